Context: an optimization exercise on an open-source flow, tuned for small area and few clock cycles per item. The choices shown serve that exercise and are no tape-out recipe. RTL that was checked went through simulation tests only; none was proved equivalent to the original. Runs are listed by start time; runs that overlapped did not see each other's results, and the first one shown may already differ from the original design. The series may have gaps, and a smaller design here may also do less where the tests do not look. The RTL of run 3 was laid out without a check of its function. Power figures rest on the tool's default switching activity, not on a simulated workload.

==> design.v <==
module dff_s (din, clk, q, se, si, so);
parameter SIZE = 1;
input	[SIZE-1:0]	din ;	 
input			clk ;	 
output	[SIZE-1:0]	q ;	 
input			se ;	 
input	[SIZE-1:0]	si ;	 
output	[SIZE-1:0]	so ;	 
reg 	[SIZE-1:0]	q ;
always @ (posedge clk)
	q[SIZE-1:0]  <= (se) ? si[SIZE-1:0]  : din[SIZE-1:0] ;
assign so[SIZE-1:0] = q[SIZE-1:0] ;
endmodule  
module dffrl_async (din, clk, rst_l, q, se, si, so);
parameter SIZE = 1;
input   [SIZE-1:0]      din ;    
input                   clk ;    
input                   rst_l ;    
output  [SIZE-1:0]      q ;      
input                   se ;     
input   [SIZE-1:0]      si ;     
output  [SIZE-1:0]      so ;     
reg     [SIZE-1:0]      q ;
always @ (posedge clk or negedge rst_l)
  if ((!rst_l)) q[SIZE-1:0] <= {SIZE{1'b0}};
  else q[SIZE-1:0] <= ((se) ? si[SIZE-1:0]  : din[SIZE-1:0] );
assign so[SIZE-1:0] = q[SIZE-1:0] ;
endmodule  
module mux2ds (dout, in0, in1, sel0, sel1) ;
parameter SIZE = 1;
output 	[SIZE-1:0] 	dout;
input	[SIZE-1:0]	in0;
input	[SIZE-1:0]	in1;
input			sel0;
input			sel1;
reg	[SIZE-1:0]	dout ;
wire [1:0] sel = {sel1, sel0};  
always @ (sel0 or sel1 or in0 or in1)
	case ({sel1,sel0})  
		2'b01 :	dout = in0 ;
		2'b10 : dout = in1 ;
		2'b11 : dout = {SIZE{1'bx}} ;
		2'b00 : dout = {SIZE{1'bx}} ;
		default : dout = {SIZE{1'bx}};
	endcase
endmodule  
module mux3ds (dout, in0, in1, in2, sel0, sel1, sel2) ;
parameter SIZE = 1;
output 	[SIZE-1:0] 	dout;
input	[SIZE-1:0]	in0;
input	[SIZE-1:0]	in1;
input	[SIZE-1:0]	in2;
input			sel0;
input			sel1;
input			sel2;
reg	[SIZE-1:0]	dout ;
wire [2:0] sel = {sel2,sel1,sel0};  
always @ (sel0 or sel1 or sel2 or in0 or in1 or in2)
	case ({sel2,sel1,sel0}) 
		3'b001 : dout = in0 ;
		3'b010 : dout = in1 ;
		3'b100 : dout = in2 ;
		3'b000 : dout = {SIZE{1'bx}} ;
		3'b011 : dout = {SIZE{1'bx}} ;
		3'b101 : dout = {SIZE{1'bx}} ;
		3'b110 : dout = {SIZE{1'bx}} ;
		3'b111 : dout = {SIZE{1'bx}} ;
		default : dout = {SIZE{1'bx}};
	endcase
endmodule  
module mux4ds (dout, in0, in1, in2, in3, sel0, sel1, sel2, sel3) ;
parameter SIZE = 1;
output 	[SIZE-1:0] 	dout;
input	[SIZE-1:0]	in0;
input	[SIZE-1:0]	in1;
input	[SIZE-1:0]	in2;
input	[SIZE-1:0]	in3;
input			sel0;
input			sel1;
input			sel2;
input			sel3;
reg	[SIZE-1:0]	dout ;
wire [3:0] sel = {sel3,sel2,sel1,sel0};  
always @ (sel0 or sel1 or sel2 or sel3 or in0 or in1 or in2 or in3)
	case ({sel3,sel2,sel1,sel0}) 
		4'b0001 : dout = in0 ;
		4'b0010 : dout = in1 ;
		4'b0100 : dout = in2 ;
		4'b1000 : dout = in3 ;
		4'b0000 : dout = {SIZE{1'bx}} ;
		4'b0011 : dout = {SIZE{1'bx}} ;
		4'b0101 : dout = {SIZE{1'bx}} ;
		4'b0110 : dout = {SIZE{1'bx}} ;
		4'b0111 : dout = {SIZE{1'bx}} ;
		4'b1001 : dout = {SIZE{1'bx}} ;
		4'b1010 : dout = {SIZE{1'bx}} ;
		4'b1011 : dout = {SIZE{1'bx}} ;
		4'b1100 : dout = {SIZE{1'bx}} ;
		4'b1101 : dout = {SIZE{1'bx}} ;
		4'b1110 : dout = {SIZE{1'bx}} ;
		4'b1111 : dout = {SIZE{1'bx}} ;
		default : dout = {SIZE{1'bx}};
	endcase
endmodule  
module dff_s_cg (din, clk, cen, q, se, si, so);
parameter SIZE = 1;
input	[SIZE-1:0]	din ;
input			clk ;
input			cen ;
output	[SIZE-1:0]	q ;
input			se ;
input	[SIZE-1:0]	si ;
output	[SIZE-1:0]	so ;
reg 	[SIZE-1:0]	q ;
always @ (posedge clk)
  if (cen) q[SIZE-1:0]  <= (se) ? si[SIZE-1:0]  : din[SIZE-1:0] ;
assign so[SIZE-1:0] = q[SIZE-1:0] ;
endmodule  
module ccx_arb( 
   ccx_dest_data_rdy_x, ccx_dest_atom_x, arb_src7_grant_a, 
   arb_src6_grant_a, arb_src5_grant_a, arb_src4_grant_a, 
   arb_src3_grant_a, arb_src2_grant_a, arb_src1_grant_a, 
   arb_src0_grant_a, arb_dp_shift_x, arb_dp_qsel1_a, arb_dp_qsel0_a, 
   arb_dp_q0_hold_a, arb_dp_grant_a, scan_out, 
   stall2_q, stall1_q, src7_arb_req_q, src7_arb_atom_q, 
   src6_arb_req_q, src6_arb_atom_q, src5_arb_req_q, src5_arb_atom_q, 
   src4_arb_req_q, src4_arb_atom_q, src3_arb_req_q, src3_arb_atom_q, 
   src2_arb_req_q, src2_arb_atom_q, src1_arb_req_q, src1_arb_atom_q, 
   src0_arb_req_q, src0_arb_atom_q, reset_l, rclk, adbginit_l, 
   scan_in, se
   );
   output [7:0]		arb_dp_grant_a;		 
   output [7:0]		arb_dp_q0_hold_a;	 
   output [7:0]		arb_dp_qsel0_a;		 
   output [7:0]		arb_dp_qsel1_a;		 
   output [7:0]		arb_dp_shift_x;		 
   output		arb_src0_grant_a;	 
   output		arb_src1_grant_a;	 
   output		arb_src2_grant_a;	 
   output		arb_src3_grant_a;	 
   output		arb_src4_grant_a;	 
   output		arb_src5_grant_a;	 
   output		arb_src6_grant_a;	 
   output		arb_src7_grant_a;	 
   output		ccx_dest_atom_x;	 
   output		ccx_dest_data_rdy_x;	 
   output 		scan_out;
   input		adbginit_l;		 
   input		rclk;			 
   input		reset_l;		 
   input		src0_arb_atom_q;	 
   input		src0_arb_req_q;		 
   input		src1_arb_atom_q;	 
   input		src1_arb_req_q;		 
   input		src2_arb_atom_q;	 
   input		src2_arb_req_q;		 
   input		src3_arb_atom_q;	 
   input		src3_arb_req_q;		 
   input		src4_arb_atom_q;	 
   input		src4_arb_req_q;		 
   input		src5_arb_atom_q;	 
   input		src5_arb_req_q;		 
   input		src6_arb_atom_q;	 
   input		src6_arb_req_q;		 
   input		src7_arb_atom_q;	 
   input		src7_arb_req_q;		 
   input		stall1_q;		 
   input		stall2_q;		 
   input 		scan_in, se;
   wire [7:0]		arbctl_atom;		 
   wire			ccx_dest_atom_a;	 
   wire			ccx_dest_data_rdy_a;	 
   wire			current_req_sel;	 
   wire			direction;		 
   wire			fifo_bypass;		 
   wire			fifo_bypass_l;		 
   wire			fifo_req_sel;		 
   wire			fifo_sel11_8;		 
   wire			fifo_sel15_12;		 
   wire			fifo_sel3_0;		 
   wire			fifo_sel7_4;		 
   wire			fifo_valid;		 
   wire [7:0]		grant_a;		 
   wire			input_req_sel;		 
   wire			input_req_sel_d1;	 
   wire			inreg_req_vld_d1;	 
   wire [7:0]		qfull;			 
   wire [15:0]		rdptr;			 
   wire			req_pkt_empty;		 
   wire			reset_d1;		 
   wire			stall_a;		 
   wire [15:0]		wrptr_l;		 
       ccx_arbctl arbctl( 
			 .reset_d1	(reset_d1),
			 .direction	(direction),
			 .wrptr_l	(wrptr_l[15:0]),
			 .rdptr		(rdptr[15:0]),
			 .fifo_sel15_12	(fifo_sel15_12),
			 .fifo_sel11_8	(fifo_sel11_8),
			 .fifo_sel7_4	(fifo_sel7_4),
			 .fifo_sel3_0	(fifo_sel3_0),
			 .fifo_bypass	(fifo_bypass),
			 .fifo_bypass_l	(fifo_bypass_l),
			 .fifo_valid	(fifo_valid),
			 .qfull		(qfull[7:0]),
			 .input_req_sel	(input_req_sel),
			 .input_req_sel_d1(input_req_sel_d1),
			 .fifo_req_sel	(fifo_req_sel),
			 .current_req_sel(current_req_sel),
			 .stall_a	(stall_a),
			 .ccx_dest_data_rdy_x(ccx_dest_data_rdy_x),
			 .ccx_dest_atom_x(ccx_dest_atom_x),
			 .arb_dp_q0_hold_a(arb_dp_q0_hold_a[7:0]),
			 .arb_dp_qsel0_a(arb_dp_qsel0_a[7:0]),
			 .arb_dp_qsel1_a(arb_dp_qsel1_a[7:0]),
			 .arb_dp_shift_x(arb_dp_shift_x[7:0]),
			 .arbctl_atom	(arbctl_atom[7:0]),
			 .scan_out	(scan_out),
			 .src7_arb_atom_q(src7_arb_atom_q),
			 .src6_arb_atom_q(src6_arb_atom_q),
			 .src5_arb_atom_q(src5_arb_atom_q),
			 .src4_arb_atom_q(src4_arb_atom_q),
			 .src3_arb_atom_q(src3_arb_atom_q),
			 .src2_arb_atom_q(src2_arb_atom_q),
			 .src1_arb_atom_q(src1_arb_atom_q),
			 .src0_arb_atom_q(src0_arb_atom_q),
			 .src7_arb_req_q(src7_arb_req_q),
			 .src6_arb_req_q(src6_arb_req_q),
			 .src5_arb_req_q(src5_arb_req_q),
			 .src4_arb_req_q(src4_arb_req_q),
			 .src3_arb_req_q(src3_arb_req_q),
			 .src2_arb_req_q(src2_arb_req_q),
			 .src1_arb_req_q(src1_arb_req_q),
			 .src0_arb_req_q(src0_arb_req_q),
			 .stall1_q	(stall1_q),
			 .stall2_q	(stall2_q),
			 .ccx_dest_data_rdy_a(ccx_dest_data_rdy_a),
			 .ccx_dest_atom_a(ccx_dest_atom_a),
			 .grant_a	(grant_a[7:0]),
			 .req_pkt_empty	(req_pkt_empty),
			 .inreg_req_vld_d1(inreg_req_vld_d1),
			 .reset_l	(reset_l),
			 .rclk		(rclk),
			 .adbginit_l	(adbginit_l),
			 .se		(se));
       ccx_arbdp arbdp( 
		       .arb_dp_grant_a	(arb_dp_grant_a[7:0]),
		       .arb_src7_grant_a(arb_src7_grant_a),
		       .arb_src6_grant_a(arb_src6_grant_a),
		       .arb_src5_grant_a(arb_src5_grant_a),
		       .arb_src4_grant_a(arb_src4_grant_a),
		       .arb_src3_grant_a(arb_src3_grant_a),
		       .arb_src2_grant_a(arb_src2_grant_a),
		       .arb_src1_grant_a(arb_src1_grant_a),
		       .arb_src0_grant_a(arb_src0_grant_a),
		       .ccx_dest_data_rdy_a(ccx_dest_data_rdy_a),
		       .ccx_dest_atom_a	(ccx_dest_atom_a),
		       .req_pkt_empty	(req_pkt_empty),
		       .grant_a		(grant_a[7:0]),
		       .inreg_req_vld_d1(inreg_req_vld_d1),
		       .src7_arb_atom_q	(src7_arb_atom_q),
		       .src6_arb_atom_q	(src6_arb_atom_q),
		       .src5_arb_atom_q	(src5_arb_atom_q),
		       .src4_arb_atom_q	(src4_arb_atom_q),
		       .src3_arb_atom_q	(src3_arb_atom_q),
		       .src2_arb_atom_q	(src2_arb_atom_q),
		       .src1_arb_atom_q	(src1_arb_atom_q),
		       .src0_arb_atom_q	(src0_arb_atom_q),
		       .src7_arb_req_q	(src7_arb_req_q),
		       .src6_arb_req_q	(src6_arb_req_q),
		       .src5_arb_req_q	(src5_arb_req_q),
		       .src4_arb_req_q	(src4_arb_req_q),
		       .src3_arb_req_q	(src3_arb_req_q),
		       .src2_arb_req_q	(src2_arb_req_q),
		       .src1_arb_req_q	(src1_arb_req_q),
		       .src0_arb_req_q	(src0_arb_req_q),
		       .reset_d1	(reset_d1),
		       .qfull		(qfull[7:0]),
		       .direction	(direction),
		       .stall_a		(stall_a),
		       .fifo_req_sel	(fifo_req_sel),
		       .current_req_sel	(current_req_sel),
		       .input_req_sel	(input_req_sel),
		       .input_req_sel_d1(input_req_sel_d1),
		       .fifo_bypass	(fifo_bypass),
		       .fifo_bypass_l	(fifo_bypass_l),
		       .wrptr_l		(wrptr_l[15:0]),
		       .rdptr		(rdptr[15:0]),
		       .fifo_sel15_12	(fifo_sel15_12),
		       .fifo_sel11_8	(fifo_sel11_8),
		       .fifo_sel7_4	(fifo_sel7_4),
		       .fifo_sel3_0	(fifo_sel3_0),
		       .fifo_valid	(fifo_valid),
		       .arbctl_atom	(arbctl_atom[7:0]),
		       .rclk		(rclk),
		       .se		(se));
endmodule
module ccx_arb_atomq( 
   q0_dataout, scan_out, 
   ctl_qsel1_a_l, ctl_qsel0_a, ctl_shift_a, atom_a, rclk, reset_d1
   );	
   output         q0_dataout;   
   output 	  scan_out;
   input  	           ctl_qsel1_a_l;   
   input  	           ctl_qsel0_a;   
   input 		   ctl_shift_a; 
   input   atom_a;   
   input 		   rclk;
   input		   reset_d1;
   wire    q0_datain_pa;
   wire    q1_datain_pa;
   wire    q1_dataout;
   wire    q1_data_out;
   wire    q0_data_out;
assign	q1_datain_pa  =  ~ctl_qsel1_a_l ? atom_a : q1_dataout;
   dff_s   #(1) dff_pcx_atomin_q1(
	    .din           (q1_datain_pa),
	    .q             (q1_data_out),
	    .clk           (rclk),
	    .se            (1'b0),
	    .si            (),
	    .so            ());
assign	q1_dataout  =  ~reset_d1 ? q1_data_out : 1'b0;
assign q0_datain_pa = 
             ctl_qsel0_a ? atom_a :
	     ctl_shift_a ? q1_dataout : 
             q0_dataout;
   dff_s   #(1) dff_pcx_atomin_q0(
	    .din           (q0_datain_pa),
	    .q             (q0_data_out),
	    .clk           (rclk),
	    .se            (1'b0),
	    .si            (),
	    .so            ());
assign q0_dataout = ~reset_d1 ? q0_data_out : 1'b0;
endmodule
module ccx_arb_srcq( 
   qfull, qsel0, qsel1, shift_x, ctl_qsel0_a, ctl_qsel1_a_l, 
   ctl_shift_a, q0_hold_a, atom_a, 
   req_q, atom_q, grant_a, rclk, reset_d1
   );
   output        qfull;
   output 	 qsel0;
   output 	 qsel1;
   output 	 shift_x;
   output 	 ctl_qsel0_a,ctl_qsel1_a_l;
   output 	 ctl_shift_a;
   output 	 q0_hold_a;
   output        atom_a;
   input 	 req_q;
   input 	 atom_q;
   input 	 grant_a;
   input 	 rclk;
   input 	 reset_d1;
   wire [1:0] 	 qcount_decr, qcount_decr_d1, qcount_decr_r_d1;
   wire [1:0] 	 qcount_incr;
   wire  	 qsel0,qsel1_l;
   wire 	 shift_a, shift_x, q0_hold_a_l;
   wire 	 shift_hi, shift_hi_d1;
   wire 	 qfull;
   wire 	 incr_a;
   wire 	 decr;
   wire 	 atom_rqqual_x, atom_rqqual_a ;
   wire 	 req_atomqual_a;
   wire 	 req_a, atom_a, qfull_a;
   dff_s #(1) dff_ccx_com_atom(
            .din           (atom_q),
	    .q             (atom_a),
	    .clk           (rclk),
	    .se            (1'b0),
	    .si            (1'b0),
	    .so            ());
   dff_s #(1) dff_ccx_com_req(
            .din           (req_q),
	    .q             (req_a),
	    .clk           (rclk),
	    .se            (1'b0),
	    .si            (1'b0),
	    .so            ());
   dff_s #(1) dff_ccx_com_qf(
            .din           (qfull),
	    .q             (qfull_a),
	    .clk           (rclk),
	    .se            (1'b0),
	    .si            (1'b0),
	    .so            ());
 assign atom_rqqual_a = atom_a & req_a | atom_rqqual_x & qfull_a & ~reset_d1;
   dff_s #(1) dff_ccx_com_atomq(
            .din           (atom_rqqual_a),
	    .q             (atom_rqqual_x),
	    .clk           (rclk),
	    .se            (1'b0),
	    .si            (1'b0),
	    .so            ());
   assign req_atomqual_a = (atom_rqqual_x | req_a) & (~qfull_a & ~reset_d1);
   assign incr_a = req_atomqual_a ;
   assign qfull = qcount_incr[1];
   assign shift_hi = ~(qcount_decr[1] | qcount_decr[0]);
   dff_s #(1) dff_ccx_com_shift_hi(
            .din           (shift_hi),
	    .q             (shift_hi_d1),
	    .clk           (rclk),
	    .se            (1'b0),
	    .si            (1'b0),
	    .so            ());
   assign decr = grant_a & ~reset_d1;
      mux2ds #(1) mx2ds_ccx_com_decr0(
	    .dout            (qcount_decr[0]),
	    .in0             (qcount_incr[0]),		    	    
            .in1             (qcount_incr[1]),
	    .sel0            (~decr),
	    .sel1            (decr));
      mux2ds #(1) mx2ds_ccx_com_decr1(
	    .dout            (qcount_decr[1]),
	    .in0             (qcount_incr[1]),		    	    
            .in1             (1'b0),
	    .sel0            (~decr),
	    .sel1            (decr));
   dff_s #(1) dff_ccx_com_decr0(
            .din           (qcount_decr[0]),
	    .q             (qcount_decr_d1[0]),
	    .clk           (rclk),
	    .se            (1'b0),
	    .si            (1'b0),
	    .so            ());
   assign qcount_decr_r_d1[0] = qcount_decr_d1[0] & ~reset_d1;
   dff_s #(1) dff_ccx_com_decr1(
            .din           (qcount_decr[1]),
	    .q             (qcount_decr_d1[1]),
	    .clk           (rclk),
	    .se            (1'b0),
	    .si            (1'b0),
	    .so            ());
   assign qcount_decr_r_d1[1] = qcount_decr_d1[1] & ~reset_d1;
      mux2ds #(1) mx2ds_ccx_com_incr0(
	    .dout            (qcount_incr[0]),
	    .in0             (qcount_decr_r_d1[0]),		    	    
            .in1             (shift_hi_d1),
	    .sel0            (~incr_a),
	    .sel1            (incr_a));
      mux2ds #(1) mx2ds_ccx_com_incr1(
	    .dout            (qcount_incr[1]),
	    .in0             (qcount_decr_r_d1[1]),		    	    
            .in1             (qcount_decr_r_d1[0]),
	    .sel0            (~incr_a),
	    .sel1            (incr_a));
   assign qsel1 = (qcount_incr[1] & incr_a);
   assign qsel0 = qcount_incr[0] & incr_a;
   assign shift_a = qcount_incr[1] & grant_a;
      dff_s #(1) dff_ccx_com_shiftx(
            .din           (shift_a),
	    .q             (shift_x),
	    .clk           (rclk),
	    .se            (1'b0),
	    .si            (1'b0),
	    .so            ());
   assign q0_hold_a = ~(~qsel0  & ~shift_x);
   assign ctl_qsel1_a_l = ~(qcount_decr_r_d1[0] & incr_a & ~grant_a);
   assign ctl_qsel0_a = (qcount_incr[0] & incr_a) |
                        (qcount_decr_r_d1[0] & incr_a & grant_a);
   assign ctl_shift_a = qcount_decr_r_d1[1] & grant_a;
endmodule 
module ccx_arbc( 
   scan_out, ccx_dest_data_rdy_x, arb_src5_grant_a, arb_src4_grant_a, 
   arb_src3_grant_a, arb_src2_grant_a, arb_src1_grant_a, 
   arb_src0_grant_a, arb_dp_grant_a, arb_dp_q0_hold_a, 
   arb_dp_qsel0_a, arb_dp_qsel1_a, arb_dp_shift_x, 
   src5_arb_req_q, src5_arb_atom_q, src4_arb_req_q, src4_arb_atom_q, 
   src3_arb_req_q, src3_arb_atom_q, src2_arb_req_q, src2_arb_atom_q, 
   src1_arb_req_q, src1_arb_atom_q, src0_arb_req_q, src0_arb_atom_q, 
   se, scan_in, reset_l, rclk, adbginit_l
   );
output			arb_src0_grant_a;	 
output			arb_src1_grant_a;	 
output			arb_src2_grant_a;	 
output			arb_src3_grant_a;	 
output			arb_src4_grant_a;	 
output			arb_src5_grant_a;	 
output			ccx_dest_data_rdy_x;	 
output			scan_out;		 
   output [5:0]		arb_dp_grant_a;		
   output [5:0]		arb_dp_q0_hold_a;	
   output [5:0]		arb_dp_qsel0_a;		
   output [5:0]		arb_dp_qsel1_a;		
   output [5:0]		arb_dp_shift_x;		
   input		adbginit_l;		 
   input		rclk;			 
   input		reset_l;		 
   input		scan_in;		 
   input		se;			 
   input		src0_arb_atom_q;	 
   input		src0_arb_req_q;		 
   input		src1_arb_atom_q;	 
   input		src1_arb_req_q;		 
   input		src2_arb_atom_q;	 
   input		src2_arb_req_q;		 
   input		src3_arb_atom_q;	 
   input		src3_arb_req_q;		 
   input		src4_arb_atom_q;	 
   input		src4_arb_req_q;		 
   input		src5_arb_atom_q;	 
   input		src5_arb_req_q;		 
   wire  src6_arb_atom_q ;	
   wire  src6_arb_req_q ;	
   wire  src7_arb_atom_q ;	
   wire  src7_arb_req_q ;	
   wire  stall1_q ;		
   wire  stall2_q ;		
   wire [1:0] 		sinka;
   wire [1:0] 		sinkb;
   wire [1:0] 		sinkc;
   wire [1:0] 		sinkd;
   wire [1:0] 		sinke;
   assign  src6_arb_atom_q = 1'b0;	
   assign  src6_arb_req_q = 1'b0;	
   assign  src7_arb_atom_q = 1'b0;	
   assign  src7_arb_req_q = 1'b0;	
   assign  stall1_q = 1'b0;
   assign  stall2_q = 1'b0;
   ccx_arb ccx_arb( 
		   .arb_dp_grant_a	({sinka[0], sinka[1],arb_dp_grant_a[5:0]}),  
		   .arb_dp_q0_hold_a	({sinkb[0], sinkb[1],arb_dp_q0_hold_a[5:0]}),  
		   .arb_dp_qsel0_a	({sinkc[0], sinkc[1],arb_dp_qsel0_a[5:0]}),  
		   .arb_dp_qsel1_a	({sinkd[0], sinkd[1],arb_dp_qsel1_a[5:0]}),  
		   .arb_dp_shift_x	({sinke[0], sinke[1],arb_dp_shift_x[5:0]}),  
		   .arb_src0_grant_a	(arb_src0_grant_a),
		   .arb_src1_grant_a	(arb_src1_grant_a),
		   .arb_src2_grant_a	(arb_src2_grant_a),
		   .arb_src3_grant_a	(arb_src3_grant_a),
		   .arb_src4_grant_a	(arb_src4_grant_a),
		   .arb_src5_grant_a	(arb_src5_grant_a),
		   .arb_src6_grant_a	(),			  
		   .arb_src7_grant_a	(),			  
		   .ccx_dest_atom_x	(),			  
		   .ccx_dest_data_rdy_x	(ccx_dest_data_rdy_x),
		   .scan_out		(scan_out),
		   .adbginit_l		(adbginit_l),
		   .rclk		(rclk),
		   .reset_l		(reset_l),
		   .src0_arb_atom_q	(src0_arb_atom_q),
		   .src0_arb_req_q	(src0_arb_req_q),
		   .src1_arb_atom_q	(src1_arb_atom_q),
		   .src1_arb_req_q	(src1_arb_req_q),
		   .src2_arb_atom_q	(src2_arb_atom_q),
		   .src2_arb_req_q	(src2_arb_req_q),
		   .src3_arb_atom_q	(src3_arb_atom_q),
		   .src3_arb_req_q	(src3_arb_req_q),
		   .src4_arb_atom_q	(src4_arb_atom_q),
		   .src4_arb_req_q	(src4_arb_req_q),
		   .src5_arb_atom_q	(src5_arb_atom_q),
		   .src5_arb_req_q	(src5_arb_req_q),
		   .src6_arb_atom_q	(src6_arb_atom_q),
		   .src6_arb_req_q	(src6_arb_req_q),
		   .src7_arb_atom_q	(src7_arb_atom_q),
		   .src7_arb_req_q	(src7_arb_req_q),
		   .stall1_q		(stall1_q),
		   .stall2_q		(stall2_q),
		   .scan_in		(scan_in),
		   .se			(se));
endmodule  
module ccx_arbctl( 
   scan_out, arbctl_atom, reset_d1, direction, wrptr_l, rdptr, 
   fifo_sel15_12, fifo_sel11_8, fifo_sel7_4, fifo_sel3_0, 
   fifo_bypass, fifo_bypass_l, fifo_valid, qfull, input_req_sel, 
   input_req_sel_d1, fifo_req_sel, current_req_sel, stall_a, 
   ccx_dest_data_rdy_x, ccx_dest_atom_x, arb_dp_q0_hold_a, 
   arb_dp_qsel0_a, arb_dp_qsel1_a, arb_dp_shift_x, 
   src7_arb_atom_q, src6_arb_atom_q, src5_arb_atom_q, 
   src4_arb_atom_q, src3_arb_atom_q, src2_arb_atom_q, 
   src1_arb_atom_q, src0_arb_atom_q, src7_arb_req_q, src6_arb_req_q, 
   src5_arb_req_q, src4_arb_req_q, src3_arb_req_q, src2_arb_req_q, 
   src1_arb_req_q, src0_arb_req_q, stall1_q, stall2_q, 
   ccx_dest_data_rdy_a, ccx_dest_atom_a, grant_a, req_pkt_empty, 
   inreg_req_vld_d1, reset_l, rclk, adbginit_l, se
   );
   output             reset_d1;
   output 	     direction; 
   output [15:0]     wrptr_l;
   output [15:0]     rdptr;
   output 	     fifo_sel15_12,fifo_sel11_8, fifo_sel7_4, fifo_sel3_0;
   output 	     fifo_bypass, fifo_bypass_l;
   output 	     fifo_valid;
   output [7:0]      qfull;
   output 	     input_req_sel, input_req_sel_d1;
   output 	     fifo_req_sel, current_req_sel;
   output 	     stall_a;
   output 	     ccx_dest_data_rdy_x;
   output 	     ccx_dest_atom_x;
   output [7:0]      arb_dp_q0_hold_a;
   output [7:0]      arb_dp_qsel0_a;
   output [7:0]      arb_dp_qsel1_a;
   output [7:0]      arb_dp_shift_x;
   output [7:0]		arbctl_atom;		 
   output		scan_out;		 
   input        src7_arb_atom_q;
   input        src6_arb_atom_q;  
   input        src5_arb_atom_q;  
   input        src4_arb_atom_q;  
   input        src3_arb_atom_q;  
   input        src2_arb_atom_q;  
   input        src1_arb_atom_q;  
   input        src0_arb_atom_q;  
   input        src7_arb_req_q; 
   input        src6_arb_req_q;   
   input        src5_arb_req_q;   
   input        src4_arb_req_q;   
   input        src3_arb_req_q;   
   input        src2_arb_req_q;   
   input        src1_arb_req_q;   
   input        src0_arb_req_q;   
   input 	     stall1_q;
   input 	     stall2_q;
   input 	     ccx_dest_data_rdy_a;
   input 	     ccx_dest_atom_a;
   input [7:0] 	     grant_a;
   input 	     req_pkt_empty;
   input 	     inreg_req_vld_d1;
   input 	     reset_l;
   input 	     rclk;
   input             adbginit_l;
   input             se;
   wire 	     reset;
   wire 	     dbginit;
   wire 	   fifo_rd_vld_d1;
   wire 	   fifo_wr_vld_d1;
   wire 	   fifo_empty_d1 ;
   wire 	   fifo_empty_d1_l;
   wire 	   fifo_empty_d2 ;
   wire 	   fifo_bypass_d1,fifo_bypass, fifo_bypass_l;
   wire 	   fifo_valid ;
   wire [4:0] 	   rdptr_mux,rdptr_d1, rdptr_inc,rdptr_inc_d1;
   wire [4:0] 	   wrptr,wrptr_d1, wrptr_inc;
   wire 	   wr_en, wr_en_d1 ;
   wire 	   rd_en, rd_en_d1 ;
   wire [15:0] 	   wrptr_dcd,wrptr_l;
   wire [15:0] 	   rdptr;
   wire 	   current_req_sel_d1;
   wire 	   fifo_req_sel_d1;
   wire 	   direction_in;
   wire		   stall1_a, stall2_a;
   wire            wrap_wren;
   wire            rdptr_dcd_3,
                   rdptr_dcd_7,
                   rdptr_dcd_11,
                   rdptr_dcd_15;
wire [7:0]		atom_a;			 
wire [7:0]		ctl_qsel0_a;		 
wire [7:0]		ctl_qsel1_a_l;		 
wire [7:0]		ctl_shift_a;		 
wire  ccx_reset_l_d1,ccx_reset2_l_d1;
wire  dbginit_d1;
   assign dbginit_d1 = ~ccx_reset2_l_d1;
   dffrl_async  ff_rstl(
                .din(reset_l),
                .q(ccx_reset_l_d1),
                .clk(rclk), 
                .se(se),
                .rst_l(adbginit_l));
   assign       reset_d1 = ~ccx_reset_l_d1;
   dffrl_async  ff_rstl2(
                .din(reset_l),
                .q(ccx_reset2_l_d1),
                .clk(rclk), 
                .se(se),
                .rst_l(adbginit_l));
   assign direction_in = ~direction | dbginit_d1;
   dff_s #(1) dff_ccx_com_dir(
            .din           (direction_in),
	    .q             (direction),
	    .clk           (rclk),
	    .se            (1'b0),
	    .si            (1'b0),
	    .so            ());
   assign current_req_sel = ~req_pkt_empty & ~reset_d1;
   assign fifo_req_sel    =  req_pkt_empty & (fifo_valid & ~input_req_sel_d1) & ~reset_d1;
   assign input_req_sel   =  req_pkt_empty & ~(fifo_valid & ~input_req_sel_d1) | reset_d1;
      dff_s #(1) dff_ccx_com_dr(                               
            .din           (ccx_dest_data_rdy_a),         
	    .q             (ccx_dest_data_rdy_x),
	    .clk           (rclk),
	    .se            (1'b0),
	    .si            (1'b0),
	    .so            ());
      dff_s #(1) dff_ccx_atom_dr(         
            .din           (ccx_dest_atom_a),
	    .q             (ccx_dest_atom_x),
	    .clk           (rclk),
	    .se            (1'b0),
	    .si            (1'b0),
	    .so            ());
   dff_s  dff_ccx_arb_stall1(
	.din           (stall1_q),
	.q             (stall1_a),
	.clk           (rclk),
	.se            (1'd0),
	.si            (1'd0),
	.so            ());
   dff_s  dff_ccx_arb_stall2(
	.din           (stall2_q),
	.q             (stall2_a),
	.clk           (rclk),
	.se            (1'd0),
	.si            (1'd0),
	.so            ());
assign	stall_a  =  stall1_a | stall2_a;
   dff_s  dff_ccx_arb_inpsel(
	.din           (input_req_sel),
	.q             (input_req_sel_d1),
	.clk           (rclk),
	.se            (1'd0),
	.si            (1'd0),
	.so            ());
   dff_s #(5) dff_ccx_com_fifo_wrptrd1(
            .din           (wrptr[4:0]),
	    .q             (wrptr_d1[4:0]),
	    .clk           (rclk),
	    .se            (1'b0),
	    .si            (5'd0),
	    .so            ());
   dff_s #(5) dff_ccx_com_fifo_rdptrd1(
            .din           (rdptr_mux[4:0]),
	    .q             (rdptr_d1[4:0]),
	    .clk           (rclk),
	    .se            (1'b0),
	    .si            (5'd0),
	    .so            ());
   dff_s #(1) dff_ccx_com_fifo_wrend1(
            .din           (wr_en),
	    .q             (wr_en_d1),
	    .clk           (rclk),
	    .se            (1'b0),
	    .si            (1'b0),
	    .so            ());
   dff_s #(1) dff_ccx_com_fifo_rdend1(
            .din           (rd_en),
	    .q             (rd_en_d1),
	    .clk           (rclk),
	    .se            (1'b0),
	    .si            (1'b0),
	    .so            ());
   dff_s #(1) dff_ccx_com_fifo_emptyd1(
            .din           (fifo_empty_d1),
	    .q             (fifo_empty_d2),
	    .clk           (rclk),
	    .se            (1'b0),
	    .si            (1'b0),
	    .so            ());
   dff_s #(1) dff_ccx_com_fifo_bypassd1(
            .din           (fifo_bypass),
	    .q             (fifo_bypass_d1),
	    .clk           (rclk),
	    .se            (1'b0),
	    .si            (1'b0),
	    .so            ());
   dff_s #(1) dff_ccx_com_fifo_fifoseld1(
            .din           (fifo_req_sel),
	    .q             (fifo_req_sel_d1),
	    .clk           (rclk),
	    .se            (1'b0),
	    .si            (1'b0),
	    .so            ());
      dff_s #(1) dff_ccx_com_fifo_currseld1(
            .din           (current_req_sel),
	    .q             (current_req_sel_d1),
	    .clk           (rclk),
	    .se            (1'b0),
	    .si            (1'b0),
	    .so            ());
      dff_s #(5) dff_ccx_rdptr_incd1(
            .din           (rdptr_inc[4:0]),
	    .q             (rdptr_inc_d1[4:0]),
	    .clk           (rclk),
	    .se            (1'b0),
	    .si            (5'd0),
	    .so            ());
   assign fifo_rd_vld_d1 =  rd_en_d1 & ~fifo_bypass_d1 & fifo_req_sel_d1;
   assign fifo_wr_vld_d1 =  wr_en_d1 & ~(fifo_bypass_d1 & fifo_req_sel_d1);
   assign fifo_empty_d1 = &(wrptr[4:0] ~^ rdptr_mux[4:0]);
   assign fifo_empty_d1_l = ~fifo_empty_d1 ;
   assign fifo_bypass   = inreg_req_vld_d1 & fifo_empty_d1 ;
   assign fifo_bypass_l = ~fifo_bypass;
   assign fifo_valid    = inreg_req_vld_d1 | fifo_empty_d1_l;
   assign rdptr_inc[0] = ~rdptr_mux[0];
   assign rdptr_inc[1] =  rdptr_mux[1] ^ rdptr_mux[0];
   assign rdptr_inc[2] = (~&(rdptr_mux[1:0]) ~^ rdptr_mux[2]);
   assign rdptr_inc[3] = (~&(rdptr_mux[2:0]) ~^ rdptr_mux[3]);
   assign rdptr_inc[4] = (~&(rdptr_mux[3:0]) ~^ rdptr_mux[4]);
   assign wrptr_inc[0] = ~wrptr_d1[0];
   assign wrptr_inc[1] =  wrptr_d1[1] ^ wrptr_d1[0];
   assign wrptr_inc[2] = (~&(wrptr_d1[1:0]) ~^ wrptr_d1[2]);
   assign wrptr_inc[3] = (~&(wrptr_d1[2:0]) ~^ wrptr_d1[3]);
   assign wrptr_inc[4] = (~&(wrptr_d1[3:0]) ~^ wrptr_d1[4]);
   assign wrptr[4:0] = (fifo_empty_d2 & ~fifo_wr_vld_d1| reset_d1) ? 5'h0 : (fifo_wr_vld_d1 ? wrptr_inc[4:0] : wrptr_d1[4:0]);
   assign wrptr_dcd[0]  =  (~wrptr[3] & ~wrptr[2] & ~wrptr[1] & ~wrptr[0]);
   assign wrptr_dcd[1]  =  (~wrptr[3] & ~wrptr[2] & ~wrptr[1] &  wrptr[0]);
   assign wrptr_dcd[2]  =  (~wrptr[3] & ~wrptr[2] &  wrptr[1] & ~wrptr[0]);
   assign wrptr_dcd[3]  =  (~wrptr[3] & ~wrptr[2] &  wrptr[1] &  wrptr[0]);
   assign wrptr_dcd[4]  =  (~wrptr[3] &  wrptr[2] & ~wrptr[1] & ~wrptr[0]);
   assign wrptr_dcd[5]  =  (~wrptr[3] &  wrptr[2] & ~wrptr[1] &  wrptr[0]);
   assign wrptr_dcd[6]  =  (~wrptr[3] &  wrptr[2] &  wrptr[1] & ~wrptr[0]);
   assign wrptr_dcd[7]  =  (~wrptr[3] &  wrptr[2] &  wrptr[1] &  wrptr[0]);
   assign wrptr_dcd[8]  =  ( wrptr[3] & ~wrptr[2] & ~wrptr[1] & ~wrptr[0]);
   assign wrptr_dcd[9]  =  ( wrptr[3] & ~wrptr[2] & ~wrptr[1] &  wrptr[0]);
   assign wrptr_dcd[10] =  ( wrptr[3] & ~wrptr[2] &  wrptr[1] & ~wrptr[0]);
   assign wrptr_dcd[11] =  ( wrptr[3] & ~wrptr[2] &  wrptr[1] &  wrptr[0]);
   assign wrptr_dcd[12] =  ( wrptr[3] &  wrptr[2] & ~wrptr[1] & ~wrptr[0]);
   assign wrptr_dcd[13] =  ( wrptr[3] &  wrptr[2] & ~wrptr[1] &  wrptr[0]);
   assign wrptr_dcd[14] =  ( wrptr[3] &  wrptr[2] &  wrptr[1] & ~wrptr[0]);
   assign wrptr_dcd[15] =  ( wrptr[3] &  wrptr[2] &  wrptr[1] &  wrptr[0]);
   assign wrptr_l[15:0] = ~(wrptr_dcd[15:0]);
   assign rdptr_mux[4:0]=(fifo_empty_d2 & ~fifo_wr_vld_d1 | reset_d1) ? 5'h0 : (fifo_rd_vld_d1 ? rdptr_inc_d1[4:0] : rdptr_d1[4:0]);    
   assign rdptr[0]  =  (~rdptr_mux[3] & ~rdptr_mux[2] & ~rdptr_mux[1] & ~rdptr_mux[0]);
   assign rdptr[1]  =  (~rdptr_mux[3] & ~rdptr_mux[2] & ~rdptr_mux[1] &  rdptr_mux[0]);
   assign rdptr[2]  =  (~rdptr_mux[3] & ~rdptr_mux[2] &  rdptr_mux[1] & ~rdptr_mux[0]);
   assign rdptr[3]  =  ~|rdptr[2:0];
   assign rdptr_dcd_3  =  (~rdptr_mux[3] & ~rdptr_mux[2] &  rdptr_mux[1] &  rdptr_mux[0]);
   assign rdptr[4]  =  (~rdptr_mux[3] &  rdptr_mux[2] & ~rdptr_mux[1] & ~rdptr_mux[0]);
   assign rdptr[5]  =  (~rdptr_mux[3] &  rdptr_mux[2] & ~rdptr_mux[1] &  rdptr_mux[0]);
   assign rdptr[6]  =  (~rdptr_mux[3] &  rdptr_mux[2] &  rdptr_mux[1] & ~rdptr_mux[0]);
   assign rdptr[7]  =  ~|rdptr[6:4];
   assign rdptr_dcd_7  =  (~rdptr_mux[3] &  rdptr_mux[2] &  rdptr_mux[1] &  rdptr_mux[0]);
   assign rdptr[8]  =  ( rdptr_mux[3] & ~rdptr_mux[2] & ~rdptr_mux[1] & ~rdptr_mux[0]);
   assign rdptr[9]  =  ( rdptr_mux[3] & ~rdptr_mux[2] & ~rdptr_mux[1] &  rdptr_mux[0]);
   assign rdptr[10] =  ( rdptr_mux[3] & ~rdptr_mux[2] &  rdptr_mux[1] & ~rdptr_mux[0]);
   assign rdptr[11] =  ~|rdptr[10:8];
   assign rdptr_dcd_11 =  ( rdptr_mux[3] & ~rdptr_mux[2] &  rdptr_mux[1] &  rdptr_mux[0]);
   assign rdptr[12] =  ( rdptr_mux[3] &  rdptr_mux[2] & ~rdptr_mux[1] & ~rdptr_mux[0]);
   assign rdptr[13] =  ( rdptr_mux[3] &  rdptr_mux[2] & ~rdptr_mux[1] &  rdptr_mux[0]);
   assign rdptr[14] =  ( rdptr_mux[3] &  rdptr_mux[2] &  rdptr_mux[1] & ~rdptr_mux[0]);
   assign rdptr[15] =  ~|rdptr[14:12];
   assign rdptr_dcd_15 =  ( rdptr_mux[3] &  rdptr_mux[2] &  rdptr_mux[1] &  rdptr_mux[0]);
   assign fifo_sel15_12 = |({rdptr_dcd_15,rdptr[14:12]});
   assign fifo_sel11_8  = |({rdptr_dcd_11,rdptr[10:8]});
   assign fifo_sel7_4   = |({rdptr_dcd_7, rdptr[6:4]});
   assign fifo_sel3_0   = |({rdptr_dcd_3, rdptr[2:0]});
   assign wrap_wren  = ~(&(wrptr[3:0] ~^ rdptr_mux[3:0]) & (wrptr_inc[4] ^ rdptr_inc[4])) | fifo_empty_d1;
   assign wr_en = (inreg_req_vld_d1 & (fifo_req_sel_d1 | current_req_sel_d1)) & wrap_wren & ~reset_d1;
   assign rd_en = fifo_empty_d1_l & ~reset_d1 ;
   ccx_arb_srcq q0( 
		   .qfull		(qfull[0]),		  
		   .qsel0		(arb_dp_qsel0_a[0]),	  
		   .qsel1		(arb_dp_qsel1_a[0]),	  
		   .shift_x		(arb_dp_shift_x[0]),	  
		   .ctl_qsel0_a		(ctl_qsel0_a[0]),	  
		   .ctl_qsel1_a_l	(ctl_qsel1_a_l[0]),	  
		   .ctl_shift_a		(ctl_shift_a[0]),	  
		   .q0_hold_a		(arb_dp_q0_hold_a[0]),	  
		   .atom_a		(atom_a[0]),		  
		   .req_q		(src0_arb_req_q),	  
		   .atom_q		(src0_arb_atom_q),	  
		   .grant_a		(grant_a[0]),		  
		   .rclk		(rclk),
		   .reset_d1		(reset_d1));		  
   ccx_arb_srcq q1( 
		   .qfull		(qfull[1]),		  
		   .qsel0		(arb_dp_qsel0_a[1]),	  
		   .qsel1		(arb_dp_qsel1_a[1]),	  
		   .shift_x		(arb_dp_shift_x[1]),	  
		   .ctl_qsel0_a		(ctl_qsel0_a[1]),	  
		   .ctl_qsel1_a_l	(ctl_qsel1_a_l[1]),	  
		   .ctl_shift_a		(ctl_shift_a[1]),	  
		   .q0_hold_a		(arb_dp_q0_hold_a[1]),	  
		   .atom_a		(atom_a[1]),		  
		   .req_q		(src1_arb_req_q),	  
		   .atom_q		(src1_arb_atom_q),	  
		   .grant_a		(grant_a[1]),		  
		   .rclk		(rclk),
		   .reset_d1		(reset_d1));		  
   ccx_arb_srcq q2( 
		   .qfull		(qfull[2]),		  
		   .qsel0		(arb_dp_qsel0_a[2]),	  
		   .qsel1		(arb_dp_qsel1_a[2]),	  
		   .shift_x		(arb_dp_shift_x[2]),	  
		   .ctl_qsel0_a		(ctl_qsel0_a[2]),	  
		   .ctl_qsel1_a_l	(ctl_qsel1_a_l[2]),	  
		   .ctl_shift_a		(ctl_shift_a[2]),	  
		   .q0_hold_a		(arb_dp_q0_hold_a[2]),	  
		   .atom_a		(atom_a[2]),		  
		   .req_q		(src2_arb_req_q),	  
		   .atom_q		(src2_arb_atom_q),	  
		   .grant_a		(grant_a[2]),		  
		   .rclk		(rclk),
		   .reset_d1		(reset_d1));		  
   ccx_arb_srcq q3( 
		   .qfull		(qfull[3]),		  
		   .qsel0		(arb_dp_qsel0_a[3]),	  
		   .qsel1		(arb_dp_qsel1_a[3]),	  
		   .shift_x		(arb_dp_shift_x[3]),	  
		   .ctl_qsel0_a		(ctl_qsel0_a[3]),	  
		   .ctl_qsel1_a_l	(ctl_qsel1_a_l[3]),	  
		   .ctl_shift_a		(ctl_shift_a[3]),	  
		   .q0_hold_a		(arb_dp_q0_hold_a[3]),	  
		   .atom_a		(atom_a[3]),		  
		   .req_q		(src3_arb_req_q),	  
		   .atom_q		(src3_arb_atom_q),	  
		   .grant_a		(grant_a[3]),		  
		   .rclk		(rclk),
		   .reset_d1		(reset_d1));		  
   ccx_arb_srcq q4( 
		   .qfull		(qfull[4]),		  
		   .qsel0		(arb_dp_qsel0_a[4]),	  
		   .qsel1		(arb_dp_qsel1_a[4]),	  
		   .shift_x		(arb_dp_shift_x[4]),	  
		   .ctl_qsel0_a		(ctl_qsel0_a[4]),	  
		   .ctl_qsel1_a_l	(ctl_qsel1_a_l[4]),	  
		   .ctl_shift_a		(ctl_shift_a[4]),	  
		   .q0_hold_a		(arb_dp_q0_hold_a[4]),	  
		   .atom_a		(atom_a[4]),		  
		   .req_q		(src4_arb_req_q),	  
		   .atom_q		(src4_arb_atom_q),	  
		   .grant_a		(grant_a[4]),		  
		   .rclk		(rclk),
		   .reset_d1		(reset_d1));		  
   ccx_arb_srcq q5( 
		   .qfull		(qfull[5]),		  
		   .qsel0		(arb_dp_qsel0_a[5]),	  
		   .qsel1		(arb_dp_qsel1_a[5]),	  
		   .shift_x		(arb_dp_shift_x[5]),	  
		   .ctl_qsel0_a		(ctl_qsel0_a[5]),	  
		   .ctl_qsel1_a_l	(ctl_qsel1_a_l[5]),	  
		   .ctl_shift_a		(ctl_shift_a[5]),	  
		   .q0_hold_a		(arb_dp_q0_hold_a[5]),	  
		   .atom_a		(atom_a[5]),		  
		   .req_q		(src5_arb_req_q),	  
		   .atom_q		(src5_arb_atom_q),	  
		   .grant_a		(grant_a[5]),		  
		   .rclk		(rclk),
		   .reset_d1		(reset_d1));		  
   ccx_arb_srcq q6( 
		   .qfull		(qfull[6]),		  
		   .qsel0		(arb_dp_qsel0_a[6]),	  
		   .qsel1		(arb_dp_qsel1_a[6]),	  
		   .shift_x		(arb_dp_shift_x[6]),	  
		   .ctl_qsel0_a		(ctl_qsel0_a[6]),	  
		   .ctl_qsel1_a_l	(ctl_qsel1_a_l[6]),	  
		   .ctl_shift_a		(ctl_shift_a[6]),	  
		   .q0_hold_a		(arb_dp_q0_hold_a[6]),	  
		   .atom_a		(atom_a[6]),		  
		   .req_q		(src6_arb_req_q),	  
		   .atom_q		(src6_arb_atom_q),	  
		   .grant_a		(grant_a[6]),		  
		   .rclk		(rclk),
		   .reset_d1		(reset_d1));		  
   ccx_arb_srcq q7( 
		   .qfull		(qfull[7]),		  
		   .qsel0		(arb_dp_qsel0_a[7]),	  
		   .qsel1		(arb_dp_qsel1_a[7]),	  
		   .shift_x		(arb_dp_shift_x[7]),	  
		   .ctl_qsel0_a		(ctl_qsel0_a[7]),	  
		   .ctl_qsel1_a_l	(ctl_qsel1_a_l[7]),	  
		   .ctl_shift_a		(ctl_shift_a[7]),	  
		   .q0_hold_a		(arb_dp_q0_hold_a[7]),	  
		   .atom_a		(atom_a[7]),		  
		   .req_q		(src7_arb_req_q),	  
		   .atom_q		(src7_arb_atom_q),	  
		   .grant_a		(grant_a[7]),		  
		   .rclk		(rclk),
		   .reset_d1		(reset_d1));		  
   ccx_arb_atomq atomq0( 
			.q0_dataout	(arbctl_atom[0]),	  
			.scan_out	(scan_out),
			.ctl_qsel1_a_l	(ctl_qsel1_a_l[0]),	  
			.ctl_qsel0_a	(ctl_qsel0_a[0]),	  
			.ctl_shift_a	(ctl_shift_a[0]),	  
			.atom_a		(atom_a[0]),		  
			.rclk		(rclk),
			.reset_d1	(reset_d1));
   ccx_arb_atomq atomq1( 
			.q0_dataout	(arbctl_atom[1]),	  
			.scan_out	(scan_out),
			.ctl_qsel1_a_l	(ctl_qsel1_a_l[1]),	  
			.ctl_qsel0_a	(ctl_qsel0_a[1]),	  
			.ctl_shift_a	(ctl_shift_a[1]),	  
			.atom_a		(atom_a[1]),		  
			.rclk		(rclk),
			.reset_d1	(reset_d1));
   ccx_arb_atomq atomq2( 
			.q0_dataout	(arbctl_atom[2]),	  
			.scan_out	(scan_out),
			.ctl_qsel1_a_l	(ctl_qsel1_a_l[2]),	  
			.ctl_qsel0_a	(ctl_qsel0_a[2]),	  
			.ctl_shift_a	(ctl_shift_a[2]),	  
			.atom_a		(atom_a[2]),		  
			.rclk		(rclk),
			.reset_d1	(reset_d1));
   ccx_arb_atomq atomq3( 
			.q0_dataout	(arbctl_atom[3]),	  
			.scan_out	(scan_out),
			.ctl_qsel1_a_l	(ctl_qsel1_a_l[3]),	  
			.ctl_qsel0_a	(ctl_qsel0_a[3]),	  
			.ctl_shift_a	(ctl_shift_a[3]),	  
			.atom_a		(atom_a[3]),		  
			.rclk		(rclk),
			.reset_d1	(reset_d1));
   ccx_arb_atomq atomq4( 
			.q0_dataout	(arbctl_atom[4]),	  
			.scan_out	(scan_out),
			.ctl_qsel1_a_l	(ctl_qsel1_a_l[4]),	  
			.ctl_qsel0_a	(ctl_qsel0_a[4]),	  
			.ctl_shift_a	(ctl_shift_a[4]),	  
			.atom_a		(atom_a[4]),		  
			.rclk		(rclk),
			.reset_d1	(reset_d1));
   ccx_arb_atomq atomq5( 
			.q0_dataout	(arbctl_atom[5]),	  
			.scan_out	(scan_out),
			.ctl_qsel1_a_l	(ctl_qsel1_a_l[5]),	  
			.ctl_qsel0_a	(ctl_qsel0_a[5]),	  
			.ctl_shift_a	(ctl_shift_a[5]),	  
			.atom_a		(atom_a[5]),		  
			.rclk		(rclk),
			.reset_d1	(reset_d1));
   ccx_arb_atomq atomq6( 
			.q0_dataout	(arbctl_atom[6]),	  
			.scan_out	(scan_out),
			.ctl_qsel1_a_l	(ctl_qsel1_a_l[6]),	  
			.ctl_qsel0_a	(ctl_qsel0_a[6]),	  
			.ctl_shift_a	(ctl_shift_a[6]),	  
			.atom_a		(atom_a[6]),		  
			.rclk		(rclk),
			.reset_d1	(reset_d1));
   ccx_arb_atomq atomq7( 
			.q0_dataout	(arbctl_atom[7]),	  
			.scan_out	(scan_out),
			.ctl_qsel1_a_l	(ctl_qsel1_a_l[7]),	  
			.ctl_qsel0_a	(ctl_qsel0_a[7]),	  
			.ctl_shift_a	(ctl_shift_a[7]),	  
			.atom_a		(atom_a[7]),		  
			.rclk		(rclk),
			.reset_d1	(reset_d1));
endmodule
module ccx_arbdp( 
   arb_dp_grant_a, arb_src7_grant_a, arb_src6_grant_a, 
   arb_src5_grant_a, arb_src4_grant_a, arb_src3_grant_a, 
   arb_src2_grant_a, arb_src1_grant_a, arb_src0_grant_a, 
   ccx_dest_data_rdy_a, ccx_dest_atom_a, req_pkt_empty, grant_a, 
   inreg_req_vld_d1, 
   src7_arb_atom_q, src6_arb_atom_q, src5_arb_atom_q, 
   src4_arb_atom_q, src3_arb_atom_q, src2_arb_atom_q, 
   src1_arb_atom_q, src0_arb_atom_q, src7_arb_req_q, src6_arb_req_q, 
   src5_arb_req_q, src4_arb_req_q, src3_arb_req_q, src2_arb_req_q, 
   src1_arb_req_q, src0_arb_req_q, reset_d1, qfull, direction, 
   stall_a, fifo_req_sel, current_req_sel, input_req_sel, 
   input_req_sel_d1, fifo_bypass, fifo_bypass_l, wrptr_l, rdptr, 
   fifo_sel15_12, fifo_sel11_8, fifo_sel7_4, fifo_sel3_0, fifo_valid, 
   arbctl_atom, rclk, se
   );
   output [7:0] arb_dp_grant_a;  
   output 		      arb_src7_grant_a;
   output 		      arb_src6_grant_a;
   output 		      arb_src5_grant_a;
   output 		      arb_src4_grant_a;
   output 		      arb_src3_grant_a;
   output 		      arb_src2_grant_a;
   output 		      arb_src1_grant_a;
   output 		      arb_src0_grant_a;
   output 		      ccx_dest_data_rdy_a;
   output 		      ccx_dest_atom_a;
   output 		      req_pkt_empty;
   output [7:0]               grant_a;      
   output 		      inreg_req_vld_d1;
		 input 	      src7_arb_atom_q; 
		 input 	      src6_arb_atom_q;
		 input 	      src5_arb_atom_q;
		 input 	      src4_arb_atom_q;
		 input 	      src3_arb_atom_q;
		 input 	      src2_arb_atom_q;
		 input 	      src1_arb_atom_q;
		 input 	      src0_arb_atom_q;
		 input 	      src7_arb_req_q; 
		 input 	      src6_arb_req_q;
		 input 	      src5_arb_req_q;
		 input 	      src4_arb_req_q;
		 input 	      src3_arb_req_q;
		 input 	      src2_arb_req_q;
		 input 	      src1_arb_req_q;
		 input 	      src0_arb_req_q;
		 input        reset_d1;  
		 input [7:0]  qfull;
		 input 	      direction;
                 input        stall_a;  
		 input 	      fifo_req_sel, current_req_sel;
		 input 	      input_req_sel, input_req_sel_d1;
		 input        fifo_bypass, fifo_bypass_l; 
                 input [15:0]  wrptr_l;  
		 input [15:0]  rdptr;
		 input         fifo_sel15_12, fifo_sel11_8, fifo_sel7_4, fifo_sel3_0;
                 input       fifo_valid;
                 input [7:0]  arbctl_atom;
		 input        rclk;
                 input 	      se ;
                 wire [7:0]   req_q, atom_q;
		 wire [7:0]   fq_req, fq_atomic; 
		 wire 	      fq_dir;             
		 wire [7:0]   qual_req, qual_atomic,qual_atomic_d1; 
		 wire 	      qual_dir;             
		 wire [7:0]   fifo_req, fifo_atomic; 
		 wire 	      fifo_dir;            
		 wire [7:0]   req_fifo_a, atom_fifo_a;
                 wire [7:0]   fq_atomic_a, fq_req_a;
		 wire [7:0]   grant_asc, grant_des, grant_a;
		 wire [7:0]   qfull_a;
		 wire [7:0]   req_a, atom_a;
		 wire [7:0]   req, atom;
		 wire         dir_a;
   wire 		      dira, dird; 
		 wire [8:0]  fifo_wdata;
		 wire [8:0]  fifo_rdata15;
		 wire [8:0]  fifo_rdata14;
		 wire [8:0]  fifo_rdata13;
		 wire [8:0]  fifo_rdata12;
		 wire [8:0]  fifo_rdata11;
		 wire [8:0]  fifo_rdata10;
		 wire [8:0]  fifo_rdata9;
		 wire [8:0]  fifo_rdata8;
		 wire [8:0]  fifo_rdata7;
		 wire [8:0]  fifo_rdata6;
		 wire [8:0]  fifo_rdata5;
		 wire [8:0]  fifo_rdata4;
		 wire [8:0]  fifo_rdata3;
		 wire [8:0]  fifo_rdata2;
		 wire [8:0]  fifo_rdata1;
		 wire [8:0]  fifo_rdata0;
		 wire [8:0]  fifo_rdata15_12;
		 wire [8:0]  fifo_rdata11_8;
		 wire [8:0]  fifo_rdata7_4;
		 wire [8:0]  fifo_rdata3_0;
		 wire [8:0]  fifo_rdata15_0;
                 wire [8:0]  fifo_rdata;
		 wire [15:0]  clk_fifo_write;
assign atom_q[7:0] = { src7_arb_atom_q,
			src6_arb_atom_q,
			src5_arb_atom_q,
			src4_arb_atom_q,
			src3_arb_atom_q,
			src2_arb_atom_q,
			src1_arb_atom_q,
			src0_arb_atom_q };
assign req_q[7:0] =    { src7_arb_req_q,
			src6_arb_req_q,
			src5_arb_req_q,
			src4_arb_req_q,
			src3_arb_req_q,
			src2_arb_req_q,
			src1_arb_req_q,
			src0_arb_req_q };
		 assign req_fifo_a[7:0] = ~qfull_a[7:0] & req_a[7:0] ;
		 assign atom_fifo_a[7:0] =  ~qfull_a[7:0] & req_a[7:0] & atom_a[7:0] ;
		 assign fifo_wdata[8:0] = {dir_a, req_fifo_a[7:0]};
wire  se_l ;
assign se_l =  ~se ;
   wire clk_fifo_write_0_cen = ~(wrptr_l[0]) | ~(se_l);   
   wire clk_fifo_write_1_cen = ~(wrptr_l[1]) | ~(se_l);   
   wire clk_fifo_write_2_cen = ~(wrptr_l[2]) | ~(se_l);   
   wire clk_fifo_write_3_cen = ~(wrptr_l[3]) | ~(se_l);   
   wire clk_fifo_write_4_cen = ~(wrptr_l[4]) | ~(se_l);   
   wire clk_fifo_write_5_cen = ~(wrptr_l[5]) | ~(se_l);   
   wire clk_fifo_write_6_cen = ~(wrptr_l[6]) | ~(se_l);   
   wire clk_fifo_write_7_cen = ~(wrptr_l[7]) | ~(se_l);   
   wire clk_fifo_write_8_cen = ~(wrptr_l[8]) | ~(se_l);   
   wire clk_fifo_write_9_cen = ~(wrptr_l[9]) | ~(se_l);   
   wire clk_fifo_write_10_cen = ~(wrptr_l[10]) | ~(se_l);   
   wire clk_fifo_write_11_cen = ~(wrptr_l[11]) | ~(se_l);   
   wire clk_fifo_write_12_cen = ~(wrptr_l[12]) | ~(se_l);   
   wire clk_fifo_write_13_cen = ~(wrptr_l[13]) | ~(se_l);   
   wire clk_fifo_write_14_cen = ~(wrptr_l[14]) | ~(se_l);   
   wire clk_fifo_write_15_cen = ~(wrptr_l[15]) | ~(se_l);   
 dff_s_cg #(9) dff_ccx_arb_fmem15(
	.din            (fifo_wdata[8:0]),
	.q              (fifo_rdata15[8:0]),
	.clk(rclk), .cen(clk_fifo_write_15_cen),
	.se             (1'd0),
	.si             (9'd0),
	.so             ());		
 dff_s_cg #(9) dff_ccx_arb_fmem14(
	.din            (fifo_wdata[8:0]),
	.q              (fifo_rdata14[8:0]),
	.clk(rclk), .cen(clk_fifo_write_14_cen),
	.se             (1'd0),
	.si             (9'd0),
	.so             ());		
 dff_s_cg #(9) dff_ccx_arb_fmem13(
	.din            (fifo_wdata[8:0]),
	.q              (fifo_rdata13[8:0]),
	.clk(rclk), .cen(clk_fifo_write_13_cen),
	.se             (1'd0),
	.si             (9'd0),
	.so             ());		
 dff_s_cg #(9) dff_ccx_arb_fmem12(
	.din            (fifo_wdata[8:0]),
	.q              (fifo_rdata12[8:0]),
	.clk(rclk), .cen(clk_fifo_write_12_cen),
	.se             (1'd0),
	.si             (9'd0),
	.so             ());		
 mux4ds #(9) mux4ds_ccx_arb_fmem15_12(
	    .dout            (fifo_rdata15_12[8:0]),
	    .in0             (fifo_rdata15[8:0]),		    	    
            .in1             (fifo_rdata14[8:0]),
	    .in2             (fifo_rdata13[8:0]),
	    .in3             (fifo_rdata12[8:0]),
	    .sel0            (rdptr[15]),
	    .sel1            (rdptr[14]),
	    .sel2            (rdptr[13]),
            .sel3            (rdptr[12]));
 dff_s_cg #(9) dff_ccx_arb_fmem11(
	.din            (fifo_wdata[8:0]),
	.q              (fifo_rdata11[8:0]),
	.clk(rclk), .cen(clk_fifo_write_11_cen),
	.se             (1'd0),
	.si             (9'd0),
	.so             ());		
 dff_s_cg #(9) dff_ccx_arb_fmem10(
	.din            (fifo_wdata[8:0]),
	.q              (fifo_rdata10[8:0]),
	.clk(rclk), .cen(clk_fifo_write_10_cen),
	.se             (1'd0),
	.si             (9'd0),
	.so             ());		
 dff_s_cg #(9) dff_ccx_arb_fmem9(
	.din            (fifo_wdata[8:0]),
	.q              (fifo_rdata9[8:0]),
	.clk(rclk), .cen(clk_fifo_write_9_cen),
	.se             (1'd0),
	.si             (9'd0),
	.so             ());		
 dff_s_cg #(9) dff_ccx_arb_fmem8(
	.din            (fifo_wdata[8:0]),
	.q              (fifo_rdata8[8:0]),
	.clk(rclk), .cen(clk_fifo_write_8_cen),
	.se             (1'd0),
	.si             (9'd0),
	.so             ());		
 mux4ds #(9) mux4ds_ccx_arb_fmem11_8(
	    .dout            (fifo_rdata11_8[8:0]),
	    .in0             (fifo_rdata11[8:0]),		    	    
            .in1             (fifo_rdata10[8:0]),
	    .in2             (fifo_rdata9[8:0]),
	    .in3             (fifo_rdata8[8:0]),
	    .sel0            (rdptr[11]),
	    .sel1            (rdptr[10]),
	    .sel2            (rdptr[9]),
            .sel3            (rdptr[8]));
 dff_s_cg #(9) dff_ccx_arb_fmem7(
	.din            (fifo_wdata[8:0]),
	.q              (fifo_rdata7[8:0]),
	.clk(rclk), .cen(clk_fifo_write_7_cen),
	.se             (1'd0),
	.si             (9'd0),
	.so             ());		
 dff_s_cg #(9) dff_ccx_arb_fmem6(
	.din            (fifo_wdata[8:0]),
	.q              (fifo_rdata6[8:0]),
	.clk(rclk), .cen(clk_fifo_write_6_cen),
	.se             (1'd0),
	.si             (9'd0),
	.so             ());		
 dff_s_cg #(9) dff_ccx_arb_fmem5(
	.din            (fifo_wdata[8:0]),
	.q              (fifo_rdata5[8:0]),
	.clk(rclk), .cen(clk_fifo_write_5_cen),
	.se             (1'd0),
	.si             (9'd0),
	.so             ());		
 dff_s_cg #(9) dff_ccx_arb_fmem4(
	.din            (fifo_wdata[8:0]),
	.q              (fifo_rdata4[8:0]),
	.clk(rclk), .cen(clk_fifo_write_4_cen),
	.se             (1'd0),
	.si             (9'd0),
	.so             ());		
 mux4ds #(9) mux4ds_ccx_arb_fmem7_4(
	    .dout            (fifo_rdata7_4[8:0]),
	    .in0             (fifo_rdata7[8:0]),		    	    
            .in1             (fifo_rdata6[8:0]),
	    .in2             (fifo_rdata5[8:0]),
	    .in3             (fifo_rdata4[8:0]),
	    .sel0            (rdptr[7]),
	    .sel1            (rdptr[6]),
	    .sel2            (rdptr[5]),
            .sel3            (rdptr[4]));
 dff_s_cg #(9) dff_ccx_arb_fmem3(
	.din            (fifo_wdata[8:0]),
	.q              (fifo_rdata3[8:0]),
	.clk(rclk), .cen(clk_fifo_write_3_cen),
	.se             (1'd0),
	.si             (9'd0),
	.so             ());		
 dff_s_cg #(9) dff_ccx_arb_fmem2(
	.din            (fifo_wdata[8:0]),
	.q              (fifo_rdata2[8:0]),
	.clk(rclk), .cen(clk_fifo_write_2_cen),
	.se             (1'd0),
	.si             (9'd0),
	.so             ());		
 dff_s_cg #(9) dff_ccx_arb_fmem1(
	.din            (fifo_wdata[8:0]),
	.q              (fifo_rdata1[8:0]),
	.clk(rclk), .cen(clk_fifo_write_1_cen),
	.se             (1'd0),
	.si             (9'd0),
	.so             ());		
 dff_s_cg #(9) dff_ccx_arb_fmem0(
	.din            (fifo_wdata[8:0]),
	.q              (fifo_rdata0[8:0]),
	.clk(rclk), .cen(clk_fifo_write_0_cen),
	.se             (1'd0),
	.si             (9'd0),
	.so             ());		
 mux4ds #(9) mux4ds_ccx_arb_fmem3_0(
	    .dout            (fifo_rdata3_0[8:0]),
	    .in0             (fifo_rdata3[8:0]),		    	    
            .in1             (fifo_rdata2[8:0]),
	    .in2             (fifo_rdata1[8:0]),
	    .in3             (fifo_rdata0[8:0]),
	    .sel0            (rdptr[3]),
	    .sel1            (rdptr[2]),
	    .sel2            (rdptr[1]),
            .sel3            (rdptr[0]));
 mux4ds #(9) mux4ds_ccx_arb_fmem15_0(
	    .dout            (fifo_rdata15_0[8:0]),
	    .in0             (fifo_rdata15_12[8:0]),		    	    
            .in1             (fifo_rdata11_8[8:0]),
	    .in2             (fifo_rdata7_4[8:0]),
	    .in3             (fifo_rdata3_0[8:0]),
	    .sel0            (fifo_sel15_12),
	    .sel1            (fifo_sel11_8),
	    .sel2            (fifo_sel7_4),
            .sel3            (fifo_sel3_0));
 assign fifo_rdata = (fifo_sel15_12 | fifo_sel11_8 | fifo_sel7_4 | fifo_sel3_0)  ? fifo_rdata15_0[8:0] : 9'd0;
   mux2ds #(9) mx2ds_ccx_arb_bypmx(
	    .dout            ({fifo_dir,fifo_req[7:0]}),
	    .in0             ({fifo_rdata[8:0]}),		    	    
            .in1             ({fifo_wdata[8:0]}),
	    .sel0            (fifo_bypass_l),
	    .sel1            (fifo_bypass));
dff_s #(8) dff_ccx_arb_newreq(
	.din           (req_q[7:0]),
	.q             (req_a[7:0]),
	.clk           (rclk),
	.se            (1'd0),
	.si            (8'd0),
	.so            ());
dff_s #(8) dff_ccx_arb_newatom(
	.din           (atom_q[7:0]),
	.q             (atom_a[7:0]),
	.clk           (rclk),
	.se            (1'd0),
	.si            (8'd0),
	.so            ());
dff_s  dff_ccx_arb_newdir(
	.din           (direction),
	.q             (dir_a),
	.clk           (rclk),
	.se            (1'd0),
	.si            (1'd0),
	.so            ());
dff_s #(8) dff_ccx_arb_qfull_l(
	.din           (qfull[7:0]),
	.q             (qfull_a[7:0]),
	.clk           (rclk),
	.se            (1'b0), 
	.si            (8'd0),
	.so            ());
  mux3ds #(9) mx3ds_ccx_arb_l(
	.dout            ({fq_dir,fq_req[7:0]}),
	.in0             ({qual_dir,qual_req[7:0]}),		    	    
	.in1             ({fifo_dir,fifo_req[7:0]}),
	.in2             (9'd0),
	.sel0            (current_req_sel),
	.sel1            (fifo_req_sel),
	.sel2            (input_req_sel));
 dff_s #(9) dff_ccx_arb_fqreg(
	.din           ({fq_dir,fq_req[7:0]}),
	.q             ({fq_dir_a,fq_req_a[7:0]}),
	.clk           (rclk),
	.se            (1'd0),
	.si            (9'd0),
	.so            ());
   assign inreg_req_vld_d1 = |((req_a[7:0] & ~qfull_a[7:0])) ;
assign req[7:0] = (input_req_sel_d1 ? (~qfull_a[7:0] & req_a[7:0]) : 8'd0) | fq_req_a[7:0];
assign atom[7:0] = input_req_sel_d1 ? ~qfull_a[7:0] & req_a[7:0] & atom_a[7:0] : arbctl_atom[7:0];
assign dira = ((input_req_sel_d1 & dir_a) | fq_dir_a) & ~stall_a & ~reset_d1;
assign dird = ~((input_req_sel_d1 & dir_a) | fq_dir_a) & ~stall_a & ~reset_d1;
   assign grant_asc[0] =  req[0]&dira;
   assign grant_asc[1] = ~req[0]& req[1]&dira;
   assign grant_asc[2] = ~req[0]&~req[1]& req[2]&dira;
   assign grant_asc[3] = ~req[0]&~req[1]&~req[2]& req[3]&dira;
   assign grant_asc[4] = ~req[0]&~req[1]&~req[2]&~req[3]& req[4]&dira;
   assign grant_asc[5] = ~req[0]&~req[1]&~req[2]&~req[3]&~req[4]& req[5]&dira;
   assign grant_asc[6] = ~req[0]&~req[1]&~req[2]&~req[3]&~req[4]&~req[5]& req[6]&dira;
   assign grant_asc[7] = ~req[0]&~req[1]&~req[2]&~req[3]&~req[4]&~req[5]&~req[6]& req[7]&dira;
   assign grant_des[7] =  req[7]&dird;
   assign grant_des[6] = ~req[7]& req[6]&dird;
   assign grant_des[5] = ~req[7]&~req[6]& req[5]&dird;
   assign grant_des[4] = ~req[7]&~req[6]&~req[5]& req[4]&dird;                                  
   assign grant_des[3] = ~req[7]&~req[6]&~req[5]&~req[4]& req[3]&dird;                          
   assign grant_des[2] = ~req[7]&~req[6]&~req[5]&~req[4]&~req[3]& req[2]&dird;                    
   assign grant_des[1] = ~req[7]&~req[6]&~req[5]&~req[4]&~req[3]&~req[2]& req[1]&dird;        
   assign grant_des[0] = ~req[7]&~req[6]&~req[5]&~req[4]&~req[3]&~req[2]&~req[1]&req[0]&dird;
   assign grant_a[7:0] = grant_asc[7:0] | grant_des[7:0];
   assign ccx_dest_data_rdy_a = |(grant_a[7:0]);
   assign ccx_dest_atom_a = |(grant_a[7:0] & atom[7:0] & ~qual_atomic_d1[7:0]);
   assign arb_src7_grant_a = grant_a[7]; 
   assign arb_src6_grant_a = grant_a[6];
   assign arb_src5_grant_a = grant_a[5];
   assign arb_src4_grant_a = grant_a[4];
   assign arb_src3_grant_a = grant_a[3];
   assign arb_src2_grant_a = grant_a[2];
   assign arb_src1_grant_a = grant_a[1];
   assign arb_src0_grant_a = grant_a[0];
   assign arb_dp_grant_a[7:0] = grant_a[7:0]; 
   assign qual_req[7:0] = (req[7:0] & ~grant_a[7:0]) | 
                          (atom[7:0] & grant_a[7:0] & ~qual_atomic_d1[7:0]) ;
   assign req_pkt_empty  = ~(|(qual_req[7:0]));
   assign qual_atomic[7:0] = (atom[7:0] & grant_a[7:0] & ~qual_atomic_d1[7:0]) |  
			     (~{8{reset_d1}} & ~grant_a[7:0] & qual_atomic_d1[7:0]);	 
   assign qual_dir = ((input_req_sel_d1 & dir_a) | fq_dir_a) & ~reset_d1;
 dff_s #(8) dff_qual_atomic_d1(
	.din           (qual_atomic[7:0]),
	.q             (qual_atomic_d1[7:0]),
	.clk           (rclk),
	.se            (1'd0),
	.si            (8'd0),
	.so            ());
endmodule
module pcx( 
   pcx_spc7_grant_px, pcx_spc6_grant_px, pcx_spc5_grant_px, 
   pcx_spc4_grant_px, pcx_spc3_grant_px, pcx_spc2_grant_px, 
   pcx_spc1_grant_px, pcx_spc0_grant_px, pcx_sctag3_data_rdy_px1, 
   pcx_sctag3_data_px2, pcx_sctag3_atm_px1, pcx_sctag2_data_rdy_px1, 
   pcx_sctag2_data_px2, pcx_sctag2_atm_px1, pcx_sctag1_data_rdy_px1, 
   pcx_sctag1_data_px2, pcx_sctag1_atm_px1, pcx_sctag0_data_rdy_px1, 
   pcx_sctag0_data_px2, pcx_sctag0_atm_px1, pcx_scache2_dat_px2_so_1, 
   pcx_scache1_dat_px2_so_1, pcx_scache0_dat_px2_so_1, 
   pcx_iodata_px2_so_1, pcx_io_data_rdy_px2, pcx_io_data_px2, 
   pcx_fpio_data_rdy_px2, pcx_fpio_data_px2, pcx_buf_top_pt0_so_0, 
   arst_l_buf_fpio_inff, 
   spc7_pcx_req_pq, spc7_pcx_atom_pq, spc6_pcx_req_pq, 
   spc6_pcx_atom_pq, spc5_pcx_req_pq, spc5_pcx_atom_pq, 
   spc4_pcx_req_pq, spc4_pcx_atom_pq, spc3_pcx_req_pq, 
   spc3_pcx_atom_pq, spc2_pcx_req_pq, spc2_pcx_atom_pq, 
   spc1_pcx_req_pq, spc1_pcx_atom_pq, spc0_pcx_req_pq, 
   spc0_pcx_atom_pq, si_1, si_0, se_buf5_top, se_buf5_bottom, 
   se_buf4_top, se_buf4_bottom, se_buf3_top, se_buf3_middle, 
   se_buf3_bottom, se_buf2_top, se_buf2_middle, se_buf2_bottom, 
   se_buf1_top, se_buf1_middle, se_buf1_bottom, se_buf0_middle, 
   sctag3_pcx_stall_pq, sctag2_pcx_stall_pq, sctag1_pcx_stall_pq, 
   sctag0_pcx_stall_pq, rst_l_buf2_middle, rst_l_buf1_middle, rclk, 
   pt1_so_1, io_pcx_stall_pq, cpx_buf_top_pt0_so_1, cmp_arst_l, 
   ccx_clk_hdr_so_1, adbginit_l_buf2_middle, adbginit_l_buf1_middle, 
   spc0_pcx_data_pa, spc1_pcx_data_pa, spc2_pcx_data_pa, 
   spc3_pcx_data_pa, spc4_pcx_data_pa, spc5_pcx_data_pa, 
   spc6_pcx_data_pa, spc7_pcx_data_pa
   );
   output		arst_l_buf_fpio_inff;	 
   output		pcx_buf_top_pt0_so_0;	 
   output [124-1:0]pcx_fpio_data_px2;	 
   output		pcx_fpio_data_rdy_px2;	 
   output [124-1:0]pcx_io_data_px2;	 
   output		pcx_io_data_rdy_px2;	 
   output		pcx_iodata_px2_so_1;	 
   output		pcx_scache0_dat_px2_so_1; 
   output		pcx_scache1_dat_px2_so_1; 
   output		pcx_scache2_dat_px2_so_1; 
   output		pcx_sctag0_atm_px1;	 
   output [124-1:0]pcx_sctag0_data_px2;	 
   output		pcx_sctag0_data_rdy_px1; 
   output		pcx_sctag1_atm_px1;	 
   output [124-1:0]pcx_sctag1_data_px2;	 
   output		pcx_sctag1_data_rdy_px1; 
   output		pcx_sctag2_atm_px1;	 
   output [124-1:0]pcx_sctag2_data_px2;	 
   output		pcx_sctag2_data_rdy_px1; 
   output		pcx_sctag3_atm_px1;	 
   output [124-1:0]pcx_sctag3_data_px2;	 
   output		pcx_sctag3_data_rdy_px1; 
   output [4:0]		pcx_spc0_grant_px;	 
   output [4:0]		pcx_spc1_grant_px;	 
   output [4:0]		pcx_spc2_grant_px;	 
   output [4:0]		pcx_spc3_grant_px;	 
   output [4:0]		pcx_spc4_grant_px;	 
   output [4:0]		pcx_spc5_grant_px;	 
   output [4:0]		pcx_spc6_grant_px;	 
   output [4:0]		pcx_spc7_grant_px;	 
   input [124-1:0]	spc0_pcx_data_pa;
   input [124-1:0]	spc1_pcx_data_pa;
   input [124-1:0]	spc2_pcx_data_pa;
   input [124-1:0]	spc3_pcx_data_pa;
   input [124-1:0]	spc4_pcx_data_pa;
   input [124-1:0]	spc5_pcx_data_pa;
   input [124-1:0]	spc6_pcx_data_pa;
   input [124-1:0]	spc7_pcx_data_pa;
   input		adbginit_l_buf1_middle;	 
   input		adbginit_l_buf2_middle;	 
   input		ccx_clk_hdr_so_1;	 
   input		cmp_arst_l;		 
   input		cpx_buf_top_pt0_so_1;	 
   input		io_pcx_stall_pq;	 
   input		pt1_so_1;		 
   input		rclk;			 
   input		rst_l_buf1_middle;	 
   input		rst_l_buf2_middle;	 
   input		sctag0_pcx_stall_pq;	 
   input		sctag1_pcx_stall_pq;	 
   input		sctag2_pcx_stall_pq;	 
   input		sctag3_pcx_stall_pq;	 
   input		se_buf0_middle;		 
   input		se_buf1_bottom;		 
   input		se_buf1_middle;		 
   input		se_buf1_top;		 
   input		se_buf2_bottom;		 
   input		se_buf2_middle;		 
   input		se_buf2_top;		 
   input		se_buf3_bottom;		 
   input		se_buf3_middle;		 
   input		se_buf3_top;		 
   input		se_buf4_bottom;		 
   input		se_buf4_top;		 
   input		se_buf5_bottom;		 
   input		se_buf5_top;		 
   input		si_0;			 
   input		si_1;			 
   input		spc0_pcx_atom_pq;	 
   input [4:0]		spc0_pcx_req_pq;	 
   input		spc1_pcx_atom_pq;	 
   input [4:0]		spc1_pcx_req_pq;	 
   input		spc2_pcx_atom_pq;	 
   input [4:0]		spc2_pcx_req_pq;	 
   input		spc3_pcx_atom_pq;	 
   input [4:0]		spc3_pcx_req_pq;	 
   input		spc4_pcx_atom_pq;	 
   input [4:0]		spc4_pcx_req_pq;	 
   input		spc5_pcx_atom_pq;	 
   input [4:0]		spc5_pcx_req_pq;	 
   input		spc6_pcx_atom_pq;	 
   input [4:0]		spc6_pcx_req_pq;	 
   input		spc7_pcx_atom_pq;	 
   input [4:0]		spc7_pcx_req_pq;	 
   wire [7:0]		arbpc0_pcxdp_grant_arbbf_pa; 
   wire [7:0]		arbpc0_pcxdp_grant_pa;	 
   wire [7:0]		arbpc0_pcxdp_q0_hold_arbbf_pa; 
   wire [7:0]		arbpc0_pcxdp_q0_hold_pa_l; 
   wire [7:0]		arbpc0_pcxdp_qsel0_arbbf_pa; 
   wire [7:0]		arbpc0_pcxdp_qsel0_pa;	 
   wire [7:0]		arbpc0_pcxdp_qsel1_arbbf_pa; 
   wire [7:0]		arbpc0_pcxdp_qsel1_pa_l; 
   wire [7:0]		arbpc0_pcxdp_shift_arbbf_px; 
   wire [7:0]		arbpc0_pcxdp_shift_px;	 
   wire [7:0]		arbpc1_pcxdp_grant_arbbf_pa; 
   wire [7:0]		arbpc1_pcxdp_grant_pa;	 
   wire [7:0]		arbpc1_pcxdp_q0_hold_arbbf_pa; 
   wire [7:0]		arbpc1_pcxdp_q0_hold_pa_l; 
   wire [7:0]		arbpc1_pcxdp_qsel0_arbbf_pa; 
   wire [7:0]		arbpc1_pcxdp_qsel0_pa;	 
   wire [7:0]		arbpc1_pcxdp_qsel1_arbbf_pa; 
   wire [7:0]		arbpc1_pcxdp_qsel1_pa_l; 
   wire [7:0]		arbpc1_pcxdp_shift_arbbf_px; 
   wire [7:0]		arbpc1_pcxdp_shift_px;	 
   wire [7:0]		arbpc2_pcxdp_grant_arbbf_pa; 
   wire [7:0]		arbpc2_pcxdp_grant_pa;	 
   wire [7:0]		arbpc2_pcxdp_q0_hold_arbbf_pa; 
   wire [7:0]		arbpc2_pcxdp_q0_hold_pa_l; 
   wire [7:0]		arbpc2_pcxdp_qsel0_arbbf_pa; 
   wire [7:0]		arbpc2_pcxdp_qsel0_pa;	 
   wire [7:0]		arbpc2_pcxdp_qsel1_arbbf_pa; 
   wire [7:0]		arbpc2_pcxdp_qsel1_pa_l; 
   wire [7:0]		arbpc2_pcxdp_shift_arbbf_px; 
   wire [7:0]		arbpc2_pcxdp_shift_px;	 
   wire [7:0]		arbpc3_pcxdp_grant_arbbf_pa; 
   wire [7:0]		arbpc3_pcxdp_grant_pa;	 
   wire [7:0]		arbpc3_pcxdp_q0_hold_arbbf_pa; 
   wire [7:0]		arbpc3_pcxdp_q0_hold_pa_l; 
   wire [7:0]		arbpc3_pcxdp_qsel0_arbbf_pa; 
   wire [7:0]		arbpc3_pcxdp_qsel0_pa;	 
   wire [7:0]		arbpc3_pcxdp_qsel1_arbbf_pa; 
   wire [7:0]		arbpc3_pcxdp_qsel1_pa_l; 
   wire [7:0]		arbpc3_pcxdp_shift_arbbf_px; 
   wire [7:0]		arbpc3_pcxdp_shift_px;	 
   wire [7:0]		arbpc4_pcxdp_grant_arbbf_pa; 
   wire [7:0]		arbpc4_pcxdp_grant_pa;	 
   wire [7:0]		arbpc4_pcxdp_q0_hold_arbbf_pa; 
   wire [7:0]		arbpc4_pcxdp_q0_hold_pa_l; 
   wire [7:0]		arbpc4_pcxdp_qsel0_arbbf_pa; 
   wire [7:0]		arbpc4_pcxdp_qsel0_pa;	 
   wire [7:0]		arbpc4_pcxdp_qsel1_arbbf_pa; 
   wire [7:0]		arbpc4_pcxdp_qsel1_pa_l; 
   wire [7:0]		arbpc4_pcxdp_shift_arbbf_px; 
   wire [7:0]		arbpc4_pcxdp_shift_px;	 
   wire			io_pcx_stall_bufp3_pq;	 
   wire			pcx_arb0_so_0;		 
   wire			pcx_arb1_so_0;		 
   wire			pcx_arb2_so_0;		 
   wire			pcx_arb3_so_0;		 
   wire			pcx_arb4_so_0;		 
   wire			pcx_dp_array02_so_1;	 
   wire			pcx_dp_array134_so_0;	 
   wire [124-1:0]pcx_fpio_data_px_l;	 
   wire			pcx_fpio_data_rdy_arb_px; 
   wire			pcx_scache0_atom_px;	 
   wire [124-1:0]pcx_scache0_data_px_l;	 
   wire			pcx_scache0_data_rdy_arb_px; 
   wire			pcx_scache1_atom_px;	 
   wire [124-1:0]pcx_scache1_data_px_l;	 
   wire			pcx_scache1_data_rdy_arb_px; 
   wire			pcx_scache2_atom_px;	 
   wire [124-1:0]pcx_scache2_data_px_l;	 
   wire			pcx_scache2_data_rdy_arb_px; 
   wire			pcx_scache3_atom_px;	 
   wire [124-1:0]pcx_scache3_data_px_l;	 
   wire			pcx_scache3_data_rdy_arb_px; 
   wire [4:0]		pcx_spc0_grant_pa;	 
   wire [4:0]		pcx_spc1_grant_pa;	 
   wire [4:0]		pcx_spc2_grant_pa;	 
   wire [4:0]		pcx_spc3_grant_pa;	 
   wire [4:0]		pcx_spc4_grant_pa;	 
   wire [4:0]		pcx_spc5_grant_pa;	 
   wire [4:0]		pcx_spc6_grant_pa;	 
   wire [4:0]		pcx_spc7_grant_pa;	 
   wire			scache0_pcx_stall_bufp1_pq; 
   wire			scache3_pcx_stall_bufp3_pq; 
   wire			sctag1_pcx_stall_bufp1_pq; 
   wire			spc0_pcx_atom_bufp1_pq;	 
   wire [124-1:0]spc0_pcx_data_buf_pa;	 
   wire [4:0]		spc0_pcx_req_bufp1_pq;	 
   wire			spc1_pcx_atom_bufp1_pq;	 
   wire [124-1:0]spc1_pcx_data_buf_pa;	 
   wire [4:0]		spc1_pcx_req_bufp1_pq;	 
   wire			spc2_pcx_atom_bufp1_pq;	 
   wire [124-1:0]spc2_pcx_data_buf_pa;	 
   wire [4:0]		spc2_pcx_req_bufp1_pq;	 
   wire			spc3_pcx_atom_bufp1_pq;	 
   wire [124-1:0]spc3_pcx_data_buf_pa;	 
   wire [4:0]		spc3_pcx_req_bufp1_pq;	 
   wire			spc4_pcx_atom_bufp1_pq;	 
   wire [124-1:0]spc4_pcx_data_buf_pa;	 
   wire [4:0]		spc4_pcx_req_bufp1_pq;	 
   wire			spc5_pcx_atom_bufp3_pq;	 
   wire [124-1:0]spc5_pcx_data_buf_pa;	 
   wire [4:0]		spc5_pcx_req_bufp3_pq;	 
   wire			spc6_pcx_atom_bufp3_pq;	 
   wire [124-1:0]spc6_pcx_data_buf_pa;	 
   wire [4:0]		spc6_pcx_req_bufp3_pq;	 
   wire			spc7_pcx_atom_bufp3_pq;	 
   wire [124-1:0]spc7_pcx_data_buf_pa;	 
   wire [4:0]		spc7_pcx_req_bufp3_pq;	 
   pcx_dp_array pcx_dp_array( 
			     .pcx_dp_array02_so_1(pcx_dp_array02_so_1),
			     .pcx_dp_array134_so_0(pcx_dp_array134_so_0),
			     .pcx_fpio_data_px_l(pcx_fpio_data_px_l[124-1:0]),
			     .pcx_scache0_data_px_l(pcx_scache0_data_px_l[124-1:0]),
			     .pcx_scache1_data_px_l(pcx_scache1_data_px_l[124-1:0]),
			     .pcx_scache2_data_px_l(pcx_scache2_data_px_l[124-1:0]),
			     .pcx_scache3_data_px_l(pcx_scache3_data_px_l[124-1:0]),
			     .arbpc0_pcxdp_grant_pa(arbpc0_pcxdp_grant_pa[7:0]),
			     .arbpc0_pcxdp_q0_hold_pa(arbpc0_pcxdp_q0_hold_pa_l[7:0]),  
			     .arbpc0_pcxdp_qsel0_pa(arbpc0_pcxdp_qsel0_pa[7:0]),
			     .arbpc0_pcxdp_qsel1_pa(arbpc0_pcxdp_qsel1_pa_l[7:0]),  
			     .arbpc0_pcxdp_shift_px(arbpc0_pcxdp_shift_px[7:0]),
			     .arbpc1_pcxdp_grant_pa(arbpc1_pcxdp_grant_pa[7:0]),
			     .arbpc1_pcxdp_q0_hold_pa(arbpc1_pcxdp_q0_hold_pa_l[7:0]),  
			     .arbpc1_pcxdp_qsel0_pa(arbpc1_pcxdp_qsel0_pa[7:0]),
			     .arbpc1_pcxdp_qsel1_pa(arbpc1_pcxdp_qsel1_pa_l[7:0]),  
			     .arbpc1_pcxdp_shift_px(arbpc1_pcxdp_shift_px[7:0]),
			     .arbpc2_pcxdp_grant_pa(arbpc2_pcxdp_grant_pa[7:0]),
			     .arbpc2_pcxdp_q0_hold_pa(arbpc2_pcxdp_q0_hold_pa_l[7:0]),  
			     .arbpc2_pcxdp_qsel0_pa(arbpc2_pcxdp_qsel0_pa[7:0]),
			     .arbpc2_pcxdp_qsel1_pa(arbpc2_pcxdp_qsel1_pa_l[7:0]),  
			     .arbpc2_pcxdp_shift_px(arbpc2_pcxdp_shift_px[7:0]),
			     .arbpc3_pcxdp_grant_pa(arbpc3_pcxdp_grant_pa[7:0]),
			     .arbpc3_pcxdp_q0_hold_pa(arbpc3_pcxdp_q0_hold_pa_l[7:0]),  
			     .arbpc3_pcxdp_qsel0_pa(arbpc3_pcxdp_qsel0_pa[7:0]),
			     .arbpc3_pcxdp_qsel1_pa(arbpc3_pcxdp_qsel1_pa_l[7:0]),  
			     .arbpc3_pcxdp_shift_px(arbpc3_pcxdp_shift_px[7:0]),
			     .arbpc4_pcxdp_grant_pa(arbpc4_pcxdp_grant_pa[7:0]),
			     .arbpc4_pcxdp_q0_hold_pa(arbpc4_pcxdp_q0_hold_pa_l[7:0]),  
			     .arbpc4_pcxdp_qsel0_pa(arbpc4_pcxdp_qsel0_pa[7:0]),
			     .arbpc4_pcxdp_qsel1_pa(arbpc4_pcxdp_qsel1_pa_l[7:0]),  
			     .arbpc4_pcxdp_shift_px(arbpc4_pcxdp_shift_px[7:0]),
			     .rclk	(rclk),
			     .se_buf1_bottom(se_buf1_bottom),
			     .se_buf1_top(se_buf1_top),
			     .si_0	(si_0),
			     .si_1	(si_1),
			     .spc0_pcx_data_pa(spc0_pcx_data_buf_pa[124-1:0]),  
			     .spc1_pcx_data_pa(spc1_pcx_data_buf_pa[124-1:0]),  
			     .spc2_pcx_data_pa(spc2_pcx_data_buf_pa[124-1:0]),  
			     .spc3_pcx_data_pa(spc3_pcx_data_buf_pa[124-1:0]),  
			     .spc4_pcx_data_pa(spc4_pcx_data_buf_pa[124-1:0]),  
			     .spc5_pcx_data_pa(spc5_pcx_data_buf_pa[124-1:0]),  
			     .spc6_pcx_data_pa(spc6_pcx_data_buf_pa[124-1:0]),  
			     .spc7_pcx_data_pa(spc7_pcx_data_buf_pa[124-1:0]));  
ccx_arb arb0( 
	     .arb_dp_grant_a		(arbpc0_pcxdp_grant_arbbf_pa[7:0]),  
	     .arb_dp_q0_hold_a		(arbpc0_pcxdp_q0_hold_arbbf_pa[7:0]),  
	     .arb_dp_qsel0_a		(arbpc0_pcxdp_qsel0_arbbf_pa[7:0]),  
	     .arb_dp_qsel1_a		(arbpc0_pcxdp_qsel1_arbbf_pa[7:0]),  
	     .arb_dp_shift_x		(arbpc0_pcxdp_shift_arbbf_px[7:0]),  
	     .arb_src0_grant_a		(pcx_spc0_grant_pa[0]),	  
	     .arb_src1_grant_a		(pcx_spc1_grant_pa[0]),	  
	     .arb_src2_grant_a		(pcx_spc2_grant_pa[0]),	  
	     .arb_src3_grant_a		(pcx_spc3_grant_pa[0]),	  
	     .arb_src4_grant_a		(pcx_spc4_grant_pa[0]),	  
	     .arb_src5_grant_a		(pcx_spc5_grant_pa[0]),	  
	     .arb_src6_grant_a		(pcx_spc6_grant_pa[0]),	  
	     .arb_src7_grant_a		(pcx_spc7_grant_pa[0]),	  
	     .ccx_dest_atom_x		(pcx_scache0_atom_px),	  
	     .ccx_dest_data_rdy_x	(pcx_scache0_data_rdy_arb_px),  
	     .scan_out			(pcx_arb0_so_0),	  
	     .adbginit_l		(adbginit_l_buf2_middle),  
	     .rclk			(rclk),
	     .reset_l			(rst_l_buf2_middle),	  
	     .src0_arb_atom_q		(spc0_pcx_atom_bufp1_pq),  
	     .src0_arb_req_q		(spc0_pcx_req_bufp1_pq[0]),  
	     .src1_arb_atom_q		(spc1_pcx_atom_bufp1_pq),  
	     .src1_arb_req_q		(spc1_pcx_req_bufp1_pq[0]),  
	     .src2_arb_atom_q		(spc2_pcx_atom_bufp1_pq),  
	     .src2_arb_req_q		(spc2_pcx_req_bufp1_pq[0]),  
	     .src3_arb_atom_q		(spc3_pcx_atom_bufp1_pq),  
	     .src3_arb_req_q		(spc3_pcx_req_bufp1_pq[0]),  
	     .src4_arb_atom_q		(spc4_pcx_atom_bufp1_pq),  
	     .src4_arb_req_q		(spc4_pcx_req_bufp1_pq[0]),  
	     .src5_arb_atom_q		(spc5_pcx_atom_bufp3_pq),  
	     .src5_arb_req_q		(spc5_pcx_req_bufp3_pq[0]),  
	     .src6_arb_atom_q		(spc6_pcx_atom_bufp3_pq),  
	     .src6_arb_req_q		(spc6_pcx_req_bufp3_pq[0]),  
	     .src7_arb_atom_q		(spc7_pcx_atom_bufp3_pq),  
	     .src7_arb_req_q		(spc7_pcx_req_bufp3_pq[0]),  
	     .stall1_q			(scache0_pcx_stall_bufp1_pq),  
	     .stall2_q			(1'b0),			  
	     .scan_in			(pcx_dp_array134_so_0),	  
	     .se			(se_buf2_middle));	  
ccx_arb arb1( 
	     .arb_dp_grant_a		(arbpc1_pcxdp_grant_arbbf_pa[7:0]),  
	     .arb_dp_q0_hold_a		(arbpc1_pcxdp_q0_hold_arbbf_pa[7:0]),  
	     .arb_dp_qsel0_a		(arbpc1_pcxdp_qsel0_arbbf_pa[7:0]),  
	     .arb_dp_qsel1_a		(arbpc1_pcxdp_qsel1_arbbf_pa[7:0]),  
	     .arb_dp_shift_x		(arbpc1_pcxdp_shift_arbbf_px[7:0]),  
	     .arb_src0_grant_a		(pcx_spc0_grant_pa[1]),	  
	     .arb_src1_grant_a		(pcx_spc1_grant_pa[1]),	  
	     .arb_src2_grant_a		(pcx_spc2_grant_pa[1]),	  
	     .arb_src3_grant_a		(pcx_spc3_grant_pa[1]),	  
	     .arb_src4_grant_a		(pcx_spc4_grant_pa[1]),	  
	     .arb_src5_grant_a		(pcx_spc5_grant_pa[1]),	  
	     .arb_src6_grant_a		(pcx_spc6_grant_pa[1]),	  
	     .arb_src7_grant_a		(pcx_spc7_grant_pa[1]),	  
	     .ccx_dest_atom_x		(pcx_scache1_atom_px),	  
	     .ccx_dest_data_rdy_x	(pcx_scache1_data_rdy_arb_px),  
	     .scan_out			(pcx_arb1_so_0),	  
	     .adbginit_l		(adbginit_l_buf2_middle),  
	     .rclk			(rclk),
	     .reset_l			(rst_l_buf2_middle),	  
	     .src0_arb_atom_q		(spc0_pcx_atom_bufp1_pq),  
	     .src0_arb_req_q		(spc0_pcx_req_bufp1_pq[1]),  
	     .src1_arb_atom_q		(spc1_pcx_atom_bufp1_pq),  
	     .src1_arb_req_q		(spc1_pcx_req_bufp1_pq[1]),  
	     .src2_arb_atom_q		(spc2_pcx_atom_bufp1_pq),  
	     .src2_arb_req_q		(spc2_pcx_req_bufp1_pq[1]),  
	     .src3_arb_atom_q		(spc3_pcx_atom_bufp1_pq),  
	     .src3_arb_req_q		(spc3_pcx_req_bufp1_pq[1]),  
	     .src4_arb_atom_q		(spc4_pcx_atom_bufp1_pq),  
	     .src4_arb_req_q		(spc4_pcx_req_bufp1_pq[1]),  
	     .src5_arb_atom_q		(spc5_pcx_atom_bufp3_pq),  
	     .src5_arb_req_q		(spc5_pcx_req_bufp3_pq[1]),  
	     .src6_arb_atom_q		(spc6_pcx_atom_bufp3_pq),  
	     .src6_arb_req_q		(spc6_pcx_req_bufp3_pq[1]),  
	     .src7_arb_atom_q		(spc7_pcx_atom_bufp3_pq),  
	     .src7_arb_req_q		(spc7_pcx_req_bufp3_pq[1]),  
	     .stall1_q			(sctag1_pcx_stall_bufp1_pq),  
	     .stall2_q			(1'b0),			  
	     .scan_in			(pcx_arb0_so_0),	  
	     .se			(se_buf2_middle));	  
ccx_arb arb2( 
	     .arb_dp_grant_a		(arbpc2_pcxdp_grant_arbbf_pa[7:0]),  
	     .arb_dp_q0_hold_a		(arbpc2_pcxdp_q0_hold_arbbf_pa[7:0]),  
	     .arb_dp_qsel0_a		(arbpc2_pcxdp_qsel0_arbbf_pa[7:0]),  
	     .arb_dp_qsel1_a		(arbpc2_pcxdp_qsel1_arbbf_pa[7:0]),  
	     .arb_dp_shift_x		(arbpc2_pcxdp_shift_arbbf_px[7:0]),  
	     .arb_src0_grant_a		(pcx_spc0_grant_pa[2]),	  
	     .arb_src1_grant_a		(pcx_spc1_grant_pa[2]),	  
	     .arb_src2_grant_a		(pcx_spc2_grant_pa[2]),	  
	     .arb_src3_grant_a		(pcx_spc3_grant_pa[2]),	  
	     .arb_src4_grant_a		(pcx_spc4_grant_pa[2]),	  
	     .arb_src5_grant_a		(pcx_spc5_grant_pa[2]),	  
	     .arb_src6_grant_a		(pcx_spc6_grant_pa[2]),	  
	     .arb_src7_grant_a		(pcx_spc7_grant_pa[2]),	  
	     .ccx_dest_atom_x		(pcx_scache2_atom_px),	  
	     .ccx_dest_data_rdy_x	(pcx_scache2_data_rdy_arb_px),  
	     .scan_out			(pcx_arb2_so_0),	  
	     .adbginit_l		(adbginit_l_buf2_middle),  
	     .rclk			(rclk),
	     .reset_l			(rst_l_buf2_middle),	  
	     .src0_arb_atom_q		(spc0_pcx_atom_bufp1_pq),  
	     .src0_arb_req_q		(spc0_pcx_req_bufp1_pq[2]),  
	     .src1_arb_atom_q		(spc1_pcx_atom_bufp1_pq),  
	     .src1_arb_req_q		(spc1_pcx_req_bufp1_pq[2]),  
	     .src2_arb_atom_q		(spc2_pcx_atom_bufp1_pq),  
	     .src2_arb_req_q		(spc2_pcx_req_bufp1_pq[2]),  
	     .src3_arb_atom_q		(spc3_pcx_atom_bufp1_pq),  
	     .src3_arb_req_q		(spc3_pcx_req_bufp1_pq[2]),  
	     .src4_arb_atom_q		(spc4_pcx_atom_bufp1_pq),  
	     .src4_arb_req_q		(spc4_pcx_req_bufp1_pq[2]),  
	     .src5_arb_atom_q		(spc5_pcx_atom_bufp3_pq),  
	     .src5_arb_req_q		(spc5_pcx_req_bufp3_pq[2]),  
	     .src6_arb_atom_q		(spc6_pcx_atom_bufp3_pq),  
	     .src6_arb_req_q		(spc6_pcx_req_bufp3_pq[2]),  
	     .src7_arb_atom_q		(spc7_pcx_atom_bufp3_pq),  
	     .src7_arb_req_q		(spc7_pcx_req_bufp3_pq[2]),  
	     .stall1_q			(sctag2_pcx_stall_pq),	  
	     .stall2_q			(1'b0),			  
	     .scan_in			(pcx_arb1_so_0),	  
	     .se			(se_buf2_middle));	  
ccx_arb arb3( 
	     .arb_dp_grant_a		(arbpc3_pcxdp_grant_arbbf_pa[7:0]),  
	     .arb_dp_q0_hold_a		(arbpc3_pcxdp_q0_hold_arbbf_pa[7:0]),  
	     .arb_dp_qsel0_a		(arbpc3_pcxdp_qsel0_arbbf_pa[7:0]),  
	     .arb_dp_qsel1_a		(arbpc3_pcxdp_qsel1_arbbf_pa[7:0]),  
	     .arb_dp_shift_x		(arbpc3_pcxdp_shift_arbbf_px[7:0]),  
	     .arb_src0_grant_a		(pcx_spc0_grant_pa[3]),	  
	     .arb_src1_grant_a		(pcx_spc1_grant_pa[3]),	  
	     .arb_src2_grant_a		(pcx_spc2_grant_pa[3]),	  
	     .arb_src3_grant_a		(pcx_spc3_grant_pa[3]),	  
	     .arb_src4_grant_a		(pcx_spc4_grant_pa[3]),	  
	     .arb_src5_grant_a		(pcx_spc5_grant_pa[3]),	  
	     .arb_src6_grant_a		(pcx_spc6_grant_pa[3]),	  
	     .arb_src7_grant_a		(pcx_spc7_grant_pa[3]),	  
	     .ccx_dest_atom_x		(pcx_scache3_atom_px),	  
	     .ccx_dest_data_rdy_x	(pcx_scache3_data_rdy_arb_px),  
	     .scan_out			(pcx_arb3_so_0),	  
	     .adbginit_l		(adbginit_l_buf1_middle),  
	     .rclk			(rclk),
	     .reset_l			(rst_l_buf1_middle),	  
	     .src0_arb_atom_q		(spc0_pcx_atom_bufp1_pq),  
	     .src0_arb_req_q		(spc0_pcx_req_bufp1_pq[3]),  
	     .src1_arb_atom_q		(spc1_pcx_atom_bufp1_pq),  
	     .src1_arb_req_q		(spc1_pcx_req_bufp1_pq[3]),  
	     .src2_arb_atom_q		(spc2_pcx_atom_bufp1_pq),  
	     .src2_arb_req_q		(spc2_pcx_req_bufp1_pq[3]),  
	     .src3_arb_atom_q		(spc3_pcx_atom_bufp1_pq),  
	     .src3_arb_req_q		(spc3_pcx_req_bufp1_pq[3]),  
	     .src4_arb_atom_q		(spc4_pcx_atom_bufp1_pq),  
	     .src4_arb_req_q		(spc4_pcx_req_bufp1_pq[3]),  
	     .src5_arb_atom_q		(spc5_pcx_atom_bufp3_pq),  
	     .src5_arb_req_q		(spc5_pcx_req_bufp3_pq[3]),  
	     .src6_arb_atom_q		(spc6_pcx_atom_bufp3_pq),  
	     .src6_arb_req_q		(spc6_pcx_req_bufp3_pq[3]),  
	     .src7_arb_atom_q		(spc7_pcx_atom_bufp3_pq),  
	     .src7_arb_req_q		(spc7_pcx_req_bufp3_pq[3]),  
	     .stall1_q			(scache3_pcx_stall_bufp3_pq),  
	     .stall2_q			(1'b0),			  
	     .scan_in			(pcx_arb2_so_0),	  
	     .se			(se_buf1_middle));	  
ccx_arb arb4( 
	     .arb_dp_grant_a		(arbpc4_pcxdp_grant_arbbf_pa[7:0]),  
	     .arb_dp_q0_hold_a		(arbpc4_pcxdp_q0_hold_arbbf_pa[7:0]),  
	     .arb_dp_qsel0_a		(arbpc4_pcxdp_qsel0_arbbf_pa[7:0]),  
	     .arb_dp_qsel1_a		(arbpc4_pcxdp_qsel1_arbbf_pa[7:0]),  
	     .arb_dp_shift_x		(arbpc4_pcxdp_shift_arbbf_px[7:0]),  
	     .arb_src0_grant_a		(pcx_spc0_grant_pa[4]),	  
	     .arb_src1_grant_a		(pcx_spc1_grant_pa[4]),	  
	     .arb_src2_grant_a		(pcx_spc2_grant_pa[4]),	  
	     .arb_src3_grant_a		(pcx_spc3_grant_pa[4]),	  
	     .arb_src4_grant_a		(pcx_spc4_grant_pa[4]),	  
	     .arb_src5_grant_a		(pcx_spc5_grant_pa[4]),	  
	     .arb_src6_grant_a		(pcx_spc6_grant_pa[4]),	  
	     .arb_src7_grant_a		(pcx_spc7_grant_pa[4]),	  
	     .ccx_dest_atom_x		(),			  
	     .ccx_dest_data_rdy_x	(pcx_fpio_data_rdy_arb_px),  
	     .scan_out			(pcx_arb4_so_0),	  
	     .adbginit_l		(adbginit_l_buf1_middle),  
	     .rclk			(rclk),
	     .reset_l			(rst_l_buf1_middle),	  
	     .src0_arb_atom_q		(spc0_pcx_atom_bufp1_pq),  
	     .src0_arb_req_q		(spc0_pcx_req_bufp1_pq[4]),  
	     .src1_arb_atom_q		(spc1_pcx_atom_bufp1_pq),  
	     .src1_arb_req_q		(spc1_pcx_req_bufp1_pq[4]),  
	     .src2_arb_atom_q		(spc2_pcx_atom_bufp1_pq),  
	     .src2_arb_req_q		(spc2_pcx_req_bufp1_pq[4]),  
	     .src3_arb_atom_q		(spc3_pcx_atom_bufp1_pq),  
	     .src3_arb_req_q		(spc3_pcx_req_bufp1_pq[4]),  
	     .src4_arb_atom_q		(spc4_pcx_atom_bufp1_pq),  
	     .src4_arb_req_q		(spc4_pcx_req_bufp1_pq[4]),  
	     .src5_arb_atom_q		(spc5_pcx_atom_bufp3_pq),  
	     .src5_arb_req_q		(spc5_pcx_req_bufp3_pq[4]),  
	     .src6_arb_atom_q		(spc6_pcx_atom_bufp3_pq),  
	     .src6_arb_req_q		(spc6_pcx_req_bufp3_pq[4]),  
	     .src7_arb_atom_q		(spc7_pcx_atom_bufp3_pq),  
	     .src7_arb_req_q		(spc7_pcx_req_bufp3_pq[4]),  
	     .stall1_q			(1'b0),			  
	     .stall2_q			(io_pcx_stall_bufp3_pq),  
	     .scan_in			(pcx_arb3_so_0),	  
	     .se			(se_buf1_middle));	  
   pcx_buf_top pcx_buf_top( 
			   .arbpc0_pcxdp_grant_pa(arbpc0_pcxdp_grant_pa[7:0]),
			   .arbpc0_pcxdp_q0_hold_pa_l(arbpc0_pcxdp_q0_hold_pa_l[7:0]),
			   .arbpc0_pcxdp_qsel0_pa(arbpc0_pcxdp_qsel0_pa[7:0]),
			   .arbpc0_pcxdp_qsel1_pa_l(arbpc0_pcxdp_qsel1_pa_l[7:0]),
			   .arbpc0_pcxdp_shift_px(arbpc0_pcxdp_shift_px[7:0]),
			   .arbpc1_pcxdp_grant_pa(arbpc1_pcxdp_grant_pa[7:0]),
			   .arbpc1_pcxdp_q0_hold_pa_l(arbpc1_pcxdp_q0_hold_pa_l[7:0]),
			   .arbpc1_pcxdp_qsel0_pa(arbpc1_pcxdp_qsel0_pa[7:0]),
			   .arbpc1_pcxdp_qsel1_pa_l(arbpc1_pcxdp_qsel1_pa_l[7:0]),
			   .arbpc1_pcxdp_shift_px(arbpc1_pcxdp_shift_px[7:0]),
			   .arbpc2_pcxdp_grant_pa(arbpc2_pcxdp_grant_pa[7:0]),
			   .arbpc2_pcxdp_q0_hold_pa_l(arbpc2_pcxdp_q0_hold_pa_l[7:0]),
			   .arbpc2_pcxdp_qsel0_pa(arbpc2_pcxdp_qsel0_pa[7:0]),
			   .arbpc2_pcxdp_qsel1_pa_l(arbpc2_pcxdp_qsel1_pa_l[7:0]),
			   .arbpc2_pcxdp_shift_px(arbpc2_pcxdp_shift_px[7:0]),
			   .arbpc3_pcxdp_grant_pa(arbpc3_pcxdp_grant_pa[7:0]),
			   .arbpc3_pcxdp_q0_hold_pa_l(arbpc3_pcxdp_q0_hold_pa_l[7:0]),
			   .arbpc3_pcxdp_qsel0_pa(arbpc3_pcxdp_qsel0_pa[7:0]),
			   .arbpc3_pcxdp_qsel1_pa_l(arbpc3_pcxdp_qsel1_pa_l[7:0]),
			   .arbpc3_pcxdp_shift_px(arbpc3_pcxdp_shift_px[7:0]),
			   .arbpc4_pcxdp_grant_pa(arbpc4_pcxdp_grant_pa[7:0]),
			   .arbpc4_pcxdp_q0_hold_pa_l(arbpc4_pcxdp_q0_hold_pa_l[7:0]),
			   .arbpc4_pcxdp_qsel0_pa(arbpc4_pcxdp_qsel0_pa[7:0]),
			   .arbpc4_pcxdp_qsel1_pa_l(arbpc4_pcxdp_qsel1_pa_l[7:0]),
			   .arbpc4_pcxdp_shift_px(arbpc4_pcxdp_shift_px[7:0]),
			   .arst_l_buf_fpio_inff(arst_l_buf_fpio_inff),
			   .io_pcx_stall_bufp3_pq(io_pcx_stall_bufp3_pq),
			   .pcx_buf_top_pt0_so_0(pcx_buf_top_pt0_so_0),
			   .pcx_fpio_data_px2(pcx_fpio_data_px2[124-1:0]),
			   .pcx_fpio_data_rdy_px2(pcx_fpio_data_rdy_px2),
			   .pcx_io_data_px2(pcx_io_data_px2[124-1:0]),
			   .pcx_io_data_rdy_px2(pcx_io_data_rdy_px2),
			   .pcx_iodata_px2_so_1(pcx_iodata_px2_so_1),
			   .pcx_scache0_atom_px1(pcx_sctag0_atm_px1),  
			   .pcx_scache0_dat_px2_so_1(pcx_scache0_dat_px2_so_1),
			   .pcx_scache0_data_px2(pcx_sctag0_data_px2[124-1:0]),  
			   .pcx_scache0_data_rdy_px(pcx_sctag0_data_rdy_px1),  
			   .pcx_scache1_atom_px1(pcx_sctag1_atm_px1),  
			   .pcx_scache1_dat_px2_so_1(pcx_scache1_dat_px2_so_1),
			   .pcx_scache1_data_px2(pcx_sctag1_data_px2[124-1:0]),  
			   .pcx_scache1_data_rdy_px(pcx_sctag1_data_rdy_px1),  
			   .pcx_scache2_atom_px1(pcx_sctag2_atm_px1),  
			   .pcx_scache2_dat_px2_so_1(pcx_scache2_dat_px2_so_1),
			   .pcx_scache2_data_px2(pcx_sctag2_data_px2[124-1:0]),  
			   .pcx_scache2_data_rdy_px(pcx_sctag2_data_rdy_px1),  
			   .pcx_scache3_atom_px1(pcx_sctag3_atm_px1),  
			   .pcx_scache3_data_px2(pcx_sctag3_data_px2[124-1:0]),  
			   .pcx_scache3_data_rdy_px(pcx_sctag3_data_rdy_px1),  
			   .pcx_spc0_grant_px(pcx_spc0_grant_px[4:0]),
			   .pcx_spc1_grant_px(pcx_spc1_grant_px[4:0]),
			   .pcx_spc2_grant_px(pcx_spc2_grant_px[4:0]),
			   .pcx_spc3_grant_px(pcx_spc3_grant_px[4:0]),
			   .pcx_spc4_grant_px(pcx_spc4_grant_px[4:0]),
			   .pcx_spc5_grant_px(pcx_spc5_grant_px[4:0]),
			   .pcx_spc6_grant_px(pcx_spc6_grant_px[4:0]),
			   .pcx_spc7_grant_px(pcx_spc7_grant_px[4:0]),
			   .scache0_pcx_stall_bufp1_pq(scache0_pcx_stall_bufp1_pq),
			   .scache3_pcx_stall_bufp3_pq(scache3_pcx_stall_bufp3_pq),
			   .sctag1_pcx_stall_bufp1_pq(sctag1_pcx_stall_bufp1_pq),
			   .spc0_pcx_atom_bufp1_pq(spc0_pcx_atom_bufp1_pq),
			   .spc0_pcx_data_buf_pa(spc0_pcx_data_buf_pa[124-1:0]),
			   .spc0_pcx_req_bufp1_pq(spc0_pcx_req_bufp1_pq[4:0]),
			   .spc1_pcx_atom_bufp1_pq(spc1_pcx_atom_bufp1_pq),
			   .spc1_pcx_data_buf_pa(spc1_pcx_data_buf_pa[124-1:0]),
			   .spc1_pcx_req_bufp1_pq(spc1_pcx_req_bufp1_pq[4:0]),
			   .spc2_pcx_atom_bufp1_pq(spc2_pcx_atom_bufp1_pq),
			   .spc2_pcx_data_buf_pa(spc2_pcx_data_buf_pa[124-1:0]),
			   .spc2_pcx_req_bufp1_pq(spc2_pcx_req_bufp1_pq[4:0]),
			   .spc3_pcx_atom_bufp1_pq(spc3_pcx_atom_bufp1_pq),
			   .spc3_pcx_data_buf_pa(spc3_pcx_data_buf_pa[124-1:0]),
			   .spc3_pcx_req_bufp1_pq(spc3_pcx_req_bufp1_pq[4:0]),
			   .spc4_pcx_atom_bufp1_pq(spc4_pcx_atom_bufp1_pq),
			   .spc4_pcx_data_buf_pa(spc4_pcx_data_buf_pa[124-1:0]),
			   .spc4_pcx_req_bufp1_pq(spc4_pcx_req_bufp1_pq[4:0]),
			   .spc5_pcx_atom_bufp3_pq(spc5_pcx_atom_bufp3_pq),
			   .spc5_pcx_data_buf_pa(spc5_pcx_data_buf_pa[124-1:0]),
			   .spc5_pcx_req_bufp3_pq(spc5_pcx_req_bufp3_pq[4:0]),
			   .spc6_pcx_atom_bufp3_pq(spc6_pcx_atom_bufp3_pq),
			   .spc6_pcx_data_buf_pa(spc6_pcx_data_buf_pa[124-1:0]),
			   .spc6_pcx_req_bufp3_pq(spc6_pcx_req_bufp3_pq[4:0]),
			   .spc7_pcx_atom_bufp3_pq(spc7_pcx_atom_bufp3_pq),
			   .spc7_pcx_data_buf_pa(spc7_pcx_data_buf_pa[124-1:0]),
			   .spc7_pcx_req_bufp3_pq(spc7_pcx_req_bufp3_pq[4:0]),
			   .arbpc0_pcxdp_grant_arbbf_pa(arbpc0_pcxdp_grant_arbbf_pa[7:0]),
			   .arbpc0_pcxdp_q0_hold_arbbf_pa_l(arbpc0_pcxdp_q0_hold_arbbf_pa[7:0]),  
			   .arbpc0_pcxdp_qsel0_arbbf_pa(arbpc0_pcxdp_qsel0_arbbf_pa[7:0]),
			   .arbpc0_pcxdp_qsel1_arbbf_pa_l(arbpc0_pcxdp_qsel1_arbbf_pa[7:0]),  
			   .arbpc0_pcxdp_shift_arbbf_px(arbpc0_pcxdp_shift_arbbf_px[7:0]),
			   .arbpc1_pcxdp_grant_arbbf_pa(arbpc1_pcxdp_grant_arbbf_pa[7:0]),
			   .arbpc1_pcxdp_q0_hold_arbbf_pa_l(arbpc1_pcxdp_q0_hold_arbbf_pa[7:0]),  
			   .arbpc1_pcxdp_qsel0_arbbf_pa(arbpc1_pcxdp_qsel0_arbbf_pa[7:0]),
			   .arbpc1_pcxdp_qsel1_arbbf_pa_l(arbpc1_pcxdp_qsel1_arbbf_pa[7:0]),  
			   .arbpc1_pcxdp_shift_arbbf_px(arbpc1_pcxdp_shift_arbbf_px[7:0]),
			   .arbpc2_pcxdp_grant_arbbf_pa(arbpc2_pcxdp_grant_arbbf_pa[7:0]),
			   .arbpc2_pcxdp_q0_hold_arbbf_pa_l(arbpc2_pcxdp_q0_hold_arbbf_pa[7:0]),  
			   .arbpc2_pcxdp_qsel0_arbbf_pa(arbpc2_pcxdp_qsel0_arbbf_pa[7:0]),
			   .arbpc2_pcxdp_qsel1_arbbf_pa_l(arbpc2_pcxdp_qsel1_arbbf_pa[7:0]),  
			   .arbpc2_pcxdp_shift_arbbf_px(arbpc2_pcxdp_shift_arbbf_px[7:0]),
			   .arbpc3_pcxdp_grant_arbbf_pa(arbpc3_pcxdp_grant_arbbf_pa[7:0]),
			   .arbpc3_pcxdp_q0_hold_arbbf_pa_l(arbpc3_pcxdp_q0_hold_arbbf_pa[7:0]),  
			   .arbpc3_pcxdp_qsel0_arbbf_pa(arbpc3_pcxdp_qsel0_arbbf_pa[7:0]),
			   .arbpc3_pcxdp_qsel1_arbbf_pa_l(arbpc3_pcxdp_qsel1_arbbf_pa[7:0]),  
			   .arbpc3_pcxdp_shift_arbbf_px(arbpc3_pcxdp_shift_arbbf_px[7:0]),
			   .arbpc4_pcxdp_grant_arbbf_pa(arbpc4_pcxdp_grant_arbbf_pa[7:0]),
			   .arbpc4_pcxdp_q0_hold_arbbf_pa_l(arbpc4_pcxdp_q0_hold_arbbf_pa[7:0]),  
			   .arbpc4_pcxdp_qsel0_arbbf_pa(arbpc4_pcxdp_qsel0_arbbf_pa[7:0]),
			   .arbpc4_pcxdp_qsel1_arbbf_pa_l(arbpc4_pcxdp_qsel1_arbbf_pa[7:0]),  
			   .arbpc4_pcxdp_shift_arbbf_px(arbpc4_pcxdp_shift_arbbf_px[7:0]),
			   .ccx_clk_hdr_so_1(ccx_clk_hdr_so_1),
			   .cmp_arst_l	(cmp_arst_l),
			   .cpx_buf_top_pt0_so_1(cpx_buf_top_pt0_so_1),
			   .io_pcx_stall_pq(io_pcx_stall_pq),
			   .pcx_fpio_data_px_l(pcx_fpio_data_px_l[124-1:0]),
			   .pcx_fpio_data_rdy_arb_px(pcx_fpio_data_rdy_arb_px),
			   .pcx_scache0_atom_px(pcx_scache0_atom_px),
			   .pcx_scache0_data_px_l(pcx_scache0_data_px_l[124-1:0]),
			   .pcx_scache0_data_rdy_arb_px(pcx_scache0_data_rdy_arb_px),
			   .pcx_scache1_atom_px(pcx_scache1_atom_px),
			   .pcx_scache1_data_px_l(pcx_scache1_data_px_l[124-1:0]),
			   .pcx_scache1_data_rdy_arb_px(pcx_scache1_data_rdy_arb_px),
			   .pcx_scache2_atom_px(pcx_scache2_atom_px),
			   .pcx_scache2_data_px_l(pcx_scache2_data_px_l[124-1:0]),
			   .pcx_scache2_data_rdy_arb_px(pcx_scache2_data_rdy_arb_px),
			   .pcx_scache3_atom_px(pcx_scache3_atom_px),
			   .pcx_scache3_data_px_l(pcx_scache3_data_px_l[124-1:0]),
			   .pcx_scache3_data_rdy_arb_px(pcx_scache3_data_rdy_arb_px),
			   .pcx_spc0_grant_pa(pcx_spc0_grant_pa[4:0]),
			   .pcx_spc1_grant_pa(pcx_spc1_grant_pa[4:0]),
			   .pcx_spc2_grant_pa(pcx_spc2_grant_pa[4:0]),
			   .pcx_spc3_grant_pa(pcx_spc3_grant_pa[4:0]),
			   .pcx_spc4_grant_pa(pcx_spc4_grant_pa[4:0]),
			   .pcx_spc5_grant_pa(pcx_spc5_grant_pa[4:0]),
			   .pcx_spc6_grant_pa(pcx_spc6_grant_pa[4:0]),
			   .pcx_spc7_grant_pa(pcx_spc7_grant_pa[4:0]),
			   .pt1_so_1	(pt1_so_1),
			   .rclk	(rclk),
			   .scache0_pcx_stall_pq(sctag0_pcx_stall_pq),  
			   .scache3_pcx_stall_pq(sctag3_pcx_stall_pq),  
			   .sctag1_pcx_stall_pq(sctag1_pcx_stall_pq),
			   .se_buf0_middle(se_buf0_middle),
			   .se_buf1_bottom(se_buf1_bottom),
			   .se_buf1_top	(se_buf1_top),
			   .se_buf2_bottom(se_buf2_bottom),
			   .se_buf2_top	(se_buf2_top),
			   .se_buf3_bottom(se_buf3_bottom),
			   .se_buf3_middle(se_buf3_middle),
			   .se_buf3_top	(se_buf3_top),
			   .se_buf4_bottom(se_buf4_bottom),
			   .se_buf4_top	(se_buf4_top),
			   .se_buf5_bottom(se_buf5_bottom),
			   .se_buf5_top	(se_buf5_top),
			   .si_0	(pcx_arb4_so_0),	  
			   .si_1	(pcx_dp_array02_so_1),	  
			   .spc0_pcx_atom_pq(spc0_pcx_atom_pq),
			   .spc0_pcx_req_pq(spc0_pcx_req_pq[4:0]),
			   .spc1_pcx_atom_pq(spc1_pcx_atom_pq),
			   .spc1_pcx_req_pq(spc1_pcx_req_pq[4:0]),
			   .spc2_pcx_atom_pq(spc2_pcx_atom_pq),
			   .spc2_pcx_req_pq(spc2_pcx_req_pq[4:0]),
			   .spc3_pcx_atom_pq(spc3_pcx_atom_pq),
			   .spc3_pcx_req_pq(spc3_pcx_req_pq[4:0]),
			   .spc4_pcx_atom_pq(spc4_pcx_atom_pq),
			   .spc4_pcx_req_pq(spc4_pcx_req_pq[4:0]),
			   .spc5_pcx_atom_pq(spc5_pcx_atom_pq),
			   .spc5_pcx_req_pq(spc5_pcx_req_pq[4:0]),
			   .spc6_pcx_atom_pq(spc6_pcx_atom_pq),
			   .spc6_pcx_req_pq(spc6_pcx_req_pq[4:0]),
			   .spc7_pcx_atom_pq(spc7_pcx_atom_pq),
			   .spc7_pcx_req_pq(spc7_pcx_req_pq[4:0]),
			   .spc1_pcx_data_pa(spc1_pcx_data_pa[124-1:0]),
			   .spc3_pcx_data_pa(spc3_pcx_data_pa[124-1:0]),
			   .spc5_pcx_data_pa(spc5_pcx_data_pa[124-1:0]),
			   .spc7_pcx_data_pa(spc7_pcx_data_pa[124-1:0]),
			   .spc0_pcx_data_pa(spc0_pcx_data_pa[124-1:0]),
			   .spc2_pcx_data_pa(spc2_pcx_data_pa[124-1:0]),
			   .spc4_pcx_data_pa(spc4_pcx_data_pa[124-1:0]),
			   .spc6_pcx_data_pa(spc6_pcx_data_pa[124-1:0]));
endmodule
module pcx_buf_fpio( 
   pcx_fpio_data_px, pcx_fpio_data_rdy_px, 
   pcx_fpio_data_ff_px, pcx_fpio_data_rdy_arb_px
   );
   output [124-1:0]pcx_fpio_data_px;
   output                 pcx_fpio_data_rdy_px;
   input [124-1:0]pcx_fpio_data_ff_px;
   input                 pcx_fpio_data_rdy_arb_px;
   assign pcx_fpio_data_px[124-1:0] = pcx_fpio_data_ff_px[124-1:0];
   assign pcx_fpio_data_rdy_px = pcx_fpio_data_rdy_arb_px;
endmodule
module pcx_buf_p0( 
   pcx_spc0_grant_bufp0_pa, spc0_pcx_req_bufp0_pq, 
   spc0_pcx_atom_bufp0_pq, spc1_pcx_req_bufp0_pq, 
   spc1_pcx_atom_bufp0_pq, 
   spc0_pcx_req_bufpt_pq_l, spc0_pcx_atom_bufpt_pq_l, 
   spc1_pcx_req_bufpt_pq_l, spc1_pcx_atom_bufpt_pq_l, 
   pcx_spc0_grant_bufp1_pa_l
   );
   output [4:0]		pcx_spc0_grant_bufp0_pa;
   output [4:0]		spc0_pcx_req_bufp0_pq;	
   output 		spc0_pcx_atom_bufp0_pq;	
   output [4:0]		spc1_pcx_req_bufp0_pq;	
   output 		spc1_pcx_atom_bufp0_pq;	
   input [4:0]		spc0_pcx_req_bufpt_pq_l;	
   input 		spc0_pcx_atom_bufpt_pq_l;	
   input [4:0]		spc1_pcx_req_bufpt_pq_l;	
   input 		spc1_pcx_atom_bufpt_pq_l;	
   input [4:0]		pcx_spc0_grant_bufp1_pa_l;
   assign 		spc0_pcx_req_bufp0_pq[4:0]		=        ~spc0_pcx_req_bufpt_pq_l[4:0];
   assign 		spc0_pcx_atom_bufp0_pq			=        ~spc0_pcx_atom_bufpt_pq_l;
   assign               pcx_spc0_grant_bufp0_pa                 =        ~pcx_spc0_grant_bufp1_pa_l;
   assign 		spc1_pcx_req_bufp0_pq[4:0]		=        ~spc1_pcx_req_bufpt_pq_l[4:0];
   assign 		spc1_pcx_atom_bufp0_pq			=        ~spc1_pcx_atom_bufpt_pq_l;
endmodule 
module pcx_buf_p0_even( 
   arbpc0_pcxdp_grant_pa, arbpc0_pcxdp_q0_hold_pa_l, 
   arbpc0_pcxdp_qsel0_pa, arbpc0_pcxdp_qsel1_pa_l, 
   arbpc0_pcxdp_shift_px, arbpc2_pcxdp_grant_pa, 
   arbpc2_pcxdp_q0_hold_pa_l, arbpc2_pcxdp_qsel0_pa, 
   arbpc2_pcxdp_qsel1_pa_l, arbpc2_pcxdp_shift_px, 
   scache0_pcx_stall_bufp0even_pq, 
   arbpc0_pcxdp_grant_bufp1_pa_l, arbpc0_pcxdp_q0_hold_bufp1_pa, 
   arbpc0_pcxdp_qsel0_bufp1_pa_l, arbpc0_pcxdp_qsel1_bufp1_pa, 
   arbpc0_pcxdp_shift_bufp1_px_l, arbpc2_pcxdp_grant_bufp1_pa_l, 
   arbpc2_pcxdp_q0_hold_bufp1_pa, arbpc2_pcxdp_qsel0_bufp1_pa_l, 
   arbpc2_pcxdp_qsel1_bufp1_pa, arbpc2_pcxdp_shift_bufp1_px_l, 
   scache0_pcx_stall_pq
   );
   output 		arbpc0_pcxdp_grant_pa;	
   output 		arbpc0_pcxdp_q0_hold_pa_l;
   output 		arbpc0_pcxdp_qsel0_pa;	
   output 		arbpc0_pcxdp_qsel1_pa_l;	
   output 		arbpc0_pcxdp_shift_px;	
   output 		arbpc2_pcxdp_grant_pa;	
   output 		arbpc2_pcxdp_q0_hold_pa_l;
   output 		arbpc2_pcxdp_qsel0_pa;	
   output 		arbpc2_pcxdp_qsel1_pa_l;	
   output 		arbpc2_pcxdp_shift_px;	
   output 		scache0_pcx_stall_bufp0even_pq;	
   input		arbpc0_pcxdp_grant_bufp1_pa_l;	
   input		arbpc0_pcxdp_q0_hold_bufp1_pa;
   input		arbpc0_pcxdp_qsel0_bufp1_pa_l;	
   input		arbpc0_pcxdp_qsel1_bufp1_pa;	
   input		arbpc0_pcxdp_shift_bufp1_px_l;	
   input		arbpc2_pcxdp_grant_bufp1_pa_l;	
   input		arbpc2_pcxdp_q0_hold_bufp1_pa;
   input		arbpc2_pcxdp_qsel0_bufp1_pa_l;	
   input		arbpc2_pcxdp_qsel1_bufp1_pa;	
   input		arbpc2_pcxdp_shift_bufp1_px_l;	
   input		scache0_pcx_stall_pq;	
   assign		arbpc0_pcxdp_grant_pa		   =    ~arbpc0_pcxdp_grant_bufp1_pa_l;      	
   assign		arbpc0_pcxdp_q0_hold_pa_l	   =    ~arbpc0_pcxdp_q0_hold_bufp1_pa;
   assign		arbpc0_pcxdp_qsel0_pa		   =    ~arbpc0_pcxdp_qsel0_bufp1_pa_l;
   assign		arbpc0_pcxdp_qsel1_pa_l		   =    ~arbpc0_pcxdp_qsel1_bufp1_pa;
   assign		arbpc0_pcxdp_shift_px		   =    ~arbpc0_pcxdp_shift_bufp1_px_l;
   assign		arbpc2_pcxdp_grant_pa		   =    ~arbpc2_pcxdp_grant_bufp1_pa_l;      	
   assign		arbpc2_pcxdp_q0_hold_pa_l	   =    ~arbpc2_pcxdp_q0_hold_bufp1_pa;
   assign		arbpc2_pcxdp_qsel0_pa		   =    ~arbpc2_pcxdp_qsel0_bufp1_pa_l;
   assign		arbpc2_pcxdp_qsel1_pa_l		   =    ~arbpc2_pcxdp_qsel1_bufp1_pa;
   assign		arbpc2_pcxdp_shift_px		   =    ~arbpc2_pcxdp_shift_bufp1_px_l;
   assign		scache0_pcx_stall_bufp0even_pq	   =    scache0_pcx_stall_pq;
endmodule 
module pcx_buf_p0_odd( 
   arbpc1_pcxdp_grant_pa, arbpc1_pcxdp_q0_hold_pa_l, 
   arbpc1_pcxdp_qsel0_pa, arbpc1_pcxdp_qsel1_pa_l, 
   arbpc1_pcxdp_shift_px, arbpc3_pcxdp_grant_pa, 
   arbpc3_pcxdp_q0_hold_pa_l, arbpc3_pcxdp_qsel0_pa, 
   arbpc3_pcxdp_qsel1_pa_l, arbpc3_pcxdp_shift_px, 
   arbpc4_pcxdp_grant_pa, arbpc4_pcxdp_q0_hold_pa_l, 
   arbpc4_pcxdp_qsel0_pa, arbpc4_pcxdp_qsel1_pa_l, 
   arbpc4_pcxdp_shift_px, sctag1_pcx_stall_bufp0odd_pq, 
   arbpc1_pcxdp_grant_bufp1_pa_l, arbpc1_pcxdp_q0_hold_bufp1_pa, 
   arbpc1_pcxdp_qsel0_bufp1_pa_l, arbpc1_pcxdp_qsel1_bufp1_pa, 
   arbpc1_pcxdp_shift_bufp1_px_l, arbpc3_pcxdp_grant_bufp1_pa_l, 
   arbpc3_pcxdp_q0_hold_bufp1_pa, arbpc3_pcxdp_qsel0_bufp1_pa_l, 
   arbpc3_pcxdp_qsel1_bufp1_pa, arbpc3_pcxdp_shift_bufp1_px_l, 
   arbpc4_pcxdp_grant_bufp1_pa_l, arbpc4_pcxdp_q0_hold_bufp1_pa, 
   arbpc4_pcxdp_qsel0_bufp1_pa_l, arbpc4_pcxdp_qsel1_bufp1_pa, 
   arbpc4_pcxdp_shift_bufp1_px_l, sctag1_pcx_stall_pq
   );
   output 		arbpc1_pcxdp_grant_pa;	
   output 		arbpc1_pcxdp_q0_hold_pa_l;
   output 		arbpc1_pcxdp_qsel0_pa;	
   output 		arbpc1_pcxdp_qsel1_pa_l;	
   output 		arbpc1_pcxdp_shift_px;	
   output 		arbpc3_pcxdp_grant_pa;	
   output 		arbpc3_pcxdp_q0_hold_pa_l;
   output 		arbpc3_pcxdp_qsel0_pa;	
   output 		arbpc3_pcxdp_qsel1_pa_l;	
   output 		arbpc3_pcxdp_shift_px;	
   output 		arbpc4_pcxdp_grant_pa;	
   output 		arbpc4_pcxdp_q0_hold_pa_l;
   output 		arbpc4_pcxdp_qsel0_pa;	
   output 		arbpc4_pcxdp_qsel1_pa_l;	
   output 		arbpc4_pcxdp_shift_px;	
   output 		sctag1_pcx_stall_bufp0odd_pq;	
   input		arbpc1_pcxdp_grant_bufp1_pa_l;	
   input		arbpc1_pcxdp_q0_hold_bufp1_pa;
   input		arbpc1_pcxdp_qsel0_bufp1_pa_l;	
   input		arbpc1_pcxdp_qsel1_bufp1_pa;	
   input		arbpc1_pcxdp_shift_bufp1_px_l;	
   input		arbpc3_pcxdp_grant_bufp1_pa_l;	
   input		arbpc3_pcxdp_q0_hold_bufp1_pa;
   input		arbpc3_pcxdp_qsel0_bufp1_pa_l;	
   input		arbpc3_pcxdp_qsel1_bufp1_pa;	
   input		arbpc3_pcxdp_shift_bufp1_px_l;	
   input		arbpc4_pcxdp_grant_bufp1_pa_l;	
   input		arbpc4_pcxdp_q0_hold_bufp1_pa;
   input		arbpc4_pcxdp_qsel0_bufp1_pa_l;	
   input		arbpc4_pcxdp_qsel1_bufp1_pa;	
   input		arbpc4_pcxdp_shift_bufp1_px_l;	
   input		sctag1_pcx_stall_pq;	
   assign		arbpc1_pcxdp_grant_pa		   =    ~arbpc1_pcxdp_grant_bufp1_pa_l;      	
   assign		arbpc1_pcxdp_q0_hold_pa_l	   =    ~arbpc1_pcxdp_q0_hold_bufp1_pa;
   assign		arbpc1_pcxdp_qsel0_pa		   =    ~arbpc1_pcxdp_qsel0_bufp1_pa_l;
   assign		arbpc1_pcxdp_qsel1_pa_l		   =    ~arbpc1_pcxdp_qsel1_bufp1_pa;
   assign		arbpc1_pcxdp_shift_px		   =    ~arbpc1_pcxdp_shift_bufp1_px_l;
   assign		arbpc3_pcxdp_grant_pa		   =    ~arbpc3_pcxdp_grant_bufp1_pa_l;      	
   assign		arbpc3_pcxdp_q0_hold_pa_l	   =    ~arbpc3_pcxdp_q0_hold_bufp1_pa;
   assign		arbpc3_pcxdp_qsel0_pa		   =    ~arbpc3_pcxdp_qsel0_bufp1_pa_l;
   assign		arbpc3_pcxdp_qsel1_pa_l		   =    ~arbpc3_pcxdp_qsel1_bufp1_pa;
   assign		arbpc3_pcxdp_shift_px		   =    ~arbpc3_pcxdp_shift_bufp1_px_l;
   assign		arbpc4_pcxdp_grant_pa		   =    ~arbpc4_pcxdp_grant_bufp1_pa_l;      	
   assign		arbpc4_pcxdp_q0_hold_pa_l	   =    ~arbpc4_pcxdp_q0_hold_bufp1_pa;
   assign		arbpc4_pcxdp_qsel0_pa		   =    ~arbpc4_pcxdp_qsel0_bufp1_pa_l;
   assign		arbpc4_pcxdp_qsel1_pa_l		   =    ~arbpc4_pcxdp_qsel1_bufp1_pa;
   assign		arbpc4_pcxdp_shift_px		   =    ~arbpc4_pcxdp_shift_bufp1_px_l;
   assign		sctag1_pcx_stall_bufp0odd_pq	   =    sctag1_pcx_stall_pq;
endmodule 
module pcx_buf_p1( 
   scache0_pcx_stall_bufp1_pq, spc0_pcx_req_bufp1_pq, 
   spc0_pcx_atom_bufp1_pq, spc1_pcx_req_bufp1_pq, 
   spc1_pcx_atom_bufp1_pq, spc2_pcx_req_bufp1_pq, 
   spc2_pcx_atom_bufp1_pq, spc3_pcx_req_bufp1_pq, 
   spc3_pcx_atom_bufp1_pq, spc4_pcx_req_bufp1_pq, 
   spc4_pcx_atom_bufp1_pq, pcx_spc0_grant_bufp1_pa_l, 
   pcx_spc1_grant_bufp1_pa_l, pcx_spc2_grant_bufp1_pa_l, 
   arbpc0_pcxdp_grant_bufp1_pa_l, arbpc0_pcxdp_q0_hold_bufp1_pa, 
   arbpc0_pcxdp_qsel0_bufp1_pa_l, arbpc0_pcxdp_qsel1_bufp1_pa, 
   arbpc0_pcxdp_shift_bufp1_px_l, arbpc1_pcxdp_grant_bufp1_pa_l, 
   arbpc1_pcxdp_q0_hold_bufp1_pa, arbpc1_pcxdp_qsel0_bufp1_pa_l, 
   arbpc1_pcxdp_qsel1_bufp1_pa, arbpc1_pcxdp_shift_bufp1_px_l, 
   arbpc2_pcxdp_grant_bufp1_pa_l, arbpc2_pcxdp_q0_hold_bufp1_pa, 
   arbpc2_pcxdp_qsel0_bufp1_pa_l, arbpc2_pcxdp_qsel1_bufp1_pa, 
   arbpc2_pcxdp_shift_bufp1_px_l, arbpc3_pcxdp_grant_bufp1_pa_l, 
   arbpc3_pcxdp_q0_hold_bufp1_pa, arbpc3_pcxdp_qsel0_bufp1_pa_l, 
   arbpc3_pcxdp_qsel1_bufp1_pa, arbpc3_pcxdp_shift_bufp1_px_l, 
   arbpc4_pcxdp_grant_bufp1_pa_l, arbpc4_pcxdp_q0_hold_bufp1_pa, 
   arbpc4_pcxdp_qsel0_bufp1_pa_l, arbpc4_pcxdp_qsel1_bufp1_pa, 
   arbpc4_pcxdp_shift_bufp1_px_l, sctag1_pcx_stall_bufp1_pq, 
   scache0_pcx_stall_bufp0even_pq, spc0_pcx_req_bufp0_pq, 
   spc0_pcx_atom_bufp0_pq, spc1_pcx_req_bufp0_pq, 
   spc1_pcx_atom_bufp0_pq, spc2_pcx_req_bufpt_pq_l, 
   spc2_pcx_atom_bufpt_pq_l, spc3_pcx_req_bufpt1_pq, 
   spc3_pcx_atom_bufpt1_pq, spc4_pcx_req_bufpt1_pq, 
   spc4_pcx_atom_bufpt1_pq, pcx_spc0_grant_pa, pcx_spc1_grant_pa, 
   pcx_spc2_grant_pa, arbpc0_pcxdp_grant_arbbf_pa, 
   arbpc0_pcxdp_q0_hold_arbbf_pa_l, arbpc0_pcxdp_qsel0_arbbf_pa, 
   arbpc0_pcxdp_qsel1_arbbf_pa_l, arbpc0_pcxdp_shift_arbbf_px, 
   arbpc1_pcxdp_grant_arbbf_pa, arbpc1_pcxdp_q0_hold_arbbf_pa_l, 
   arbpc1_pcxdp_qsel0_arbbf_pa, arbpc1_pcxdp_qsel1_arbbf_pa_l, 
   arbpc1_pcxdp_shift_arbbf_px, arbpc2_pcxdp_grant_arbbf_pa, 
   arbpc2_pcxdp_q0_hold_arbbf_pa_l, arbpc2_pcxdp_qsel0_arbbf_pa, 
   arbpc2_pcxdp_qsel1_arbbf_pa_l, arbpc2_pcxdp_shift_arbbf_px, 
   arbpc3_pcxdp_grant_arbbf_pa, arbpc3_pcxdp_q0_hold_arbbf_pa_l, 
   arbpc3_pcxdp_qsel0_arbbf_pa, arbpc3_pcxdp_qsel1_arbbf_pa_l, 
   arbpc3_pcxdp_shift_arbbf_px, arbpc4_pcxdp_grant_arbbf_pa, 
   arbpc4_pcxdp_q0_hold_arbbf_pa_l, arbpc4_pcxdp_qsel0_arbbf_pa, 
   arbpc4_pcxdp_qsel1_arbbf_pa_l, arbpc4_pcxdp_shift_arbbf_px, 
   sctag1_pcx_stall_bufp0odd_pq
   );
   output               scache0_pcx_stall_bufp1_pq		; 
   output [4:0]		spc0_pcx_req_bufp1_pq		        ;	
   output 		spc0_pcx_atom_bufp1_pq		        ;	
   output [4:0]		spc1_pcx_req_bufp1_pq		        ;	
   output 		spc1_pcx_atom_bufp1_pq		        ;	
   output [4:0]		spc2_pcx_req_bufp1_pq		        ;	
   output 		spc2_pcx_atom_bufp1_pq		        ;	
   output [4:0]		spc3_pcx_req_bufp1_pq		        ;	
   output 		spc3_pcx_atom_bufp1_pq		        ;	
   output [4:0]		spc4_pcx_req_bufp1_pq		        ;	
   output 		spc4_pcx_atom_bufp1_pq		        ;	
   output [4:0] 	pcx_spc0_grant_bufp1_pa_l;
   output [4:0] 	pcx_spc1_grant_bufp1_pa_l;
   output [4:0] 	pcx_spc2_grant_bufp1_pa_l;
   output [2:0] 		arbpc0_pcxdp_grant_bufp1_pa_l;	
   output [2:0] 		arbpc0_pcxdp_q0_hold_bufp1_pa;
   output [2:0] 		arbpc0_pcxdp_qsel0_bufp1_pa_l;	
   output [2:0] 		arbpc0_pcxdp_qsel1_bufp1_pa;	
   output [2:0] 		arbpc0_pcxdp_shift_bufp1_px_l;	
   output [2:0] 		arbpc1_pcxdp_grant_bufp1_pa_l;	
   output [2:0] 		arbpc1_pcxdp_q0_hold_bufp1_pa;
   output [2:0] 		arbpc1_pcxdp_qsel0_bufp1_pa_l;	
   output [2:0] 		arbpc1_pcxdp_qsel1_bufp1_pa;	
   output [2:0] 		arbpc1_pcxdp_shift_bufp1_px_l;	
   output [2:0] 		arbpc2_pcxdp_grant_bufp1_pa_l;	
   output [2:0] 		arbpc2_pcxdp_q0_hold_bufp1_pa;
   output [2:0] 		arbpc2_pcxdp_qsel0_bufp1_pa_l;	
   output [2:0] 		arbpc2_pcxdp_qsel1_bufp1_pa;	
   output [2:0] 		arbpc2_pcxdp_shift_bufp1_px_l;	
   output [2:0] 		arbpc3_pcxdp_grant_bufp1_pa_l;	
   output [2:0] 		arbpc3_pcxdp_q0_hold_bufp1_pa;
   output [2:0] 		arbpc3_pcxdp_qsel0_bufp1_pa_l;	
   output [2:0] 		arbpc3_pcxdp_qsel1_bufp1_pa;	
   output [2:0] 		arbpc3_pcxdp_shift_bufp1_px_l;	
   output [2:0] 		arbpc4_pcxdp_grant_bufp1_pa_l;	
   output [2:0] 		arbpc4_pcxdp_q0_hold_bufp1_pa;
   output [2:0] 		arbpc4_pcxdp_qsel0_bufp1_pa_l;	
   output [2:0] 		arbpc4_pcxdp_qsel1_bufp1_pa;	
   output [2:0] 		arbpc4_pcxdp_shift_bufp1_px_l;	
   output 		        sctag1_pcx_stall_bufp1_pq;	
   input                scache0_pcx_stall_bufp0even_pq ; 
   input [4:0]		spc0_pcx_req_bufp0_pq;	
   input 		spc0_pcx_atom_bufp0_pq;	
   input [4:0]		spc1_pcx_req_bufp0_pq;	
   input 		spc1_pcx_atom_bufp0_pq;	
   input [4:0]		spc2_pcx_req_bufpt_pq_l;	
   input 		spc2_pcx_atom_bufpt_pq_l;	
   input [4:0]		spc3_pcx_req_bufpt1_pq;	
   input 		spc3_pcx_atom_bufpt1_pq;	
   input [4:0]		spc4_pcx_req_bufpt1_pq;	
   input 		spc4_pcx_atom_bufpt1_pq;	
   input [4:0] 		pcx_spc0_grant_pa;
   input [4:0] 		pcx_spc1_grant_pa;
   input [4:0] 		pcx_spc2_grant_pa;
   input [2:0]		arbpc0_pcxdp_grant_arbbf_pa;	
   input [2:0]		arbpc0_pcxdp_q0_hold_arbbf_pa_l;
   input [2:0]		arbpc0_pcxdp_qsel0_arbbf_pa;	
   input [2:0]		arbpc0_pcxdp_qsel1_arbbf_pa_l;	
   input [2:0]		arbpc0_pcxdp_shift_arbbf_px;	
   input [2:0]		arbpc1_pcxdp_grant_arbbf_pa;	
   input [2:0]		arbpc1_pcxdp_q0_hold_arbbf_pa_l;
   input [2:0]		arbpc1_pcxdp_qsel0_arbbf_pa;	
   input [2:0]		arbpc1_pcxdp_qsel1_arbbf_pa_l;	
   input [2:0]		arbpc1_pcxdp_shift_arbbf_px;	
   input [2:0]		arbpc2_pcxdp_grant_arbbf_pa;	
   input [2:0]		arbpc2_pcxdp_q0_hold_arbbf_pa_l;
   input [2:0]		arbpc2_pcxdp_qsel0_arbbf_pa;	
   input [2:0]		arbpc2_pcxdp_qsel1_arbbf_pa_l;	
   input [2:0]		arbpc2_pcxdp_shift_arbbf_px;	
   input [2:0]		arbpc3_pcxdp_grant_arbbf_pa;	
   input [2:0]		arbpc3_pcxdp_q0_hold_arbbf_pa_l;
   input [2:0]		arbpc3_pcxdp_qsel0_arbbf_pa;	
   input [2:0]		arbpc3_pcxdp_qsel1_arbbf_pa_l;	
   input [2:0]		arbpc3_pcxdp_shift_arbbf_px;	
   input [2:0]		arbpc4_pcxdp_grant_arbbf_pa;	
   input [2:0]		arbpc4_pcxdp_q0_hold_arbbf_pa_l;
   input [2:0]		arbpc4_pcxdp_qsel0_arbbf_pa;	
   input [2:0]		arbpc4_pcxdp_qsel1_arbbf_pa_l;	
   input [2:0]		arbpc4_pcxdp_shift_arbbf_px;	
   input 		sctag1_pcx_stall_bufp0odd_pq;	
   assign		sctag1_pcx_stall_bufp1_pq		=        sctag1_pcx_stall_bufp0odd_pq;
   assign		scache0_pcx_stall_bufp1_pq		=        scache0_pcx_stall_bufp0even_pq;
   assign		spc0_pcx_req_bufp1_pq[4:0]		=        spc0_pcx_req_bufp0_pq[4:0];
   assign 		spc0_pcx_atom_bufp1_pq			=        spc0_pcx_atom_bufp0_pq;
   assign		spc1_pcx_req_bufp1_pq[4:0]		=        spc1_pcx_req_bufp0_pq[4:0];
   assign 		spc1_pcx_atom_bufp1_pq			=        spc1_pcx_atom_bufp0_pq;
   assign		spc2_pcx_req_bufp1_pq[4:0]		=        ~spc2_pcx_req_bufpt_pq_l[4:0];
   assign 		spc2_pcx_atom_bufp1_pq			=        ~spc2_pcx_atom_bufpt_pq_l;
   assign		spc3_pcx_req_bufp1_pq[4:0]		=        spc3_pcx_req_bufpt1_pq[4:0];
   assign 		spc3_pcx_atom_bufp1_pq			=        spc3_pcx_atom_bufpt1_pq;
   assign		spc4_pcx_req_bufp1_pq[4:0]		=        spc4_pcx_req_bufpt1_pq[4:0];
   assign 		spc4_pcx_atom_bufp1_pq			=        spc4_pcx_atom_bufpt1_pq;
   assign               pcx_spc0_grant_bufp1_pa_l[4:0]          =        ~pcx_spc0_grant_pa[4:0];
   assign               pcx_spc1_grant_bufp1_pa_l[4:0]          =        ~pcx_spc1_grant_pa[4:0];
   assign               pcx_spc2_grant_bufp1_pa_l[4:0]          =        ~pcx_spc2_grant_pa[4:0];
   assign		arbpc0_pcxdp_grant_bufp1_pa_l	   =       ~arbpc0_pcxdp_grant_arbbf_pa;      	
   assign		arbpc0_pcxdp_q0_hold_bufp1_pa	   =       ~arbpc0_pcxdp_q0_hold_arbbf_pa_l;  
   assign		arbpc0_pcxdp_qsel0_bufp1_pa_l	   =       ~arbpc0_pcxdp_qsel0_arbbf_pa;      
   assign		arbpc0_pcxdp_qsel1_bufp1_pa	   =       ~arbpc0_pcxdp_qsel1_arbbf_pa_l;    
   assign		arbpc0_pcxdp_shift_bufp1_px_l	   =       ~arbpc0_pcxdp_shift_arbbf_px;      
   assign		arbpc1_pcxdp_grant_bufp1_pa_l	   =       ~arbpc1_pcxdp_grant_arbbf_pa;      	
   assign		arbpc1_pcxdp_q0_hold_bufp1_pa	   =       ~arbpc1_pcxdp_q0_hold_arbbf_pa_l;  
   assign		arbpc1_pcxdp_qsel0_bufp1_pa_l	   =       ~arbpc1_pcxdp_qsel0_arbbf_pa;      
   assign		arbpc1_pcxdp_qsel1_bufp1_pa	   =       ~arbpc1_pcxdp_qsel1_arbbf_pa_l;    
   assign		arbpc1_pcxdp_shift_bufp1_px_l	   =       ~arbpc1_pcxdp_shift_arbbf_px;      
   assign		arbpc2_pcxdp_grant_bufp1_pa_l	   =       ~arbpc2_pcxdp_grant_arbbf_pa;      	
   assign		arbpc2_pcxdp_q0_hold_bufp1_pa	   =       ~arbpc2_pcxdp_q0_hold_arbbf_pa_l;  
   assign		arbpc2_pcxdp_qsel0_bufp1_pa_l	   =       ~arbpc2_pcxdp_qsel0_arbbf_pa;      
   assign		arbpc2_pcxdp_qsel1_bufp1_pa	   =       ~arbpc2_pcxdp_qsel1_arbbf_pa_l;    
   assign		arbpc2_pcxdp_shift_bufp1_px_l	   =       ~arbpc2_pcxdp_shift_arbbf_px;      
   assign		arbpc3_pcxdp_grant_bufp1_pa_l	   =       ~arbpc3_pcxdp_grant_arbbf_pa;      	
   assign		arbpc3_pcxdp_q0_hold_bufp1_pa	   =       ~arbpc3_pcxdp_q0_hold_arbbf_pa_l;  
   assign		arbpc3_pcxdp_qsel0_bufp1_pa_l	   =       ~arbpc3_pcxdp_qsel0_arbbf_pa;      
   assign		arbpc3_pcxdp_qsel1_bufp1_pa	   =       ~arbpc3_pcxdp_qsel1_arbbf_pa_l;    
   assign		arbpc3_pcxdp_shift_bufp1_px_l	   =       ~arbpc3_pcxdp_shift_arbbf_px;      
   assign		arbpc4_pcxdp_grant_bufp1_pa_l	   =       ~arbpc4_pcxdp_grant_arbbf_pa;      	
   assign		arbpc4_pcxdp_q0_hold_bufp1_pa	   =       ~arbpc4_pcxdp_q0_hold_arbbf_pa_l;  
   assign		arbpc4_pcxdp_qsel0_bufp1_pa_l	   =       ~arbpc4_pcxdp_qsel0_arbbf_pa;      
   assign		arbpc4_pcxdp_qsel1_bufp1_pa	   =       ~arbpc4_pcxdp_qsel1_arbbf_pa_l;    
   assign		arbpc4_pcxdp_shift_bufp1_px_l	   =       ~arbpc4_pcxdp_shift_arbbf_px;      
endmodule  
module pcx_buf_p3( 
   scache3_pcx_stall_bufp3_pq, spc7_pcx_req_bufp3_pq, 
   spc7_pcx_atom_bufp3_pq, spc6_pcx_req_bufp3_pq, 
   spc6_pcx_atom_bufp3_pq, spc5_pcx_req_bufp3_pq, 
   spc5_pcx_atom_bufp3_pq, pcx_spc5_grant_bufp3_pa_l, 
   pcx_spc6_grant_bufp3_pa_l, pcx_spc7_grant_bufp3_pa_l, 
   arbpc0_pcxdp_grant_bufp3_pa_l, arbpc0_pcxdp_q0_hold_bufp3_pa, 
   arbpc0_pcxdp_qsel0_bufp3_pa_l, arbpc0_pcxdp_qsel1_bufp3_pa, 
   arbpc0_pcxdp_shift_bufp3_px_l, arbpc1_pcxdp_grant_bufp3_pa_l, 
   arbpc1_pcxdp_q0_hold_bufp3_pa, arbpc1_pcxdp_qsel0_bufp3_pa_l, 
   arbpc1_pcxdp_qsel1_bufp3_pa, arbpc1_pcxdp_shift_bufp3_px_l, 
   arbpc2_pcxdp_grant_bufp3_pa_l, arbpc2_pcxdp_q0_hold_bufp3_pa, 
   arbpc2_pcxdp_qsel0_bufp3_pa_l, arbpc2_pcxdp_qsel1_bufp3_pa, 
   arbpc2_pcxdp_shift_bufp3_px_l, arbpc3_pcxdp_grant_bufp3_pa_l, 
   arbpc3_pcxdp_q0_hold_bufp3_pa, arbpc3_pcxdp_qsel0_bufp3_pa_l, 
   arbpc3_pcxdp_qsel1_bufp3_pa, arbpc3_pcxdp_shift_bufp3_px_l, 
   arbpc4_pcxdp_grant_bufp3_pa_l, arbpc4_pcxdp_q0_hold_bufp3_pa, 
   arbpc4_pcxdp_qsel0_bufp3_pa_l, arbpc4_pcxdp_qsel1_bufp3_pa, 
   arbpc4_pcxdp_shift_bufp3_px_l, 
   scache3_pcx_stall_pq, spc7_pcx_req_bufp4_pq, 
   spc7_pcx_atom_bufp4_pq, spc6_pcx_req_bufp4_pq, 
   spc6_pcx_atom_bufp4_pq, spc5_pcx_req_bufpt_pq_l, 
   spc5_pcx_atom_bufpt_pq_l, pcx_spc5_grant_pa, pcx_spc6_grant_pa, 
   pcx_spc7_grant_pa, arbpc0_pcxdp_grant_arbbf_pa, 
   arbpc0_pcxdp_q0_hold_arbbf_pa_l, arbpc0_pcxdp_qsel0_arbbf_pa, 
   arbpc0_pcxdp_qsel1_arbbf_pa_l, arbpc0_pcxdp_shift_arbbf_px, 
   arbpc1_pcxdp_grant_arbbf_pa, arbpc1_pcxdp_q0_hold_arbbf_pa_l, 
   arbpc1_pcxdp_qsel0_arbbf_pa, arbpc1_pcxdp_qsel1_arbbf_pa_l, 
   arbpc1_pcxdp_shift_arbbf_px, arbpc2_pcxdp_grant_arbbf_pa, 
   arbpc2_pcxdp_q0_hold_arbbf_pa_l, arbpc2_pcxdp_qsel0_arbbf_pa, 
   arbpc2_pcxdp_qsel1_arbbf_pa_l, arbpc2_pcxdp_shift_arbbf_px, 
   arbpc3_pcxdp_grant_arbbf_pa, arbpc3_pcxdp_q0_hold_arbbf_pa_l, 
   arbpc3_pcxdp_qsel0_arbbf_pa, arbpc3_pcxdp_qsel1_arbbf_pa_l, 
   arbpc3_pcxdp_shift_arbbf_px, arbpc4_pcxdp_grant_arbbf_pa, 
   arbpc4_pcxdp_q0_hold_arbbf_pa_l, arbpc4_pcxdp_qsel0_arbbf_pa, 
   arbpc4_pcxdp_qsel1_arbbf_pa_l, arbpc4_pcxdp_shift_arbbf_px
   );
   output               scache3_pcx_stall_bufp3_pq		; 
   output [4:0]		spc7_pcx_req_bufp3_pq		        ;	
   output 		spc7_pcx_atom_bufp3_pq		        ;	
   output [4:0]		spc6_pcx_req_bufp3_pq		        ;	
   output 		spc6_pcx_atom_bufp3_pq		        ;	
   output [4:0]		spc5_pcx_req_bufp3_pq		        ;	
   output 		spc5_pcx_atom_bufp3_pq		        ;	
   output [4:0] 	pcx_spc5_grant_bufp3_pa_l;
   output [4:0] 	pcx_spc6_grant_bufp3_pa_l;
   output [4:0] 	pcx_spc7_grant_bufp3_pa_l;
   output [7:5] 		arbpc0_pcxdp_grant_bufp3_pa_l		;	
   output [7:5] 		arbpc0_pcxdp_q0_hold_bufp3_pa		;
   output [7:5] 		arbpc0_pcxdp_qsel0_bufp3_pa_l		;	
   output [7:5] 		arbpc0_pcxdp_qsel1_bufp3_pa		;	
   output [7:5] 		arbpc0_pcxdp_shift_bufp3_px_l		;	
   output [7:5] 		arbpc1_pcxdp_grant_bufp3_pa_l		;	
   output [7:5] 		arbpc1_pcxdp_q0_hold_bufp3_pa		;
   output [7:5] 		arbpc1_pcxdp_qsel0_bufp3_pa_l		;	
   output [7:5] 		arbpc1_pcxdp_qsel1_bufp3_pa		;	
   output [7:5] 		arbpc1_pcxdp_shift_bufp3_px_l		;	
   output [7:5] 		arbpc2_pcxdp_grant_bufp3_pa_l		;	
   output [7:5] 		arbpc2_pcxdp_q0_hold_bufp3_pa		;
   output [7:5] 		arbpc2_pcxdp_qsel0_bufp3_pa_l		;	
   output [7:5] 		arbpc2_pcxdp_qsel1_bufp3_pa		;	
   output [7:5] 		arbpc2_pcxdp_shift_bufp3_px_l		;	
   output [7:5] 		arbpc3_pcxdp_grant_bufp3_pa_l		;	
   output [7:5] 		arbpc3_pcxdp_q0_hold_bufp3_pa		;
   output [7:5] 		arbpc3_pcxdp_qsel0_bufp3_pa_l		;	
   output [7:5] 		arbpc3_pcxdp_qsel1_bufp3_pa		;	
   output [7:5] 		arbpc3_pcxdp_shift_bufp3_px_l		;	
   output [7:5] 		arbpc4_pcxdp_grant_bufp3_pa_l		;	
   output [7:5] 		arbpc4_pcxdp_q0_hold_bufp3_pa		;
   output [7:5] 		arbpc4_pcxdp_qsel0_bufp3_pa_l		;	
   output [7:5] 		arbpc4_pcxdp_qsel1_bufp3_pa		;	
   output [7:5] 		arbpc4_pcxdp_shift_bufp3_px_l		;	
   input                scache3_pcx_stall_pq ; 
   input [4:0]		spc7_pcx_req_bufp4_pq;	
   input 		spc7_pcx_atom_bufp4_pq;	
   input [4:0]		spc6_pcx_req_bufp4_pq;	
   input 		spc6_pcx_atom_bufp4_pq;	
   input [4:0]		spc5_pcx_req_bufpt_pq_l;	
   input 		spc5_pcx_atom_bufpt_pq_l;	
   input [4:0] 		pcx_spc5_grant_pa;
   input [4:0] 		pcx_spc6_grant_pa;
   input [4:0] 		pcx_spc7_grant_pa;
   input [7:5]		arbpc0_pcxdp_grant_arbbf_pa;	
   input [7:5]		arbpc0_pcxdp_q0_hold_arbbf_pa_l;
   input [7:5]		arbpc0_pcxdp_qsel0_arbbf_pa;	
   input [7:5]		arbpc0_pcxdp_qsel1_arbbf_pa_l;	
   input [7:5]		arbpc0_pcxdp_shift_arbbf_px;	
   input [7:5]		arbpc1_pcxdp_grant_arbbf_pa;	
   input [7:5]		arbpc1_pcxdp_q0_hold_arbbf_pa_l;
   input [7:5]		arbpc1_pcxdp_qsel0_arbbf_pa;	
   input [7:5]		arbpc1_pcxdp_qsel1_arbbf_pa_l;	
   input [7:5]		arbpc1_pcxdp_shift_arbbf_px;	
   input [7:5]		arbpc2_pcxdp_grant_arbbf_pa;	
   input [7:5]		arbpc2_pcxdp_q0_hold_arbbf_pa_l;
   input [7:5]		arbpc2_pcxdp_qsel0_arbbf_pa;	
   input [7:5]		arbpc2_pcxdp_qsel1_arbbf_pa_l;	
   input [7:5]		arbpc2_pcxdp_shift_arbbf_px;	
   input [7:5]		arbpc3_pcxdp_grant_arbbf_pa;	
   input [7:5]		arbpc3_pcxdp_q0_hold_arbbf_pa_l;
   input [7:5]		arbpc3_pcxdp_qsel0_arbbf_pa;	
   input [7:5]		arbpc3_pcxdp_qsel1_arbbf_pa_l;	
   input [7:5]		arbpc3_pcxdp_shift_arbbf_px;	
   input [7:5]		arbpc4_pcxdp_grant_arbbf_pa;	
   input [7:5]		arbpc4_pcxdp_q0_hold_arbbf_pa_l;
   input [7:5]		arbpc4_pcxdp_qsel0_arbbf_pa;	
   input [7:5]		arbpc4_pcxdp_qsel1_arbbf_pa_l;	
   input [7:5]		arbpc4_pcxdp_shift_arbbf_px;	
   assign		scache3_pcx_stall_bufp3_pq		=        scache3_pcx_stall_pq;
   assign		spc7_pcx_req_bufp3_pq[4:0]		=        spc7_pcx_req_bufp4_pq[4:0];
   assign 		spc7_pcx_atom_bufp3_pq			=        spc7_pcx_atom_bufp4_pq;
   assign		spc6_pcx_req_bufp3_pq[4:0]		=        spc6_pcx_req_bufp4_pq[4:0];
   assign 		spc6_pcx_atom_bufp3_pq			=        spc6_pcx_atom_bufp4_pq;
   assign		spc5_pcx_req_bufp3_pq[4:0]		=        ~spc5_pcx_req_bufpt_pq_l[4:0];
   assign 		spc5_pcx_atom_bufp3_pq			=        ~spc5_pcx_atom_bufpt_pq_l;
   assign               pcx_spc5_grant_bufp3_pa_l[4:0]          =        ~pcx_spc5_grant_pa[4:0];
   assign               pcx_spc6_grant_bufp3_pa_l[4:0]          =        ~pcx_spc6_grant_pa[4:0];
   assign               pcx_spc7_grant_bufp3_pa_l[4:0]          =        ~pcx_spc7_grant_pa[4:0];
   assign		arbpc0_pcxdp_grant_bufp3_pa_l	   =       ~arbpc0_pcxdp_grant_arbbf_pa; 
   assign		arbpc0_pcxdp_q0_hold_bufp3_pa	   =       ~arbpc0_pcxdp_q0_hold_arbbf_pa_l;  
   assign		arbpc0_pcxdp_qsel0_bufp3_pa_l	   =       ~arbpc0_pcxdp_qsel0_arbbf_pa;      
   assign		arbpc0_pcxdp_qsel1_bufp3_pa	   =       ~arbpc0_pcxdp_qsel1_arbbf_pa_l;    
   assign		arbpc0_pcxdp_shift_bufp3_px_l	   =       ~arbpc0_pcxdp_shift_arbbf_px;      
   assign		arbpc1_pcxdp_grant_bufp3_pa_l	   =       ~arbpc1_pcxdp_grant_arbbf_pa;  
   assign		arbpc1_pcxdp_q0_hold_bufp3_pa	   =       ~arbpc1_pcxdp_q0_hold_arbbf_pa_l;  
   assign		arbpc1_pcxdp_qsel0_bufp3_pa_l	   =       ~arbpc1_pcxdp_qsel0_arbbf_pa;      
   assign		arbpc1_pcxdp_qsel1_bufp3_pa	   =       ~arbpc1_pcxdp_qsel1_arbbf_pa_l;    
   assign		arbpc1_pcxdp_shift_bufp3_px_l	   =       ~arbpc1_pcxdp_shift_arbbf_px;      
   assign		arbpc2_pcxdp_grant_bufp3_pa_l	   =       ~arbpc2_pcxdp_grant_arbbf_pa; 
   assign		arbpc2_pcxdp_q0_hold_bufp3_pa	   =       ~arbpc2_pcxdp_q0_hold_arbbf_pa_l;  
   assign		arbpc2_pcxdp_qsel0_bufp3_pa_l	   =       ~arbpc2_pcxdp_qsel0_arbbf_pa;      
   assign		arbpc2_pcxdp_qsel1_bufp3_pa	   =       ~arbpc2_pcxdp_qsel1_arbbf_pa_l;    
   assign		arbpc2_pcxdp_shift_bufp3_px_l	   =       ~arbpc2_pcxdp_shift_arbbf_px;      
   assign		arbpc3_pcxdp_grant_bufp3_pa_l	   =       ~arbpc3_pcxdp_grant_arbbf_pa; 
   assign		arbpc3_pcxdp_q0_hold_bufp3_pa	   =       ~arbpc3_pcxdp_q0_hold_arbbf_pa_l;  
   assign		arbpc3_pcxdp_qsel0_bufp3_pa_l	   =       ~arbpc3_pcxdp_qsel0_arbbf_pa;      
   assign		arbpc3_pcxdp_qsel1_bufp3_pa	   =       ~arbpc3_pcxdp_qsel1_arbbf_pa_l;    
   assign		arbpc3_pcxdp_shift_bufp3_px_l	   =       ~arbpc3_pcxdp_shift_arbbf_px;      
   assign		arbpc4_pcxdp_grant_bufp3_pa_l	   =       ~arbpc4_pcxdp_grant_arbbf_pa; 
   assign		arbpc4_pcxdp_q0_hold_bufp3_pa	   =       ~arbpc4_pcxdp_q0_hold_arbbf_pa_l;  
   assign		arbpc4_pcxdp_qsel0_bufp3_pa_l	   =       ~arbpc4_pcxdp_qsel0_arbbf_pa;      
   assign		arbpc4_pcxdp_qsel1_bufp3_pa	   =       ~arbpc4_pcxdp_qsel1_arbbf_pa_l;    
   assign		arbpc4_pcxdp_shift_bufp3_px_l	   =       ~arbpc4_pcxdp_shift_arbbf_px;      
endmodule  
module pcx_buf_p4( 
   pcx_spc7_grant_bufp4_pa, spc6_pcx_req_bufp4_pq, 
   spc6_pcx_atom_bufp4_pq, spc7_pcx_req_bufp4_pq, 
   spc7_pcx_atom_bufp4_pq, 
   spc6_pcx_req_bufpt_pq_l, spc6_pcx_atom_bufpt_pq_l, 
   spc7_pcx_req_bufpt_pq_l, spc7_pcx_atom_bufpt_pq_l, 
   pcx_spc7_grant_bufp3_pa_l
   );
   output [4:0]		pcx_spc7_grant_bufp4_pa;
   output [4:0]		spc6_pcx_req_bufp4_pq;	
   output 		spc6_pcx_atom_bufp4_pq;	
   output [4:0]		spc7_pcx_req_bufp4_pq;	
   output 		spc7_pcx_atom_bufp4_pq;	
   input [4:0]		spc6_pcx_req_bufpt_pq_l;	
   input 		spc6_pcx_atom_bufpt_pq_l;	
   input [4:0]		spc7_pcx_req_bufpt_pq_l;	
   input 		spc7_pcx_atom_bufpt_pq_l;	
   input [4:0]		pcx_spc7_grant_bufp3_pa_l;
   assign               pcx_spc7_grant_bufp4_pa                 =        ~pcx_spc7_grant_bufp3_pa_l;
   assign        	spc6_pcx_req_bufp4_pq[4:0]		=        ~spc6_pcx_req_bufpt_pq_l[4:0];
   assign 		spc6_pcx_atom_bufp4_pq			=        ~spc6_pcx_atom_bufpt_pq_l;
   assign        	spc7_pcx_req_bufp4_pq[4:0]		=        ~spc7_pcx_req_bufpt_pq_l[4:0];
   assign 		spc7_pcx_atom_bufp4_pq			=        ~spc7_pcx_atom_bufpt_pq_l;
endmodule 
module pcx_buf_p4_even( 
   arbpc0_pcxdp_grant_pa, arbpc0_pcxdp_q0_hold_pa_l, 
   arbpc0_pcxdp_qsel0_pa, arbpc0_pcxdp_qsel1_pa_l, 
   arbpc0_pcxdp_shift_px, arbpc2_pcxdp_grant_pa, 
   arbpc2_pcxdp_q0_hold_pa_l, arbpc2_pcxdp_qsel0_pa, 
   arbpc2_pcxdp_qsel1_pa_l, arbpc2_pcxdp_shift_px, 
   arbpc0_pcxdp_grant_bufp3_pa_l, arbpc0_pcxdp_q0_hold_bufp3_pa, 
   arbpc0_pcxdp_qsel0_bufp3_pa_l, arbpc0_pcxdp_qsel1_bufp3_pa, 
   arbpc0_pcxdp_shift_bufp3_px_l, arbpc2_pcxdp_grant_bufp3_pa_l, 
   arbpc2_pcxdp_q0_hold_bufp3_pa, arbpc2_pcxdp_qsel0_bufp3_pa_l, 
   arbpc2_pcxdp_qsel1_bufp3_pa, arbpc2_pcxdp_shift_bufp3_px_l
   );
   output 		arbpc0_pcxdp_grant_pa;	
   output 		arbpc0_pcxdp_q0_hold_pa_l;
   output 		arbpc0_pcxdp_qsel0_pa;	
   output 		arbpc0_pcxdp_qsel1_pa_l;	
   output 		arbpc0_pcxdp_shift_px;	
   output 		arbpc2_pcxdp_grant_pa;	
   output 		arbpc2_pcxdp_q0_hold_pa_l;
   output 		arbpc2_pcxdp_qsel0_pa;	
   output 		arbpc2_pcxdp_qsel1_pa_l;	
   output 		arbpc2_pcxdp_shift_px;	
   input		arbpc0_pcxdp_grant_bufp3_pa_l;	
   input		arbpc0_pcxdp_q0_hold_bufp3_pa;
   input		arbpc0_pcxdp_qsel0_bufp3_pa_l;	
   input		arbpc0_pcxdp_qsel1_bufp3_pa;	
   input		arbpc0_pcxdp_shift_bufp3_px_l;	
   input		arbpc2_pcxdp_grant_bufp3_pa_l;	
   input		arbpc2_pcxdp_q0_hold_bufp3_pa;
   input		arbpc2_pcxdp_qsel0_bufp3_pa_l;	
   input		arbpc2_pcxdp_qsel1_bufp3_pa;	
   input		arbpc2_pcxdp_shift_bufp3_px_l;	
   assign		arbpc0_pcxdp_grant_pa		   =    ~arbpc0_pcxdp_grant_bufp3_pa_l;      	
   assign		arbpc0_pcxdp_q0_hold_pa_l	   =    ~arbpc0_pcxdp_q0_hold_bufp3_pa;
   assign		arbpc0_pcxdp_qsel0_pa		   =    ~arbpc0_pcxdp_qsel0_bufp3_pa_l;
   assign		arbpc0_pcxdp_qsel1_pa_l		   =    ~arbpc0_pcxdp_qsel1_bufp3_pa;
   assign		arbpc0_pcxdp_shift_px		   =    ~arbpc0_pcxdp_shift_bufp3_px_l;
   assign		arbpc2_pcxdp_grant_pa		   =    ~arbpc2_pcxdp_grant_bufp3_pa_l;      	
   assign		arbpc2_pcxdp_q0_hold_pa_l	   =    ~arbpc2_pcxdp_q0_hold_bufp3_pa;
   assign		arbpc2_pcxdp_qsel0_pa		   =    ~arbpc2_pcxdp_qsel0_bufp3_pa_l;
   assign		arbpc2_pcxdp_qsel1_pa_l		   =    ~arbpc2_pcxdp_qsel1_bufp3_pa;
   assign		arbpc2_pcxdp_shift_px		   =    ~arbpc2_pcxdp_shift_bufp3_px_l;
endmodule 
module pcx_buf_p4_odd( 
   arbpc1_pcxdp_grant_pa, arbpc1_pcxdp_q0_hold_pa_l, 
   arbpc1_pcxdp_qsel0_pa, arbpc1_pcxdp_qsel1_pa_l, 
   arbpc1_pcxdp_shift_px, arbpc3_pcxdp_grant_pa, 
   arbpc3_pcxdp_q0_hold_pa_l, arbpc3_pcxdp_qsel0_pa, 
   arbpc3_pcxdp_qsel1_pa_l, arbpc3_pcxdp_shift_px, 
   arbpc4_pcxdp_grant_pa, arbpc4_pcxdp_q0_hold_pa_l, 
   arbpc4_pcxdp_qsel0_pa, arbpc4_pcxdp_qsel1_pa_l, 
   arbpc4_pcxdp_shift_px, 
   arbpc1_pcxdp_grant_bufp3_pa_l, arbpc1_pcxdp_q0_hold_bufp3_pa, 
   arbpc1_pcxdp_qsel0_bufp3_pa_l, arbpc1_pcxdp_qsel1_bufp3_pa, 
   arbpc1_pcxdp_shift_bufp3_px_l, arbpc3_pcxdp_grant_bufp3_pa_l, 
   arbpc3_pcxdp_q0_hold_bufp3_pa, arbpc3_pcxdp_qsel0_bufp3_pa_l, 
   arbpc3_pcxdp_qsel1_bufp3_pa, arbpc3_pcxdp_shift_bufp3_px_l, 
   arbpc4_pcxdp_grant_bufp3_pa_l, arbpc4_pcxdp_q0_hold_bufp3_pa, 
   arbpc4_pcxdp_qsel0_bufp3_pa_l, arbpc4_pcxdp_qsel1_bufp3_pa, 
   arbpc4_pcxdp_shift_bufp3_px_l
   );
   output 		arbpc1_pcxdp_grant_pa;	
   output 		arbpc1_pcxdp_q0_hold_pa_l;
   output 		arbpc1_pcxdp_qsel0_pa;	
   output 		arbpc1_pcxdp_qsel1_pa_l;	
   output 		arbpc1_pcxdp_shift_px;	
   output 		arbpc3_pcxdp_grant_pa;	
   output 		arbpc3_pcxdp_q0_hold_pa_l;
   output 		arbpc3_pcxdp_qsel0_pa;	
   output 		arbpc3_pcxdp_qsel1_pa_l;	
   output 		arbpc3_pcxdp_shift_px;	
   output 		arbpc4_pcxdp_grant_pa;	
   output 		arbpc4_pcxdp_q0_hold_pa_l;
   output 		arbpc4_pcxdp_qsel0_pa;	
   output 		arbpc4_pcxdp_qsel1_pa_l;	
   output 		arbpc4_pcxdp_shift_px;	
   input		arbpc1_pcxdp_grant_bufp3_pa_l;	
   input		arbpc1_pcxdp_q0_hold_bufp3_pa;
   input		arbpc1_pcxdp_qsel0_bufp3_pa_l;	
   input		arbpc1_pcxdp_qsel1_bufp3_pa;	
   input		arbpc1_pcxdp_shift_bufp3_px_l;	
   input		arbpc3_pcxdp_grant_bufp3_pa_l;	
   input		arbpc3_pcxdp_q0_hold_bufp3_pa;
   input		arbpc3_pcxdp_qsel0_bufp3_pa_l;	
   input		arbpc3_pcxdp_qsel1_bufp3_pa;	
   input		arbpc3_pcxdp_shift_bufp3_px_l;	
   input		arbpc4_pcxdp_grant_bufp3_pa_l;	
   input		arbpc4_pcxdp_q0_hold_bufp3_pa;
   input		arbpc4_pcxdp_qsel0_bufp3_pa_l;	
   input		arbpc4_pcxdp_qsel1_bufp3_pa;	
   input		arbpc4_pcxdp_shift_bufp3_px_l;	
   assign		arbpc1_pcxdp_grant_pa		   =    ~arbpc1_pcxdp_grant_bufp3_pa_l;      	
   assign		arbpc1_pcxdp_q0_hold_pa_l	   =    ~arbpc1_pcxdp_q0_hold_bufp3_pa;
   assign		arbpc1_pcxdp_qsel0_pa		   =    ~arbpc1_pcxdp_qsel0_bufp3_pa_l;
   assign		arbpc1_pcxdp_qsel1_pa_l		   =    ~arbpc1_pcxdp_qsel1_bufp3_pa;
   assign		arbpc1_pcxdp_shift_px		   =    ~arbpc1_pcxdp_shift_bufp3_px_l;
   assign		arbpc3_pcxdp_grant_pa		   =    ~arbpc3_pcxdp_grant_bufp3_pa_l;      	
   assign		arbpc3_pcxdp_q0_hold_pa_l	   =    ~arbpc3_pcxdp_q0_hold_bufp3_pa;
   assign		arbpc3_pcxdp_qsel0_pa		   =    ~arbpc3_pcxdp_qsel0_bufp3_pa_l;
   assign		arbpc3_pcxdp_qsel1_pa_l		   =    ~arbpc3_pcxdp_qsel1_bufp3_pa;
   assign		arbpc3_pcxdp_shift_px		   =    ~arbpc3_pcxdp_shift_bufp3_px_l;
   assign		arbpc4_pcxdp_grant_pa		   =    ~arbpc4_pcxdp_grant_bufp3_pa_l;      	
   assign		arbpc4_pcxdp_q0_hold_pa_l	   =    ~arbpc4_pcxdp_q0_hold_bufp3_pa;
   assign		arbpc4_pcxdp_qsel0_pa		   =    ~arbpc4_pcxdp_qsel0_bufp3_pa_l;
   assign		arbpc4_pcxdp_qsel1_pa_l		   =    ~arbpc4_pcxdp_qsel1_bufp3_pa;
   assign		arbpc4_pcxdp_shift_px		   =    ~arbpc4_pcxdp_shift_bufp3_px_l;
endmodule  
module pcx_buf_pdl( 
   pcx_spc_grant_bufpdl_pa, 
   pcx_spc_grant_bufp1_pa_l
   );
   output [4:0] 	pcx_spc_grant_bufpdl_pa;
   input [4:0] 		pcx_spc_grant_bufp1_pa_l;
   assign pcx_spc_grant_bufpdl_pa =	~pcx_spc_grant_bufp1_pa_l;
endmodule 
module pcx_buf_pdl_even( 
   arbpc0_pcxdp_grant_pa, arbpc0_pcxdp_q0_hold_pa_l, 
   arbpc0_pcxdp_qsel0_pa, arbpc0_pcxdp_qsel1_pa_l, 
   arbpc0_pcxdp_shift_px, arbpc2_pcxdp_grant_pa, 
   arbpc2_pcxdp_q0_hold_pa_l, arbpc2_pcxdp_qsel0_pa, 
   arbpc2_pcxdp_qsel1_pa_l, arbpc2_pcxdp_shift_px, 
   arbpc0_pcxdp_grant_bufp1_pa_l, arbpc0_pcxdp_q0_hold_bufp1_pa, 
   arbpc0_pcxdp_qsel0_bufp1_pa_l, arbpc0_pcxdp_qsel1_bufp1_pa, 
   arbpc0_pcxdp_shift_bufp1_px_l, arbpc2_pcxdp_grant_bufp1_pa_l, 
   arbpc2_pcxdp_q0_hold_bufp1_pa, arbpc2_pcxdp_qsel0_bufp1_pa_l, 
   arbpc2_pcxdp_qsel1_bufp1_pa, arbpc2_pcxdp_shift_bufp1_px_l
   );
   output 		arbpc0_pcxdp_grant_pa		;	
   output 		arbpc0_pcxdp_q0_hold_pa_l		;
   output 		arbpc0_pcxdp_qsel0_pa		;	
   output 		arbpc0_pcxdp_qsel1_pa_l		;	
   output 		arbpc0_pcxdp_shift_px		;	
   output 		arbpc2_pcxdp_grant_pa		;	
   output 		arbpc2_pcxdp_q0_hold_pa_l		;
   output 		arbpc2_pcxdp_qsel0_pa		;	
   output 		arbpc2_pcxdp_qsel1_pa_l		;	
   output 		arbpc2_pcxdp_shift_px		;	
   input 		arbpc0_pcxdp_grant_bufp1_pa_l;	
   input 		arbpc0_pcxdp_q0_hold_bufp1_pa;
   input 		arbpc0_pcxdp_qsel0_bufp1_pa_l;	
   input 		arbpc0_pcxdp_qsel1_bufp1_pa;	
   input 		arbpc0_pcxdp_shift_bufp1_px_l;	
   input 		arbpc2_pcxdp_grant_bufp1_pa_l;	
   input 		arbpc2_pcxdp_q0_hold_bufp1_pa;
   input 		arbpc2_pcxdp_qsel0_bufp1_pa_l;	
   input 		arbpc2_pcxdp_qsel1_bufp1_pa;	
   input 		arbpc2_pcxdp_shift_bufp1_px_l;	
   assign		arbpc0_pcxdp_grant_pa	   =        ~arbpc0_pcxdp_grant_bufp1_pa_l;           
   assign		arbpc0_pcxdp_q0_hold_pa_l  =        ~arbpc0_pcxdp_q0_hold_bufp1_pa;  
   assign		arbpc0_pcxdp_qsel0_pa	   =        ~arbpc0_pcxdp_qsel0_bufp1_pa_l;      
   assign		arbpc0_pcxdp_qsel1_pa_l	   =        ~arbpc0_pcxdp_qsel1_bufp1_pa;    
   assign		arbpc0_pcxdp_shift_px	   =        ~arbpc0_pcxdp_shift_bufp1_px_l;      
   assign		arbpc2_pcxdp_grant_pa	   =        ~arbpc2_pcxdp_grant_bufp1_pa_l;      	
   assign		arbpc2_pcxdp_q0_hold_pa_l  =        ~arbpc2_pcxdp_q0_hold_bufp1_pa;  
   assign		arbpc2_pcxdp_qsel0_pa	   =        ~arbpc2_pcxdp_qsel0_bufp1_pa_l;      
   assign		arbpc2_pcxdp_qsel1_pa_l	   =        ~arbpc2_pcxdp_qsel1_bufp1_pa;    
   assign		arbpc2_pcxdp_shift_px	   =        ~arbpc2_pcxdp_shift_bufp1_px_l;      
endmodule 
module pcx_buf_pdl_odd( 
   arbpc1_pcxdp_grant_pa, arbpc1_pcxdp_q0_hold_pa_l, 
   arbpc1_pcxdp_qsel0_pa, arbpc1_pcxdp_qsel1_pa_l, 
   arbpc1_pcxdp_shift_px, arbpc3_pcxdp_grant_pa, 
   arbpc3_pcxdp_q0_hold_pa_l, arbpc3_pcxdp_qsel0_pa, 
   arbpc3_pcxdp_qsel1_pa_l, arbpc3_pcxdp_shift_px, 
   arbpc4_pcxdp_grant_pa, arbpc4_pcxdp_q0_hold_pa_l, 
   arbpc4_pcxdp_qsel0_pa, arbpc4_pcxdp_qsel1_pa_l, 
   arbpc4_pcxdp_shift_px, 
   arbpc1_pcxdp_grant_bufp1_pa_l, arbpc1_pcxdp_q0_hold_bufp1_pa, 
   arbpc1_pcxdp_qsel0_bufp1_pa_l, arbpc1_pcxdp_qsel1_bufp1_pa, 
   arbpc1_pcxdp_shift_bufp1_px_l, arbpc3_pcxdp_grant_bufp1_pa_l, 
   arbpc3_pcxdp_q0_hold_bufp1_pa, arbpc3_pcxdp_qsel0_bufp1_pa_l, 
   arbpc3_pcxdp_qsel1_bufp1_pa, arbpc3_pcxdp_shift_bufp1_px_l, 
   arbpc4_pcxdp_grant_bufp1_pa_l, arbpc4_pcxdp_q0_hold_bufp1_pa, 
   arbpc4_pcxdp_qsel0_bufp1_pa_l, arbpc4_pcxdp_qsel1_bufp1_pa, 
   arbpc4_pcxdp_shift_bufp1_px_l
   );
   output 		arbpc1_pcxdp_grant_pa		;	
   output 		arbpc1_pcxdp_q0_hold_pa_l		;
   output 		arbpc1_pcxdp_qsel0_pa		;	
   output 		arbpc1_pcxdp_qsel1_pa_l		;	
   output 		arbpc1_pcxdp_shift_px		;	
   output 		arbpc3_pcxdp_grant_pa		;	
   output 		arbpc3_pcxdp_q0_hold_pa_l		;
   output 		arbpc3_pcxdp_qsel0_pa		;	
   output 		arbpc3_pcxdp_qsel1_pa_l		;	
   output 		arbpc3_pcxdp_shift_px		;	
   output 		arbpc4_pcxdp_grant_pa		;	
   output 		arbpc4_pcxdp_q0_hold_pa_l		;
   output 		arbpc4_pcxdp_qsel0_pa		;	
   output 		arbpc4_pcxdp_qsel1_pa_l		;	
   output 		arbpc4_pcxdp_shift_px		;	
   input 		arbpc1_pcxdp_grant_bufp1_pa_l;	
   input 		arbpc1_pcxdp_q0_hold_bufp1_pa;
   input 		arbpc1_pcxdp_qsel0_bufp1_pa_l;	
   input 		arbpc1_pcxdp_qsel1_bufp1_pa;	
   input 		arbpc1_pcxdp_shift_bufp1_px_l;	
   input 		arbpc3_pcxdp_grant_bufp1_pa_l;	
   input 		arbpc3_pcxdp_q0_hold_bufp1_pa;
   input 		arbpc3_pcxdp_qsel0_bufp1_pa_l;	
   input 		arbpc3_pcxdp_qsel1_bufp1_pa;	
   input 		arbpc3_pcxdp_shift_bufp1_px_l;	
   input 		arbpc4_pcxdp_grant_bufp1_pa_l;	
   input 		arbpc4_pcxdp_q0_hold_bufp1_pa;
   input 		arbpc4_pcxdp_qsel0_bufp1_pa_l;	
   input 		arbpc4_pcxdp_qsel1_bufp1_pa;	
   input 		arbpc4_pcxdp_shift_bufp1_px_l;	
   assign		arbpc1_pcxdp_grant_pa	   =        ~arbpc1_pcxdp_grant_bufp1_pa_l;      	
   assign		arbpc1_pcxdp_q0_hold_pa_l  =        ~arbpc1_pcxdp_q0_hold_bufp1_pa;  
   assign		arbpc1_pcxdp_qsel0_pa	   =        ~arbpc1_pcxdp_qsel0_bufp1_pa_l;      
   assign		arbpc1_pcxdp_qsel1_pa_l	   =        ~arbpc1_pcxdp_qsel1_bufp1_pa;    
   assign		arbpc1_pcxdp_shift_px	   =        ~arbpc1_pcxdp_shift_bufp1_px_l;      
   assign		arbpc3_pcxdp_grant_pa	   =        ~arbpc3_pcxdp_grant_bufp1_pa_l;      	
   assign		arbpc3_pcxdp_q0_hold_pa_l  =        ~arbpc3_pcxdp_q0_hold_bufp1_pa;  
   assign		arbpc3_pcxdp_qsel0_pa	   =        ~arbpc3_pcxdp_qsel0_bufp1_pa_l;      
   assign		arbpc3_pcxdp_qsel1_pa_l	   =        ~arbpc3_pcxdp_qsel1_bufp1_pa;    
   assign		arbpc3_pcxdp_shift_px	   =        ~arbpc3_pcxdp_shift_bufp1_px_l;      
   assign		arbpc4_pcxdp_grant_pa	   =        ~arbpc4_pcxdp_grant_bufp1_pa_l;      	
   assign		arbpc4_pcxdp_q0_hold_pa_l  =        ~arbpc4_pcxdp_q0_hold_bufp1_pa;  
   assign		arbpc4_pcxdp_qsel0_pa	   =        ~arbpc4_pcxdp_qsel0_bufp1_pa_l;      
   assign		arbpc4_pcxdp_qsel1_pa_l	   =        ~arbpc4_pcxdp_qsel1_bufp1_pa;    
   assign		arbpc4_pcxdp_shift_px	   =        ~arbpc4_pcxdp_shift_bufp1_px_l;      
endmodule 
module pcx_buf_pdr( 
   pcx_spc_grant_bufpdr_pa, 
   pcx_spc_grant_bufp3_pa_l
   );
   output [4:0] 	pcx_spc_grant_bufpdr_pa;
   input [4:0] 		pcx_spc_grant_bufp3_pa_l;
   assign pcx_spc_grant_bufpdr_pa =	~pcx_spc_grant_bufp3_pa_l;
endmodule 
module pcx_buf_pdr_even( 
   arbpc0_pcxdp_grant_pa, arbpc0_pcxdp_q0_hold_pa_l, 
   arbpc0_pcxdp_qsel0_pa, arbpc0_pcxdp_qsel1_pa_l, 
   arbpc0_pcxdp_shift_px, arbpc2_pcxdp_grant_pa, 
   arbpc2_pcxdp_q0_hold_pa_l, arbpc2_pcxdp_qsel0_pa, 
   arbpc2_pcxdp_qsel1_pa_l, arbpc2_pcxdp_shift_px, 
   arbpc0_pcxdp_grant_bufp3_pa_l, arbpc0_pcxdp_q0_hold_bufp3_pa, 
   arbpc0_pcxdp_qsel0_bufp3_pa_l, arbpc0_pcxdp_qsel1_bufp3_pa, 
   arbpc0_pcxdp_shift_bufp3_px_l, arbpc2_pcxdp_grant_bufp3_pa_l, 
   arbpc2_pcxdp_q0_hold_bufp3_pa, arbpc2_pcxdp_qsel0_bufp3_pa_l, 
   arbpc2_pcxdp_qsel1_bufp3_pa, arbpc2_pcxdp_shift_bufp3_px_l
   );
   output 		arbpc0_pcxdp_grant_pa		;	
   output 		arbpc0_pcxdp_q0_hold_pa_l		;
   output 		arbpc0_pcxdp_qsel0_pa		;	
   output 		arbpc0_pcxdp_qsel1_pa_l		;	
   output 		arbpc0_pcxdp_shift_px		;	
   output 		arbpc2_pcxdp_grant_pa		;	
   output 		arbpc2_pcxdp_q0_hold_pa_l		;
   output 		arbpc2_pcxdp_qsel0_pa		;	
   output 		arbpc2_pcxdp_qsel1_pa_l		;	
   output 		arbpc2_pcxdp_shift_px		;	
   input 		arbpc0_pcxdp_grant_bufp3_pa_l;	
   input 		arbpc0_pcxdp_q0_hold_bufp3_pa;
   input 		arbpc0_pcxdp_qsel0_bufp3_pa_l;	
   input 		arbpc0_pcxdp_qsel1_bufp3_pa;	
   input 		arbpc0_pcxdp_shift_bufp3_px_l;	
   input 		arbpc2_pcxdp_grant_bufp3_pa_l;	
   input 		arbpc2_pcxdp_q0_hold_bufp3_pa;
   input 		arbpc2_pcxdp_qsel0_bufp3_pa_l;	
   input 		arbpc2_pcxdp_qsel1_bufp3_pa;	
   input 		arbpc2_pcxdp_shift_bufp3_px_l;	
   assign		arbpc0_pcxdp_grant_pa	   =        ~arbpc0_pcxdp_grant_bufp3_pa_l;           
   assign		arbpc0_pcxdp_q0_hold_pa_l  =        ~arbpc0_pcxdp_q0_hold_bufp3_pa;  
   assign		arbpc0_pcxdp_qsel0_pa	   =        ~arbpc0_pcxdp_qsel0_bufp3_pa_l;      
   assign		arbpc0_pcxdp_qsel1_pa_l	   =        ~arbpc0_pcxdp_qsel1_bufp3_pa;    
   assign		arbpc0_pcxdp_shift_px	   =        ~arbpc0_pcxdp_shift_bufp3_px_l;      
   assign		arbpc2_pcxdp_grant_pa	   =        ~arbpc2_pcxdp_grant_bufp3_pa_l;      	
   assign		arbpc2_pcxdp_q0_hold_pa_l  =        ~arbpc2_pcxdp_q0_hold_bufp3_pa;  
   assign		arbpc2_pcxdp_qsel0_pa	   =        ~arbpc2_pcxdp_qsel0_bufp3_pa_l;      
   assign		arbpc2_pcxdp_qsel1_pa_l	   =        ~arbpc2_pcxdp_qsel1_bufp3_pa;    
   assign		arbpc2_pcxdp_shift_px	   =        ~arbpc2_pcxdp_shift_bufp3_px_l;      
endmodule 
module pcx_buf_pdr_odd( 
   arbpc1_pcxdp_grant_pa, arbpc1_pcxdp_q0_hold_pa_l, 
   arbpc1_pcxdp_qsel0_pa, arbpc1_pcxdp_qsel1_pa_l, 
   arbpc1_pcxdp_shift_px, arbpc3_pcxdp_grant_pa, 
   arbpc3_pcxdp_q0_hold_pa_l, arbpc3_pcxdp_qsel0_pa, 
   arbpc3_pcxdp_qsel1_pa_l, arbpc3_pcxdp_shift_px, 
   arbpc4_pcxdp_grant_pa, arbpc4_pcxdp_q0_hold_pa_l, 
   arbpc4_pcxdp_qsel0_pa, arbpc4_pcxdp_qsel1_pa_l, 
   arbpc4_pcxdp_shift_px, 
   arbpc1_pcxdp_grant_bufp3_pa_l, arbpc1_pcxdp_q0_hold_bufp3_pa, 
   arbpc1_pcxdp_qsel0_bufp3_pa_l, arbpc1_pcxdp_qsel1_bufp3_pa, 
   arbpc1_pcxdp_shift_bufp3_px_l, arbpc3_pcxdp_grant_bufp3_pa_l, 
   arbpc3_pcxdp_q0_hold_bufp3_pa, arbpc3_pcxdp_qsel0_bufp3_pa_l, 
   arbpc3_pcxdp_qsel1_bufp3_pa, arbpc3_pcxdp_shift_bufp3_px_l, 
   arbpc4_pcxdp_grant_bufp3_pa_l, arbpc4_pcxdp_q0_hold_bufp3_pa, 
   arbpc4_pcxdp_qsel0_bufp3_pa_l, arbpc4_pcxdp_qsel1_bufp3_pa, 
   arbpc4_pcxdp_shift_bufp3_px_l
   );
   output 		arbpc1_pcxdp_grant_pa		;	
   output 		arbpc1_pcxdp_q0_hold_pa_l		;
   output 		arbpc1_pcxdp_qsel0_pa		;	
   output 		arbpc1_pcxdp_qsel1_pa_l		;	
   output 		arbpc1_pcxdp_shift_px		;	
   output 		arbpc3_pcxdp_grant_pa		;	
   output 		arbpc3_pcxdp_q0_hold_pa_l		;
   output 		arbpc3_pcxdp_qsel0_pa		;	
   output 		arbpc3_pcxdp_qsel1_pa_l		;	
   output 		arbpc3_pcxdp_shift_px		;	
   output 		arbpc4_pcxdp_grant_pa		;	
   output 		arbpc4_pcxdp_q0_hold_pa_l		;
   output 		arbpc4_pcxdp_qsel0_pa		;	
   output 		arbpc4_pcxdp_qsel1_pa_l		;	
   output 		arbpc4_pcxdp_shift_px		;	
   input 		arbpc1_pcxdp_grant_bufp3_pa_l;	
   input 		arbpc1_pcxdp_q0_hold_bufp3_pa;
   input 		arbpc1_pcxdp_qsel0_bufp3_pa_l;	
   input 		arbpc1_pcxdp_qsel1_bufp3_pa;	
   input 		arbpc1_pcxdp_shift_bufp3_px_l;	
   input 		arbpc3_pcxdp_grant_bufp3_pa_l;	
   input 		arbpc3_pcxdp_q0_hold_bufp3_pa;
   input 		arbpc3_pcxdp_qsel0_bufp3_pa_l;	
   input 		arbpc3_pcxdp_qsel1_bufp3_pa;	
   input 		arbpc3_pcxdp_shift_bufp3_px_l;	
   input 		arbpc4_pcxdp_grant_bufp3_pa_l;	
   input 		arbpc4_pcxdp_q0_hold_bufp3_pa;
   input 		arbpc4_pcxdp_qsel0_bufp3_pa_l;	
   input 		arbpc4_pcxdp_qsel1_bufp3_pa;	
   input 		arbpc4_pcxdp_shift_bufp3_px_l;	
   assign		arbpc1_pcxdp_grant_pa	   =        ~arbpc1_pcxdp_grant_bufp3_pa_l;      	
   assign		arbpc1_pcxdp_q0_hold_pa_l  =        ~arbpc1_pcxdp_q0_hold_bufp3_pa;  
   assign		arbpc1_pcxdp_qsel0_pa	   =        ~arbpc1_pcxdp_qsel0_bufp3_pa_l;      
   assign		arbpc1_pcxdp_qsel1_pa_l	   =        ~arbpc1_pcxdp_qsel1_bufp3_pa;    
   assign		arbpc1_pcxdp_shift_px	   =        ~arbpc1_pcxdp_shift_bufp3_px_l;      
   assign		arbpc3_pcxdp_grant_pa	   =        ~arbpc3_pcxdp_grant_bufp3_pa_l;      	
   assign		arbpc3_pcxdp_q0_hold_pa_l  =        ~arbpc3_pcxdp_q0_hold_bufp3_pa;  
   assign		arbpc3_pcxdp_qsel0_pa	   =        ~arbpc3_pcxdp_qsel0_bufp3_pa_l;      
   assign		arbpc3_pcxdp_qsel1_pa_l	   =        ~arbpc3_pcxdp_qsel1_bufp3_pa;    
   assign		arbpc3_pcxdp_shift_px	   =        ~arbpc3_pcxdp_shift_bufp3_px_l;      
   assign		arbpc4_pcxdp_grant_pa	   =        ~arbpc4_pcxdp_grant_bufp3_pa_l;      	
   assign		arbpc4_pcxdp_q0_hold_pa_l  =        ~arbpc4_pcxdp_q0_hold_bufp3_pa;  
   assign		arbpc4_pcxdp_qsel0_pa	   =        ~arbpc4_pcxdp_qsel0_bufp3_pa_l;      
   assign		arbpc4_pcxdp_qsel1_pa_l	   =        ~arbpc4_pcxdp_qsel1_bufp3_pa;    
   assign		arbpc4_pcxdp_shift_px	   =        ~arbpc4_pcxdp_shift_bufp3_px_l;      
endmodule 
module pcx_buf_pm( 
   pcx_spc_grant_bufpm_pa, pcx_stall_bufpm_pq, 
   pcx_spc_grant_pa, pcx_stall_pq
   );
   output [4:0]		pcx_spc_grant_bufpm_pa;
   output               pcx_stall_bufpm_pq;
   input [4:0]		pcx_spc_grant_pa;
   input                pcx_stall_pq;
   assign               pcx_spc_grant_bufpm_pa     =        pcx_spc_grant_pa;
   assign               pcx_stall_bufpm_pq         =        pcx_stall_pq;
endmodule 
module pcx_buf_pm_even( 
   arbpc0_pcxdp_grant_pa, arbpc0_pcxdp_q0_hold_pa_l, 
   arbpc0_pcxdp_qsel0_pa, arbpc0_pcxdp_qsel1_pa_l, 
   arbpc0_pcxdp_shift_px, arbpc2_pcxdp_grant_pa, 
   arbpc2_pcxdp_q0_hold_pa_l, arbpc2_pcxdp_qsel0_pa, 
   arbpc2_pcxdp_qsel1_pa_l, arbpc2_pcxdp_shift_px, 
   arbpc0_pcxdp_grant_arbbf_pa, arbpc0_pcxdp_q0_hold_arbbf_pa_l, 
   arbpc0_pcxdp_qsel0_arbbf_pa, arbpc0_pcxdp_qsel1_arbbf_pa_l, 
   arbpc0_pcxdp_shift_arbbf_px, arbpc2_pcxdp_grant_arbbf_pa, 
   arbpc2_pcxdp_q0_hold_arbbf_pa_l, arbpc2_pcxdp_qsel0_arbbf_pa, 
   arbpc2_pcxdp_qsel1_arbbf_pa_l, arbpc2_pcxdp_shift_arbbf_px
   );
   output 		arbpc0_pcxdp_grant_pa		;	
   output 		arbpc0_pcxdp_q0_hold_pa_l		;
   output 		arbpc0_pcxdp_qsel0_pa		;	
   output 		arbpc0_pcxdp_qsel1_pa_l		;	
   output 		arbpc0_pcxdp_shift_px		;	
   output 		arbpc2_pcxdp_grant_pa		;	
   output 		arbpc2_pcxdp_q0_hold_pa_l		;
   output 		arbpc2_pcxdp_qsel0_pa		;	
   output 		arbpc2_pcxdp_qsel1_pa_l		;	
   output 		arbpc2_pcxdp_shift_px		;	
   input 		arbpc0_pcxdp_grant_arbbf_pa;	
   input 		arbpc0_pcxdp_q0_hold_arbbf_pa_l;
   input 		arbpc0_pcxdp_qsel0_arbbf_pa;	
   input 		arbpc0_pcxdp_qsel1_arbbf_pa_l;	
   input 		arbpc0_pcxdp_shift_arbbf_px;	
   input 		arbpc2_pcxdp_grant_arbbf_pa;	
   input 		arbpc2_pcxdp_q0_hold_arbbf_pa_l;
   input 		arbpc2_pcxdp_qsel0_arbbf_pa;	
   input 		arbpc2_pcxdp_qsel1_arbbf_pa_l;	
   input 		arbpc2_pcxdp_shift_arbbf_px;	
   assign		arbpc0_pcxdp_grant_pa	   =         arbpc0_pcxdp_grant_arbbf_pa;      	
   assign		arbpc0_pcxdp_q0_hold_pa_l  =        arbpc0_pcxdp_q0_hold_arbbf_pa_l;  
   assign		arbpc0_pcxdp_qsel0_pa	   =        arbpc0_pcxdp_qsel0_arbbf_pa;      
   assign		arbpc0_pcxdp_qsel1_pa_l	   =        arbpc0_pcxdp_qsel1_arbbf_pa_l;    
   assign		arbpc0_pcxdp_shift_px	   =        arbpc0_pcxdp_shift_arbbf_px;      
   assign		arbpc2_pcxdp_grant_pa	   =         arbpc2_pcxdp_grant_arbbf_pa;      	
   assign		arbpc2_pcxdp_q0_hold_pa_l  =        arbpc2_pcxdp_q0_hold_arbbf_pa_l;  
   assign		arbpc2_pcxdp_qsel0_pa	   =        arbpc2_pcxdp_qsel0_arbbf_pa;      
   assign		arbpc2_pcxdp_qsel1_pa_l	   =        arbpc2_pcxdp_qsel1_arbbf_pa_l;    
   assign		arbpc2_pcxdp_shift_px	   =        arbpc2_pcxdp_shift_arbbf_px;      
endmodule 
module pcx_buf_pm_odd( 
   arbpc1_pcxdp_grant_pa, arbpc1_pcxdp_q0_hold_pa_l, 
   arbpc1_pcxdp_qsel0_pa, arbpc1_pcxdp_qsel1_pa_l, 
   arbpc1_pcxdp_shift_px, arbpc3_pcxdp_grant_pa, 
   arbpc3_pcxdp_q0_hold_pa_l, arbpc3_pcxdp_qsel0_pa, 
   arbpc3_pcxdp_qsel1_pa_l, arbpc3_pcxdp_shift_px, 
   arbpc4_pcxdp_grant_pa, arbpc4_pcxdp_q0_hold_pa_l, 
   arbpc4_pcxdp_qsel0_pa, arbpc4_pcxdp_qsel1_pa_l, 
   arbpc4_pcxdp_shift_px, 
   arbpc1_pcxdp_grant_arbbf_pa, arbpc1_pcxdp_q0_hold_arbbf_pa_l, 
   arbpc1_pcxdp_qsel0_arbbf_pa, arbpc1_pcxdp_qsel1_arbbf_pa_l, 
   arbpc1_pcxdp_shift_arbbf_px, arbpc3_pcxdp_grant_arbbf_pa, 
   arbpc3_pcxdp_q0_hold_arbbf_pa_l, arbpc3_pcxdp_qsel0_arbbf_pa, 
   arbpc3_pcxdp_qsel1_arbbf_pa_l, arbpc3_pcxdp_shift_arbbf_px, 
   arbpc4_pcxdp_grant_arbbf_pa, arbpc4_pcxdp_q0_hold_arbbf_pa_l, 
   arbpc4_pcxdp_qsel0_arbbf_pa, arbpc4_pcxdp_qsel1_arbbf_pa_l, 
   arbpc4_pcxdp_shift_arbbf_px
   );
   output 		arbpc1_pcxdp_grant_pa		;	
   output 		arbpc1_pcxdp_q0_hold_pa_l		;
   output 		arbpc1_pcxdp_qsel0_pa		;	
   output 		arbpc1_pcxdp_qsel1_pa_l		;	
   output 		arbpc1_pcxdp_shift_px		;	
   output 		arbpc3_pcxdp_grant_pa		;	
   output 		arbpc3_pcxdp_q0_hold_pa_l		;
   output 		arbpc3_pcxdp_qsel0_pa		;	
   output 		arbpc3_pcxdp_qsel1_pa_l		;	
   output 		arbpc3_pcxdp_shift_px		;	
   output 		arbpc4_pcxdp_grant_pa		;	
   output 		arbpc4_pcxdp_q0_hold_pa_l		;
   output 		arbpc4_pcxdp_qsel0_pa		;	
   output 		arbpc4_pcxdp_qsel1_pa_l		;	
   output 		arbpc4_pcxdp_shift_px		;	
   input 		arbpc1_pcxdp_grant_arbbf_pa;	
   input 		arbpc1_pcxdp_q0_hold_arbbf_pa_l;
   input 		arbpc1_pcxdp_qsel0_arbbf_pa;	
   input 		arbpc1_pcxdp_qsel1_arbbf_pa_l;	
   input 		arbpc1_pcxdp_shift_arbbf_px;	
   input 		arbpc3_pcxdp_grant_arbbf_pa;	
   input 		arbpc3_pcxdp_q0_hold_arbbf_pa_l;
   input 		arbpc3_pcxdp_qsel0_arbbf_pa;	
   input 		arbpc3_pcxdp_qsel1_arbbf_pa_l;	
   input 		arbpc3_pcxdp_shift_arbbf_px;	
   input 		arbpc4_pcxdp_grant_arbbf_pa;	
   input 		arbpc4_pcxdp_q0_hold_arbbf_pa_l;
   input 		arbpc4_pcxdp_qsel0_arbbf_pa;	
   input 		arbpc4_pcxdp_qsel1_arbbf_pa_l;	
   input 		arbpc4_pcxdp_shift_arbbf_px;	
   assign		arbpc1_pcxdp_grant_pa	   =         arbpc1_pcxdp_grant_arbbf_pa;      	
   assign		arbpc1_pcxdp_q0_hold_pa_l  =        arbpc1_pcxdp_q0_hold_arbbf_pa_l;  
   assign		arbpc1_pcxdp_qsel0_pa	   =        arbpc1_pcxdp_qsel0_arbbf_pa;      
   assign		arbpc1_pcxdp_qsel1_pa_l	   =        arbpc1_pcxdp_qsel1_arbbf_pa_l;    
   assign		arbpc1_pcxdp_shift_px	   =        arbpc1_pcxdp_shift_arbbf_px;      
   assign		arbpc3_pcxdp_grant_pa	   =         arbpc3_pcxdp_grant_arbbf_pa;      	
   assign		arbpc3_pcxdp_q0_hold_pa_l  =        arbpc3_pcxdp_q0_hold_arbbf_pa_l;  
   assign		arbpc3_pcxdp_qsel0_pa	   =        arbpc3_pcxdp_qsel0_arbbf_pa;      
   assign		arbpc3_pcxdp_qsel1_pa_l	   =        arbpc3_pcxdp_qsel1_arbbf_pa_l;    
   assign		arbpc3_pcxdp_shift_px	   =        arbpc3_pcxdp_shift_arbbf_px;      
   assign		arbpc4_pcxdp_grant_pa	   =         arbpc4_pcxdp_grant_arbbf_pa;      	
   assign		arbpc4_pcxdp_q0_hold_pa_l  =        arbpc4_pcxdp_q0_hold_arbbf_pa_l;  
   assign		arbpc4_pcxdp_qsel0_pa	   =        arbpc4_pcxdp_qsel0_arbbf_pa;      
   assign		arbpc4_pcxdp_qsel1_pa_l	   =        arbpc4_pcxdp_qsel1_arbbf_pa_l;    
   assign		arbpc4_pcxdp_shift_px	   =        arbpc4_pcxdp_shift_arbbf_px;      
endmodule 
module pcx_buf_pt( 
   out0_l, out1_l, pcx_spc_grant_px, so, 
   in0, in1, pcx_spc_grant_buf_pa, rclk, si, se
   );
   output [4:0]		out0_l;	
   output 		out1_l;	
   output [4:0]		pcx_spc_grant_px;	
   output 		so;
   input [4:0] 		in0;
   input            	in1;
   input [4:0]		pcx_spc_grant_buf_pa;	
   input 		rclk;
   input 		si, se;
   dff_s #(5) dff_ccx_com_spc(
            .din           (pcx_spc_grant_buf_pa[4:0]),
	    .q             (pcx_spc_grant_px[4:0]),
	    .clk           (rclk),
	    .se            (1'b0),
	    .si            (5'd0),
	    .so            ());
   assign out0_l[4:0] = ~in0[4:0];
   assign out1_l = ~in1;
endmodule  
module pcx_buf_pt1( 
   out0, out1, pcx_spc_grant_px, so, 
   in0, in1, pcx_spc_grant_buf_pa, rclk, si, se
   );
   output [4:0]		out0;	
   output 		out1;	
   output [4:0]		pcx_spc_grant_px;	
   output 		so;
   input [4:0] 		in0;
   input            	in1;
   input [4:0]		pcx_spc_grant_buf_pa;	
   input 		rclk;
   input 		si, se;
   dff_s #(5) dff_ccx_com_spc(
            .din           (pcx_spc_grant_buf_pa[4:0]),
	    .q             (pcx_spc_grant_px[4:0]),
	    .clk           (rclk),
	    .se            (1'b0),
	    .si            (5'd0),
	    .so            ());
   assign out0[4:0] = in0[4:0];
   assign out1 = in1;
endmodule  
module pcx_buf_scache( 
   pcx_scache_data_px, pcx_scache_data_rdy_px, 
   pcx_scache_data_px_l, pcx_scache_data_rdy_arb_px
   );
   output [124-1:0]pcx_scache_data_px;
   output                 pcx_scache_data_rdy_px;
   input [124-1:0]pcx_scache_data_px_l;
   input                 pcx_scache_data_rdy_arb_px;
   assign pcx_scache_data_px[124-1:0] = ~pcx_scache_data_px_l[124-1:0];
   assign pcx_scache_data_rdy_px = pcx_scache_data_rdy_arb_px;
endmodule
  module pcx_buf_top( 
   spc7_pcx_req_bufp3_pq, spc7_pcx_data_buf_pa, 
   spc7_pcx_atom_bufp3_pq, spc6_pcx_req_bufp3_pq, 
   spc6_pcx_data_buf_pa, spc6_pcx_atom_bufp3_pq, 
   spc5_pcx_req_bufp3_pq, spc5_pcx_data_buf_pa, 
   spc5_pcx_atom_bufp3_pq, spc4_pcx_req_bufp1_pq, 
   spc4_pcx_data_buf_pa, spc4_pcx_atom_bufp1_pq, 
   spc3_pcx_req_bufp1_pq, spc3_pcx_data_buf_pa, 
   spc3_pcx_atom_bufp1_pq, spc2_pcx_req_bufp1_pq, 
   spc2_pcx_data_buf_pa, spc2_pcx_atom_bufp1_pq, 
   spc1_pcx_req_bufp1_pq, spc1_pcx_data_buf_pa, 
   spc1_pcx_atom_bufp1_pq, spc0_pcx_req_bufp1_pq, 
   spc0_pcx_data_buf_pa, spc0_pcx_atom_bufp1_pq, 
   sctag1_pcx_stall_bufp1_pq, scache3_pcx_stall_bufp3_pq, 
   scache0_pcx_stall_bufp1_pq, pcx_spc7_grant_px, pcx_spc6_grant_px, 
   pcx_spc5_grant_px, pcx_spc4_grant_px, pcx_spc3_grant_px, 
   pcx_spc2_grant_px, pcx_spc1_grant_px, pcx_spc0_grant_px, 
   pcx_scache3_data_rdy_px, pcx_scache3_data_px2, 
   pcx_scache3_atom_px1, pcx_scache2_data_rdy_px, 
   pcx_scache2_data_px2, pcx_scache2_dat_px2_so_1, 
   pcx_scache2_atom_px1, pcx_scache1_data_rdy_px, 
   pcx_scache1_data_px2, pcx_scache1_dat_px2_so_1, 
   pcx_scache1_atom_px1, pcx_scache0_data_rdy_px, 
   pcx_scache0_data_px2, pcx_scache0_dat_px2_so_1, 
   pcx_scache0_atom_px1, pcx_iodata_px2_so_1, pcx_io_data_rdy_px2, 
   pcx_io_data_px2, pcx_fpio_data_rdy_px2, pcx_fpio_data_px2, 
   pcx_buf_top_pt0_so_0, io_pcx_stall_bufp3_pq, arst_l_buf_fpio_inff, 
   arbpc4_pcxdp_shift_px, arbpc4_pcxdp_qsel1_pa_l, 
   arbpc4_pcxdp_qsel0_pa, arbpc4_pcxdp_q0_hold_pa_l, 
   arbpc4_pcxdp_grant_pa, arbpc3_pcxdp_shift_px, 
   arbpc3_pcxdp_qsel1_pa_l, arbpc3_pcxdp_qsel0_pa, 
   arbpc3_pcxdp_q0_hold_pa_l, arbpc3_pcxdp_grant_pa, 
   arbpc2_pcxdp_shift_px, arbpc2_pcxdp_qsel1_pa_l, 
   arbpc2_pcxdp_qsel0_pa, arbpc2_pcxdp_q0_hold_pa_l, 
   arbpc2_pcxdp_grant_pa, arbpc1_pcxdp_shift_px, 
   arbpc1_pcxdp_qsel1_pa_l, arbpc1_pcxdp_qsel0_pa, 
   arbpc1_pcxdp_q0_hold_pa_l, arbpc1_pcxdp_grant_pa, 
   arbpc0_pcxdp_shift_px, arbpc0_pcxdp_qsel1_pa_l, 
   arbpc0_pcxdp_qsel0_pa, arbpc0_pcxdp_q0_hold_pa_l, 
   arbpc0_pcxdp_grant_pa, 
   spc7_pcx_req_pq, spc7_pcx_atom_pq, spc6_pcx_req_pq, 
   spc6_pcx_atom_pq, spc5_pcx_req_pq, spc5_pcx_atom_pq, 
   spc4_pcx_req_pq, spc4_pcx_atom_pq, spc3_pcx_req_pq, 
   spc3_pcx_atom_pq, spc2_pcx_req_pq, spc2_pcx_atom_pq, 
   spc1_pcx_req_pq, spc1_pcx_atom_pq, spc0_pcx_req_pq, 
   spc0_pcx_atom_pq, si_1, si_0, se_buf5_top, se_buf5_bottom, 
   se_buf4_top, se_buf4_bottom, se_buf3_top, se_buf3_middle, 
   se_buf3_bottom, se_buf2_top, se_buf2_bottom, se_buf1_top, 
   se_buf1_bottom, se_buf0_middle, sctag1_pcx_stall_pq, 
   scache3_pcx_stall_pq, scache0_pcx_stall_pq, rclk, pt1_so_1, 
   pcx_spc7_grant_pa, pcx_spc6_grant_pa, pcx_spc5_grant_pa, 
   pcx_spc4_grant_pa, pcx_spc3_grant_pa, pcx_spc2_grant_pa, 
   pcx_spc1_grant_pa, pcx_spc0_grant_pa, pcx_scache3_data_rdy_arb_px, 
   pcx_scache3_data_px_l, pcx_scache3_atom_px, 
   pcx_scache2_data_rdy_arb_px, pcx_scache2_data_px_l, 
   pcx_scache2_atom_px, pcx_scache1_data_rdy_arb_px, 
   pcx_scache1_data_px_l, pcx_scache1_atom_px, 
   pcx_scache0_data_rdy_arb_px, pcx_scache0_data_px_l, 
   pcx_scache0_atom_px, pcx_fpio_data_rdy_arb_px, pcx_fpio_data_px_l, 
   io_pcx_stall_pq, cpx_buf_top_pt0_so_1, cmp_arst_l, 
   ccx_clk_hdr_so_1, arbpc4_pcxdp_shift_arbbf_px, 
   arbpc4_pcxdp_qsel1_arbbf_pa_l, arbpc4_pcxdp_qsel0_arbbf_pa, 
   arbpc4_pcxdp_q0_hold_arbbf_pa_l, arbpc4_pcxdp_grant_arbbf_pa, 
   arbpc3_pcxdp_shift_arbbf_px, arbpc3_pcxdp_qsel1_arbbf_pa_l, 
   arbpc3_pcxdp_qsel0_arbbf_pa, arbpc3_pcxdp_q0_hold_arbbf_pa_l, 
   arbpc3_pcxdp_grant_arbbf_pa, arbpc2_pcxdp_shift_arbbf_px, 
   arbpc2_pcxdp_qsel1_arbbf_pa_l, arbpc2_pcxdp_qsel0_arbbf_pa, 
   arbpc2_pcxdp_q0_hold_arbbf_pa_l, arbpc2_pcxdp_grant_arbbf_pa, 
   arbpc1_pcxdp_shift_arbbf_px, arbpc1_pcxdp_qsel1_arbbf_pa_l, 
   arbpc1_pcxdp_qsel0_arbbf_pa, arbpc1_pcxdp_q0_hold_arbbf_pa_l, 
   arbpc1_pcxdp_grant_arbbf_pa, arbpc0_pcxdp_shift_arbbf_px, 
   arbpc0_pcxdp_qsel1_arbbf_pa_l, arbpc0_pcxdp_qsel0_arbbf_pa, 
   arbpc0_pcxdp_q0_hold_arbbf_pa_l, arbpc0_pcxdp_grant_arbbf_pa, 
   spc1_pcx_data_pa, spc3_pcx_data_pa, spc5_pcx_data_pa, 
   spc7_pcx_data_pa, spc0_pcx_data_pa, spc2_pcx_data_pa, 
   spc4_pcx_data_pa, spc6_pcx_data_pa
   );
   output [7:0]		arbpc0_pcxdp_grant_pa;	 
   output [7:0]		arbpc0_pcxdp_q0_hold_pa_l; 
   output [7:0]		arbpc0_pcxdp_qsel0_pa;	 
   output [7:0]		arbpc0_pcxdp_qsel1_pa_l; 
   output [7:0]		arbpc0_pcxdp_shift_px;	 
   output [7:0]		arbpc1_pcxdp_grant_pa;	 
   output [7:0]		arbpc1_pcxdp_q0_hold_pa_l; 
   output [7:0]		arbpc1_pcxdp_qsel0_pa;	 
   output [7:0]		arbpc1_pcxdp_qsel1_pa_l; 
   output [7:0]		arbpc1_pcxdp_shift_px;	 
   output [7:0]		arbpc2_pcxdp_grant_pa;	 
   output [7:0]		arbpc2_pcxdp_q0_hold_pa_l; 
   output [7:0]		arbpc2_pcxdp_qsel0_pa;	 
   output [7:0]		arbpc2_pcxdp_qsel1_pa_l; 
   output [7:0]		arbpc2_pcxdp_shift_px;	 
   output [7:0]		arbpc3_pcxdp_grant_pa;	 
   output [7:0]		arbpc3_pcxdp_q0_hold_pa_l; 
   output [7:0]		arbpc3_pcxdp_qsel0_pa;	 
   output [7:0]		arbpc3_pcxdp_qsel1_pa_l; 
   output [7:0]		arbpc3_pcxdp_shift_px;	 
   output [7:0]		arbpc4_pcxdp_grant_pa;	 
   output [7:0]		arbpc4_pcxdp_q0_hold_pa_l; 
   output [7:0]		arbpc4_pcxdp_qsel0_pa;	 
   output [7:0]		arbpc4_pcxdp_qsel1_pa_l; 
   output [7:0]		arbpc4_pcxdp_shift_px;	 
   output		arst_l_buf_fpio_inff;	 
   output		io_pcx_stall_bufp3_pq;	 
   output		pcx_buf_top_pt0_so_0;	 
   output [124-1:0]pcx_fpio_data_px2;	 
   output		pcx_fpio_data_rdy_px2;	 
   output [124-1:0]pcx_io_data_px2;	 
   output		pcx_io_data_rdy_px2;	 
   output		pcx_iodata_px2_so_1;	 
   output		pcx_scache0_atom_px1;	 
   output		pcx_scache0_dat_px2_so_1; 
   output [124-1:0]pcx_scache0_data_px2;	 
   output		pcx_scache0_data_rdy_px; 
   output		pcx_scache1_atom_px1;	 
   output		pcx_scache1_dat_px2_so_1; 
   output [124-1:0]pcx_scache1_data_px2;	 
   output		pcx_scache1_data_rdy_px; 
   output		pcx_scache2_atom_px1;	 
   output		pcx_scache2_dat_px2_so_1; 
   output [124-1:0]pcx_scache2_data_px2;	 
   output		pcx_scache2_data_rdy_px; 
   output		pcx_scache3_atom_px1;	 
   output [124-1:0]pcx_scache3_data_px2;	 
   output		pcx_scache3_data_rdy_px; 
   output [4:0]		pcx_spc0_grant_px;	 
   output [4:0]		pcx_spc1_grant_px;	 
   output [4:0]		pcx_spc2_grant_px;	 
   output [4:0]		pcx_spc3_grant_px;	 
   output [4:0]		pcx_spc4_grant_px;	 
   output [4:0]		pcx_spc5_grant_px;	 
   output [4:0]		pcx_spc6_grant_px;	 
   output [4:0]		pcx_spc7_grant_px;	 
   output		scache0_pcx_stall_bufp1_pq; 
   output		scache3_pcx_stall_bufp3_pq; 
   output		sctag1_pcx_stall_bufp1_pq; 
   output		spc0_pcx_atom_bufp1_pq;	 
   output [124-1:0]spc0_pcx_data_buf_pa;	 
   output [4:0]		spc0_pcx_req_bufp1_pq;	 
   output		spc1_pcx_atom_bufp1_pq;	 
   output [124-1:0]spc1_pcx_data_buf_pa;	 
   output [4:0]		spc1_pcx_req_bufp1_pq;	 
   output		spc2_pcx_atom_bufp1_pq;	 
   output [124-1:0]spc2_pcx_data_buf_pa;	 
   output [4:0]		spc2_pcx_req_bufp1_pq;	 
   output		spc3_pcx_atom_bufp1_pq;	 
   output [124-1:0]spc3_pcx_data_buf_pa;	 
   output [4:0]		spc3_pcx_req_bufp1_pq;	 
   output		spc4_pcx_atom_bufp1_pq;	 
   output [124-1:0]spc4_pcx_data_buf_pa;	 
   output [4:0]		spc4_pcx_req_bufp1_pq;	 
   output		spc5_pcx_atom_bufp3_pq;	 
   output [124-1:0]spc5_pcx_data_buf_pa;	 
   output [4:0]		spc5_pcx_req_bufp3_pq;	 
   output		spc6_pcx_atom_bufp3_pq;	 
   output [124-1:0]spc6_pcx_data_buf_pa;	 
   output [4:0]		spc6_pcx_req_bufp3_pq;	 
   output		spc7_pcx_atom_bufp3_pq;	 
   output [124-1:0]spc7_pcx_data_buf_pa;	 
   output [4:0]		spc7_pcx_req_bufp3_pq;	 
   input [7:0]		arbpc0_pcxdp_grant_arbbf_pa; 
   input [7:0]		arbpc0_pcxdp_q0_hold_arbbf_pa_l; 
   input [7:0]		arbpc0_pcxdp_qsel0_arbbf_pa; 
   input [7:0]		arbpc0_pcxdp_qsel1_arbbf_pa_l; 
   input [7:0]		arbpc0_pcxdp_shift_arbbf_px; 
   input [7:0]		arbpc1_pcxdp_grant_arbbf_pa; 
   input [7:0]		arbpc1_pcxdp_q0_hold_arbbf_pa_l; 
   input [7:0]		arbpc1_pcxdp_qsel0_arbbf_pa; 
   input [7:0]		arbpc1_pcxdp_qsel1_arbbf_pa_l; 
   input [7:0]		arbpc1_pcxdp_shift_arbbf_px; 
   input [7:0]		arbpc2_pcxdp_grant_arbbf_pa; 
   input [7:0]		arbpc2_pcxdp_q0_hold_arbbf_pa_l; 
   input [7:0]		arbpc2_pcxdp_qsel0_arbbf_pa; 
   input [7:0]		arbpc2_pcxdp_qsel1_arbbf_pa_l; 
   input [7:0]		arbpc2_pcxdp_shift_arbbf_px; 
   input [7:0]		arbpc3_pcxdp_grant_arbbf_pa; 
   input [7:0]		arbpc3_pcxdp_q0_hold_arbbf_pa_l; 
   input [7:0]		arbpc3_pcxdp_qsel0_arbbf_pa; 
   input [7:0]		arbpc3_pcxdp_qsel1_arbbf_pa_l; 
   input [7:0]		arbpc3_pcxdp_shift_arbbf_px; 
   input [7:0]		arbpc4_pcxdp_grant_arbbf_pa; 
   input [7:0]		arbpc4_pcxdp_q0_hold_arbbf_pa_l; 
   input [7:0]		arbpc4_pcxdp_qsel0_arbbf_pa; 
   input [7:0]		arbpc4_pcxdp_qsel1_arbbf_pa_l; 
   input [7:0]		arbpc4_pcxdp_shift_arbbf_px; 
   input		ccx_clk_hdr_so_1;	 
   input		cmp_arst_l;		 
   input		cpx_buf_top_pt0_so_1;	 
   input		io_pcx_stall_pq;	 
   input [124-1:0]pcx_fpio_data_px_l;	 
   input		pcx_fpio_data_rdy_arb_px; 
   input		pcx_scache0_atom_px;	 
   input [124-1:0]pcx_scache0_data_px_l;	 
   input		pcx_scache0_data_rdy_arb_px; 
   input		pcx_scache1_atom_px;	 
   input [124-1:0]pcx_scache1_data_px_l;	 
   input		pcx_scache1_data_rdy_arb_px; 
   input		pcx_scache2_atom_px;	 
   input [124-1:0]pcx_scache2_data_px_l;	 
   input		pcx_scache2_data_rdy_arb_px; 
   input		pcx_scache3_atom_px;	 
   input [124-1:0]pcx_scache3_data_px_l;	 
   input		pcx_scache3_data_rdy_arb_px; 
   input [4:0]		pcx_spc0_grant_pa;	 
   input [4:0]		pcx_spc1_grant_pa;	 
   input [4:0]		pcx_spc2_grant_pa;	 
   input [4:0]		pcx_spc3_grant_pa;	 
   input [4:0]		pcx_spc4_grant_pa;	 
   input [4:0]		pcx_spc5_grant_pa;	 
   input [4:0]		pcx_spc6_grant_pa;	 
   input [4:0]		pcx_spc7_grant_pa;	 
   input		pt1_so_1;		 
   input		rclk;			 
   input		scache0_pcx_stall_pq;	 
   input		scache3_pcx_stall_pq;	 
   input		sctag1_pcx_stall_pq;	 
   input		se_buf0_middle;		 
   input		se_buf1_bottom;		 
   input		se_buf1_top;		 
   input		se_buf2_bottom;		 
   input		se_buf2_top;		 
   input		se_buf3_bottom;		 
   input		se_buf3_middle;		 
   input		se_buf3_top;		 
   input		se_buf4_bottom;		 
   input		se_buf4_top;		 
   input		se_buf5_bottom;		 
   input		se_buf5_top;		 
   input		si_0;			 
   input		si_1;			 
   input		spc0_pcx_atom_pq;	 
   input [4:0]		spc0_pcx_req_pq;	 
   input		spc1_pcx_atom_pq;	 
   input [4:0]		spc1_pcx_req_pq;	 
   input		spc2_pcx_atom_pq;	 
   input [4:0]		spc2_pcx_req_pq;	 
   input		spc3_pcx_atom_pq;	 
   input [4:0]		spc3_pcx_req_pq;	 
   input		spc4_pcx_atom_pq;	 
   input [4:0]		spc4_pcx_req_pq;	 
   input		spc5_pcx_atom_pq;	 
   input [4:0]		spc5_pcx_req_pq;	 
   input		spc6_pcx_atom_pq;	 
   input [4:0]		spc6_pcx_req_pq;	 
   input		spc7_pcx_atom_pq;	 
   input [4:0]		spc7_pcx_req_pq;	 
   input [124-1:0] spc1_pcx_data_pa;
   input [124-1:0] spc3_pcx_data_pa;
   input [124-1:0] spc5_pcx_data_pa;
   input [124-1:0] spc7_pcx_data_pa;
   input [124-1:0] spc0_pcx_data_pa;
   input [124-1:0] spc2_pcx_data_pa;
   input [124-1:0] spc4_pcx_data_pa;
   input [124-1:0] spc6_pcx_data_pa;
   wire [2:0]		arbpc0_pcxdp_grant_bufp1_pa_l; 
   wire [7:5]		arbpc0_pcxdp_grant_bufp3_pa_l; 
   wire [2:0]		arbpc0_pcxdp_q0_hold_bufp1_pa; 
   wire [7:5]		arbpc0_pcxdp_q0_hold_bufp3_pa; 
   wire [2:0]		arbpc0_pcxdp_qsel0_bufp1_pa_l; 
   wire [7:5]		arbpc0_pcxdp_qsel0_bufp3_pa_l; 
   wire [2:0]		arbpc0_pcxdp_qsel1_bufp1_pa; 
   wire [7:5]		arbpc0_pcxdp_qsel1_bufp3_pa; 
   wire [2:0]		arbpc0_pcxdp_shift_bufp1_px_l; 
   wire [7:5]		arbpc0_pcxdp_shift_bufp3_px_l; 
   wire [2:0]		arbpc1_pcxdp_grant_bufp1_pa_l; 
   wire [7:5]		arbpc1_pcxdp_grant_bufp3_pa_l; 
   wire [2:0]		arbpc1_pcxdp_q0_hold_bufp1_pa; 
   wire [7:5]		arbpc1_pcxdp_q0_hold_bufp3_pa; 
   wire [2:0]		arbpc1_pcxdp_qsel0_bufp1_pa_l; 
   wire [7:5]		arbpc1_pcxdp_qsel0_bufp3_pa_l; 
   wire [2:0]		arbpc1_pcxdp_qsel1_bufp1_pa; 
   wire [7:5]		arbpc1_pcxdp_qsel1_bufp3_pa; 
   wire [2:0]		arbpc1_pcxdp_shift_bufp1_px_l; 
   wire [7:5]		arbpc1_pcxdp_shift_bufp3_px_l; 
   wire [2:0]		arbpc2_pcxdp_grant_bufp1_pa_l; 
   wire [7:5]		arbpc2_pcxdp_grant_bufp3_pa_l; 
   wire [2:0]		arbpc2_pcxdp_q0_hold_bufp1_pa; 
   wire [7:5]		arbpc2_pcxdp_q0_hold_bufp3_pa; 
   wire [2:0]		arbpc2_pcxdp_qsel0_bufp1_pa_l; 
   wire [7:5]		arbpc2_pcxdp_qsel0_bufp3_pa_l; 
   wire [2:0]		arbpc2_pcxdp_qsel1_bufp1_pa; 
   wire [7:5]		arbpc2_pcxdp_qsel1_bufp3_pa; 
   wire [2:0]		arbpc2_pcxdp_shift_bufp1_px_l; 
   wire [7:5]		arbpc2_pcxdp_shift_bufp3_px_l; 
   wire [2:0]		arbpc3_pcxdp_grant_bufp1_pa_l; 
   wire [7:5]		arbpc3_pcxdp_grant_bufp3_pa_l; 
   wire [2:0]		arbpc3_pcxdp_q0_hold_bufp1_pa; 
   wire [7:5]		arbpc3_pcxdp_q0_hold_bufp3_pa; 
   wire [2:0]		arbpc3_pcxdp_qsel0_bufp1_pa_l; 
   wire [7:5]		arbpc3_pcxdp_qsel0_bufp3_pa_l; 
   wire [2:0]		arbpc3_pcxdp_qsel1_bufp1_pa; 
   wire [7:5]		arbpc3_pcxdp_qsel1_bufp3_pa; 
   wire [2:0]		arbpc3_pcxdp_shift_bufp1_px_l; 
   wire [7:5]		arbpc3_pcxdp_shift_bufp3_px_l; 
   wire [2:0]		arbpc4_pcxdp_grant_bufp1_pa_l; 
   wire [7:5]		arbpc4_pcxdp_grant_bufp3_pa_l; 
   wire [2:0]		arbpc4_pcxdp_q0_hold_bufp1_pa; 
   wire [7:5]		arbpc4_pcxdp_q0_hold_bufp3_pa; 
   wire [2:0]		arbpc4_pcxdp_qsel0_bufp1_pa_l; 
   wire [7:5]		arbpc4_pcxdp_qsel0_bufp3_pa_l; 
   wire [2:0]		arbpc4_pcxdp_qsel1_bufp1_pa; 
   wire [7:5]		arbpc4_pcxdp_qsel1_bufp3_pa; 
   wire [2:0]		arbpc4_pcxdp_shift_bufp1_px_l; 
   wire [7:5]		arbpc4_pcxdp_shift_bufp3_px_l; 
   wire			io_pcx_stall_buf1_pq;	 
   wire [124-1:0]pcx_fpio_data_ff_px2;	 
   wire [124-1:0]pcx_fpio_data_px_buf_l;	 
   wire			pcx_fpio_data_rdy_ff_px2; 
   wire			pcx_fpiodata_px2_so_1;	 
   wire [124-1:0]pcx_io_data_ff_px2;	 
   wire [124-1:0]pcx_io_data_px_buf_l;	 
   wire			pcx_io_data_rdy_arb_buf_px; 
   wire			pcx_io_data_rdy_ff_px2;	 
   wire			pcx_scache0_atom_buf0_2_px1; 
   wire [124-1:0]pcx_scache0_data_buf2_l; 
   wire [124-1:0]pcx_scache0_data_px_buf1; 
   wire [124-1:0]pcx_scache0_data_px_buf3; 
   wire [124-1:0]pcx_scache0_data_px_buf4_l; 
   wire			pcx_scache0_data_rdy_buf1_px; 
   wire			pcx_scache1_atom_buf1_2_px1; 
   wire [124-1:0]pcx_scache1_data_buf2_l; 
   wire [124-1:0]pcx_scache1_data_px_buf1; 
   wire [124-1:0]pcx_scache1_data_px_buf3; 
   wire [124-1:0]pcx_scache1_data_px_buf4_l; 
   wire			pcx_scache1_data_rdy_buf1_px; 
   wire [124-1:0]pcx_scache2_data_buf2_l; 
   wire [124-1:0]pcx_scache2_data_px_buf1; 
   wire [124-1:0]pcx_scache2_data_px_buf3; 
   wire [124-1:0]pcx_scache2_data_px_buf4_l; 
   wire			pcx_scache2_data_rdy_buf1_px; 
   wire			pcx_scache3_dat_px2_so_1; 
   wire [124-1:0]pcx_scache3_data_buf2_l; 
   wire [124-1:0]pcx_scache3_data_px_buf1; 
   wire [124-1:0]pcx_scache3_data_px_buf3; 
   wire [124-1:0]pcx_scache3_data_px_buf4_l; 
   wire			pcx_scache3_data_rdy_buf1_px; 
   wire [4:0]		pcx_spc0_grant_bufp0_pa; 
   wire [4:0]		pcx_spc0_grant_bufp1_pa_l; 
   wire [4:0]		pcx_spc1_grant_bufp1_pa_l; 
   wire [4:0]		pcx_spc1_grant_bufpdl_pa; 
   wire [4:0]		pcx_spc2_grant_bufp1_pa_l; 
   wire [4:0]		pcx_spc2_grant_bufpdl_pa; 
   wire [4:0]		pcx_spc3_grant_bufpm_pa; 
   wire [4:0]		pcx_spc4_grant_bufpm_pa; 
   wire [4:0]		pcx_spc5_grant_bufp3_pa_l; 
   wire [4:0]		pcx_spc5_grant_bufpdr_pa; 
   wire [4:0]		pcx_spc6_grant_bufp3_pa_l; 
   wire [4:0]		pcx_spc6_grant_bufpdr_pa; 
   wire [4:0]		pcx_spc7_grant_bufp3_pa_l; 
   wire [4:0]		pcx_spc7_grant_bufp4_pa; 
   wire			pt1_so_0;		 
   wire			pt2_so_0;		 
   wire			pt3_so_0;		 
   wire			pt4_so_0;		 
   wire			pt5_so_0;		 
   wire			pt6_so_0;		 
   wire			pt7_so_0;		 
   wire			scache0_pcx_stall_bufp0even_pq; 
   wire			sctag1_pcx_stall_bufp0odd_pq; 
   wire			spc0_pcx_atom_bufp0_pq;	 
   wire			spc0_pcx_atom_bufpt_pq_l; 
   wire [4:0]		spc0_pcx_req_bufp0_pq;	 
   wire [4:0]		spc0_pcx_req_bufpt_pq_l; 
   wire			spc1_pcx_atom_bufp0_pq;	 
   wire			spc1_pcx_atom_bufpt_pq_l; 
   wire [4:0]		spc1_pcx_req_bufp0_pq;	 
   wire [4:0]		spc1_pcx_req_bufpt_pq_l; 
   wire			spc2_pcx_atom_bufpt_pq_l; 
   wire [4:0]		spc2_pcx_req_bufpt_pq_l; 
   wire			spc3_pcx_atom_bufpt1_pq; 
   wire [4:0]		spc3_pcx_req_bufpt1_pq;	 
   wire			spc4_pcx_atom_bufpt1_pq; 
   wire [4:0]		spc4_pcx_req_bufpt1_pq;	 
   wire			spc5_pcx_atom_bufpt_pq_l; 
   wire [4:0]		spc5_pcx_req_bufpt_pq_l; 
   wire			spc6_pcx_atom_bufp4_pq;	 
   wire			spc6_pcx_atom_bufpt_pq_l; 
   wire [4:0]		spc6_pcx_req_bufp4_pq;	 
   wire [4:0]		spc6_pcx_req_bufpt_pq_l; 
   wire			spc7_pcx_atom_bufp4_pq;	 
   wire			spc7_pcx_atom_bufpt_pq_l; 
   wire [4:0]		spc7_pcx_req_bufp4_pq;	 
   wire [4:0]		spc7_pcx_req_bufpt_pq_l; 
   pcx_buf_pm pm3( 
		  .pcx_spc_grant_bufpm_pa(pcx_spc3_grant_bufpm_pa[4:0]),  
		  .pcx_stall_bufpm_pq	(),			  
		  .pcx_spc_grant_pa	(pcx_spc3_grant_pa[4:0]),  
		  .pcx_stall_pq		(1'b0));			  
   pcx_buf_pm pm4( 
		  .pcx_spc_grant_bufpm_pa(pcx_spc4_grant_bufpm_pa[4:0]),  
		  .pcx_stall_bufpm_pq	(io_pcx_stall_bufp3_pq),  
		  .pcx_spc_grant_pa	(pcx_spc4_grant_pa[4:0]),  
		  .pcx_stall_pq		(io_pcx_stall_buf1_pq));	  
   pcx_buf_pm_even pm3_even( 
			    .arbpc0_pcxdp_grant_pa(arbpc0_pcxdp_grant_pa[3]),  
			    .arbpc0_pcxdp_q0_hold_pa_l(arbpc0_pcxdp_q0_hold_pa_l[3]),  
			    .arbpc0_pcxdp_qsel0_pa(arbpc0_pcxdp_qsel0_pa[3]),  
			    .arbpc0_pcxdp_qsel1_pa_l(arbpc0_pcxdp_qsel1_pa_l[3]),  
			    .arbpc0_pcxdp_shift_px(arbpc0_pcxdp_shift_px[3]),  
			    .arbpc2_pcxdp_grant_pa(arbpc2_pcxdp_grant_pa[3]),  
			    .arbpc2_pcxdp_q0_hold_pa_l(arbpc2_pcxdp_q0_hold_pa_l[3]),  
			    .arbpc2_pcxdp_qsel0_pa(arbpc2_pcxdp_qsel0_pa[3]),  
			    .arbpc2_pcxdp_qsel1_pa_l(arbpc2_pcxdp_qsel1_pa_l[3]),  
			    .arbpc2_pcxdp_shift_px(arbpc2_pcxdp_shift_px[3]),  
			    .arbpc0_pcxdp_grant_arbbf_pa(arbpc0_pcxdp_grant_arbbf_pa[3]),  
			    .arbpc0_pcxdp_q0_hold_arbbf_pa_l(arbpc0_pcxdp_q0_hold_arbbf_pa_l[3]),  
			    .arbpc0_pcxdp_qsel0_arbbf_pa(arbpc0_pcxdp_qsel0_arbbf_pa[3]),  
			    .arbpc0_pcxdp_qsel1_arbbf_pa_l(arbpc0_pcxdp_qsel1_arbbf_pa_l[3]),  
			    .arbpc0_pcxdp_shift_arbbf_px(arbpc0_pcxdp_shift_arbbf_px[3]),  
			    .arbpc2_pcxdp_grant_arbbf_pa(arbpc2_pcxdp_grant_arbbf_pa[3]),  
			    .arbpc2_pcxdp_q0_hold_arbbf_pa_l(arbpc2_pcxdp_q0_hold_arbbf_pa_l[3]),  
			    .arbpc2_pcxdp_qsel0_arbbf_pa(arbpc2_pcxdp_qsel0_arbbf_pa[3]),  
			    .arbpc2_pcxdp_qsel1_arbbf_pa_l(arbpc2_pcxdp_qsel1_arbbf_pa_l[3]),  
			    .arbpc2_pcxdp_shift_arbbf_px(arbpc2_pcxdp_shift_arbbf_px[3]));  
   pcx_buf_pm_even pm4_even( 
			    .arbpc0_pcxdp_grant_pa(arbpc0_pcxdp_grant_pa[4]),  
			    .arbpc0_pcxdp_q0_hold_pa_l(arbpc0_pcxdp_q0_hold_pa_l[4]),  
			    .arbpc0_pcxdp_qsel0_pa(arbpc0_pcxdp_qsel0_pa[4]),  
			    .arbpc0_pcxdp_qsel1_pa_l(arbpc0_pcxdp_qsel1_pa_l[4]),  
			    .arbpc0_pcxdp_shift_px(arbpc0_pcxdp_shift_px[4]),  
			    .arbpc2_pcxdp_grant_pa(arbpc2_pcxdp_grant_pa[4]),  
			    .arbpc2_pcxdp_q0_hold_pa_l(arbpc2_pcxdp_q0_hold_pa_l[4]),  
			    .arbpc2_pcxdp_qsel0_pa(arbpc2_pcxdp_qsel0_pa[4]),  
			    .arbpc2_pcxdp_qsel1_pa_l(arbpc2_pcxdp_qsel1_pa_l[4]),  
			    .arbpc2_pcxdp_shift_px(arbpc2_pcxdp_shift_px[4]),  
			    .arbpc0_pcxdp_grant_arbbf_pa(arbpc0_pcxdp_grant_arbbf_pa[4]),  
			    .arbpc0_pcxdp_q0_hold_arbbf_pa_l(arbpc0_pcxdp_q0_hold_arbbf_pa_l[4]),  
			    .arbpc0_pcxdp_qsel0_arbbf_pa(arbpc0_pcxdp_qsel0_arbbf_pa[4]),  
			    .arbpc0_pcxdp_qsel1_arbbf_pa_l(arbpc0_pcxdp_qsel1_arbbf_pa_l[4]),  
			    .arbpc0_pcxdp_shift_arbbf_px(arbpc0_pcxdp_shift_arbbf_px[4]),  
			    .arbpc2_pcxdp_grant_arbbf_pa(arbpc2_pcxdp_grant_arbbf_pa[4]),  
			    .arbpc2_pcxdp_q0_hold_arbbf_pa_l(arbpc2_pcxdp_q0_hold_arbbf_pa_l[4]),  
			    .arbpc2_pcxdp_qsel0_arbbf_pa(arbpc2_pcxdp_qsel0_arbbf_pa[4]),  
			    .arbpc2_pcxdp_qsel1_arbbf_pa_l(arbpc2_pcxdp_qsel1_arbbf_pa_l[4]),  
			    .arbpc2_pcxdp_shift_arbbf_px(arbpc2_pcxdp_shift_arbbf_px[4]));  
   pcx_buf_pm_odd pm3_odd( 
			  .arbpc1_pcxdp_grant_pa(arbpc1_pcxdp_grant_pa[3]),  
			  .arbpc1_pcxdp_q0_hold_pa_l(arbpc1_pcxdp_q0_hold_pa_l[3]),  
			  .arbpc1_pcxdp_qsel0_pa(arbpc1_pcxdp_qsel0_pa[3]),  
			  .arbpc1_pcxdp_qsel1_pa_l(arbpc1_pcxdp_qsel1_pa_l[3]),  
			  .arbpc1_pcxdp_shift_px(arbpc1_pcxdp_shift_px[3]),  
			  .arbpc3_pcxdp_grant_pa(arbpc3_pcxdp_grant_pa[3]),  
			  .arbpc3_pcxdp_q0_hold_pa_l(arbpc3_pcxdp_q0_hold_pa_l[3]),  
			  .arbpc3_pcxdp_qsel0_pa(arbpc3_pcxdp_qsel0_pa[3]),  
			  .arbpc3_pcxdp_qsel1_pa_l(arbpc3_pcxdp_qsel1_pa_l[3]),  
			  .arbpc3_pcxdp_shift_px(arbpc3_pcxdp_shift_px[3]),  
			  .arbpc4_pcxdp_grant_pa(arbpc4_pcxdp_grant_pa[3]),  
			  .arbpc4_pcxdp_q0_hold_pa_l(arbpc4_pcxdp_q0_hold_pa_l[3]),  
			  .arbpc4_pcxdp_qsel0_pa(arbpc4_pcxdp_qsel0_pa[3]),  
			  .arbpc4_pcxdp_qsel1_pa_l(arbpc4_pcxdp_qsel1_pa_l[3]),  
			  .arbpc4_pcxdp_shift_px(arbpc4_pcxdp_shift_px[3]),  
			  .arbpc1_pcxdp_grant_arbbf_pa(arbpc1_pcxdp_grant_arbbf_pa[3]),  
			  .arbpc1_pcxdp_q0_hold_arbbf_pa_l(arbpc1_pcxdp_q0_hold_arbbf_pa_l[3]),  
			  .arbpc1_pcxdp_qsel0_arbbf_pa(arbpc1_pcxdp_qsel0_arbbf_pa[3]),  
			  .arbpc1_pcxdp_qsel1_arbbf_pa_l(arbpc1_pcxdp_qsel1_arbbf_pa_l[3]),  
			  .arbpc1_pcxdp_shift_arbbf_px(arbpc1_pcxdp_shift_arbbf_px[3]),  
			  .arbpc3_pcxdp_grant_arbbf_pa(arbpc3_pcxdp_grant_arbbf_pa[3]),  
			  .arbpc3_pcxdp_q0_hold_arbbf_pa_l(arbpc3_pcxdp_q0_hold_arbbf_pa_l[3]),  
			  .arbpc3_pcxdp_qsel0_arbbf_pa(arbpc3_pcxdp_qsel0_arbbf_pa[3]),  
			  .arbpc3_pcxdp_qsel1_arbbf_pa_l(arbpc3_pcxdp_qsel1_arbbf_pa_l[3]),  
			  .arbpc3_pcxdp_shift_arbbf_px(arbpc3_pcxdp_shift_arbbf_px[3]),  
			  .arbpc4_pcxdp_grant_arbbf_pa(arbpc4_pcxdp_grant_arbbf_pa[3]),  
			  .arbpc4_pcxdp_q0_hold_arbbf_pa_l(arbpc4_pcxdp_q0_hold_arbbf_pa_l[3]),  
			  .arbpc4_pcxdp_qsel0_arbbf_pa(arbpc4_pcxdp_qsel0_arbbf_pa[3]),  
			  .arbpc4_pcxdp_qsel1_arbbf_pa_l(arbpc4_pcxdp_qsel1_arbbf_pa_l[3]),  
			  .arbpc4_pcxdp_shift_arbbf_px(arbpc4_pcxdp_shift_arbbf_px[3]));  
   pcx_buf_pm_odd pm4_odd( 
			  .arbpc1_pcxdp_grant_pa(arbpc1_pcxdp_grant_pa[4]),  
			  .arbpc1_pcxdp_q0_hold_pa_l(arbpc1_pcxdp_q0_hold_pa_l[4]),  
			  .arbpc1_pcxdp_qsel0_pa(arbpc1_pcxdp_qsel0_pa[4]),  
			  .arbpc1_pcxdp_qsel1_pa_l(arbpc1_pcxdp_qsel1_pa_l[4]),  
			  .arbpc1_pcxdp_shift_px(arbpc1_pcxdp_shift_px[4]),  
			  .arbpc3_pcxdp_grant_pa(arbpc3_pcxdp_grant_pa[4]),  
			  .arbpc3_pcxdp_q0_hold_pa_l(arbpc3_pcxdp_q0_hold_pa_l[4]),  
			  .arbpc3_pcxdp_qsel0_pa(arbpc3_pcxdp_qsel0_pa[4]),  
			  .arbpc3_pcxdp_qsel1_pa_l(arbpc3_pcxdp_qsel1_pa_l[4]),  
			  .arbpc3_pcxdp_shift_px(arbpc3_pcxdp_shift_px[4]),  
			  .arbpc4_pcxdp_grant_pa(arbpc4_pcxdp_grant_pa[4]),  
			  .arbpc4_pcxdp_q0_hold_pa_l(arbpc4_pcxdp_q0_hold_pa_l[4]),  
			  .arbpc4_pcxdp_qsel0_pa(arbpc4_pcxdp_qsel0_pa[4]),  
			  .arbpc4_pcxdp_qsel1_pa_l(arbpc4_pcxdp_qsel1_pa_l[4]),  
			  .arbpc4_pcxdp_shift_px(arbpc4_pcxdp_shift_px[4]),  
			  .arbpc1_pcxdp_grant_arbbf_pa(arbpc1_pcxdp_grant_arbbf_pa[4]),  
			  .arbpc1_pcxdp_q0_hold_arbbf_pa_l(arbpc1_pcxdp_q0_hold_arbbf_pa_l[4]),  
			  .arbpc1_pcxdp_qsel0_arbbf_pa(arbpc1_pcxdp_qsel0_arbbf_pa[4]),  
			  .arbpc1_pcxdp_qsel1_arbbf_pa_l(arbpc1_pcxdp_qsel1_arbbf_pa_l[4]),  
			  .arbpc1_pcxdp_shift_arbbf_px(arbpc1_pcxdp_shift_arbbf_px[4]),  
			  .arbpc3_pcxdp_grant_arbbf_pa(arbpc3_pcxdp_grant_arbbf_pa[4]),  
			  .arbpc3_pcxdp_q0_hold_arbbf_pa_l(arbpc3_pcxdp_q0_hold_arbbf_pa_l[4]),  
			  .arbpc3_pcxdp_qsel0_arbbf_pa(arbpc3_pcxdp_qsel0_arbbf_pa[4]),  
			  .arbpc3_pcxdp_qsel1_arbbf_pa_l(arbpc3_pcxdp_qsel1_arbbf_pa_l[4]),  
			  .arbpc3_pcxdp_shift_arbbf_px(arbpc3_pcxdp_shift_arbbf_px[4]),  
			  .arbpc4_pcxdp_grant_arbbf_pa(arbpc4_pcxdp_grant_arbbf_pa[4]),  
			  .arbpc4_pcxdp_q0_hold_arbbf_pa_l(arbpc4_pcxdp_q0_hold_arbbf_pa_l[4]),  
			  .arbpc4_pcxdp_qsel0_arbbf_pa(arbpc4_pcxdp_qsel0_arbbf_pa[4]),  
			  .arbpc4_pcxdp_qsel1_arbbf_pa_l(arbpc4_pcxdp_qsel1_arbbf_pa_l[4]),  
			  .arbpc4_pcxdp_shift_arbbf_px(arbpc4_pcxdp_shift_arbbf_px[4]));  
   pcx_buf_pt pt0( 
		  .out0_l		(spc0_pcx_req_bufpt_pq_l[4:0]),  
		  .out1_l		(spc0_pcx_atom_bufpt_pq_l),  
		  .pcx_spc_grant_px	(pcx_spc0_grant_px[4:0]),  
		  .so			(pcx_buf_top_pt0_so_0),	  
		  .in0			(spc0_pcx_req_pq[4:0]),	  
		  .in1			(spc0_pcx_atom_pq),	  
		  .pcx_spc_grant_buf_pa	(pcx_spc0_grant_bufp0_pa[4:0]),  
		  .rclk			(rclk),
		  .si			(pt1_so_0),		  
		  .se			(se_buf5_top));		  
   pcx_buf_pt pt1( 
		  .out0_l		(spc1_pcx_req_bufpt_pq_l[4:0]),  
		  .out1_l		(spc1_pcx_atom_bufpt_pq_l),  
		  .pcx_spc_grant_px	(pcx_spc1_grant_px[4:0]),  
		  .so			(pt1_so_0),		  
		  .in0			(spc1_pcx_req_pq[4:0]),	  
		  .in1			(spc1_pcx_atom_pq),	  
		  .pcx_spc_grant_buf_pa	(pcx_spc1_grant_bufpdl_pa[4:0]),  
		  .rclk			(rclk),
		  .si			(pt2_so_0),		  
		  .se			(se_buf5_bottom));	  
   pcx_buf_pt pt2( 
		  .out0_l		(spc2_pcx_req_bufpt_pq_l[4:0]),  
		  .out1_l		(spc2_pcx_atom_bufpt_pq_l),  
		  .pcx_spc_grant_px	(pcx_spc2_grant_px[4:0]),  
		  .so			(pt2_so_0),		  
		  .in0			(spc2_pcx_req_pq[4:0]),	  
		  .in1			(spc2_pcx_atom_pq),	  
		  .pcx_spc_grant_buf_pa	(pcx_spc2_grant_bufpdl_pa[4:0]),  
		  .rclk			(rclk),
		  .si			(pt4_so_0),		  
		  .se			(se_buf3_top));		  
   pcx_buf_pt pt5( 
		  .out0_l		(spc5_pcx_req_bufpt_pq_l[4:0]),  
		  .out1_l		(spc5_pcx_atom_bufpt_pq_l),  
		  .pcx_spc_grant_px	(pcx_spc5_grant_px[4:0]),  
		  .so			(pt5_so_0),		  
		  .in0			(spc5_pcx_req_pq[4:0]),	  
		  .in1			(spc5_pcx_atom_pq),	  
		  .pcx_spc_grant_buf_pa	(pcx_spc5_grant_bufpdr_pa[4:0]),  
		  .rclk			(rclk),
		  .si			(pt3_so_0),		  
		  .se			(se_buf3_bottom));	  
   pcx_buf_pt pt6( 
		  .out0_l		(spc6_pcx_req_bufpt_pq_l[4:0]),  
		  .out1_l		(spc6_pcx_atom_bufpt_pq_l),  
		  .pcx_spc_grant_px	(pcx_spc6_grant_px[4:0]),  
		  .so			(pt6_so_0),		  
		  .in0			(spc6_pcx_req_pq[4:0]),	  
		  .in1			(spc6_pcx_atom_pq),	  
		  .pcx_spc_grant_buf_pa	(pcx_spc6_grant_bufpdr_pa[4:0]),  
		  .rclk			(rclk),
		  .si			(pt7_so_0),		  
		  .se			(se_buf1_top));		  
   pcx_buf_pt pt7( 
		  .out0_l		(spc7_pcx_req_bufpt_pq_l[4:0]),  
		  .out1_l		(spc7_pcx_atom_bufpt_pq_l),  
		  .pcx_spc_grant_px	(pcx_spc7_grant_px[4:0]),  
		  .so			(pt7_so_0),		  
		  .in0			(spc7_pcx_req_pq[4:0]),	  
		  .in1			(spc7_pcx_atom_pq),	  
		  .pcx_spc_grant_buf_pa	(pcx_spc7_grant_bufp4_pa[4:0]),  
		  .rclk			(rclk),
		  .si			(pt5_so_0),		  
		  .se			(se_buf1_bottom));	  
   pcx_buf_pt1 pt3( 
		   .out0		(spc3_pcx_req_bufpt1_pq[4:0]),  
		   .out1		(spc3_pcx_atom_bufpt1_pq),  
		   .pcx_spc_grant_px	(pcx_spc3_grant_px[4:0]),  
		   .so			(pt3_so_0),		  
		   .in0			(spc3_pcx_req_pq[4:0]),	  
		   .in1			(spc3_pcx_atom_pq),	  
		   .pcx_spc_grant_buf_pa(pcx_spc3_grant_bufpm_pa[4:0]),  
		   .rclk		(rclk),
		   .si			(si_0),			  
		   .se			(se_buf3_bottom));	  
   pcx_buf_pt1 pt4( 
		   .out0		(spc4_pcx_req_bufpt1_pq[4:0]),  
		   .out1		(spc4_pcx_atom_bufpt1_pq),  
		   .pcx_spc_grant_px	(pcx_spc4_grant_px[4:0]),  
		   .so			(pt4_so_0),		  
		   .in0			(spc4_pcx_req_pq[4:0]),	  
		   .in1			(spc4_pcx_atom_pq),	  
		   .pcx_spc_grant_buf_pa(pcx_spc4_grant_bufpm_pa[4:0]),  
		   .rclk		(rclk),
		   .si			(pt6_so_0),		  
		   .se			(se_buf3_top));		  
   pcx_buf_p0 p0( 
		 .pcx_spc0_grant_bufp0_pa(pcx_spc0_grant_bufp0_pa[4:0]),
		 .spc0_pcx_req_bufp0_pq	(spc0_pcx_req_bufp0_pq[4:0]),
		 .spc0_pcx_atom_bufp0_pq(spc0_pcx_atom_bufp0_pq),
		 .spc1_pcx_req_bufp0_pq	(spc1_pcx_req_bufp0_pq[4:0]),
		 .spc1_pcx_atom_bufp0_pq(spc1_pcx_atom_bufp0_pq),
		 .spc0_pcx_req_bufpt_pq_l(spc0_pcx_req_bufpt_pq_l[4:0]),
		 .spc0_pcx_atom_bufpt_pq_l(spc0_pcx_atom_bufpt_pq_l),
		 .spc1_pcx_req_bufpt_pq_l(spc1_pcx_req_bufpt_pq_l[4:0]),
		 .spc1_pcx_atom_bufpt_pq_l(spc1_pcx_atom_bufpt_pq_l),
		 .pcx_spc0_grant_bufp1_pa_l(pcx_spc0_grant_bufp1_pa_l[4:0]));
  pcx_buf_p0_even p0_even( 
			  .arbpc0_pcxdp_grant_pa(arbpc0_pcxdp_grant_pa[0]),  
			  .arbpc0_pcxdp_q0_hold_pa_l(arbpc0_pcxdp_q0_hold_pa_l[0]),  
			  .arbpc0_pcxdp_qsel0_pa(arbpc0_pcxdp_qsel0_pa[0]),  
			  .arbpc0_pcxdp_qsel1_pa_l(arbpc0_pcxdp_qsel1_pa_l[0]),  
			  .arbpc0_pcxdp_shift_px(arbpc0_pcxdp_shift_px[0]),  
			  .arbpc2_pcxdp_grant_pa(arbpc2_pcxdp_grant_pa[0]),  
			  .arbpc2_pcxdp_q0_hold_pa_l(arbpc2_pcxdp_q0_hold_pa_l[0]),  
			  .arbpc2_pcxdp_qsel0_pa(arbpc2_pcxdp_qsel0_pa[0]),  
			  .arbpc2_pcxdp_qsel1_pa_l(arbpc2_pcxdp_qsel1_pa_l[0]),  
			  .arbpc2_pcxdp_shift_px(arbpc2_pcxdp_shift_px[0]),  
			  .scache0_pcx_stall_bufp0even_pq(scache0_pcx_stall_bufp0even_pq),
			  .arbpc0_pcxdp_grant_bufp1_pa_l(arbpc0_pcxdp_grant_bufp1_pa_l[0]),  
			  .arbpc0_pcxdp_q0_hold_bufp1_pa(arbpc0_pcxdp_q0_hold_bufp1_pa[0]),  
			  .arbpc0_pcxdp_qsel0_bufp1_pa_l(arbpc0_pcxdp_qsel0_bufp1_pa_l[0]),  
			  .arbpc0_pcxdp_qsel1_bufp1_pa(arbpc0_pcxdp_qsel1_bufp1_pa[0]),  
			  .arbpc0_pcxdp_shift_bufp1_px_l(arbpc0_pcxdp_shift_bufp1_px_l[0]),  
			  .arbpc2_pcxdp_grant_bufp1_pa_l(arbpc2_pcxdp_grant_bufp1_pa_l[0]),  
			  .arbpc2_pcxdp_q0_hold_bufp1_pa(arbpc2_pcxdp_q0_hold_bufp1_pa[0]),  
			  .arbpc2_pcxdp_qsel0_bufp1_pa_l(arbpc2_pcxdp_qsel0_bufp1_pa_l[0]),  
			  .arbpc2_pcxdp_qsel1_bufp1_pa(arbpc2_pcxdp_qsel1_bufp1_pa[0]),  
			  .arbpc2_pcxdp_shift_bufp1_px_l(arbpc2_pcxdp_shift_bufp1_px_l[0]),  
			  .scache0_pcx_stall_pq(scache0_pcx_stall_pq));
   pcx_buf_p0_odd p0_odd( 
			 .arbpc1_pcxdp_grant_pa(arbpc1_pcxdp_grant_pa[0]),  
			 .arbpc1_pcxdp_q0_hold_pa_l(arbpc1_pcxdp_q0_hold_pa_l[0]),  
			 .arbpc1_pcxdp_qsel0_pa(arbpc1_pcxdp_qsel0_pa[0]),  
			 .arbpc1_pcxdp_qsel1_pa_l(arbpc1_pcxdp_qsel1_pa_l[0]),  
			 .arbpc1_pcxdp_shift_px(arbpc1_pcxdp_shift_px[0]),  
			 .arbpc3_pcxdp_grant_pa(arbpc3_pcxdp_grant_pa[0]),  
			 .arbpc3_pcxdp_q0_hold_pa_l(arbpc3_pcxdp_q0_hold_pa_l[0]),  
			 .arbpc3_pcxdp_qsel0_pa(arbpc3_pcxdp_qsel0_pa[0]),  
			 .arbpc3_pcxdp_qsel1_pa_l(arbpc3_pcxdp_qsel1_pa_l[0]),  
			 .arbpc3_pcxdp_shift_px(arbpc3_pcxdp_shift_px[0]),  
			 .arbpc4_pcxdp_grant_pa(arbpc4_pcxdp_grant_pa[0]),  
			 .arbpc4_pcxdp_q0_hold_pa_l(arbpc4_pcxdp_q0_hold_pa_l[0]),  
			 .arbpc4_pcxdp_qsel0_pa(arbpc4_pcxdp_qsel0_pa[0]),  
			 .arbpc4_pcxdp_qsel1_pa_l(arbpc4_pcxdp_qsel1_pa_l[0]),  
			 .arbpc4_pcxdp_shift_px(arbpc4_pcxdp_shift_px[0]),  
			 .sctag1_pcx_stall_bufp0odd_pq(sctag1_pcx_stall_bufp0odd_pq),
			 .arbpc1_pcxdp_grant_bufp1_pa_l(arbpc1_pcxdp_grant_bufp1_pa_l[0]),  
			 .arbpc1_pcxdp_q0_hold_bufp1_pa(arbpc1_pcxdp_q0_hold_bufp1_pa[0]),  
			 .arbpc1_pcxdp_qsel0_bufp1_pa_l(arbpc1_pcxdp_qsel0_bufp1_pa_l[0]),  
			 .arbpc1_pcxdp_qsel1_bufp1_pa(arbpc1_pcxdp_qsel1_bufp1_pa[0]),  
			 .arbpc1_pcxdp_shift_bufp1_px_l(arbpc1_pcxdp_shift_bufp1_px_l[0]),  
			 .arbpc3_pcxdp_grant_bufp1_pa_l(arbpc3_pcxdp_grant_bufp1_pa_l[0]),  
			 .arbpc3_pcxdp_q0_hold_bufp1_pa(arbpc3_pcxdp_q0_hold_bufp1_pa[0]),  
			 .arbpc3_pcxdp_qsel0_bufp1_pa_l(arbpc3_pcxdp_qsel0_bufp1_pa_l[0]),  
			 .arbpc3_pcxdp_qsel1_bufp1_pa(arbpc3_pcxdp_qsel1_bufp1_pa[0]),  
			 .arbpc3_pcxdp_shift_bufp1_px_l(arbpc3_pcxdp_shift_bufp1_px_l[0]),  
			 .arbpc4_pcxdp_grant_bufp1_pa_l(arbpc4_pcxdp_grant_bufp1_pa_l[0]),  
			 .arbpc4_pcxdp_q0_hold_bufp1_pa(arbpc4_pcxdp_q0_hold_bufp1_pa[0]),  
			 .arbpc4_pcxdp_qsel0_bufp1_pa_l(arbpc4_pcxdp_qsel0_bufp1_pa_l[0]),  
			 .arbpc4_pcxdp_qsel1_bufp1_pa(arbpc4_pcxdp_qsel1_bufp1_pa[0]),  
			 .arbpc4_pcxdp_shift_bufp1_px_l(arbpc4_pcxdp_shift_bufp1_px_l[0]),  
			 .sctag1_pcx_stall_pq(sctag1_pcx_stall_pq));
   pcx_buf_p1 p1( 
		 .scache0_pcx_stall_bufp1_pq(scache0_pcx_stall_bufp1_pq),
		 .spc0_pcx_req_bufp1_pq	(spc0_pcx_req_bufp1_pq[4:0]),
		 .spc0_pcx_atom_bufp1_pq(spc0_pcx_atom_bufp1_pq),
		 .spc1_pcx_req_bufp1_pq	(spc1_pcx_req_bufp1_pq[4:0]),
		 .spc1_pcx_atom_bufp1_pq(spc1_pcx_atom_bufp1_pq),
		 .spc2_pcx_req_bufp1_pq	(spc2_pcx_req_bufp1_pq[4:0]),
		 .spc2_pcx_atom_bufp1_pq(spc2_pcx_atom_bufp1_pq),
		 .spc3_pcx_req_bufp1_pq	(spc3_pcx_req_bufp1_pq[4:0]),
		 .spc3_pcx_atom_bufp1_pq(spc3_pcx_atom_bufp1_pq),
		 .spc4_pcx_req_bufp1_pq	(spc4_pcx_req_bufp1_pq[4:0]),
		 .spc4_pcx_atom_bufp1_pq(spc4_pcx_atom_bufp1_pq),
		 .pcx_spc0_grant_bufp1_pa_l(pcx_spc0_grant_bufp1_pa_l[4:0]),
		 .pcx_spc1_grant_bufp1_pa_l(pcx_spc1_grant_bufp1_pa_l[4:0]),
		 .pcx_spc2_grant_bufp1_pa_l(pcx_spc2_grant_bufp1_pa_l[4:0]),
		 .arbpc0_pcxdp_grant_bufp1_pa_l(arbpc0_pcxdp_grant_bufp1_pa_l[2:0]),
		 .arbpc0_pcxdp_q0_hold_bufp1_pa(arbpc0_pcxdp_q0_hold_bufp1_pa[2:0]),
		 .arbpc0_pcxdp_qsel0_bufp1_pa_l(arbpc0_pcxdp_qsel0_bufp1_pa_l[2:0]),
		 .arbpc0_pcxdp_qsel1_bufp1_pa(arbpc0_pcxdp_qsel1_bufp1_pa[2:0]),
		 .arbpc0_pcxdp_shift_bufp1_px_l(arbpc0_pcxdp_shift_bufp1_px_l[2:0]),
		 .arbpc1_pcxdp_grant_bufp1_pa_l(arbpc1_pcxdp_grant_bufp1_pa_l[2:0]),
		 .arbpc1_pcxdp_q0_hold_bufp1_pa(arbpc1_pcxdp_q0_hold_bufp1_pa[2:0]),
		 .arbpc1_pcxdp_qsel0_bufp1_pa_l(arbpc1_pcxdp_qsel0_bufp1_pa_l[2:0]),
		 .arbpc1_pcxdp_qsel1_bufp1_pa(arbpc1_pcxdp_qsel1_bufp1_pa[2:0]),
		 .arbpc1_pcxdp_shift_bufp1_px_l(arbpc1_pcxdp_shift_bufp1_px_l[2:0]),
		 .arbpc2_pcxdp_grant_bufp1_pa_l(arbpc2_pcxdp_grant_bufp1_pa_l[2:0]),
		 .arbpc2_pcxdp_q0_hold_bufp1_pa(arbpc2_pcxdp_q0_hold_bufp1_pa[2:0]),
		 .arbpc2_pcxdp_qsel0_bufp1_pa_l(arbpc2_pcxdp_qsel0_bufp1_pa_l[2:0]),
		 .arbpc2_pcxdp_qsel1_bufp1_pa(arbpc2_pcxdp_qsel1_bufp1_pa[2:0]),
		 .arbpc2_pcxdp_shift_bufp1_px_l(arbpc2_pcxdp_shift_bufp1_px_l[2:0]),
		 .arbpc3_pcxdp_grant_bufp1_pa_l(arbpc3_pcxdp_grant_bufp1_pa_l[2:0]),
		 .arbpc3_pcxdp_q0_hold_bufp1_pa(arbpc3_pcxdp_q0_hold_bufp1_pa[2:0]),
		 .arbpc3_pcxdp_qsel0_bufp1_pa_l(arbpc3_pcxdp_qsel0_bufp1_pa_l[2:0]),
		 .arbpc3_pcxdp_qsel1_bufp1_pa(arbpc3_pcxdp_qsel1_bufp1_pa[2:0]),
		 .arbpc3_pcxdp_shift_bufp1_px_l(arbpc3_pcxdp_shift_bufp1_px_l[2:0]),
		 .arbpc4_pcxdp_grant_bufp1_pa_l(arbpc4_pcxdp_grant_bufp1_pa_l[2:0]),
		 .arbpc4_pcxdp_q0_hold_bufp1_pa(arbpc4_pcxdp_q0_hold_bufp1_pa[2:0]),
		 .arbpc4_pcxdp_qsel0_bufp1_pa_l(arbpc4_pcxdp_qsel0_bufp1_pa_l[2:0]),
		 .arbpc4_pcxdp_qsel1_bufp1_pa(arbpc4_pcxdp_qsel1_bufp1_pa[2:0]),
		 .arbpc4_pcxdp_shift_bufp1_px_l(arbpc4_pcxdp_shift_bufp1_px_l[2:0]),
		 .sctag1_pcx_stall_bufp1_pq(sctag1_pcx_stall_bufp1_pq),
		 .scache0_pcx_stall_bufp0even_pq(scache0_pcx_stall_bufp0even_pq),
		 .spc0_pcx_req_bufp0_pq	(spc0_pcx_req_bufp0_pq[4:0]),
		 .spc0_pcx_atom_bufp0_pq(spc0_pcx_atom_bufp0_pq),
		 .spc1_pcx_req_bufp0_pq	(spc1_pcx_req_bufp0_pq[4:0]),
		 .spc1_pcx_atom_bufp0_pq(spc1_pcx_atom_bufp0_pq),
		 .spc2_pcx_req_bufpt_pq_l(spc2_pcx_req_bufpt_pq_l[4:0]),
		 .spc2_pcx_atom_bufpt_pq_l(spc2_pcx_atom_bufpt_pq_l),
		 .spc3_pcx_req_bufpt1_pq(spc3_pcx_req_bufpt1_pq[4:0]),
		 .spc3_pcx_atom_bufpt1_pq(spc3_pcx_atom_bufpt1_pq),
		 .spc4_pcx_req_bufpt1_pq(spc4_pcx_req_bufpt1_pq[4:0]),
		 .spc4_pcx_atom_bufpt1_pq(spc4_pcx_atom_bufpt1_pq),
		 .pcx_spc0_grant_pa	(pcx_spc0_grant_pa[4:0]),
		 .pcx_spc1_grant_pa	(pcx_spc1_grant_pa[4:0]),
		 .pcx_spc2_grant_pa	(pcx_spc2_grant_pa[4:0]),
		 .arbpc0_pcxdp_grant_arbbf_pa(arbpc0_pcxdp_grant_arbbf_pa[2:0]),
		 .arbpc0_pcxdp_q0_hold_arbbf_pa_l(arbpc0_pcxdp_q0_hold_arbbf_pa_l[2:0]),
		 .arbpc0_pcxdp_qsel0_arbbf_pa(arbpc0_pcxdp_qsel0_arbbf_pa[2:0]),
		 .arbpc0_pcxdp_qsel1_arbbf_pa_l(arbpc0_pcxdp_qsel1_arbbf_pa_l[2:0]),
		 .arbpc0_pcxdp_shift_arbbf_px(arbpc0_pcxdp_shift_arbbf_px[2:0]),
		 .arbpc1_pcxdp_grant_arbbf_pa(arbpc1_pcxdp_grant_arbbf_pa[2:0]),
		 .arbpc1_pcxdp_q0_hold_arbbf_pa_l(arbpc1_pcxdp_q0_hold_arbbf_pa_l[2:0]),
		 .arbpc1_pcxdp_qsel0_arbbf_pa(arbpc1_pcxdp_qsel0_arbbf_pa[2:0]),
		 .arbpc1_pcxdp_qsel1_arbbf_pa_l(arbpc1_pcxdp_qsel1_arbbf_pa_l[2:0]),
		 .arbpc1_pcxdp_shift_arbbf_px(arbpc1_pcxdp_shift_arbbf_px[2:0]),
		 .arbpc2_pcxdp_grant_arbbf_pa(arbpc2_pcxdp_grant_arbbf_pa[2:0]),
		 .arbpc2_pcxdp_q0_hold_arbbf_pa_l(arbpc2_pcxdp_q0_hold_arbbf_pa_l[2:0]),
		 .arbpc2_pcxdp_qsel0_arbbf_pa(arbpc2_pcxdp_qsel0_arbbf_pa[2:0]),
		 .arbpc2_pcxdp_qsel1_arbbf_pa_l(arbpc2_pcxdp_qsel1_arbbf_pa_l[2:0]),
		 .arbpc2_pcxdp_shift_arbbf_px(arbpc2_pcxdp_shift_arbbf_px[2:0]),
		 .arbpc3_pcxdp_grant_arbbf_pa(arbpc3_pcxdp_grant_arbbf_pa[2:0]),
		 .arbpc3_pcxdp_q0_hold_arbbf_pa_l(arbpc3_pcxdp_q0_hold_arbbf_pa_l[2:0]),
		 .arbpc3_pcxdp_qsel0_arbbf_pa(arbpc3_pcxdp_qsel0_arbbf_pa[2:0]),
		 .arbpc3_pcxdp_qsel1_arbbf_pa_l(arbpc3_pcxdp_qsel1_arbbf_pa_l[2:0]),
		 .arbpc3_pcxdp_shift_arbbf_px(arbpc3_pcxdp_shift_arbbf_px[2:0]),
		 .arbpc4_pcxdp_grant_arbbf_pa(arbpc4_pcxdp_grant_arbbf_pa[2:0]),
		 .arbpc4_pcxdp_q0_hold_arbbf_pa_l(arbpc4_pcxdp_q0_hold_arbbf_pa_l[2:0]),
		 .arbpc4_pcxdp_qsel0_arbbf_pa(arbpc4_pcxdp_qsel0_arbbf_pa[2:0]),
		 .arbpc4_pcxdp_qsel1_arbbf_pa_l(arbpc4_pcxdp_qsel1_arbbf_pa_l[2:0]),
		 .arbpc4_pcxdp_shift_arbbf_px(arbpc4_pcxdp_shift_arbbf_px[2:0]),
		 .sctag1_pcx_stall_bufp0odd_pq(sctag1_pcx_stall_bufp0odd_pq)); 
   pcx_buf_pdl pdl1( 
		    .pcx_spc_grant_bufpdl_pa(pcx_spc1_grant_bufpdl_pa[4:0]),  
		    .pcx_spc_grant_bufp1_pa_l(pcx_spc1_grant_bufp1_pa_l[4:0]));  
   pcx_buf_pdl pdl2( 
		    .pcx_spc_grant_bufpdl_pa(pcx_spc2_grant_bufpdl_pa[4:0]),  
		    .pcx_spc_grant_bufp1_pa_l(pcx_spc2_grant_bufp1_pa_l[4:0]));  
   pcx_buf_pdl_even pdl1_even( 
			      .arbpc0_pcxdp_grant_pa(arbpc0_pcxdp_grant_pa[1]),  
			      .arbpc0_pcxdp_q0_hold_pa_l(arbpc0_pcxdp_q0_hold_pa_l[1]),  
			      .arbpc0_pcxdp_qsel0_pa(arbpc0_pcxdp_qsel0_pa[1]),  
			      .arbpc0_pcxdp_qsel1_pa_l(arbpc0_pcxdp_qsel1_pa_l[1]),  
			      .arbpc0_pcxdp_shift_px(arbpc0_pcxdp_shift_px[1]),  
			      .arbpc2_pcxdp_grant_pa(arbpc2_pcxdp_grant_pa[1]),  
			      .arbpc2_pcxdp_q0_hold_pa_l(arbpc2_pcxdp_q0_hold_pa_l[1]),  
			      .arbpc2_pcxdp_qsel0_pa(arbpc2_pcxdp_qsel0_pa[1]),  
			      .arbpc2_pcxdp_qsel1_pa_l(arbpc2_pcxdp_qsel1_pa_l[1]),  
			      .arbpc2_pcxdp_shift_px(arbpc2_pcxdp_shift_px[1]),  
			      .arbpc0_pcxdp_grant_bufp1_pa_l(arbpc0_pcxdp_grant_bufp1_pa_l[1]),  
			      .arbpc0_pcxdp_q0_hold_bufp1_pa(arbpc0_pcxdp_q0_hold_bufp1_pa[1]),  
			      .arbpc0_pcxdp_qsel0_bufp1_pa_l(arbpc0_pcxdp_qsel0_bufp1_pa_l[1]),  
			      .arbpc0_pcxdp_qsel1_bufp1_pa(arbpc0_pcxdp_qsel1_bufp1_pa[1]),  
			      .arbpc0_pcxdp_shift_bufp1_px_l(arbpc0_pcxdp_shift_bufp1_px_l[1]),  
			      .arbpc2_pcxdp_grant_bufp1_pa_l(arbpc2_pcxdp_grant_bufp1_pa_l[1]),  
			      .arbpc2_pcxdp_q0_hold_bufp1_pa(arbpc2_pcxdp_q0_hold_bufp1_pa[1]),  
			      .arbpc2_pcxdp_qsel0_bufp1_pa_l(arbpc2_pcxdp_qsel0_bufp1_pa_l[1]),  
			      .arbpc2_pcxdp_qsel1_bufp1_pa(arbpc2_pcxdp_qsel1_bufp1_pa[1]),  
			      .arbpc2_pcxdp_shift_bufp1_px_l(arbpc2_pcxdp_shift_bufp1_px_l[1]));  
   pcx_buf_pdl_even pdl2_even( 
			      .arbpc0_pcxdp_grant_pa(arbpc0_pcxdp_grant_pa[2]),  
			      .arbpc0_pcxdp_q0_hold_pa_l(arbpc0_pcxdp_q0_hold_pa_l[2]),  
			      .arbpc0_pcxdp_qsel0_pa(arbpc0_pcxdp_qsel0_pa[2]),  
			      .arbpc0_pcxdp_qsel1_pa_l(arbpc0_pcxdp_qsel1_pa_l[2]),  
			      .arbpc0_pcxdp_shift_px(arbpc0_pcxdp_shift_px[2]),  
			      .arbpc2_pcxdp_grant_pa(arbpc2_pcxdp_grant_pa[2]),  
			      .arbpc2_pcxdp_q0_hold_pa_l(arbpc2_pcxdp_q0_hold_pa_l[2]),  
			      .arbpc2_pcxdp_qsel0_pa(arbpc2_pcxdp_qsel0_pa[2]),  
			      .arbpc2_pcxdp_qsel1_pa_l(arbpc2_pcxdp_qsel1_pa_l[2]),  
			      .arbpc2_pcxdp_shift_px(arbpc2_pcxdp_shift_px[2]),  
			      .arbpc0_pcxdp_grant_bufp1_pa_l(arbpc0_pcxdp_grant_bufp1_pa_l[2]),  
			      .arbpc0_pcxdp_q0_hold_bufp1_pa(arbpc0_pcxdp_q0_hold_bufp1_pa[2]),  
			      .arbpc0_pcxdp_qsel0_bufp1_pa_l(arbpc0_pcxdp_qsel0_bufp1_pa_l[2]),  
			      .arbpc0_pcxdp_qsel1_bufp1_pa(arbpc0_pcxdp_qsel1_bufp1_pa[2]),  
			      .arbpc0_pcxdp_shift_bufp1_px_l(arbpc0_pcxdp_shift_bufp1_px_l[2]),  
			      .arbpc2_pcxdp_grant_bufp1_pa_l(arbpc2_pcxdp_grant_bufp1_pa_l[2]),  
			      .arbpc2_pcxdp_q0_hold_bufp1_pa(arbpc2_pcxdp_q0_hold_bufp1_pa[2]),  
			      .arbpc2_pcxdp_qsel0_bufp1_pa_l(arbpc2_pcxdp_qsel0_bufp1_pa_l[2]),  
			      .arbpc2_pcxdp_qsel1_bufp1_pa(arbpc2_pcxdp_qsel1_bufp1_pa[2]),  
			      .arbpc2_pcxdp_shift_bufp1_px_l(arbpc2_pcxdp_shift_bufp1_px_l[2]));  
   pcx_buf_pdl_odd pdl1_odd( 
			    .arbpc1_pcxdp_grant_pa(arbpc1_pcxdp_grant_pa[1]),  
			    .arbpc1_pcxdp_q0_hold_pa_l(arbpc1_pcxdp_q0_hold_pa_l[1]),  
			    .arbpc1_pcxdp_qsel0_pa(arbpc1_pcxdp_qsel0_pa[1]),  
			    .arbpc1_pcxdp_qsel1_pa_l(arbpc1_pcxdp_qsel1_pa_l[1]),  
			    .arbpc1_pcxdp_shift_px(arbpc1_pcxdp_shift_px[1]),  
			    .arbpc3_pcxdp_grant_pa(arbpc3_pcxdp_grant_pa[1]),  
			    .arbpc3_pcxdp_q0_hold_pa_l(arbpc3_pcxdp_q0_hold_pa_l[1]),  
			    .arbpc3_pcxdp_qsel0_pa(arbpc3_pcxdp_qsel0_pa[1]),  
			    .arbpc3_pcxdp_qsel1_pa_l(arbpc3_pcxdp_qsel1_pa_l[1]),  
			    .arbpc3_pcxdp_shift_px(arbpc3_pcxdp_shift_px[1]),  
			    .arbpc4_pcxdp_grant_pa(arbpc4_pcxdp_grant_pa[1]),  
			    .arbpc4_pcxdp_q0_hold_pa_l(arbpc4_pcxdp_q0_hold_pa_l[1]),  
			    .arbpc4_pcxdp_qsel0_pa(arbpc4_pcxdp_qsel0_pa[1]),  
			    .arbpc4_pcxdp_qsel1_pa_l(arbpc4_pcxdp_qsel1_pa_l[1]),  
			    .arbpc4_pcxdp_shift_px(arbpc4_pcxdp_shift_px[1]),  
			    .arbpc1_pcxdp_grant_bufp1_pa_l(arbpc1_pcxdp_grant_bufp1_pa_l[1]),  
			    .arbpc1_pcxdp_q0_hold_bufp1_pa(arbpc1_pcxdp_q0_hold_bufp1_pa[1]),  
			    .arbpc1_pcxdp_qsel0_bufp1_pa_l(arbpc1_pcxdp_qsel0_bufp1_pa_l[1]),  
			    .arbpc1_pcxdp_qsel1_bufp1_pa(arbpc1_pcxdp_qsel1_bufp1_pa[1]),  
			    .arbpc1_pcxdp_shift_bufp1_px_l(arbpc1_pcxdp_shift_bufp1_px_l[1]),  
			    .arbpc3_pcxdp_grant_bufp1_pa_l(arbpc3_pcxdp_grant_bufp1_pa_l[1]),  
			    .arbpc3_pcxdp_q0_hold_bufp1_pa(arbpc3_pcxdp_q0_hold_bufp1_pa[1]),  
			    .arbpc3_pcxdp_qsel0_bufp1_pa_l(arbpc3_pcxdp_qsel0_bufp1_pa_l[1]),  
			    .arbpc3_pcxdp_qsel1_bufp1_pa(arbpc3_pcxdp_qsel1_bufp1_pa[1]),  
			    .arbpc3_pcxdp_shift_bufp1_px_l(arbpc3_pcxdp_shift_bufp1_px_l[1]),  
			    .arbpc4_pcxdp_grant_bufp1_pa_l(arbpc4_pcxdp_grant_bufp1_pa_l[1]),  
			    .arbpc4_pcxdp_q0_hold_bufp1_pa(arbpc4_pcxdp_q0_hold_bufp1_pa[1]),  
			    .arbpc4_pcxdp_qsel0_bufp1_pa_l(arbpc4_pcxdp_qsel0_bufp1_pa_l[1]),  
			    .arbpc4_pcxdp_qsel1_bufp1_pa(arbpc4_pcxdp_qsel1_bufp1_pa[1]),  
			    .arbpc4_pcxdp_shift_bufp1_px_l(arbpc4_pcxdp_shift_bufp1_px_l[1]));  
   pcx_buf_pdl_odd pdl2_odd( 
			    .arbpc1_pcxdp_grant_pa(arbpc1_pcxdp_grant_pa[2]),  
			    .arbpc1_pcxdp_q0_hold_pa_l(arbpc1_pcxdp_q0_hold_pa_l[2]),  
			    .arbpc1_pcxdp_qsel0_pa(arbpc1_pcxdp_qsel0_pa[2]),  
			    .arbpc1_pcxdp_qsel1_pa_l(arbpc1_pcxdp_qsel1_pa_l[2]),  
			    .arbpc1_pcxdp_shift_px(arbpc1_pcxdp_shift_px[2]),  
			    .arbpc3_pcxdp_grant_pa(arbpc3_pcxdp_grant_pa[2]),  
			    .arbpc3_pcxdp_q0_hold_pa_l(arbpc3_pcxdp_q0_hold_pa_l[2]),  
			    .arbpc3_pcxdp_qsel0_pa(arbpc3_pcxdp_qsel0_pa[2]),  
			    .arbpc3_pcxdp_qsel1_pa_l(arbpc3_pcxdp_qsel1_pa_l[2]),  
			    .arbpc3_pcxdp_shift_px(arbpc3_pcxdp_shift_px[2]),  
			    .arbpc4_pcxdp_grant_pa(arbpc4_pcxdp_grant_pa[2]),  
			    .arbpc4_pcxdp_q0_hold_pa_l(arbpc4_pcxdp_q0_hold_pa_l[2]),  
			    .arbpc4_pcxdp_qsel0_pa(arbpc4_pcxdp_qsel0_pa[2]),  
			    .arbpc4_pcxdp_qsel1_pa_l(arbpc4_pcxdp_qsel1_pa_l[2]),  
			    .arbpc4_pcxdp_shift_px(arbpc4_pcxdp_shift_px[2]),  
			    .arbpc1_pcxdp_grant_bufp1_pa_l(arbpc1_pcxdp_grant_bufp1_pa_l[2]),  
			    .arbpc1_pcxdp_q0_hold_bufp1_pa(arbpc1_pcxdp_q0_hold_bufp1_pa[2]),  
			    .arbpc1_pcxdp_qsel0_bufp1_pa_l(arbpc1_pcxdp_qsel0_bufp1_pa_l[2]),  
			    .arbpc1_pcxdp_qsel1_bufp1_pa(arbpc1_pcxdp_qsel1_bufp1_pa[2]),  
			    .arbpc1_pcxdp_shift_bufp1_px_l(arbpc1_pcxdp_shift_bufp1_px_l[2]),  
			    .arbpc3_pcxdp_grant_bufp1_pa_l(arbpc3_pcxdp_grant_bufp1_pa_l[2]),  
			    .arbpc3_pcxdp_q0_hold_bufp1_pa(arbpc3_pcxdp_q0_hold_bufp1_pa[2]),  
			    .arbpc3_pcxdp_qsel0_bufp1_pa_l(arbpc3_pcxdp_qsel0_bufp1_pa_l[2]),  
			    .arbpc3_pcxdp_qsel1_bufp1_pa(arbpc3_pcxdp_qsel1_bufp1_pa[2]),  
			    .arbpc3_pcxdp_shift_bufp1_px_l(arbpc3_pcxdp_shift_bufp1_px_l[2]),  
			    .arbpc4_pcxdp_grant_bufp1_pa_l(arbpc4_pcxdp_grant_bufp1_pa_l[2]),  
			    .arbpc4_pcxdp_q0_hold_bufp1_pa(arbpc4_pcxdp_q0_hold_bufp1_pa[2]),  
			    .arbpc4_pcxdp_qsel0_bufp1_pa_l(arbpc4_pcxdp_qsel0_bufp1_pa_l[2]),  
			    .arbpc4_pcxdp_qsel1_bufp1_pa(arbpc4_pcxdp_qsel1_bufp1_pa[2]),  
			    .arbpc4_pcxdp_shift_bufp1_px_l(arbpc4_pcxdp_shift_bufp1_px_l[2]));  
   pcx_buf_p3 p3( 
		 .scache3_pcx_stall_bufp3_pq(scache3_pcx_stall_bufp3_pq),
		 .spc7_pcx_req_bufp3_pq	(spc7_pcx_req_bufp3_pq[4:0]),
		 .spc7_pcx_atom_bufp3_pq(spc7_pcx_atom_bufp3_pq),
		 .spc6_pcx_req_bufp3_pq	(spc6_pcx_req_bufp3_pq[4:0]),
		 .spc6_pcx_atom_bufp3_pq(spc6_pcx_atom_bufp3_pq),
		 .spc5_pcx_req_bufp3_pq	(spc5_pcx_req_bufp3_pq[4:0]),
		 .spc5_pcx_atom_bufp3_pq(spc5_pcx_atom_bufp3_pq),
		 .pcx_spc5_grant_bufp3_pa_l(pcx_spc5_grant_bufp3_pa_l[4:0]),
		 .pcx_spc6_grant_bufp3_pa_l(pcx_spc6_grant_bufp3_pa_l[4:0]),
		 .pcx_spc7_grant_bufp3_pa_l(pcx_spc7_grant_bufp3_pa_l[4:0]),
		 .arbpc0_pcxdp_grant_bufp3_pa_l(arbpc0_pcxdp_grant_bufp3_pa_l[7:5]),
		 .arbpc0_pcxdp_q0_hold_bufp3_pa(arbpc0_pcxdp_q0_hold_bufp3_pa[7:5]),
		 .arbpc0_pcxdp_qsel0_bufp3_pa_l(arbpc0_pcxdp_qsel0_bufp3_pa_l[7:5]),
		 .arbpc0_pcxdp_qsel1_bufp3_pa(arbpc0_pcxdp_qsel1_bufp3_pa[7:5]),
		 .arbpc0_pcxdp_shift_bufp3_px_l(arbpc0_pcxdp_shift_bufp3_px_l[7:5]),
		 .arbpc1_pcxdp_grant_bufp3_pa_l(arbpc1_pcxdp_grant_bufp3_pa_l[7:5]),
		 .arbpc1_pcxdp_q0_hold_bufp3_pa(arbpc1_pcxdp_q0_hold_bufp3_pa[7:5]),
		 .arbpc1_pcxdp_qsel0_bufp3_pa_l(arbpc1_pcxdp_qsel0_bufp3_pa_l[7:5]),
		 .arbpc1_pcxdp_qsel1_bufp3_pa(arbpc1_pcxdp_qsel1_bufp3_pa[7:5]),
		 .arbpc1_pcxdp_shift_bufp3_px_l(arbpc1_pcxdp_shift_bufp3_px_l[7:5]),
		 .arbpc2_pcxdp_grant_bufp3_pa_l(arbpc2_pcxdp_grant_bufp3_pa_l[7:5]),
		 .arbpc2_pcxdp_q0_hold_bufp3_pa(arbpc2_pcxdp_q0_hold_bufp3_pa[7:5]),
		 .arbpc2_pcxdp_qsel0_bufp3_pa_l(arbpc2_pcxdp_qsel0_bufp3_pa_l[7:5]),
		 .arbpc2_pcxdp_qsel1_bufp3_pa(arbpc2_pcxdp_qsel1_bufp3_pa[7:5]),
		 .arbpc2_pcxdp_shift_bufp3_px_l(arbpc2_pcxdp_shift_bufp3_px_l[7:5]),
		 .arbpc3_pcxdp_grant_bufp3_pa_l(arbpc3_pcxdp_grant_bufp3_pa_l[7:5]),
		 .arbpc3_pcxdp_q0_hold_bufp3_pa(arbpc3_pcxdp_q0_hold_bufp3_pa[7:5]),
		 .arbpc3_pcxdp_qsel0_bufp3_pa_l(arbpc3_pcxdp_qsel0_bufp3_pa_l[7:5]),
		 .arbpc3_pcxdp_qsel1_bufp3_pa(arbpc3_pcxdp_qsel1_bufp3_pa[7:5]),
		 .arbpc3_pcxdp_shift_bufp3_px_l(arbpc3_pcxdp_shift_bufp3_px_l[7:5]),
		 .arbpc4_pcxdp_grant_bufp3_pa_l(arbpc4_pcxdp_grant_bufp3_pa_l[7:5]),
		 .arbpc4_pcxdp_q0_hold_bufp3_pa(arbpc4_pcxdp_q0_hold_bufp3_pa[7:5]),
		 .arbpc4_pcxdp_qsel0_bufp3_pa_l(arbpc4_pcxdp_qsel0_bufp3_pa_l[7:5]),
		 .arbpc4_pcxdp_qsel1_bufp3_pa(arbpc4_pcxdp_qsel1_bufp3_pa[7:5]),
		 .arbpc4_pcxdp_shift_bufp3_px_l(arbpc4_pcxdp_shift_bufp3_px_l[7:5]),
		 .scache3_pcx_stall_pq	(scache3_pcx_stall_pq),
		 .spc7_pcx_req_bufp4_pq	(spc7_pcx_req_bufp4_pq[4:0]),
		 .spc7_pcx_atom_bufp4_pq(spc7_pcx_atom_bufp4_pq),
		 .spc6_pcx_req_bufp4_pq	(spc6_pcx_req_bufp4_pq[4:0]),
		 .spc6_pcx_atom_bufp4_pq(spc6_pcx_atom_bufp4_pq),
		 .spc5_pcx_req_bufpt_pq_l(spc5_pcx_req_bufpt_pq_l[4:0]),
		 .spc5_pcx_atom_bufpt_pq_l(spc5_pcx_atom_bufpt_pq_l),
		 .pcx_spc5_grant_pa	(pcx_spc5_grant_pa[4:0]),
		 .pcx_spc6_grant_pa	(pcx_spc6_grant_pa[4:0]),
		 .pcx_spc7_grant_pa	(pcx_spc7_grant_pa[4:0]),
		 .arbpc0_pcxdp_grant_arbbf_pa(arbpc0_pcxdp_grant_arbbf_pa[7:5]),
		 .arbpc0_pcxdp_q0_hold_arbbf_pa_l(arbpc0_pcxdp_q0_hold_arbbf_pa_l[7:5]),
		 .arbpc0_pcxdp_qsel0_arbbf_pa(arbpc0_pcxdp_qsel0_arbbf_pa[7:5]),
		 .arbpc0_pcxdp_qsel1_arbbf_pa_l(arbpc0_pcxdp_qsel1_arbbf_pa_l[7:5]),
		 .arbpc0_pcxdp_shift_arbbf_px(arbpc0_pcxdp_shift_arbbf_px[7:5]),
		 .arbpc1_pcxdp_grant_arbbf_pa(arbpc1_pcxdp_grant_arbbf_pa[7:5]),
		 .arbpc1_pcxdp_q0_hold_arbbf_pa_l(arbpc1_pcxdp_q0_hold_arbbf_pa_l[7:5]),
		 .arbpc1_pcxdp_qsel0_arbbf_pa(arbpc1_pcxdp_qsel0_arbbf_pa[7:5]),
		 .arbpc1_pcxdp_qsel1_arbbf_pa_l(arbpc1_pcxdp_qsel1_arbbf_pa_l[7:5]),
		 .arbpc1_pcxdp_shift_arbbf_px(arbpc1_pcxdp_shift_arbbf_px[7:5]),
		 .arbpc2_pcxdp_grant_arbbf_pa(arbpc2_pcxdp_grant_arbbf_pa[7:5]),
		 .arbpc2_pcxdp_q0_hold_arbbf_pa_l(arbpc2_pcxdp_q0_hold_arbbf_pa_l[7:5]),
		 .arbpc2_pcxdp_qsel0_arbbf_pa(arbpc2_pcxdp_qsel0_arbbf_pa[7:5]),
		 .arbpc2_pcxdp_qsel1_arbbf_pa_l(arbpc2_pcxdp_qsel1_arbbf_pa_l[7:5]),
		 .arbpc2_pcxdp_shift_arbbf_px(arbpc2_pcxdp_shift_arbbf_px[7:5]),
		 .arbpc3_pcxdp_grant_arbbf_pa(arbpc3_pcxdp_grant_arbbf_pa[7:5]),
		 .arbpc3_pcxdp_q0_hold_arbbf_pa_l(arbpc3_pcxdp_q0_hold_arbbf_pa_l[7:5]),
		 .arbpc3_pcxdp_qsel0_arbbf_pa(arbpc3_pcxdp_qsel0_arbbf_pa[7:5]),
		 .arbpc3_pcxdp_qsel1_arbbf_pa_l(arbpc3_pcxdp_qsel1_arbbf_pa_l[7:5]),
		 .arbpc3_pcxdp_shift_arbbf_px(arbpc3_pcxdp_shift_arbbf_px[7:5]),
		 .arbpc4_pcxdp_grant_arbbf_pa(arbpc4_pcxdp_grant_arbbf_pa[7:5]),
		 .arbpc4_pcxdp_q0_hold_arbbf_pa_l(arbpc4_pcxdp_q0_hold_arbbf_pa_l[7:5]),
		 .arbpc4_pcxdp_qsel0_arbbf_pa(arbpc4_pcxdp_qsel0_arbbf_pa[7:5]),
		 .arbpc4_pcxdp_qsel1_arbbf_pa_l(arbpc4_pcxdp_qsel1_arbbf_pa_l[7:5]),
		 .arbpc4_pcxdp_shift_arbbf_px(arbpc4_pcxdp_shift_arbbf_px[7:5]));
  pcx_buf_pdr pdr5( 
		   .pcx_spc_grant_bufpdr_pa(pcx_spc5_grant_bufpdr_pa[4:0]),  
		   .pcx_spc_grant_bufp3_pa_l(pcx_spc5_grant_bufp3_pa_l[4:0]));  
  pcx_buf_pdr pdr6( 
		   .pcx_spc_grant_bufpdr_pa(pcx_spc6_grant_bufpdr_pa[4:0]),  
		   .pcx_spc_grant_bufp3_pa_l(pcx_spc6_grant_bufp3_pa_l[4:0]));  
  pcx_buf_pdr_even pdr5_even( 
			     .arbpc0_pcxdp_grant_pa(arbpc0_pcxdp_grant_pa[5]),  
			     .arbpc0_pcxdp_q0_hold_pa_l(arbpc0_pcxdp_q0_hold_pa_l[5]),  
			     .arbpc0_pcxdp_qsel0_pa(arbpc0_pcxdp_qsel0_pa[5]),  
			     .arbpc0_pcxdp_qsel1_pa_l(arbpc0_pcxdp_qsel1_pa_l[5]),  
			     .arbpc0_pcxdp_shift_px(arbpc0_pcxdp_shift_px[5]),  
			     .arbpc2_pcxdp_grant_pa(arbpc2_pcxdp_grant_pa[5]),  
			     .arbpc2_pcxdp_q0_hold_pa_l(arbpc2_pcxdp_q0_hold_pa_l[5]),  
			     .arbpc2_pcxdp_qsel0_pa(arbpc2_pcxdp_qsel0_pa[5]),  
			     .arbpc2_pcxdp_qsel1_pa_l(arbpc2_pcxdp_qsel1_pa_l[5]),  
			     .arbpc2_pcxdp_shift_px(arbpc2_pcxdp_shift_px[5]),  
			     .arbpc0_pcxdp_grant_bufp3_pa_l(arbpc0_pcxdp_grant_bufp3_pa_l[5]),  
			     .arbpc0_pcxdp_q0_hold_bufp3_pa(arbpc0_pcxdp_q0_hold_bufp3_pa[5]),  
			     .arbpc0_pcxdp_qsel0_bufp3_pa_l(arbpc0_pcxdp_qsel0_bufp3_pa_l[5]),  
			     .arbpc0_pcxdp_qsel1_bufp3_pa(arbpc0_pcxdp_qsel1_bufp3_pa[5]),  
			     .arbpc0_pcxdp_shift_bufp3_px_l(arbpc0_pcxdp_shift_bufp3_px_l[5]),  
			     .arbpc2_pcxdp_grant_bufp3_pa_l(arbpc2_pcxdp_grant_bufp3_pa_l[5]),  
			     .arbpc2_pcxdp_q0_hold_bufp3_pa(arbpc2_pcxdp_q0_hold_bufp3_pa[5]),  
			     .arbpc2_pcxdp_qsel0_bufp3_pa_l(arbpc2_pcxdp_qsel0_bufp3_pa_l[5]),  
			     .arbpc2_pcxdp_qsel1_bufp3_pa(arbpc2_pcxdp_qsel1_bufp3_pa[5]),  
			     .arbpc2_pcxdp_shift_bufp3_px_l(arbpc2_pcxdp_shift_bufp3_px_l[5]));  
  pcx_buf_pdr_even pdr6_even( 
			     .arbpc0_pcxdp_grant_pa(arbpc0_pcxdp_grant_pa[6]),  
			     .arbpc0_pcxdp_q0_hold_pa_l(arbpc0_pcxdp_q0_hold_pa_l[6]),  
			     .arbpc0_pcxdp_qsel0_pa(arbpc0_pcxdp_qsel0_pa[6]),  
			     .arbpc0_pcxdp_qsel1_pa_l(arbpc0_pcxdp_qsel1_pa_l[6]),  
			     .arbpc0_pcxdp_shift_px(arbpc0_pcxdp_shift_px[6]),  
			     .arbpc2_pcxdp_grant_pa(arbpc2_pcxdp_grant_pa[6]),  
			     .arbpc2_pcxdp_q0_hold_pa_l(arbpc2_pcxdp_q0_hold_pa_l[6]),  
			     .arbpc2_pcxdp_qsel0_pa(arbpc2_pcxdp_qsel0_pa[6]),  
			     .arbpc2_pcxdp_qsel1_pa_l(arbpc2_pcxdp_qsel1_pa_l[6]),  
			     .arbpc2_pcxdp_shift_px(arbpc2_pcxdp_shift_px[6]),  
			     .arbpc0_pcxdp_grant_bufp3_pa_l(arbpc0_pcxdp_grant_bufp3_pa_l[6]),  
			     .arbpc0_pcxdp_q0_hold_bufp3_pa(arbpc0_pcxdp_q0_hold_bufp3_pa[6]),  
			     .arbpc0_pcxdp_qsel0_bufp3_pa_l(arbpc0_pcxdp_qsel0_bufp3_pa_l[6]),  
			     .arbpc0_pcxdp_qsel1_bufp3_pa(arbpc0_pcxdp_qsel1_bufp3_pa[6]),  
			     .arbpc0_pcxdp_shift_bufp3_px_l(arbpc0_pcxdp_shift_bufp3_px_l[6]),  
			     .arbpc2_pcxdp_grant_bufp3_pa_l(arbpc2_pcxdp_grant_bufp3_pa_l[6]),  
			     .arbpc2_pcxdp_q0_hold_bufp3_pa(arbpc2_pcxdp_q0_hold_bufp3_pa[6]),  
			     .arbpc2_pcxdp_qsel0_bufp3_pa_l(arbpc2_pcxdp_qsel0_bufp3_pa_l[6]),  
			     .arbpc2_pcxdp_qsel1_bufp3_pa(arbpc2_pcxdp_qsel1_bufp3_pa[6]),  
			     .arbpc2_pcxdp_shift_bufp3_px_l(arbpc2_pcxdp_shift_bufp3_px_l[6]));  
   pcx_buf_pdr_odd pdr5_odd( 
			    .arbpc1_pcxdp_grant_pa(arbpc1_pcxdp_grant_pa[5]),  
			    .arbpc1_pcxdp_q0_hold_pa_l(arbpc1_pcxdp_q0_hold_pa_l[5]),  
			    .arbpc1_pcxdp_qsel0_pa(arbpc1_pcxdp_qsel0_pa[5]),  
			    .arbpc1_pcxdp_qsel1_pa_l(arbpc1_pcxdp_qsel1_pa_l[5]),  
			    .arbpc1_pcxdp_shift_px(arbpc1_pcxdp_shift_px[5]),  
			    .arbpc3_pcxdp_grant_pa(arbpc3_pcxdp_grant_pa[5]),  
			    .arbpc3_pcxdp_q0_hold_pa_l(arbpc3_pcxdp_q0_hold_pa_l[5]),  
			    .arbpc3_pcxdp_qsel0_pa(arbpc3_pcxdp_qsel0_pa[5]),  
			    .arbpc3_pcxdp_qsel1_pa_l(arbpc3_pcxdp_qsel1_pa_l[5]),  
			    .arbpc3_pcxdp_shift_px(arbpc3_pcxdp_shift_px[5]),  
			    .arbpc4_pcxdp_grant_pa(arbpc4_pcxdp_grant_pa[5]),  
			    .arbpc4_pcxdp_q0_hold_pa_l(arbpc4_pcxdp_q0_hold_pa_l[5]),  
			    .arbpc4_pcxdp_qsel0_pa(arbpc4_pcxdp_qsel0_pa[5]),  
			    .arbpc4_pcxdp_qsel1_pa_l(arbpc4_pcxdp_qsel1_pa_l[5]),  
			    .arbpc4_pcxdp_shift_px(arbpc4_pcxdp_shift_px[5]),  
			    .arbpc1_pcxdp_grant_bufp3_pa_l(arbpc1_pcxdp_grant_bufp3_pa_l[5]),  
			    .arbpc1_pcxdp_q0_hold_bufp3_pa(arbpc1_pcxdp_q0_hold_bufp3_pa[5]),  
			    .arbpc1_pcxdp_qsel0_bufp3_pa_l(arbpc1_pcxdp_qsel0_bufp3_pa_l[5]),  
			    .arbpc1_pcxdp_qsel1_bufp3_pa(arbpc1_pcxdp_qsel1_bufp3_pa[5]),  
			    .arbpc1_pcxdp_shift_bufp3_px_l(arbpc1_pcxdp_shift_bufp3_px_l[5]),  
			    .arbpc3_pcxdp_grant_bufp3_pa_l(arbpc3_pcxdp_grant_bufp3_pa_l[5]),  
			    .arbpc3_pcxdp_q0_hold_bufp3_pa(arbpc3_pcxdp_q0_hold_bufp3_pa[5]),  
			    .arbpc3_pcxdp_qsel0_bufp3_pa_l(arbpc3_pcxdp_qsel0_bufp3_pa_l[5]),  
			    .arbpc3_pcxdp_qsel1_bufp3_pa(arbpc3_pcxdp_qsel1_bufp3_pa[5]),  
			    .arbpc3_pcxdp_shift_bufp3_px_l(arbpc3_pcxdp_shift_bufp3_px_l[5]),  
			    .arbpc4_pcxdp_grant_bufp3_pa_l(arbpc4_pcxdp_grant_bufp3_pa_l[5]),  
			    .arbpc4_pcxdp_q0_hold_bufp3_pa(arbpc4_pcxdp_q0_hold_bufp3_pa[5]),  
			    .arbpc4_pcxdp_qsel0_bufp3_pa_l(arbpc4_pcxdp_qsel0_bufp3_pa_l[5]),  
			    .arbpc4_pcxdp_qsel1_bufp3_pa(arbpc4_pcxdp_qsel1_bufp3_pa[5]),  
			    .arbpc4_pcxdp_shift_bufp3_px_l(arbpc4_pcxdp_shift_bufp3_px_l[5]));  
   pcx_buf_pdr_odd pdr6_odd( 
			    .arbpc1_pcxdp_grant_pa(arbpc1_pcxdp_grant_pa[6]),  
			    .arbpc1_pcxdp_q0_hold_pa_l(arbpc1_pcxdp_q0_hold_pa_l[6]),  
			    .arbpc1_pcxdp_qsel0_pa(arbpc1_pcxdp_qsel0_pa[6]),  
			    .arbpc1_pcxdp_qsel1_pa_l(arbpc1_pcxdp_qsel1_pa_l[6]),  
			    .arbpc1_pcxdp_shift_px(arbpc1_pcxdp_shift_px[6]),  
			    .arbpc3_pcxdp_grant_pa(arbpc3_pcxdp_grant_pa[6]),  
			    .arbpc3_pcxdp_q0_hold_pa_l(arbpc3_pcxdp_q0_hold_pa_l[6]),  
			    .arbpc3_pcxdp_qsel0_pa(arbpc3_pcxdp_qsel0_pa[6]),  
			    .arbpc3_pcxdp_qsel1_pa_l(arbpc3_pcxdp_qsel1_pa_l[6]),  
			    .arbpc3_pcxdp_shift_px(arbpc3_pcxdp_shift_px[6]),  
			    .arbpc4_pcxdp_grant_pa(arbpc4_pcxdp_grant_pa[6]),  
			    .arbpc4_pcxdp_q0_hold_pa_l(arbpc4_pcxdp_q0_hold_pa_l[6]),  
			    .arbpc4_pcxdp_qsel0_pa(arbpc4_pcxdp_qsel0_pa[6]),  
			    .arbpc4_pcxdp_qsel1_pa_l(arbpc4_pcxdp_qsel1_pa_l[6]),  
			    .arbpc4_pcxdp_shift_px(arbpc4_pcxdp_shift_px[6]),  
			    .arbpc1_pcxdp_grant_bufp3_pa_l(arbpc1_pcxdp_grant_bufp3_pa_l[6]),  
			    .arbpc1_pcxdp_q0_hold_bufp3_pa(arbpc1_pcxdp_q0_hold_bufp3_pa[6]),  
			    .arbpc1_pcxdp_qsel0_bufp3_pa_l(arbpc1_pcxdp_qsel0_bufp3_pa_l[6]),  
			    .arbpc1_pcxdp_qsel1_bufp3_pa(arbpc1_pcxdp_qsel1_bufp3_pa[6]),  
			    .arbpc1_pcxdp_shift_bufp3_px_l(arbpc1_pcxdp_shift_bufp3_px_l[6]),  
			    .arbpc3_pcxdp_grant_bufp3_pa_l(arbpc3_pcxdp_grant_bufp3_pa_l[6]),  
			    .arbpc3_pcxdp_q0_hold_bufp3_pa(arbpc3_pcxdp_q0_hold_bufp3_pa[6]),  
			    .arbpc3_pcxdp_qsel0_bufp3_pa_l(arbpc3_pcxdp_qsel0_bufp3_pa_l[6]),  
			    .arbpc3_pcxdp_qsel1_bufp3_pa(arbpc3_pcxdp_qsel1_bufp3_pa[6]),  
			    .arbpc3_pcxdp_shift_bufp3_px_l(arbpc3_pcxdp_shift_bufp3_px_l[6]),  
			    .arbpc4_pcxdp_grant_bufp3_pa_l(arbpc4_pcxdp_grant_bufp3_pa_l[6]),  
			    .arbpc4_pcxdp_q0_hold_bufp3_pa(arbpc4_pcxdp_q0_hold_bufp3_pa[6]),  
			    .arbpc4_pcxdp_qsel0_bufp3_pa_l(arbpc4_pcxdp_qsel0_bufp3_pa_l[6]),  
			    .arbpc4_pcxdp_qsel1_bufp3_pa(arbpc4_pcxdp_qsel1_bufp3_pa[6]),  
			    .arbpc4_pcxdp_shift_bufp3_px_l(arbpc4_pcxdp_shift_bufp3_px_l[6]));  
   pcx_buf_p4 p4( 
		 .pcx_spc7_grant_bufp4_pa(pcx_spc7_grant_bufp4_pa[4:0]),
		 .spc6_pcx_req_bufp4_pq	(spc6_pcx_req_bufp4_pq[4:0]),
		 .spc6_pcx_atom_bufp4_pq(spc6_pcx_atom_bufp4_pq),
		 .spc7_pcx_req_bufp4_pq	(spc7_pcx_req_bufp4_pq[4:0]),
		 .spc7_pcx_atom_bufp4_pq(spc7_pcx_atom_bufp4_pq),
		 .spc6_pcx_req_bufpt_pq_l(spc6_pcx_req_bufpt_pq_l[4:0]),
		 .spc6_pcx_atom_bufpt_pq_l(spc6_pcx_atom_bufpt_pq_l),
		 .spc7_pcx_req_bufpt_pq_l(spc7_pcx_req_bufpt_pq_l[4:0]),
		 .spc7_pcx_atom_bufpt_pq_l(spc7_pcx_atom_bufpt_pq_l),
		 .pcx_spc7_grant_bufp3_pa_l(pcx_spc7_grant_bufp3_pa_l[4:0]));
  pcx_buf_p4_even p4_even( 
			  .arbpc0_pcxdp_grant_pa(arbpc0_pcxdp_grant_pa[7]),  
			  .arbpc0_pcxdp_q0_hold_pa_l(arbpc0_pcxdp_q0_hold_pa_l[7]),  
			  .arbpc0_pcxdp_qsel0_pa(arbpc0_pcxdp_qsel0_pa[7]),  
			  .arbpc0_pcxdp_qsel1_pa_l(arbpc0_pcxdp_qsel1_pa_l[7]),  
			  .arbpc0_pcxdp_shift_px(arbpc0_pcxdp_shift_px[7]),  
			  .arbpc2_pcxdp_grant_pa(arbpc2_pcxdp_grant_pa[7]),  
			  .arbpc2_pcxdp_q0_hold_pa_l(arbpc2_pcxdp_q0_hold_pa_l[7]),  
			  .arbpc2_pcxdp_qsel0_pa(arbpc2_pcxdp_qsel0_pa[7]),  
			  .arbpc2_pcxdp_qsel1_pa_l(arbpc2_pcxdp_qsel1_pa_l[7]),  
			  .arbpc2_pcxdp_shift_px(arbpc2_pcxdp_shift_px[7]),  
			  .arbpc0_pcxdp_grant_bufp3_pa_l(arbpc0_pcxdp_grant_bufp3_pa_l[7]),  
			  .arbpc0_pcxdp_q0_hold_bufp3_pa(arbpc0_pcxdp_q0_hold_bufp3_pa[7]),  
			  .arbpc0_pcxdp_qsel0_bufp3_pa_l(arbpc0_pcxdp_qsel0_bufp3_pa_l[7]),  
			  .arbpc0_pcxdp_qsel1_bufp3_pa(arbpc0_pcxdp_qsel1_bufp3_pa[7]),  
			  .arbpc0_pcxdp_shift_bufp3_px_l(arbpc0_pcxdp_shift_bufp3_px_l[7]),  
			  .arbpc2_pcxdp_grant_bufp3_pa_l(arbpc2_pcxdp_grant_bufp3_pa_l[7]),  
			  .arbpc2_pcxdp_q0_hold_bufp3_pa(arbpc2_pcxdp_q0_hold_bufp3_pa[7]),  
			  .arbpc2_pcxdp_qsel0_bufp3_pa_l(arbpc2_pcxdp_qsel0_bufp3_pa_l[7]),  
			  .arbpc2_pcxdp_qsel1_bufp3_pa(arbpc2_pcxdp_qsel1_bufp3_pa[7]),  
			  .arbpc2_pcxdp_shift_bufp3_px_l(arbpc2_pcxdp_shift_bufp3_px_l[7]));  
   pcx_buf_p4_odd p4_odd( 
			 .arbpc1_pcxdp_grant_pa(arbpc1_pcxdp_grant_pa[7]),  
			 .arbpc1_pcxdp_q0_hold_pa_l(arbpc1_pcxdp_q0_hold_pa_l[7]),  
			 .arbpc1_pcxdp_qsel0_pa(arbpc1_pcxdp_qsel0_pa[7]),  
			 .arbpc1_pcxdp_qsel1_pa_l(arbpc1_pcxdp_qsel1_pa_l[7]),  
			 .arbpc1_pcxdp_shift_px(arbpc1_pcxdp_shift_px[7]),  
			 .arbpc3_pcxdp_grant_pa(arbpc3_pcxdp_grant_pa[7]),  
			 .arbpc3_pcxdp_q0_hold_pa_l(arbpc3_pcxdp_q0_hold_pa_l[7]),  
			 .arbpc3_pcxdp_qsel0_pa(arbpc3_pcxdp_qsel0_pa[7]),  
			 .arbpc3_pcxdp_qsel1_pa_l(arbpc3_pcxdp_qsel1_pa_l[7]),  
			 .arbpc3_pcxdp_shift_px(arbpc3_pcxdp_shift_px[7]),  
			 .arbpc4_pcxdp_grant_pa(arbpc4_pcxdp_grant_pa[7]),  
			 .arbpc4_pcxdp_q0_hold_pa_l(arbpc4_pcxdp_q0_hold_pa_l[7]),  
			 .arbpc4_pcxdp_qsel0_pa(arbpc4_pcxdp_qsel0_pa[7]),  
			 .arbpc4_pcxdp_qsel1_pa_l(arbpc4_pcxdp_qsel1_pa_l[7]),  
			 .arbpc4_pcxdp_shift_px(arbpc4_pcxdp_shift_px[7]),  
			 .arbpc1_pcxdp_grant_bufp3_pa_l(arbpc1_pcxdp_grant_bufp3_pa_l[7]),  
			 .arbpc1_pcxdp_q0_hold_bufp3_pa(arbpc1_pcxdp_q0_hold_bufp3_pa[7]),  
			 .arbpc1_pcxdp_qsel0_bufp3_pa_l(arbpc1_pcxdp_qsel0_bufp3_pa_l[7]),  
			 .arbpc1_pcxdp_qsel1_bufp3_pa(arbpc1_pcxdp_qsel1_bufp3_pa[7]),  
			 .arbpc1_pcxdp_shift_bufp3_px_l(arbpc1_pcxdp_shift_bufp3_px_l[7]),  
			 .arbpc3_pcxdp_grant_bufp3_pa_l(arbpc3_pcxdp_grant_bufp3_pa_l[7]),  
			 .arbpc3_pcxdp_q0_hold_bufp3_pa(arbpc3_pcxdp_q0_hold_bufp3_pa[7]),  
			 .arbpc3_pcxdp_qsel0_bufp3_pa_l(arbpc3_pcxdp_qsel0_bufp3_pa_l[7]),  
			 .arbpc3_pcxdp_qsel1_bufp3_pa(arbpc3_pcxdp_qsel1_bufp3_pa[7]),  
			 .arbpc3_pcxdp_shift_bufp3_px_l(arbpc3_pcxdp_shift_bufp3_px_l[7]),  
			 .arbpc4_pcxdp_grant_bufp3_pa_l(arbpc4_pcxdp_grant_bufp3_pa_l[7]),  
			 .arbpc4_pcxdp_q0_hold_bufp3_pa(arbpc4_pcxdp_q0_hold_bufp3_pa[7]),  
			 .arbpc4_pcxdp_qsel0_bufp3_pa_l(arbpc4_pcxdp_qsel0_bufp3_pa_l[7]),  
			 .arbpc4_pcxdp_qsel1_bufp3_pa(arbpc4_pcxdp_qsel1_bufp3_pa[7]),  
			 .arbpc4_pcxdp_shift_bufp3_px_l(arbpc4_pcxdp_shift_bufp3_px_l[7]));  
   pcx_buf_scache buf0_1( 
			 .pcx_scache_data_px(pcx_scache0_data_px_buf1[124-1:0]),  
			 .pcx_scache_data_rdy_px(pcx_scache0_data_rdy_buf1_px),  
			 .pcx_scache_data_px_l(pcx_scache0_data_px_l[124-1:0]),  
			 .pcx_scache_data_rdy_arb_px(pcx_scache0_data_rdy_arb_px));  
   pcx_buf_scache buf1_1( 
			 .pcx_scache_data_px(pcx_scache1_data_px_buf1[124-1:0]),  
			 .pcx_scache_data_rdy_px(pcx_scache1_data_rdy_buf1_px),  
			 .pcx_scache_data_px_l(pcx_scache1_data_px_l[124-1:0]),  
			 .pcx_scache_data_rdy_arb_px(pcx_scache1_data_rdy_arb_px));  
   pcx_buf_scache buf2_1( 
			 .pcx_scache_data_px(pcx_scache2_data_px_buf1[124-1:0]),  
			 .pcx_scache_data_rdy_px(pcx_scache2_data_rdy_buf1_px),  
			 .pcx_scache_data_px_l(pcx_scache2_data_px_l[124-1:0]),  
			 .pcx_scache_data_rdy_arb_px(pcx_scache2_data_rdy_arb_px));  
   pcx_buf_scache buf3_1( 
			 .pcx_scache_data_px(pcx_scache3_data_px_buf1[124-1:0]),  
			 .pcx_scache_data_rdy_px(pcx_scache3_data_rdy_buf1_px),  
			 .pcx_scache_data_px_l(pcx_scache3_data_px_l[124-1:0]),  
			 .pcx_scache_data_rdy_arb_px(pcx_scache3_data_rdy_arb_px));  
   pcx_buf_scache buf0_2( 
			 .pcx_scache_data_px(pcx_scache0_data_buf2_l[124-1:0]),  
			 .pcx_scache_data_rdy_px(pcx_scache0_atom_buf0_2_px1),  
			 .pcx_scache_data_px_l(pcx_scache0_data_px_buf1[124-1:0]),  
			 .pcx_scache_data_rdy_arb_px(pcx_scache0_atom_px));  
   pcx_buf_scache buf1_2( 
			 .pcx_scache_data_px(pcx_scache1_data_buf2_l[124-1:0]),  
			 .pcx_scache_data_rdy_px(pcx_scache1_atom_buf1_2_px1),  
			 .pcx_scache_data_px_l(pcx_scache1_data_px_buf1[124-1:0]),  
			 .pcx_scache_data_rdy_arb_px(pcx_scache1_atom_px));  
   pcx_buf_scache buf2_2( 
			 .pcx_scache_data_px(pcx_scache2_data_buf2_l[124-1:0]),  
			 .pcx_scache_data_rdy_px(),		  
			 .pcx_scache_data_px_l(pcx_scache2_data_px_buf1[124-1:0]),  
			 .pcx_scache_data_rdy_arb_px(1'b0));	  
   pcx_buf_scache buf3_2( 
			 .pcx_scache_data_px(pcx_scache3_data_buf2_l[124-1:0]),  
			 .pcx_scache_data_rdy_px(),		  
			 .pcx_scache_data_px_l(pcx_scache3_data_px_buf1[124-1:0]),  
			 .pcx_scache_data_rdy_arb_px(1'b0));	  
   pcx_buf_scache buf0_3( 
			 .pcx_scache_data_px(pcx_scache0_data_px_buf3[124-1:0]),  
			 .pcx_scache_data_rdy_px(pcx_scache0_data_rdy_px),  
			 .pcx_scache_data_px_l(pcx_scache0_data_buf2_l[124-1:0]),  
			 .pcx_scache_data_rdy_arb_px(pcx_scache0_data_rdy_buf1_px));  
   pcx_buf_scache buf1_3( 
			 .pcx_scache_data_px(pcx_scache1_data_px_buf3[124-1:0]),  
			 .pcx_scache_data_rdy_px(pcx_scache1_data_rdy_px),  
			 .pcx_scache_data_px_l(pcx_scache1_data_buf2_l[124-1:0]),  
			 .pcx_scache_data_rdy_arb_px(pcx_scache1_data_rdy_buf1_px));  
   pcx_buf_scache buf2_3( 
			 .pcx_scache_data_px(pcx_scache2_data_px_buf3[124-1:0]),  
			 .pcx_scache_data_rdy_px(pcx_scache2_data_rdy_px),  
			 .pcx_scache_data_px_l(pcx_scache2_data_buf2_l[124-1:0]),  
			 .pcx_scache_data_rdy_arb_px(pcx_scache2_data_rdy_buf1_px));  
   pcx_buf_scache buf3_3( 
			 .pcx_scache_data_px(pcx_scache3_data_px_buf3[124-1:0]),  
			 .pcx_scache_data_rdy_px(pcx_scache3_data_rdy_px),  
			 .pcx_scache_data_px_l(pcx_scache3_data_buf2_l[124-1:0]),  
			 .pcx_scache_data_rdy_arb_px(pcx_scache3_data_rdy_buf1_px));  
   pcx_buf_scache buf0_4( 
			 .pcx_scache_data_px(pcx_scache0_data_px_buf4_l[124-1:0]),  
			 .pcx_scache_data_rdy_px(pcx_scache0_atom_px1),  
			 .pcx_scache_data_px_l(pcx_scache0_data_px_buf3[124-1:0]),  
			 .pcx_scache_data_rdy_arb_px(pcx_scache0_atom_buf0_2_px1));  
   pcx_buf_scache buf1_4( 
			 .pcx_scache_data_px(pcx_scache1_data_px_buf4_l[124-1:0]),  
			 .pcx_scache_data_rdy_px(pcx_scache1_atom_px1),  
			 .pcx_scache_data_px_l(pcx_scache1_data_px_buf3[124-1:0]),  
			 .pcx_scache_data_rdy_arb_px(pcx_scache1_atom_buf1_2_px1));  
   pcx_buf_scache buf2_4( 
			 .pcx_scache_data_px(pcx_scache2_data_px_buf4_l[124-1:0]),  
			 .pcx_scache_data_rdy_px(pcx_scache2_atom_px1),  
			 .pcx_scache_data_px_l(pcx_scache2_data_px_buf3[124-1:0]),  
			 .pcx_scache_data_rdy_arb_px(pcx_scache2_atom_px));  
   pcx_buf_scache buf3_4( 
			 .pcx_scache_data_px(pcx_scache3_data_px_buf4_l[124-1:0]),  
			 .pcx_scache_data_rdy_px(pcx_scache3_atom_px1),  
			 .pcx_scache_data_px_l(pcx_scache3_data_px_buf3[124-1:0]),  
			 .pcx_scache_data_rdy_arb_px(pcx_scache3_atom_px));  
   pcx_data_px2	pcx_scache0_dat_px2( 
				    .pcx_data_px2(pcx_scache0_data_px2[124-1:0]),  
				    .pcx_data_rdy_px2(),	  
				    .pcx_stall_pq_buf(),	  
				    .so	(pcx_scache0_dat_px2_so_1),  
				    .pcx_data_px_l(pcx_scache0_data_px_buf4_l[124-1:0]),  
				    .pcx_data_rdy_px(1'b0),	  
				    .pcx_stall_pq(1'b0),	  
				    .rclk(rclk),
				    .si	(cpx_buf_top_pt0_so_1),	  
				    .se	(se_buf4_top));		  
   pcx_data_px2	pcx_scache1_dat_px2( 
				    .pcx_data_px2(pcx_scache1_data_px2[124-1:0]),  
				    .pcx_data_rdy_px2(),	  
				    .pcx_stall_pq_buf(),	  
				    .so	(pcx_scache1_dat_px2_so_1),  
				    .pcx_data_px_l(pcx_scache1_data_px_buf4_l[124-1:0]),  
				    .pcx_data_rdy_px(1'b0),	  
				    .pcx_stall_pq(1'b0),	  
				    .rclk(rclk),
				    .si	(pt1_so_1),		  
				    .se	(se_buf4_bottom));	  
   pcx_data_px2	pcx_scache2_dat_px2( 
				    .pcx_data_px2(pcx_scache2_data_px2[124-1:0]),  
				    .pcx_data_rdy_px2(),	  
				    .pcx_stall_pq_buf(),	  
				    .so	(pcx_scache2_dat_px2_so_1),  
				    .pcx_data_px_l(pcx_scache2_data_px_buf4_l[124-1:0]),  
				    .pcx_data_rdy_px(1'b0),	  
				    .pcx_stall_pq(1'b0),	  
				    .rclk(rclk),
				    .si	(pcx_scache3_dat_px2_so_1),  
				    .se	(se_buf2_top));		  
   pcx_data_px2	pcx_scache3_dat_px2( 
				    .pcx_data_px2(pcx_scache3_data_px2[124-1:0]),  
				    .pcx_data_rdy_px2(),	  
				    .pcx_stall_pq_buf(),	  
				    .so	(pcx_scache3_dat_px2_so_1),  
				    .pcx_data_px_l(pcx_scache3_data_px_buf4_l[124-1:0]),  
				    .pcx_data_rdy_px(1'b0),	  
				    .pcx_stall_pq(1'b0),	  
				    .rclk(rclk),
				    .si	(pcx_fpiodata_px2_so_1),  
				    .se	(se_buf2_bottom));	  
   pcx_buf_fpio buffpio( 
			.pcx_fpio_data_px(pcx_fpio_data_px2[124-1:0]),  
			.pcx_fpio_data_rdy_px(pcx_fpio_data_rdy_px2),  
			.pcx_fpio_data_ff_px(pcx_fpio_data_ff_px2[124-1:0]),  
			.pcx_fpio_data_rdy_arb_px(pcx_fpio_data_rdy_ff_px2));  
   pcx_data_px2 pcx_fpiodata_px2( 
				 .pcx_data_px2(pcx_fpio_data_ff_px2[124-1:0]),  
				 .pcx_data_rdy_px2(pcx_fpio_data_rdy_ff_px2),  
				 .pcx_stall_pq_buf(),		  
				 .so	(pcx_fpiodata_px2_so_1),  
				 .pcx_data_px_l(pcx_fpio_data_px_buf_l[124-1:0]),  
				 .pcx_data_rdy_px(pcx_fpio_data_rdy_arb_px),  
				 .pcx_stall_pq(1'b0),		  
				 .rclk	(rclk),
				 .si	(si_1),			  
				 .se	(se_buf0_middle));	  
  pcx_buf_fpio  buffpio_inff( 
			     .pcx_fpio_data_px(pcx_fpio_data_px_buf_l[124-1:0]),  
			     .pcx_fpio_data_rdy_px(arst_l_buf_fpio_inff),  
			     .pcx_fpio_data_ff_px(pcx_fpio_data_px_l[124-1:0]),  
			     .pcx_fpio_data_rdy_arb_px(cmp_arst_l));  
  pcx_databuf_pa  bufio_outff( 
			      .spc_pcx_data_buf_pa(pcx_io_data_px2[124-1:0]),  
			      .spc_pcx_data_buf_rdy(pcx_io_data_rdy_px2),  
			      .spc_pcx_data_pa(pcx_io_data_ff_px2[124-1:0]),  
			      .spc_pcx_data_rdy(pcx_io_data_rdy_ff_px2));  
   pcx_data_px2 pcx_iodata_px2( 
			       .pcx_data_px2(pcx_io_data_ff_px2[124-1:0]),  
			       .pcx_data_rdy_px2(pcx_io_data_rdy_ff_px2),  
			       .pcx_stall_pq_buf(io_pcx_stall_buf1_pq),  
			       .so	(pcx_iodata_px2_so_1),	  
			       .pcx_data_px_l(pcx_io_data_px_buf_l[124-1:0]),  
			       .pcx_data_rdy_px(pcx_io_data_rdy_arb_buf_px),  
			       .pcx_stall_pq(io_pcx_stall_pq),	  
			       .rclk	(rclk),
			       .si	(ccx_clk_hdr_so_1),	  
			       .se	(se_buf3_middle));	  
  pcx_databuf_pa  bufio_inff( 
			     .spc_pcx_data_buf_pa(pcx_io_data_px_buf_l[124-1:0]),  
			     .spc_pcx_data_buf_rdy(pcx_io_data_rdy_arb_buf_px),  
			     .spc_pcx_data_pa(pcx_fpio_data_px_l[124-1:0]),  
			     .spc_pcx_data_rdy(pcx_fpio_data_rdy_arb_px));  
   pcx_databuf_pa pcx_databuf_pa1( 
				  .spc_pcx_data_buf_pa(spc1_pcx_data_buf_pa[124-1:0]),  
				  .spc_pcx_data_buf_rdy(),	  
				  .spc_pcx_data_pa(spc1_pcx_data_pa[124-1:0]),  
				  .spc_pcx_data_rdy(1'b0));	  
   pcx_databuf_pa pcx_databuf_pa3( 
				  .spc_pcx_data_buf_pa(spc3_pcx_data_buf_pa[124-1:0]),  
				  .spc_pcx_data_buf_rdy(),	  
				  .spc_pcx_data_pa(spc3_pcx_data_pa[124-1:0]),  
				  .spc_pcx_data_rdy(1'b0));	  
   pcx_databuf_pa pcx_databuf_pa5( 
				  .spc_pcx_data_buf_pa(spc5_pcx_data_buf_pa[124-1:0]),  
				  .spc_pcx_data_buf_rdy(),	  
				  .spc_pcx_data_pa(spc5_pcx_data_pa[124-1:0]),  
				  .spc_pcx_data_rdy(1'b0));	  
   pcx_databuf_pa pcx_databuf_pa7( 
				  .spc_pcx_data_buf_pa(spc7_pcx_data_buf_pa[124-1:0]),  
				  .spc_pcx_data_buf_rdy(),	  
				  .spc_pcx_data_pa(spc7_pcx_data_pa[124-1:0]),  
				  .spc_pcx_data_rdy(1'b0));	  
   pcx_databuf_pa pcx_databuf_pa0( 
				  .spc_pcx_data_buf_pa(spc0_pcx_data_buf_pa[124-1:0]),  
				  .spc_pcx_data_buf_rdy(),	  
				  .spc_pcx_data_pa(spc0_pcx_data_pa[124-1:0]),  
				  .spc_pcx_data_rdy(1'b0));	  
   pcx_databuf_pa pcx_databuf_pa2( 
				  .spc_pcx_data_buf_pa(spc2_pcx_data_buf_pa[124-1:0]),  
				  .spc_pcx_data_buf_rdy(),	  
				  .spc_pcx_data_pa(spc2_pcx_data_pa[124-1:0]),  
				  .spc_pcx_data_rdy(1'b0));	  
   pcx_databuf_pa pcx_databuf_pa4( 
				  .spc_pcx_data_buf_pa(spc4_pcx_data_buf_pa[124-1:0]),  
				  .spc_pcx_data_buf_rdy(),	  
				  .spc_pcx_data_pa(spc4_pcx_data_pa[124-1:0]),  
				  .spc_pcx_data_rdy(1'b0));	  
   pcx_databuf_pa pcx_databuf_pa6( 
				  .spc_pcx_data_buf_pa(spc6_pcx_data_buf_pa[124-1:0]),  
				  .spc_pcx_data_buf_rdy(),	  
				  .spc_pcx_data_pa(spc6_pcx_data_pa[124-1:0]),  
				  .spc_pcx_data_rdy(1'b0));	  
endmodule
module pcx_data_px2( 
   pcx_data_px2, pcx_data_rdy_px2, pcx_stall_pq_buf, so, 
   pcx_data_px_l, pcx_data_rdy_px, pcx_stall_pq, rclk, si, se
   );
   output [124-1:0]		pcx_data_px2;	
   output 		pcx_data_rdy_px2;	
   output 		pcx_stall_pq_buf;	
   output 		so;
   input [124-1:0]		pcx_data_px_l;	
   input 		pcx_data_rdy_px;	
   input 		pcx_stall_pq;	
   input 		rclk;
   input 		si;
   input 		se;
   wire [124-1:0]		pcx_data_px2_l;	
   dff_s #(124) dff_cpx_data(
            .din           (pcx_data_px_l[124-1:0]),
	    .q             (pcx_data_px2_l[124-1:0]),
	    .clk           (rclk),
	    .se            (1'b0),
	    .si            (124'd0),
	    .so            ());
assign pcx_data_px2 = ~pcx_data_px2_l; 
      dff_s #(1) dff_cpx_datardy(
            .din           (pcx_data_rdy_px),
	    .q             (pcx_data_rdy_px2),
	    .clk           (rclk),
	    .se            (1'b0),
	    .si            (1'd0),
	    .so            ());
assign pcx_stall_pq_buf  =  pcx_stall_pq ;
endmodule  
module pcx_databuf_pa( 
   spc_pcx_data_buf_pa, spc_pcx_data_buf_rdy, 
   spc_pcx_data_pa, spc_pcx_data_rdy
   );
   output [123:0]spc_pcx_data_buf_pa;
   output        spc_pcx_data_buf_rdy;
   input [123:0]spc_pcx_data_pa;
   input        spc_pcx_data_rdy;
   assign spc_pcx_data_buf_pa = spc_pcx_data_pa;
   assign spc_pcx_data_buf_rdy  =  spc_pcx_data_rdy;
endmodule
module pcx_dp0( 
   scan_out, pcx_scache0_data_px_l, 
   shiftenable, scan_in, rclk, arbpc0_pcxdp_shift_px, 
   arbpc0_pcxdp_qsel1_pa, arbpc0_pcxdp_qsel0_pa, 
   arbpc0_pcxdp_q0_hold_pa, arbpc0_pcxdp_grant_pa, spc0_pcx_data_pa, 
   spc1_pcx_data_pa, spc2_pcx_data_pa, spc3_pcx_data_pa, 
   spc4_pcx_data_pa, spc5_pcx_data_pa, spc6_pcx_data_pa, 
   spc7_pcx_data_pa
   );	
	      output [7:0]    scan_out;		       
	      output [124-1:0]  pcx_scache0_data_px_l;   
	      input [7:0]     arbpc0_pcxdp_grant_pa;   
	      input [7:0]     arbpc0_pcxdp_q0_hold_pa; 
	      input [7:0]     arbpc0_pcxdp_qsel0_pa;   
	      input [7:0]     arbpc0_pcxdp_qsel1_pa;   
	      input [7:0]     arbpc0_pcxdp_shift_px;   
	      input	      rclk;		       
	      input [7:0]     scan_in;		       
	      input	      shiftenable;	       
	      input [124-1:0]   spc0_pcx_data_pa;	       
	      input [124-1:0]   spc1_pcx_data_pa;	       
	      input [124-1:0]   spc2_pcx_data_pa;	       
	      input [124-1:0]   spc3_pcx_data_pa;	       
	      input [124-1:0]   spc4_pcx_data_pa;	       
	      input [124-1:0]   spc5_pcx_data_pa;	       
	      input [124-1:0]   spc6_pcx_data_pa;	       
	      input [124-1:0]   spc7_pcx_data_pa;	       
	      wire [129:0]    pcx_col0_data_px_l;      
	      wire [129:0]    pcx_col1_data_px_l;      
	      wire [129:0]    pcx_col2_data_px_l;      
	      wire [129:0]    pcx_col4_data_px_l;      
	      wire [129:0]    pcx_col5_data_px_l;      
	      wire [129:0]    pcx_col6_data_px_l;      
	      wire [129:0]    pcx_col7_data_px_l;      
	      wire [7:1]      shiftenable_buf;	       
              wire [5:0]      unused;
   pcx_dp_maca_r mac0( 
		      .data_out_px_l	(pcx_col0_data_px_l[129:0]),  
		      .scan_out		(scan_out[0]),		  
		      .shiftenable_buf	(),			  
		      .arb_pcxdp_qsel1_pa(arbpc0_pcxdp_qsel1_pa[0]),  
		      .arb_pcxdp_qsel0_pa(arbpc0_pcxdp_qsel0_pa[0]),  
		      .arb_pcxdp_grant_pa(arbpc0_pcxdp_grant_pa[0]),  
		      .arb_pcxdp_shift_px(arbpc0_pcxdp_shift_px[0]),  
		      .arb_pcxdp_q0_hold_pa(arbpc0_pcxdp_q0_hold_pa[0]),  
		      .src_pcx_data_pa	({6'b000000,spc0_pcx_data_pa[124-1:0]}),  
		      .rclk		(rclk),
		      .scan_in		(scan_in[0]),		  
		      .shiftenable	(shiftenable_buf[1]));	  
   pcx_dp_macb_r mac1( 
		      .data_out_px_l	(pcx_col1_data_px_l[129:0]),  
		      .scan_out		(scan_out[1]),		  
		      .shiftenable_buf	(shiftenable_buf[1]),	  
		      .arb_pcxdp_qsel1_pa(arbpc0_pcxdp_qsel1_pa[1]),  
		      .arb_pcxdp_qsel0_pa(arbpc0_pcxdp_qsel0_pa[1]),  
		      .arb_pcxdp_grant_pa(arbpc0_pcxdp_grant_pa[1]),  
		      .arb_pcxdp_shift_px(arbpc0_pcxdp_shift_px[1]),  
		      .arb_pcxdp_q0_hold_pa(arbpc0_pcxdp_q0_hold_pa[1]),  
		      .src_pcx_data_pa	({6'b000000,spc1_pcx_data_pa[124-1:0]}),  
		      .data_prev_px_l	(pcx_col0_data_px_l[129:0]),  
		      .rclk		(rclk),
		      .scan_in		(scan_in[1]),		  
		      .shiftenable	(shiftenable_buf[2]));	  
   pcx_dp_macb_r mac2( 
		      .data_out_px_l	(pcx_col2_data_px_l[129:0]),  
		      .scan_out		(scan_out[2]),		  
		      .shiftenable_buf	(shiftenable_buf[2]),	  
		      .arb_pcxdp_qsel1_pa(arbpc0_pcxdp_qsel1_pa[2]),  
		      .arb_pcxdp_qsel0_pa(arbpc0_pcxdp_qsel0_pa[2]),  
		      .arb_pcxdp_grant_pa(arbpc0_pcxdp_grant_pa[2]),  
		      .arb_pcxdp_shift_px(arbpc0_pcxdp_shift_px[2]),  
		      .arb_pcxdp_q0_hold_pa(arbpc0_pcxdp_q0_hold_pa[2]),  
		      .src_pcx_data_pa	({6'b000000,spc2_pcx_data_pa[124-1:0]}),  
		      .data_prev_px_l	(pcx_col1_data_px_l[129:0]),  
		      .rclk		(rclk),
		      .scan_in		(scan_in[2]),		  
		      .shiftenable	(shiftenable_buf[3]));	  
   pcx_dp_macc_r mac3( 
		      .data_out_px_l	({unused[5:0],pcx_scache0_data_px_l[124-1:0]}),  
		      .scan_out		(scan_out[3]),		  
		      .shiftenable_buf	(shiftenable_buf[3]),	  
		      .arb_pcxdp_qsel1_pa(arbpc0_pcxdp_qsel1_pa[3]),  
		      .arb_pcxdp_qsel0_pa(arbpc0_pcxdp_qsel0_pa[3]),  
		      .arb_pcxdp_grant_pa(arbpc0_pcxdp_grant_pa[3]),  
		      .arb_pcxdp_shift_px(arbpc0_pcxdp_shift_px[3]),  
		      .arb_pcxdp_q0_hold_pa(arbpc0_pcxdp_q0_hold_pa[3]),  
		      .src_pcx_data_pa	({6'b000000,spc3_pcx_data_pa[124-1:0]}),  
		      .data_crit_px_l	(pcx_col4_data_px_l[129:0]),  
		      .data_ncrit_px_l	(pcx_col2_data_px_l[129:0]),  
		      .rclk		(rclk),
		      .scan_in		(scan_in[3]),		  
		      .shiftenable	(shiftenable_buf[4]));	  
   pcx_dp_macb_l mac4( 
		      .data_out_px_l	(pcx_col4_data_px_l[129:0]),  
		      .scan_out		(scan_out[4]),		  
		      .shiftenable_buf	(shiftenable_buf[4]),	  
		      .arb_pcxdp_qsel1_pa(arbpc0_pcxdp_qsel1_pa[4]),  
		      .arb_pcxdp_qsel0_pa(arbpc0_pcxdp_qsel0_pa[4]),  
		      .arb_pcxdp_grant_pa(arbpc0_pcxdp_grant_pa[4]),  
		      .arb_pcxdp_shift_px(arbpc0_pcxdp_shift_px[4]),  
		      .arb_pcxdp_q0_hold_pa(arbpc0_pcxdp_q0_hold_pa[4]),  
		      .src_pcx_data_pa	({6'b000000,spc4_pcx_data_pa[124-1:0]}),  
		      .data_prev_px_l	(pcx_col5_data_px_l[129:0]),  
		      .rclk		(rclk),
		      .scan_in		(scan_in[4]),		  
		      .shiftenable	(shiftenable_buf[5]));	  
   pcx_dp_macb_l mac5( 
		      .data_out_px_l	(pcx_col5_data_px_l[129:0]),  
		      .scan_out		(scan_out[5]),		  
		      .shiftenable_buf	(shiftenable_buf[5]),	  
		      .arb_pcxdp_qsel1_pa(arbpc0_pcxdp_qsel1_pa[5]),  
		      .arb_pcxdp_qsel0_pa(arbpc0_pcxdp_qsel0_pa[5]),  
		      .arb_pcxdp_grant_pa(arbpc0_pcxdp_grant_pa[5]),  
		      .arb_pcxdp_shift_px(arbpc0_pcxdp_shift_px[5]),  
		      .arb_pcxdp_q0_hold_pa(arbpc0_pcxdp_q0_hold_pa[5]),  
		      .src_pcx_data_pa	({6'b000000,spc5_pcx_data_pa[124-1:0]}),  
		      .data_prev_px_l	(pcx_col6_data_px_l[129:0]),  
		      .rclk		(rclk),
		      .scan_in		(scan_in[5]),		  
		      .shiftenable	(shiftenable_buf[6]));	  
   pcx_dp_macb_l mac6( 
		      .data_out_px_l	(pcx_col6_data_px_l[129:0]),  
		      .scan_out		(scan_out[6]),		  
		      .shiftenable_buf	(shiftenable_buf[6]),	  
		      .arb_pcxdp_qsel1_pa(arbpc0_pcxdp_qsel1_pa[6]),  
		      .arb_pcxdp_qsel0_pa(arbpc0_pcxdp_qsel0_pa[6]),  
		      .arb_pcxdp_grant_pa(arbpc0_pcxdp_grant_pa[6]),  
		      .arb_pcxdp_shift_px(arbpc0_pcxdp_shift_px[6]),  
		      .arb_pcxdp_q0_hold_pa(arbpc0_pcxdp_q0_hold_pa[6]),  
		      .src_pcx_data_pa	({6'b000000,spc6_pcx_data_pa[124-1:0]}),  
		      .data_prev_px_l	(pcx_col7_data_px_l[129:0]),  
		      .rclk		(rclk),
		      .scan_in		(scan_in[6]),		  
		      .shiftenable	(shiftenable_buf[7]));	  
   pcx_dp_maca_l mac7( 
		      .data_out_px_l	(pcx_col7_data_px_l[129:0]),  
		      .scan_out		(scan_out[7]),		  
		      .shiftenable_buf	(shiftenable_buf[7]),	  
		      .arb_pcxdp_qsel1_pa(arbpc0_pcxdp_qsel1_pa[7]),  
		      .arb_pcxdp_qsel0_pa(arbpc0_pcxdp_qsel0_pa[7]),  
		      .arb_pcxdp_grant_pa(arbpc0_pcxdp_grant_pa[7]),  
		      .arb_pcxdp_shift_px(arbpc0_pcxdp_shift_px[7]),  
		      .arb_pcxdp_q0_hold_pa(arbpc0_pcxdp_q0_hold_pa[7]),  
		      .src_pcx_data_pa	({6'b000000,spc7_pcx_data_pa[124-1:0]}),  
		      .rclk		(rclk),
		      .scan_in		(scan_in[7]),		  
		      .shiftenable	(shiftenable));		  
endmodule
module pcx_dp1( 
   scan_out, pcx_scache1_data_px_l, 
   shiftenable, scan_in, rclk, arbpc1_pcxdp_shift_px, 
   arbpc1_pcxdp_qsel1_pa, arbpc1_pcxdp_qsel0_pa, 
   arbpc1_pcxdp_q0_hold_pa, arbpc1_pcxdp_grant_pa, spc0_pcx_data_pa, 
   spc1_pcx_data_pa, spc2_pcx_data_pa, spc3_pcx_data_pa, 
   spc4_pcx_data_pa, spc5_pcx_data_pa, spc6_pcx_data_pa, 
   spc7_pcx_data_pa
   );	
	      output [7:0]    scan_out;		       
              output [124-1:0]  pcx_scache1_data_px_l;   
	      input [7:0]     arbpc1_pcxdp_grant_pa;   
	      input [7:0]     arbpc1_pcxdp_q0_hold_pa; 
	      input [7:0]     arbpc1_pcxdp_qsel0_pa;   
	      input [7:0]     arbpc1_pcxdp_qsel1_pa;   
	      input [7:0]     arbpc1_pcxdp_shift_px;   
	      input	      rclk;		       
	      input [7:0]     scan_in;		       
	      input	      shiftenable;	       
              input [124-1:0]   spc0_pcx_data_pa;        
              input [124-1:0]   spc1_pcx_data_pa;        
              input [124-1:0]   spc2_pcx_data_pa;        
              input [124-1:0]   spc3_pcx_data_pa;        
              input [124-1:0]   spc4_pcx_data_pa;        
              input [124-1:0]   spc5_pcx_data_pa;        
              input [124-1:0]   spc6_pcx_data_pa;        
              input [124-1:0]   spc7_pcx_data_pa;        
	      wire [129:0]    pcx_col0_data_px_l;      
	      wire [129:0]    pcx_col1_data_px_l;      
	      wire [129:0]    pcx_col2_data_px_l;      
	      wire [129:0]    pcx_col4_data_px_l;      
	      wire [129:0]    pcx_col5_data_px_l;      
	      wire [129:0]    pcx_col6_data_px_l;      
	      wire [129:0]    pcx_col7_data_px_l;      
	      wire [7:1]      shiftenable_buf;	       
              wire [5:0]      unused;
   pcx_dp_maca_r mac0( 
		      .data_out_px_l	(pcx_col0_data_px_l[129:0]),  
		      .scan_out		(scan_out[0]),		  
		      .shiftenable_buf	(),			  
		      .arb_pcxdp_qsel1_pa(arbpc1_pcxdp_qsel1_pa[0]),  
		      .arb_pcxdp_qsel0_pa(arbpc1_pcxdp_qsel0_pa[0]),  
		      .arb_pcxdp_grant_pa(arbpc1_pcxdp_grant_pa[0]),  
		      .arb_pcxdp_shift_px(arbpc1_pcxdp_shift_px[0]),  
		      .arb_pcxdp_q0_hold_pa(arbpc1_pcxdp_q0_hold_pa[0]),  
		      .src_pcx_data_pa	({6'b000000,spc0_pcx_data_pa[124-1:0]}),  
		      .rclk		(rclk),
		      .scan_in		(scan_in[0]),		  
		      .shiftenable	(shiftenable_buf[1]));	  
   pcx_dp_macb_r mac1( 
		      .data_out_px_l	(pcx_col1_data_px_l[129:0]),  
		      .scan_out		(scan_out[1]),		  
		      .shiftenable_buf	(shiftenable_buf[1]),	  
		      .arb_pcxdp_qsel1_pa(arbpc1_pcxdp_qsel1_pa[1]),  
		      .arb_pcxdp_qsel0_pa(arbpc1_pcxdp_qsel0_pa[1]),  
		      .arb_pcxdp_grant_pa(arbpc1_pcxdp_grant_pa[1]),  
		      .arb_pcxdp_shift_px(arbpc1_pcxdp_shift_px[1]),  
		      .arb_pcxdp_q0_hold_pa(arbpc1_pcxdp_q0_hold_pa[1]),  
		      .src_pcx_data_pa	({6'b000000,spc1_pcx_data_pa[124-1:0]}),  
		      .data_prev_px_l	(pcx_col0_data_px_l[129:0]),  
		      .rclk		(rclk),
		      .scan_in		(scan_in[1]),		  
		      .shiftenable	(shiftenable_buf[2]));	  
   pcx_dp_macb_r mac2( 
		      .data_out_px_l	(pcx_col2_data_px_l[129:0]),  
		      .scan_out		(scan_out[2]),		  
		      .shiftenable_buf	(shiftenable_buf[2]),	  
		      .arb_pcxdp_qsel1_pa(arbpc1_pcxdp_qsel1_pa[2]),  
		      .arb_pcxdp_qsel0_pa(arbpc1_pcxdp_qsel0_pa[2]),  
		      .arb_pcxdp_grant_pa(arbpc1_pcxdp_grant_pa[2]),  
		      .arb_pcxdp_shift_px(arbpc1_pcxdp_shift_px[2]),  
		      .arb_pcxdp_q0_hold_pa(arbpc1_pcxdp_q0_hold_pa[2]),  
		      .src_pcx_data_pa	({6'b000000,spc2_pcx_data_pa[124-1:0]}),  
		      .data_prev_px_l	(pcx_col1_data_px_l[129:0]),  
		      .rclk		(rclk),
		      .scan_in		(scan_in[2]),		  
		      .shiftenable	(shiftenable_buf[3]));	  
   pcx_dp_macc_r mac3( 
		      .data_out_px_l	({unused[5:0],pcx_scache1_data_px_l[124-1:0]}),  
		      .scan_out		(scan_out[3]),		  
		      .shiftenable_buf	(shiftenable_buf[3]),	  
		      .arb_pcxdp_qsel1_pa(arbpc1_pcxdp_qsel1_pa[3]),  
		      .arb_pcxdp_qsel0_pa(arbpc1_pcxdp_qsel0_pa[3]),  
		      .arb_pcxdp_grant_pa(arbpc1_pcxdp_grant_pa[3]),  
		      .arb_pcxdp_shift_px(arbpc1_pcxdp_shift_px[3]),  
		      .arb_pcxdp_q0_hold_pa(arbpc1_pcxdp_q0_hold_pa[3]),  
		      .src_pcx_data_pa	({6'b000000,spc3_pcx_data_pa[124-1:0]}),  
		      .data_crit_px_l	(pcx_col4_data_px_l[129:0]),  
		      .data_ncrit_px_l	(pcx_col2_data_px_l[129:0]),  
		      .rclk		(rclk),
		      .scan_in		(scan_in[3]),		  
		      .shiftenable	(shiftenable_buf[4]));	  
   pcx_dp_macb_l mac4( 
		      .data_out_px_l	(pcx_col4_data_px_l[129:0]),  
		      .scan_out		(scan_out[4]),		  
		      .shiftenable_buf	(shiftenable_buf[4]),	  
		      .arb_pcxdp_qsel1_pa(arbpc1_pcxdp_qsel1_pa[4]),  
		      .arb_pcxdp_qsel0_pa(arbpc1_pcxdp_qsel0_pa[4]),  
		      .arb_pcxdp_grant_pa(arbpc1_pcxdp_grant_pa[4]),  
		      .arb_pcxdp_shift_px(arbpc1_pcxdp_shift_px[4]),  
		      .arb_pcxdp_q0_hold_pa(arbpc1_pcxdp_q0_hold_pa[4]),  
		      .src_pcx_data_pa	({6'b000000,spc4_pcx_data_pa[124-1:0]}),  
		      .data_prev_px_l	(pcx_col5_data_px_l[129:0]),  
		      .rclk		(rclk),
		      .scan_in		(scan_in[4]),		  
		      .shiftenable	(shiftenable_buf[5]));	  
   pcx_dp_macb_l mac5( 
		      .data_out_px_l	(pcx_col5_data_px_l[129:0]),  
		      .scan_out		(scan_out[5]),		  
		      .shiftenable_buf	(shiftenable_buf[5]),	  
		      .arb_pcxdp_qsel1_pa(arbpc1_pcxdp_qsel1_pa[5]),  
		      .arb_pcxdp_qsel0_pa(arbpc1_pcxdp_qsel0_pa[5]),  
		      .arb_pcxdp_grant_pa(arbpc1_pcxdp_grant_pa[5]),  
		      .arb_pcxdp_shift_px(arbpc1_pcxdp_shift_px[5]),  
		      .arb_pcxdp_q0_hold_pa(arbpc1_pcxdp_q0_hold_pa[5]),  
		      .src_pcx_data_pa	({6'b000000,spc5_pcx_data_pa[124-1:0]}),  
		      .data_prev_px_l	(pcx_col6_data_px_l[129:0]),  
		      .rclk		(rclk),
		      .scan_in		(scan_in[5]),		  
		      .shiftenable	(shiftenable_buf[6]));	  
   pcx_dp_macb_l mac6( 
		      .data_out_px_l	(pcx_col6_data_px_l[129:0]),  
		      .scan_out		(scan_out[6]),		  
		      .shiftenable_buf	(shiftenable_buf[6]),	  
		      .arb_pcxdp_qsel1_pa(arbpc1_pcxdp_qsel1_pa[6]),  
		      .arb_pcxdp_qsel0_pa(arbpc1_pcxdp_qsel0_pa[6]),  
		      .arb_pcxdp_grant_pa(arbpc1_pcxdp_grant_pa[6]),  
		      .arb_pcxdp_shift_px(arbpc1_pcxdp_shift_px[6]),  
		      .arb_pcxdp_q0_hold_pa(arbpc1_pcxdp_q0_hold_pa[6]),  
		      .src_pcx_data_pa	({6'b000000,spc6_pcx_data_pa[124-1:0]}),  
		      .data_prev_px_l	(pcx_col7_data_px_l[129:0]),  
		      .rclk		(rclk),
		      .scan_in		(scan_in[6]),		  
		      .shiftenable	(shiftenable_buf[7]));	  
   pcx_dp_maca_l mac7( 
		      .data_out_px_l	(pcx_col7_data_px_l[129:0]),  
		      .scan_out		(scan_out[7]),		  
		      .shiftenable_buf	(shiftenable_buf[7]),	  
		      .arb_pcxdp_qsel1_pa(arbpc1_pcxdp_qsel1_pa[7]),  
		      .arb_pcxdp_qsel0_pa(arbpc1_pcxdp_qsel0_pa[7]),  
		      .arb_pcxdp_grant_pa(arbpc1_pcxdp_grant_pa[7]),  
		      .arb_pcxdp_shift_px(arbpc1_pcxdp_shift_px[7]),  
		      .arb_pcxdp_q0_hold_pa(arbpc1_pcxdp_q0_hold_pa[7]),  
		      .src_pcx_data_pa	({6'b000000,spc7_pcx_data_pa[124-1:0]}),  
		      .rclk		(rclk),
		      .scan_in		(scan_in[7]),		  
		      .shiftenable	(shiftenable));		  
endmodule
module pcx_dp2( 
   scan_out, pcx_scache2_data_px_l, 
   shiftenable, scan_in, rclk, arbpc2_pcxdp_shift_px, 
   arbpc2_pcxdp_qsel1_pa, arbpc2_pcxdp_qsel0_pa, 
   arbpc2_pcxdp_q0_hold_pa, arbpc2_pcxdp_grant_pa, spc0_pcx_data_pa, 
   spc1_pcx_data_pa, spc2_pcx_data_pa, spc3_pcx_data_pa, 
   spc4_pcx_data_pa, spc5_pcx_data_pa, spc6_pcx_data_pa, 
   spc7_pcx_data_pa
   );	
	      output [7:0]    scan_out;		       
              output [124-1:0]  pcx_scache2_data_px_l;   
	      input [7:0]     arbpc2_pcxdp_grant_pa;   
	      input [7:0]     arbpc2_pcxdp_q0_hold_pa; 
	      input [7:0]     arbpc2_pcxdp_qsel0_pa;   
	      input [7:0]     arbpc2_pcxdp_qsel1_pa;   
	      input [7:0]     arbpc2_pcxdp_shift_px;   
	      input	      rclk;		       
	      input [7:0]     scan_in;		       
	      input	      shiftenable;	       
              input [124-1:0]   spc0_pcx_data_pa;        
              input [124-1:0]   spc1_pcx_data_pa;        
              input [124-1:0]   spc2_pcx_data_pa;        
              input [124-1:0]   spc3_pcx_data_pa;        
              input [124-1:0]   spc4_pcx_data_pa;        
              input [124-1:0]   spc5_pcx_data_pa;        
              input [124-1:0]   spc6_pcx_data_pa;        
              input [124-1:0]   spc7_pcx_data_pa;        
	      wire [129:0]    pcx_col0_data_px_l;      
	      wire [129:0]    pcx_col1_data_px_l;      
	      wire [129:0]    pcx_col2_data_px_l;      
	      wire [129:0]    pcx_col3_data_px_l;      
	      wire [129:0]    pcx_col5_data_px_l;      
	      wire [129:0]    pcx_col6_data_px_l;      
	      wire [129:0]    pcx_col7_data_px_l;      
	      wire [7:1]      shiftenable_buf;	       
              wire [5:0]      unused;
   pcx_dp_maca_r mac0( 
		      .data_out_px_l	(pcx_col0_data_px_l[129:0]),  
		      .scan_out		(scan_out[0]),		  
		      .shiftenable_buf	(),			  
		      .arb_pcxdp_qsel1_pa(arbpc2_pcxdp_qsel1_pa[0]),  
		      .arb_pcxdp_qsel0_pa(arbpc2_pcxdp_qsel0_pa[0]),  
		      .arb_pcxdp_grant_pa(arbpc2_pcxdp_grant_pa[0]),  
		      .arb_pcxdp_shift_px(arbpc2_pcxdp_shift_px[0]),  
		      .arb_pcxdp_q0_hold_pa(arbpc2_pcxdp_q0_hold_pa[0]),  
		      .src_pcx_data_pa	({6'b000000,spc0_pcx_data_pa[124-1:0]}),  
		      .rclk		(rclk),
		      .scan_in		(scan_in[0]),		  
		      .shiftenable	(shiftenable_buf[1]));	  
   pcx_dp_macb_r mac1( 
		      .data_out_px_l	(pcx_col1_data_px_l[129:0]),  
		      .scan_out		(scan_out[1]),		  
		      .shiftenable_buf	(shiftenable_buf[1]),	  
		      .arb_pcxdp_qsel1_pa(arbpc2_pcxdp_qsel1_pa[1]),  
		      .arb_pcxdp_qsel0_pa(arbpc2_pcxdp_qsel0_pa[1]),  
		      .arb_pcxdp_grant_pa(arbpc2_pcxdp_grant_pa[1]),  
		      .arb_pcxdp_shift_px(arbpc2_pcxdp_shift_px[1]),  
		      .arb_pcxdp_q0_hold_pa(arbpc2_pcxdp_q0_hold_pa[1]),  
		      .src_pcx_data_pa	({6'b000000,spc1_pcx_data_pa[124-1:0]}),  
		      .data_prev_px_l	(pcx_col0_data_px_l[129:0]),  
		      .rclk		(rclk),
		      .scan_in		(scan_in[1]),		  
		      .shiftenable	(shiftenable_buf[2]));	  
   pcx_dp_macb_r mac2( 
		      .data_out_px_l	(pcx_col2_data_px_l[129:0]),  
		      .scan_out		(scan_out[2]),		  
		      .shiftenable_buf	(shiftenable_buf[2]),	  
		      .arb_pcxdp_qsel1_pa(arbpc2_pcxdp_qsel1_pa[2]),  
		      .arb_pcxdp_qsel0_pa(arbpc2_pcxdp_qsel0_pa[2]),  
		      .arb_pcxdp_grant_pa(arbpc2_pcxdp_grant_pa[2]),  
		      .arb_pcxdp_shift_px(arbpc2_pcxdp_shift_px[2]),  
		      .arb_pcxdp_q0_hold_pa(arbpc2_pcxdp_q0_hold_pa[2]),  
		      .src_pcx_data_pa	({6'b000000,spc2_pcx_data_pa[124-1:0]}),  
		      .data_prev_px_l	(pcx_col1_data_px_l[129:0]),  
		      .rclk		(rclk),
		      .scan_in		(scan_in[2]),		  
		      .shiftenable	(shiftenable_buf[3]));	  
   pcx_dp_macb_r mac3( 
		      .data_out_px_l	(pcx_col3_data_px_l[129:0]),  
		      .scan_out		(scan_out[3]),		  
		      .shiftenable_buf	(shiftenable_buf[3]),	  
		      .arb_pcxdp_qsel1_pa(arbpc2_pcxdp_qsel1_pa[3]),  
		      .arb_pcxdp_qsel0_pa(arbpc2_pcxdp_qsel0_pa[3]),  
		      .arb_pcxdp_grant_pa(arbpc2_pcxdp_grant_pa[3]),  
		      .arb_pcxdp_shift_px(arbpc2_pcxdp_shift_px[3]),  
		      .arb_pcxdp_q0_hold_pa(arbpc2_pcxdp_q0_hold_pa[3]),  
		      .src_pcx_data_pa	({6'b000000,spc3_pcx_data_pa[124-1:0]}),  
		      .data_prev_px_l	(pcx_col2_data_px_l[129:0]),  
		      .rclk		(rclk),
		      .scan_in		(scan_in[3]),		  
		      .shiftenable	(shiftenable_buf[4]));	  
   pcx_dp_macc_l mac4( 
		      .data_out_px_l	({unused[5:0],pcx_scache2_data_px_l[124-1:0]}),  
		      .scan_out		(scan_out[4]),		  
		      .shiftenable_buf	(shiftenable_buf[4]),	  
		      .arb_pcxdp_qsel1_pa(arbpc2_pcxdp_qsel1_pa[4]),  
		      .arb_pcxdp_qsel0_pa(arbpc2_pcxdp_qsel0_pa[4]),  
		      .arb_pcxdp_grant_pa(arbpc2_pcxdp_grant_pa[4]),  
		      .arb_pcxdp_shift_px(arbpc2_pcxdp_shift_px[4]),  
		      .arb_pcxdp_q0_hold_pa(arbpc2_pcxdp_q0_hold_pa[4]),  
		      .src_pcx_data_pa	({6'b000000,spc4_pcx_data_pa[124-1:0]}),  
		      .data_crit_px_l	(pcx_col3_data_px_l[129:0]),  
		      .data_ncrit_px_l	(pcx_col5_data_px_l[129:0]),  
		      .rclk		(rclk),
		      .scan_in		(scan_in[4]),		  
		      .shiftenable	(shiftenable_buf[5]));	  
   pcx_dp_macb_l mac5( 
		      .data_out_px_l	(pcx_col5_data_px_l[129:0]),  
		      .scan_out		(scan_out[5]),		  
		      .shiftenable_buf	(shiftenable_buf[5]),	  
		      .arb_pcxdp_qsel1_pa(arbpc2_pcxdp_qsel1_pa[5]),  
		      .arb_pcxdp_qsel0_pa(arbpc2_pcxdp_qsel0_pa[5]),  
		      .arb_pcxdp_grant_pa(arbpc2_pcxdp_grant_pa[5]),  
		      .arb_pcxdp_shift_px(arbpc2_pcxdp_shift_px[5]),  
		      .arb_pcxdp_q0_hold_pa(arbpc2_pcxdp_q0_hold_pa[5]),  
		      .src_pcx_data_pa	({6'b000000,spc5_pcx_data_pa[124-1:0]}),  
		      .data_prev_px_l	(pcx_col6_data_px_l[129:0]),  
		      .rclk		(rclk),
		      .scan_in		(scan_in[5]),		  
		      .shiftenable	(shiftenable_buf[6]));	  
   pcx_dp_macb_l mac6( 
		      .data_out_px_l	(pcx_col6_data_px_l[129:0]),  
		      .scan_out		(scan_out[6]),		  
		      .shiftenable_buf	(shiftenable_buf[6]),	  
		      .arb_pcxdp_qsel1_pa(arbpc2_pcxdp_qsel1_pa[6]),  
		      .arb_pcxdp_qsel0_pa(arbpc2_pcxdp_qsel0_pa[6]),  
		      .arb_pcxdp_grant_pa(arbpc2_pcxdp_grant_pa[6]),  
		      .arb_pcxdp_shift_px(arbpc2_pcxdp_shift_px[6]),  
		      .arb_pcxdp_q0_hold_pa(arbpc2_pcxdp_q0_hold_pa[6]),  
		      .src_pcx_data_pa	({6'b000000,spc6_pcx_data_pa[124-1:0]}),  
		      .data_prev_px_l	(pcx_col7_data_px_l[129:0]),  
		      .rclk		(rclk),
		      .scan_in		(scan_in[6]),		  
		      .shiftenable	(shiftenable_buf[7]));	  
   pcx_dp_maca_l mac7( 
		      .data_out_px_l	(pcx_col7_data_px_l[129:0]),  
		      .scan_out		(scan_out[7]),		  
		      .shiftenable_buf	(shiftenable_buf[7]),	  
		      .arb_pcxdp_qsel1_pa(arbpc2_pcxdp_qsel1_pa[7]),  
		      .arb_pcxdp_qsel0_pa(arbpc2_pcxdp_qsel0_pa[7]),  
		      .arb_pcxdp_grant_pa(arbpc2_pcxdp_grant_pa[7]),  
		      .arb_pcxdp_shift_px(arbpc2_pcxdp_shift_px[7]),  
		      .arb_pcxdp_q0_hold_pa(arbpc2_pcxdp_q0_hold_pa[7]),  
		      .src_pcx_data_pa	({6'b000000,spc7_pcx_data_pa[124-1:0]}),  
		      .rclk		(rclk),
		      .scan_in		(scan_in[7]),		  
		      .shiftenable	(shiftenable));		  
endmodule
module pcx_dp3( 
   scan_out, pcx_scache3_data_px_l, 
   shiftenable, scan_in, rclk, arbpc3_pcxdp_shift_px, 
   arbpc3_pcxdp_qsel1_pa, arbpc3_pcxdp_qsel0_pa, 
   arbpc3_pcxdp_q0_hold_pa, arbpc3_pcxdp_grant_pa, spc0_pcx_data_pa, 
   spc1_pcx_data_pa, spc2_pcx_data_pa, spc3_pcx_data_pa, 
   spc4_pcx_data_pa, spc5_pcx_data_pa, spc6_pcx_data_pa, 
   spc7_pcx_data_pa
   );	
	      output [7:0]    scan_out;		       
	      output [124-1:0]  pcx_scache3_data_px_l;   
	      input [7:0]     arbpc3_pcxdp_grant_pa;   
	      input [7:0]     arbpc3_pcxdp_q0_hold_pa; 
	      input [7:0]     arbpc3_pcxdp_qsel0_pa;   
	      input [7:0]     arbpc3_pcxdp_qsel1_pa;   
	      input [7:0]     arbpc3_pcxdp_shift_px;   
	      input	      rclk;		       
	      input [7:0]     scan_in;		       
	      input	      shiftenable;	       
	      input [124-1:0]   spc0_pcx_data_pa;	       
	      input [124-1:0]   spc1_pcx_data_pa;	       
	      input [124-1:0]   spc2_pcx_data_pa;	       
	      input [124-1:0]   spc3_pcx_data_pa;	       
	      input [124-1:0]   spc4_pcx_data_pa;	       
	      input [124-1:0]   spc5_pcx_data_pa;	       
	      input [124-1:0]   spc6_pcx_data_pa;	       
	      input [124-1:0]   spc7_pcx_data_pa;	       
	      wire [129:0]    pcx_col0_data_px_l;      
	      wire [129:0]    pcx_col1_data_px_l;      
	      wire [129:0]    pcx_col2_data_px_l;      
	      wire [129:0]    pcx_col3_data_px_l;      
	      wire [129:0]    pcx_col5_data_px_l;      
	      wire [129:0]    pcx_col6_data_px_l;      
	      wire [129:0]    pcx_col7_data_px_l;      
	      wire [7:1]      shiftenable_buf;	       
              wire [5:0]      unused;
   pcx_dp_maca_r mac0( 
		      .data_out_px_l	(pcx_col0_data_px_l[129:0]),  
		      .scan_out		(scan_out[0]),		  
		      .shiftenable_buf	(),			  
		      .arb_pcxdp_qsel1_pa(arbpc3_pcxdp_qsel1_pa[0]),  
		      .arb_pcxdp_qsel0_pa(arbpc3_pcxdp_qsel0_pa[0]),  
		      .arb_pcxdp_grant_pa(arbpc3_pcxdp_grant_pa[0]),  
		      .arb_pcxdp_shift_px(arbpc3_pcxdp_shift_px[0]),  
		      .arb_pcxdp_q0_hold_pa(arbpc3_pcxdp_q0_hold_pa[0]),  
		      .src_pcx_data_pa	({6'b000000,spc0_pcx_data_pa[124-1:0]}),  
		      .rclk		(rclk),
		      .scan_in		(scan_in[0]),		  
		      .shiftenable	(shiftenable_buf[1]));	  
   pcx_dp_macb_r mac1( 
		      .data_out_px_l	(pcx_col1_data_px_l[129:0]),  
		      .scan_out		(scan_out[1]),		  
		      .shiftenable_buf	(shiftenable_buf[1]),	  
		      .arb_pcxdp_qsel1_pa(arbpc3_pcxdp_qsel1_pa[1]),  
		      .arb_pcxdp_qsel0_pa(arbpc3_pcxdp_qsel0_pa[1]),  
		      .arb_pcxdp_grant_pa(arbpc3_pcxdp_grant_pa[1]),  
		      .arb_pcxdp_shift_px(arbpc3_pcxdp_shift_px[1]),  
		      .arb_pcxdp_q0_hold_pa(arbpc3_pcxdp_q0_hold_pa[1]),  
		      .src_pcx_data_pa	({6'b000000,spc1_pcx_data_pa[124-1:0]}),  
		      .data_prev_px_l	(pcx_col0_data_px_l[129:0]),  
		      .rclk		(rclk),
		      .scan_in		(scan_in[1]),		  
		      .shiftenable	(shiftenable_buf[2]));	  
   pcx_dp_macb_r mac2( 
		      .data_out_px_l	(pcx_col2_data_px_l[129:0]),  
		      .scan_out		(scan_out[2]),		  
		      .shiftenable_buf	(shiftenable_buf[2]),	  
		      .arb_pcxdp_qsel1_pa(arbpc3_pcxdp_qsel1_pa[2]),  
		      .arb_pcxdp_qsel0_pa(arbpc3_pcxdp_qsel0_pa[2]),  
		      .arb_pcxdp_grant_pa(arbpc3_pcxdp_grant_pa[2]),  
		      .arb_pcxdp_shift_px(arbpc3_pcxdp_shift_px[2]),  
		      .arb_pcxdp_q0_hold_pa(arbpc3_pcxdp_q0_hold_pa[2]),  
		      .src_pcx_data_pa	({6'b000000,spc2_pcx_data_pa[124-1:0]}),  
		      .data_prev_px_l	(pcx_col1_data_px_l[129:0]),  
		      .rclk		(rclk),
		      .scan_in		(scan_in[2]),		  
		      .shiftenable	(shiftenable_buf[3]));	  
   pcx_dp_macb_r mac3( 
		      .data_out_px_l	(pcx_col3_data_px_l[129:0]),  
		      .scan_out		(scan_out[3]),		  
		      .shiftenable_buf	(shiftenable_buf[3]),	  
		      .arb_pcxdp_qsel1_pa(arbpc3_pcxdp_qsel1_pa[3]),  
		      .arb_pcxdp_qsel0_pa(arbpc3_pcxdp_qsel0_pa[3]),  
		      .arb_pcxdp_grant_pa(arbpc3_pcxdp_grant_pa[3]),  
		      .arb_pcxdp_shift_px(arbpc3_pcxdp_shift_px[3]),  
		      .arb_pcxdp_q0_hold_pa(arbpc3_pcxdp_q0_hold_pa[3]),  
		      .src_pcx_data_pa	({6'b000000,spc3_pcx_data_pa[124-1:0]}),  
		      .data_prev_px_l	(pcx_col2_data_px_l[129:0]),  
		      .rclk		(rclk),
		      .scan_in		(scan_in[3]),		  
		      .shiftenable	(shiftenable_buf[4]));	  
   pcx_dp_macc_l mac4( 
		      .data_out_px_l	({unused[5:0],pcx_scache3_data_px_l[124-1:0]}),  
		      .scan_out		(scan_out[4]),		  
		      .shiftenable_buf	(shiftenable_buf[4]),	  
		      .arb_pcxdp_qsel1_pa(arbpc3_pcxdp_qsel1_pa[4]),  
		      .arb_pcxdp_qsel0_pa(arbpc3_pcxdp_qsel0_pa[4]),  
		      .arb_pcxdp_grant_pa(arbpc3_pcxdp_grant_pa[4]),  
		      .arb_pcxdp_shift_px(arbpc3_pcxdp_shift_px[4]),  
		      .arb_pcxdp_q0_hold_pa(arbpc3_pcxdp_q0_hold_pa[4]),  
		      .src_pcx_data_pa	({6'b000000,spc4_pcx_data_pa[124-1:0]}),  
		      .data_crit_px_l	(pcx_col3_data_px_l[129:0]),  
		      .data_ncrit_px_l	(pcx_col5_data_px_l[129:0]),  
		      .rclk		(rclk),
		      .scan_in		(scan_in[4]),		  
		      .shiftenable	(shiftenable_buf[5]));	  
   pcx_dp_macb_l mac5( 
		      .data_out_px_l	(pcx_col5_data_px_l[129:0]),  
		      .scan_out		(scan_out[5]),		  
		      .shiftenable_buf	(shiftenable_buf[5]),	  
		      .arb_pcxdp_qsel1_pa(arbpc3_pcxdp_qsel1_pa[5]),  
		      .arb_pcxdp_qsel0_pa(arbpc3_pcxdp_qsel0_pa[5]),  
		      .arb_pcxdp_grant_pa(arbpc3_pcxdp_grant_pa[5]),  
		      .arb_pcxdp_shift_px(arbpc3_pcxdp_shift_px[5]),  
		      .arb_pcxdp_q0_hold_pa(arbpc3_pcxdp_q0_hold_pa[5]),  
		      .src_pcx_data_pa	({6'b000000,spc5_pcx_data_pa[124-1:0]}),  
		      .data_prev_px_l	(pcx_col6_data_px_l[129:0]),  
		      .rclk		(rclk),
		      .scan_in		(scan_in[5]),		  
		      .shiftenable	(shiftenable_buf[6]));	  
   pcx_dp_macb_l mac6( 
		      .data_out_px_l	(pcx_col6_data_px_l[129:0]),  
		      .scan_out		(scan_out[6]),		  
		      .shiftenable_buf	(shiftenable_buf[6]),	  
		      .arb_pcxdp_qsel1_pa(arbpc3_pcxdp_qsel1_pa[6]),  
		      .arb_pcxdp_qsel0_pa(arbpc3_pcxdp_qsel0_pa[6]),  
		      .arb_pcxdp_grant_pa(arbpc3_pcxdp_grant_pa[6]),  
		      .arb_pcxdp_shift_px(arbpc3_pcxdp_shift_px[6]),  
		      .arb_pcxdp_q0_hold_pa(arbpc3_pcxdp_q0_hold_pa[6]),  
		      .src_pcx_data_pa	({6'b000000,spc6_pcx_data_pa[124-1:0]}),  
		      .data_prev_px_l	(pcx_col7_data_px_l[129:0]),  
		      .rclk		(rclk),
		      .scan_in		(scan_in[6]),		  
		      .shiftenable	(shiftenable_buf[7]));	  
   pcx_dp_maca_l mac7( 
		      .data_out_px_l	(pcx_col7_data_px_l[129:0]),  
		      .scan_out		(scan_out[7]),		  
		      .shiftenable_buf	(shiftenable_buf[7]),	  
		      .arb_pcxdp_qsel1_pa(arbpc3_pcxdp_qsel1_pa[7]),  
		      .arb_pcxdp_qsel0_pa(arbpc3_pcxdp_qsel0_pa[7]),  
		      .arb_pcxdp_grant_pa(arbpc3_pcxdp_grant_pa[7]),  
		      .arb_pcxdp_shift_px(arbpc3_pcxdp_shift_px[7]),  
		      .arb_pcxdp_q0_hold_pa(arbpc3_pcxdp_q0_hold_pa[7]),  
		      .src_pcx_data_pa	({6'b000000,spc7_pcx_data_pa[124-1:0]}),  
		      .rclk		(rclk),
		      .scan_in		(scan_in[7]),		  
		      .shiftenable	(shiftenable));		  
endmodule
module pcx_dp4( 
   scan_out, pcx_io_data_px_l, 
   shiftenable, scan_in, rclk, arbpc4_pcxdp_shift_px, 
   arbpc4_pcxdp_qsel1_pa, arbpc4_pcxdp_qsel0_pa, 
   arbpc4_pcxdp_q0_hold_pa, arbpc4_pcxdp_grant_pa, spc0_pcx_data_pa, 
   spc1_pcx_data_pa, spc2_pcx_data_pa, spc3_pcx_data_pa, 
   spc4_pcx_data_pa, spc5_pcx_data_pa, spc6_pcx_data_pa, 
   spc7_pcx_data_pa
   );	
	      output [7:0]    scan_out;		       
              output [124-1:0]  pcx_io_data_px_l;        
	      input [7:0]     arbpc4_pcxdp_grant_pa;   
	      input [7:0]     arbpc4_pcxdp_q0_hold_pa; 
	      input [7:0]     arbpc4_pcxdp_qsel0_pa;   
	      input [7:0]     arbpc4_pcxdp_qsel1_pa;   
	      input [7:0]     arbpc4_pcxdp_shift_px;   
	      input	      rclk;		       
	      input [7:0]     scan_in;		       
	      input	      shiftenable;	       
              input [124-1:0]   spc0_pcx_data_pa;        
              input [124-1:0]   spc1_pcx_data_pa;        
              input [124-1:0]   spc2_pcx_data_pa;        
              input [124-1:0]   spc3_pcx_data_pa;        
              input [124-1:0]   spc4_pcx_data_pa;        
              input [124-1:0]   spc5_pcx_data_pa;        
              input [124-1:0]   spc6_pcx_data_pa;        
              input [124-1:0]   spc7_pcx_data_pa;        
	      wire [129:0]    pcx_col0_data_px_l;      
	      wire [129:0]    pcx_col1_data_px_l;      
	      wire [129:0]    pcx_col2_data_px_l;      
	      wire [129:0]    pcx_col3_data_px_l;      
	      wire [129:0]    pcx_col5_data_px_l;      
	      wire [129:0]    pcx_col6_data_px_l;      
	      wire [129:0]    pcx_col7_data_px_l;      
	      wire [7:1]      shiftenable_buf;	       
              wire [5:0]      unused;
   pcx_dp_maca_r mac0( 
		      .data_out_px_l	(pcx_col0_data_px_l[129:0]),  
		      .scan_out		(scan_out[0]),		  
		      .shiftenable_buf	(),			  
		      .arb_pcxdp_qsel1_pa(arbpc4_pcxdp_qsel1_pa[0]),  
		      .arb_pcxdp_qsel0_pa(arbpc4_pcxdp_qsel0_pa[0]),  
		      .arb_pcxdp_grant_pa(arbpc4_pcxdp_grant_pa[0]),  
		      .arb_pcxdp_shift_px(arbpc4_pcxdp_shift_px[0]),  
		      .arb_pcxdp_q0_hold_pa(arbpc4_pcxdp_q0_hold_pa[0]),  
		      .src_pcx_data_pa	({6'b000000,spc0_pcx_data_pa[124-1:0]}),  
		      .rclk		(rclk),
		      .scan_in		(scan_in[0]),		  
		      .shiftenable	(shiftenable_buf[1]));	  
   pcx_dp_macb_r mac1( 
		      .data_out_px_l	(pcx_col1_data_px_l[129:0]),  
		      .scan_out		(scan_out[1]),		  
		      .shiftenable_buf	(shiftenable_buf[1]),	  
		      .arb_pcxdp_qsel1_pa(arbpc4_pcxdp_qsel1_pa[1]),  
		      .arb_pcxdp_qsel0_pa(arbpc4_pcxdp_qsel0_pa[1]),  
		      .arb_pcxdp_grant_pa(arbpc4_pcxdp_grant_pa[1]),  
		      .arb_pcxdp_shift_px(arbpc4_pcxdp_shift_px[1]),  
		      .arb_pcxdp_q0_hold_pa(arbpc4_pcxdp_q0_hold_pa[1]),  
		      .src_pcx_data_pa	({6'b000000,spc1_pcx_data_pa[124-1:0]}),  
		      .data_prev_px_l	(pcx_col0_data_px_l[129:0]),  
		      .rclk		(rclk),
		      .scan_in		(scan_in[1]),		  
		      .shiftenable	(shiftenable_buf[2]));	  
   pcx_dp_macb_r mac2( 
		      .data_out_px_l	(pcx_col2_data_px_l[129:0]),  
		      .scan_out		(scan_out[2]),		  
		      .shiftenable_buf	(shiftenable_buf[2]),	  
		      .arb_pcxdp_qsel1_pa(arbpc4_pcxdp_qsel1_pa[2]),  
		      .arb_pcxdp_qsel0_pa(arbpc4_pcxdp_qsel0_pa[2]),  
		      .arb_pcxdp_grant_pa(arbpc4_pcxdp_grant_pa[2]),  
		      .arb_pcxdp_shift_px(arbpc4_pcxdp_shift_px[2]),  
		      .arb_pcxdp_q0_hold_pa(arbpc4_pcxdp_q0_hold_pa[2]),  
		      .src_pcx_data_pa	({6'b000000,spc2_pcx_data_pa[124-1:0]}),  
		      .data_prev_px_l	(pcx_col1_data_px_l[129:0]),  
		      .rclk		(rclk),
		      .scan_in		(scan_in[2]),		  
		      .shiftenable	(shiftenable_buf[3]));	  
   pcx_dp_macb_r mac3( 
		      .data_out_px_l	(pcx_col3_data_px_l[129:0]),  
		      .scan_out		(scan_out[3]),		  
		      .shiftenable_buf	(shiftenable_buf[3]),	  
		      .arb_pcxdp_qsel1_pa(arbpc4_pcxdp_qsel1_pa[3]),  
		      .arb_pcxdp_qsel0_pa(arbpc4_pcxdp_qsel0_pa[3]),  
		      .arb_pcxdp_grant_pa(arbpc4_pcxdp_grant_pa[3]),  
		      .arb_pcxdp_shift_px(arbpc4_pcxdp_shift_px[3]),  
		      .arb_pcxdp_q0_hold_pa(arbpc4_pcxdp_q0_hold_pa[3]),  
		      .src_pcx_data_pa	({6'b000000,spc3_pcx_data_pa[124-1:0]}),  
		      .data_prev_px_l	(pcx_col2_data_px_l[129:0]),  
		      .rclk		(rclk),
		      .scan_in		(scan_in[3]),		  
		      .shiftenable	(shiftenable_buf[4]));	  
   pcx_dp_macc_l mac4( 
		      .data_out_px_l	({unused[5:0],pcx_io_data_px_l[124-1:0]}),  
		      .scan_out		(scan_out[4]),		  
		      .shiftenable_buf	(shiftenable_buf[4]),	  
		      .arb_pcxdp_qsel1_pa(arbpc4_pcxdp_qsel1_pa[4]),  
		      .arb_pcxdp_qsel0_pa(arbpc4_pcxdp_qsel0_pa[4]),  
		      .arb_pcxdp_grant_pa(arbpc4_pcxdp_grant_pa[4]),  
		      .arb_pcxdp_shift_px(arbpc4_pcxdp_shift_px[4]),  
		      .arb_pcxdp_q0_hold_pa(arbpc4_pcxdp_q0_hold_pa[4]),  
		      .src_pcx_data_pa	({6'b000000,spc4_pcx_data_pa[124-1:0]}),  
		      .data_crit_px_l	(pcx_col3_data_px_l[129:0]),  
		      .data_ncrit_px_l	(pcx_col5_data_px_l[129:0]),  
		      .rclk		(rclk),
		      .scan_in		(scan_in[4]),		  
		      .shiftenable	(shiftenable_buf[5]));	  
   pcx_dp_macb_l mac5( 
		      .data_out_px_l	(pcx_col5_data_px_l[129:0]),  
		      .scan_out		(scan_out[5]),		  
		      .shiftenable_buf	(shiftenable_buf[5]),	  
		      .arb_pcxdp_qsel1_pa(arbpc4_pcxdp_qsel1_pa[5]),  
		      .arb_pcxdp_qsel0_pa(arbpc4_pcxdp_qsel0_pa[5]),  
		      .arb_pcxdp_grant_pa(arbpc4_pcxdp_grant_pa[5]),  
		      .arb_pcxdp_shift_px(arbpc4_pcxdp_shift_px[5]),  
		      .arb_pcxdp_q0_hold_pa(arbpc4_pcxdp_q0_hold_pa[5]),  
		      .src_pcx_data_pa	({6'b000000,spc5_pcx_data_pa[124-1:0]}),  
		      .data_prev_px_l	(pcx_col6_data_px_l[129:0]),  
		      .rclk		(rclk),
		      .scan_in		(scan_in[5]),		  
		      .shiftenable	(shiftenable_buf[6]));	  
   pcx_dp_macb_l mac6( 
		      .data_out_px_l	(pcx_col6_data_px_l[129:0]),  
		      .scan_out		(scan_out[6]),		  
		      .shiftenable_buf	(shiftenable_buf[6]),	  
		      .arb_pcxdp_qsel1_pa(arbpc4_pcxdp_qsel1_pa[6]),  
		      .arb_pcxdp_qsel0_pa(arbpc4_pcxdp_qsel0_pa[6]),  
		      .arb_pcxdp_grant_pa(arbpc4_pcxdp_grant_pa[6]),  
		      .arb_pcxdp_shift_px(arbpc4_pcxdp_shift_px[6]),  
		      .arb_pcxdp_q0_hold_pa(arbpc4_pcxdp_q0_hold_pa[6]),  
		      .src_pcx_data_pa	({6'b000000,spc6_pcx_data_pa[124-1:0]}),  
		      .data_prev_px_l	(pcx_col7_data_px_l[129:0]),  
		      .rclk		(rclk),
		      .scan_in		(scan_in[6]),		  
		      .shiftenable	(shiftenable_buf[7]));	  
   pcx_dp_maca_l mac7( 
		      .data_out_px_l	(pcx_col7_data_px_l[129:0]),  
		      .scan_out		(scan_out[7]),		  
		      .shiftenable_buf	(shiftenable_buf[7]),	  
		      .arb_pcxdp_qsel1_pa(arbpc4_pcxdp_qsel1_pa[7]),  
		      .arb_pcxdp_qsel0_pa(arbpc4_pcxdp_qsel0_pa[7]),  
		      .arb_pcxdp_grant_pa(arbpc4_pcxdp_grant_pa[7]),  
		      .arb_pcxdp_shift_px(arbpc4_pcxdp_shift_px[7]),  
		      .arb_pcxdp_q0_hold_pa(arbpc4_pcxdp_q0_hold_pa[7]),  
		      .src_pcx_data_pa	({6'b000000,spc7_pcx_data_pa[124-1:0]}),  
		      .rclk		(rclk),
		      .scan_in		(scan_in[7]),		  
		      .shiftenable	(shiftenable));		  
endmodule
module pcx_dp_array( 
   pcx_scache3_data_px_l, pcx_scache2_data_px_l, 
   pcx_scache1_data_px_l, pcx_scache0_data_px_l, pcx_fpio_data_px_l, 
   pcx_dp_array134_so_0, pcx_dp_array02_so_1, 
   spc7_pcx_data_pa, spc6_pcx_data_pa, spc5_pcx_data_pa, 
   spc4_pcx_data_pa, spc3_pcx_data_pa, spc2_pcx_data_pa, 
   spc1_pcx_data_pa, spc0_pcx_data_pa, si_1, si_0, se_buf1_top, 
   se_buf1_bottom, rclk, arbpc4_pcxdp_shift_px, 
   arbpc4_pcxdp_qsel1_pa, arbpc4_pcxdp_qsel0_pa, 
   arbpc4_pcxdp_q0_hold_pa, arbpc4_pcxdp_grant_pa, 
   arbpc3_pcxdp_shift_px, arbpc3_pcxdp_qsel1_pa, 
   arbpc3_pcxdp_qsel0_pa, arbpc3_pcxdp_q0_hold_pa, 
   arbpc3_pcxdp_grant_pa, arbpc2_pcxdp_shift_px, 
   arbpc2_pcxdp_qsel1_pa, arbpc2_pcxdp_qsel0_pa, 
   arbpc2_pcxdp_q0_hold_pa, arbpc2_pcxdp_grant_pa, 
   arbpc1_pcxdp_shift_px, arbpc1_pcxdp_qsel1_pa, 
   arbpc1_pcxdp_qsel0_pa, arbpc1_pcxdp_q0_hold_pa, 
   arbpc1_pcxdp_grant_pa, arbpc0_pcxdp_shift_px, 
   arbpc0_pcxdp_qsel1_pa, arbpc0_pcxdp_qsel0_pa, 
   arbpc0_pcxdp_q0_hold_pa, arbpc0_pcxdp_grant_pa
   );
   output		pcx_dp_array02_so_1;	 
   output		pcx_dp_array134_so_0;	 
   output [124-1:0]pcx_fpio_data_px_l;	 
   output [124-1:0]pcx_scache0_data_px_l; 
   output [124-1:0]pcx_scache1_data_px_l; 
   output [124-1:0]pcx_scache2_data_px_l; 
   output [124-1:0]pcx_scache3_data_px_l; 
   input [7:0]		arbpc0_pcxdp_grant_pa;	 
   input [7:0]		arbpc0_pcxdp_q0_hold_pa; 
   input [7:0]		arbpc0_pcxdp_qsel0_pa;	 
   input [7:0]		arbpc0_pcxdp_qsel1_pa;	 
   input [7:0]		arbpc0_pcxdp_shift_px;	 
   input [7:0]		arbpc1_pcxdp_grant_pa;	 
   input [7:0]		arbpc1_pcxdp_q0_hold_pa; 
   input [7:0]		arbpc1_pcxdp_qsel0_pa;	 
   input [7:0]		arbpc1_pcxdp_qsel1_pa;	 
   input [7:0]		arbpc1_pcxdp_shift_px;	 
   input [7:0]		arbpc2_pcxdp_grant_pa;	 
   input [7:0]		arbpc2_pcxdp_q0_hold_pa; 
   input [7:0]		arbpc2_pcxdp_qsel0_pa;	 
   input [7:0]		arbpc2_pcxdp_qsel1_pa;	 
   input [7:0]		arbpc2_pcxdp_shift_px;	 
   input [7:0]		arbpc3_pcxdp_grant_pa;	 
   input [7:0]		arbpc3_pcxdp_q0_hold_pa; 
   input [7:0]		arbpc3_pcxdp_qsel0_pa;	 
   input [7:0]		arbpc3_pcxdp_qsel1_pa;	 
   input [7:0]		arbpc3_pcxdp_shift_px;	 
   input [7:0]		arbpc4_pcxdp_grant_pa;	 
   input [7:0]		arbpc4_pcxdp_q0_hold_pa; 
   input [7:0]		arbpc4_pcxdp_qsel0_pa;	 
   input [7:0]		arbpc4_pcxdp_qsel1_pa;	 
   input [7:0]		arbpc4_pcxdp_shift_px;	 
   input		rclk;			 
   input		se_buf1_bottom;		 
   input		se_buf1_top;		 
   input		si_0;			 
   input		si_1;			 
   input [124-1:0]spc0_pcx_data_pa;	 
   input [124-1:0]spc1_pcx_data_pa;	 
   input [124-1:0]spc2_pcx_data_pa;	 
   input [124-1:0]spc3_pcx_data_pa;	 
   input [124-1:0]spc4_pcx_data_pa;	 
   input [124-1:0]spc5_pcx_data_pa;	 
   input [124-1:0]spc6_pcx_data_pa;	 
   input [124-1:0]spc7_pcx_data_pa;	 
   pcx_dp_array02 pcx_dp_array02( 
				 .pcx_scache0_data_px_l(pcx_scache0_data_px_l[124-1:0]),
				 .pcx_scache2_data_px_l(pcx_scache2_data_px_l[124-1:0]),
				 .scan_out(pcx_dp_array02_so_1),  
				 .arbpc0_pcxdp_grant_pa(arbpc0_pcxdp_grant_pa[7:0]),
				 .arbpc0_pcxdp_q0_hold_pa(arbpc0_pcxdp_q0_hold_pa[7:0]),
				 .arbpc0_pcxdp_qsel0_pa(arbpc0_pcxdp_qsel0_pa[7:0]),
				 .arbpc0_pcxdp_qsel1_pa(arbpc0_pcxdp_qsel1_pa[7:0]),
				 .arbpc0_pcxdp_shift_px(arbpc0_pcxdp_shift_px[7:0]),
				 .arbpc2_pcxdp_grant_pa(arbpc2_pcxdp_grant_pa[7:0]),
				 .arbpc2_pcxdp_q0_hold_pa(arbpc2_pcxdp_q0_hold_pa[7:0]),
				 .arbpc2_pcxdp_qsel0_pa(arbpc2_pcxdp_qsel0_pa[7:0]),
				 .arbpc2_pcxdp_qsel1_pa(arbpc2_pcxdp_qsel1_pa[7:0]),
				 .arbpc2_pcxdp_shift_px(arbpc2_pcxdp_shift_px[7:0]),
				 .rclk	(rclk),
				 .shiftenable(se_buf1_top),	  
				 .spc0_pcx_data_pa(spc0_pcx_data_pa[124-1:0]),
				 .spc1_pcx_data_pa(spc1_pcx_data_pa[124-1:0]),
				 .spc2_pcx_data_pa(spc2_pcx_data_pa[124-1:0]),
				 .spc3_pcx_data_pa(spc3_pcx_data_pa[124-1:0]),
				 .spc4_pcx_data_pa(spc4_pcx_data_pa[124-1:0]),
				 .spc5_pcx_data_pa(spc5_pcx_data_pa[124-1:0]),
				 .spc6_pcx_data_pa(spc6_pcx_data_pa[124-1:0]),
				 .spc7_pcx_data_pa(spc7_pcx_data_pa[124-1:0]),
				 .scan_in(si_1));		  
   pcx_dp_array134 pcx_dp_array134( 
				   .pcx_fpio_data_px_l(pcx_fpio_data_px_l[124-1:0]),
				   .pcx_scache1_data_px_l(pcx_scache1_data_px_l[124-1:0]),
				   .pcx_scache3_data_px_l(pcx_scache3_data_px_l[124-1:0]),
				   .scan_out(pcx_dp_array134_so_0),  
				   .arbpc1_pcxdp_grant_pa(arbpc1_pcxdp_grant_pa[7:0]),
				   .arbpc1_pcxdp_q0_hold_pa(arbpc1_pcxdp_q0_hold_pa[7:0]),
				   .arbpc1_pcxdp_qsel0_pa(arbpc1_pcxdp_qsel0_pa[7:0]),
				   .arbpc1_pcxdp_qsel1_pa(arbpc1_pcxdp_qsel1_pa[7:0]),
				   .arbpc1_pcxdp_shift_px(arbpc1_pcxdp_shift_px[7:0]),
				   .arbpc3_pcxdp_grant_pa(arbpc3_pcxdp_grant_pa[7:0]),
				   .arbpc3_pcxdp_q0_hold_pa(arbpc3_pcxdp_q0_hold_pa[7:0]),
				   .arbpc3_pcxdp_qsel0_pa(arbpc3_pcxdp_qsel0_pa[7:0]),
				   .arbpc3_pcxdp_qsel1_pa(arbpc3_pcxdp_qsel1_pa[7:0]),
				   .arbpc3_pcxdp_shift_px(arbpc3_pcxdp_shift_px[7:0]),
				   .arbpc4_pcxdp_grant_pa(arbpc4_pcxdp_grant_pa[7:0]),
				   .arbpc4_pcxdp_q0_hold_pa(arbpc4_pcxdp_q0_hold_pa[7:0]),
				   .arbpc4_pcxdp_qsel0_pa(arbpc4_pcxdp_qsel0_pa[7:0]),
				   .arbpc4_pcxdp_qsel1_pa(arbpc4_pcxdp_qsel1_pa[7:0]),
				   .arbpc4_pcxdp_shift_px(arbpc4_pcxdp_shift_px[7:0]),
				   .rclk(rclk),
				   .shiftenable(se_buf1_bottom),  
				   .spc0_pcx_data_pa(spc0_pcx_data_pa[124-1:0]),
				   .spc1_pcx_data_pa(spc1_pcx_data_pa[124-1:0]),
				   .spc2_pcx_data_pa(spc2_pcx_data_pa[124-1:0]),
				   .spc3_pcx_data_pa(spc3_pcx_data_pa[124-1:0]),
				   .spc4_pcx_data_pa(spc4_pcx_data_pa[124-1:0]),
				   .spc5_pcx_data_pa(spc5_pcx_data_pa[124-1:0]),
				   .spc6_pcx_data_pa(spc6_pcx_data_pa[124-1:0]),
				   .spc7_pcx_data_pa(spc7_pcx_data_pa[124-1:0]),
				   .scan_in(si_0));		  
endmodule  
module pcx_dp_array02( 
   pcx_scache2_data_px_l, pcx_scache0_data_px_l, scan_out, 
   spc7_pcx_data_pa, spc6_pcx_data_pa, spc5_pcx_data_pa, 
   spc4_pcx_data_pa, spc3_pcx_data_pa, spc2_pcx_data_pa, 
   spc1_pcx_data_pa, spc0_pcx_data_pa, shiftenable, rclk, 
   arbpc2_pcxdp_shift_px, arbpc2_pcxdp_qsel1_pa, 
   arbpc2_pcxdp_qsel0_pa, arbpc2_pcxdp_q0_hold_pa, 
   arbpc2_pcxdp_grant_pa, arbpc0_pcxdp_shift_px, 
   arbpc0_pcxdp_qsel1_pa, arbpc0_pcxdp_qsel0_pa, 
   arbpc0_pcxdp_q0_hold_pa, arbpc0_pcxdp_grant_pa, scan_in
   );
   output [124-1:0]pcx_scache0_data_px_l; 
   output [124-1:0]pcx_scache2_data_px_l; 
   input [7:0]		arbpc0_pcxdp_grant_pa;	 
   input [7:0]		arbpc0_pcxdp_q0_hold_pa; 
   input [7:0]		arbpc0_pcxdp_qsel0_pa;	 
   input [7:0]		arbpc0_pcxdp_qsel1_pa;	 
   input [7:0]		arbpc0_pcxdp_shift_px;	 
   input [7:0]		arbpc2_pcxdp_grant_pa;	 
   input [7:0]		arbpc2_pcxdp_q0_hold_pa; 
   input [7:0]		arbpc2_pcxdp_qsel0_pa;	 
   input [7:0]		arbpc2_pcxdp_qsel1_pa;	 
   input [7:0]		arbpc2_pcxdp_shift_px;	 
   input		rclk;			 
   input		shiftenable;		 
   input [124-1:0]spc0_pcx_data_pa;	 
   input [124-1:0]spc1_pcx_data_pa;	 
   input [124-1:0]spc2_pcx_data_pa;	 
   input [124-1:0]spc3_pcx_data_pa;	 
   input [124-1:0]spc4_pcx_data_pa;	 
   input [124-1:0]spc5_pcx_data_pa;	 
   input [124-1:0]spc6_pcx_data_pa;	 
   input [124-1:0]spc7_pcx_data_pa;	 
   input  scan_in;
   output scan_out;
   pcx_dp0 pcx_dp0( 
		   .scan_out		(),			  
		   .pcx_scache0_data_px_l(pcx_scache0_data_px_l[124-1:0]),
		   .arbpc0_pcxdp_grant_pa(arbpc0_pcxdp_grant_pa[7:0]),
		   .arbpc0_pcxdp_q0_hold_pa(arbpc0_pcxdp_q0_hold_pa[7:0]),
		   .arbpc0_pcxdp_qsel0_pa(arbpc0_pcxdp_qsel0_pa[7:0]),
		   .arbpc0_pcxdp_qsel1_pa(arbpc0_pcxdp_qsel1_pa[7:0]),
		   .arbpc0_pcxdp_shift_px(arbpc0_pcxdp_shift_px[7:0]),
		   .rclk		(rclk),
		   .scan_in		(),			  
		   .shiftenable		(shiftenable),
		   .spc0_pcx_data_pa	(spc0_pcx_data_pa[124-1:0]),
		   .spc1_pcx_data_pa	(spc1_pcx_data_pa[124-1:0]),
		   .spc2_pcx_data_pa	(spc2_pcx_data_pa[124-1:0]),
		   .spc3_pcx_data_pa	(spc3_pcx_data_pa[124-1:0]),
		   .spc4_pcx_data_pa	(spc4_pcx_data_pa[124-1:0]),
		   .spc5_pcx_data_pa	(spc5_pcx_data_pa[124-1:0]),
		   .spc6_pcx_data_pa	(spc6_pcx_data_pa[124-1:0]),
		   .spc7_pcx_data_pa	(spc7_pcx_data_pa[124-1:0]));
   pcx_dp2 pcx_dp2( 
		   .scan_out		(),			  
		   .pcx_scache2_data_px_l(pcx_scache2_data_px_l[124-1:0]),
		   .arbpc2_pcxdp_grant_pa(arbpc2_pcxdp_grant_pa[7:0]),
		   .arbpc2_pcxdp_q0_hold_pa(arbpc2_pcxdp_q0_hold_pa[7:0]),
		   .arbpc2_pcxdp_qsel0_pa(arbpc2_pcxdp_qsel0_pa[7:0]),
		   .arbpc2_pcxdp_qsel1_pa(arbpc2_pcxdp_qsel1_pa[7:0]),
		   .arbpc2_pcxdp_shift_px(arbpc2_pcxdp_shift_px[7:0]),
		   .rclk		(rclk),
		   .scan_in		(),			  
		   .shiftenable		(shiftenable),
		   .spc0_pcx_data_pa	(spc0_pcx_data_pa[124-1:0]),
		   .spc1_pcx_data_pa	(spc1_pcx_data_pa[124-1:0]),
		   .spc2_pcx_data_pa	(spc2_pcx_data_pa[124-1:0]),
		   .spc3_pcx_data_pa	(spc3_pcx_data_pa[124-1:0]),
		   .spc4_pcx_data_pa	(spc4_pcx_data_pa[124-1:0]),
		   .spc5_pcx_data_pa	(spc5_pcx_data_pa[124-1:0]),
		   .spc6_pcx_data_pa	(spc6_pcx_data_pa[124-1:0]),
		   .spc7_pcx_data_pa	(spc7_pcx_data_pa[124-1:0]));
endmodule  
module pcx_dp_array134( 
   pcx_scache3_data_px_l, pcx_scache1_data_px_l, pcx_fpio_data_px_l, 
   scan_out, 
   spc7_pcx_data_pa, spc6_pcx_data_pa, spc5_pcx_data_pa, 
   spc4_pcx_data_pa, spc3_pcx_data_pa, spc2_pcx_data_pa, 
   spc1_pcx_data_pa, spc0_pcx_data_pa, shiftenable, rclk, 
   arbpc4_pcxdp_shift_px, arbpc4_pcxdp_qsel1_pa, 
   arbpc4_pcxdp_qsel0_pa, arbpc4_pcxdp_q0_hold_pa, 
   arbpc4_pcxdp_grant_pa, arbpc3_pcxdp_shift_px, 
   arbpc3_pcxdp_qsel1_pa, arbpc3_pcxdp_qsel0_pa, 
   arbpc3_pcxdp_q0_hold_pa, arbpc3_pcxdp_grant_pa, 
   arbpc1_pcxdp_shift_px, arbpc1_pcxdp_qsel1_pa, 
   arbpc1_pcxdp_qsel0_pa, arbpc1_pcxdp_q0_hold_pa, 
   arbpc1_pcxdp_grant_pa, scan_in
   );
   output [124-1:0]pcx_fpio_data_px_l;	 
   output [124-1:0]pcx_scache1_data_px_l; 
   output [124-1:0]pcx_scache3_data_px_l; 
   input [7:0]		arbpc1_pcxdp_grant_pa;	 
   input [7:0]		arbpc1_pcxdp_q0_hold_pa; 
   input [7:0]		arbpc1_pcxdp_qsel0_pa;	 
   input [7:0]		arbpc1_pcxdp_qsel1_pa;	 
   input [7:0]		arbpc1_pcxdp_shift_px;	 
   input [7:0]		arbpc3_pcxdp_grant_pa;	 
   input [7:0]		arbpc3_pcxdp_q0_hold_pa; 
   input [7:0]		arbpc3_pcxdp_qsel0_pa;	 
   input [7:0]		arbpc3_pcxdp_qsel1_pa;	 
   input [7:0]		arbpc3_pcxdp_shift_px;	 
   input [7:0]		arbpc4_pcxdp_grant_pa;	 
   input [7:0]		arbpc4_pcxdp_q0_hold_pa; 
   input [7:0]		arbpc4_pcxdp_qsel0_pa;	 
   input [7:0]		arbpc4_pcxdp_qsel1_pa;	 
   input [7:0]		arbpc4_pcxdp_shift_px;	 
   input		rclk;			 
   input		shiftenable;		 
   input [124-1:0]spc0_pcx_data_pa;	 
   input [124-1:0]spc1_pcx_data_pa;	 
   input [124-1:0]spc2_pcx_data_pa;	 
   input [124-1:0]spc3_pcx_data_pa;	 
   input [124-1:0]spc4_pcx_data_pa;	 
   input [124-1:0]spc5_pcx_data_pa;	 
   input [124-1:0]spc6_pcx_data_pa;	 
   input [124-1:0]spc7_pcx_data_pa;	 
   input  scan_in;
   output scan_out;
   pcx_dp1 pcx_dp1( 
		   .scan_out		(),			  
		   .pcx_scache1_data_px_l(pcx_scache1_data_px_l[124-1:0]),
		   .arbpc1_pcxdp_grant_pa(arbpc1_pcxdp_grant_pa[7:0]),
		   .arbpc1_pcxdp_q0_hold_pa(arbpc1_pcxdp_q0_hold_pa[7:0]),
		   .arbpc1_pcxdp_qsel0_pa(arbpc1_pcxdp_qsel0_pa[7:0]),
		   .arbpc1_pcxdp_qsel1_pa(arbpc1_pcxdp_qsel1_pa[7:0]),
		   .arbpc1_pcxdp_shift_px(arbpc1_pcxdp_shift_px[7:0]),
		   .rclk		(rclk),
		   .scan_in		(),			  
		   .shiftenable		(shiftenable),
		   .spc0_pcx_data_pa	(spc0_pcx_data_pa[124-1:0]),
		   .spc1_pcx_data_pa	(spc1_pcx_data_pa[124-1:0]),
		   .spc2_pcx_data_pa	(spc2_pcx_data_pa[124-1:0]),
		   .spc3_pcx_data_pa	(spc3_pcx_data_pa[124-1:0]),
		   .spc4_pcx_data_pa	(spc4_pcx_data_pa[124-1:0]),
		   .spc5_pcx_data_pa	(spc5_pcx_data_pa[124-1:0]),
		   .spc6_pcx_data_pa	(spc6_pcx_data_pa[124-1:0]),
		   .spc7_pcx_data_pa	(spc7_pcx_data_pa[124-1:0]));
   pcx_dp3 pcx_dp3( 
		   .scan_out		(),			  
		   .pcx_scache3_data_px_l(pcx_scache3_data_px_l[124-1:0]),
		   .arbpc3_pcxdp_grant_pa(arbpc3_pcxdp_grant_pa[7:0]),
		   .arbpc3_pcxdp_q0_hold_pa(arbpc3_pcxdp_q0_hold_pa[7:0]),
		   .arbpc3_pcxdp_qsel0_pa(arbpc3_pcxdp_qsel0_pa[7:0]),
		   .arbpc3_pcxdp_qsel1_pa(arbpc3_pcxdp_qsel1_pa[7:0]),
		   .arbpc3_pcxdp_shift_px(arbpc3_pcxdp_shift_px[7:0]),
		   .rclk		(rclk),
		   .scan_in		(),			  
		   .shiftenable		(shiftenable),
		   .spc0_pcx_data_pa	(spc0_pcx_data_pa[124-1:0]),
		   .spc1_pcx_data_pa	(spc1_pcx_data_pa[124-1:0]),
		   .spc2_pcx_data_pa	(spc2_pcx_data_pa[124-1:0]),
		   .spc3_pcx_data_pa	(spc3_pcx_data_pa[124-1:0]),
		   .spc4_pcx_data_pa	(spc4_pcx_data_pa[124-1:0]),
		   .spc5_pcx_data_pa	(spc5_pcx_data_pa[124-1:0]),
		   .spc6_pcx_data_pa	(spc6_pcx_data_pa[124-1:0]),
		   .spc7_pcx_data_pa	(spc7_pcx_data_pa[124-1:0]));
   pcx_dp4 pcx_dp4( 
		   .scan_out		(),			  
		   .pcx_io_data_px_l	(pcx_fpio_data_px_l[124-1:0]),  
		   .arbpc4_pcxdp_grant_pa(arbpc4_pcxdp_grant_pa[7:0]),
		   .arbpc4_pcxdp_q0_hold_pa(arbpc4_pcxdp_q0_hold_pa[7:0]),
		   .arbpc4_pcxdp_qsel0_pa(arbpc4_pcxdp_qsel0_pa[7:0]),
		   .arbpc4_pcxdp_qsel1_pa(arbpc4_pcxdp_qsel1_pa[7:0]),
		   .arbpc4_pcxdp_shift_px(arbpc4_pcxdp_shift_px[7:0]),
		   .rclk		(rclk),
		   .scan_in		(),			  
		   .shiftenable		(shiftenable),
		   .spc0_pcx_data_pa	(spc0_pcx_data_pa[124-1:0]),
		   .spc1_pcx_data_pa	(spc1_pcx_data_pa[124-1:0]),
		   .spc2_pcx_data_pa	(spc2_pcx_data_pa[124-1:0]),
		   .spc3_pcx_data_pa	(spc3_pcx_data_pa[124-1:0]),
		   .spc4_pcx_data_pa	(spc4_pcx_data_pa[124-1:0]),
		   .spc5_pcx_data_pa	(spc5_pcx_data_pa[124-1:0]),
		   .spc6_pcx_data_pa	(spc6_pcx_data_pa[124-1:0]),
		   .spc7_pcx_data_pa	(spc7_pcx_data_pa[124-1:0]));
endmodule  
module pcx_dp_maca_l( 
   data_out_px_l, scan_out, shiftenable_buf, 
   arb_pcxdp_qsel1_pa, arb_pcxdp_qsel0_pa, arb_pcxdp_grant_pa, 
   arb_pcxdp_shift_px, arb_pcxdp_q0_hold_pa, src_pcx_data_pa, rclk, 
   scan_in, shiftenable
   );	
   output [129:0] data_out_px_l;   
   output 		   scan_out;
   output 		   shiftenable_buf;
   input  	           arb_pcxdp_qsel1_pa;   
   input  	           arb_pcxdp_qsel0_pa;   
   input 		   arb_pcxdp_grant_pa; 
   input 		   arb_pcxdp_shift_px; 
   input 		   arb_pcxdp_q0_hold_pa; 
   input [129:0]  src_pcx_data_pa;   
   input 		   rclk;
   input 		   scan_in;
   input 		   shiftenable;
   wire 		   grant_px;
   wire [129:0]   q0_datain_pa;
   wire [129:0]   q1_dataout, q0_dataout;
   wire 		   clkq0, clkq1;
   reg 			   clkenq0, clkenq1;
assign shiftenable_buf  =  shiftenable;
wire   se_l ;
assign se_l  = ~shiftenable ;
wire clkq0_cen = ~(~arb_pcxdp_q0_hold_pa) | ~(se_l);   
wire clkq1_cen = ~(~arb_pcxdp_qsel1_pa) | ~(se_l);   
   dff_s   #(1) dff_pcx_grin_r(
	    .din           (arb_pcxdp_grant_pa),
	    .q             (grant_px),
	    .clk           (rclk),
	    .se            (1'b0),
	    .si            (1'b0),
	    .so            ());
   dff_s_cg   #(130) dff_pcx_datain_q1(
	    .din           (src_pcx_data_pa[129:0]),
	    .q             (q1_dataout[129:0]),
	    .clk(rclk), .cen(clkq1_cen),
	    .se            (1'b0),
	    .si            (),
	    .so            ());
assign q0_datain_pa[129:0] = 
             (arb_pcxdp_qsel0_pa ? src_pcx_data_pa[129:0] : 130'd0) |
	     (arb_pcxdp_shift_px ? q1_dataout[129:0] : 130'd0) ;
   dff_s_cg   #(130) dff_pcx_datain_q0(
	    .din           (q0_datain_pa[129:0]),
	    .q             (q0_dataout[129:0]),
	    .clk(rclk), .cen(clkq0_cen),
	    .se            (1'b0),
	    .si            (),
	    .so            ());
   assign data_out_px_l[129:0] = ~(grant_px ? q0_dataout[129:0]:130'd0);
endmodule
module pcx_dp_maca_r( 
   data_out_px_l, scan_out, shiftenable_buf, 
   arb_pcxdp_qsel1_pa, arb_pcxdp_qsel0_pa, arb_pcxdp_grant_pa, 
   arb_pcxdp_shift_px, arb_pcxdp_q0_hold_pa, src_pcx_data_pa, rclk, 
   scan_in, shiftenable
   );	
   output [129:0] data_out_px_l;   
   output 		   scan_out;
   output 		   shiftenable_buf;
   input  	           arb_pcxdp_qsel1_pa;   
   input  	           arb_pcxdp_qsel0_pa;   
   input 		   arb_pcxdp_grant_pa; 
   input 		   arb_pcxdp_shift_px; 
   input 		   arb_pcxdp_q0_hold_pa; 
   input [129:0]  src_pcx_data_pa;   
   input 		   rclk;
   input 		   scan_in;
   input 		   shiftenable;
   wire 		   grant_px;
   wire [129:0]   q0_datain_pa;
   wire [129:0]   q1_dataout, q0_dataout;
   wire 		   clkq0, clkq1;
   reg 			   clkenq0, clkenq1;
assign shiftenable_buf  =  shiftenable;
wire   se_l ;
assign se_l  = ~shiftenable ;
wire clkq0_cen = ~(~arb_pcxdp_q0_hold_pa) | ~(se_l);   
wire clkq1_cen = ~(~arb_pcxdp_qsel1_pa) | ~(se_l);   
   dff_s   #(1) dff_pcx_grin_r(
	    .din           (arb_pcxdp_grant_pa),
	    .q             (grant_px),
	    .clk           (rclk),
	    .se            (1'b0),
	    .si            (1'b0),
	    .so            ());
   dff_s_cg   #(130) dff_pcx_datain_q1(
	    .din           (src_pcx_data_pa[129:0]),
	    .q             (q1_dataout[129:0]),
	    .clk(rclk), .cen(clkq1_cen),
	    .se            (1'b0),
	    .si            (),
	    .so            ());
assign q0_datain_pa[129:0] = 
             (arb_pcxdp_qsel0_pa ? src_pcx_data_pa[129:0] : 130'd0) |
	     (arb_pcxdp_shift_px ? q1_dataout[129:0] : 130'd0) ;
   dff_s_cg   #(130) dff_pcx_datain_q0(
	    .din           (q0_datain_pa[129:0]),
	    .q             (q0_dataout[129:0]),
	    .clk(rclk), .cen(clkq0_cen),
	    .se            (1'b0),
	    .si            (),
	    .so            ());
   assign data_out_px_l[129:0] = ~(grant_px ? q0_dataout[129:0]:130'd0);
endmodule
module pcx_dp_macb_l( 
   data_out_px_l, scan_out, shiftenable_buf, 
   arb_pcxdp_qsel1_pa, arb_pcxdp_qsel0_pa, arb_pcxdp_grant_pa, 
   arb_pcxdp_shift_px, arb_pcxdp_q0_hold_pa, src_pcx_data_pa, 
   data_prev_px_l, rclk, scan_in, shiftenable
   );	
   output [129:0] data_out_px_l;   
   output 		   scan_out;
   output 		   shiftenable_buf;
   input  	           arb_pcxdp_qsel1_pa;   
   input  	           arb_pcxdp_qsel0_pa;   
   input 		   arb_pcxdp_grant_pa; 
   input 		   arb_pcxdp_shift_px; 
   input 		   arb_pcxdp_q0_hold_pa; 
   input [129:0]  src_pcx_data_pa;   
   input [129:0]  data_prev_px_l;   
   input 		   rclk;
   input 		   scan_in;
   input 		   shiftenable;
   wire 		   grant_px;
   wire [129:0]   q0_datain_pa;
   wire [129:0]   q1_dataout, q0_dataout;
   wire [129:0]   data_px_l;
   wire 		   clkq0, clkq1;
   reg 			   clkenq0, clkenq1;
assign shiftenable_buf  =  shiftenable;
wire   se_l ;
assign se_l  = ~shiftenable ;
wire clkq0_cen = ~(~arb_pcxdp_q0_hold_pa) | ~(se_l);   
wire clkq1_cen = ~(~arb_pcxdp_qsel1_pa) | ~(se_l);   
   dff_s   #(1) dff_pcx_grin_r(
	    .din           (arb_pcxdp_grant_pa),
	    .q             (grant_px),
	    .clk           (rclk),
	    .se            (1'b0),
	    .si            (1'b0),
	    .so            ());
   dff_s_cg   #(130) dff_pcx_datain_q1(
	    .din           (src_pcx_data_pa[129:0]),
	    .q             (q1_dataout[129:0]),
	    .clk(rclk), .cen(clkq1_cen),
	    .se            (1'b0),
	    .si            (),
	    .so            ());
assign q0_datain_pa[129:0] = 
             (arb_pcxdp_qsel0_pa ? src_pcx_data_pa[129:0] : 130'd0) |
	     (arb_pcxdp_shift_px ? q1_dataout[129:0] : 130'd0) ;
   dff_s_cg   #(130) dff_pcx_datain_q0(
	    .din           (q0_datain_pa[129:0]),
	    .q             (q0_dataout[129:0]),
	    .clk(rclk), .cen(clkq0_cen),
	    .se            (1'b0),
	    .si            (),
	    .so            ());
   assign data_px_l[129:0] = ~(grant_px ? q0_dataout[129:0]:130'd0);
   assign data_out_px_l[129:0] = data_px_l[129:0] & data_prev_px_l[129:0];
endmodule
module pcx_dp_macb_r( 
   data_out_px_l, scan_out, shiftenable_buf, 
   arb_pcxdp_qsel1_pa, arb_pcxdp_qsel0_pa, arb_pcxdp_grant_pa, 
   arb_pcxdp_shift_px, arb_pcxdp_q0_hold_pa, src_pcx_data_pa, 
   data_prev_px_l, rclk, scan_in, shiftenable
   );	
   output [129:0] data_out_px_l;   
   output 		   scan_out;
   output 		   shiftenable_buf;
   input  	           arb_pcxdp_qsel1_pa;   
   input  	           arb_pcxdp_qsel0_pa;   
   input 		   arb_pcxdp_grant_pa; 
   input 		   arb_pcxdp_shift_px; 
   input 		   arb_pcxdp_q0_hold_pa; 
   input [129:0]  src_pcx_data_pa;   
   input [129:0]  data_prev_px_l;   
   input 		   rclk;
   input 		   scan_in;
   input 		   shiftenable;
   wire 		   grant_px;
   wire [129:0]   q0_datain_pa;
   wire [129:0]   q1_dataout, q0_dataout;
   wire [129:0]   data_px_l;
   wire 		   clkq0, clkq1;
   reg 			   clkenq0, clkenq1;
assign shiftenable_buf  =  shiftenable;
wire   se_l ;
assign se_l  = ~shiftenable ;
wire clkq0_cen = ~(~arb_pcxdp_q0_hold_pa) | ~(se_l);   
wire clkq1_cen = ~(~arb_pcxdp_qsel1_pa) | ~(se_l);   
   dff_s   #(1) dff_pcx_grin_r(
	    .din           (arb_pcxdp_grant_pa),
	    .q             (grant_px),
	    .clk           (rclk),
	    .se            (1'b0),
	    .si            (1'b0),
	    .so            ());
   dff_s_cg   #(130) dff_pcx_datain_q1(
	    .din           (src_pcx_data_pa[129:0]),
	    .q             (q1_dataout[129:0]),
	    .clk(rclk), .cen(clkq1_cen),
	    .se            (1'b0),
	    .si            (),
	    .so            ());
assign q0_datain_pa[129:0] = 
             (arb_pcxdp_qsel0_pa ? src_pcx_data_pa[129:0] : 130'd0) |
	     (arb_pcxdp_shift_px ? q1_dataout[129:0] : 130'd0) ;
   dff_s_cg   #(130) dff_pcx_datain_q0(
	    .din           (q0_datain_pa[129:0]),
	    .q             (q0_dataout[129:0]),
	    .clk(rclk), .cen(clkq0_cen),
	    .se            (1'b0),
	    .si            (),
	    .so            ());
   assign data_px_l[129:0] = ~(grant_px ? q0_dataout[129:0]:130'd0);
   assign data_out_px_l[129:0] = data_px_l[129:0] & data_prev_px_l[129:0];
endmodule
module pcx_dp_macc_l( 
   data_out_px_l, scan_out, shiftenable_buf, 
   arb_pcxdp_qsel1_pa, arb_pcxdp_qsel0_pa, arb_pcxdp_grant_pa, 
   arb_pcxdp_shift_px, arb_pcxdp_q0_hold_pa, src_pcx_data_pa, 
   data_crit_px_l, data_ncrit_px_l, rclk, scan_in, shiftenable
   );	
   output [129:0] data_out_px_l;   
   output 		   scan_out;
   output 		   shiftenable_buf;
   input  	           arb_pcxdp_qsel1_pa;   
   input  	           arb_pcxdp_qsel0_pa;   
   input 		   arb_pcxdp_grant_pa; 
   input 		   arb_pcxdp_shift_px; 
   input 		   arb_pcxdp_q0_hold_pa; 
   input [129:0]  src_pcx_data_pa;   
   input [129:0]  data_crit_px_l;   
   input [129:0]  data_ncrit_px_l;   
   input 		   rclk;
   input 		   scan_in;
   input 		   shiftenable;
   wire 		   grant_px;
   wire [129:0]   q0_datain_pa;
   wire [129:0]   q1_dataout, q0_dataout;
   wire [129:0]   data_px_l;
   wire 		   clkq0, clkq1;
   reg 			   clkenq0, clkenq1;
assign shiftenable_buf  =  shiftenable;
wire   se_l ;
assign se_l  = ~shiftenable ;
wire clkq0_cen = ~(~arb_pcxdp_q0_hold_pa) | ~(se_l);   
wire clkq1_cen = ~(~arb_pcxdp_qsel1_pa) | ~(se_l);   
   dff_s   #(1) dff_pcx_grin_r(
	    .din           (arb_pcxdp_grant_pa),
	    .q             (grant_px),
	    .clk           (rclk),
	    .se            (1'b0),
	    .si            (1'b0),
	    .so            ());
   dff_s_cg   #(130) dff_pcx_datain_q1(
	    .din           (src_pcx_data_pa[129:0]),
	    .q             (q1_dataout[129:0]),
	    .clk(rclk), .cen(clkq1_cen),
	    .se            (1'b0),
	    .si            (),
	    .so            ());
assign q0_datain_pa[129:0] = 
             (arb_pcxdp_qsel0_pa ? src_pcx_data_pa[129:0] : 130'd0) |
	     (arb_pcxdp_shift_px ? q1_dataout[129:0] : 130'd0) ;
   dff_s_cg   #(130) dff_pcx_datain_q0(
	    .din           (q0_datain_pa[129:0]),
	    .q             (q0_dataout[129:0]),
	    .clk(rclk), .cen(clkq0_cen),
	    .se            (1'b0),
	    .si            (),
	    .so            ());
   assign data_px_l[129:0] = ~(grant_px ? q0_dataout[129:0]:130'd0);
   assign data_out_px_l[129:0] = data_px_l[129:0] & data_crit_px_l[129:0] & data_ncrit_px_l[129:0];
endmodule
module pcx_dp_macc_r( 
   data_out_px_l, scan_out, shiftenable_buf, 
   arb_pcxdp_qsel1_pa, arb_pcxdp_qsel0_pa, arb_pcxdp_grant_pa, 
   arb_pcxdp_shift_px, arb_pcxdp_q0_hold_pa, src_pcx_data_pa, 
   data_crit_px_l, data_ncrit_px_l, rclk, scan_in, shiftenable
   );	
   output [129:0] data_out_px_l;   
   output 		   scan_out;
   output 		   shiftenable_buf;
   input  	           arb_pcxdp_qsel1_pa;   
   input  	           arb_pcxdp_qsel0_pa;   
   input 		   arb_pcxdp_grant_pa; 
   input 		   arb_pcxdp_shift_px; 
   input 		   arb_pcxdp_q0_hold_pa; 
   input [129:0]  src_pcx_data_pa;   
   input [129:0]  data_crit_px_l;   
   input [129:0]  data_ncrit_px_l;   
   input 		   rclk;
   input 		   scan_in;
   input 		   shiftenable;
   wire 		   grant_px;
   wire [129:0]   q0_datain_pa;
   wire [129:0]   q1_dataout, q0_dataout;
   wire [129:0]   data_px_l;
   wire 		   clkq0, clkq1;
   reg 			   clkenq0, clkenq1;
assign shiftenable_buf  =  shiftenable;
wire   se_l ;
assign se_l  = ~shiftenable ;
wire clkq0_cen = ~(~arb_pcxdp_q0_hold_pa) | ~(se_l);   
wire clkq1_cen = ~(~arb_pcxdp_qsel1_pa) | ~(se_l);   
   dff_s   #(1) dff_pcx_grin_r(
	    .din           (arb_pcxdp_grant_pa),
	    .q             (grant_px),
	    .clk           (rclk),
	    .se            (1'b0),
	    .si            (1'b0),
	    .so            ());
   dff_s_cg   #(130) dff_pcx_datain_q1(
	    .din           (src_pcx_data_pa[129:0]),
	    .q             (q1_dataout[129:0]),
	    .clk(rclk), .cen(clkq1_cen),
	    .se            (1'b0),
	    .si            (),
	    .so            ());
assign q0_datain_pa[129:0] = 
             (arb_pcxdp_qsel0_pa ? src_pcx_data_pa[129:0] : 130'd0) |
	     (arb_pcxdp_shift_px ? q1_dataout[129:0] : 130'd0) ;
   dff_s_cg   #(130) dff_pcx_datain_q0(
	    .din           (q0_datain_pa[129:0]),
	    .q             (q0_dataout[129:0]),
	    .clk(rclk), .cen(clkq0_cen),
	    .se            (1'b0),
	    .si            (),
	    .so            ());
   assign data_px_l[129:0] = ~(grant_px ? q0_dataout[129:0]:130'd0);
   assign data_out_px_l[129:0] = data_px_l[129:0] & data_crit_px_l[129:0] & data_ncrit_px_l[129:0];
endmodule
module pcx_top (
	clk,
	rst_l,
	spc0_pcx_req_pq,
	spc0_pcx_atom_pq,
	spc0_pcx_data_pa,
	spc1_pcx_req_pq,
	spc1_pcx_atom_pq,
	spc1_pcx_data_pa,
	spc2_pcx_req_pq,
	spc2_pcx_atom_pq,
	spc2_pcx_data_pa,
	spc3_pcx_req_pq,
	spc3_pcx_atom_pq,
	spc3_pcx_data_pa,
	spc4_pcx_req_pq,
	spc4_pcx_atom_pq,
	spc4_pcx_data_pa,
	spc5_pcx_req_pq,
	spc5_pcx_atom_pq,
	spc5_pcx_data_pa,
	spc6_pcx_req_pq,
	spc6_pcx_atom_pq,
	spc6_pcx_data_pa,
	spc7_pcx_req_pq,
	spc7_pcx_atom_pq,
	spc7_pcx_data_pa,
	sctag0_pcx_stall_pq,
	sctag1_pcx_stall_pq,
	sctag2_pcx_stall_pq,
	sctag3_pcx_stall_pq,
	io_pcx_stall_pq,
	pcx_spc0_grant_px,
	pcx_spc1_grant_px,
	pcx_spc2_grant_px,
	pcx_spc3_grant_px,
	pcx_spc4_grant_px,
	pcx_spc5_grant_px,
	pcx_spc6_grant_px,
	pcx_spc7_grant_px,
	pcx_sctag0_data_rdy_px1,
	pcx_sctag0_atm_px1,
	pcx_sctag0_data_px2,
	pcx_sctag1_data_rdy_px1,
	pcx_sctag1_atm_px1,
	pcx_sctag1_data_px2,
	pcx_sctag2_data_rdy_px1,
	pcx_sctag2_atm_px1,
	pcx_sctag2_data_px2,
	pcx_sctag3_data_rdy_px1,
	pcx_sctag3_atm_px1,
	pcx_sctag3_data_px2,
	pcx_fpio_data_rdy_px2,
	pcx_fpio_data_px2,
	pcx_io_data_rdy_px2,
	pcx_io_data_px2
);
input clk;
input rst_l;
input [4:0] spc0_pcx_req_pq;
input spc0_pcx_atom_pq;
input [123:0] spc0_pcx_data_pa;
input [4:0] spc1_pcx_req_pq;
input spc1_pcx_atom_pq;
input [123:0] spc1_pcx_data_pa;
input [4:0] spc2_pcx_req_pq;
input spc2_pcx_atom_pq;
input [123:0] spc2_pcx_data_pa;
input [4:0] spc3_pcx_req_pq;
input spc3_pcx_atom_pq;
input [123:0] spc3_pcx_data_pa;
input [4:0] spc4_pcx_req_pq;
input spc4_pcx_atom_pq;
input [123:0] spc4_pcx_data_pa;
input [4:0] spc5_pcx_req_pq;
input spc5_pcx_atom_pq;
input [123:0] spc5_pcx_data_pa;
input [4:0] spc6_pcx_req_pq;
input spc6_pcx_atom_pq;
input [123:0] spc6_pcx_data_pa;
input [4:0] spc7_pcx_req_pq;
input spc7_pcx_atom_pq;
input [123:0] spc7_pcx_data_pa;
input sctag0_pcx_stall_pq;
input sctag1_pcx_stall_pq;
input sctag2_pcx_stall_pq;
input sctag3_pcx_stall_pq;
input io_pcx_stall_pq;
output [4:0] pcx_spc0_grant_px;
output [4:0] pcx_spc1_grant_px;
output [4:0] pcx_spc2_grant_px;
output [4:0] pcx_spc3_grant_px;
output [4:0] pcx_spc4_grant_px;
output [4:0] pcx_spc5_grant_px;
output [4:0] pcx_spc6_grant_px;
output [4:0] pcx_spc7_grant_px;
output pcx_sctag0_data_rdy_px1;
output pcx_sctag0_atm_px1;
output [123:0] pcx_sctag0_data_px2;
output pcx_sctag1_data_rdy_px1;
output pcx_sctag1_atm_px1;
output [123:0] pcx_sctag1_data_px2;
output pcx_sctag2_data_rdy_px1;
output pcx_sctag2_atm_px1;
output [123:0] pcx_sctag2_data_px2;
output pcx_sctag3_data_rdy_px1;
output pcx_sctag3_atm_px1;
output [123:0] pcx_sctag3_data_px2;
output pcx_fpio_data_rdy_px2;
output [123:0] pcx_fpio_data_px2;
output pcx_io_data_rdy_px2;
output [123:0] pcx_io_data_px2;
pcx pcx (
	.rclk(clk),
	.rst_l_buf1_middle(rst_l),
	.rst_l_buf2_middle(rst_l),
	.adbginit_l_buf1_middle(rst_l),
	.adbginit_l_buf2_middle(rst_l),
	.cmp_arst_l(rst_l),
	.spc0_pcx_req_pq(spc0_pcx_req_pq),
	.spc0_pcx_atom_pq(spc0_pcx_atom_pq),
	.spc0_pcx_data_pa(spc0_pcx_data_pa),
	.spc1_pcx_req_pq(spc1_pcx_req_pq),
	.spc1_pcx_atom_pq(spc1_pcx_atom_pq),
	.spc1_pcx_data_pa(spc1_pcx_data_pa),
	.spc2_pcx_req_pq(spc2_pcx_req_pq),
	.spc2_pcx_atom_pq(spc2_pcx_atom_pq),
	.spc2_pcx_data_pa(spc2_pcx_data_pa),
	.spc3_pcx_req_pq(spc3_pcx_req_pq),
	.spc3_pcx_atom_pq(spc3_pcx_atom_pq),
	.spc3_pcx_data_pa(spc3_pcx_data_pa),
	.spc4_pcx_req_pq(spc4_pcx_req_pq),
	.spc4_pcx_atom_pq(spc4_pcx_atom_pq),
	.spc4_pcx_data_pa(spc4_pcx_data_pa),
	.spc5_pcx_req_pq(spc5_pcx_req_pq),
	.spc5_pcx_atom_pq(spc5_pcx_atom_pq),
	.spc5_pcx_data_pa(spc5_pcx_data_pa),
	.spc6_pcx_req_pq(spc6_pcx_req_pq),
	.spc6_pcx_atom_pq(spc6_pcx_atom_pq),
	.spc6_pcx_data_pa(spc6_pcx_data_pa),
	.spc7_pcx_req_pq(spc7_pcx_req_pq),
	.spc7_pcx_atom_pq(spc7_pcx_atom_pq),
	.spc7_pcx_data_pa(spc7_pcx_data_pa),
	.sctag0_pcx_stall_pq(sctag0_pcx_stall_pq),
	.sctag1_pcx_stall_pq(sctag1_pcx_stall_pq),
	.sctag2_pcx_stall_pq(sctag2_pcx_stall_pq),
	.sctag3_pcx_stall_pq(sctag3_pcx_stall_pq),
	.io_pcx_stall_pq(io_pcx_stall_pq),
	.pcx_spc0_grant_px(pcx_spc0_grant_px),
	.pcx_spc1_grant_px(pcx_spc1_grant_px),
	.pcx_spc2_grant_px(pcx_spc2_grant_px),
	.pcx_spc3_grant_px(pcx_spc3_grant_px),
	.pcx_spc4_grant_px(pcx_spc4_grant_px),
	.pcx_spc5_grant_px(pcx_spc5_grant_px),
	.pcx_spc6_grant_px(pcx_spc6_grant_px),
	.pcx_spc7_grant_px(pcx_spc7_grant_px),
	.pcx_sctag0_data_rdy_px1(pcx_sctag0_data_rdy_px1),
	.pcx_sctag0_atm_px1(pcx_sctag0_atm_px1),
	.pcx_sctag0_data_px2(pcx_sctag0_data_px2),
	.pcx_sctag1_data_rdy_px1(pcx_sctag1_data_rdy_px1),
	.pcx_sctag1_atm_px1(pcx_sctag1_atm_px1),
	.pcx_sctag1_data_px2(pcx_sctag1_data_px2),
	.pcx_sctag2_data_rdy_px1(pcx_sctag2_data_rdy_px1),
	.pcx_sctag2_atm_px1(pcx_sctag2_atm_px1),
	.pcx_sctag2_data_px2(pcx_sctag2_data_px2),
	.pcx_sctag3_data_rdy_px1(pcx_sctag3_data_rdy_px1),
	.pcx_sctag3_atm_px1(pcx_sctag3_atm_px1),
	.pcx_sctag3_data_px2(pcx_sctag3_data_px2),
	.pcx_fpio_data_rdy_px2(pcx_fpio_data_rdy_px2),
	.pcx_fpio_data_px2(pcx_fpio_data_px2),
	.pcx_io_data_rdy_px2(pcx_io_data_rdy_px2),
	.pcx_io_data_px2(pcx_io_data_px2),
	.se_buf0_middle(1'b0),
	.se_buf1_bottom(1'b0),
	.se_buf1_middle(1'b0),
	.se_buf1_top(1'b0),
	.se_buf2_bottom(1'b0),
	.se_buf2_middle(1'b0),
	.se_buf2_top(1'b0),
	.se_buf3_bottom(1'b0),
	.se_buf3_middle(1'b0),
	.se_buf3_top(1'b0),
	.se_buf4_bottom(1'b0),
	.se_buf4_top(1'b0),
	.se_buf5_bottom(1'b0),
	.se_buf5_top(1'b0),
	.si_0(1'b0),
	.si_1(1'b0),
	.ccx_clk_hdr_so_1(1'b0),
	.cpx_buf_top_pt0_so_1(1'b0),
	.pt1_so_1(1'b0),
	.arst_l_buf_fpio_inff(),
	.pcx_buf_top_pt0_so_0(),
	.pcx_iodata_px2_so_1(),
	.pcx_scache0_dat_px2_so_1(),
	.pcx_scache1_dat_px2_so_1(),
	.pcx_scache2_dat_px2_so_1()
);
endmodule
==> run.sh <==
#!/bin/bash
# synth_recipe.tcl (not shown) runs the flow's synth.tcl, then flattens the netlist and writes it again
# the make line also repeats each setting of config.mk as NAME=value (left out here)
make -C /OpenROAD-flow-scripts/flow DESIGN_CONFIG=/design/flow/config.mk WORK_HOME=/design/flow/orfs CLKGATE_MAP_FILE= SYNTH_SCRIPT=/design/flow/synth_recipe.tcl finish
==> config.mk <==
export PLATFORM = sky130hd
export DESIGN_NAME = pcx_top
export DESIGN_NICKNAME = pcx_top
export VERILOG_FILES = /design/flow/design.v
export SDC_FILE = /design/flow/constraint.sdc
export NUM_CORES = 8
export LEC_CHECK = 0
export CAP_MARGIN = 30
export CORE_MARGIN = 2
export CORE_UTILIZATION = 40
export SLEW_MARGIN = 50
==> constraint.sdc <==
create_clock -name core_clock -period 5.5 [get_ports {clk}]
set_input_delay 1.1000 -clock core_clock [delete_from_list [all_inputs] [get_ports {clk}]]
set_output_delay 1.1000 -clock core_clock [all_outputs]
set_load 0.01 [all_outputs]
==> flow_summary.toml, run 1 <==
[run_status]
outcome = "timing/DRC/antenna clean"

[yosys]
synth_fp_nets = 26900
yosys.area.top_type_share = 0.723
seq_area_frac_synth = 0.780
syn-instance-count = 25800
synth.distinct_cells = 94
yosysTopAreaCell = "edfxtp_1"
avgSynthCellArea_um2 = 17.1
synth_area_leaders = "edfxtp_1 (72%), a22o_1 (9.8%), dfxtp_1 (5.7%), a22oi_1 (4.3%), clkbuf_1 (1.4%)"
ys_warn_count = 14
ys_seq_elements = 11900
async_flop_share = 0.0000841
ys_top_cells_by_count = "edfxtp_1 (10600), a22o_1 (4967), a22oi_1 (2542)"
synth_most_common_cell = "edfxtp_1"
synth.cell_area_mm2 = 0.442
synth_edf_count = 10600
ys.flop_type = "edfxtp_1"

[drt]
vias = 311000
drc = 0
wl_per_cell_um = 48.5
routed_via_density = 6.87
first_pass_iters = 9
first_iter_violations = 64900
routed_wl_um = 2200000
ant_nets = 0

[critical_path]
crit_required_ns = 6.38
cpPeakStageDelay_ns = 0.80
arrival_ns = 5.43
cp_max_fo = 40
end_kind = "flip-flop"
path_class = "flip-flop to flip-flop"
crit_top_cell = "buf_4"
reg2reg_depth = 8
crit_chain = "inv_4 -> buf_4 -> buf_4 -> nor3_1 -> and2_4 -> or2_4 -> buf_12 -> buf_16"
start_kind = "flip-flop"
slowest_stage = "dfrtp_4"

[timing]
max_clock_freq_mhz = 220
post-route-min-period_ns = 4.55
hold_violations = 0
tightestPinTransition_ns = 1.12
period_share = 0.827
max-slew-margin-rel = 0.255
finClkSkew_ns = 0.187
setup_viol = 0
slew_violations = 0
rsz0062_at_grt = "no"

[worst_hold_path]
hold_class = "input port to flip-flop"
min_path_cells = 1

[global_route]
antenna_found_initial = 629
first_global_vias = 283000
grt-ovfl-total = 0
grt_use_total = 0.378
grt_pass1_wl_um = 2780000
grt_max_degree = 80

[clocking]
clock-sinks = 11900
cts_tree = "yes"
h-tree-depth = 7
clk_root_buffer_cell = "clkbuf_16"
clockBufferDepth = 6
ctsResizeCount = 0
cts_made_buffers = 1318
path_clk_slew_ns = 0.07
clock_latency_ns = 1.39

[pwr]
power_frac_seq = 0.478
p_leak_uw = 0.178
switchingPower_uw = 70800
clock_power_share = 0.356
p_int_uw = 171000
p_comb_frac = 0.166
powerDensity_mw_per_mm2 = 456
power_uw = 242000
power.share.switching = 0.293
ir_worst_vdd_uv = 278

[floorplanning]
io_pins = 1841
core_mm2 = 1.10
fp.dieW_um = 1060
rows = 386
start_util = 0.401
dieHeight_um = 1060
die-area_mm2 = 1.11

[final_layout]
nets = 29200
drive_gt1_frac = 0.136
area_growth_pct = 19.8
fin_cells = 45200
fin_util = 0.480

[placement]
place.gp.congestion = 0.920
dp_cells = 41500
dp_hpwl_um = 1490000
port_buffers = 1840

[flow_run]
cap_violations = 0
cells by family after synthesis:
family,Yosys count,share of synthesized area
compound gates,8815,0.162
simple gates,2112,0.0290
mux,88,0.00203
fa+ha+maj,21,0.000589
xor+xnor,58,0.00134
buf+inv,2848,0.0257
flops,11900,0.780
critical path: cells and delay by family (launching register included):
kind | cells | cell delay [ns]
DFF | 1 | 0.80
and+or+nand+nor | 3 | 1.40
buffers and inverters | 5 | 1.49
worst paths after layout:
kind	startpoint	to	slack [ns]
worst max-delay path	pcx.arb1.arbctl.ff_rstl.q	flip-flop	0.95
worst min-delay path	spc3_pcx_data_pa[32]	flip-flop	0.18
worst max register to register	pcx.arb1.arbctl.ff_rstl.q	flip-flop	0.95
worst min register to register	pcx.arb4.arbctl.dff_ccx_com_dir.q	pcx.arb4.arbdp.dff_ccx_arb_newdir.q	0.32
max in group asynchronous	rst_l	pcx.arb1.arbctl.ff_rstl.q	4.76
min in group asynchronous	rst_l	pcx.arb1.arbctl.ff_rstl.q	0.60
cell usage in the layout, fill, tap and decap left out, types with 402 or more instances in the layout:
| cell type | instances |
|---|---|
| edfxtp_1 | 10600 |
| a22o_1 | 4967 |
| a22oi_1 | 2530 |
| diode_2 | 1408 |
| clkbuf_16 | 1347 |
| clkdlybuf4s50_1 | 1334 |
| dfxtp_1 | 1156 |
| inv_1 | 730 |
| and4_1 | 619 |
| buf_4 | 606 |
| buf_2 | 525 |
| a21oi_1 | 417 |
| nand2_1 | 402 |
per-layer routing:
metal / wire (µm) / vias up / track usage
li1: - / 112000 / -
met1: 704000 / 158000 / 0.445
met4: 215000 / 144 / 0.322
met5: 1200 / - / 0.00123
met2: 954000 / 33000 / 0.557
met3: 322000 / 7011 / 0.131
power groups by stage:
stage	Combinational, µW	Sequential, µW	Clock, µW
after floorplan	13700	115000	0
after global placement	37200	117000	0
after detailed placement	37900	117000	0
after CTS	38100	115000	85800
after global routing	39500	116000	89300
final	40200	115000	86000
timing repair:
action,4_1_cts,5_1_grt
buffers inserted,0,0
hold endpoints to repair,1,0
hold buffers,1,0
stage by stage:
stage                     cell area (µm²)  TNS, ns  hold slack, ns  worst slack, ns
after CTS                          525000        0           0.167             1.18
final                              529000        0           0.177            0.951
after global routing               529000        0           0.205            0.982
after floorplan                    442000  -0.0972           0.310          -0.0972
after detailed placement           485000        0           0.326             1.18
after global placement             483000        0           0.324             1.10
area by class of cell:
| cell class | instances | area (µm²) |
|---|---|---|
| multi-input cells | 11100 | 87000 |
| flip-flops and latches | 11900 | 345000 |
| repair buffers | 3032 | 31600 |
| clock buffers | 1758 | 36100 |
| fillers | 93000 | 574000 |
| diodes | 1408 | 3520 |
| inverters | 784 | 3260 |
| well taps | 14700 | 18400 |
| clock inverters | 535 | 4640 |
Testbench counts, summed over its fixed seeds: cycles 4,132, packets 13,484.
--- run 2: outline of the changes from run 1 ---
design.v: 5977 -> 270 lines; modules unchanged: 0
  pcx_top: edited, 199 -> 270 lines, shown in part
  removed: dff_s, dffrl_async, mux2ds, mux3ds, mux4ds, dff_s_cg, ccx_arb, ccx_arb_atomq, ccx_arb_srcq, ccx_arbc, ccx_arbctl, ccx_arbdp, pcx, pcx_buf_fpio, pcx_buf_p0, pcx_buf_p0_even, pcx_buf_p0_odd, pcx_buf_p1, pcx_buf_p3, pcx_buf_p4, pcx_buf_p4_even, pcx_buf_p4_odd, pcx_buf_pdl, pcx_buf_pdl_even, pcx_buf_pdl_odd, pcx_buf_pdr, pcx_buf_pdr_even, pcx_buf_pdr_odd, pcx_buf_pm, pcx_buf_pm_even and 21 more
==> module pcx_top as of run 2, first 82 of 270 lines <==
module pcx_top (
	clk,
	rst_l,
	spc0_pcx_req_pq,
	spc0_pcx_atom_pq,
	spc0_pcx_data_pa,
	spc1_pcx_req_pq,
	spc1_pcx_atom_pq,
	spc1_pcx_data_pa,
	spc2_pcx_req_pq,
	spc2_pcx_atom_pq,
	spc2_pcx_data_pa,
	spc3_pcx_req_pq,
	spc3_pcx_atom_pq,
	spc3_pcx_data_pa,
	spc4_pcx_req_pq,
	spc4_pcx_atom_pq,
	spc4_pcx_data_pa,
	spc5_pcx_req_pq,
	spc5_pcx_atom_pq,
	spc5_pcx_data_pa,
	spc6_pcx_req_pq,
	spc6_pcx_atom_pq,
	spc6_pcx_data_pa,
	spc7_pcx_req_pq,
	spc7_pcx_atom_pq,
	spc7_pcx_data_pa,
	sctag0_pcx_stall_pq,
	sctag1_pcx_stall_pq,
	sctag2_pcx_stall_pq,
	sctag3_pcx_stall_pq,
	io_pcx_stall_pq,
	pcx_spc0_grant_px,
	pcx_spc1_grant_px,
	pcx_spc2_grant_px,
	pcx_spc3_grant_px,
	pcx_spc4_grant_px,
	pcx_spc5_grant_px,
	pcx_spc6_grant_px,
	pcx_spc7_grant_px,
	pcx_sctag0_data_rdy_px1,
	pcx_sctag0_atm_px1,
	pcx_sctag0_data_px2,
	pcx_sctag1_data_rdy_px1,
	pcx_sctag1_atm_px1,
	pcx_sctag1_data_px2,
	pcx_sctag2_data_rdy_px1,
	pcx_sctag2_atm_px1,
	pcx_sctag2_data_px2,
	pcx_sctag3_data_rdy_px1,
	pcx_sctag3_atm_px1,
	pcx_sctag3_data_px2,
	pcx_fpio_data_rdy_px2,
	pcx_fpio_data_px2,
	pcx_io_data_rdy_px2,
	pcx_io_data_px2
);
input clk;
input rst_l;
input [4:0] spc0_pcx_req_pq;
input spc0_pcx_atom_pq;
input [123:0] spc0_pcx_data_pa;
input [4:0] spc1_pcx_req_pq;
input spc1_pcx_atom_pq;
input [123:0] spc1_pcx_data_pa;
input [4:0] spc2_pcx_req_pq;
input spc2_pcx_atom_pq;
input [123:0] spc2_pcx_data_pa;
input [4:0] spc3_pcx_req_pq;
input spc3_pcx_atom_pq;
input [123:0] spc3_pcx_data_pa;
input [4:0] spc4_pcx_req_pq;
input spc4_pcx_atom_pq;
input [123:0] spc4_pcx_data_pa;
input [4:0] spc5_pcx_req_pq;
input spc5_pcx_atom_pq;
input [123:0] spc5_pcx_data_pa;
input [4:0] spc6_pcx_req_pq;
input spc6_pcx_atom_pq;
input [123:0] spc6_pcx_data_pa;
input [4:0] spc7_pcx_req_pq;
input spc7_pcx_atom_pq;
==> run 2 against run 1 <==
Against the previous run:
- the layout now fails its checks (setup timing)
- routed wire length is 16% lower
- power is 22% higher
- clock power is 15% lower
- synthesized cell count is 26% lower
- count of clock-buffer cells in the layout is 399 lower
- sequential share of layout area is 2.8 points higher
- critical path depth is 1 lower
- global-route usage is 0.10 points lower
- cell area is 14% lower
- combinational power grew to 2.7 times the previous value
- critical path type is now flip-flop to output pin
- highest routed layer unchanged
==> flow_summary.toml, run 2 <==
[placement]
dpl-instance-area_mm2 = 0.419
port_buffers = 1840
dp_cells = 33300
pre_cts_ws_ns = 0.774
place.gp.congestion = 0.925
dp_hpwl_um = 1200000

[worst_hold_path]
min_path_cells = 1
worstHoldStart = "spc5_pcx_data_pa[43]"
hold_end = "src[5].dst[1].e0[43]"
hold_class = "input port to flip-flop"

[yosys]
synth_fp_nets = 20200
yosys.area_share.xor_xnor = 0.00499
ys_top_cells_by_count = "edfxtp_1 (9920), a22o_1 (2495), a221oi_1 (2482)"
synth_edf_count = 9920
ys_warn_count = 1
seq_area_frac_synth = 0.828
syn-instance-count = 19100
synth.distinct_cells = 95
ys.flop_type = "edfxtp_1"
yosys.area.top_type_share = 0.796
yosysTopAreaCell = "edfxtp_1"
avgSynthCellArea_um2 = 19.6
async_flop_share = 0.0422
synth_area_leaders = "edfxtp_1 (80%), a22o_1 (5.8%), a221oi_1 (5.8%), dfrtp_1 (2.9%), nand4_1 (1.1%)"
synth_most_common_cell = "edfxtp_1"
synth-compound-area-share = 0.126
synth_adder_area_share = 0.00284
synth-simple-area-share = 0.0204
synth_top_family_by_area = "compound AO/OA/AOI/OAI gates"
synth.cell_area_mm2 = 0.374
synthMuxAreaShare = 0.00121
ys_seq_elements = 10400

[drt]
first_iter_violations = 56800
drc = 0
routed_wl_um = 1840000
routed_via_density = 7.20
first_pass_iters = 8
wl_per_cell_um = 51.7
ant_nets = 0
vias = 257000

[final_layout]
final_area_mm2 = 0.456
fin_cells = 35700
layout_common_cells = "edfxtp_1 (9920), a22o_1 (2495), a221oi_1 (2476)"
mostFrequentLayoutCell = "edfxtp_1"
area_growth_pct = 21.9
reg_top3 = "src.dst.e0: 4960 flops, src.dst.e1: 4960 flops"
fin_util = 0.489
drive_gt1_frac = 0.148
nets = 23100

[timing]
post-route-min-period_ns = 5.68
setup_viol = 92
finClkSkew_ns = 0.108
period_share = 1.03
layout_setup_ws_ns = -0.182
slew_violations = 0
hold_violations = 0
tightestPinTransition_ns = 1.11
final.setup.tns_ns = -5.44
max_clock_freq_mhz = 176
max-slew-margin-rel = 0.262

[critical_path]
cp_max_fo = 29
timing.rr.start = "arb[2].lockv[0]"
arrival_ns = 4.58
rrSetupSlack_ns = 1.77
start_kind = "flip-flop"
reg2reg_to = "c2[2]"
crit_required_ns = 4.40
worstSetupStartpoint = "arb[2].src2[0]"
path_class = "flip-flop to output pin"
end_kind = "output pin"
reg2reg_depth = 12

[global_route]
grt_max_degree = 92
grt_util_met1 = 0.472
grtUsageMet3 = 0.171
grt_use_total = 0.377
antenna_found_initial = 521
grt-ovfl-total = 0
first_global_vias = 234000
grt_busiest_layer = "met2"
grt_pass1_wl_um = 2340000
use_met2 = 0.523

[pwr]
powerDensity_mw_per_mm2 = 648
ir_worst_vdd_uv = 914
p_leak_uw = 0.152

[floorplanning]
dieHeight_um = 971
die-area_mm2 = 0.943
fp.dieW_um = 971
io_pins = 1841
core_mm2 = 0.933
start_util = 0.401
rows = 355

[clocking]
h-tree-depth = 7
clock_latency_ns = 1.18
path_clk_slew_ns = 0.06
clock-sinks = 10400
cts_made_buffers = 1090
cts_tree = "yes"
clockBufferDepth = 5
clk_root_buffer_cell = "clkbuf_16"

[run_status]
outcome = "failed layout checks"
so.violations = "setup timing"

[flow_run]
cap_violations = 0
run 2: cell count changes in the layout (fill, tap and decap cells not counted), sizes merged, moves of 625 or more:
| cell | before | now |
|---|---|---|
| a22oi | 2542 | 13 |
| a22o | 4967 | 2495 |
| a221oi | 40 | 2482 |
| dfxtp | 1248 | 40 |
| diode | 1408 | 375 |
| edfxtp | 10640 | 9920 |
| and4 | 628 | 3 |
run 2: cell families (layout without fill, tap and decap cells):
family,count (synthesis),after routing
other cells,0,375
mux,43,43
fa+ha+maj,85,85
compound gates,5490,5490
flops,10400,10400
buf+inv,1515,5253
simple gates,1338,1338
xor+xnor,213,213
run 2: final cells by class:
cell class	instances	area [µm²]
Multi-Input combinational cell	7169	60000
Inverter	219	822
Tap cell	12500	15600
Antenna cell	375	938
Fill cell	75600	477000
Timing Repair Buffer	3103	34600
Clock inverter	572	5340
Sequential cell	10400	310000
Clock buffer	1359	29100
run 2: worst max-delay path by stage:
stage,end,slack [ns]
floorplan,src[0].dst[1].e0[0],-1.76
global placement,pcx_io_data_px2[116],0.56
detailed placement,pcx_io_data_px2[45],0.77
CTS,pcx_sctag3_data_px2[24],-0.01
global route,pcx_io_data_px2[41],-0.08
finish,pcx_sctag2_data_px2[122],-0.18
run 2: metal layers:
layer  up-vias  routed length (µm)
met5         -                1630
met3      6742              342000
met2     31600              754000
met4       212              153000
met1    130000              593000
li1      88400                   -
run 2: repair_timing:
item                       4_1_cts  5_1_grt
buffers inserted                53       14
gates resized for setup        102       35
gates cloned                     6        0
pin swaps                       62       29
setup endpoints to repair      372       94
hold buffers                     1        0
hold endpoints to repair        46        0
run 2: worst max-delay path: stages, from the launching register on:
cell and delay [ns]:
dfxtp_2 0.47, nand2b_2 0.31, nor3_4 0.08, bufbuf_16 0.34, buf_4 0.42, a221oi_1 0.31
nand4_1 0.62, clkdlybuf4s50_1 0.73
run 2: power breakdown:
| part | internal (µW) | switching, µW | leakage, µW |
|---|---|---|---|
| clock | 41100 | 31800 | 0.0168 |
| sequential | 108000 | 5770 | 0.100 |
| combinational | 32500 | 76400 | 0.0351 |
run 2: metrics by stage:
stage          total power [µW]  hold slack, ns
2_1_floorplan            153000           0.310
3_3_place_gp             214000           0.408
3_5_place_dp             216000           0.397
4_1_cts                  289000           0.313
5_1_grt                  297000           0.347
6_report                 295000           0.372
Testbench counts for the RTL of run 2, summed over its fixed seeds: cycles 3,902, packets 13,484.
--- run 3: outline of the changes from run 2 ---
design.v: 270 -> 286 lines; modules unchanged: 0
  pcx_top: edited, 270 -> 286 lines, shown in part
==> module pcx_top, changes in run 3, first 52 of 223 lines <==
@@ -122,13 +122,10 @@
 wire [ND-1:0]   stall_in = {io_pcx_stall_pq, sctag3_pcx_stall_pq, sctag2_pcx_stall_pq,
                             sctag1_pcx_stall_pq, sctag0_pcx_stall_pq};
-reg [ND-1:0] stall_r;
-always @(posedge clk or negedge rst_l)
-  if (!rst_l) stall_r <= {ND{1'b0}};
-  else        stall_r <= stall_in;
-reg  [NS*ND-1:0] wp;         
 reg  [NS*ND-1:0] rp;         
 reg  [NS*ND-1:0] c1;         
 reg  [NS*ND-1:0] c2;
-reg  [NS*ND-1:0] af0, af1;   
+reg  [NS*ND-1:0] af;         
+wire [NS*ND-1:0] wp = rp ^ c1;    
+wire [NS*ND-1:0] sel;        
 wire [NS*ND-1:0] gnt;        
 reg  [NS*ND-1:0] w1;         
@@ -139,44 +136,37 @@
 wire [NS*ND*W*2-1:0] ent;    
 wire [ND*W-1:0]  dout;       
-wire [ND-1:0]    rdy1, atm1, rdy2;
-genvar s, d;
+wire [ND-1:0]    rdy_b, atm_b, rdy_f;
+wire [NS*3-1:0]  gsum;
+genvar s, t, d;
 generate
   for (s = 0; s < NS; s = s + 1) begin : src
     wire [ND-1:0] rq = req_in[s*5 +: 5];
-    always @(posedge clk or negedge rst_l)
-      if (!rst_l) begin
-        w1[s*ND +: ND] <= {ND{1'b0}};
-        w2[s*ND +: ND] <= {ND{1'b0}};
-        w1s[s] <= 1'b0;
-        w1a[s] <= 1'b0;
-        w2s[s] <= 1'b0;
-      end else begin
-        w1[s*ND +: ND] <= rq;
-        w1s[s] <= |(rq & wp[s*ND +: ND]);
-        w1a[s] <= atom_in[s];
-        w2[s*ND +: ND] <= w1a[s] ? w1[s*ND +: ND] : {ND{1'b0}};
-        w2s[s] <= ~w1s[s];
-      end
+    wire [ND-1:0] gs = gnt[s*ND +: ND];
+    assign gsum[s*3 +: 3] = gs[0] + gs[1] + gs[2] + gs[3] + gs[4];
+    always @(posedge clk) begin
+      w1[s*ND +: ND] <= rq;
+      w1s[s] <= |(rq & wp[s*ND +: ND]);
+      w1a[s] <= atom_in[s];
+      w2[s*ND +: ND] <= w1a[s] ? w1[s*ND +: ND] : {ND{1'b0}};
+      w2s[s] <= ~w1s[s];
+    end
     for (d = 0; d < ND; d = d + 1) begin : dst
==> run 3 against run 2 <==
Against the previous run:
- still fails the layout checks on setup timing
- core utilization about the same
- die area grew 3.9%
- critical path depth down 2
- largest cell class unchanged
- sequential power about the same
- sequential share of layout area fell by 2.1 points
- count of clock-buffer cells in the layout rose by 23
- via count up 8.3%
- global-route usage up 3.1 points
- sequential cell count up 123
- synthesized cell count increased by 9.3%
- routed wire length is 12% higher
- highest routed layer unchanged
==> flow_summary.toml, run 3 <==
[floorplanning]
die-area_mm2 = 0.980
fp.dieW_um = 990
start_util = 0.401
rows = 362
io_pins = 1841
dieHeight_um = 990
core_mm2 = 0.970

[critical_path]
cp_max_fo = 17
reg2reg_depth = 14
crit_chain = "buf_4 -> buf_4 -> a221oi_1 -> nand4_1 -> clkdlybuf4s50_1"
arrival_ns = 4.49
cpPeakStageDelay_ns = 0.88
path_class = "flip-flop to output pin"
slowest_stage = "dfxtp_4"
rrSetupSlack_ns = 0.56
cp_num_buf_inv = 3
reg2reg_to = "lsf[0].pr[1].df[0]"
timing.rr.start = "arb[0].g1[0]"
crit_top_cell = "buf_4"
crit_required_ns = 4.40
start_kind = "flip-flop"
end_kind = "output pin"
critPathTopFamily = "buffers and inverters"

[final_layout]
fin_util = 0.489
layout_common_cells = "edfxtp_1 (9960), a22o_1 (2509), a221oi_1 (2481)"
fillers = 79700
reg_top3 = "src.dst.e0: 4960 flops, src.dst.e1: 4960 flops, lsf.pr.df: 84 flops"
drive_gt1_frac = 0.149
fin_cells = 38300
nets = 25400
area_growth_pct = 22.0
mostFrequentLayoutCell = "edfxtp_1"

[timing]
post-route-min-period_ns = 5.59
rsz0062_at_grt = "no"
max-slew-margin-rel = 0.322
tightestPinTransition_ns = 1.02
setup_viol = 5
slew_violations = 0
period_share = 1.02
max_clock_freq_mhz = 179
hold_violations = 0
layout_setup_ws_ns = -0.0862
finClkSkew_ns = 0.160

[global_route]
grt_max_degree = 96
grt-ovfl-total = 0
antenna_found_initial = 618
grt_use_total = 0.409
grt_pass1_wl_um = 2620000
first_global_vias = 253000

[run_status]
outcome = "failed layout checks"
so.violations = "setup timing"

[drt]
first_pass_iters = 9
drc = 0
routed_via_density = 7.26
first_iter_violations = 61700
vias = 278000
routed_wl_um = 2070000
wl_per_cell_um = 54.1
ant_nets = 0

[yosys]
ys_seq_elements = 10500
seq_area_frac_synth = 0.802
avgSynthCellArea_um2 = 18.6
ys_top_cells_by_count = "edfxtp_1 (9960), a22o_1 (2509), a221oi_1 (2485)"
ys_warn_count = 1
syn-instance-count = 20900
synth_top_family_by_area = "compound AO/OA/AOI/OAI gates"
yosys.area.top_type_share = 0.769
yosys.area_share.xor_xnor = 0.00676
synth-simple-area-share = 0.0261
synth.distinct_cells = 113
async_flop_share = 0.0314
ys.flop_type = "edfxtp_1"
yosysTopAreaCell = "edfxtp_1"
synth-compound-area-share = 0.131
synth_adder_area_share = 0.0126
synth_edf_count = 9960
synthMuxAreaShare = 0.000846
synth_fp_nets = 22200
synth_most_common_cell = "edfxtp_1"
synth.cell_area_mm2 = 0.389
synth_area_leaders = "edfxtp_1 (77%), a22o_1 (5.7%), a221oi_1 (5.6%), dfrtp_1 (2.1%), dfxtp_1 (1.2%)"

[worst_hold_path]
worstHoldStart = "arb[2].src1[2]"
hold_end = "arb[2].src2[2]"
hold_class = "flip-flop to flip-flop"
min_path_cells = 0

[pwr]
power_uw = 309000
p_leak_uw = 0.160
powerDensity_mw_per_mm2 = 653
ir_worst_vdd_uv = 546

[clocking]
clockBufferDepth = 5
cts_tree = "yes"
cts_made_buffers = 1108
h-tree-depth = 7
post-cts-setup-buffer-count = 0
clk_root_buffer_cell = "clkbuf_16"
path_clk_slew_ns = 0.06
clock-sinks = 10500
clock_latency_ns = 1.20

[placement]
dp_hpwl_um = 1350000
port_buffers = 1840
dp_cells = 35800
place.gp.congestion = 0.981

[flow_run]
cap_violations = 0
## run 3: changes by cell type after synthesis, moves of 105 or more
cell | before | now
nor2_1 | 127 | 269
inv_1 | 219 | 490
a21oi_1 | 18 | 157
a22oi_1 | 13 | 118
buf_1 | 95 | 230
dfxtp_1 | 40 | 232
dfrtp_1 | 434 | 325
ha_1 | 85 | 233
## run 3: per-stage QoR
step           setup slack, ns  TNS [ns]  cell area [µm²]  hold slack, ns
2_1_floorplan            -1.69  -8372.69           389000           0.310
3_3_place_gp            -0.358     -4.52           434000           0.319
3_5_place_dp            -0.300     -3.24           438000           0.318
4_1_cts                 0.0915         0           473000           0.292
5_1_grt                 0.0714         0           474000           0.278
6_report               -0.0862    -0.240           474000           0.264
## run 3: worst max-delay path by stage
stage                        from                       to  slack (ns)  cells after the start
2_1_floorplan              w2s[0]      src[0].dst[0].e0[0]       -1.69                      2
3_3_place_gp   spc0_pcx_req_pq[2]                   c2[22]       -0.36                     17
3_5_place_dp   spc0_pcx_req_pq[2]                   c2[22]       -0.30                     17
4_1_cts            arb[1].osel[0]  pcx_sctag1_data_px2[64]        0.09                      7
5_1_grt            arb[4].osel[4]    pcx_fpio_data_px2[77]        0.07                      5
6_report           arb[4].osel[4]    pcx_fpio_data_px2[77]       -0.09                      5
## run 3: cells by family after synthesis
logic type	Yosys count
simple gates	1776
fa+ha+maj	333
mux	31
compound gates	5993
xor+xnor	300
flops	10500
buf+inv	1911
## run 3: area by class of cell
class	count	area, µm²	share of cell area
clock buffer	1382	29500	0.0623
inverter	496	1860	0.00393
multi-input combinational	8433	70300	0.148
clock inverter	590	5360	0.0113
antenna	506	1270	0.00267
tap	12900	16200	0.0341
sequential	10500	312000	0.658
timing repair buffer	3484	37500	0.0791
## run 3: repair_timing
action	4_1_cts	5_1_grt
gates resized for setup	0	0
hold buffers	1	0
endpoints found under the hold margin	42	0
## run 3: report_power, final
part	total, µW	switching, µW	internal, µW	leakage, µW
combinational	121000	83600	37500	0.0418
clock	74100	32500	41600	0.0171
sequential	114000	7450	107000	0.101
total	309000	124000	186000	0.160
## run 3: per-layer routing
metal  track usage  wire [µm]  up-vias
li1              -          -    95500
met1         0.500     671000   141000
met2         0.566     838000    33400
met3         0.185     365000     7870
met4         0.306     198000      180
met5       0.00563       1370        -
==> run 4: changes to the inputs <==
--- a/design.v
+++ b/design.v
@@ -122,4 +122,7 @@
 wire [ND-1:0]   stall_in = {io_pcx_stall_pq, sctag3_pcx_stall_pq, sctag2_pcx_stall_pq,
                             sctag1_pcx_stall_pq, sctag0_pcx_stall_pq};
+reg [ND-1:0] stall_r;
+always @(posedge clk)
+  stall_r <= stall_in;
 reg  [NS*ND-1:0] rp;         
 reg  [NS*ND-1:0] c1;         
@@ -129,26 +132,25 @@
 wire [NS*ND-1:0] sel;        
 wire [NS*ND-1:0] gnt;        
-reg  [NS*ND-1:0] w1;         
+reg  [NS*ND-1:0] w1;
 reg  [NS-1:0]    w1s;
-reg  [NS-1:0]    w1a;        
-reg  [NS*ND-1:0] w2;         
-reg  [NS-1:0]    w2s;
+reg  [NS-1:0]    w1a;
 wire [NS*ND*W*2-1:0] ent;    
 wire [ND*W-1:0]  dout;       
 wire [ND-1:0]    rdy_b, atm_b, rdy_f;
-wire [NS*3-1:0]  gsum;
+wire [NS-1:0]    anyreq;     
 genvar s, t, d;
 generate
   for (s = 0; s < NS; s = s + 1) begin : src
     wire [ND-1:0] rq = req_in[s*5 +: 5];
-    wire [ND-1:0] gs = gnt[s*ND +: ND];
-    assign gsum[s*3 +: 3] = gs[0] + gs[1] + gs[2] + gs[3] + gs[4];
-    always @(posedge clk) begin
-      w1[s*ND +: ND] <= rq;
-      w1s[s] <= |(rq & wp[s*ND +: ND]);
-      w1a[s] <= atom_in[s];
-      w2[s*ND +: ND] <= w1a[s] ? w1[s*ND +: ND] : {ND{1'b0}};
-      w2s[s] <= ~w1s[s];
-    end
+    assign anyreq[s] = |rq;
+    always @(posedge clk)
+      if (w1a[s]) begin
+        w1s[s] <= ~w1s[s];
+        w1a[s] <= 1'b0;
+      end else begin
+        w1[s*ND +: ND] <= rq;
+        w1s[s] <= |(rq & wp[s*ND +: ND]);
+        w1a[s] <= atom_in[s] & |rq;
+      end
     for (d = 0; d < ND; d = d + 1) begin : dst
       localparam integer I = s*ND + d;
@@ -169,6 +171,6 @@
         if (r)      af[I] <= a & ~g;
         else if (g) af[I] <= 1'b0;
-      wire we0 = (w1[I] & ~w1s[s]) | (w2[I] & ~w2s[s]);
-      wire we1 = (w1[I] &  w1s[s]) | (w2[I] &  w2s[s]);
+      wire we0 = w1[I] & ~w1s[s];
+      wire we1 = w1[I] &  w1s[s];
       reg [W-1:0] e0, e1;
       always @(posedge clk) begin
@@ -180,17 +182,29 @@
     end
   end
+  wire idle = ~|{c1, c2, anyreq};
+  wire [NS-1:0] top;
+  wire [NS*8-1:0] rc;
+  for (s = 0; s < NS; s = s + 1) begin : lsf
+    reg [7:0] n;
+    always @(posedge clk or negedge rst_l)
+      if (!rst_l)
+        n <= 8'd0;
+      else if (idle)
+        n <= 8'd0;
+      else
+        n <= {n[7] & ~&top, n[6:0]} + {7'd0, anyreq[s] & ~&n};
+    assign top[s] = n[7];
+    assign rc[s*8 +: 8] = n;
+  end
   wire [NS*NS-1:0] le;       
-  for (s = 0; s < NS; s = s + 1) begin : lsf
-    assign le[s*NS+s] = 1'b1;
-    for (t = s + 1; t < NS; t = t + 1) begin : pr
-      reg  signed [2:0] df;
-      wire signed [4:0] nx = df + $signed({2'b00, gsum[s*3 +: 3]}) - $signed({2'b00, gsum[t*3 +: 3]});
-      always @(posedge clk or negedge rst_l)
-        if (!rst_l)           df <= 3'sd0;
-        else if (nx > 5'sd3)  df <= 3'sd3;
-        else if (nx < -5'sd3) df <= -3'sd3;
-        else                  df <= nx[2:0];
-      assign le[s*NS+t] = (df <= 3'sd0);
-      assign le[t*NS+s] = (df >= 3'sd0);
+  for (s = 0; s < NS; s = s + 1) begin : cmp
+    for (t = 0; t < NS; t = t + 1) begin : pr
+      if (t == s) begin : eq
+        assign le[s*NS+t] = 1'b1;
+      end else if (t > s) begin : lo
+        assign le[s*NS+t] = rc[s*8 +: 8] <= rc[t*8 +: 8];
+      end else begin : hi
+        assign le[s*NS+t] = ~le[t*NS+s] | (rc[s*8 +: 8] == rc[t*8 +: 8]);
+      end
     end
   end
@@ -205,13 +219,20 @@
       assign afh[s]   = booked ? af[s*ND+d] : atom_in[s];
     end
-    reg  [NS-1:0] lockv;     
-    reg  [NS-1:0] last;      
-    wire [NS-1:0] elig = stall_in[d] ? {NS{1'b0}} : ((|lockv) ? lockv : avail);
+    reg  [2:0] src1;         
+    reg  lock;               
+    reg  v1, sl1;
+    wire [NS-1:0] last = 8'd1 << src1;
+    wire [NS-1:0] elig = stall_r[d] ? {NS{1'b0}} : (lock ? last : avail);
     wire [NS-1:0] least;
     for (s = 0; s < NS; s = s + 1) begin : lst
       assign least[s] = elig[s] & &(le[s*NS +: NS] | ~elig);
     end
-    wire [NS-1:0] e2 = (|least) ? least : elig;
-    wire [NS-1:0] hi = e2 & ~(({last[NS-2:0],1'b0}) - 1'b1) & ~last;
+    reg  [3:0] fc;
+    reg  [2:0] rrp;
+    wire fair = &fc & ~lock;
+    wire [NS-1:0] e2 = (fair | ~|least) ? elig : least;
+    wire [NS-1:0] rrbase = 8'd1 << (fair ? rrp : src1);
+    wire [NS-1:0] above = ~((rrbase << 1) - 1'b1);
+    wire [NS-1:0] hi = e2 & above;
     wire [NS-1:0] pick_hi = hi & (~hi + 1'b1);
     wire [NS-1:0] pick_lo = e2 & (~e2 + 1'b1);
@@ -224,34 +245,29 @@
     wire wslot = |(win & rph);
     wire [2:0] wsrc = {|(win & 8'hf0), |(win & 8'hcc), |(win & 8'haa)};
-    reg  [NS-1:0] g1;
-    reg  v2, a2, v3;
-    reg  [2:0] src1, src2;
-    reg  sl1, sl2, a1;
+    reg  v2;
     reg  [NS*2-1:0] osel;
     always @(posedge clk or negedge rst_l)
       if (!rst_l) begin
-        lockv <= {NS{1'b0}};
-        last  <= {{(NS-1){1'b0}}, 1'b1};
-        g1 <= {NS{1'b0}};
-        v2 <= 1'b0; v3 <= 1'b0;
+        src1 <= 3'd0; lock <= 1'b0;
+        fc <= 4'd0; rrp <= 3'd0;
+        v1 <= 1'b0; v2 <= 1'b0;
       end else begin
         if (any) begin
-          lockv <= watm ? win : {NS{1'b0}};
-          last  <= win;
+          src1 <= wsrc;
+          lock <= watm;
         end
-        g1 <= win;
-        v2 <= |g1;
-        v3 <= v2;
-      end
-    always @(posedge clk) begin
-      src1 <= wsrc; sl1 <= wslot; a1 <= watm;
-      src2 <= src1; sl2 <= sl1;   a2 <= a1;
-    end
+        if (any & ~lock) fc <= fc + 4'd1;
+        if (any & fair) rrp <= wsrc;
+        v1 <= any;
+        v2 <= v1;
+      end
+    always @(posedge clk)
+      sl1 <= wslot;
     for (s = 0; s < NS; s = s + 1) begin : dec
       always @(posedge clk) begin
-        osel[s*2+0] <= (src2 == s) & ~sl2;
-        osel[s*2+1] <= (src2 == s) &  sl2;
-      end
-      assign gnt[s*ND+d] = g1[s];
+        osel[s*2+0] <= (src1 == s) & ~sl1;
+        osel[s*2+1] <= (src1 == s) &  sl1;
+      end
+      assign gnt[s*ND+d] = v1 & (src1 == s);
     end
     wire [(NS*2+1)*W-1:0] acc;
@@ -261,7 +277,7 @@
     end
     assign dout[d*W +: W] = acc[NS*2*W +: W];
-    assign rdy_b[d] = v2;
-    assign atm_b[d] = a2;
-    assign rdy_f[d] = v3;
+    assign rdy_b[d] = v1;
+    assign atm_b[d] = lock;
+    assign rdy_f[d] = v2;
   end
 endgenerate
==> flow/run.sh (new file) <==
#!/bin/bash
# Own flow: the standard layout (standard.sh, unchanged synthesis), with
# two layout choices the flow settings cannot express:
#   * the port buffers are sky130_fd_sc_hd__buf_2 instead of the default
#     delay cell (every input and output port still gets its own buffer);
#   * clock tree synthesis without dummy loads, with larger sink clusters.
# Each tool's full output stays in orfs/logs/; make's own output in make.log.
set -euo pipefail
bash standard.sh \
  "BUFFER_PORTS_ARGS=-buffer_cell sky130_fd_sc_hd__buf_2" \
  "CTS_ARGS=-sink_clustering_enable -repair_clock_nets -sink_clustering_size 25 -sink_clustering_max_diameter 70 -dont_use_dummy_load" \
  finish > make.log 2>&1
==> standard.sh (new file) <==
#!/bin/bash
# synth_recipe.tcl (not shown) runs the flow's synth.tcl, then flattens the netlist and writes it again
# the make line also repeats each setting of config.mk as NAME=value (left out here)
make -C /OpenROAD-flow-scripts/flow DESIGN_CONFIG=/design/flow/config.mk WORK_HOME=/design/flow/orfs CLKGATE_MAP_FILE= SYNTH_SCRIPT=/design/flow/synth_recipe.tcl "${@:-finish}"
--- a/config.mk
+++ b/config.mk
@@ -8,4 +8,4 @@
 export CAP_MARGIN = 30
 export CORE_MARGIN = 2
-export CORE_UTILIZATION = 40
+export CORE_UTILIZATION = 50
 export SLEW_MARGIN = 50
removed: run.sh
==> run 4 against run 3 <==
Against the previous run:
- now clean on timing, DRC and antenna
- area after synthesis down 1.8%
- critical path depth up 18
- worst hold slack worse by 0.20 ns
- sequential power about the same
- register-to-register slack worse by 0.42 ns
- critical endpoint is now c2[16]
- largest cell class unchanged
- largest power group unchanged
- highest routed layer unchanged
==> flow_summary.toml, run 4 <==
[critical_path]
reg2reg_depth = 23
end_kind = "flip-flop"
arrival_ns = 6.45
crit_required_ns = 6.59
path_class = "flip-flop to flip-flop"
rrSetupSlack_ns = 0.14
start_kind = "flip-flop"
timing.rr.start = "lsf[7].n[5]"
cp_max_fo = 6
reg2reg_to = "c2[16]"

[pwr]
p_leak_uw = 0.145
ir_worst_vdd_uv = 540
powerDensity_mw_per_mm2 = 639

[yosys]
yosys.area.top_type_share = 0.787
yosysTopAreaCell = "edfxtp_1"
ys_seq_elements = 10400
async_flop_share = 0.0237
seq_area_frac_synth = 0.808
yosys.area_share.xor_xnor = 0.00624
synth_fp_nets = 21500
synth-compound-area-share = 0.129
synth_adder_area_share = 0.0109
synth_most_common_cell = "edfxtp_1"
synth-simple-area-share = 0.0279
synth.cell_area_mm2 = 0.382
synthMuxAreaShare = 0.00174
syn-instance-count = 20100
synth_edf_count = 10000
synth.distinct_cells = 122
ys.flop_type = "edfxtp_1"
avgSynthCellArea_um2 = 19.0
ys_top_cells_by_count = "edfxtp_1 (10000), a22o_1 (2494), a221oi_1 (2491)"
synth_area_leaders = "edfxtp_1 (79%), a22o_1 (5.7%), a221oi_1 (5.7%), dfrtp_1 (1.6%), nand4_1 (1.1%)"
ys_warn_count = 1
synth_top_family_by_area = "compound AO/OA/AOI/OAI gates"

[floorplanning]
rows = 320
io_pins = 1841
die-area_mm2 = 0.771
start_util = 0.502
core_mm2 = 0.760
dieHeight_um = 878
fp.dieW_um = 878

[worst_hold_path]
hold_class = "input port to flip-flop"
hold_end = "stall_r[3]"
min_path_cells = 1
worstHoldStart = "sctag3_pcx_stall_pq"

[timing]
finClkSkew_ns = 0.102
post-route-min-period_ns = 5.36
final.setup.tns_ns = 0
slew_violations = 0
tightestPinTransition_ns = 1.09
max_clock_freq_mhz = 187
period_share = 0.975
hold_violations = 0
max-slew-margin-rel = 0.272
rsz0062_at_grt = "yes"
setup_viol = 0
layout_setup_ws_ns = 0.140

[global_route]
grt_use_total = 0.510
grt-ovfl-total = 0
grt_pass1_wl_um = 2550000
antenna_found_initial = 611
grt_max_degree = 100
first_global_vias = 244000

[drt]
vias = 276000
ant_nets = 0
first_iter_violations = 67100
drc = 0
routed_via_density = 8.20
first_pass_iters = 10
routed_wl_um = 2020000
wl_per_cell_um = 60.1

[final_layout]
fin_util = 0.572
nets = 24200
final_area_mm2 = 0.434
layout_common_cells = "edfxtp_1 (10000), a22o_1 (2494), a221oi_1 (2487)"
area_growth_pct = 13.8
mostFrequentLayoutCell = "edfxtp_1"
reg_top3 = "src.dst.e0: 4960 flops, src.dst.e1: 4960 flops, arb.osel: 80 flops"
drive_gt1_frac = 0.196

[clocking]
cts_tree = "yes"
clk_root_buffer_cell = "clkbuf_16"
path_clk_slew_ns = 0.08
clock_latency_ns = 1.21
clock-sinks = 10400
h-tree-depth = 6
clockBufferDepth = 4
cts_made_buffers = 558

[run_status]
outcome = "timing/DRC/antenna clean"

[placement]
pre_cts_ws_ns = -0.0765
place.gp.congestion = 1.00
dp_hpwl_um = 1280000
port_buffers = 1840
dpl-instance-area_mm2 = 0.418

[flow_run]
cap_violations = 0
## run 4: logic make-up after synthesis
group | Yosys count
multiplexers | 61
adder cells (fa/ha/maj) | 334
XOR/XNOR | 272
AO/OA/AOI/OAI | 5727
AND/OR/NAND/NOR | 1877
buffers and inverters | 1498
flip-flops | 10400
## run 4: worst max-delay path by stage
stage | startpoint | endpoint | slack, ns | cells after the start
after floorplan | w1s[4] | src[4].dst[3].e0[0] | -1.04 | 2
after global placement | lsf[7].n[5] | c2[16] | -0.25 | 23
after detailed placement | spc0_pcx_req_pq[4] | arb[4].rrp[2] | -0.08 | 18
after CTS | lsf[7].n[5] | c2[13] | 0.04 | 22
after global routing | lsf[6].n[1] | c2[16] | -0.11 | 24
final | lsf[7].n[5] | c2[16] | 0.14 | 23
## run 4: final cells by class
cell class              instances  area [µm²]
fillers                     57600      325000
flip-flops and latches      10400      309000
multi-input cells            8271       67800
repair buffers               3495       28900
clock buffers                 558       14000
well taps                   10100       12700
diodes                        687        1720
inverters                     168         638
## run 4: power by group
part           switching [µW]  internal, µW  leakage, µW
Clock                   25000         18100      0.00688
Sequential               6580        104000       0.0977
Combinational           89900         34000       0.0404
Total                  122000        156000        0.145
## run 4: what timing repair did
| item | in CTS | in global routing |
|---|---|---|
| pin swaps | 0 | 10 |
| endpoints found under the hold margin | 66 | 0 |
| setup buffers | 0 | 5 |
| gates resized for setup | 4 | 47 |
| hold buffers | 5 | 0 |
| setup endpoints to repair | 14 | 87 |
## run 4: routing by layer
layer,up-vias,part of all wire,track usage
met3,8789,0.19,0.246
met5,-,0.0014,0.0222
li1,91700,-,-
met1,139000,0.31,0.622
met2,36300,0.40,0.684
met4,214,0.10,0.413
## run 4: metrics by stage
stage	hold slack (ns)	total power, µW	std cells
CTS	0.0251	266000	32900
floorplan	0.354	157000	20100
detailed placement	0.443	226000	32400
global route	0.0922	277000	33400
finish	0.0632	278000	33700
global placement	0.435	223000	32100
## run 4: critical path, stage by stage, from the launching register on
cell and delay, ns:
dfrtp_1 0.40, inv_1 0.23, ha_1 0.31, a21oi_1 0.14
o21ai_0 0.20, buf_4 0.23, o22ai_2 0.47, buf_4 0.23
o22ai_1 0.10, nor4_2 0.37, buf_4 0.22, nor4_4 0.06
a211oi_2 0.37, o211ai_1 0.19, buf_4 0.19, nor4_2 0.39
o21ai_2 0.16, inv_2 0.11, ha_1 0.23, inv_1 0.05
ha_1 0.14, xnor2_1 0.13, xnor2_1 0.15, xnor2_1 0.14
Testbench counts for the RTL of run 4, summed over its fixed seeds: cycles 3,820, packets 13,484.
==> run 5: changes to the inputs <==
--- a/design.v
+++ b/design.v
@@ -197,13 +197,13 @@
     assign rc[s*8 +: 8] = n;
   end
-  wire [NS*NS-1:0] le;       
+  wire [NS*NS-1:0] le;
   for (s = 0; s < NS; s = s + 1) begin : cmp
     for (t = 0; t < NS; t = t + 1) begin : pr
       if (t == s) begin : eq
         assign le[s*NS+t] = 1'b1;
-      end else if (t > s) begin : lo
-        assign le[s*NS+t] = rc[s*8 +: 8] <= rc[t*8 +: 8];
-      end else begin : hi
-        assign le[s*NS+t] = ~le[t*NS+s] | (rc[s*8 +: 8] == rc[t*8 +: 8]);
+      end else begin : ne
+        reg r;
+        always @(posedge clk) r <= rc[s*8 +: 8] <= rc[t*8 +: 8];
+        assign le[s*NS+t] = r;
       end
     end
--- a/config.mk
+++ b/config.mk
@@ -6,6 +6,6 @@
 export NUM_CORES = 8
 export LEC_CHECK = 0
-export CAP_MARGIN = 30
+export CAP_MARGIN = 20
 export CORE_MARGIN = 2
 export CORE_UTILIZATION = 50
-export SLEW_MARGIN = 50
+export SLEW_MARGIN = 20
==> run 5 against run 4 <==
Against the previous run:
- global-route usage down 0.65 points
- routed wire length down 1.0%
- power down 5.4%
- worst hold slack better by 0.061 ns
- final cell count down 1.2%
- largest power group is now sequential cells
- largest cell class unchanged
- now fails the layout checks on slew limit, setup timing
- sequential power about the same
==> flow_summary.toml, run 5 <==
[pwr]
power.share.switching = 0.434
p_int_uw = 149000
p_comb_frac = 0.401
ir_worst_vdd_uv = 520
powerDensity_mw_per_mm2 = 614
power_frac_seq = 0.435
clock_power_share = 0.164
p_leak_uw = 0.142
power_uw = 263000
switchingPower_uw = 114000

[placement]
place.gp.congestion = 0.981
dp_hpwl_um = 1210000
dpl-instance-area_mm2 = 0.412
dp_cells = 32000
port_buffers = 1840

[drt]
ant_nets = 0
routed_via_density = 8.27
first_iter_violations = 66400
drc = 0
vias = 275000
routed_wl_um = 2000000
wl_per_cell_um = 60.2
first_pass_iters = 9

[yosys]
synthMuxAreaShare = 0.00281
async_flop_share = 0.0235
avgSynthCellArea_um2 = 19.0
yosysTopAreaCell = "edfxtp_1"
ys.flop_type = "edfxtp_1"
synth.cell_area_mm2 = 0.383
synth.distinct_cells = 105
yosys.area_share.xor_xnor = 0.00615
synth_fp_nets = 21600
ys_seq_elements = 10400
ys_warn_count = 1
yosys.area.top_type_share = 0.784
synth_top_family_by_area = "compound AO/OA/AOI/OAI gates"
synth_edf_count = 10000
seq_area_frac_synth = 0.808
syn-instance-count = 20200
ys_top_cells_by_count = "edfxtp_1 (10000), a221oi_1 (2488), a22o_1 (2488)"
synth-compound-area-share = 0.129
synth_adder_area_share = 0.00996
synth_area_leaders = "edfxtp_1 (78%), a221oi_1 (5.7%), a22o_1 (5.7%), dfrtp_1 (1.6%), nand4_1 (1.2%)"
synth-simple-area-share = 0.0283
synth_most_common_cell = "edfxtp_1"

[critical_path]
crit_required_ns = 4.40
arrival_ns = 4.51
crit_chain = "buf_4 -> a22o_1 -> a221oi_1 -> nand4_1 -> buf_2"
start_kind = "flip-flop"
slowest_stage = "dfxtp_4"
critPathTopFamily = "flip-flops"
end_kind = "output pin"
cp_max_fo = 26
reg2reg_depth = 16
cpPeakStageDelay_ns = 1.14
rrSetupSlack_ns = 0.26
crit_cells = 5
path_class = "flip-flop to output pin"
cp_num_buf_inv = 2

[timing]
period_share = 1.02
layout_setup_ws_ns = -0.109
finClkSkew_ns = 0.160
hold_violations = 0
max-slew-margin-rel = -0.0118
post-route-min-period_ns = 5.61
rsz0062_at_grt = "no"
max_clock_freq_mhz = 178
slew_violations = 21
setup_viol = 8
tightestPinTransition_ns = 1.52

[clocking]
h-tree-depth = 6
cts_tree = "yes"
cts_made_buffers = 556
clock_latency_ns = 1.25
clockBufferDepth = 4
path_clk_slew_ns = 0.10
clock-sinks = 10400
clk_root_buffer_cell = "clkbuf_16"

[floorplanning]
rows = 321
io_pins = 1841
fp.dieW_um = 879
die-area_mm2 = 0.774
start_util = 0.502
dieHeight_um = 879
core_mm2 = 0.764

[final_layout]
area_growth_pct = 11.7
layout_common_cells = "edfxtp_1 (10000), a221oi_1 (2488), a22o_1 (2488)"
mostFrequentLayoutCell = "edfxtp_1"
reg_top3 = "src.dst.e0: 4960 flops, src.dst.e1: 4960 flops, arb.osel: 80 flops"
fillers = 58600
nets = 23700
fin_cells = 33300
fin_util = 0.560
final_area_mm2 = 0.428
drive_gt1_frac = 0.171

[global_route]
grt-ovfl-total = 0
grt_max_degree = 96
antenna_found_initial = 653
first_global_vias = 242000
grt_use_total = 0.503
grt_pass1_wl_um = 2520000

[worst_hold_path]
hold_class = "input port to flip-flop"
min_path_cells = 1

[run_status]
outcome = "failed layout checks"
so.violations = "slew limit, setup timing"

[flow_run]
cap_violations = 0
run 5: changes by cell type after synthesis, moves of 27 or more:
cell       change
nor2_1        -85
a2111oi_0     +75
clkbuf_1      +59
dfxtp_1       +56
o21ai_0       +54
a21oi_1       -52
a21o_1        +50
inv_1         -39
mux2i_1       +39
o21bai_1      +31
ha_1          -29
a31oi_1       -28
o211ai_1      -27
o22ai_1       -27
run 5: path summary, 6_finish.rpt:
check                                     from                 endpoint
max                             arb[3].osel[1]  pcx_sctag3_data_px2[28]
min                        sctag1_pcx_stall_pq               stall_r[1]
max reg2reg                     arb[3].src1[0]            arb[3].rrp[2]
min reg2reg                             w1a[0]                   w1s[0]
max in group asynchronous                rst_l             arb[0].fc[2]
min in group asynchronous                rst_l             arb[1].fc[1]
run 5: power groups by stage:
stage | Sequential [µW] | Clock [µW] | Combinational [µW]
finish | 114000 | 43100 | 105000
global route | 115000 | 44800 | 102000
detailed placement | 115000 | 0 | 97300
global placement | 115000 | 0 | 97000
CTS | 114000 | 42300 | 97600
floorplan | 112000 | 0 | 41100
run 5: cells by family after synthesis:
group                    Yosys count
adder cells (fa/ha/maj)          305
AND/OR/NAND/NOR                 1898
AO/OA/AOI/OAI                   5759
XOR/XNOR                         269
buffers and inverters           1472
multiplexers                     102
flip-flops                     10400
run 5: through the flow:
step                worst slack [ns]  hold slack [ns]  TNS (ns)
floorplan                      -1.04            0.375  -5063.00
CTS                          0.00916           0.0730         0
finish                        -0.109            0.124    -0.424
global placement              -0.517            0.435     -4.89
detailed placement            -0.418            0.437     -3.69
global route                  0.0192            0.106         0
run 5: layout make-up:
cell class                      instances  area (µm²)  area share
Tap cell                            10200       12700      0.0297
Multi-Input combinational cell       8333       67900       0.159
Sequential cell                     10400      310000       0.724
Antenna cell                          744        1860     0.00435
Inverter                              120         450     0.00105
Clock buffer                          556       13900      0.0325
Timing Repair Buffer                 2948       21100      0.0493
run 5: repair_timing:
item / 4_1_cts / 5_1_grt
hold buffers: 1 / 0
setup buffers: 0 / 1
setup endpoints to repair: 0 / 30
resized for setup: 0 / 10
endpoints found under the hold margin: 22 / 0
run 5: per-layer routing:
layer	vias to the layer above	global-route usage	wire (µm)
met2	36700	0.673	799000
met4	221	0.398	203000
met5	-	0.0184	2920
met3	9220	0.247	379000
met1	138000	0.617	619000
li1	91100	-	-
Testbench counts for the RTL of run 5, summed over its fixed seeds: cycles 3,822, packets 13,484.
==> run 6: changes to the inputs <==
--- a/flow/run.sh
+++ b/flow/run.sh
@@ -9,4 +9,4 @@
 bash standard.sh \
   "BUFFER_PORTS_ARGS=-buffer_cell sky130_fd_sc_hd__buf_2" \
-  "CTS_ARGS=-sink_clustering_enable -repair_clock_nets -sink_clustering_size 25 -sink_clustering_max_diameter 70 -dont_use_dummy_load" \
+  "CTS_ARGS=-sink_clustering_enable -repair_clock_nets -sink_clustering_size 30 -sink_clustering_max_diameter 60 -dont_use_dummy_load" \
   finish > make.log 2>&1
--- a/config.mk
+++ b/config.mk
@@ -8,4 +8,4 @@
 export CAP_MARGIN = 20
 export CORE_MARGIN = 2
-export CORE_UTILIZATION = 50
+export CORE_UTILIZATION = 55
 export SLEW_MARGIN = 20
==> run 6 against run 5 <==
Against the previous run:
- the layout still fails its checks (slew limit, setup timing)
- count of clock-buffer cells in the layout is 66 higher
- clock skew fell by 0.053 ns
- non-clock buffer count up 55
- worst hold slack worse by 0.059 ns
- critical endpoint is now pcx_sctag0_data_px2[36]
- critical path depth is 1 lower
- largest cell class unchanged
- via count rose by 2.0%
- first-iteration DRC count increased by 3.0%
- routed wire length grew 2.2%
- maximum frequency grew 0.60%
- global-route usage rose by 6.5 points
- synthesized cell count stayed put
==> flow_summary.toml, run 6 <==
[clocking]
clockBufferDepth = 4
clock-sinks = 10400
cts_tree = "yes"
clk_root_buffer_cell = "clkbuf_16"
cts_made_buffers = 622
clock_latency_ns = 1.19
h-tree-depth = 6
path_clk_slew_ns = 0.09
post-cts-setup-buffer-count = 0

[drt]
routed_wl_um = 2050000
wl_per_cell_um = 63.1
drc = 0
first_pass_iters = 13
first_iter_violations = 68300
vias = 281000
routed_via_density = 8.65
ant_nets = 0

[floorplanning]
die-area_mm2 = 0.703
core_mm2 = 0.695
dieHeight_um = 839
io_pins = 1841
rows = 306
fp.dieW_um = 839
start_util = 0.552

[yosys]
synth_fp_nets = 21600
ys.flop_type = "edfxtp_1"
synth_area_leaders = "edfxtp_1 (78%), a221oi_1 (5.7%), a22o_1 (5.7%), dfrtp_1 (1.6%), nand4_1 (1.2%)"
async_flop_share = 0.0235
avgSynthCellArea_um2 = 19.0
synth.distinct_cells = 105
synth.cell_area_mm2 = 0.383
yosys.area.top_type_share = 0.784
yosysTopAreaCell = "edfxtp_1"
seq_area_frac_synth = 0.808
ys_seq_elements = 10400
ys_top_cells_by_count = "edfxtp_1 (10000), a221oi_1 (2488), a22o_1 (2488)"
syn-instance-count = 20200
synth_most_common_cell = "edfxtp_1"
synth_edf_count = 10000
ys_warn_count = 1

[final_layout]
fin_util = 0.617
area_growth_pct = 11.9
nets = 23800
drive_gt1_frac = 0.175
layout_common_cells = "edfxtp_1 (10000), a221oi_1 (2488), a22o_1 (2488)"
reg_top3 = "src.dst.e0: 4960 flops, src.dst.e1: 4960 flops, arb.osel: 80 flops"
mostFrequentLayoutCell = "edfxtp_1"

[global_route]
grt_pass1_wl_um = 2570000
grt-ovfl-total = 0
first_global_vias = 245000
grt_use_total = 0.568
antenna_found_initial = 640
grt_max_degree = 97

[timing]
layout_setup_ws_ns = -0.0754
max-slew-margin-rel = -0.253
period_share = 1.01
rsz0062_at_grt = "no"
tightestPinTransition_ns = 1.88
hold_violations = 0
finClkSkew_ns = 0.107
worst_hold_slack_ns = 0.0658
max_clock_freq_mhz = 179
post-route-min-period_ns = 5.58
setup_viol = 5
slew_violations = 44

[placement]
pre_cts_ws_ns = -0.146
place.gp.congestion = 0.982
dp_hpwl_um = 1230000
port_buffers = 1840

[pwr]
powerDensity_mw_per_mm2 = 626
p_leak_uw = 0.143
ir_worst_vdd_uv = 673

[critical_path]
arrival_ns = 4.48
start_kind = "flip-flop"
crit_required_ns = 4.40
cp_max_fo = 27
end_kind = "output pin"
path_class = "flip-flop to output pin"

[worst_hold_path]
hold_class = "input port to flip-flop"

[run_status]
so.violations = "slew limit, setup timing"
outcome = "failed layout checks"

[flow_run]
cap_violations = 0
==> run 6: report_power, final <==
| part | internal [µW] | switching (µW) |
|---|---|---|
| logic | 26500 | 81900 |
| registers | 105000 | 9680 |
| clock network | 20100 | 25400 |
==> run 6: cell families (layout without fill, tap and decap cells) <==
| group | after synthesis | count (layout) | share of synthesized area |
|---|---|---|---|
| xor+xnor | 269 | 269 | 0.00615 |
| flops | 10400 | 10400 | 0.808 |
| buf+inv | 1472 | 3745 | 0.0159 |
| simple gates | 1898 | 1898 | 0.0283 |
| compound gates | 5759 | 5759 | 0.129 |
| fa+ha+maj | 305 | 305 | 0.00996 |
| mux | 102 | 102 | 0.00281 |
| other cells | 0 | 717 | 0 |
==> run 6: repair_timing <==
item                       in CTS  in global routing
gates resized for setup         0                  6
setup endpoints to repair       0                 18
hold endpoints to repair       55                  0
hold buffers                    1                  0
==> run 6: final timing paths <==
path / startpoint / endpoint / slack (ns) / cells past startpoint
setup / recovery: arb[0].osel[8] / pcx_sctag0_data_px2[36] / -0.08 / 4
hold / removal: sctag1_pcx_stall_pq / stall_r[1] / 0.07 / 1
setup reg to reg: arb[3].src1[2] / arb[3].fc[1] / 0.31 / 16
hold reg to reg: w1a[6] / w1a[6] / 0.46 / 1
max in group asynchronous: rst_l / arb[2].src1[1] / 3.64 / 3
min in group asynchronous: rst_l / arb[3].fc[1] / 0.43 / 2
==> run 6: worst max-delay path, cell delays in order, from the launching register on <==
cell and delay (ns):
dfxtp_4 1.09, buf_4 0.82, a221oi_1 0.32, nand4_1 0.42, buf_2 0.47
==> run 6: final cells by class <==
| cell class | count | area (µm²) |
|---|---|---|
| repair buffers | 3003 | 21600 |
| inverters | 120 | 450 |
| well taps | 9240 | 11600 |
| diodes | 717 | 1790 |
| fillers | 49900 | 266000 |
| clock buffers | 622 | 15600 |
| multi-input cells | 8333 | 67900 |
| flip-flops and latches | 10400 | 310000 |
==> run 6: metrics by stage <==
| step | setup TNS (ns) | cells | cell area, µm² | total power (µW) |
|---|---|---|---|---|
| 4_1_cts | 0 | 31700 | 427000 | 257000 |
| 3_3_place_gp | -2.51 | 31100 | 411000 | 213000 |
| 6_report | -0.207 | 32400 | 429000 | 268000 |
| 2_1_floorplan | -5063.00 | 20200 | 383000 | 153000 |
| 3_5_place_dp | -1.24 | 31100 | 411000 | 214000 |
| 5_1_grt | 0 | 32200 | 428000 | 266000 |
==> run 6: metal layers <==
metal / routed length [µm] / share of wire / track usage / up-vias
met5: 3740 / 0.0018 / 0.0365 / -
met4: 214000 / 0.10 / 0.463 / 219
met3: 406000 / 0.20 / 0.307 / 9812
met2: 804000 / 0.39 / 0.743 / 38500
met1: 619000 / 0.30 / 0.688 / 141000
li1: - / - / - / 91400
==> run 7: changes to the inputs <==
--- a/design.v
+++ b/design.v
@@ -114,4 +114,5 @@
 localparam ND = 5;
 localparam W  = 124;
+localparam CW = 5;   
 wire [NS*5-1:0] req_in = {spc7_pcx_req_pq, spc6_pcx_req_pq, spc5_pcx_req_pq, spc4_pcx_req_pq,
                           spc3_pcx_req_pq, spc2_pcx_req_pq, spc1_pcx_req_pq, spc0_pcx_req_pq};
@@ -184,16 +185,16 @@
   wire idle = ~|{c1, c2, anyreq};
   wire [NS-1:0] top;
-  wire [NS*8-1:0] rc;
+  wire [NS*CW-1:0] rc;
   for (s = 0; s < NS; s = s + 1) begin : lsf
-    reg [7:0] n;
+    reg [CW-1:0] n;
     always @(posedge clk or negedge rst_l)
       if (!rst_l)
-        n <= 8'd0;
+        n <= {CW{1'b0}};
       else if (idle)
-        n <= 8'd0;
+        n <= {CW{1'b0}};
       else
-        n <= {n[7] & ~&top, n[6:0]} + {7'd0, anyreq[s] & ~&n};
-    assign top[s] = n[7];
-    assign rc[s*8 +: 8] = n;
+        n <= {n[CW-1] & ~&top, n[CW-2:0]} + {{(CW-1){1'b0}}, anyreq[s] & ~&n};
+    assign top[s] = n[CW-1];
+    assign rc[s*CW +: CW] = n;
   end
   wire [NS*NS-1:0] le;
@@ -204,5 +205,5 @@
       end else begin : ne
         reg r;
-        always @(posedge clk) r <= rc[s*8 +: 8] <= rc[t*8 +: 8];
+        always @(posedge clk) r <= rc[s*CW +: CW] <= rc[t*CW +: CW];
         assign le[s*NS+t] = r;
       end
--- a/flow/run.sh
+++ b/flow/run.sh
@@ -9,4 +9,4 @@
 bash standard.sh \
   "BUFFER_PORTS_ARGS=-buffer_cell sky130_fd_sc_hd__buf_2" \
-  "CTS_ARGS=-sink_clustering_enable -repair_clock_nets -sink_clustering_size 30 -sink_clustering_max_diameter 60 -dont_use_dummy_load" \
+  "CTS_ARGS=-sink_clustering_enable -repair_clock_nets -sink_clustering_size 25 -sink_clustering_max_diameter 70 -dont_use_dummy_load" \
   finish > make.log 2>&1
--- a/config.mk
+++ b/config.mk
@@ -6,6 +6,6 @@
 export NUM_CORES = 8
 export LEC_CHECK = 0
-export CAP_MARGIN = 20
+export CAP_MARGIN = 30
 export CORE_MARGIN = 2
-export CORE_UTILIZATION = 55
-export SLEW_MARGIN = 20
+export CORE_UTILIZATION = 50
+export SLEW_MARGIN = 50
==> run 7 against run 6 <==
Against the previous run:
- register-to-register slack got worse by 0.08 ns
- core utilization decreased by 4.9 points
- count of clock-buffer cells in the layout decreased by 68
- now clean on timing, DRC and antenna
- clock power decreased by 5.5%
- critical path type unchanged
- cell area increased by 0.57%
- global-route usage decreased by 7.3 points
- highest routed layer unchanged
- first-iteration DRC count decreased by 6.1%
==> flow_summary.toml, run 7 <==
[drt]
first_iter_violations = 64100
routed_wl_um = 1960000
vias = 270000
ant_nets = 0
first_pass_iters = 16
drc = 0
routed_via_density = 8.13
wl_per_cell_um = 59.2

[floorplanning]
dieHeight_um = 877
core_mm2 = 0.759
rows = 320
die-area_mm2 = 0.768
fp.dieW_um = 877
io_pins = 1841
start_util = 0.501

[yosys]
synth_area_leaders = "edfxtp_1 (79%), a221oi_1 (5.7%), a22o_1 (5.7%), dfrtp_1 (1.5%), nand4_1 (1.1%)"
ys_warn_count = 1
synth_edf_count = 10000
ys_seq_elements = 10400
async_flop_share = 0.0213
synth.cell_area_mm2 = 0.381
yosys.area.top_type_share = 0.789
synth_most_common_cell = "edfxtp_1"
ys_top_cells_by_count = "edfxtp_1 (10000), a221oi_1 (2484), a22o_1 (2481)"
syn-instance-count = 19900
ys.flop_type = "edfxtp_1"
synth_fp_nets = 21200
avgSynthCellArea_um2 = 19.1
seq_area_frac_synth = 0.812
yosysTopAreaCell = "edfxtp_1"
synth.distinct_cells = 124

[timing]
post-route-min-period_ns = 5.37
tightestPinTransition_ns = 1.03
slew_violations = 0
max_clock_freq_mhz = 186
period_share = 0.976
hold_violations = 0
setup_viol = 0
finClkSkew_ns = 0.152
max-slew-margin-rel = 0.311
rsz0062_at_grt = "no"

[clocking]
cts_made_buffers = 554
clockBufferDepth = 4
post-cts-setup-buffer-count = 0
h-tree-depth = 6
path_clk_slew_ns = 0.08
clock_latency_ns = 1.26
cts_tree = "yes"
clock-sinks = 10400
clk_root_buffer_cell = "clkbuf_16"

[placement]
dpl-instance-area_mm2 = 0.415
dp_hpwl_um = 1240000
place.gp.congestion = 0.960
port_buffers = 1840
dp_cells = 31900

[critical_path]
end_kind = "output pin"
path_class = "flip-flop to output pin"
cp_max_fo = 27
crit_required_ns = 4.40
start_kind = "flip-flop"
arrival_ns = 4.27

[pwr]
power_frac_seq = 0.421
clock_power_share = 0.162
powerDensity_mw_per_mm2 = 616
p_comb_frac = 0.418
ir_worst_vdd_uv = 533
power.share.switching = 0.430
p_int_uw = 151000
p_leak_uw = 0.143
switchingPower_uw = 114000

[final_layout]
layout_common_cells = "edfxtp_1 (10000), a221oi_1 (2483), a22o_1 (2481)"
area_growth_pct = 13.3
mostFrequentLayoutCell = "edfxtp_1"
reg_top3 = "src.dst.e0: 4960 flops, src.dst.e1: 4960 flops, arb.osel: 80 flops"
nets = 23600
drive_gt1_frac = 0.187
fin_cells = 33200
final_area_mm2 = 0.431

[worst_hold_path]
hold_class = "input port to flip-flop"

[global_route]
antenna_found_initial = 621
grt_pass1_wl_um = 2480000
grt_max_degree = 109
first_global_vias = 238000
grt_use_total = 0.496
grt-ovfl-total = 0

[flow_run]
cap_violations = 0

[run_status]
outcome = "timing/DRC/antenna clean"
[run 7: worst max-delay path, stage by stage, from the launching register on]
cell	delay, ns
dfxtp_4	0.51
buf_12	0.24
buf_16	0.18
buf_12	0.23
buf_12	0.29
a221oi_1	0.33
nand4_1	0.69
buf_2	0.39
[run 7: cell type report]
class | instances | area [µm²]
fillers | 57800 | 328000
flip-flops and latches | 10400 | 309000
multi-input cells | 8052 | 66100
repair buffers | 3250 | 27100
clock buffers | 554 | 13900
well taps | 10100 | 12700
diodes | 672 | 1680
inverters | 136 | 510
[run 7: logic make-up after synthesis]
| family | after synthesis | share of synthesized area |
|---|---|---|
| AO/OA/AOI/OAI | 5663 | 0.129 |
| XOR/XNOR | 246 | 0.00566 |
| adder cells (fa/ha/maj) | 223 | 0.00733 |
| buffers and inverters | 1489 | 0.0161 |
| flip-flops | 10400 | 0.812 |
| multiplexers | 77 | 0.00212 |
| AND/OR/NAND/NOR | 1843 | 0.0283 |
[run 7: timing repair]
item,in CTS,in global routing
hold buffers,1,0
gates resized for setup,1,3
hold endpoints to repair,79,0
endpoints found under the setup margin,1,4
pin swaps,0,0
[run 7: power groups by stage]
stage	clock (µW)	combinational, µW	sequential, µW
5_1_grt	44500	108000	112000
4_1_cts	42200	103000	111000
2_1_floorplan	0	41400	112000
6_report	43000	111000	112000
3_3_place_gp	0	97500	115000
3_5_place_dp	0	102000	113000
[run 7: through the flow]
step	power, µW	worst slack (ns)	hold slack, ns	setup TNS, ns	utilization
after CTS	256000	0.108	0.0338	0	0.565
final	266000	0.133	0.0490	0	0.568
after global placement	212000	-0.278	0.430	-4.25	0.540
after detailed placement	215000	-0.225	0.437	-0.638	0.547
after global routing	265000	0.00440	0.0666	0	0.567
after floorplan	153000	-1.04	0.374	-5063.00	-
[run 7: final timing paths]
| path | from | to | slack [ns] | cells after the start |
|---|---|---|---|---|
| worst max-delay path | arb[4].osel[2] | pcx_io_data_px2[70] | 0.13 | 7 |
| worst min-delay path | sctag2_pcx_stall_pq | stall_r[2] | 0.05 | 1 |
| worst max register to register | arb[1].lock | arb[1].rrp[2] | 0.23 | 15 |
| max in group asynchronous | rst_l | lsf[3].n[0] | 4.21 | 4 |
| worst min register to register | w1a[6] | w1a[6] | 0.45 | 1 |
| min in group asynchronous | rst_l | arb[0].fc[0] | 0.32 | 2 |
[run 7: per-layer routing]
metal | routed length, µm | share of wire | global-route usage | up-vias
met5 | 1390 | 0.00071 | 0.00646 | -
met4 | 201000 | 0.10 | 0.400 | 188
met3 | 365000 | 0.19 | 0.232 | 8433
met2 | 791000 | 0.40 | 0.670 | 34600
met1 | 606000 | 0.31 | 0.608 | 136000
li1 | - | - | - | 90500
Testbench counts for the RTL of run 7, summed over its fixed seeds: cycles 3,825, packets 13,484.
==> run 8: changes to the inputs <==
--- a/flow/run.sh
+++ b/flow/run.sh
@@ -9,4 +9,4 @@
 bash standard.sh \
   "BUFFER_PORTS_ARGS=-buffer_cell sky130_fd_sc_hd__buf_2" \
-  "CTS_ARGS=-sink_clustering_enable -repair_clock_nets -sink_clustering_size 25 -sink_clustering_max_diameter 70 -dont_use_dummy_load" \
+  "CTS_ARGS=-sink_clustering_enable -repair_clock_nets -sink_clustering_size 30 -sink_clustering_max_diameter 80 -dont_use_dummy_load" \
   finish > make.log 2>&1
--- a/config.mk
+++ b/config.mk
@@ -8,4 +8,4 @@
 export CAP_MARGIN = 30
 export CORE_MARGIN = 2
-export CORE_UTILIZATION = 50
+export CORE_UTILIZATION = 60
 export SLEW_MARGIN = 50
==> run 8 against run 7 <==
Against the previous run:
- the layout now fails its checks (antenna rules, setup timing)
- sequential power is essentially flat
- worst setup slack lost 0.13 ns
- routed wire length shrank 1.8%
- non-clock buffer count shrank 78
- cell area shrank 1.2%
- area after synthesis is the same
- critical path depth is the same
- sequential cell count is the same
- clock power shrank 9.3%
- highest routed layer unchanged
==> flow_summary.toml, run 8 <==
[drt]
vias = 277000
routed_via_density = 8.85
drc = 0
first_iter_violations = 69100
wl_per_cell_um = 61.6
routed_wl_um = 1930000
ant_nets = 1
first_pass_iters = 10

[timing]
setup_viol = 1
finClkSkew_ns = 0.156
hold_violations = 0
post-route-min-period_ns = 5.50
period_share = 1.00
tightestPinTransition_ns = 1.04
layout_setup_ws_ns = -0.000532
max_clock_freq_mhz = 182
worst_hold_slack_ns = 0.0915
max-slew-margin-rel = 0.307
rsz0062_at_grt = "no"
slew_violations = 0

[pwr]
p_int_uw = 148000
clock_power_share = 0.149
p_leak_uw = 0.141
switchingPower_uw = 113000
powerDensity_mw_per_mm2 = 613
power.share.switching = 0.434
ir_worst_vdd_uv = 636
power_frac_seq = 0.428
p_comb_frac = 0.423

[yosys]
syn-instance-count = 19900
ys_seq_elements = 10400
ys_warn_count = 1
yosys.area.top_type_share = 0.789
synth_fp_nets = 21200
synth_edf_count = 10000
seq_area_frac_synth = 0.812
yosysTopAreaCell = "edfxtp_1"
synth.cell_area_mm2 = 0.381
synth_most_common_cell = "edfxtp_1"
ys.flop_type = "edfxtp_1"
synth.distinct_cells = 124
avgSynthCellArea_um2 = 19.1
ys_top_cells_by_count = "edfxtp_1 (10000), a221oi_1 (2484), a22o_1 (2481)"
async_flop_share = 0.0213
synth_area_leaders = "edfxtp_1 (79%), a221oi_1 (5.7%), a22o_1 (5.7%), dfrtp_1 (1.5%), nand4_1 (1.1%)"

[clocking]
ctsResizeCount = 0
hold_buffers = 1
path_clk_slew_ns = 0.11
clockBufferDepth = 4
clock-sinks = 10400
cts_made_buffers = 462
clk_root_buffer_cell = "clkbuf_16"
clock_latency_ns = 1.22
cts_tree = "yes"
h-tree-depth = 5
post-cts-setup-buffer-count = 0

[final_layout]
area_growth_pct = 12.0
mostFrequentLayoutCell = "edfxtp_1"
drive_gt1_frac = 0.180
multiInputGateArea_mm2 = 0.0660
layout_common_cells = "edfxtp_1 (10000), a221oi_1 (2483), a22o_1 (2481)"
nets = 23500
final-seq-area_mm2 = 0.309
fillers = 41900
reg_top3 = "src.dst.e0: 4960 flops, src.dst.e1: 4960 flops, arb.osel: 80 flops"

[critical_path]
cp_max_fo = 19
slowest_stage = "dfxtp_4"
crit_required_ns = 4.40
start_kind = "flip-flop"
cpPeakStageDelay_ns = 0.69
path_class = "flip-flop to output pin"
crit_chain = "buf_12 -> buf_4 -> buf_4 -> a22o_1 -> a221oi_1 -> nand4_1 -> buf_2"
rrSetupSlack_ns = 0.18
arrival_ns = 4.40
worstSetupStartpoint = "arb[4].osel[13]"
crit_top_cell = "buf_4"
end_kind = "output pin"
reg2reg_to = "arb[1].rrp[2]"
endpoint = "pcx_io_data_px2[116]"
timing.rr.start = "arb[1].lock"
reg2reg_depth = 17

[flow_run]
cap_violations = 0

[global_route]
grt_max_degree = 72
grt_busiest_layer = "met2"
grt_util_met1 = 0.697
grt-ovfl-total = 0
antenna_found_initial = 582
use_met2 = 0.760
grtUsageMet3 = 0.337
grt_pass1_wl_um = 2430000
first_global_vias = 241000
grt_use_total = 0.586

[worst_hold_path]
worstHoldStart = "sctag2_pcx_stall_pq"
hold_class = "input port to flip-flop"

[placement]
port_buffers = 1840
pre_cts_ws_ns = -0.0441
dp_hpwl_um = 1200000
place.gp.congestion = 0.973

[floorplanning]
fp.dieW_um = 801
start_util = 0.602
die-area_mm2 = 0.641
io_pins = 1841
rows = 292
core_mm2 = 0.632
dieHeight_um = 801

[run_status]
outcome = "failed layout checks"
so.violations = "antenna rules, setup timing"
==> run 8: cell counts after synthesis <==
Identical to the previous run, type by type.
==> run 8: worst min-delay path by stage <==
stage | endpoint | cells after the start
2_1_floorplan | arb[4].v2 | 0
3_3_place_gp | w1a[1] | 1
3_5_place_dp | w1a[5] | 1
4_1_cts | stall_r[2] | 1
5_1_grt | stall_r[0] | 1
6_report | stall_r[2] | 1
==> run 8: metrics by stage <==
step	TNS [ns]	total power, µW	utilization	instances	instance area [µm²]
floorplan	-5063.00	153000	-	19900	381000
global placement	-4.37	209000	0.643	29800	407000
detailed placement	-0.0901	212000	0.651	30100	412000
CTS	0	249000	0.670	30500	423000
global route	0	258000	0.673	31000	425000
finish	-0.000532	261000	0.674	31300	426000
==> run 8: layout make-up <==
cell class / instances / share of cell area
inverters: 136 / 0.00120
flip-flops and latches: 10400 / 0.726
repair buffers: 3172 / 0.0619
clock buffers: 462 / 0.0271
multi-input cells: 8052 / 0.155
well taps: 8379 / 0.0246
diodes: 755 / 0.00443
==> run 8: cells by family (layout without fill, tap and decap cells) <==
logic type	count (synthesis)	in the layout	share of synthesized area
compound gates	5663	5663	0.129
xor+xnor	246	246	0.00566
fa+ha+maj	223	223	0.00733
buf+inv	1489	3770	0.0161
flops	10400	10400	0.812
mux	77	77	0.00212
other cells	0	755	0
simple gates	1843	1843	0.0283
==> run 8: power groups by stage <==
stage / combinational (µW) / sequential (µW) / clock, µW
final: 111000 / 112000 / 39000
after global routing: 106000 / 112000 / 40300
after CTS: 99700 / 111000 / 38000
after detailed placement: 99300 / 113000 / 0
after global placement: 94700 / 115000 / 0
after floorplan: 41400 / 112000 / 0
==> run 8: layer usage <==
layer | share of wire | vias to the layer above
li1 | - | 90200
met1 | 0.29 | 136000
met4 | 0.11 | 198
met3 | 0.21 | 10800
met5 | 0.0017 | -
met2 | 0.39 | 39700
==> run 8: critical path: cells and delay by family (launching register included) <==
kind / cells / cell delay (ns)
buf+inv: 4 / 1.57
flops: 1 / 0.69
simple gates: 1 / 0.55
compound gates: 2 / 0.32
==> run 9: changes to the inputs <==
--- a/design.v
+++ b/design.v
@@ -224,5 +224,6 @@
     reg  v1, sl1;
     wire [NS-1:0] last = 8'd1 << src1;
-    wire [NS-1:0] elig = stall_r[d] ? {NS{1'b0}} : (lock ? last : avail);
+    wire stl = (d == 4) ? stall_in[d] : stall_r[d];
+    wire [NS-1:0] elig = stl ? {NS{1'b0}} : (lock ? last : avail);
     wire [NS-1:0] least;
     for (s = 0; s < NS; s = s + 1) begin : lst
@@ -277,8 +278,20 @@
       assign acc[(s+1)*W +: W] = acc[s*W +: W] | ({W{osel[s]}} & ent[((s/2)*ND*2 + d*2 + (s%2))*W +: W]);
     end
-    assign dout[d*W +: W] = acc[NS*2*W +: W];
+    if (d == 4) begin : oreg
+      reg [W-1:0] dreg;
+      reg v3;
+      always @(posedge clk)
+        dreg <= acc[NS*2*W +: W];
+      always @(posedge clk or negedge rst_l)
+        if (!rst_l) v3 <= 1'b0;
+        else        v3 <= v2;
+      assign dout[d*W +: W] = dreg;
+      assign rdy_f[d] = v3;
+    end else begin : ocomb
+      assign dout[d*W +: W] = acc[NS*2*W +: W];
+      assign rdy_f[d] = v2;
+    end
     assign rdy_b[d] = v1;
     assign atm_b[d] = lock;
-    assign rdy_f[d] = v2;
   end
 endgenerate
==> run 9 against run 8 <==
Against the previous run:
- now clean on timing, DRC and antenna
- count of clock-buffer cells in the layout grew 6
- global-route usage grew 0.11 points
- register-to-register slack gained 0.14 ns
- combinational power shrank 5%
- power shrank 0.84%
- worst setup slack gained 0.29 ns
- maximum frequency grew 5.6%
- final cell count shrank 0.15%
- clock skew grew 0.0075 ns
- critical path type unchanged
- critical endpoint is now pcx_sctag0_data_px2[84]
==> flow_summary.toml, run 9 <==
[pwr]
p_leak_uw = 0.142
powerDensity_mw_per_mm2 = 605
ir_worst_vdd_uv = 519

[drt]
drc = 0
wl_per_cell_um = 62.0
ant_nets = 0
vias = 278000
routed_via_density = 8.87
first_pass_iters = 17
first_iter_violations = 69700
routed_wl_um = 1940000

[worst_hold_path]
worstHoldStart = "sctag1_pcx_stall_pq"
hold_end = "stall_r[1]"
hold_class = "input port to flip-flop"
min_path_cells = 1

[final_layout]
drive_gt1_frac = 0.177
fillers = 42300
layout_common_cells = "edfxtp_1 (10000), a221oi_1 (2483), a22o_1 (2481)"
area_growth_pct = 11.6
fin_util = 0.672
final_area_mm2 = 0.428
reg_top3 = "src.dst.e0: 4960 flops, src.dst.e1: 4960 flops, arb.oreg.dreg: 124 flops"
fin_cells = 31300
nets = 23500
mostFrequentLayoutCell = "edfxtp_1"

[floorplanning]
rows = 293
fp.dieW_um = 803
io_pins = 1841
core_mm2 = 0.637
dieHeight_um = 803
start_util = 0.602
die-area_mm2 = 0.645

[critical_path]
crit_required_ns = 4.40
arrival_ns = 4.11
end_kind = "output pin"
reg2reg_to = "arb[1].rrp[2]"
start_kind = "flip-flop"
path_class = "flip-flop to output pin"
cp_max_fo = 37
timing.rr.start = "arb[1].src1[0]"
rrSetupSlack_ns = 0.32
reg2reg_depth = 17

[yosys]
synth.distinct_cells = 127
async_flop_share = 0.0211
synth_area_leaders = "edfxtp_1 (78%), a221oi_1 (5.7%), a22o_1 (5.7%), dfxtp_1 (1.5%), dfrtp_1 (1.4%)"
syn-instance-count = 20000
synth_fp_nets = 21300
synth_edf_count = 10000
yosysTopAreaCell = "edfxtp_1"
synth_most_common_cell = "edfxtp_1"
synth.cell_area_mm2 = 0.383
ys_warn_count = 1
ys_top_cells_by_count = "edfxtp_1 (10000), a221oi_1 (2484), a22o_1 (2481)"
yosys.area.top_type_share = 0.783
seq_area_frac_synth = 0.813
ys.flop_type = "edfxtp_1"
ys_seq_elements = 10500
avgSynthCellArea_um2 = 19.2

[clocking]
hold_buffers = 1
ctsResizeCount = 0
path_clk_slew_ns = 0.10
post-cts-setup-buffer-count = 0
clock-sinks = 10500
clockBufferDepth = 4
cts_made_buffers = 468
clock_latency_ns = 1.25
clk_root_buffer_cell = "clkbuf_16"
cts_tree = "yes"
h-tree-depth = 5

[timing]
rsz0062_at_grt = "no"
slew_violations = 0
layout_setup_ws_ns = 0.289
period_share = 0.947
final.setup.tns_ns = 0
setup_viol = 0
max_clock_freq_mhz = 192
tightestPinTransition_ns = 0.968
post-route-min-period_ns = 5.21
hold_violations = 0
finClkSkew_ns = 0.163
max-slew-margin-rel = 0.354

[global_route]
grt_max_degree = 94
grt_pass1_wl_um = 2440000
first_global_vias = 242000
grt-ovfl-total = 0
antenna_found_initial = 624
grt_use_total = 0.588

[placement]
dp_cells = 30100
place.gp.congestion = 0.978
pre_cts_ws_ns = 0.0398
port_buffers = 1840
dpl-instance-area_mm2 = 0.413
dp_hpwl_um = 1190000

[run_status]
outcome = "timing/DRC/antenna clean"

[flow_run]
cap_violations = 0
-- run 9: cell count changes after synthesis, sizes merged, moves of 12 or more --
cell,delta
buf,+12
nor4,-14
mux2,+15
o22ai,-21
dfxtp,+123
nand2b,+12
nand2,-23
a2111oi,+26
nand3,+14
o21bai,-14
-- run 9: cell families (layout without fill, tap and decap cells) --
group,after synthesis,in the layout,synth area share
muxes,98,98,0.00271
DFF,10500,10500,0.813
and+or+nand+nor,1788,1788,0.0277
buffers and inverters,1492,3673,0.0162
other,0,690,0
xor gates and xnor gates,246,246,0.00562
adders and majority gates,223,223,0.00728
AOI/OAI and AO/OA,5660,5660,0.128
-- run 9: worst max path at each step --
stage	start	end	slack, ns	depth (start not counted)
floorplan	w1s[4]	src[4].dst[3].e0[0]	-1.04	2
global placement	spc3_pcx_req_pq[1]	arb[1].rrp[2]	-0.03	18
detailed placement	spc3_pcx_req_pq[1]	arb[1].rrp[2]	0.04	18
CTS	arb[1].src1[0]	arb[1].rrp[2]	0.36	17
global route	arb[3].lock	c2[3]	0.03	16
finish	arb[0].osel[1]	pcx_sctag0_data_px2[84]	0.29	6
-- run 9: per-layer routing --
metal / track usage / vias up / part of all wire
met3: 0.340 / 10500 / 0.21
met5: 0.0324 / - / 0.0019
li1: - / 90200 / -
met1: 0.704 / 137000 / 0.29
met2: 0.752 / 39900 / 0.38
met4: 0.499 / 214 / 0.11
-- run 9: power breakdown --
part	internal (µW)	switching [µW]
combinational	27100	77800
sequential	106000	8970
clock	15100	24300
total	148000	111000
-- run 9: stage by stage --
step	total power, µW	hold slack (ns)
final	259000	0.113
after CTS	247000	0.0985
after detailed placement	210000	0.439
after global routing	257000	0.147
after global placement	208000	0.436
after floorplan	153000	0.331
-- run 9: worst max-delay path: stages (launching register included) --
cell      delay (ns)
dfxtp_4         0.58
buf_12          0.33
buf_16          0.22
a22o_1          0.36
a221oi_1        0.25
nand4_1         0.51
buf_2           0.34
-- run 9: area by class of cell --
class	instances	area (µm²)	area share
Sequential cell	10500	312000	0.729
Multi-Input combinational cell	8015	66200	0.155
Timing Repair Buffer	3072	25400	0.0594
Clock buffer	468	11700	0.0274
Tap cell	8407	10500	0.0246
Antenna cell	690	1730	0.00403
Inverter	133	499	0.00117
Testbench counts for the RTL of run 9, summed over its fixed seeds: cycles 3,842, packets 13,484.
==> run 10: changes to the inputs <==
--- a/design.v
+++ b/design.v
@@ -224,6 +224,5 @@
     reg  v1, sl1;
     wire [NS-1:0] last = 8'd1 << src1;
-    wire stl = (d == 4) ? stall_in[d] : stall_r[d];
-    wire [NS-1:0] elig = stl ? {NS{1'b0}} : (lock ? last : avail);
+    wire [NS-1:0] elig = stall_r[d] ? {NS{1'b0}} : (lock ? last : avail);
     wire [NS-1:0] least;
     for (s = 0; s < NS; s = s + 1) begin : lst
@@ -278,20 +277,8 @@
       assign acc[(s+1)*W +: W] = acc[s*W +: W] | ({W{osel[s]}} & ent[((s/2)*ND*2 + d*2 + (s%2))*W +: W]);
     end
-    if (d == 4) begin : oreg
-      reg [W-1:0] dreg;
-      reg v3;
-      always @(posedge clk)
-        dreg <= acc[NS*2*W +: W];
-      always @(posedge clk or negedge rst_l)
-        if (!rst_l) v3 <= 1'b0;
-        else        v3 <= v2;
-      assign dout[d*W +: W] = dreg;
-      assign rdy_f[d] = v3;
-    end else begin : ocomb
-      assign dout[d*W +: W] = acc[NS*2*W +: W];
-      assign rdy_f[d] = v2;
-    end
+    assign dout[d*W +: W] = acc[NS*2*W +: W];
     assign rdy_b[d] = v1;
     assign atm_b[d] = lock;
+    assign rdy_f[d] = v2;
   end
 endgenerate
==> flow/run.sh (replaced) <==
#!/bin/bash
# Own flow: the standard layout (standard.sh, unchanged synthesis), with
# two layout choices the flow settings cannot express:
#   * the port buffers are sky130_fd_sc_hd__buf_1 instead of the default
#     delay cell (every input and output port still gets its own buffer);
#   * clock tree synthesis without dummy loads, with larger sink clusters.
# Each tool's full output stays in orfs/logs/; make's own output in make.log.
set -euo pipefail
bash standard.sh \
  "BUFFER_PORTS_ARGS=-buffer_cell sky130_fd_sc_hd__buf_1" \
  "CTS_ARGS=-sink_clustering_enable -repair_clock_nets -sink_clustering_size 25 -sink_clustering_max_diameter 70 -dont_use_dummy_load" \
  finish > make.log 2>&1
--- a/config.mk
+++ b/config.mk
@@ -8,4 +8,4 @@
 export CAP_MARGIN = 30
 export CORE_MARGIN = 2
-export CORE_UTILIZATION = 60
+export CORE_UTILIZATION = 50
 export SLEW_MARGIN = 50
==> run 10 against run 9 <==
Against the previous run:
- now fails the layout checks on setup timing
- die area grew 19%
- via count shrank 2.2%
- global-route usage shrank 8.6 points
- count of clock-buffer cells in the layout grew 85
- core utilization shrank 11 points
- clock skew shrank 0.034 ns
- first-iteration DRC count shrank 5.2%
- final cell count grew 5.7%
- area after synthesis shrank 0.71%
- worst setup slack lost 0.33 ns
- sequential power is essentially flat
- routed wire length grew 2.4%
- largest cell class unchanged
- highest routed layer unchanged
==> flow_summary.toml, run 10 <==
[run_status]
outcome = "failed layout checks"
so.violations = "setup timing"

[final_layout]
mostFrequentLayoutCell = "edfxtp_1"
nets = 23700
drive_gt1_frac = 0.122
fin_util = 0.566
area_growth_pct = 12.9
layout_common_cells = "edfxtp_1 (10000), a221oi_1 (2483), a22o_1 (2481)"
reg_top3 = "src.dst.e0: 4960 flops, src.dst.e1: 4960 flops, arb.osel: 80 flops"

[drt]
first_pass_iters = 12
first_iter_violations = 66100
routed_wl_um = 1990000
vias = 272000
ant_nets = 0
wl_per_cell_um = 60.1
drc = 0
routed_via_density = 8.21

[timing]
layout_setup_ws_ns = -0.0383
hold_violations = 0
rsz0062_at_grt = "no"
period_share = 1.01
max-slew-margin-rel = 0.297
post-route-min-period_ns = 5.54
slew_violations = 0
tightestPinTransition_ns = 1.05
final.setup.tns_ns = -0.0758
setup_viol = 2
finClkSkew_ns = 0.129
worst_hold_slack_ns = 0.0558
max_clock_freq_mhz = 181

[floorplanning]
io_pins = 1841
start_util = 0.501
fp.dieW_um = 877
dieHeight_um = 877
rows = 320
die-area_mm2 = 0.768
core_mm2 = 0.759

[yosys]
synth_most_common_cell = "edfxtp_1"
ys.flop_type = "edfxtp_1"
async_flop_share = 0.0213
avgSynthCellArea_um2 = 19.1
synth_area_leaders = "edfxtp_1 (79%), a221oi_1 (5.7%), a22o_1 (5.7%), dfrtp_1 (1.5%), nand4_1 (1.1%)"
synth_fp_nets = 21200
yosys.area.top_type_share = 0.789
syn-instance-count = 19900
seq_area_frac_synth = 0.812
ys_top_cells_by_count = "edfxtp_1 (10000), a221oi_1 (2484), a22o_1 (2481)"
ys_seq_elements = 10400
synth_edf_count = 10000
ys_warn_count = 1
yosysTopAreaCell = "edfxtp_1"
synth.distinct_cells = 124
synth.cell_area_mm2 = 0.381

[clocking]
clock-sinks = 10400
path_clk_slew_ns = 0.10
clock_latency_ns = 1.27
h-tree-depth = 6
clk_root_buffer_cell = "clkbuf_16"
cts_tree = "yes"
clockBufferDepth = 4
post-cts-setup-buffer-count = 0
cts_made_buffers = 553

[pwr]
p_leak_uw = 0.139
powerDensity_mw_per_mm2 = 619
ir_worst_vdd_uv = 572

[critical_path]
reg2reg_to = "arb[1].sl1"
path_class = "flip-flop to output pin"
cp_max_fo = 25
start_kind = "flip-flop"
crit_required_ns = 4.40
reg2reg_depth = 19
arrival_ns = 4.44
end_kind = "output pin"
rrSetupSlack_ns = 0.05
timing.rr.start = "arb[1].src1[0]"

[placement]
dp_hpwl_um = 1250000
pre_cts_ws_ns = -0.218
port_buffers = 1840
place.gp.congestion = 0.963

[global_route]
grt_pass1_wl_um = 2510000
first_global_vias = 240000
grt-ovfl-total = 0
grt_max_degree = 76
antenna_found_initial = 567
grt_use_total = 0.501

[worst_hold_path]
hold_end = "stall_r[4]"
hold_class = "input port to flip-flop"
worstHoldStart = "io_pcx_stall_pq"
min_path_cells = 1

[flow_run]
cap_violations = 0
## run 10: cell types whose count changed after synthesis, moves of 15 or more
| cell | previous run | this run |
|---|---|---|
| a2111oi_0 | 112 | 86 |
| dfxtp_1 | 285 | 162 |
| nand2_1 | 167 | 189 |
| nor4_1 | 23 | 58 |
| nor4_2 | 30 | 12 |
| o21bai_1 | 6 | 21 |
| o22ai_1 | 37 | 58 |
## run 10: what timing repair did
action	in CTS	in global routing
gates resized for setup	0	3
endpoints found under the hold margin	23	0
hold buffers	1	0
endpoints found under the setup margin	0	8
## run 10: final cells by class
type                    count  area, µm²
diodes                    506       1270
clock buffers             553      13800
well taps               10100      12700
flip-flops and latches  10400     309000
fillers                 57700     329000
repair buffers           3297      25900
multi-input cells        8052      66100
inverters                 136        510
## run 10: cells by family after synthesis
family / Yosys count / synth area share
multiplexers: 77 / 0.00212
XOR/XNOR: 246 / 0.00566
AO/OA/AOI/OAI: 5663 / 0.129
adder cells (fa/ha/maj): 223 / 0.00733
buffers and inverters: 1489 / 0.0161
flip-flops: 10400 / 0.812
AND/OR/NAND/NOR: 1843 / 0.0283
## run 10: layer usage
layer  global-route usage  routed length, µm  vias to the layer above
met4                0.404             211000                      186
met1                0.612             609000                   137000
met3                0.240             375000                     8830
met5              0.00492               2300                        -
met2                0.677             790000                    35200
li1                     -                  -                    90400
## run 10: worst max-delay path, stage by stage, from the launching register on
cell and delay [ns]:
dfxtp_4 0.75, buf_4 0.51, buf_4 0.69, a221oi_1 0.36, nand4_1 0.22, buf_1 0.55
## run 10: how the worst max path moves through the flow
stage / cells after the start / endpoint / startpoint
final: 5 / pcx_sctag2_data_px2[60] / arb[2].osel[5]
after global routing: 16 / arb[3].rrp[2] / arb[3].lock
after CTS: 19 / arb[1].sl1 / arb[1].src1[0]
after detailed placement: 16 / arb[3].rrp[2] / spc2_pcx_req_pq[3]
after global placement: 19 / arb[3].rrp[2] / spc2_pcx_req_pq[3]
after floorplan: 2 / src[4].dst[3].e0[0] / w1s[4]
## run 10: per-stage QoR
step           instances  power [µW]  instance area (µm²)
2_1_floorplan      19900      153000               381000
3_3_place_gp       31700      211000               407000
3_5_place_dp       31900      215000               413000
4_1_cts            32500      255000               427000
5_1_grt            32900      265000               429000
6_report           33100      266000               430000
## run 10: power by group
part / total, µW / internal (µW) / leakage (µW) / switching [µW]
Sequential: 112000 / 104000 / 0.0979 / 7290
Clock: 43000 / 18000 / 0.00682 / 25100
Combinational: 111000 / 27800 / 0.0341 / 83500
Testbench counts for the RTL of run 10, summed over its fixed seeds: cycles 3,825, packets 13,484.
==> run 11: changes to the inputs <==
--- a/design.v
+++ b/design.v
@@ -224,5 +224,6 @@
     reg  v1, sl1;
     wire [NS-1:0] last = 8'd1 << src1;
-    wire [NS-1:0] elig = stall_r[d] ? {NS{1'b0}} : (lock ? last : avail);
+    wire stl = (d == 4) ? stall_in[d] : stall_r[d];
+    wire [NS-1:0] elig = stl ? {NS{1'b0}} : (lock ? last : avail);
     wire [NS-1:0] least;
     for (s = 0; s < NS; s = s + 1) begin : lst
@@ -277,8 +278,20 @@
       assign acc[(s+1)*W +: W] = acc[s*W +: W] | ({W{osel[s]}} & ent[((s/2)*ND*2 + d*2 + (s%2))*W +: W]);
     end
-    assign dout[d*W +: W] = acc[NS*2*W +: W];
+    if (d == 4) begin : oreg
+      reg [W-1:0] dreg;
+      reg v3;
+      always @(posedge clk)
+        dreg <= acc[NS*2*W +: W];
+      always @(posedge clk or negedge rst_l)
+        if (!rst_l) v3 <= 1'b0;
+        else        v3 <= v2;
+      assign dout[d*W +: W] = dreg;
+      assign rdy_f[d] = v3;
+    end else begin : ocomb
+      assign dout[d*W +: W] = acc[NS*2*W +: W];
+      assign rdy_f[d] = v2;
+    end
     assign rdy_b[d] = v1;
     assign atm_b[d] = lock;
-    assign rdy_f[d] = v2;
   end
 endgenerate
--- a/config.mk
+++ b/config.mk
@@ -8,4 +8,4 @@
 export CAP_MARGIN = 30
 export CORE_MARGIN = 2
-export CORE_UTILIZATION = 50
+export CORE_UTILIZATION = 60
 export SLEW_MARGIN = 50
==> run 11 against run 10 <==
Against the previous run:
- the run now finishes clean
- maximum frequency up 3.3%
- largest cell class unchanged
- via count up 1.9%
- combinational power down 6%
- sequential share of layout area up 0.75 points
- routed wire length down 2.2%
- sequential power about the same
- core utilization up 11 points
- clock power about the same
- area after synthesis up 0.71%
- critical path depth up 1
- highest routed layer unchanged
- critical endpoint is now pcx_sctag1_data_px2[0]
- worst hold slack better by 0.035 ns
==> flow_summary.toml, run 11 <==
[final_layout]
area_growth_pct = 11.8
reg_top3 = "src.dst.e0: 4960 flops, src.dst.e1: 4960 flops, arb.oreg.dreg: 124 flops"
nets = 23600
mostFrequentLayoutCell = "edfxtp_1"
layout_common_cells = "edfxtp_1 (10000), a221oi_1 (2483), a22o_1 (2481)"
drive_gt1_frac = 0.110

[drt]
drc = 0
routed_via_density = 8.84
first_iter_violations = 69700
ant_nets = 0
first_pass_iters = 12
routed_wl_um = 1940000
vias = 277000
wl_per_cell_um = 62.1

[timing]
max-slew-margin-rel = 0.295
slew_violations = 0
max_clock_freq_mhz = 186
post-route-min-period_ns = 5.36
rsz0062_at_grt = "no"
setup_viol = 0
worst_hold_slack_ns = 0.0910
layout_setup_ws_ns = 0.138
hold_violations = 0
finClkSkew_ns = 0.126
period_share = 0.975
tightestPinTransition_ns = 1.06

[critical_path]
path_class = "flip-flop to output pin"
crit_required_ns = 4.40
start_kind = "flip-flop"
arrival_ns = 4.26
cp_num_buf_inv = 3
critPathTopFamily = "buffers and inverters"
slowest_stage = "nand4_1"
cp_max_fo = 15
crit_chain = "buf_12 -> buf_4 -> a22o_1 -> a221oi_1 -> nand4_1 -> buf_1"
end_kind = "output pin"
cpPeakStageDelay_ns = 0.81

[yosys]
yosys.area.top_type_share = 0.783
ys_top_cells_by_count = "edfxtp_1 (10000), a221oi_1 (2484), a22o_1 (2481)"
ys_seq_elements = 10500
synthMuxAreaShare = 0.00271
synth_adder_area_share = 0.00728
syn-instance-count = 20000
synth.cell_area_mm2 = 0.383
synth.distinct_cells = 127
async_flop_share = 0.0211
yosys.area_share.xor_xnor = 0.00562
synth_fp_nets = 21300
synth_area_leaders = "edfxtp_1 (78%), a221oi_1 (5.7%), a22o_1 (5.7%), dfxtp_1 (1.5%), dfrtp_1 (1.4%)"
avgSynthCellArea_um2 = 19.2
yosysTopAreaCell = "edfxtp_1"
ys.flop_type = "edfxtp_1"
synth-compound-area-share = 0.128
synth_most_common_cell = "edfxtp_1"
synth_edf_count = 10000
ys_warn_count = 1
synth_top_family_by_area = "compound AO/OA/AOI/OAI gates"
seq_area_frac_synth = 0.813
synth-simple-area-share = 0.0277

[pwr]
powerDensity_mw_per_mm2 = 610
clock_power_share = 0.164
power_frac_seq = 0.438
ir_worst_vdd_uv = 624
power.share.switching = 0.428
p_leak_uw = 0.139
p_comb_frac = 0.398
switchingPower_uw = 112000
p_int_uw = 150000

[clocking]
cts_made_buffers = 553
ctsResizeCount = 0
clock_latency_ns = 1.25
h-tree-depth = 6
clockBufferDepth = 4
path_clk_slew_ns = 0.10
cts_tree = "yes"
clk_root_buffer_cell = "clkbuf_16"
clock-sinks = 10500

[floorplanning]
start_util = 0.602
rows = 293
fp.dieW_um = 803
dieHeight_um = 803
die-area_mm2 = 0.645
core_mm2 = 0.637
io_pins = 1841

[global_route]
antenna_found_initial = 572
grt-ovfl-total = 0
grt_max_degree = 116
grt_use_total = 0.590
grt_pass1_wl_um = 2450000
first_global_vias = 242000

[flow_run]
cap_violations = 0

[worst_hold_path]
hold_class = "input port to flip-flop"

[placement]
place.gp.congestion = 0.980
dp_hpwl_um = 1200000
pre_cts_ws_ns = 0.0364
port_buffers = 1840

[run_status]
outcome = "timing/DRC/antenna clean"
[run 11: cell types whose count changed after synthesis, moves of 9 or more]
cell / change
and2_1: -9
nor4_1: -35
nand3_1: +11
o22ai_1: -21
o21bai_1: -15
nand2_1: -22
a2111oi_0: +26
buf_2: +12
dfxtp_1: +123
o21ai_0: -9
nand2b_1: +12
nor4_2: +18
[run 11: cell families after synthesis]
| group | Yosys count |
|---|---|
| buffers and inverters | 1492 |
| AO/OA/AOI/OAI | 5660 |
| AND/OR/NAND/NOR | 1788 |
| flip-flops | 10500 |
| XOR/XNOR | 246 |
| multiplexers | 98 |
| adder cells (fa/ha/maj) | 223 |
[run 11: path summary, 6_finish.rpt]
kind                                          start                endpoint  slack [ns]  cells past startpoint
worst max register to register          arb[1].lock           arb[1].rrp[1]        0.35                     16
max in group asynchronous                     rst_l               arb[4].v1        3.94                      4
worst max-delay path                 arb[1].osel[7]  pcx_sctag1_data_px2[0]        0.14                      6
worst min-delay path            sctag1_pcx_stall_pq              stall_r[1]        0.09                      1
min in group asynchronous                     rst_l             lsf[7].n[3]        0.40                      2
worst min register to register            arb[4].v2          arb[4].oreg.v3        0.35                      0
[run 11: timing repair]
item,in CTS,in global routing
setup buffers,0,0
hold buffers,1,0
hold endpoints to repair,21,0
[run 11: power by group through the flow]
stage               Sequential, µW  Clock [µW]  Combinational (µW)
floorplan                   114000           0               39000
global placement            117000           0               89100
detailed placement          116000           0               93800
CTS                         114000       41900               94100
global route                115000       44300               99600
finish                      115000       43000              104000
[run 11: metrics by stage]
step	instances	total power, µW	TNS [ns]	util	instance area (µm²)
floorplan	20000	153000	-5063.00	-	383000
global placement	29900	206000	0	0.638	406000
detailed placement	30100	209000	0	0.648	412000
CTS	30700	250000	0	0.669	426000
global route	31100	259000	0	0.672	428000
finish	31300	262000	0	0.673	429000
[run 11: final cells by class]
class	instances	area [µm²]
Timing Repair Buffer	3120	24400
Antenna cell	557	1390
Inverter	133	499
Tap cell	8407	10500
Clock buffer	553	13800
Fill cell	42100	208000
Sequential cell	10500	312000
Multi-Input combinational cell	8015	66200
[run 11: metal layers]
metal	GRT usage	wire, µm	vias up
met3	0.339	405000	10300
met1	0.703	565000	136000
li1	-	-	90400
met5	0.0326	3000	-
met2	0.760	750000	39300
met4	0.497	221000	152
Testbench counts for the RTL of run 11, summed over its fixed seeds: cycles 3,842, packets 13,484.
==> run 12: changes to the inputs <==
--- a/config.mk
+++ b/config.mk
@@ -8,4 +8,4 @@
 export CAP_MARGIN = 30
 export CORE_MARGIN = 2
-export CORE_UTILIZATION = 60
+export CORE_UTILIZATION = 55
 export SLEW_MARGIN = 50
==> run 12 against run 11 <==
Against the previous run:
- power is 1.4% higher
- register-to-register slack improved by 0.11 ns
- combinational power grew 4%
- worst setup slack got worse by 0.11 ns
- routed wire length is 3.6% higher
- still clean on timing, DRC and antenna
- critical path depth unchanged
- area after synthesis unchanged
- cell area is 0.55% higher
==> flow_summary.toml, run 12 <==
[yosys]
ys_warn_count = 1
synth_area_leaders = "edfxtp_1 (78%), a221oi_1 (5.7%), a22o_1 (5.7%), dfxtp_1 (1.5%), dfrtp_1 (1.4%)"
synth.distinct_cells = 127
synth_edf_count = 10000
ys.flop_type = "edfxtp_1"
yosys.area.top_type_share = 0.783
yosysTopAreaCell = "edfxtp_1"
avgSynthCellArea_um2 = 19.2
synth_most_common_cell = "edfxtp_1"
synth.cell_area_mm2 = 0.383
ys_seq_elements = 10500
syn-instance-count = 20000
async_flop_share = 0.0211
ys_top_cells_by_count = "edfxtp_1 (10000), a221oi_1 (2484), a22o_1 (2481)"
synth_fp_nets = 21300
seq_area_frac_synth = 0.813

[global_route]
grt-ovfl-total = 0
antenna_found_initial = 600
grt_max_degree = 75
grt_pass1_wl_um = 2520000
first_global_vias = 243000
grt_util_met1 = 0.676
use_met2 = 0.734
grt_use_total = 0.558
grt_busiest_layer = "met2"
grtUsageMet3 = 0.288

[critical_path]
crit_required_ns = 4.40
crit_chain = "buf_4 -> buf_4 -> a22o_1 -> a221oi_1 -> nand4_1 -> buf_1"
reg2reg_to = "c2[9]"
end_kind = "output pin"
crit_top_cell = "buf_4"
rrSetupSlack_ns = 0.46
path_class = "flip-flop to output pin"
start_kind = "flip-flop"
worstSetupStartpoint = "arb[1].osel[7]"
reg2reg_depth = 17
timing.rr.start = "arb[4].lock"
cp_max_fo = 18
cpPeakStageDelay_ns = 0.85
slowest_stage = "dfxtp_4"
arrival_ns = 4.37

[placement]
place.gp.congestion = 0.977
dp_hpwl_um = 1260000
port_buffers = 1840
dpl-instance-area_mm2 = 0.415
pre_cts_ws_ns = 0.0136

[timing]
max_clock_freq_mhz = 183
rsz0062_at_grt = "no"
setup_viol = 0
period_share = 0.995
slew_violations = 0
layout_setup_ws_ns = 0.0253
hold_violations = 0
max-slew-margin-rel = 0.207
final.setup.tns_ns = 0
finClkSkew_ns = 0.125
tightestPinTransition_ns = 1.19
post-route-min-period_ns = 5.47

[pwr]
power.share.switching = 0.432
clock_power_share = 0.163
switchingPower_uw = 115000
p_leak_uw = 0.140
p_int_uw = 151000
ir_worst_vdd_uv = 476
p_comb_frac = 0.407
powerDensity_mw_per_mm2 = 615
power_frac_seq = 0.430

[run_status]
outcome = "timing/DRC/antenna clean"

[floorplanning]
rows = 306
core_mm2 = 0.695
start_util = 0.552
io_pins = 1841
die-area_mm2 = 0.704
dieHeight_um = 839
fp.dieW_um = 839

[final_layout]
final_area_mm2 = 0.431
mostFrequentLayoutCell = "edfxtp_1"
nets = 23800
reg_top3 = "src.dst.e0: 4960 flops, src.dst.e1: 4960 flops, arb.oreg.dreg: 124 flops"
drive_gt1_frac = 0.119
area_growth_pct = 12.4
layout_common_cells = "edfxtp_1 (10000), a22o_1 (2481), a221oi_1 (2481)"
fin_util = 0.621

[drt]
routed_wl_um = 2010000
drc = 0
routed_via_density = 8.56
ant_nets = 0
first_pass_iters = 10
first_iter_violations = 66800
vias = 277000
wl_per_cell_um = 62.3

[worst_hold_path]
worstHoldStart = "sctag0_pcx_stall_pq"
hold_end = "stall_r[0]"
min_path_cells = 1
hold_class = "input port to flip-flop"

[clocking]
post-cts-setup-buffer-count = 0
hold_buffers = 2
cts_made_buffers = 554
path_clk_slew_ns = 0.10
ctsResizeCount = 0
clk_root_buffer_cell = "clkbuf_16"
clock_latency_ns = 1.26
h-tree-depth = 6
cts_tree = "yes"
clock-sinks = 10500
clockBufferDepth = 4

[flow_run]
cap_violations = 0
[run 12: routing by layer]
| layer | vias to the layer above | share of wire | routed length (µm) |
|---|---|---|---|
| met1 | 139000 | 0.30 | 608000 |
| met5 | - | 0.0012 | 2360 |
| met2 | 37900 | 0.39 | 791000 |
| met4 | 144 | 0.11 | 220000 |
| met3 | 9585 | 0.19 | 393000 |
| li1 | 90800 | - | - |
[run 12: power groups by stage]
| stage | sequential [µW] | clock, µW | combinational, µW |
|---|---|---|---|
| 2_1_floorplan | 114000 | 0 | 39000 |
| 6_report | 114000 | 43200 | 108000 |
| 4_1_cts | 114000 | 42300 | 98100 |
| 5_1_grt | 115000 | 44800 | 104000 |
| 3_5_place_dp | 115000 | 0 | 97800 |
| 3_3_place_gp | 117000 | 0 | 93000 |
[run 12: final cells by class]
type | count | area (µm²)
Antenna cell | 616 | 1540
Clock buffer | 554 | 13900
Fill cell | 49700 | 263000
Inverter | 133 | 499
Multi-Input combinational cell | 8015 | 66200
Sequential cell | 10500 | 312000
Tap cell | 9240 | 11600
Timing Repair Buffer | 3280 | 25600
[run 12: kinds of logic (layout without fill, tap and decap cells)]
family,Yosys count,after routing,synth area share
compound gates,5660,5660,0.128
xor+xnor,246,246,0.00562
fa+ha+maj,223,223,0.00728
other cells,0,616,0
mux,98,98,0.00271
simple gates,1788,1788,0.0277
buf+inv,1492,3967,0.0162
flops,10500,10500,0.813
[run 12: worst max path at each step]
stage                                    to
finish              pcx_sctag1_data_px2[74]
global route                          c2[2]
CTS                 pcx_sctag1_data_px2[74]
detailed placement            arb[1].rrp[1]
global placement                     c2[36]
floorplan               src[4].dst[3].e0[0]
[run 12: through the flow]
step | hold slack [ns] | instances | total power, µW
2_1_floorplan | 0.331 | 20000 | 153000
4_1_cts | 0.0223 | 31700 | 254000
5_1_grt | 0.0370 | 32100 | 263000
3_3_place_gp | 0.432 | 30900 | 210000
6_report | 0.0203 | 32300 | 265000
3_5_place_dp | 0.434 | 31100 | 213000
[run 12: critical path, delay by kind of cell, from the launching register on]
kind | cells | cell delay, ns
AO/OA/AOI/OAI | 2 | 0.33
buffers and inverters | 3 | 1.66
flip-flops | 1 | 0.85
AND/OR/NAND/NOR | 1 | 0.16

## what the ideal ports hide
No port has a modelled driver above. Below, the same layouts with a new extraction and two added sets of constraints.
Step 1: set_driving_cell puts a clkbuf_16 on clk and a buf_2 on each other input, an assumption about the parent block.
Step 2 moves the port delays by t, midway between the first and last clock arrival at a register: inputs arrive t later, outputs are due t later. That takes back most of the time a late clock gives input paths.
a / b / c = ideal ports / drivers / drivers and shift; a / b = the first two.
run	t (ns)	slack for setup (ns)	worst hold slack (ns)	pins driven straight from the clock port
run 1	1.454	0.951 / 0.951 / 0.951	0.177 / 0.050 / 0.320	1
run 2	1.275	-0.182 / -0.347 / 0.928	0.372 / 0.232 / 0.421	1
run 3	1.261	-0.086 / -0.228 / -0.403	0.264 / 0.255 / 0.264	1
run 4	1.341	0.140 / -0.025 / -0.137	0.063 / -0.077 / 0.406	1
run 5	1.335	-0.109 / -0.278 / -0.291	0.124 / -0.023 / 0.451	1
run 6	1.331	-0.075 / -0.245 / -0.145	0.066 / -0.052 / 0.456	1
run 7	1.351	0.133 / -0.036 / -0.222	0.049 / -0.053 / 0.447	1
run 8	1.293	-0.001 / -0.166 / -0.181	0.091 / -0.050 / 0.392	1
run 9	1.321	0.289 / 0.121 / -0.138	0.113 / -0.036 / 0.447	1
run 10	1.365	-0.038 / -0.198 / -0.426	0.056 / -0.082 / 0.449	1
run 11	1.356	0.138 / -0.029 / -0.066	0.091 / -0.050 / 0.349	1
run 12	1.369	0.025 / -0.141 / -0.057	0.020 / -0.123 / 0.444	1
Met with ideal ports but missed after step 2: setup timing in 5 of these runs. The setup slack of run 9, which loses most, moves by -0.168 ns with the drivers and by -0.427 ns with both steps.
